This is an optimization exercise on Yosys and OpenROAD, whose aim is small area, a short achievable clock period and few clock cycles, not a production implementation. Where RTL was checked, it was by simulation tests only, not by an equivalence proof against the original. The runs stand in the order in which they began. Some may have run side by side, so a run need not build on the results above it, and the first need not be the original design. The series may have gaps, and a smaller design here may also do less where the tests do not look. Only the layout flow was run in runs 1 and 8; the RTL was not checked for function there.

### design/flow/run.sh
#!/bin/bash
# synth_recipe.tcl (not shown) runs the flow's synth.tcl, then flattens the netlist and writes it again
# the make line also repeats each setting of config.mk as NAME=value (left out here)
make -C /OpenROAD-flow-scripts/flow DESIGN_CONFIG=/design/flow/config.mk WORK_HOME=/design/flow/orfs CLKGATE_MAP_FILE= SYNTH_SCRIPT=/design/flow/synth_recipe.tcl finish
### design/flow/config.mk
export PLATFORM = sky130hd
export DESIGN_NAME = EC_TOP
export DESIGN_NICKNAME = EC_TOP
export VERILOG_FILES = /design/flow/design.v
export SDC_FILE = /design/flow/constraint.sdc
export NUM_CORES = 4
export LEC_CHECK = 0
export CAP_MARGIN = 20
export CORE_MARGIN = 2
export CORE_UTILIZATION = 30
export PLACE_DENSITY = 0.5
export SLEW_MARGIN = 20
### design/flow/constraint.sdc
create_clock -name core_clock -period 80.0 [get_ports {clk}]
set_input_delay 16.0000 -clock core_clock [delete_from_list [all_inputs] [get_ports {clk}]]
set_output_delay 16.0000 -clock core_clock [all_outputs]
set_load 0.01 [all_outputs]
### design/flow/design.v
module INV_IP #(parameter IP_WIDTH = 6) (
    IN_1, IN_2,
    OUT_INV
);
input      [IP_WIDTH-1:0] IN_1, IN_2;
output reg [IP_WIDTH-1:0] OUT_INV;
wire  [1:128] out;
wire  [IP_WIDTH-1:0]prime;
wire  [IP_WIDTH-1:0]x;
assign prime = (IN_1 > IN_2 ) ? IN_1 : IN_2 ;
assign x     = (IN_1 > IN_2 ) ? IN_2 : IN_1 ;
function [5:0] mod13;
    input [12:0] n;
    input [5:0]  d;
    integer k;
    reg [6:0] r;
    begin
        r = 7'd0;
        for (k = 12; k >= 0; k = k - 1) begin
            r = {r[5:0], n[k]};
            if (r >= {1'b0, d}) r = r - {1'b0, d};
        end
        mod13 = r[5:0];
    end
endfunction
genvar i ;
generate
    for(i=1; i < 64; i= i+1)begin : g_out
        wire [12:0] prod = i * x;
        assign out[i] = (mod13(prod, prime) == 6'd1) ? 1'b1 : 1'b0 ;
    end
    for(i=64; i < 128; i= i+1)begin : g_zero
        assign out[i] = 1'b0 ;
    end
endgenerate
always@(*)begin
    if(x == 1) OUT_INV = 1;
    else if(out[1  ] == 1)  OUT_INV = 1  ;
    else if(out[2  ] == 1)  OUT_INV = 2  ;
    else if(out[3  ] == 1)  OUT_INV = 3  ;
    else if(out[4  ] == 1)  OUT_INV = 4  ;
    else if(out[5  ] == 1)  OUT_INV = 5  ;
    else if(out[6  ] == 1)  OUT_INV = 6  ;
    else if(out[7  ] == 1)  OUT_INV = 7  ;
    else if(out[8  ] == 1)  OUT_INV = 8  ;
    else if(out[9  ] == 1)  OUT_INV = 9  ;
    else if(out[10 ] == 1)  OUT_INV = 10 ;
    else if(out[11 ] == 1)  OUT_INV = 11 ;
    else if(out[12 ] == 1)  OUT_INV = 12 ;
    else if(out[13 ] == 1)  OUT_INV = 13 ;
    else if(out[14 ] == 1)  OUT_INV = 14 ;
    else if(out[15 ] == 1)  OUT_INV = 15 ;
    else if(out[16 ] == 1)  OUT_INV = 16 ;
    else if(out[17 ] == 1)  OUT_INV = 17 ;
    else if(out[18 ] == 1)  OUT_INV = 18 ;
    else if(out[19 ] == 1)  OUT_INV = 19 ;
    else if(out[20 ] == 1)  OUT_INV = 20 ;
    else if(out[21 ] == 1)  OUT_INV = 21 ;
    else if(out[22 ] == 1)  OUT_INV = 22 ;
    else if(out[23 ] == 1)  OUT_INV = 23 ;
    else if(out[24 ] == 1)  OUT_INV = 24 ;
    else if(out[25 ] == 1)  OUT_INV = 25 ;
    else if(out[26 ] == 1)  OUT_INV = 26 ;
    else if(out[27 ] == 1)  OUT_INV = 27 ;
    else if(out[28 ] == 1)  OUT_INV = 28 ;
    else if(out[29 ] == 1)  OUT_INV = 29 ;
    else if(out[30 ] == 1)  OUT_INV = 30 ;
    else if(out[31 ] == 1)  OUT_INV = 31 ;
    else if(out[32 ] == 1)  OUT_INV = 32 ;
    else if(out[33 ] == 1)  OUT_INV = 33 ;
    else if(out[34 ] == 1)  OUT_INV = 34 ;
    else if(out[35 ] == 1)  OUT_INV = 35 ;
    else if(out[36 ] == 1)  OUT_INV = 36 ;
    else if(out[37 ] == 1)  OUT_INV = 37 ;
    else if(out[38 ] == 1)  OUT_INV = 38 ;
    else if(out[39 ] == 1)  OUT_INV = 39 ;
    else if(out[40 ] == 1)  OUT_INV = 40 ;
    else if(out[41 ] == 1)  OUT_INV = 41 ;
    else if(out[42 ] == 1)  OUT_INV = 42 ;
    else if(out[43 ] == 1)  OUT_INV = 43 ;
    else if(out[44 ] == 1)  OUT_INV = 44 ;
    else if(out[45 ] == 1)  OUT_INV = 45 ;
    else if(out[46 ] == 1)  OUT_INV = 46 ;
    else if(out[47 ] == 1)  OUT_INV = 47 ;
    else if(out[48 ] == 1)  OUT_INV = 48 ;
    else if(out[49 ] == 1)  OUT_INV = 49 ;
    else if(out[50 ] == 1)  OUT_INV = 50 ;
    else if(out[51 ] == 1)  OUT_INV = 51 ;
    else if(out[52 ] == 1)  OUT_INV = 52 ;
    else if(out[53 ] == 1)  OUT_INV = 53 ;
    else if(out[54 ] == 1)  OUT_INV = 54 ;
    else if(out[55 ] == 1)  OUT_INV = 55 ;
    else if(out[56 ] == 1)  OUT_INV = 56 ;
    else if(out[57 ] == 1)  OUT_INV = 57 ;
    else if(out[58 ] == 1)  OUT_INV = 58 ;
    else if(out[59 ] == 1)  OUT_INV = 59 ;
    else if(out[60 ] == 1)  OUT_INV = 60 ;
    else if(out[61 ] == 1)  OUT_INV = 61 ;
    else if(out[62 ] == 1)  OUT_INV = 62 ;
    else if(out[63 ] == 1)  OUT_INV = 63 ;
    else if(out[64 ] == 1)  OUT_INV = 64 ;
    else if(out[65 ] == 1)  OUT_INV = 65 ;
    else if(out[66 ] == 1)  OUT_INV = 66 ;
    else if(out[67 ] == 1)  OUT_INV = 67 ;
    else if(out[68 ] == 1)  OUT_INV = 68 ;
    else if(out[69 ] == 1)  OUT_INV = 69 ;
    else if(out[70 ] == 1)  OUT_INV = 70 ;
    else if(out[71] == 1)  OUT_INV =  71;
    else if(out[72] == 1)  OUT_INV =  72;
    else if(out[73] == 1)  OUT_INV =  73;
    else if(out[74] == 1)  OUT_INV =  74;
    else if(out[75] == 1)  OUT_INV =  75;
    else if(out[76] == 1)  OUT_INV =  76;
    else if(out[77] == 1)  OUT_INV =  77;
    else if(out[78] == 1)  OUT_INV =  78;
    else if(out[79] == 1)  OUT_INV =  79;
    else if(out[80] == 1)  OUT_INV =  80;
    else if(out[81] == 1)  OUT_INV =  81;
    else if(out[82] == 1)  OUT_INV =  82;
    else if(out[83] == 1)  OUT_INV =  83;
    else if(out[84] == 1)  OUT_INV =  84;
    else if(out[85] == 1)  OUT_INV =  85;
    else if(out[86] == 1)  OUT_INV =  86;
    else if(out[87] == 1)  OUT_INV =  87;
    else if(out[88] == 1)  OUT_INV =  88;
    else if(out[89] == 1)  OUT_INV =  89;
    else if(out[90] == 1)  OUT_INV =  90;
    else if(out[91 ] == 1)  OUT_INV =  91 ;
    else if(out[92 ] == 1)  OUT_INV =  92 ;
    else if(out[93 ] == 1)  OUT_INV =  93 ;
    else if(out[94 ] == 1)  OUT_INV =  94 ;
    else if(out[95 ] == 1)  OUT_INV =  95 ;
    else if(out[96 ] == 1)  OUT_INV =  96 ;
    else if(out[97 ] == 1)  OUT_INV =  97 ;
    else if(out[98 ] == 1)  OUT_INV =  98 ;
    else if(out[99 ] == 1)  OUT_INV =  99 ;
    else if(out[100] == 1)  OUT_INV =  100;
    else if(out[101] == 1)  OUT_INV =  101;
    else if(out[102] == 1)  OUT_INV =  102;
    else if(out[103] == 1)  OUT_INV =  103;
    else if(out[104] == 1)  OUT_INV =  104;
    else if(out[105] == 1)  OUT_INV =  105;
    else if(out[106] == 1)  OUT_INV =  106;
    else if(out[107] == 1)  OUT_INV =  107;
    else if(out[108] == 1)  OUT_INV =  108;
    else if(out[109] == 1)  OUT_INV =  109;
    else if(out[110] == 1)  OUT_INV =  110;
    else if(out[111] == 1)  OUT_INV = 111 ;
    else if(out[112] == 1)  OUT_INV = 112 ;
    else if(out[113] == 1)  OUT_INV = 113 ;
    else if(out[114] == 1)  OUT_INV = 114 ;
    else if(out[115] == 1)  OUT_INV = 115 ;
    else if(out[116] == 1)  OUT_INV = 116 ;
    else if(out[117] == 1)  OUT_INV = 117 ;
    else if(out[118] == 1)  OUT_INV = 118 ;
    else if(out[119] == 1)  OUT_INV = 119 ;
    else if(out[120] == 1)  OUT_INV = 120 ;
    else if(out[121] == 1)  OUT_INV =  121;
    else if(out[122] == 1)  OUT_INV =  122;
    else if(out[123] == 1)  OUT_INV =  123;
    else if(out[124] == 1)  OUT_INV =  124;
    else if(out[125] == 1)  OUT_INV =  125;
    else if(out[126] == 1)  OUT_INV =  126;
    else if(out[127] == 1)  OUT_INV =  127;
    else  OUT_INV =  0;
end
endmodule
module EC_TOP(
    clk, rst_n, in_valid,
    in_Px, in_Py, in_Qx, in_Qy, in_prime, in_a,
    out_valid, out_Rx, out_Ry
);
input clk, rst_n, in_valid;
input [6-1:0] in_Px, in_Py, in_Qx, in_Qy, in_prime, in_a;
output reg out_valid;
output reg [6-1:0] out_Rx, out_Ry;
parameter IP_WIDTH = 6;
parameter IDLE    = 4'd0; 
parameter COMPUTE_1   = 4'd1;
parameter COMPUTE_2   = 4'd2;
parameter COMPUTE_3   = 4'd3;
parameter COMPUTE_4   = 4'd4;
parameter COMPUTE_5   = 4'd5;
parameter RESULT   = 4'd6;
reg 	[3:0]current_state ;
reg		[3:0]next_state;
reg     [5:0]prime;
reg     [3:0]cnt_in;
reg     [5:0]Px,Py,Qx,Qy,a;
wire     EQUAL;
wire signed [20:0]DOWN;
wire signed [20:0]UP;
wire signed [20:0]DOWN_1;
wire signed [20:0]UP_1;
wire        [5:0]DOWN_pa ;
wire        [5:0]DOWN_INV;
reg         [5:0]DOWN_REG;
reg         [5:0]PRIME_REG;
wire        [5:0]DOWN_IP ;
wire        [5:0]prime_IP;
reg         [5:0]DOWN_RESULT;
wire        [20:0]s;  
reg         [20:0]s_REG;
wire  signed[20:0]x1,x2,x3,x4;
wire        [5:0] x5;
reg         [5:0] x5_REG;
wire  signed[20:0]y1,y2,y3,y4;
wire        [5:0] y5;
reg         [5:0] y4_REG;
assign prime_IP = PRIME_REG;
assign DOWN_IP = DOWN_REG;
INV_IP #(.IP_WIDTH(IP_WIDTH)) IV1(.IN_1(prime), .IN_2(DOWN_IP), .OUT_INV(DOWN_INV));
always@(posedge clk or negedge rst_n)begin
    if(!rst_n) DOWN_REG <= 6'b000000;
    else begin
        case(current_state)
            IDLE : DOWN_REG <= 6'b000000;
            COMPUTE_1 : DOWN_REG <= DOWN_pa;
            default :;
        endcase
    end
end
always@(posedge clk or negedge rst_n)begin
    if(!rst_n) DOWN_RESULT <= 6'b000000;
    else begin
        case(current_state)
            IDLE : DOWN_RESULT <= 6'b000000;
            COMPUTE_2 : DOWN_RESULT <= DOWN_INV;
            default :;
        endcase
    end
end
always @ (posedge clk or negedge rst_n)
begin
    if(!rst_n)  current_state <= IDLE;
    else current_state <= next_state;
end
always@(*)begin
    case(current_state)
        IDLE : begin
            if(!in_valid && cnt_in != 0) next_state = COMPUTE_1;
            else                         next_state = IDLE;
        end
        COMPUTE_1 : begin
            next_state = COMPUTE_2;
        end
        COMPUTE_2 : begin
            next_state = COMPUTE_3;
        end
        COMPUTE_3 : begin
            next_state = COMPUTE_4;
        end
        COMPUTE_4 : begin
            next_state = COMPUTE_5;
        end
        COMPUTE_5 : begin
            next_state = RESULT;
        end
        RESULT : begin
            next_state = IDLE;
        end
        default: next_state = current_state;
    endcase
end
always@(posedge clk or negedge rst_n)begin
    if(!rst_n)begin
        Px <= 6'b000000;
        Py <= 6'b000000;
    end
    else if(in_valid)begin
        Px <= in_Px;
        Py <= in_Py;
    end
    else begin
        Px <= Px;
        Py <= Py;
    end
end
always@(posedge clk or negedge rst_n)begin
    if(!rst_n)begin
        Qx <= 6'b000000;
        Qy <= 6'b000000;
    end
    else if(in_valid)begin
        Qx <= in_Qx;
        Qy <= in_Qy;
    end
    else begin
        Qx <= Qx;
        Qy <= Qy;
    end
end
always@(posedge clk or negedge rst_n)begin
    if(!rst_n)begin
        prime <= 6'b000000;
    end
    else if(in_valid)begin
        prime <= in_prime;
    end
    else begin
        prime <= prime;
    end
end
always@(posedge clk or negedge rst_n)begin
    if(!rst_n)begin
        a <= 6'b000000;
    end
    else if(in_valid)begin
        a <= in_a;
    end
    else begin
        a <= a;
    end
end
always@(posedge clk or negedge rst_n)begin
    if(!rst_n)          cnt_in <= 4'b0000;
    else if(in_valid)   cnt_in <= cnt_in + 1 ;
    else                cnt_in <= 4'b0000;
end
assign EQUAL = ((Px == Qx) && (Py == Qy)) ? 1 : 0;
assign UP    = (EQUAL == 1) ? 3*Px*Px + a  : Qy - Py;
assign DOWN  = (EQUAL == 1) ? 2*Py         : Qx - Px;
assign UP_1   = (UP < 0)   ? UP + prime : UP ;
assign DOWN_1 = (DOWN < 0) ? DOWN + prime : DOWN ;
assign DOWN_pa = DOWN_1 % prime;
assign s = (DOWN_RESULT * UP_1) % prime;
always@(posedge clk or negedge rst_n)begin
    if(!rst_n)  s_REG <= 6'b000000;
    else begin
        case(current_state)
            IDLE : s_REG <= 6'b000000;
            COMPUTE_3 : s_REG <= s;
            default:;
        endcase
    end
end
assign  x1 = s_REG*s_REG - Px;
assign  x2 = (x1 < 0 ) ? x1 + prime : x1;
assign  x3 = x2 - Qx;
assign  x4 = (x3 < 0 ) ? x3 + prime : x3;
assign  x5 = x4 % prime ;
always@(posedge clk or negedge rst_n)begin
    if(!rst_n) x5_REG <= 6'b000000;
    else begin
        case(current_state)
            IDLE : x5_REG <= 6'b000000;
            COMPUTE_4 : x5_REG <= x5;
            default:;
        endcase
    end
end
assign  y1 = Px - x5_REG ;
assign  y2 = (y1 < 0 ) ? y1 + prime : y1;
assign  y3 = s_REG * y2 - Py;
assign  y4 = (y3 < 0 ) ? y3 + prime : y3;
assign  y5 = y4 % prime ;
always@(posedge clk or negedge rst_n)begin
    if(!rst_n)begin
        out_valid <= 0 ;
    end
    else begin
    case(current_state)
        IDLE : out_valid <= 0 ;
        COMPUTE_5 : out_valid <= 1 ;
        default : out_valid <= 0 ;
    endcase
    end
end
always@(posedge clk or negedge rst_n)begin
    if(!rst_n)begin
        out_Rx <= 0 ;
    end
    else begin
    case(current_state)
        IDLE : out_Rx <= 0 ;
        COMPUTE_5 : out_Rx <= x5_REG;
        default : out_Rx <= 0 ;
    endcase
    end
end
always@(posedge clk or negedge rst_n)begin
    if(!rst_n)begin
        out_Ry <= 0 ;
    end
    else begin
    case(current_state)
        IDLE : out_Ry <= 0 ;
        COMPUTE_5 : out_Ry <= y5 ;
        default : out_Ry <= 0 ;
    endcase
    end
end
endmodule 
==> run_results.csv, run 1 <==
group,metric,value,unit
worst_setup_path,critPathMostFrequentCell,"o21a_1",
yosys,synth_warnings,2,
worst_setup_path,cp.arrival,63.32,ns
yosys,synthCells,30500,
worst_setup_path,required,80.29,ns
clock_network,htree_levels,3,
floorplanning,row_count,327,
sta,setup_viol_count_final,0,
job,cap_violations,0,
clock_network,clock_latency,0.41,ns
sta,period_share,78.8,%
floorplanning,initial_core_util,30.1,%
sta,slew_headroom,20.2,%
layout,instances_no_fill,41100,
floorplanning,die_area,0.803,mm^2
sta,maxSlewViolCount,0,
yosys,synthArstFlopShare,100,%
yosys,synth_flop_cell,"dfrtp_1",
worst_setup_path,endpoint,"s_REG[20]",
worst_setup_path,cp-end-kind,"flop",
clock_network,cts_buffers,9,
placement,dp_cells,41100,
sta,rsz0062_at_grt,"false",
grt,track_usage,20.8,%
layout,drive_above_1_share,7.86,%
layout,num-nets-final,36200,
worst_setup_path,cpMaxStageDelayCell,"nor2_1",
worst_setup_path,r2r_slack,16.97,ns
sta,min_period,63.03,ns
yosys,synth-edff-count,0,
worst_setup_path,crit_start,"Px[0]",
sta,fin_tns_setup,0,ns
placement,portBuffers,51,
clock_network,cts.sinks,95,
grt,overflow,0,
placement,hpwl,696,mm
worst_setup_path,max_stage_delay,0.80,ns
grt,antenna_found_initial,42,
sta,tightest_slew,1.19,ns
grt,grt_pass1_wl,1320,mm
layout,fin_util,32.3,%
clock_network,path_clk_slew,0.09,ns
sta,skew,0.0164,ns
grt,grt_pass1_vias,221000,
yosys,synth_area_per_cell,7.84,um^2
min_path,hp-start,"cnt_in[0]",
worst_setup_path,cp_max_fo,17,
detailed_routing,wl_per_cell,21.0,um
sta,finalHoldViolCount,0,
clock_network,cts_setup_buffers,0,
worst_setup_path,critPathLaunchType,"flop",
clock_network,clockBufferDepth,2,
detailed_routing,routed_via_density,5.46,
worst_setup_path,critical_path_class,"reg -> reg",
layout,area_growth,7.16,%
detailed_routing,antenna_left,0,
clock_network,clock-root-buffer,"clkbuf_16",
min_path,hp-class,"reg -> reg",
floorplanning,core-area,0.793,mm^2
worst_setup_path,r2r_end,"s_REG[20]",
worst_setup_path,r2r_start,"Px[0]",
floorplanning,die_w,896,um
yosys,synth.distinct_cells,174,
detailed_routing,wirelength,863,mm
sta,fmax,15.9,MHz
clock_network,cts_tree,"done",
worst_setup_path,worstRegToRegCells,276,
floorplanning,io_pins,52,
placement,dp_slack,17.23,ns
status,outcome,"timing/DRC/antenna clean",
detailed_routing,first_iter_violations,13500,
sta,worst_slack,16.97,ns
detailed_routing,num_vias,224000,
clock_network,cts_resized,0,
yosys,yosysSeqAreaShare,0.995,%
grt,grt_max_degree,74,
yosys,netlist_area,0.239,mm^2
detailed_routing,drc,0,
yosys,ys_ff_latch,95,
floorplanning,die_h,896,um
placement,place.gp.congestion,0.919,
clock_network,hold_buffers,0,
detailed_routing,drtPass1Iterations,6,
[cells in the mapped netlist (677+ instances only)]
| cell type | n | area share, % |
|---|---|---|
| xor2_1 | 1192 | 4.4 |
| ha_1 | 4425 | 23 |
| nand2_1 | 2134 | 3.4 |
| a21o_1 | 1737 | 5.5 |
| nor2_1 | 1912 | 3.0 |
| xnor2_1 | 2075 | 7.6 |
| mux2i_1 | 1125 | 4.7 |
| mux2_2 | 1081 | 5.1 |
| fa_1 | 1233 | 10 |
| inv_1 | 2501 | 3.9 |
| a21oi_1 | 3318 | 7.0 |
| o21bai_1 | 677 | 2.1 |
| o21ai_0 | 1596 | 3.3 |
[sequential cells by signal, summed over array words and instances, names as in the netlist]
signal and cells:
Qy 6, out_Ry 6, s_REG 21, cnt_in 4
DOWN_RESULT 6, current_state 3, out_Rx 6, a 6
DOWN_REG 6, Py 6, prime 6, out_valid 1
Px 6, Qx 6, x5_REG 6
[worst max-delay path: cells and delay by family, from the launching register on]
family | cells | cell delay, ns
buffers and inverters | 23 | 2.26
XOR/XNOR | 4 | 0.93
multiplexers | 4 | 0.95
AO/OA/AOI/OAI | 130 | 27.96
adder cells (fa/ha/maj) | 33 | 11.45
flip-flops | 1 | 0.53
AND/OR/NAND/NOR | 82 | 18.74
[logic make-up (layout without fill, tap and decap cells)]
| family | Yosys count | in the layout | share of synthesized area (%) |
|---|---|---|---|
| buf+inv | 3002 | 3080 | 4.86 |
| compound gates | 9342 | 9342 | 24.6 |
| flops | 95 | 95 | 0.995 |
| other cells | 1 | 19 | 0.00157 |
| mux | 2221 | 2221 | 9.89 |
| xor+xnor | 3279 | 3279 | 12.1 |
| simple gates | 6864 | 6864 | 14.0 |
| fa+ha+maj | 5665 | 5665 | 33.5 |
[stage by stage]
stage	area (um^2)	hold WS (ns)
detailed placement	256000	0.482
global placement	256000	0.477
CTS	256000	0.495
finish	256000	0.491
floorplan	240000	0.452
global route	256000	0.534
[cells in the final DEF, fill, tap and decap left out, types with 483 or more instances in the layout]
| master | netlist | layout |
|---|---|---|
| ha_1 | 4425 | 4414 |
| a21oi_1 | 3318 | 3285 |
| inv_1 | 2501 | 2483 |
| nand2_1 | 2134 | 2111 |
| xnor2_1 | 2075 | 2071 |
| nor2_1 | 1912 | 1904 |
| a21o_1 | 1737 | 1737 |
| o21ai_0 | 1596 | 1543 |
| fa_1 | 1233 | 1233 |
| xor2_1 | 1192 | 1192 |
| mux2i_1 | 1125 | 1086 |
| mux2_2 | 1081 | 1068 |
| o21bai_1 | 677 | 677 |
| buf_4 | 8 | 483 |
[area by class of cell]
type	instances	area, um^2
clock buffer	9	225
sequential	95	2380
multi-input combinational	27400	226000
fill	84100	537000
antenna	17	42.5
inverter	2516	9480
clock inverter	7	85.1
timing repair buffer	548	4420
tap	10500	13200
[layer usage]
layer | global-route usage (%) | wire length (um) | vias to the layer above
li1 | - | - | 111000
met5 | 0 | 13 | -
met1 | 27.4 | 390000 | 108000
met4 | 6.52 | 32700 | 2
met2 | 36.1 | 404000 | 4553
met3 | 1.48 | 35900 | 905
[how the worst min path moves through the flow]
stage                      to  slack, ns  depth (start not counted)
CTS                 cnt_in[0]       0.50                          1
global placement    cnt_in[0]       0.48                          1
floorplan           cnt_in[0]       0.45                          1
finish              cnt_in[0]       0.49                          1
detailed placement  cnt_in[0]       0.48                          1
global route        cnt_in[0]       0.53                          1
Power of run 1 is not shown: default switching activity piles up to over one toggle a cycle in this logic, so the estimate is an artifact.
==> run 2, diff against run 1 <==
==> design/flow/design.v (replaced) <==
module INV_IP (
    input  [5:0] IN_P,
    input  [3:0] IN_M,
    output reg [5:0] OUT_INV
);
always @(*) begin
    case ({IN_P[5:1], IN_M})
        {5'd1, 4'd0}: OUT_INV = 6'd1;
        {5'd2, 4'd0}: OUT_INV = 6'd1;
        {5'd3, 4'd0}: OUT_INV = 6'd1;
        {5'd3, 4'd1}: OUT_INV = 6'd5;
        {5'd5, 4'd0}: OUT_INV = 6'd1;
        {5'd5, 4'd1}: OUT_INV = 6'd4;
        {5'd5, 4'd2}: OUT_INV = 6'd9;
        {5'd6, 4'd0}: OUT_INV = 6'd1;
        {5'd6, 4'd1}: OUT_INV = 6'd9;
        {5'd6, 4'd2}: OUT_INV = 6'd8;
        {5'd8, 4'd0}: OUT_INV = 6'd1;
        {5'd8, 4'd1}: OUT_INV = 6'd6;
        {5'd8, 4'd2}: OUT_INV = 6'd7;
        {5'd8, 4'd3}: OUT_INV = 6'd5;
        {5'd9, 4'd0}: OUT_INV = 6'd1;
        {5'd9, 4'd1}: OUT_INV = 6'd13;
        {5'd9, 4'd2}: OUT_INV = 6'd4;
        {5'd9, 4'd3}: OUT_INV = 6'd11;
        {5'd9, 4'd4}: OUT_INV = 6'd17;
        {5'd11, 4'd0}: OUT_INV = 6'd1;
        {5'd11, 4'd1}: OUT_INV = 6'd8;
        {5'd11, 4'd2}: OUT_INV = 6'd14;
        {5'd11, 4'd3}: OUT_INV = 6'd10;
        {5'd11, 4'd4}: OUT_INV = 6'd18;
        {5'd11, 4'd5}: OUT_INV = 6'd21;
        {5'd14, 4'd0}: OUT_INV = 6'd1;
        {5'd14, 4'd1}: OUT_INV = 6'd10;
        {5'd14, 4'd2}: OUT_INV = 6'd6;
        {5'd14, 4'd3}: OUT_INV = 6'd25;
        {5'd14, 4'd4}: OUT_INV = 6'd13;
        {5'd14, 4'd5}: OUT_INV = 6'd8;
        {5'd14, 4'd6}: OUT_INV = 6'd9;
        {5'd15, 4'd0}: OUT_INV = 6'd1;
        {5'd15, 4'd1}: OUT_INV = 6'd21;
        {5'd15, 4'd2}: OUT_INV = 6'd25;
        {5'd15, 4'd3}: OUT_INV = 6'd9;
        {5'd15, 4'd4}: OUT_INV = 6'd7;
        {5'd15, 4'd5}: OUT_INV = 6'd17;
        {5'd15, 4'd6}: OUT_INV = 6'd12;
        {5'd15, 4'd7}: OUT_INV = 6'd29;
        {5'd18, 4'd0}: OUT_INV = 6'd1;
        {5'd18, 4'd1}: OUT_INV = 6'd25;
        {5'd18, 4'd2}: OUT_INV = 6'd15;
        {5'd18, 4'd3}: OUT_INV = 6'd16;
        {5'd18, 4'd4}: OUT_INV = 6'd33;
        {5'd18, 4'd5}: OUT_INV = 6'd27;
        {5'd18, 4'd6}: OUT_INV = 6'd20;
        {5'd18, 4'd7}: OUT_INV = 6'd5;
        {5'd18, 4'd8}: OUT_INV = 6'd24;
        {5'd20, 4'd0}: OUT_INV = 6'd1;
        {5'd20, 4'd1}: OUT_INV = 6'd14;
        {5'd20, 4'd2}: OUT_INV = 6'd33;
        {5'd20, 4'd3}: OUT_INV = 6'd6;
        {5'd20, 4'd4}: OUT_INV = 6'd32;
        {5'd20, 4'd5}: OUT_INV = 6'd15;
        {5'd20, 4'd6}: OUT_INV = 6'd19;
        {5'd20, 4'd7}: OUT_INV = 6'd11;
        {5'd20, 4'd8}: OUT_INV = 6'd29;
        {5'd20, 4'd9}: OUT_INV = 6'd13;
        {5'd21, 4'd0}: OUT_INV = 6'd1;
        {5'd21, 4'd1}: OUT_INV = 6'd29;
        {5'd21, 4'd2}: OUT_INV = 6'd26;
        {5'd21, 4'd3}: OUT_INV = 6'd37;
        {5'd21, 4'd4}: OUT_INV = 6'd24;
        {5'd21, 4'd5}: OUT_INV = 6'd4;
        {5'd21, 4'd6}: OUT_INV = 6'd10;
        {5'd21, 4'd7}: OUT_INV = 6'd23;
        {5'd21, 4'd8}: OUT_INV = 6'd38;
        {5'd21, 4'd9}: OUT_INV = 6'd34;
        {5'd21, 4'd10}: OUT_INV = 6'd41;
        {5'd23, 4'd0}: OUT_INV = 6'd1;
        {5'd23, 4'd1}: OUT_INV = 6'd16;
        {5'd23, 4'd2}: OUT_INV = 6'd19;
        {5'd23, 4'd3}: OUT_INV = 6'd27;
        {5'd23, 4'd4}: OUT_INV = 6'd21;
        {5'd23, 4'd5}: OUT_INV = 6'd30;
        {5'd23, 4'd6}: OUT_INV = 6'd29;
        {5'd23, 4'd7}: OUT_INV = 6'd22;
        {5'd23, 4'd8}: OUT_INV = 6'd36;
        {5'd23, 4'd9}: OUT_INV = 6'd5;
        {5'd23, 4'd10}: OUT_INV = 6'd9;
        {5'd23, 4'd11}: OUT_INV = 6'd45;
        {5'd26, 4'd0}: OUT_INV = 6'd1;
        {5'd26, 4'd1}: OUT_INV = 6'd18;
        {5'd26, 4'd2}: OUT_INV = 6'd32;
        {5'd26, 4'd3}: OUT_INV = 6'd38;
        {5'd26, 4'd4}: OUT_INV = 6'd6;
        {5'd26, 4'd5}: OUT_INV = 6'd29;
        {5'd26, 4'd6}: OUT_INV = 6'd49;
        {5'd26, 4'd7}: OUT_INV = 6'd46;
        {5'd26, 4'd8}: OUT_INV = 6'd25;
        {5'd26, 4'd9}: OUT_INV = 6'd14;
        {5'd26, 4'd10}: OUT_INV = 6'd48;
        {5'd26, 4'd11}: OUT_INV = 6'd30;
        {5'd26, 4'd12}: OUT_INV = 6'd17;
        {5'd29, 4'd0}: OUT_INV = 6'd1;
        {5'd29, 4'd1}: OUT_INV = 6'd20;
        {5'd29, 4'd2}: OUT_INV = 6'd12;
        {5'd29, 4'd3}: OUT_INV = 6'd17;
        {5'd29, 4'd4}: OUT_INV = 6'd46;
        {5'd29, 4'd5}: OUT_INV = 6'd43;
        {5'd29, 4'd6}: OUT_INV = 6'd50;
        {5'd29, 4'd7}: OUT_INV = 6'd4;
        {5'd29, 4'd8}: OUT_INV = 6'd7;
        {5'd29, 4'd9}: OUT_INV = 6'd28;
        {5'd29, 4'd10}: OUT_INV = 6'd45;
        {5'd29, 4'd11}: OUT_INV = 6'd18;
        {5'd29, 4'd12}: OUT_INV = 6'd26;
        {5'd29, 4'd13}: OUT_INV = 6'd35;
        {5'd29, 4'd14}: OUT_INV = 6'd57;
        {5'd30, 4'd0}: OUT_INV = 6'd1;
        {5'd30, 4'd1}: OUT_INV = 6'd41;
        {5'd30, 4'd2}: OUT_INV = 6'd49;
        {5'd30, 4'd3}: OUT_INV = 6'd35;
        {5'd30, 4'd4}: OUT_INV = 6'd34;
        {5'd30, 4'd5}: OUT_INV = 6'd50;
        {5'd30, 4'd6}: OUT_INV = 6'd47;
        {5'd30, 4'd7}: OUT_INV = 6'd57;
        {5'd30, 4'd8}: OUT_INV = 6'd18;
        {5'd30, 4'd9}: OUT_INV = 6'd45;
        {5'd30, 4'd10}: OUT_INV = 6'd32;
        {5'd30, 4'd11}: OUT_INV = 6'd8;
        {5'd30, 4'd12}: OUT_INV = 6'd22;
        {5'd30, 4'd13}: OUT_INV = 6'd52;
        {5'd30, 4'd14}: OUT_INV = 6'd40;
        default: OUT_INV = 6'd0;
    endcase
end
endmodule
module EC_TOP(
    clk, rst_n, in_valid,
    in_Px, in_Py, in_Qx, in_Qy, in_prime, in_a,
    out_valid, out_Rx, out_Ry
);
input clk, rst_n, in_valid;
input [5:0] in_Px, in_Py, in_Qx, in_Qy, in_prime, in_a;
output reg out_valid;
output [5:0] out_Rx, out_Ry;
function [5:0] red6;      
    input [12:0] n;
    input [7:0]  np;      
    integer k;
    reg [12:0] r;
    reg [7:0]  d;
    begin
        r = n;
        for (k = 5; k >= 0; k = k - 1) begin
            d = {1'b0, r[k +: 7]} + np;
            if (!d[7]) r[k +: 7] = d[6:0];
        end
        red6 = r[5:0];
    end
endfunction
function [5:0] red8;      
    input [13:0] n;
    input [7:0]  np;      
    integer k;
    reg [14:0] r;
    reg [7:0]  d;
    begin
        r = {1'b0, n};
        for (k = 7; k >= 0; k = k - 1) begin
            d = {1'b0, r[k +: 7]} + np;
            if (!d[7]) r[k +: 7] = d[6:0];
        end
        red8 = r[5:0];
    end
endfunction
function [5:0] subm;
    input [5:0] a, b, p;
    reg [6:0] d;
    begin
        d = {1'b0, a} - {1'b0, b};
        subm = d[6] ? d[5:0] + p : d[5:0];
    end
endfunction
function [5:0] halfm;
    input [5:0] v, p;
    reg [6:0] t;
    begin
        t = v[0] ? {1'b0, v} + {1'b0, p} : {1'b0, v};
        halfm = t[6:1];
    end
endfunction
wire [5:0] p = in_prime;
wire [7:0] np1 = 8'd0 - {2'b0, p};
wire dbl = (in_Px == in_Qx) && (in_Py == in_Qy);
wire [11:0] sq   = in_Px * in_Px;
wire [13:0] n3   = {sq, 1'b0} + sq + in_a;
wire [5:0]  numD = red8(n3, np1);
wire [5:0]  numA = subm(in_Qy, in_Py, p);
wire [5:0]  num  = dbl ? numD : numA;
wire [6:0]  py2  = {in_Py, 1'b0};
wire [6:0]  py2r = py2 - {1'b0, p};
wire [5:0]  denD = py2r[6] ? py2[5:0] : py2r[5:0];
wire [5:0]  denA = subm(in_Qx, in_Px, p);
wire [5:0]  den  = dbl ? denD : denA;
wire        neg  = den > {1'b0, p[5:1]};
wire [5:0]  dh   = neg ? p - den : den;      
reg  [2:0]  k;
reg  [4:0]  m;
always @(*) begin
    casez (dh[4:0])
        5'b????1: begin k = 3'd0; m = dh[4:0];        end
        5'b???10: begin k = 3'd1; m = {1'b0, dh[4:1]}; end
        5'b??100: begin k = 3'd2; m = {2'b0, dh[4:2]}; end
        5'b?1000: begin k = 3'd3; m = {3'b0, dh[4:3]}; end
        default:  begin k = 3'd4; m = 5'd1;            end
    endcase
end
wire [5:0] im;
INV_IP u_inv(.IN_P(p), .IN_M(m[4:1]), .OUT_INV(im));
wire [5:0] im1 = (k > 3'd0) ? halfm(im,  p) : im;
wire [5:0] im2 = (k > 3'd1) ? halfm(im1, p) : im1;
wire [5:0] im3 = (k > 3'd2) ? halfm(im2, p) : im2;
wire [5:0] im4 = (k > 3'd3) ? halfm(im3, p) : im3;
wire [5:0] inv = neg ? subm(6'd0, im4, p) : im4;
wire [5:0] s = red6(num * inv, np1);
reg [5:0] s_r, px_r, qx_r, py_r, p_r;
always @(posedge clk) begin
    s_r  <= s;
    px_r <= in_Px;
    qx_r <= in_Qx;
    py_r <= in_Py;
    p_r  <= in_prime;
end
always @(posedge clk or negedge rst_n)
    if (!rst_n) out_valid <= 1'b0;
    else        out_valid <= in_valid;
wire [7:0] np2 = 8'd0 - {2'b0, p_r};
wire [12:0] xs = s_r * s_r + {p_r, 1'b0} - px_r - qx_r;
assign out_Rx  = red6(xs, np2);
wire [5:0]  t  = subm(px_r, out_Rx, p_r);
wire [12:0] ys = s_r * t + p_r - py_r;
assign out_Ry  = red6(ys, np2);
endmodule
==> run 2 against run 1 <==
Still clean. Synthesized cell count decreased by 92%. Cell count fell by 92%. Flip-flop and latch count down 64. Clock-buffer cell count is 4 lower. First-iteration DRC count shrank 90%. Critical path depth decreased by 111. Non-clock buffer count down 465. Worst setup slack better by 10 ns. Area after synthesis down 91%. Core utilization increased by 0.61 points. Sequential share of layout area grew 1.9 points. Largest cell class unchanged. Highest routed layer unchanged.
==> run_results.csv, run 2 <==
group,metric,value,unit
floorplanning,core-area,0.0672,mm^2
yosys,netlist_area,0.0203,mm^2
layout,final_cell_mix,"ha_1 (380), inv_1 (269), a21oi_1 (192)",
sta,min_period,52.99,ns
yosys,synth.top_cell.area_share,23.4,%
layout,area_growth,8.58,%
worst_setup_path,cp-end-kind,"flop",
clock_network,clockBufferDepth,2,
grt,top_usage_layer,"met2",
yosys,synthTopCellsByCount,"ha_1 (380), inv_1 (269), a21oi_1 (192)",
clock_network,clock-root-buffer,"clkbuf_16",
clock_network,cts_buffers,5,
clock_network,cts_resized,0,
sta,setup_viol_count_final,0,
layout,num-nets-final,3081,
worst_setup_path,max_stage_delay,0.64,ns
yosys,synthArstFlopShare,3.23,%
sta,tightest_slew,1.25,ns
yosys,synth.most_common_cell,"ha_1",
sta,rsz0062_at_grt,"false",
sta,fmax,18.9,MHz
worst_setup_path,cp.arrival,53.17,ns
floorplanning,row_count,95,
detailed_routing,first_iter_violations,1317,
grt,antenna_found_initial,4,
yosys,synth-edff-count,0,
yosys,synth_area_leaders,"ha_1 (23%), fa_1 (12%), xnor2_1 (6.5%)",
detailed_routing,routed_via_density,5.47,
yosys,ys_ff_latch,31,
detailed_routing,wl_per_cell,18.3,um
worst_setup_path,cpMaxStageDelayCell,"clkdlybuf4s50_1",
clock_network,cts_tree,"done",
grt,overflow,0,
grt,track_usage,17.7,%
min_path,hp-class,"in -> async",
floorplanning,initial_core_util,30.3,%
grt,met3_usage,1.35,%
worst_setup_path,critical_path_class,"in -> reg",
detailed_routing,drtPass1Iterations,7,
grt,gr-usage-met1,23.8,%
placement,place.gp.congestion,0.954,
placement,hpwl,50.1,mm
sta,period_share,66.2,%
grt,grt_max_degree,36,
placement,portBuffers,51,
worst_setup_path,critPathMostFrequentCell,"a21oi_1",
clock_network,cts_setup_buffers,0,
floorplanning,io_pins,52,
floorplanning,die_h,264,um
yosys,yosysSeqAreaShare,3.08,%
floorplanning,die_area,0.0699,mm^2
yosys,synth.distinct_cells,110,
grt,grt_pass1_wl,101,mm
layout,drive_above_1_share,7.67,%
worst_setup_path,cp_max_fo,10,
sta,slew_headroom,16.2,%
status,outcome,"timing/DRC/antenna clean",
sta,maxSlewViolCount,0,
clock_network,path_clk_slew,0.06,ns
layout,final_common_cell,"ha_1",
layout,diodes,0,
grt,grt_use_met2,31.0,%
clock_network,htree_levels,2,
detailed_routing,antenna_left,0,
sta,fin_tns_setup,0,ns
detailed_routing,wirelength,62.4,mm
yosys,synth_flop_cell,"dfxtp_1",
worst_setup_path,critPathLaunchType,"primary input",
detailed_routing,num_vias,18700,
yosys,synth_warnings,2,
job,cap_violations,0,
grt,grt_pass1_vias,18800,
detailed_routing,drc,0,
sta,finalHoldViolCount,0,
yosys,synthCells,2514,
clock_network,hold_buffers,0,
clock_network,cts.sinks,31,
worst_setup_path,required,80.18,ns
yosys,synth_area_per_cell,8.09,um^2
yosys,synth_top_area_cell,"ha_1",
floorplanning,die_w,264,um
## run 2: cell types whose count changed after synthesis, moves of 622 or more
cell      change
o21bai_1    -622
o21ai_0    -1475
ha_1       -4045
mux2i_1    -1099
a21oi_1    -3126
fa_1       -1111
a21o_1     -1611
inv_1      -2232
xnor2_1    -1925
xor2_1     -1113
mux2_2      -998
nand2_1    -1954
nor2_1     -1786
## run 2: worst paths after layout
| check | from | slack, ns | cells past startpoint | end |
|---|---|---|---|---|
| max | in_Px[3] | 27.01 | 165 | s_r[2] |
| min | rst_n | 15.85 | 1 | out_valid |
| max in group asynchronous | rst_n | 64.06 | 1 | out_valid |
| min in group core_clock | in_valid | 16.15 | 1 | out_valid |
## run 2: cells by family (layout without fill, tap and decap cells)
kind of cell | Yosys count | in the layout | share of synthesized area (%)
AOI/OAI and AO/OA | 753 | 753 | 25.8
and+or+nand+nor | 549 | 549 | 13.2
adders and majority gates | 502 | 502 | 35.4
xor gates and xnor gates | 229 | 229 | 9.86
muxes | 111 | 111 | 6.02
DFF | 31 | 31 | 3.08
buffers and inverters | 339 | 366 | 6.69
## run 2: cell type report
| cell class | count | area (um^2) |
|---|---|---|
| Fill cell | 7023 | 45100 |
| Multi-Input combinational cell | 2144 | 18400 |
| Tap cell | 873 | 1090 |
| Inverter | 275 | 1030 |
| Timing Repair Buffer | 83 | 751 |
| Sequential cell | 31 | 626 |
| Clock buffer | 5 | 125 |
| Clock inverter | 3 | 43.8 |
## run 2: critical path, delay by kind of cell
| kind | cells | cell delay (ns) |
|---|---|---|
| AO/OA/AOI/OAI | 89 | 15.94 |
| adder cells (fa/ha/maj) | 24 | 8.29 |
| XOR/XNOR | 16 | 5.32 |
| multiplexers | 12 | 4.87 |
| buffers and inverters | 13 | 1.75 |
| AND/OR/NAND/NOR | 11 | 0.97 |
## run 2: per-layer routing
| layer | part of all wire (%) | wire length (um) | up-vias |
|---|---|---|---|
| li1 | - | - | 9090 |
| met1 | 46 | 28700 | 9011 |
| met2 | 48 | 29700 | 475 |
| met3 | 4.5 | 2800 | 82 |
| met4 | 1.9 | 1190 | 4 |
| met5 | 0.035 | 22 | - |
## run 2: through the flow
| step | area (um^2) | hold WS, ns | util (%) | instances | setup WS, ns |
|---|---|---|---|---|---|
| after floorplan | 20300 | 15.70 | - | 2514 | 30.84 |
| after global placement | 21900 | 16.15 | 32.6 | 3406 | 27.97 |
| after detailed placement | 21900 | 16.15 | 32.6 | 3406 | 26.78 |
| after CTS | 22100 | 15.84 | 32.9 | 3414 | 27.03 |
| after global routing | 22100 | 15.85 | 32.9 | 3414 | 23.83 |
| final | 22100 | 15.85 | 32.9 | 3414 | 27.01 |
Testbench counts for the RTL of run 2, summed over its fixed seeds: cycles 1,600.
Power of run 2 is left out for the same reason.
==> run 3, diff against run 2 <==
--- a/design/flow/design.v
+++ b/design/flow/design.v
@@ -143,101 +143,190 @@
 input [5:0] in_Px, in_Py, in_Qx, in_Qy, in_prime, in_a;
 output reg out_valid;
 output [5:0] out_Rx, out_Ry;
-function [5:0] red6;      
-    input [12:0] n;
-    input [7:0]  np;      
-    integer k;
-    reg [12:0] r;
-    reg [7:0]  d;
-    begin
-        r = n;
-        for (k = 5; k >= 0; k = k - 1) begin
-            d = {1'b0, r[k +: 7]} + np;
-            if (!d[7]) r[k +: 7] = d[6:0];
-        end
-        red6 = r[5:0];
-    end
-endfunction
-function [5:0] red8;      
-    input [13:0] n;
-    input [7:0]  np;      
-    integer k;
-    reg [14:0] r;
-    reg [7:0]  d;
-    begin
-        r = {1'b0, n};
-        for (k = 7; k >= 0; k = k - 1) begin
-            d = {1'b0, r[k +: 7]} + np;
-            if (!d[7]) r[k +: 7] = d[6:0];
-        end
-        red8 = r[5:0];
-    end
-endfunction
-function [5:0] subm;
-    input [5:0] a, b, p;
-    reg [6:0] d;
-    begin
-        d = {1'b0, a} - {1'b0, b};
-        subm = d[6] ? d[5:0] + p : d[5:0];
-    end
-endfunction
-function [5:0] halfm;
-    input [5:0] v, p;
-    reg [6:0] t;
-    begin
-        t = v[0] ? {1'b0, v} + {1'b0, p} : {1'b0, v};
-        halfm = t[6:1];
-    end
-endfunction
 wire [5:0] p = in_prime;
-wire [7:0] np1 = 8'd0 - {2'b0, p};
 wire dbl = (in_Px == in_Qx) && (in_Py == in_Qy);
-wire [11:0] sq   = in_Px * in_Px;
-wire [13:0] n3   = {sq, 1'b0} + sq + in_a;
-wire [5:0]  numD = red8(n3, np1);
-wire [5:0]  numA = subm(in_Qy, in_Py, p);
-wire [5:0]  num  = dbl ? numD : numA;
-wire [6:0]  py2  = {in_Py, 1'b0};
-wire [6:0]  py2r = py2 - {1'b0, p};
-wire [5:0]  denD = py2r[6] ? py2[5:0] : py2r[5:0];
-wire [5:0]  denA = subm(in_Qx, in_Px, p);
-wire [5:0]  den  = dbl ? denD : denA;
-wire        neg  = den > {1'b0, p[5:1]};
-wire [5:0]  dh   = neg ? p - den : den;      
-reg  [2:0]  k;
-reg  [4:0]  m;
+wire [12:0] sq;
+wire [5:0]  sqr, numD, numA, num;
+ec_sqadd u_sq(.a(in_Px), .c(13'd0), .y(sq));
+ec_red6  u_r0(.n(sq), .p(p), .r(sqr));
+wire [7:0]  n2, n3;
+ec_add #(8) u_n2(.a({1'b0, sqr, 1'b0}), .b({2'b0, sqr}), .cin(1'b0), .s(n2), .co());
+ec_add #(8) u_n3(.a(n2), .b({2'b0, in_a}), .cin(1'b0), .s(n3), .co());    
+ec_red2  u_r1(.n(n3), .p(p), .r(numD));
+ec_subm  u_na(.a(in_Qy), .b(in_Py), .p(p), .r(numA));
+assign num = dbl ? numD : numA;
+wire [6:0] py2;
+wire       py2ge;
+wire [5:0] denD, denA, den;
+ec_sub7 u_py2(.a({in_Py, 1'b0}), .b(p), .ge(py2ge), .d(py2));
+assign denD = py2ge ? py2[5:0] : {in_Py[4:0], 1'b0};
+ec_subm u_da(.a(in_Qx), .b(in_Px), .p(p), .r(denA));
+assign den = dbl ? denD : denA;
+wire [6:0] hc, pd;
+wire       hge;
+ec_sub7 u_hc(.a({2'b0, p[5:1]}), .b(den), .ge(hge), .d(hc));
+wire       neg = ~hge;                       
+ec_sub7 u_pd(.a({1'b0, p}), .b(den), .ge(), .d(pd));
+wire [4:0] dh = neg ? pd[4:0] : den[4:0];    
+reg  [2:0] k;
+reg  [3:0] m;
 always @(*) begin
-    casez (dh[4:0])
-        5'b????1: begin k = 3'd0; m = dh[4:0];        end
-        5'b???10: begin k = 3'd1; m = {1'b0, dh[4:1]}; end
-        5'b??100: begin k = 3'd2; m = {2'b0, dh[4:2]}; end
-        5'b?1000: begin k = 3'd3; m = {3'b0, dh[4:3]}; end
-        default:  begin k = 3'd4; m = 5'd1;            end
+    casez (dh)
+        5'b????1: begin k = 3'd0; m = dh[4:1];         end
+        5'b???10: begin k = 3'd1; m = {1'b0, dh[4:2]}; end
+        5'b??100: begin k = 3'd2; m = {2'b0, dh[4:3]}; end
+        5'b?1000: begin k = 3'd3; m = {3'b0, dh[4]};   end
+        default:  begin k = 3'd4; m = 4'd0;            end
     endcase
 end
-wire [5:0] im;
-INV_IP u_inv(.IN_P(p), .IN_M(m[4:1]), .OUT_INV(im));
-wire [5:0] im1 = (k > 3'd0) ? halfm(im,  p) : im;
-wire [5:0] im2 = (k > 3'd1) ? halfm(im1, p) : im1;
-wire [5:0] im3 = (k > 3'd2) ? halfm(im2, p) : im2;
-wire [5:0] im4 = (k > 3'd3) ? halfm(im3, p) : im3;
-wire [5:0] inv = neg ? subm(6'd0, im4, p) : im4;
-wire [5:0] s = red6(num * inv, np1);
-reg [5:0] s_r, px_r, qx_r, py_r, p_r;
+wire [5:0] im0, im1, im2, im3, im;
+INV_IP u_inv(.IN_P(p), .IN_M(m), .OUT_INV(im0));
+ec_halfm u_h1(.v(im0), .p(p), .en(k > 3'd0), .r(im1));
+ec_halfm u_h2(.v(im1), .p(p), .en(k > 3'd1), .r(im2));
+ec_halfm u_h3(.v(im2), .p(p), .en(k > 3'd2), .r(im3));
+ec_halfm u_h4(.v(im3), .p(p), .en(k > 3'd3), .r(im));
+wire [12:0] prod;
+wire [5:0]  s;
+ec_muladd u_mu(.a(num), .b(im), .c(13'd0), .y(prod));
+ec_red6   u_r2(.n(prod), .p(p), .r(s));
+wire [6:0] pq, c2;
+wire [6:0] pmy;
+ec_add #(7) u_pq(.a({1'b0, in_Px}), .b({1'b0, in_Qx}), .cin(1'b0), .s(pq), .co());
+ec_add #(7) u_c2(.a({p, 1'b0}), .b(~pq), .cin(1'b1), .s(c2), .co());     
+ec_sub7     u_pm(.a({1'b0, p}), .b(in_Py), .ge(), .d(pmy));              
+reg [5:0] s_r, px_r, d_r, p_r;
+reg [6:0] c_r;
+reg       n_r;
 always @(posedge clk) begin
+    n_r  <= neg;
     s_r  <= s;
     px_r <= in_Px;
-    qx_r <= in_Qx;
-    py_r <= in_Py;
+    c_r  <= c2;
+    d_r  <= pmy[5:0];
     p_r  <= in_prime;
 end
 always @(posedge clk or negedge rst_n)
     if (!rst_n) out_valid <= 1'b0;
     else        out_valid <= in_valid;
-wire [7:0] np2 = 8'd0 - {2'b0, p_r};
-wire [12:0] xs = s_r * s_r + {p_r, 1'b0} - px_r - qx_r;
-assign out_Rx  = red6(xs, np2);
-wire [5:0]  t  = subm(px_r, out_Rx, p_r);
-wire [12:0] ys = s_r * t + p_r - py_r;
-assign out_Ry  = red6(ys, np2);
-endmodule
+wire [12:0] xs, ys;
+wire [5:0]  t;
+ec_sqadd  u_xs(.a(s_r), .c({6'd0, c_r}), .y(xs));           
+ec_red6   u_rx(.n(xs), .p(p_r), .r(out_Rx));
+ec_subn   u_t (.a(px_r), .b(out_Rx), .p(p_r), .neg(n_r), .r(t));  
+ec_muladd u_ys(.a(s_r), .b(t), .c({7'd0, d_r}), .y(ys));     
+ec_red6   u_ry(.n(ys), .p(p_r), .r(out_Ry));
+endmodule
+module ec_add #(parameter W = 8) (
+    input  [W-1:0] a, b,
+    input          cin,
+    output [W-1:0] s,
+    output         co
+);
+assign {co, s} = a + b + cin;
+endmodule
+module ec_sub7 (
+    input  [6:0] a,
+    input  [5:0] b,
+    output       ge,
+    output [6:0] d
+);
+ec_add #(7) u(.a(a), .b({1'b1, ~b}), .cin(1'b1), .s(d), .co(ge));
+endmodule
+module ec_red6 (
+    input  [12:0] n,
+    input  [5:0]  p,
+    output [5:0]  r
+);
+wire [12:0] v [0:6];
+assign v[6] = n;
+genvar k;
+generate
+    for (k = 5; k >= 0; k = k - 1) begin : g_st
+        wire [6:0] d;
+        wire       ge;
+        ec_sub7 u(.a(v[k+1][k +: 7]), .b(p), .ge(ge), .d(d));     
+        if (k > 0) begin : g_lo
+            assign v[k] = {v[k+1][12:k+7] & {(6-k){1'b0}}, ge ? d : v[k+1][k +: 7], v[k+1][k-1:0]};
+        end else begin : g_lo0
+            assign v[k] = {6'd0, ge ? d : v[k+1][6:0]};
+        end
+    end
+endgenerate
+assign r = v[0][5:0];
+endmodule
+module ec_red2 (
+    input  [7:0] n,
+    input  [5:0] p,
+    output [5:0] r
+);
+wire [6:0] d1, d0;
+wire       g1, g0;
+ec_sub7 u1(.a(n[7:1]), .b(p), .ge(g1), .d(d1));
+wire [6:0] v1 = {g1 ? d1[5:0] : n[6:1], n[0]};
+ec_sub7 u0(.a(v1), .b(p), .ge(g0), .d(d0));
+assign r = g0 ? d0[5:0] : v1[5:0];
+endmodule
+module ec_subm (
+    input  [5:0] a, b, p,
+    output [5:0] r
+);
+wire [6:0] d;
+wire       ge;
+wire [5:0] dp;
+ec_sub7 u0(.a({1'b0, a}), .b(b), .ge(ge), .d(d));
+ec_add #(6) u1(.a(d[5:0]), .b(p), .cin(1'b0), .s(dp), .co());
+assign r = ge ? d[5:0] : dp;
+endmodule
+module ec_subn (
+    input  [5:0] a, b, p,
+    input        neg,
+    output [5:0] r
+);
+wire [6:0] d;
+wire [5:0] dp;
+ec_add #(7) u0(.a({1'b0, a} ^ {7{neg}}), .b(~{1'b0, b} ^ {7{neg}}), .cin(1'b1), .s(d), .co());
+ec_add #(6) u1(.a(d[5:0]), .b(p), .cin(1'b0), .s(dp), .co());
+assign r = d[6] ? dp : d[5:0];
+endmodule
+module ec_halfm (
+    input  [5:0] v, p,
+    input        en,
+    output [5:0] r
+);
+wire [6:0] t;
+ec_add #(6) u(.a(v), .b(p & {6{v[0]}}), .cin(1'b0), .s(t[5:0]), .co(t[6]));
+assign r = en ? t[6:1] : v;
+endmodule
+module ec_muladd (
+    input  [5:0]  a, b,
+    input  [12:0] c,
+    output [12:0] y
+);
+wire [12:0] acc [0:6];
+assign acc[0] = c;
+genvar i;
+generate
+    for (i = 0; i < 6; i = i + 1) begin : g_row
+        wire [12:0] pp = {7'd0, a & {6{b[i]}}} << i;
+        ec_add #(13) u(.a(acc[i]), .b(pp), .cin(1'b0), .s(acc[i+1]), .co());
+    end
+endgenerate
+assign y = acc[6];
+endmodule
+module ec_sqadd (
+    input  [5:0]  a,
+    input  [12:0] c,
+    output [12:0] y
+);
+wire [12:0] acc [0:5];
+ec_add #(13) u0(.a(c), .b({2'b0, a[5], 1'b0, a[4], 1'b0, a[3], 1'b0, a[2], 1'b0, a[1], 1'b0, a[0]}),
+                .cin(1'b0), .s(acc[0]), .co());
+genvar i;
+generate
+    for (i = 0; i < 5; i = i + 1) begin : g_row
+        wire [12:0] pp = {7'd0, (a >> (i + 1)) & {6{a[i]}}} << (2 * i + 2);
+        ec_add #(13) u(.a(acc[i]), .b(pp), .cin(1'b0), .s(acc[i+1]), .co());
+    end
+endgenerate
+assign y = acc[5];
+endmodule
==> design/flow/flow/run.sh (new file) <==
#!/bin/bash
# The standard layout (standard.sh), with one change to synthesis:
# Yosys's carry-lookahead cells ($lcu) are mapped to ripple carry
# (flow/ripple_lcu.v) instead of ORFS's Kogge-Stone map, which makes the
# many small adders of this design about a fifth smaller.
set -euo pipefail
export SYNTH_OPERATIONS_ARGS="-extra-map $PWD/flow/ripple_lcu.v"
bash standard.sh finish > standard.log 2>&1
==> design/flow/flow/ripple_lcu.v (new file) <==
(* techmap_celltype = "$lcu" *)
module _80_lcu_ripple (P, G, CI, CO);
	parameter WIDTH = 2;

	(* force_downto *)
	input [WIDTH-1:0] P, G;
	input CI;

	(* force_downto *)
	output [WIDTH-1:0] CO;

	integer i;
	(* force_downto *)
	reg [WIDTH-1:0] c;

	wire [1023:0] _TECHMAP_DO_ = "proc; opt -fast";

	always @* begin
		c[0] = G[0] | (P[0] & CI);
		for (i = 1; i < WIDTH; i = i + 1)
			c[i] = G[i] | (P[i] & c[i - 1]);
	end

	assign CO = c;
endmodule
==> design/flow/standard.sh (new file) <==
#!/bin/bash
# synth_recipe.tcl (not shown) runs the flow's synth.tcl, then flattens the netlist and writes it again
# the make line also repeats each setting of config.mk as NAME=value (left out here)
make -C /OpenROAD-flow-scripts/flow DESIGN_CONFIG=/design/flow/config.mk WORK_HOME=/design/flow/orfs CLKGATE_MAP_FILE= SYNTH_SCRIPT=/design/flow/synth_recipe.tcl "${@:-finish}"
removed: design/flow/run.sh
==> run 3 against run 2 <==
Synthesized cell count is 35% lower. Area after synthesis is 26% lower. Design area is 26% lower. Global-route usage down 0.69 points. Still clean on timing, DRC and antenna. Critical path depth decreased by 12. Largest cell class unchanged. Highest routed layer unchanged. Non-clock buffer count shrank 8. Die area down 26%. Clock-buffer cell count did not move.
==> run_results.csv, run 3 <==
group,metric,value,unit
status,outcome,"timing/DRC/antenna clean",
sta,period_share,72.1,%
yosys,synth_warnings,5,
worst_setup_path,cp_max_fo,11,
yosys,ys_ff_latch,33,
clock_network,htree_levels,2,
clock_network,cts.sinks,33,
layout,final_cell_mix,"fa_1 (280), inv_1 (232), ha_1 (109)",
layout,area_growth,9.18,%
placement,place.gp.congestion,0.898,
floorplanning,die_h,228,um
detailed_routing,num_vias,12100,
sta,whs,15.84,ns
placement,dp_cells,2302,
floorplanning,die_area,0.0519,mm^2
grt,grt_max_degree,42,
floorplanning,initial_core_util,30.2,%
floorplanning,die_w,228,um
worst_setup_path,critical_path_class,"in -> reg",
layout,drive_above_1_share,9.46,%
sta,rsz0062_at_grt,"false",
detailed_routing,wirelength,43.7,mm
yosys,synth-edff-count,0,
detailed_routing,wl_met1,19.4,mm
detailed_routing,drc,0,
sta,min_period,57.68,ns
yosys,synthCells,1630,
job,cap_violations,0,
floorplanning,io_pins,52,
worst_setup_path,critPathMostFrequentCell,"fa_1",
detailed_routing,route.met3.wl,2.20,mm
worst_setup_path,cpMaxStageDelayCell,"clkdlybuf4s50_1",
worst_setup_path,max_stage_delay,0.68,ns
yosys,netlist_area,0.0150,mm^2
clock_network,hold_buffers,0,
clock_network,clock-root-buffer,"clkbuf_16",
grt,grt_pass1_wl,70.8,mm
yosys,synth_top_area_cell,"fa_1",
floorplanning,core-area,0.0498,mm^2
sta,setup_viol_count_final,0,
yosys,synthArstFlopShare,3.03,%
detailed_routing,routed_via_density,5.23,
detailed_routing,top_layer_used,"met5",
detailed_routing,first_iter_violations,873,
placement,hpwl,34.8,mm
layout,top_register,"c_r",
detailed_routing,antenna_left,0,
yosys,synth.distinct_cells,96,
yosys,synth_area_leaders,"fa_1 (37%), ha_1 (9.1%), inv_1 (5.8%)",
clock_network,path_clk_slew,0.06,ns
clock_network,cts_buffers,5,
worst_setup_path,required,80.22,ns
grt,overflow,0,
layout,instances_no_fill,2311,
grt,track_usage,17.0,%
grt,antenna_found_initial,2,
yosys,synth_flop_cell,"dfxtp_1",
min_path,hp-class,"in -> async",
layout,diodes,0,
clock_network,cts_resized,0,
yosys,synthTopCellsByCount,"fa_1 (280), inv_1 (232), ha_1 (109)",
sta,finalHoldViolCount,0,
yosys,yosysSeqAreaShare,4.43,%
yosys,synth_area_per_cell,9.22,um^2
sta,fmax,17.3,MHz
sta,tightest_slew,1.04,ns
detailed_routing,wl_per_cell,18.9,um
worst_setup_path,critPathLaunchType,"primary input",
floorplanning,row_count,82,
layout,nFillCells,5180,
worst_setup_path,cp.arrival,57.90,ns
yosys,synth.top_cell.area_share,37.3,%
sta,fin_tns_setup,0,ns
sta,maxSlewViolCount,0,
clock_network,cts_setup_buffers,0,
layout,num-nets-final,2066,
layout,stdcell_area,0.0164,mm^2
detailed_routing,routed-wl-met2,21.1,mm
clock_network,clockBufferDepth,2,
placement,place_area,0.0162,mm^2
layout,largest_reg_flops,7,
sta,slew_headroom,30.0,%
placement,portBuffers,51,
layout,final_common_cell,"fa_1",
worst_setup_path,cp-end-kind,"flop",
grt,grt_pass1_vias,12600,
worst_setup_path,crit_start,"in_Px[1]",
detailed_routing,drtPass1Iterations,6,
clock_network,cts_tree,"done",
yosys,synth.most_common_cell,"fa_1",
[run 3: cell count changes after synthesis, sizes merged, moves of 36 or more]
cell,delta
ha,-271
xor2,-68
nor2,-36
a21o,-120
nand2,-75
mux2i,+57
o21ai,-54
o21bai,-54
fa,+158
a21oi,-104
xnor2,-129
inv,-38
[run 3: area by class of cell]
| class | count | area (um^2) | share of cell area, % |
|---|---|---|---|
| Multi-Input combinational cell | 1284 | 13100 | 80.1 |
| Tap cell | 672 | 841 | 5.12 |
| Clock inverter | 3 | 68.8 | 0.419 |
| Sequential cell | 33 | 666 | 4.06 |
| Clock buffer | 5 | 125 | 0.762 |
| Timing Repair Buffer | 75 | 671 | 4.09 |
| Inverter | 239 | 900 | 5.48 |
[run 3: cells by family (layout without fill, tap and decap cells)]
kind of cell,Yosys count,after routing,share of synthesized area [%]
multiplexers,166,166,12.3
AO/OA/AOI/OAI,331,331,14.9
flip-flops,33,33,4.43
AND/OR/NAND/NOR,366,366,11.8
XOR/XNOR,32,32,1.86
adder cells (fa/ha/maj),389,389,46.4
buffers and inverters,313,322,8.35
[run 3: final timing paths]
check                      slack, ns   endpoint
min in group core_clock        16.07     p_r[1]
max in group asynchronous      64.07  out_valid
min                            15.84  out_valid
max                            22.32     s_r[0]
[run 3: metrics by stage]
step	worst slack (ns)	util, %
2_1_floorplan	25.49	-
3_3_place_gp	23.11	32.6
3_5_place_dp	22.04	32.6
4_1_cts	22.29	33.0
5_1_grt	20.01	33.0
6_report	22.32	33.0
[run 3: layer usage]
layer | vias to the layer above | global-route usage [%]
met3 | 58 | 1.94
met5 | - | 0
met2 | 331 | 28.8
met4 | 4 | 4.21
li1 | 5551 | -
met1 | 6133 | 23.1
[run 3: worst max-delay path, delay by kind of cell]
family	cells	cell delay [ns]
AOI/OAI and AO/OA	19	3.64
xor gates and xnor gates	1	0.14
adders and majority gates	85	30.39
buffers and inverters	29	2.64
muxes	5	1.66
and+or+nand+nor	14	3.39
Testbench counts for the RTL of run 3, summed over its fixed seeds: cycles 1,600.
Power of run 3 is left out for the same reason.
==> run 4, diff against run 3 <==
==> design/flow/run.sh (new file) <==
#!/bin/bash
# synth_recipe.tcl (not shown) runs the flow's synth.tcl, then flattens the netlist and writes it again
# the make line also repeats each setting of config.mk as NAME=value (left out here)
make -C /OpenROAD-flow-scripts/flow DESIGN_CONFIG=/design/flow/config.mk WORK_HOME=/design/flow/orfs CLKGATE_MAP_FILE= SYNTH_SCRIPT=/design/flow/synth_recipe.tcl finish
removed: design/flow/flow/run.sh
removed: design/flow/flow/ripple_lcu.v
removed: design/flow/standard.sh
==> run 4 against run 3 <==
Still clean on timing, DRC and antenna. Die area increased by 17%. Cell count up 32%. Worst setup slack improved by 7.3 ns. Global-route usage is 0.29 points lower. Area after synthesis grew 17%. Critical path depth fell by 8. Clock-buffer cell count is 2 higher. Critical endpoint is now s_r[4].
==> run_results.csv, run 4 <==
group,metric,value,unit
status,outcome,"timing/DRC/antenna clean",
yosys,synthCells,2262,
sta,min_period,50.41,ns
worst_setup_path,worst-path-buf-inv,12,
grt,track_usage,16.7,%
floorplanning,initial_core_util,30.5,%
clock_network,clockBufferDepth,2,
placement,portBuffers,51,
yosys,synth.top_cell.area_share,23.6,%
detailed_routing,wirelength,50.5,mm
clock_network,cts_tree,"done",
yosys,synth.distinct_cells,98,
yosys,synth-edff-count,0,
worst_setup_path,critPathMostFrequentCell,"a21o_1",
worst_setup_path,cp.arrival,50.58,ns
grt,overflow,0,
detailed_routing,drc,0,
floorplanning,core-area,0.0579,mm^2
grt,grt_max_degree,41,
floorplanning,io_pins,52,
detailed_routing,routed_via_density,5.26,
sta,maxSlewViolCount,0,
grt,grt_pass1_wl,83.0,mm
clock_network,htree_levels,2,
layout,num-nets-final,2746,
worst_setup_path,max_stage_delay,0.63,ns
sta,period_share,63.0,%
clock_network,cts.sinks,33,
yosys,ys_ff_latch,33,
detailed_routing,first_iter_violations,908,
yosys,synthTopCellsByCount,"ha_1 (333), inv_1 (237), a21oi_1 (200)",
yosys,synth_warnings,5,
worst_setup_path,cp.depth,145,
worst_setup_path,required,80.18,ns
yosys,synth_flop_cell,"dfxtp_1",
grt,grt_pass1_vias,16100,
detailed_routing,drtPass1Iterations,8,
placement,hpwl,40.0,mm
worst_setup_path,critPathLaunchType,"primary input",
floorplanning,row_count,88,
yosys,synth_area_leaders,"ha_1 (24%), fa_1 (10%), xnor2_1 (6.0%)",
sta,rsz0062_at_grt,"false",
clock_network,cts_setup_buffers,0,
clock_network,path_clk_slew,0.06,ns
yosys,synth.most_common_cell,"ha_1",
layout,nFillCells,6178,
worst_setup_path,cp_max_fo,10,
layout,largest_reg_flops,7,
yosys,netlist_area,0.0176,mm^2
yosys,yosysSeqAreaShare,3.77,%
yosys,synth_top_area_cell,"ha_1",
clock_network,cts_resized,0,
floorplanning,die_area,0.0608,mm^2
detailed_routing,antenna_left,0,
sta,setup_viol_count_final,0,
floorplanning,die_h,247,um
worst_setup_path,critical_path_class,"in -> reg",
min_path,hp-class,"in -> async",
clock_network,hold_buffers,0,
yosys,synth_area_per_cell,7.80,um^2
sta,fin_tns_setup,0,ns
sta,slew_headroom,43.2,%
layout,top_register,"c_r",
grt,antenna_found_initial,1,
sta,finalHoldViolCount,0,
clock_network,cts_buffers,5,
sta,tightest_slew,0.850,ns
placement,place.gp.congestion,0.862,
layout,final_common_cell,"ha_1",
detailed_routing,wl_per_cell,16.5,um
detailed_routing,num_vias,16000,
layout,drive_above_1_share,5.91,%
clock_network,clock-root-buffer,"clkbuf_16",
yosys,synthArstFlopShare,3.03,%
layout,area_growth,8.64,%
layout,final_cell_mix,"ha_1 (333), inv_1 (236), a21oi_1 (200)",
worst_setup_path,cpMaxStageDelayCell,"fa_1",
worst_setup_path,cp-end-kind,"flop",
floorplanning,die_w,247,um
job,cap_violations,0,
sta,fmax,19.8,MHz
worst_setup_path,crit_family,"compound AO/OA/AOI/OAI gates",
[run 4: cell types whose count changed after synthesis, sizes merged, moves of 20 or more]
cell / change
o21bai: +26
a21oi: +109
mux2i: -39
xnor2: +99
mux2: -20
xor2: +63
o21ai: +42
a21o: +112
nor2: +72
nand2: +56
ha: +224
fa: -189
[run 4: layout make-up]
class | count | area (um^2) | share of cell area, %
tap | 765 | 957 | 4.99
inverter | 244 | 917 | 4.78
clock buffer | 7 | 143 | 0.744
timing repair buffer | 75 | 681 | 3.55
sequential | 33 | 666 | 3.47
antenna | 1 | 2.50 | 0.0131
multi-input combinational | 1924 | 15800 | 82.3
clock inverter | 1 | 30.0 | 0.157
[run 4: worst paths after layout]
kind | startpoint | end | slack (ns)
worst max-delay path | in_Px[1] | s_r[4] | 29.59
worst min-delay path | rst_n | out_valid | 15.85
min in group core_clock | in_valid | out_valid | 16.15
max in group asynchronous | rst_n | out_valid | 64.06
[run 4: metal layers]
layer	track usage (%)	vias up	wire length (um)	share of wire, %
li1	-	8042	-	-
met1	22.5	7556	24200	48
met2	28.8	371	23500	46
met3	1.56	62	1990	4.0
met4	3.58	2	809	1.6
met5	0	-	13	0.026
[run 4: logic make-up (layout without fill, tap and decap cells)]
group                    count (synthesis)  count (layout)  share of synthesized area [%]
other                                    0               1                              0
flip-flops                              33              33                           3.77
AO/OA/AOI/OAI                          649             649                           24.2
adder cells (fa/ha/maj)                424             424                           33.9
XOR/XNOR                               194             194                           9.63
buffers and inverters                  305             327                           6.88
AND/OR/NAND/NOR                        550             550                           15.0
multiplexers                           107             107                           6.58
[run 4: stage by stage]
step | setup slack [ns] | cell area (um^2) | cells | utilization (%) | hold slack, ns
floorplan | 33.13 | 17600 | 2262 | - | 15.70
global placement | 30.30 | 19000 | 3041 | 32.8 | 16.15
detailed placement | 29.38 | 19000 | 3041 | 32.8 | 16.15
CTS | 29.57 | 19200 | 3049 | 33.1 | 15.83
global route | 26.62 | 19200 | 3049 | 33.1 | 15.83
finish | 29.59 | 19200 | 3050 | 33.1 | 15.85
Power of run 4 is left out for the same reason.
==> run 5, diff against run 4 <==
==> design/flow/flow/run.sh (new file) <==
#!/bin/bash
# The standard layout (standard.sh), with two changes:
# - synthesis maps Yosys's carry-lookahead cells ($lcu) to ripple carry
#   (flow/ripple_lcu.v) instead of ORFS's Kogge-Stone map, which makes the
#   many small adders of this design about a fifth smaller;
# - timing repair aims for 30 ns of setup slack, so that the resizer speeds
#   up the long adder chains (the constraints themselves are unchanged).
set -euo pipefail
export SYNTH_OPERATIONS_ARGS="-extra-map $PWD/flow/ripple_lcu.v"
bash standard.sh SETUP_SLACK_MARGIN=30 finish > standard.log 2>&1
==> design/flow/flow/ripple_lcu.v (new file) <==
(* techmap_celltype = "$lcu" *)
module _80_lcu_ripple (P, G, CI, CO);
	parameter WIDTH = 2;

	(* force_downto *)
	input [WIDTH-1:0] P, G;
	input CI;

	(* force_downto *)
	output [WIDTH-1:0] CO;

	integer i;
	(* force_downto *)
	reg [WIDTH-1:0] c;

	wire [1023:0] _TECHMAP_DO_ = "proc; opt -fast";

	always @* begin
		c[0] = G[0] | (P[0] & CI);
		for (i = 1; i < WIDTH; i = i + 1)
			c[i] = G[i] | (P[i] & c[i - 1]);
	end

	assign CO = c;
endmodule
==> design/flow/standard.sh (new file) <==
#!/bin/bash
# synth_recipe.tcl (not shown) runs the flow's synth.tcl, then flattens the netlist and writes it again
# the make line also repeats each setting of config.mk as NAME=value (left out here)
make -C /OpenROAD-flow-scripts/flow DESIGN_CONFIG=/design/flow/config.mk WORK_HOME=/design/flow/orfs CLKGATE_MAP_FILE= SYNTH_SCRIPT=/design/flow/synth_recipe.tcl "${@:-finish}"
removed: design/flow/run.sh
==> run 5 against run 4 <==
Still clean. Critical path depth up 7. Non-clock buffer count up 121. Flip-flop and latch count unchanged. Design area down 4.2%. Via count down 22%. Critical endpoint is now s_r[0]. Highest routed layer unchanged.
==> run_results.csv, run 5 <==
group,metric,value,unit
layout,drive_above_1_share,33.5,%
grt,track_usage,18.0,%
floorplanning,initial_core_util,30.2,%
clock_network,cts.sinks,33,
floorplanning,row_count,82,
yosys,ys_ff_latch,33,
job,cap_violations,0,
detailed_routing,drc,0,
grt,grt_pass1_wl,74.2,mm
yosys,synth.distinct_cells,96,
clock_network,htree_levels,2,
clock_network,cts_tree,"done",
sta,period_share,63.7,%
yosys,synth_warnings,5,
yosys,synth.top_cell.area_share,37.3,%
floorplanning,die_area,0.0519,mm^2
worst_setup_path,cp-end-kind,"flop",
floorplanning,die_w,228,um
clock_network,hold_buffers,0,
placement,place.gp.congestion,0.922,
detailed_routing,routed_via_density,5.15,
detailed_routing,wirelength,46.2,mm
sta,min_period,50.98,ns
clock_network,cts_buffers,5,
detailed_routing,wl_met1,20.2,mm
clock_network,clock-root-buffer,"clkbuf_16",
min_path,hp-start,"in_Px[2]",
sta,setup_viol_count_final,0,
yosys,synthTopCellsByCount,"fa_1 (280), inv_1 (232), ha_1 (109)",
detailed_routing,antenna_left,0,
detailed_routing,first_iter_violations,768,
yosys,netlist_area,0.0150,mm^2
min_path,min_path_cells,1,
sta,maxSlewViolCount,0,
status,outcome,"timing/DRC/antenna clean",
yosys,yosysSeqAreaShare,4.43,%
detailed_routing,num_vias,12500,
yosys,synth_area_per_cell,9.22,um^2
sta,fmax,19.6,MHz
detailed_routing,routed-wl-met2,22.8,mm
clock_network,path_clk_slew,0.06,ns
sta,finalHoldViolCount,0,
sta,tightest_slew,1.02,ns
grt,grt_max_degree,42,
worst_setup_path,cpMaxStageDelayCell,"fa_2",
sta,fin_tns_setup,0,ns
placement,portBuffers,51,
worst_setup_path,required,80.22,ns
placement,hpwl,35.3,mm
detailed_routing,top_layer_used,"met5",
layout,final_cell_mix,"inv_1 (172), fa_2 (160), buf_4 (140)",
grt,overflow,0,
worst_setup_path,critPathLaunchType,"primary input",
floorplanning,io_pins,52,
sta,rsz0062_at_grt,"true",
yosys,synth_top_area_cell,"fa_1",
worst_setup_path,cp_max_fo,6,
detailed_routing,route.met3.wl,2.01,mm
layout,final_common_cell,"inv_1",
layout,area_growth,22.2,%
layout,top_register,"c_r",
yosys,synth_area_leaders,"fa_1 (37%), ha_1 (9.1%), inv_1 (5.8%)",
floorplanning,core-area,0.0498,mm^2
grt,grt_pass1_vias,13300,
yosys,synthCells,1630,
min_path,hp-class,"in -> reg",
layout,diodes,0,
worst_setup_path,critPathMostFrequentCell,"fa_2",
floorplanning,die_h,228,um
sta,slew_headroom,30.1,%
yosys,synth_flop_cell,"dfxtp_1",
yosys,synth-edff-count,0,
detailed_routing,wl_per_cell,19.0,um
detailed_routing,drtPass1Iterations,7,
grt,antenna_found_initial,1,
yosys,synthArstFlopShare,3.03,%
yosys,synth.most_common_cell,"fa_1",
clock_network,clockBufferDepth,2,
min_path,holdPathEnd,"px_r[2]",
worst_setup_path,max_stage_delay,0.57,ns
layout,largest_reg_flops,7,
worst_setup_path,critical_path_class,"in -> reg",
layout,num-nets-final,2187,
worst_setup_path,cp.arrival,51.20,ns
[run 5: changes by cell type after synthesis, sizes merged, moves of 39 or more]
cell   delta
nor2     -72
xnor2    -99
a21oi   -109
o21ai    -42
ha      -224
xor2     -63
mux2i    +39
a21o    -112
nand2    -56
fa      +189
[run 5: logic make-up after synthesis]
kind of cell	share of synthesized area [%]
buffers and inverters	8.35
DFF	4.43
muxes	12.3
adders and majority gates	46.4
xor gates and xnor gates	1.86
and+or+nand+nor	11.8
AOI/OAI and AO/OA	14.9
[run 5: area by class of cell]
class / count / area, um^2
fill: 5042 / 31400
multi-input combinational: 1284 / 14100
timing repair buffer: 196 / 1600
inverter: 239 / 921
tap: 672 / 841
sequential: 33 / 676
clock buffer: 5 / 125
clock inverter: 3 / 68.8
[run 5: worst max-delay path by stage]
stage,from,end
6_report,in_Px[4],s_r[0]
5_1_grt,in_Px[3],s_r[0]
4_1_cts,in_Px[4],s_r[0]
3_5_place_dp,in_Px[4],s_r[0]
3_3_place_gp,in_Px[4],s_r[0]
2_1_floorplan,in_Px[3],s_r[0]
[run 5: stage by stage]
step	utilization (%)	cell area [um^2]	setup slack (ns)	instances	hold WS (ns)
after global routing	36.9	18400	27.85	2432	15.81
after floorplan	-	15700	28.74	1630	15.70
after global placement	33.7	16800	26.32	2303	16.15
final	36.9	18400	29.02	2432	15.83
after CTS	36.4	18100	28.79	2406	15.82
after detailed placement	33.7	16800	25.74	2303	16.15
[run 5: routing by layer]
metal / vias to the layer above / global-route usage (%)
li1: 5785 / -
met4: 2 / 5.37
met2: 343 / 31.1
met5: - / 0
met1: 6314 / 23.6
met3: 88 / 1.98
[run 5: timing repair]
action | in CTS | in global routing
setup buffers | 95 | 26
pin swaps | 88 | 49
endpoints found under the setup margin | 12 | 12
gates resized for setup | 219 | 22
[run 5: worst max-delay path: cells and delay by family]
kind                     cells  cell delay, ns
AO/OA/AOI/OAI               18            1.59
XOR/XNOR                     1            0.10
adder cells (fa/ha/maj)     85           28.44
buffers and inverters       29            1.70
multiplexers                 5            1.50
AND/OR/NAND/NOR             14            1.86
Power of run 5 is left out for the same reason.
==> run 6, diff against run 5 <==
==> design/flow/flow/run.sh (replaced) <==
#!/bin/bash
# The standard layout (standard.sh), with two changes:
# - synthesis maps Yosys's carry-lookahead cells ($lcu) to ripple carry
#   (flow/ripple_lcu.v) instead of ORFS's Kogge-Stone map, which makes the
#   many small adders of this design about a fifth smaller;
# - timing repair aims for 45 ns of setup slack, so that the resizer speeds
#   up the long adder chains (the constraints themselves are unchanged).
set -euo pipefail
export SYNTH_OPERATIONS_ARGS="-extra-map $PWD/flow/ripple_lcu.v"
bash standard.sh SETUP_SLACK_MARGIN=45 finish > standard.log 2>&1
==> run 6 against run 5 <==
Global-route usage barely moved. Maximum frequency fell by 0.13%. Synthesized cell count did not move. Critical path depth rose by 2. Critical path type unchanged. First-iteration DRC count rose by 3.3%. Non-clock buffer count fell by 25. Core utilization fell by 0.49 points. Design area fell by 1.3%. Clock-buffer cell count did not move. Area after synthesis did not move. Wire length fell by 0.48%. Worst setup slack got worse by 0.065 ns.
==> run_results.csv, run 6 <==
group,metric,value,unit
layout,final_common_cell,"inv_1",
layout,drive_above_1_share,32.4,%
floorplanning,die_w,228,um
floorplanning,initial_core_util,30.2,%
layout,fin_util,36.4,%
layout,diodes,0,
placement,hpwl,35.5,mm
layout,top_register,"c_r",
layout,nFillCells,5068,
grt,antenna_found_initial,0,
detailed_routing,drtPass1Iterations,5,
yosys,synth_warnings,5,
yosys,synthTopCellsByCount,"fa_1 (280), inv_1 (232), ha_1 (109)",
worst_setup_path,critPathLaunchType,"primary input",
detailed_routing,routed-wl-met2,23.0,mm
sta,whs,15.83,ns
clock_network,htree_levels,2,
yosys,synth_area_per_cell,9.22,um^2
status,outcome,"timing/DRC/antenna clean",
sta,period_share,63.8,%
detailed_routing,num_vias,12500,
layout,area_growth,20.5,%
yosys,synth.distinct_cells,96,
worst_setup_path,critical_path_class,"in -> reg",
grt,grt_max_degree,44,
floorplanning,io_pins,52,
grt,grt_pass1_wl,74.6,mm
detailed_routing,drc,0,
yosys,synth_flop_cell,"dfxtp_1",
yosys,synth.top_cell.area_share,37.3,%
sta,min_period,51.05,ns
sta,slew_headroom,29.9,%
job,cap_violations,0,
clock_network,cts_buffers,5,
clock_network,clockBufferDepth,2,
grt,overflow,0,
worst_setup_path,max_stage_delay,0.55,ns
layout,largest_reg_flops,7,
placement,place.gp.congestion,0.938,
layout,final_cell_mix,"inv_1 (174), fa_2 (161), fa_1 (119)",
sta,maxSlewViolCount,0,
yosys,synth-edff-count,0,
sta,finalHoldViolCount,0,
placement,portBuffers,51,
worst_setup_path,required,80.22,ns
yosys,synth.most_common_cell,"fa_1",
floorplanning,die_area,0.0519,mm^2
sta,rsz0062_at_grt,"true",
min_path,hp-class,"in -> async",
detailed_routing,routed_via_density,5.18,
floorplanning,core-area,0.0498,mm^2
sta,fmax,19.6,MHz
clock_network,cts_tree,"done",
worst_setup_path,cp.depth,154,
worst_setup_path,cp.arrival,51.27,ns
placement,dp_cells,2303,
floorplanning,die_h,228,um
yosys,ys_ff_latch,33,
yosys,synth_area_leaders,"fa_1 (37%), ha_1 (9.1%), inv_1 (5.8%)",
detailed_routing,wl_per_cell,19.1,um
sta,setup_viol_count_final,0,
clock_network,clock-root-buffer,"clkbuf_16",
clock_network,path_clk_slew,0.06,ns
worst_setup_path,cp-end-kind,"flop",
layout,instances_no_fill,2407,
detailed_routing,route.met3.wl,1.86,mm
worst_setup_path,critPathMostFrequentCell,"fa_2",
sta,tightest_slew,1.02,ns
yosys,synthCells,1630,
detailed_routing,top_layer_used,"met4",
worst_setup_path,worst-path-buf-inv,31,
clock_network,cts.sinks,33,
clock_network,hold_buffers,0,
grt,grt_pass1_vias,13200,
sta,fin_tns_setup,0,ns
detailed_routing,wl_met1,20.3,mm
yosys,netlist_area,0.0150,mm^2
detailed_routing,wirelength,46.0,mm
detailed_routing,first_iter_violations,793,
detailed_routing,antenna_left,0,
worst_setup_path,cpMaxStageDelayCell,"fa_1",
yosys,synth_top_area_cell,"fa_1",
floorplanning,row_count,82,
worst_setup_path,cp_max_fo,6,
yosys,yosysSeqAreaShare,4.43,%
yosys,synthArstFlopShare,3.03,%
layout,num-nets-final,2162,
grt,track_usage,18.0,%
worst_setup_path,crit_family,"adder cells",
==> run 6: cell counts after synthesis <==
Identical to the previous run, type by type.
==> run 6: worst max path at each step <==
stage	from	end	slack, ns
finish	in_Px[4]	s_r[0]	28.95
global route	in_Px[3]	s_r[0]	27.73
CTS	in_Px[3]	s_r[0]	28.82
detailed placement	in_Px[1]	s_r[0]	25.67
global placement	in_Px[4]	s_r[0]	26.33
floorplan	in_Px[3]	s_r[0]	28.74
==> run 6: per-layer routing <==
layer,track usage [%],up-vias
li1,-,5727
met1,24.0,6367
met2,31.2,313
met3,1.84,56
met4,4.74,0
met5,0,-
==> run 6: per-stage QoR <==
stage / cell area [um^2] / worst slack, ns
2_1_floorplan: 15800 / 28.74
3_3_place_gp: 16900 / 26.33
4_1_cts: 17800 / 28.82
6_report: 18100 / 28.95
3_5_place_dp: 16900 / 25.67
5_1_grt: 18100 / 27.73
==> run 6: cells by family after synthesis <==
family | count (synthesis) | synth area share, %
AOI/OAI and AO/OA | 331 | 14.9
xor gates and xnor gates | 32 | 1.86
adders and majority gates | 389 | 46.4
buffers and inverters | 313 | 8.35
DFF | 33 | 4.43
muxes | 166 | 12.3
and+or+nand+nor | 366 | 11.8
==> run 6: layout make-up <==
cell class	instances	area, um^2	area share (%)
clock buffer	5	125	0.690
clock inverter	3	46.3	0.255
inverter	239	921	5.08
multi-input combinational	1284	14100	77.8
sequential	33	677	3.74
tap	672	841	4.64
timing repair buffer	171	1420	7.83
==> run 6: what timing repair did <==
action                                  in CTS  in global routing
endpoints found under the setup margin      12                 12
resized for setup                          129                 44
pin swaps                                   77                 57
setup buffers                               68                 28
Power of run 6 is left out for the same reason.
==> run 7, diff against run 6 <==
--- a/design/flow/config.mk
+++ b/design/flow/config.mk
@@ -7,6 +7,6 @@
 export LEC_CHECK = 0
 export CAP_MARGIN = 20
 export CORE_MARGIN = 2
-export CORE_UTILIZATION = 30
-export PLACE_DENSITY = 0.5
+export CORE_UTILIZATION = 55
+export PLACE_DENSITY = 0.65
 export SLEW_MARGIN = 20
==> run 7 against run 6 <==
Critical path depth decreased by 4. Design area decreased by 1.4%. Die area decreased by 45%. Worst hold slack improved by 0.018 ns. Wire length is 5.5% lower. Via count up 2.1%.
==> run_results.csv, run 7 <==
group,metric,value,unit
grt,antenna_found_initial,1,
floorplanning,io_pins,52,
yosys,synthArstFlopShare,3.03,%
floorplanning,die_w,169,um
clock_network,htree_levels,2,
yosys,synth.distinct_cells,96,
grt,grt_max_degree,46,
detailed_routing,drc,0,
detailed_routing,num_vias,12700,
status,outcome,"timing/DRC/antenna clean",
worst_setup_path,crit_family,"adder cells",
sta,maxSlewViolCount,0,
sta,finalHoldViolCount,0,
yosys,synth_flop_cell,"dfxtp_1",
detailed_routing,wl_per_cell,20.7,um
placement,hpwl,32.7,mm
sta,tightest_slew,1.05,ns
min_path,holdPathEnd,"px_r[3]",
min_path,min_path_cells,1,
sta,min_period,51.05,ns
yosys,synth_top_area_cell,"fa_1",
sta,period_share,63.8,%
floorplanning,row_count,60,
yosys,ys_ff_latch,33,
layout,drive_above_1_share,33.3,%
placement,portBuffers,51,
worst_setup_path,max_stage_delay,0.56,ns
layout,final_cell_mix,"inv_1 (171), fa_2 (160), buf_4 (133)",
detailed_routing,drtPass1Iterations,8,
worst_setup_path,cp_max_fo,6,
yosys,synthTopCellsByCount,"fa_1 (280), inv_1 (232), ha_1 (109)",
sta,rsz0062_at_grt,"true",
yosys,synth.most_common_cell,"fa_1",
detailed_routing,antenna_left,0,
clock_network,clock-root-buffer,"clkbuf_16",
layout,largest_reg_flops,7,
yosys,synth_warnings,5,
yosys,synth_area_per_cell,9.22,um^2
min_path,hp-class,"in -> reg",
clock_network,clockBufferDepth,2,
sta,fin_tns_setup,0,ns
min_path,hp-start,"in_Px[3]",
worst_setup_path,critPathMostFrequentCell,"fa_2",
yosys,netlist_area,0.0150,mm^2
yosys,synth-edff-count,0,
clock_network,hold_buffers,0,
layout,num-nets-final,2182,
grt,track_usage,31.3,%
grt,overflow,0,
grt,grt_pass1_vias,13600,
floorplanning,die_h,169,um
yosys,synth.top_cell.area_share,37.3,%
detailed_routing,first_iter_violations,986,
yosys,synthCells,1630,
layout,instances_no_fill,2097,
sta,fmax,19.6,MHz
detailed_routing,routed_via_density,6.07,
clock_network,cts.sinks,33,
layout,final_common_cell,"inv_1",
worst_setup_path,required,80.16,ns
worst_setup_path,cp.depth,150,
floorplanning,initial_core_util,55.9,%
worst_setup_path,critPathLaunchType,"primary input",
placement,place.gp.congestion,0.982,
clock_network,cts_tree,"done",
clock_network,cts_buffers,5,
placement,dp_cells,1969,
clock_network,path_clk_slew,0.06,ns
yosys,yosysSeqAreaShare,4.43,%
yosys,synth_area_leaders,"fa_1 (37%), ha_1 (9.1%), inv_1 (5.8%)",
worst_setup_path,cp-end-kind,"flop",
detailed_routing,wirelength,43.5,mm
worst_setup_path,worst-path-buf-inv,29,
worst_setup_path,critical_path_class,"in -> reg",
worst_setup_path,cpMaxStageDelayCell,"fa_1",
sta,setup_viol_count_final,0,
floorplanning,die_area,0.0287,mm^2
layout,top_register,"c_r",
worst_setup_path,cp.arrival,51.21,ns
grt,grt_pass1_wl,71.0,mm
sta,slew_headroom,30.0,%
floorplanning,core-area,0.0269,mm^2
layout,area_growth,18.9,%
job,cap_violations,0,
==> run 7: cell types whose count changed in the layout (fill, tap and decap cells not counted), moves of 2 or more <==
| cell | delta |
|---|---|
| buf_4 | +17 |
| mux2i_2 | +4 |
| inv_1 | -3 |
| inv_2 | +3 |
| mux2i_1 | -3 |
| a21oi_2 | -2 |
| dlymetal6s2s_1 | +2 |
| ha_2 | -2 |
| ha_4 | +2 |
| o21ai_0 | +2 |
| o21ai_1 | -2 |
==> run 7: area by class of cell <==
| type | count | area (um^2) |
|---|---|---|
| diodes | 1 | 2.50 |
| clock buffers | 6 | 129 |
| clock inverters | 2 | 35.0 |
| fillers | 2220 | 9000 |
| inverters | 239 | 921 |
| multi-input cells | 1284 | 14100 |
| flip-flops and latches | 33 | 679 |
| well taps | 341 | 427 |
| repair buffers | 191 | 1580 |
==> run 7: kinds of logic (layout without fill, tap and decap cells) <==
kind of cell    after synthesis  count (layout)  share of synthesized area (%)
simple gates                366             366                           11.8
compound gates              331             331                           14.9
mux                         166             166                           12.3
flops                        33              33                           4.43
xor+xnor                     32              32                           1.86
other cells                   0               1                              0
buf+inv                     313             438                           8.35
fa+ha+maj                   389             389                           46.4
==> run 7: what timing repair did <==
item | CTS | global route
gates resized for setup | 132 | 37
setup endpoints to repair | 12 | 12
setup buffers | 95 | 24
endpoints found under the hold margin | 0 | 0
pin swaps | 73 | 20
==> run 7: metrics by stage <==
stage | utilization, % | hold slack (ns) | cell area [um^2] | worst slack, ns
floorplan | - | 15.70 | 15800 | 28.74
global placement | 61.2 | 16.15 | 16500 | 26.33
detailed placement | 61.2 | 16.15 | 16500 | 25.67
CTS | 65.5 | 15.85 | 17600 | 28.83
global route | 66.5 | 15.85 | 17900 | 27.82
finish | 66.5 | 15.85 | 17900 | 28.95
==> run 7: worst max-delay path by stage <==
stage,start,endpoint,slack [ns]
after floorplan,in_Px[3],s_r[0],28.74
after global placement,in_Px[4],s_r[0],26.33
final,in_Px[4],s_r[3],28.95
after global routing,in_Px[4],s_r[0],27.82
after CTS,in_Px[2],s_r[3],28.83
after detailed placement,in_Px[1],s_r[0],25.67
==> run 7: routing by layer <==
layer / global-route usage [%] / routed length [um]
met5: 0 / 0
met3: 2.71 / 2260
met1: 38.3 / 17200
met2: 57.8 / 22700
met4: 11.0 / 1380
Power of run 7 is left out for the same reason.
==> run 8, diff against run 7 <==
==> design/flow/design.v (replaced) <==
module INV_IP (
    input  [5:0] IN_P,
    input  [3:0] IN_M,
    output reg [5:0] OUT_INV
);
always @(*) begin
    case ({IN_P[5:1], IN_M})
        {5'd1, 4'd0}: OUT_INV = 6'd1;
        {5'd2, 4'd0}: OUT_INV = 6'd4;
        {5'd3, 4'd0}: OUT_INV = 6'd1;
        {5'd3, 4'd1}: OUT_INV = 6'd5;
        {5'd5, 4'd0}: OUT_INV = 6'd9;
        {5'd5, 4'd1}: OUT_INV = 6'd3;
        {5'd5, 4'd2}: OUT_INV = 6'd4;
        {5'd6, 4'd0}: OUT_INV = 6'd12;
        {5'd6, 4'd1}: OUT_INV = 6'd4;
        {5'd6, 4'd2}: OUT_INV = 6'd5;
        {5'd8, 4'd0}: OUT_INV = 6'd13;
        {5'd8, 4'd1}: OUT_INV = 6'd10;
        {5'd8, 4'd2}: OUT_INV = 6'd6;
        {5'd8, 4'd3}: OUT_INV = 6'd14;
        {5'd9, 4'd0}: OUT_INV = 6'd7;
        {5'd9, 4'd1}: OUT_INV = 6'd15;
        {5'd9, 4'd2}: OUT_INV = 6'd9;
        {5'd9, 4'd3}: OUT_INV = 6'd1;
        {5'd9, 4'd4}: OUT_INV = 6'd5;
        {5'd11, 4'd0}: OUT_INV = 6'd18;
        {5'd11, 4'd1}: OUT_INV = 6'd6;
        {5'd11, 4'd2}: OUT_INV = 6'd22;
        {5'd11, 4'd3}: OUT_INV = 6'd19;
        {5'd11, 4'd4}: OUT_INV = 6'd2;
        {5'd11, 4'd5}: OUT_INV = 6'd10;
        {5'd14, 4'd0}: OUT_INV = 6'd6;
        {5'd14, 4'd1}: OUT_INV = 6'd2;
        {5'd14, 4'd2}: OUT_INV = 6'd7;
        {5'd14, 4'd3}: OUT_INV = 6'd5;
        {5'd14, 4'd4}: OUT_INV = 6'd20;
        {5'd14, 4'd5}: OUT_INV = 6'd19;
        {5'd14, 4'd6}: OUT_INV = 6'd25;
        {5'd15, 4'd0}: OUT_INV = 6'd2;
        {5'd15, 4'd1}: OUT_INV = 6'd11;
        {5'd15, 4'd2}: OUT_INV = 6'd19;
        {5'd15, 4'd3}: OUT_INV = 6'd18;
        {5'd15, 4'd4}: OUT_INV = 6'd14;
        {5'd15, 4'd5}: OUT_INV = 6'd3;
        {5'd15, 4'd6}: OUT_INV = 6'd24;
        {5'd15, 4'd7}: OUT_INV = 6'd27;
        {5'd18, 4'd0}: OUT_INV = 6'd27;
        {5'd18, 4'd1}: OUT_INV = 6'd9;
        {5'd18, 4'd2}: OUT_INV = 6'd35;
        {5'd18, 4'd3}: OUT_INV = 6'd25;
        {5'd18, 4'd4}: OUT_INV = 6'd3;
        {5'd18, 4'd5}: OUT_INV = 6'd26;
        {5'd18, 4'd6}: OUT_INV = 6'd22;
        {5'd18, 4'd7}: OUT_INV = 6'd24;
        {5'd18, 4'd8}: OUT_INV = 6'd19;
        {5'd20, 4'd0}: OUT_INV = 6'd23;
        {5'd20, 4'd1}: OUT_INV = 6'd35;
        {5'd20, 4'd2}: OUT_INV = 6'd21;
        {5'd20, 4'd3}: OUT_INV = 6'd15;
        {5'd20, 4'd4}: OUT_INV = 6'd39;
        {5'd20, 4'd5}: OUT_INV = 6'd17;
        {5'd20, 4'd6}: OUT_INV = 6'd27;
        {5'd20, 4'd7}: OUT_INV = 6'd7;
        {5'd20, 4'd8}: OUT_INV = 6'd11;
        {5'd20, 4'd9}: OUT_INV = 6'd12;
        {5'd21, 4'd0}: OUT_INV = 6'd21;
        {5'd21, 4'd1}: OUT_INV = 6'd7;
        {5'd21, 4'd2}: OUT_INV = 6'd30;
        {5'd21, 4'd3}: OUT_INV = 6'd3;
        {5'd21, 4'd4}: OUT_INV = 6'd31;
        {5'd21, 4'd5}: OUT_INV = 6'd41;
        {5'd21, 4'd6}: OUT_INV = 6'd38;
        {5'd21, 4'd7}: OUT_INV = 6'd10;
        {5'd21, 4'd8}: OUT_INV = 6'd24;
        {5'd21, 4'd9}: OUT_INV = 6'd26;
        {5'd21, 4'd10}: OUT_INV = 6'd1;
        {5'd23, 4'd0}: OUT_INV = 6'd17;
        {5'd23, 4'd1}: OUT_INV = 6'd37;
        {5'd23, 4'd2}: OUT_INV = 6'd41;
        {5'd23, 4'd3}: OUT_INV = 6'd36;
        {5'd23, 4'd4}: OUT_INV = 6'd28;
        {5'd23, 4'd5}: OUT_INV = 6'd40;
        {5'd23, 4'd6}: OUT_INV = 6'd23;
        {5'd23, 4'd7}: OUT_INV = 6'd45;
        {5'd23, 4'd8}: OUT_INV = 6'd1;
        {5'd23, 4'd9}: OUT_INV = 6'd38;
        {5'd23, 4'd10}: OUT_INV = 6'd12;
        {5'd23, 4'd11}: OUT_INV = 6'd13;
        {5'd26, 4'd0}: OUT_INV = 6'd11;
        {5'd26, 4'd1}: OUT_INV = 6'd39;
        {5'd26, 4'd2}: OUT_INV = 6'd34;
        {5'd26, 4'd3}: OUT_INV = 6'd47;
        {5'd26, 4'd4}: OUT_INV = 6'd13;
        {5'd26, 4'd5}: OUT_INV = 6'd1;
        {5'd26, 4'd6}: OUT_INV = 6'd9;
        {5'd26, 4'd7}: OUT_INV = 6'd29;
        {5'd26, 4'd8}: OUT_INV = 6'd10;
        {5'd26, 4'd9}: OUT_INV = 6'd48;
        {5'd26, 4'd10}: OUT_INV = 6'd51;
        {5'd26, 4'd11}: OUT_INV = 6'd12;
        {5'd26, 4'd12}: OUT_INV = 6'd28;
        {5'd29, 4'd0}: OUT_INV = 6'd5;
        {5'd29, 4'd1}: OUT_INV = 6'd41;
        {5'd29, 4'd2}: OUT_INV = 6'd1;
        {5'd29, 4'd3}: OUT_INV = 6'd26;
        {5'd29, 4'd4}: OUT_INV = 6'd53;
        {5'd29, 4'd5}: OUT_INV = 6'd38;
        {5'd29, 4'd6}: OUT_INV = 6'd14;
        {5'd29, 4'd7}: OUT_INV = 6'd20;
        {5'd29, 4'd8}: OUT_INV = 6'd35;
        {5'd29, 4'd9}: OUT_INV = 6'd22;
        {5'd29, 4'd10}: OUT_INV = 6'd48;
        {5'd29, 4'd11}: OUT_INV = 6'd31;
        {5'd29, 4'd12}: OUT_INV = 6'd12;
        {5'd29, 4'd13}: OUT_INV = 6'd57;
        {5'd29, 4'd14}: OUT_INV = 6'd49;
        {5'd30, 4'd0}: OUT_INV = 6'd3;
        {5'd30, 4'd1}: OUT_INV = 6'd1;
        {5'd30, 4'd2}: OUT_INV = 6'd25;
        {5'd30, 4'd3}: OUT_INV = 6'd44;
        {5'd30, 4'd4}: OUT_INV = 6'd41;
        {5'd30, 4'd5}: OUT_INV = 6'd28;
        {5'd30, 4'd6}: OUT_INV = 6'd19;
        {5'd30, 4'd7}: OUT_INV = 6'd49;
        {5'd30, 4'd8}: OUT_INV = 6'd54;
        {5'd30, 4'd9}: OUT_INV = 6'd13;
        {5'd30, 4'd10}: OUT_INV = 6'd35;
        {5'd30, 4'd11}: OUT_INV = 6'd24;
        {5'd30, 4'd12}: OUT_INV = 6'd5;
        {5'd30, 4'd13}: OUT_INV = 6'd34;
        {5'd30, 4'd14}: OUT_INV = 6'd59;
        default: OUT_INV = 6'd0;
    endcase
end
endmodule
module EC_TOP(
    clk, rst_n, in_valid,
    in_Px, in_Py, in_Qx, in_Qy, in_prime, in_a,
    out_valid, out_Rx, out_Ry
);
input clk, rst_n, in_valid;
input [5:0] in_Px, in_Py, in_Qx, in_Qy, in_prime, in_a;
output reg out_valid;
output [5:0] out_Rx, out_Ry;
wire [5:0] p = in_prime;
wire dbl = (in_Px == in_Qx) && (in_Py == in_Qy);
wire [12:0] sq;
wire [13:0] n3;
wire [7:0]  nm;
wire [5:0]  numD, numA, num;
ec_sqadd u_sq(.a(in_Px), .c(13'd0), .y(sq));
assign n3 = {sq, 1'b0} + sq + in_a;                  
ec_redc6 u_rm(.n(n3), .p(p), .r(nm));                
ec_red2  u_r1(.n(nm), .p(p), .r(numD));
ec_subm  u_na(.a(in_Qy), .b(in_Py), .p(p), .r(numA));
assign num = dbl ? numD : numA;
wire [5:0] py1, py2, py3, py4, denD, denA, den;
ec_halfm u_y1(.v(in_Py), .p(p), .en(1'b1), .r(py1));
ec_halfm u_y2(.v(py1),   .p(p), .en(1'b1), .r(py2));
ec_halfm u_y3(.v(py2),   .p(p), .en(1'b1), .r(py3));
ec_halfm u_y4(.v(py3),   .p(p), .en(1'b1), .r(py4));
ec_halfm u_y5(.v(py4),   .p(p), .en(1'b1), .r(denD));
ec_subm  u_da(.a(in_Qx), .b(in_Px), .p(p), .r(denA));
assign den = dbl ? denD : denA;
wire [6:0] hc, pd;
wire       hge;
ec_sub7 u_hc(.a({2'b0, p[5:1]}), .b(den), .ge(hge), .d(hc));
wire       neg = ~hge;                       
ec_sub7 u_pd(.a({1'b0, p}), .b(den), .ge(), .d(pd));
wire [4:0] dh = neg ? pd[4:0] : den[4:0];    
reg  [2:0] k;
reg  [3:0] m;
always @(*) begin
    casez (dh)
        5'b????1: begin k = 3'd0; m = dh[4:1];         end
        5'b???10: begin k = 3'd1; m = {1'b0, dh[4:2]}; end
        5'b??100: begin k = 3'd2; m = {2'b0, dh[4:3]}; end
        5'b?1000: begin k = 3'd3; m = {3'b0, dh[4]};   end
        default:  begin k = 3'd4; m = 4'd0;            end
    endcase
end
wire [5:0] im0, im1, im2, im3, im;
INV_IP u_inv(.IN_P(p), .IN_M(m), .OUT_INV(im0));
ec_halfm u_h1(.v(im0), .p(p), .en(k > 3'd0), .r(im1));
ec_halfm u_h2(.v(im1), .p(p), .en(k > 3'd1), .r(im2));
ec_halfm u_h3(.v(im2), .p(p), .en(k > 3'd2), .r(im3));
ec_halfm u_h4(.v(im3), .p(p), .en(k > 3'd3), .r(im));
wire [12:0] prod;
wire [5:0]  s;
ec_muladd u_mu(.a(num), .b(im), .c(13'd0), .y(prod));
ec_mred   u_r2(.n(prod), .p(p), .r(s));
wire [6:0] pq, c2;
wire [6:0] pmy;
ec_add #(7) u_pq(.a({1'b0, in_Px}), .b({1'b0, in_Qx}), .cin(1'b0), .s(pq), .co());
ec_add #(7) u_c2(.a({p, 1'b0}), .b(~pq), .cin(1'b1), .s(c2), .co());     
ec_sub7     u_pm(.a({1'b0, p}), .b(in_Py), .ge(), .d(pmy));              
wire [12:0] xs;
wire [10:0] xs5;
ec_sqadd  u_xs(.a(s), .c({6'd0, c2}), .y(xs));               
ec_rstep #(5) u_x5(.n(xs), .p(p), .r(xs5));                  
reg [5:0]  s_r, px_r, d_r, p_r;
reg [10:0] x_r;
reg       n_r;
always @(posedge clk) begin
    n_r  <= neg;
    s_r  <= s;
    px_r <= in_Px;
    x_r  <= xs5;
    d_r  <= pmy[5:0];
    p_r  <= in_prime;
end
always @(posedge clk or negedge rst_n)
    if (!rst_n) out_valid <= 1'b0;
    else        out_valid <= in_valid;
wire [12:0] ys;
wire [5:0]  t;
ec_red5   u_rx(.n(x_r), .p(p_r), .r(out_Rx));
ec_subn   u_t (.a(px_r), .b(out_Rx), .p(p_r), .neg(n_r), .r(t));  
ec_muladd u_ys(.a(s_r), .b(t), .c({7'd0, d_r}), .y(ys));     
ec_red6   u_ry(.n(ys), .p(p_r), .r(out_Ry));
endmodule
module ec_add #(parameter W = 8) (
    input  [W-1:0] a, b,
    input          cin,
    output [W-1:0] s,
    output         co
);
assign {co, s} = a + b + cin;
endmodule
module ec_sub7 (
    input  [6:0] a,
    input  [5:0] b,
    output       ge,
    output [6:0] d
);
ec_add #(7) u(.a(a), .b({1'b1, ~b}), .cin(1'b1), .s(d), .co(ge));
endmodule
module ec_red6 (
    input  [12:0] n,
    input  [5:0]  p,
    output [5:0]  r
);
wire [12:0] v [0:6];
assign v[6] = n;
genvar k;
generate
    for (k = 5; k >= 0; k = k - 1) begin : g_st
        wire [6:0] d;
        wire       ge;
        ec_sub7 u(.a(v[k+1][k +: 7]), .b(p), .ge(ge), .d(d));     
        if (k > 0) begin : g_lo
            assign v[k] = {v[k+1][12:k+7] & {(6-k){1'b0}}, ge ? d : v[k+1][k +: 7], v[k+1][k-1:0]};
        end else begin : g_lo0
            assign v[k] = {6'd0, ge ? d : v[k+1][6:0]};
        end
    end
endgenerate
assign r = v[0][5:0];
endmodule
module ec_red5 (
    input  [10:0] n,
    input  [5:0]  p,
    output [5:0]  r
);
wire [10:0] v [0:5];
assign v[5] = n;
genvar k;
generate
    for (k = 4; k >= 0; k = k - 1) begin : g_st
        wire [6:0] d;
        wire       ge;
        ec_sub7 u(.a(v[k+1][k +: 7]), .b(p), .ge(ge), .d(d));     
        if (k == 4) begin : g_top
            assign v[k] = {ge ? d : v[k+1][10:4], v[k+1][3:0]};
        end else if (k > 0) begin : g_lo
            assign v[k] = {v[k+1][10:k+7] & {(4-k){1'b0}}, ge ? d : v[k+1][k +: 7], v[k+1][k-1:0]};
        end else begin : g_lo0
            assign v[k] = {4'd0, ge ? d : v[k+1][6:0]};
        end
    end
endgenerate
assign r = v[0][5:0];
endmodule
module ec_rstep #(parameter K = 5) (
    input  [K+7:0] n,
    input  [5:0]   p,
    output [K+5:0] r
);
wire [6:0] d;
wire       ge;
ec_sub7 u(.a(n[K +: 7]), .b(p), .ge(ge), .d(d));
assign r = {ge ? d[5:0] : n[K +: 6], n[K-1:0]};
endmodule
module ec_mred (
    input  [12:0] n,
    input  [5:0]  p,
    output [5:0]  r
);
wire [14:0] v [0:6];
assign v[0] = {2'b0, n};
genvar i;
generate
    for (i = 0; i < 6; i = i + 1) begin : g_st
        assign v[i+1] = v[i] + ({15{v[i][i]}} & ({9'd0, p} << i));
    end
endgenerate
wire [6:0] u = v[6][12:6];       
wire [6:0] d;
wire       ge;
ec_sub7 uc(.a(u), .b(p), .ge(ge), .d(d));
assign r = ge ? d[5:0] : u[5:0];
endmodule
module ec_redc6 (
    input  [13:0] n,
    input  [5:0]  p,
    output [7:0]  r
);
wire [14:0] v [0:6];
assign v[0] = {1'b0, n};
genvar i;
generate
    for (i = 0; i < 6; i = i + 1) begin : g_st
        assign v[i+1] = v[i] + ({15{v[i][i]}} & ({9'd0, p} << i));
    end
endgenerate
assign r = v[6][13:6];
endmodule
module ec_red2 (
    input  [7:0] n,
    input  [5:0] p,
    output [5:0] r
);
wire [6:0] d1, d0;
wire       g1, g0;
ec_sub7 u1(.a(n[7:1]), .b(p), .ge(g1), .d(d1));
wire [6:0] v1 = {g1 ? d1[5:0] : n[6:1], n[0]};
ec_sub7 u0(.a(v1), .b(p), .ge(g0), .d(d0));
assign r = g0 ? d0[5:0] : v1[5:0];
endmodule
module ec_subm (
    input  [5:0] a, b, p,
    output [5:0] r
);
wire [6:0] d;
wire       ge;
wire [5:0] dp;
ec_sub7 u0(.a({1'b0, a}), .b(b), .ge(ge), .d(d));
ec_add #(6) u1(.a(d[5:0]), .b(p), .cin(1'b0), .s(dp), .co());
assign r = ge ? d[5:0] : dp;
endmodule
module ec_subn (
    input  [5:0] a, b, p,
    input        neg,
    output [5:0] r
);
wire [6:0] d;
wire [5:0] dp;
ec_add #(7) u0(.a({1'b0, a} ^ {7{neg}}), .b(~{1'b0, b} ^ {7{neg}}), .cin(1'b1), .s(d), .co());
ec_add #(6) u1(.a(d[5:0]), .b(p), .cin(1'b0), .s(dp), .co());
assign r = d[6] ? dp : d[5:0];
endmodule
module ec_halfm (
    input  [5:0] v, p,
    input        en,
    output [5:0] r
);
wire [6:0] t;
ec_add #(6) u(.a(v), .b(p & {6{v[0]}}), .cin(1'b0), .s(t[5:0]), .co(t[6]));
assign r = en ? t[6:1] : v;
endmodule
module ec_muladd (
    input  [5:0]  a, b,
    input  [12:0] c,
    output [12:0] y
);
wire [12:0] acc [0:6];
assign acc[0] = c;
genvar i;
generate
    for (i = 0; i < 6; i = i + 1) begin : g_row
        wire [12:0] pp = {7'd0, a & {6{b[i]}}} << i;
        ec_add #(13) u(.a(acc[i]), .b(pp), .cin(1'b0), .s(acc[i+1]), .co());
    end
endgenerate
assign y = acc[6];
endmodule
module ec_sqadd (
    input  [5:0]  a,
    input  [12:0] c,
    output [12:0] y
);
wire [12:0] acc [0:5];
ec_add #(13) u0(.a(c), .b({2'b0, a[5], 1'b0, a[4], 1'b0, a[3], 1'b0, a[2], 1'b0, a[1], 1'b0, a[0]}),
                .cin(1'b0), .s(acc[0]), .co());
genvar i;
generate
    for (i = 0; i < 5; i = i + 1) begin : g_row
        wire [12:0] pp = {7'd0, (a >> (i + 1)) & {6{a[i]}}} << (2 * i + 2);
        ec_add #(13) u(.a(acc[i]), .b(pp), .cin(1'b0), .s(acc[i+1]), .co());
    end
endgenerate
assign y = acc[5];
endmodule
==> design/flow/flow/run.sh (replaced) <==
#!/bin/bash
# The standard layout (standard.sh), with these changes:
# - synthesis maps Yosys's carry-lookahead cells ($lcu) to ripple carry
#   (flow/ripple_lcu.v) instead of ORFS's Kogge-Stone map, which makes the
#   many small adders of this design about a fifth smaller;
# - timing repair aims for 45 ns of setup slack, so that the resizer speeds
#   up the long adder chains (the constraints themselves are unchanged);
# - every port is still buffered, with the smallest buffer cell.
set -euo pipefail
export SYNTH_OPERATIONS_ARGS="-extra-map $PWD/flow/ripple_lcu.v"
export BUFFER_PORTS_ARGS="-buffer_cell sky130_fd_sc_hd__buf_1"
bash standard.sh SETUP_SLACK_MARGIN=45 finish > standard.log 2>&1
--- a/design/flow/config.mk
+++ b/design/flow/config.mk
@@ -7,6 +7,6 @@
 export LEC_CHECK = 0
 export CAP_MARGIN = 20
 export CORE_MARGIN = 2
-export CORE_UTILIZATION = 55
-export PLACE_DENSITY = 0.65
+export CORE_UTILIZATION = 30
+export PLACE_DENSITY = 0.5
 export SLEW_MARGIN = 20
==> run 8 against run 7 <==
Design area rose by 13%. Sequential share of layout area is 0.053 points lower. First-iteration DRC count up 0.30%. Global-route usage is 13 points lower. Worst setup slack improved by 5.0 ns. Via count is 7.9% higher. Cell count up 27%. Highest routed layer is now met5.
==> run_results.csv, run 8 <==
group,metric,value,unit
grt,track_usage,18.7,%
layout,final_cell_mix,"inv_1 (207), fa_1 (184), ha_1 (142)",
layout,area_growth,22.3,%
floorplanning,row_count,86,
sta,tightest_slew,1.03,ns
clock_network,cts.sinks,37,
yosys,ys_ff_latch,37,
sta,slew_headroom,30.9,%
detailed_routing,routed_via_density,5.17,
worst_setup_path,critical_path_class,"reg -> out",
sta,rsz0062_at_grt,"true",
floorplanning,die_h,239,um
detailed_routing,drtPass1Iterations,5,
sta,fmax,21.7,MHz
grt,grt_pass1_vias,14700,
worst_setup_path,cp-end-kind,"output pin",
worst_setup_path,critPathMostFrequentCell,"fa_2",
detailed_routing,first_iter_violations,989,
clock_network,htree_levels,2,
layout,diodes,0,
floorplanning,initial_core_util,30.2,%
worst_setup_path,critPathLaunchType,"flop",
floorplanning,io_pins,52,
yosys,synthTopCellsByCount,"fa_1 (313), inv_1 (264), ha_1 (160)",
yosys,netlist_area,0.0165,mm^2
grt,overflow,0,
yosys,synth_area_per_cell,9.25,um^2
placement,portBuffers,51,
yosys,synthArstFlopShare,2.70,%
layout,top_register,"x_r",
clock_network,cts_tree,"done",
grt,gr-usage-met1,26.2,%
placement,hpwl,39.3,mm
layout,nFillCells,5529,
yosys,synth.top_cell.area_share,37.9,%
worst_setup_path,cp.arrival,30.06,ns
yosys,synth.most_common_cell,"fa_1",
detailed_routing,wirelength,51.9,mm
grt,antenna_found_initial,1,
sta,maxSlewViolCount,0,
status,outcome,"timing/DRC/antenna clean",
yosys,synth_area_leaders,"fa_1 (38%), ha_1 (12%), inv_1 (6.0%)",
clock_network,hold_buffers,0,
worst_setup_path,max_stage_delay,0.52,ns
detailed_routing,drc,0,
grt,grt_max_degree,59,
worst_setup_path,cpMaxStageDelayCell,"fa_1",
detailed_routing,num_vias,13700,
grt,grt_use_met2,30.4,%
detailed_routing,antenna_left,0,
clock_network,path_clk_slew,0.06,ns
clock_network,clock-root-buffer,"clkbuf_16",
yosys,yosysSeqAreaShare,4.51,%
layout,largest_reg_flops,11,
yosys,synth_flop_cell,"dfxtp_1",
sta,setup_viol_count_final,0,
sta,period_share,57.6,%
grt,grt_pass1_wl,83.5,mm
floorplanning,core-area,0.0548,mm^2
sta,fin_tns_setup,0,ns
job,cap_violations,0,
yosys,synth-edff-count,0,
yosys,synth.distinct_cells,109,
grt,top_usage_layer,"met2",
yosys,synth_top_area_cell,"fa_1",
floorplanning,die_w,239,um
yosys,synth_warnings,8,
min_path,hp-class,"in -> async",
worst_setup_path,required,64.00,ns
clock_network,cts_buffers,5,
worst_setup_path,cp_max_fo,7,
placement,place.gp.congestion,0.951,
grt,met3_usage,2.56,%
sta,finalHoldViolCount,0,
detailed_routing,wl_per_cell,19.6,um
floorplanning,die_area,0.0570,mm^2
layout,final_common_cell,"inv_1",
layout,num-nets-final,2462,
layout,drive_above_1_share,29.8,%
yosys,synthCells,1788,
clock_network,clockBufferDepth,2,
sta,min_period,46.06,ns
[run 8: cell count changes after synthesis, moves of 27 or more]
cell | before | now
nand2_1 | 105 | 136
a21oi_1 | 91 | 58
ha_1 | 109 | 160
mux2i_1 | 76 | 49
fa_1 | 280 | 313
inv_1 | 232 | 264
mux2_2 | 74 | 46
nand2b_1 | 9 | 72
[run 8: logic make-up (layout without fill, tap and decap cells)]
kind of cell	after synthesis	in the layout	synth area share (%)
adder cells (fa/ha/maj)	473	473	50.0
flip-flops	37	37	4.51
buffers and inverters	342	504	8.09
AND/OR/NAND/NOR	498	498	15.4
XOR/XNOR	44	44	2.46
multiplexers	102	102	6.68
AO/OA/AOI/OAI	292	293	12.8
[run 8: layout make-up]
class | instances | area, um^2 | share of cell area (%)
multi-input combinational | 1410 | 15600 | 77.1
timing repair buffer | 225 | 1770 | 8.75
inverter | 271 | 1070 | 5.28
tap | 704 | 881 | 4.35
sequential | 37 | 758 | 3.75
clock buffer | 5 | 125 | 0.618
clock inverter | 3 | 23.8 | 0.118
[run 8: worst max-delay path, delay by kind of cell (launching register included)]
family / cells / cell delay (ns)
AND/OR/NAND/NOR: 9 / 1.08
multiplexers: 6 / 1.93
AO/OA/AOI/OAI: 11 / 0.83
adder cells (fa/ha/maj): 73 / 24.27
buffers and inverters: 20 / 1.18
XOR/XNOR: 1 / 0.13
flip-flops: 1 / 0.33
[run 8: metal layers]
metal,routed length [um],up-vias
met5,13,-
met3,3050,107
met1,23400,6935
met2,24100,427
met4,1420,2
li1,-,6257
[run 8: worst paths after layout]
check / depth (start not counted) / startpoint / to / slack [ns]
max in group asynchronous: 1 / rst_n / out_valid / 64.44
min: 1 / rst_n / out_valid / 15.47
min in group core_clock: 1 / in_valid / out_valid / 15.81
max: 120 / x_r[4] / out_Ry[3] / 33.94
[run 8: repair_timing]
action / 4_1_cts / 5_1_grt
pin swaps: 120 / 56
buffers inserted: 130 / 18
gates cloned: 2 / 0
endpoints found under the setup margin: 23 / 23
resized for setup: 142 / 44
[run 8: metrics by stage]
stage	hold slack [ns]	utilization, %	cell area (um^2)	setup slack [ns]	std cells
floorplan	15.70	-	17400	34.22	1788
global placement	15.76	33.2	18200	33.35	2497
detailed placement	15.76	33.2	18200	32.94	2497
CTS	15.46	36.4	19900	33.96	2637
global route	15.46	36.9	20200	33.00	2655
finish	15.47	36.9	20200	33.94	2655
Power of run 8 is left out for the same reason.
==> run 9, diff against run 8 <==
==> design/flow/design.v (replaced) <==
module INV_IP (
    input  [5:0] IN_P,
    input  [4:0] IN_X,
    output [5:0] OUT_INV
);
reg [5:0] lo, hi;
always @(*) begin
    case ({IN_P[4:1], IN_X[3:0]})
        {4'd1, 4'd1}: lo = 6'd1;
        {4'd2, 4'd1}: lo = 6'd4;
        {4'd2, 4'd2}: lo = 6'd2;
        {4'd3, 4'd1}: lo = 6'd1;
        {4'd3, 4'd2}: lo = 6'd4;
        {4'd3, 4'd3}: lo = 6'd5;
        {4'd5, 4'd1}: lo = 6'd9;
        {4'd5, 4'd2}: lo = 6'd10;
        {4'd5, 4'd3}: lo = 6'd3;
        {4'd5, 4'd4}: lo = 6'd5;
        {4'd5, 4'd5}: lo = 6'd4;
        {4'd6, 4'd1}: lo = 6'd12;
        {4'd6, 4'd2}: lo = 6'd6;
        {4'd6, 4'd3}: lo = 6'd4;
        {4'd6, 4'd4}: lo = 6'd3;
        {4'd6, 4'd5}: lo = 6'd5;
        {4'd6, 4'd6}: lo = 6'd2;
        {4'd8, 4'd1}: lo = 6'd13;
        {4'd8, 4'd2}: lo = 6'd15;
        {4'd8, 4'd3}: lo = 6'd10;
        {4'd8, 4'd4}: lo = 6'd16;
        {4'd8, 4'd5}: lo = 6'd6;
        {4'd8, 4'd6}: lo = 6'd5;
        {4'd8, 4'd7}: lo = 6'd14;
        {4'd8, 4'd8}: lo = 6'd8;
        {4'd9, 4'd1}: lo = 6'd7;
        {4'd9, 4'd2}: lo = 6'd13;
        {4'd9, 4'd3}: lo = 6'd15;
        {4'd9, 4'd4}: lo = 6'd16;
        {4'd9, 4'd5}: lo = 6'd9;
        {4'd9, 4'd6}: lo = 6'd17;
        {4'd9, 4'd7}: lo = 6'd1;
        {4'd9, 4'd8}: lo = 6'd8;
        {4'd9, 4'd9}: lo = 6'd5;
        {4'd11, 4'd1}: lo = 6'd18;
        {4'd11, 4'd2}: lo = 6'd9;
        {4'd11, 4'd3}: lo = 6'd6;
        {4'd11, 4'd4}: lo = 6'd16;
        {4'd11, 4'd5}: lo = 6'd22;
        {4'd11, 4'd6}: lo = 6'd3;
        {4'd11, 4'd7}: lo = 6'd19;
        {4'd11, 4'd8}: lo = 6'd8;
        {4'd11, 4'd9}: lo = 6'd2;
        {4'd11, 4'd10}: lo = 6'd11;
        {4'd11, 4'd11}: lo = 6'd10;
        {4'd14, 4'd1}: lo = 6'd6;
        {4'd14, 4'd2}: lo = 6'd3;
        {4'd14, 4'd3}: lo = 6'd2;
        {4'd14, 4'd4}: lo = 6'd16;
        {4'd14, 4'd5}: lo = 6'd7;
        {4'd14, 4'd6}: lo = 6'd1;
        {4'd14, 4'd7}: lo = 6'd5;
        {4'd14, 4'd8}: lo = 6'd8;
        {4'd14, 4'd9}: lo = 6'd20;
        {4'd14, 4'd10}: lo = 6'd18;
        {4'd14, 4'd11}: lo = 6'd19;
        {4'd14, 4'd12}: lo = 6'd15;
        {4'd14, 4'd13}: lo = 6'd25;
        {4'd14, 4'd14}: lo = 6'd17;
        {4'd15, 4'd1}: lo = 6'd2;
        {4'd15, 4'd2}: lo = 6'd1;
        {4'd15, 4'd3}: lo = 6'd11;
        {4'd15, 4'd4}: lo = 6'd16;
        {4'd15, 4'd5}: lo = 6'd19;
        {4'd15, 4'd6}: lo = 6'd21;
        {4'd15, 4'd7}: lo = 6'd18;
        {4'd15, 4'd8}: lo = 6'd8;
        {4'd15, 4'd9}: lo = 6'd14;
        {4'd15, 4'd10}: lo = 6'd25;
        {4'd15, 4'd11}: lo = 6'd3;
        {4'd15, 4'd12}: lo = 6'd26;
        {4'd15, 4'd13}: lo = 6'd24;
        {4'd15, 4'd14}: lo = 6'd9;
        {4'd15, 4'd15}: lo = 6'd27;
        default: lo = 6'd0;
    endcase
end
always @(*) begin
    case ({IN_P[4:1], IN_X})
        {4'd2, 5'd1}: hi = 6'd27;
        {4'd2, 5'd2}: hi = 6'd32;
        {4'd2, 5'd3}: hi = 6'd9;
        {4'd2, 5'd4}: hi = 6'd16;
        {4'd2, 5'd5}: hi = 6'd35;
        {4'd2, 5'd6}: hi = 6'd23;
        {4'd2, 5'd7}: hi = 6'd25;
        {4'd2, 5'd8}: hi = 6'd8;
        {4'd2, 5'd9}: hi = 6'd3;
        {4'd2, 5'd10}: hi = 6'd36;
        {4'd2, 5'd11}: hi = 6'd26;
        {4'd2, 5'd12}: hi = 6'd30;
        {4'd2, 5'd13}: hi = 6'd22;
        {4'd2, 5'd14}: hi = 6'd31;
        {4'd2, 5'd15}: hi = 6'd24;
        {4'd2, 5'd16}: hi = 6'd4;
        {4'd2, 5'd17}: hi = 6'd19;
        {4'd2, 5'd18}: hi = 6'd20;
        {4'd4, 5'd1}: hi = 6'd23;
        {4'd4, 5'd2}: hi = 6'd32;
        {4'd4, 5'd3}: hi = 6'd35;
        {4'd4, 5'd4}: hi = 6'd16;
        {4'd4, 5'd5}: hi = 6'd21;
        {4'd4, 5'd6}: hi = 6'd38;
        {4'd4, 5'd7}: hi = 6'd15;
        {4'd4, 5'd8}: hi = 6'd8;
        {4'd4, 5'd9}: hi = 6'd39;
        {4'd4, 5'd10}: hi = 6'd31;
        {4'd4, 5'd11}: hi = 6'd17;
        {4'd4, 5'd12}: hi = 6'd19;
        {4'd4, 5'd13}: hi = 6'd27;
        {4'd4, 5'd14}: hi = 6'd28;
        {4'd4, 5'd15}: hi = 6'd7;
        {4'd4, 5'd16}: hi = 6'd4;
        {4'd4, 5'd17}: hi = 6'd11;
        {4'd4, 5'd18}: hi = 6'd40;
        {4'd4, 5'd19}: hi = 6'd12;
        {4'd4, 5'd20}: hi = 6'd36;
        {4'd5, 5'd1}: hi = 6'd21;
        {4'd5, 5'd2}: hi = 6'd32;
        {4'd5, 5'd3}: hi = 6'd7;
        {4'd5, 5'd4}: hi = 6'd16;
        {4'd5, 5'd5}: hi = 6'd30;
        {4'd5, 5'd6}: hi = 6'd25;
        {4'd5, 5'd7}: hi = 6'd3;
        {4'd5, 5'd8}: hi = 6'd8;
        {4'd5, 5'd9}: hi = 6'd31;
        {4'd5, 5'd10}: hi = 6'd15;
        {4'd5, 5'd11}: hi = 6'd41;
        {4'd5, 5'd12}: hi = 6'd34;
        {4'd5, 5'd13}: hi = 6'd38;
        {4'd5, 5'd14}: hi = 6'd23;
        {4'd5, 5'd15}: hi = 6'd10;
        {4'd5, 5'd16}: hi = 6'd4;
        {4'd5, 5'd17}: hi = 6'd24;
        {4'd5, 5'd18}: hi = 6'd37;
        {4'd5, 5'd19}: hi = 6'd26;
        {4'd5, 5'd20}: hi = 6'd29;
        {4'd5, 5'd21}: hi = 6'd1;
        {4'd7, 5'd1}: hi = 6'd17;
        {4'd7, 5'd2}: hi = 6'd32;
        {4'd7, 5'd3}: hi = 6'd37;
        {4'd7, 5'd4}: hi = 6'd16;
        {4'd7, 5'd5}: hi = 6'd41;
        {4'd7, 5'd6}: hi = 6'd42;
        {4'd7, 5'd7}: hi = 6'd36;
        {4'd7, 5'd8}: hi = 6'd8;
        {4'd7, 5'd9}: hi = 6'd28;
        {4'd7, 5'd10}: hi = 6'd44;
        {4'd7, 5'd11}: hi = 6'd40;
        {4'd7, 5'd12}: hi = 6'd21;
        {4'd7, 5'd13}: hi = 6'd23;
        {4'd7, 5'd14}: hi = 6'd18;
        {4'd7, 5'd15}: hi = 6'd45;
        {4'd7, 5'd16}: hi = 6'd4;
        {4'd7, 5'd17}: hi = 6'd1;
        {4'd7, 5'd18}: hi = 6'd14;
        {4'd7, 5'd19}: hi = 6'd38;
        {4'd7, 5'd20}: hi = 6'd22;
        {4'd7, 5'd21}: hi = 6'd12;
        {4'd7, 5'd22}: hi = 6'd20;
        {4'd7, 5'd23}: hi = 6'd13;
        {4'd10, 5'd1}: hi = 6'd11;
        {4'd10, 5'd2}: hi = 6'd32;
        {4'd10, 5'd3}: hi = 6'd39;
        {4'd10, 5'd4}: hi = 6'd16;
        {4'd10, 5'd5}: hi = 6'd34;
        {4'd10, 5'd6}: hi = 6'd46;
        {4'd10, 5'd7}: hi = 6'd47;
        {4'd10, 5'd8}: hi = 6'd8;
        {4'd10, 5'd9}: hi = 6'd13;
        {4'd10, 5'd10}: hi = 6'd17;
        {4'd10, 5'd11}: hi = 6'd1;
        {4'd10, 5'd12}: hi = 6'd23;
        {4'd10, 5'd13}: hi = 6'd9;
        {4'd10, 5'd14}: hi = 6'd50;
        {4'd10, 5'd15}: hi = 6'd29;
        {4'd10, 5'd16}: hi = 6'd4;
        {4'd10, 5'd17}: hi = 6'd10;
        {4'd10, 5'd18}: hi = 6'd33;
        {4'd10, 5'd19}: hi = 6'd48;
        {4'd10, 5'd20}: hi = 6'd35;
        {4'd10, 5'd21}: hi = 6'd51;
        {4'd10, 5'd22}: hi = 6'd27;
        {4'd10, 5'd23}: hi = 6'd12;
        {4'd10, 5'd24}: hi = 6'd38;
        {4'd10, 5'd25}: hi = 6'd28;
        {4'd10, 5'd26}: hi = 6'd31;
        {4'd13, 5'd1}: hi = 6'd5;
        {4'd13, 5'd2}: hi = 6'd32;
        {4'd13, 5'd3}: hi = 6'd41;
        {4'd13, 5'd4}: hi = 6'd16;
        {4'd13, 5'd5}: hi = 6'd1;
        {4'd13, 5'd6}: hi = 6'd50;
        {4'd13, 5'd7}: hi = 6'd26;
        {4'd13, 5'd8}: hi = 6'd8;
        {4'd13, 5'd9}: hi = 6'd53;
        {4'd13, 5'd10}: hi = 6'd30;
        {4'd13, 5'd11}: hi = 6'd38;
        {4'd13, 5'd12}: hi = 6'd25;
        {4'd13, 5'd13}: hi = 6'd14;
        {4'd13, 5'd14}: hi = 6'd13;
        {4'd13, 5'd15}: hi = 6'd20;
        {4'd13, 5'd16}: hi = 6'd4;
        {4'd13, 5'd17}: hi = 6'd35;
        {4'd13, 5'd18}: hi = 6'd56;
        {4'd13, 5'd19}: hi = 6'd22;
        {4'd13, 5'd20}: hi = 6'd15;
        {4'd13, 5'd21}: hi = 6'd48;
        {4'd13, 5'd22}: hi = 6'd19;
        {4'd13, 5'd23}: hi = 6'd31;
        {4'd13, 5'd24}: hi = 6'd42;
        {4'd13, 5'd25}: hi = 6'd12;
        {4'd13, 5'd26}: hi = 6'd7;
        {4'd13, 5'd27}: hi = 6'd57;
        {4'd13, 5'd28}: hi = 6'd36;
        {4'd13, 5'd29}: hi = 6'd49;
        {4'd14, 5'd1}: hi = 6'd3;
        {4'd14, 5'd2}: hi = 6'd32;
        {4'd14, 5'd3}: hi = 6'd1;
        {4'd14, 5'd4}: hi = 6'd16;
        {4'd14, 5'd5}: hi = 6'd25;
        {4'd14, 5'd6}: hi = 6'd31;
        {4'd14, 5'd7}: hi = 6'd44;
        {4'd14, 5'd8}: hi = 6'd8;
        {4'd14, 5'd9}: hi = 6'd41;
        {4'd14, 5'd10}: hi = 6'd43;
        {4'd14, 5'd11}: hi = 6'd28;
        {4'd14, 5'd12}: hi = 6'd46;
        {4'd14, 5'd13}: hi = 6'd19;
        {4'd14, 5'd14}: hi = 6'd22;
        {4'd14, 5'd15}: hi = 6'd49;
        {4'd14, 5'd16}: hi = 6'd4;
        {4'd14, 5'd17}: hi = 6'd54;
        {4'd14, 5'd18}: hi = 6'd51;
        {4'd14, 5'd19}: hi = 6'd13;
        {4'd14, 5'd20}: hi = 6'd52;
        {4'd14, 5'd21}: hi = 6'd35;
        {4'd14, 5'd22}: hi = 6'd14;
        {4'd14, 5'd23}: hi = 6'd24;
        {4'd14, 5'd24}: hi = 6'd23;
        {4'd14, 5'd25}: hi = 6'd5;
        {4'd14, 5'd26}: hi = 6'd40;
        {4'd14, 5'd27}: hi = 6'd34;
        {4'd14, 5'd28}: hi = 6'd11;
        {4'd14, 5'd29}: hi = 6'd59;
        {4'd14, 5'd30}: hi = 6'd55;
        default: hi = 6'd0;
    endcase
end
assign OUT_INV = IN_P[5] ? hi : lo;
endmodule
module SQ_IP (
    input  [5:0] IN_P,
    input  [4:0] IN_F,
    output [5:0] OUT_SQ
);
reg [5:0] lo, hi;
always @(*) begin
    case ({IN_P[4:1], IN_F[3:0]})
        {4'd1, 4'd0}: lo = 6'd0;
        {4'd1, 4'd1}: lo = 6'd0;
        {4'd2, 4'd0}: lo = 6'd0;
        {4'd2, 4'd1}: lo = 6'd3;
        {4'd2, 4'd2}: lo = 6'd2;
        {4'd3, 4'd0}: lo = 6'd0;
        {4'd3, 4'd1}: lo = 6'd3;
        {4'd3, 4'd2}: lo = 6'd5;
        {4'd3, 4'd3}: lo = 6'd6;
        {4'd5, 4'd0}: lo = 6'd0;
        {4'd5, 4'd1}: lo = 6'd3;
        {4'd5, 4'd2}: lo = 6'd1;
        {4'd5, 4'd3}: lo = 6'd5;
        {4'd5, 4'd4}: lo = 6'd4;
        {4'd5, 4'd5}: lo = 6'd9;
        {4'd6, 4'd0}: lo = 6'd0;
        {4'd6, 4'd1}: lo = 6'd3;
        {4'd6, 4'd2}: lo = 6'd12;
        {4'd6, 4'd3}: lo = 6'd1;
        {4'd6, 4'd4}: lo = 6'd9;
        {4'd6, 4'd5}: lo = 6'd10;
        {4'd6, 4'd6}: lo = 6'd4;
        {4'd8, 4'd0}: lo = 6'd0;
        {4'd8, 4'd1}: lo = 6'd3;
        {4'd8, 4'd2}: lo = 6'd12;
        {4'd8, 4'd3}: lo = 6'd10;
        {4'd8, 4'd4}: lo = 6'd14;
        {4'd8, 4'd5}: lo = 6'd7;
        {4'd8, 4'd6}: lo = 6'd6;
        {4'd8, 4'd7}: lo = 6'd11;
        {4'd8, 4'd8}: lo = 6'd5;
        {4'd9, 4'd0}: lo = 6'd0;
        {4'd9, 4'd1}: lo = 6'd3;
        {4'd9, 4'd2}: lo = 6'd12;
        {4'd9, 4'd3}: lo = 6'd8;
        {4'd9, 4'd4}: lo = 6'd10;
        {4'd9, 4'd5}: lo = 6'd18;
        {4'd9, 4'd6}: lo = 6'd13;
        {4'd9, 4'd7}: lo = 6'd14;
        {4'd9, 4'd8}: lo = 6'd2;
        {4'd9, 4'd9}: lo = 6'd15;
        {4'd11, 4'd0}: lo = 6'd0;
        {4'd11, 4'd1}: lo = 6'd3;
        {4'd11, 4'd2}: lo = 6'd12;
        {4'd11, 4'd3}: lo = 6'd4;
        {4'd11, 4'd4}: lo = 6'd2;
        {4'd11, 4'd5}: lo = 6'd6;
        {4'd11, 4'd6}: lo = 6'd16;
        {4'd11, 4'd7}: lo = 6'd9;
        {4'd11, 4'd8}: lo = 6'd8;
        {4'd11, 4'd9}: lo = 6'd13;
        {4'd11, 4'd10}: lo = 6'd1;
        {4'd11, 4'd11}: lo = 6'd18;
        {4'd14, 4'd0}: lo = 6'd0;
        {4'd14, 4'd1}: lo = 6'd3;
        {4'd14, 4'd2}: lo = 6'd12;
        {4'd14, 4'd3}: lo = 6'd27;
        {4'd14, 4'd4}: lo = 6'd19;
        {4'd14, 4'd5}: lo = 6'd17;
        {4'd14, 4'd6}: lo = 6'd21;
        {4'd14, 4'd7}: lo = 6'd2;
        {4'd14, 4'd8}: lo = 6'd18;
        {4'd14, 4'd9}: lo = 6'd11;
        {4'd14, 4'd10}: lo = 6'd10;
        {4'd14, 4'd11}: lo = 6'd15;
        {4'd14, 4'd12}: lo = 6'd26;
        {4'd14, 4'd13}: lo = 6'd14;
        {4'd14, 4'd14}: lo = 6'd8;
        {4'd15, 4'd0}: lo = 6'd0;
        {4'd15, 4'd1}: lo = 6'd3;
        {4'd15, 4'd2}: lo = 6'd12;
        {4'd15, 4'd3}: lo = 6'd27;
        {4'd15, 4'd4}: lo = 6'd17;
        {4'd15, 4'd5}: lo = 6'd13;
        {4'd15, 4'd6}: lo = 6'd15;
        {4'd15, 4'd7}: lo = 6'd23;
        {4'd15, 4'd8}: lo = 6'd6;
        {4'd15, 4'd9}: lo = 6'd26;
        {4'd15, 4'd10}: lo = 6'd21;
        {4'd15, 4'd11}: lo = 6'd22;
        {4'd15, 4'd12}: lo = 6'd29;
        {4'd15, 4'd13}: lo = 6'd11;
        {4'd15, 4'd14}: lo = 6'd30;
        {4'd15, 4'd15}: lo = 6'd24;
        default: lo = 6'd0;
    endcase
end
always @(*) begin
    case ({IN_P[4:1], IN_F})
        {4'd2, 5'd0}: hi = 6'd0;
        {4'd2, 5'd1}: hi = 6'd3;
        {4'd2, 5'd2}: hi = 6'd12;
        {4'd2, 5'd3}: hi = 6'd27;
        {4'd2, 5'd4}: hi = 6'd11;
        {4'd2, 5'd5}: hi = 6'd1;
        {4'd2, 5'd6}: hi = 6'd34;
        {4'd2, 5'd7}: hi = 6'd36;
        {4'd2, 5'd8}: hi = 6'd7;
        {4'd2, 5'd9}: hi = 6'd21;
        {4'd2, 5'd10}: hi = 6'd4;
        {4'd2, 5'd11}: hi = 6'd30;
        {4'd2, 5'd12}: hi = 6'd25;
        {4'd2, 5'd13}: hi = 6'd26;
        {4'd2, 5'd14}: hi = 6'd33;
        {4'd2, 5'd15}: hi = 6'd9;
        {4'd2, 5'd16}: hi = 6'd28;
        {4'd2, 5'd17}: hi = 6'd16;
        {4'd2, 5'd18}: hi = 6'd10;
        {4'd4, 5'd0}: hi = 6'd0;
        {4'd4, 5'd1}: hi = 6'd3;
        {4'd4, 5'd2}: hi = 6'd12;
        {4'd4, 5'd3}: hi = 6'd27;
        {4'd4, 5'd4}: hi = 6'd7;
        {4'd4, 5'd5}: hi = 6'd34;
        {4'd4, 5'd6}: hi = 6'd26;
        {4'd4, 5'd7}: hi = 6'd24;
        {4'd4, 5'd8}: hi = 6'd28;
        {4'd4, 5'd9}: hi = 6'd38;
        {4'd4, 5'd10}: hi = 6'd13;
        {4'd4, 5'd11}: hi = 6'd35;
        {4'd4, 5'd12}: hi = 6'd22;
        {4'd4, 5'd13}: hi = 6'd15;
        {4'd4, 5'd14}: hi = 6'd14;
        {4'd4, 5'd15}: hi = 6'd19;
        {4'd4, 5'd16}: hi = 6'd30;
        {4'd4, 5'd17}: hi = 6'd6;
        {4'd4, 5'd18}: hi = 6'd29;
        {4'd4, 5'd19}: hi = 6'd17;
        {4'd4, 5'd20}: hi = 6'd11;
        {4'd5, 5'd0}: hi = 6'd0;
        {4'd5, 5'd1}: hi = 6'd3;
        {4'd5, 5'd2}: hi = 6'd12;
        {4'd5, 5'd3}: hi = 6'd27;
        {4'd5, 5'd4}: hi = 6'd5;
        {4'd5, 5'd5}: hi = 6'd32;
        {4'd5, 5'd6}: hi = 6'd22;
        {4'd5, 5'd7}: hi = 6'd18;
        {4'd5, 5'd8}: hi = 6'd20;
        {4'd5, 5'd9}: hi = 6'd28;
        {4'd5, 5'd10}: hi = 6'd42;
        {4'd5, 5'd11}: hi = 6'd19;
        {4'd5, 5'd12}: hi = 6'd2;
        {4'd5, 5'd13}: hi = 6'd34;
        {4'd5, 5'd14}: hi = 6'd29;
        {4'd5, 5'd15}: hi = 6'd30;
        {4'd5, 5'd16}: hi = 6'd37;
        {4'd5, 5'd17}: hi = 6'd7;
        {4'd5, 5'd18}: hi = 6'd26;
        {4'd5, 5'd19}: hi = 6'd8;
        {4'd5, 5'd20}: hi = 6'd39;
        {4'd5, 5'd21}: hi = 6'd33;
        {4'd7, 5'd0}: hi = 6'd0;
        {4'd7, 5'd1}: hi = 6'd3;
        {4'd7, 5'd2}: hi = 6'd12;
        {4'd7, 5'd3}: hi = 6'd27;
        {4'd7, 5'd4}: hi = 6'd1;
        {4'd7, 5'd5}: hi = 6'd28;
        {4'd7, 5'd6}: hi = 6'd14;
        {4'd7, 5'd7}: hi = 6'd6;
        {4'd7, 5'd8}: hi = 6'd4;
        {4'd7, 5'd9}: hi = 6'd8;
        {4'd7, 5'd10}: hi = 6'd18;
        {4'd7, 5'd11}: hi = 6'd34;
        {4'd7, 5'd12}: hi = 6'd9;
        {4'd7, 5'd13}: hi = 6'd37;
        {4'd7, 5'd14}: hi = 6'd24;
        {4'd7, 5'd15}: hi = 6'd17;
        {4'd7, 5'd16}: hi = 6'd16;
        {4'd7, 5'd17}: hi = 6'd21;
        {4'd7, 5'd18}: hi = 6'd32;
        {4'd7, 5'd19}: hi = 6'd2;
        {4'd7, 5'd20}: hi = 6'd25;
        {4'd7, 5'd21}: hi = 6'd7;
        {4'd7, 5'd22}: hi = 6'd42;
        {4'd7, 5'd23}: hi = 6'd36;
        {4'd10, 5'd0}: hi = 6'd0;
        {4'd10, 5'd1}: hi = 6'd3;
        {4'd10, 5'd2}: hi = 6'd12;
        {4'd10, 5'd3}: hi = 6'd27;
        {4'd10, 5'd4}: hi = 6'd48;
        {4'd10, 5'd5}: hi = 6'd22;
        {4'd10, 5'd6}: hi = 6'd2;
        {4'd10, 5'd7}: hi = 6'd41;
        {4'd10, 5'd8}: hi = 6'd33;
        {4'd10, 5'd9}: hi = 6'd31;
        {4'd10, 5'd10}: hi = 6'd35;
        {4'd10, 5'd11}: hi = 6'd45;
        {4'd10, 5'd12}: hi = 6'd8;
        {4'd10, 5'd13}: hi = 6'd30;
        {4'd10, 5'd14}: hi = 6'd5;
        {4'd10, 5'd15}: hi = 6'd39;
        {4'd10, 5'd16}: hi = 6'd26;
        {4'd10, 5'd17}: hi = 6'd19;
        {4'd10, 5'd18}: hi = 6'd18;
        {4'd10, 5'd19}: hi = 6'd23;
        {4'd10, 5'd20}: hi = 6'd34;
        {4'd10, 5'd21}: hi = 6'd51;
        {4'd10, 5'd22}: hi = 6'd21;
        {4'd10, 5'd23}: hi = 6'd50;
        {4'd10, 5'd24}: hi = 6'd32;
        {4'd10, 5'd25}: hi = 6'd20;
        {4'd10, 5'd26}: hi = 6'd14;
        {4'd13, 5'd0}: hi = 6'd0;
        {4'd13, 5'd1}: hi = 6'd3;
        {4'd13, 5'd2}: hi = 6'd12;
        {4'd13, 5'd3}: hi = 6'd27;
        {4'd13, 5'd4}: hi = 6'd48;
        {4'd13, 5'd5}: hi = 6'd16;
        {4'd13, 5'd6}: hi = 6'd49;
        {4'd13, 5'd7}: hi = 6'd29;
        {4'd13, 5'd8}: hi = 6'd15;
        {4'd13, 5'd9}: hi = 6'd7;
        {4'd13, 5'd10}: hi = 6'd5;
        {4'd13, 5'd11}: hi = 6'd9;
        {4'd13, 5'd12}: hi = 6'd19;
        {4'd13, 5'd13}: hi = 6'd35;
        {4'd13, 5'd14}: hi = 6'd57;
        {4'd13, 5'd15}: hi = 6'd26;
        {4'd13, 5'd16}: hi = 6'd1;
        {4'd13, 5'd17}: hi = 6'd41;
        {4'd13, 5'd18}: hi = 6'd28;
        {4'd13, 5'd19}: hi = 6'd21;
        {4'd13, 5'd20}: hi = 6'd20;
        {4'd13, 5'd21}: hi = 6'd25;
        {4'd13, 5'd22}: hi = 6'd36;
        {4'd13, 5'd23}: hi = 6'd53;
        {4'd13, 5'd24}: hi = 6'd17;
        {4'd13, 5'd25}: hi = 6'd46;
        {4'd13, 5'd26}: hi = 6'd22;
        {4'd13, 5'd27}: hi = 6'd4;
        {4'd13, 5'd28}: hi = 6'd51;
        {4'd13, 5'd29}: hi = 6'd45;
        {4'd14, 5'd0}: hi = 6'd0;
        {4'd14, 5'd1}: hi = 6'd3;
        {4'd14, 5'd2}: hi = 6'd12;
        {4'd14, 5'd3}: hi = 6'd27;
        {4'd14, 5'd4}: hi = 6'd48;
        {4'd14, 5'd5}: hi = 6'd14;
        {4'd14, 5'd6}: hi = 6'd47;
        {4'd14, 5'd7}: hi = 6'd25;
        {4'd14, 5'd8}: hi = 6'd9;
        {4'd14, 5'd9}: hi = 6'd60;
        {4'd14, 5'd10}: hi = 6'd56;
        {4'd14, 5'd11}: hi = 6'd58;
        {4'd14, 5'd12}: hi = 6'd5;
        {4'd14, 5'd13}: hi = 6'd19;
        {4'd14, 5'd14}: hi = 6'd39;
        {4'd14, 5'd15}: hi = 6'd4;
        {4'd14, 5'd16}: hi = 6'd36;
        {4'd14, 5'd17}: hi = 6'd13;
        {4'd14, 5'd18}: hi = 6'd57;
        {4'd14, 5'd19}: hi = 6'd46;
        {4'd14, 5'd20}: hi = 6'd41;
        {4'd14, 5'd21}: hi = 6'd42;
        {4'd14, 5'd22}: hi = 6'd49;
        {4'd14, 5'd23}: hi = 6'd1;
        {4'd14, 5'd24}: hi = 6'd20;
        {4'd14, 5'd25}: hi = 6'd45;
        {4'd14, 5'd26}: hi = 6'd15;
        {4'd14, 5'd27}: hi = 6'd52;
        {4'd14, 5'd28}: hi = 6'd34;
        {4'd14, 5'd29}: hi = 6'd22;
        {4'd14, 5'd30}: hi = 6'd16;
        default: hi = 6'd0;
    endcase
end
assign OUT_SQ = IN_P[5] ? hi : lo;
endmodule
module EC_TOP(
    clk, rst_n, in_valid,
    in_Px, in_Py, in_Qx, in_Qy, in_prime, in_a,
    out_valid, out_Rx, out_Ry
);
input clk, rst_n, in_valid;
input [5:0] in_Px, in_Py, in_Qx, in_Qy, in_prime, in_a;
output reg out_valid;
output [5:0] out_Rx, out_Ry;
wire [5:0] p = in_prime;
wire dbl = (in_Px == in_Qx) && (in_Py == in_Qy);
wire [6:0] fc, fp;
wire       fge;
ec_sub7 u_fc(.a({2'b0, p[5:1]}), .b(in_Px), .ge(fge), .d(fc));
ec_sub7 u_fp(.a({1'b0, p}), .b(in_Px), .ge(), .d(fp));
wire [4:0] pf = fge ? in_Px[4:0] : fp[4:0];         
wire [5:0] sq3;
SQ_IP u_sqt(.IN_P(p), .IN_F(pf), .OUT_SQ(sq3));
wire [6:0] n3 = sq3 + in_a;                          
wire [5:0] numD, numA, num;
wire [6:0] n3d;
wire       n3ge;
ec_sub7 u_r1(.a(n3), .b(p), .ge(n3ge), .d(n3d));
assign numD = n3ge ? n3d[5:0] : n3[5:0];
ec_subm u_na(.a(in_Qy), .b(in_Py), .p(p), .r(numA));
assign num = dbl ? numD : numA;
wire [6:0] py2;
wire       py2ge;
wire [5:0] denD, denA, den;
ec_sub7 u_py2(.a({in_Py, 1'b0}), .b(p), .ge(py2ge), .d(py2));
assign denD = py2ge ? py2[5:0] : {in_Py[4:0], 1'b0};
ec_subm u_da(.a(in_Qx), .b(in_Px), .p(p), .r(denA));
assign den = dbl ? denD : denA;
wire [6:0] hc, pd;
wire       hge;
ec_sub7 u_hc(.a({2'b0, p[5:1]}), .b(den), .ge(hge), .d(hc));
wire       neg = ~hge;                       
ec_sub7 u_pd(.a({1'b0, p}), .b(den), .ge(), .d(pd));
wire [4:0] dh = neg ? pd[4:0] : den[4:0];    
wire [5:0] im;
INV_IP u_inv(.IN_P(p), .IN_X(dh), .OUT_INV(im));
wire [12:0] prod;
wire [5:0]  s;
ec_muladd u_mu(.a(num), .b(im), .c(13'd0), .y(prod));
ec_mred   u_r2(.n(prod), .p(p), .r(s));
wire [6:0] pq, c2;
wire [6:0] pmy;
ec_add #(7) u_pq(.a({1'b0, in_Px}), .b({1'b0, in_Qx}), .cin(1'b0), .s(pq), .co());
ec_add #(7) u_c2(.a({p, 1'b0}), .b(~pq), .cin(1'b1), .s(c2), .co());     
ec_sub7     u_pm(.a({1'b0, p}), .b(in_Py), .ge(), .d(pmy));              
wire [12:0] xs;
wire [10:0] xs5;
wire [9:0]  xs4;
wire [8:0]  xs3;
ec_sqadd  u_xs(.a(s), .c({6'd0, c2}), .y(xs));               
ec_rstep #(5) u_x5(.n(xs), .p(p), .r(xs5));                  
ec_rstep #(4) u_x4(.n({1'b0, xs5}), .p(p), .r(xs4));
ec_rstep #(3) u_x3(.n({1'b0, xs4}), .p(p), .r(xs3));
reg [5:0]  s_r, px_r, d_r, p_r;
reg [8:0]  x_r;
reg       n_r;
always @(posedge clk) begin
    n_r  <= neg;
    s_r  <= s;
    px_r <= in_Px;
    x_r  <= xs3;
    d_r  <= pmy[5:0];
    p_r  <= in_prime;
end
always @(posedge clk or negedge rst_n)
    if (!rst_n) out_valid <= 1'b0;
    else        out_valid <= in_valid;
wire [12:0] ys;
wire [5:0]  t;
ec_redk #(3) u_rx(.n(x_r), .p(p_r), .r(out_Rx));
ec_subn   u_t (.a(px_r), .b(out_Rx), .p(p_r), .neg(n_r), .r(t));  
ec_muladd u_ys(.a(s_r), .b(t), .c({7'd0, d_r}), .y(ys));     
ec_red6   u_ry(.n(ys), .p(p_r), .r(out_Ry));
endmodule
module ec_add #(parameter W = 8) (
    input  [W-1:0] a, b,
    input          cin,
    output [W-1:0] s,
    output         co
);
assign {co, s} = a + b + cin;
endmodule
module ec_sub7 (
    input  [6:0] a,
    input  [5:0] b,
    output       ge,
    output [6:0] d
);
ec_add #(7) u(.a(a), .b({1'b1, ~b}), .cin(1'b1), .s(d), .co(ge));
endmodule
module ec_red6 (
    input  [12:0] n,
    input  [5:0]  p,
    output [5:0]  r
);
wire [12:0] v [0:6];
assign v[6] = n;
genvar k;
generate
    for (k = 5; k >= 0; k = k - 1) begin : g_st
        wire [6:0] d;
        wire       ge;
        ec_sub7 u(.a(v[k+1][k +: 7]), .b(p), .ge(ge), .d(d));     
        if (k > 0) begin : g_lo
            assign v[k] = {v[k+1][12:k+7] & {(6-k){1'b0}}, ge ? d : v[k+1][k +: 7], v[k+1][k-1:0]};
        end else begin : g_lo0
            assign v[k] = {6'd0, ge ? d : v[k+1][6:0]};
        end
    end
endgenerate
assign r = v[0][5:0];
endmodule
module ec_redk #(parameter K = 4) (
    input  [K+5:0] n,
    input  [5:0]   p,
    output [5:0]   r
);
wire [K+5:0] v [0:K];
assign v[K] = n;
genvar k;
generate
    for (k = K - 1; k >= 0; k = k - 1) begin : g_st
        wire [6:0] d;
        wire       ge;
        ec_sub7 u(.a(v[k+1][k +: 7]), .b(p), .ge(ge), .d(d));     
        if (k == K - 1 && k > 0) begin : g_top
            assign v[k] = {ge ? d : v[k+1][K+5:k], v[k+1][k-1:0]};
        end else if (k == K - 1) begin : g_top0
            assign v[k] = ge ? d : v[k+1][6:0];
        end else if (k > 0) begin : g_lo
            assign v[k] = {{(K-1-k){1'b0}}, ge ? d : v[k+1][k +: 7], v[k+1][k-1:0]};
        end else begin : g_lo0
            assign v[k] = {{(K-1){1'b0}}, ge ? d : v[k+1][6:0]};
        end
    end
endgenerate
assign r = v[0][5:0];
endmodule
module ec_rstep #(parameter K = 5) (
    input  [K+7:0] n,
    input  [5:0]   p,
    output [K+5:0] r
);
wire [6:0] d;
wire       ge;
ec_sub7 u(.a(n[K +: 7]), .b(p), .ge(ge), .d(d));
assign r = {ge ? d[5:0] : n[K +: 6], n[K-1:0]};
endmodule
module ec_mred (
    input  [12:0] n,
    input  [5:0]  p,
    output [5:0]  r
);
wire [12:0] v [0:6];              
assign v[0] = n;
genvar i;
generate
    for (i = 0; i < 6; i = i + 1) begin : g_st
        assign v[i+1] = v[i] + ({13{v[i][i]}} & ({7'd0, p} << i));
    end
endgenerate
wire [6:0] u = v[6][12:6];       
wire [6:0] d;
wire       ge;
ec_sub7 uc(.a(u), .b(p), .ge(ge), .d(d));
assign r = ge ? d[5:0] : u[5:0];
endmodule
module ec_subm (
    input  [5:0] a, b, p,
    output [5:0] r
);
wire [6:0] d;
wire       ge;
wire [5:0] dp;
ec_sub7 u0(.a({1'b0, a}), .b(b), .ge(ge), .d(d));
ec_add #(6) u1(.a(d[5:0]), .b(p), .cin(1'b0), .s(dp), .co());
assign r = ge ? d[5:0] : dp;
endmodule
module ec_subn (
    input  [5:0] a, b, p,
    input        neg,
    output [5:0] r
);
wire [6:0] d;
wire [5:0] dp;
ec_add #(7) u0(.a({1'b0, a} ^ {7{neg}}), .b(~{1'b0, b} ^ {7{neg}}), .cin(1'b1), .s(d), .co());
ec_add #(6) u1(.a(d[5:0]), .b(p), .cin(1'b0), .s(dp), .co());
assign r = d[6] ? dp : d[5:0];
endmodule
module ec_muladd (
    input  [5:0]  a, b,
    input  [12:0] c,
    output [12:0] y
);
wire [11:0] acc [0:6];            
assign acc[0] = c[11:0];
genvar i;
generate
    for (i = 0; i < 6; i = i + 1) begin : g_row
        wire [11:0] pp = {6'd0, a & {6{b[i]}}} << i;
        ec_add #(12) u(.a(acc[i]), .b(pp), .cin(1'b0), .s(acc[i+1]), .co());
    end
endgenerate
assign y = {1'b0, acc[6]};
endmodule
module ec_sqadd (
    input  [5:0]  a,
    input  [12:0] c,
    output [12:0] y
);
wire [11:0] acc [0:5];            
ec_add #(12) u0(.a(c[11:0]), .b({1'b0, a[5], 1'b0, a[4], 1'b0, a[3], 1'b0, a[2], 1'b0, a[1], 1'b0, a[0]}),
                .cin(1'b0), .s(acc[0]), .co());
genvar i;
generate
    for (i = 0; i < 5; i = i + 1) begin : g_row
        wire [11:0] pp = {6'd0, (a >> (i + 1)) & {6{a[i]}}} << (2 * i + 2);
        ec_add #(12) u(.a(acc[i]), .b(pp), .cin(1'b0), .s(acc[i+1]), .co());
    end
endgenerate
assign y = {1'b0, acc[5]};
endmodule
==> design/flow/flow/run.sh (replaced) <==
#!/bin/bash
# The standard layout (standard.sh), with these changes:
# - synthesis maps Yosys's carry-lookahead cells ($lcu) to ripple carry
#   (flow/ripple_lcu.v) instead of ORFS's Kogge-Stone map, which makes the
#   many small adders of this design about a fifth smaller;
# - every port is still buffered, with the smallest buffer cell;
# - the clock tree uses small clock buffers and no dummy loads (there are only
#   a few dozen flip-flops).
set -euo pipefail
export SYNTH_OPERATIONS_ARGS="-extra-map $PWD/flow/ripple_lcu.v"
export BUFFER_PORTS_ARGS="-buffer_cell sky130_fd_sc_hd__buf_1"
export CTS_ARGS="-sink_clustering_enable -repair_clock_nets -dont_use_dummy_load -root_buf sky130_fd_sc_hd__clkbuf_4 -buf_list sky130_fd_sc_hd__clkbuf_4"
bash standard.sh finish > standard.log 2>&1
--- a/design/flow/config.mk
+++ b/design/flow/config.mk
@@ -5,6 +5,7 @@
 export SDC_FILE = /design/flow/constraint.sdc
 export NUM_CORES = 4
 export LEC_CHECK = 0
+export ABC_AREA = 1
 export CAP_MARGIN = 20
 export CORE_MARGIN = 2
 export CORE_UTILIZATION = 30
==> run 9 against run 8 <==
Highest routed layer unchanged. Worst hold slack worse by 0.058 ns. Global-route usage is 3.2 points higher. Core utilization shrank 4.6 points. Wire length grew 6.5%. Sequential share of layout area up 0.80 points. Die area shrank 11%. Non-clock buffer count down 154. Critical path type unchanged.
==> run_results.csv, run 9 <==
group,metric,value,unit
worst_setup_path,cpMaxStageDelayCell,"dfxtp_1",
grt,track_usage,21.9,%
worst_setup_path,required,64.00,ns
clock_network,cts_buffers,5,
sta,fin_tns_setup,0,ns
detailed_routing,drtPass1Iterations,6,
layout,largest_reg_flops,9,
floorplanning,io_pins,52,
sta,rsz0062_at_grt,"false",
yosys,synth.top_cell.area_share,30.5,%
worst_setup_path,cp_max_fo,11,
layout,final_cell_mix,"nand2_1 (542), inv_1 (358), fa_1 (223)",
clock_network,cts_tree,"done",
grt,overflow,0,
clock_network,hold_buffers,0,
detailed_routing,drc,0,
job,cap_violations,0,
clock_network,cts_resized,0,
worst_setup_path,critical_path_class,"reg -> out",
layout,num-nets-final,2514,
sta,slew_headroom,35.8,%
placement,hpwl,43.6,mm
placement,place.gp.congestion,0.966,
yosys,synthArstFlopShare,2.86,%
yosys,synth.most_common_cell,"nand2_1",
placement,portBuffers,51,
worst_setup_path,critPathMostFrequentCell,"fa_1",
floorplanning,initial_core_util,30.6,%
grt,antenna_found_initial,3,
clock_network,cts_setup_buffers,0,
worst_setup_path,cp.arrival,29.89,ns
yosys,ys_ff_latch,35,
yosys,synth_area_per_cell,6.94,um^2
detailed_routing,num_vias,14500,
grt,grt_max_degree,50,
floorplanning,die_h,225,um
clock_network,clockBufferDepth,2,
clock_network,clock-root-buffer,"clkbuf_4",
detailed_routing,routed_via_density,5.31,
sta,maxSlewViolCount,0,
detailed_routing,first_iter_violations,1647,
status,outcome,"timing/DRC/antenna clean",
worst_setup_path,cp-end-kind,"output pin",
layout,top_register,"x_r",
floorplanning,die_area,0.0506,mm^2
yosys,synth-edff-count,0,
sta,setup_viol_count_final,0,
sta,fmax,21.8,MHz
detailed_routing,wl_per_cell,20.2,um
worst_setup_path,max_stage_delay,0.76,ns
worst_setup_path,critPathLaunchType,"flop",
layout,nFillCells,5277,
yosys,synth_area_leaders,"fa_1 (30%), nand2_1 (14%), ha_1 (11%)",
floorplanning,die_w,225,um
floorplanning,core-area,0.0479,mm^2
min_path,hp-class,"in -> async",
grt,grt_pass1_vias,14600,
clock_network,htree_levels,2,
detailed_routing,antenna_left,0,
grt,grt_pass1_wl,85.1,mm
sta,tightest_slew,0.955,ns
sta,min_period,45.89,ns
yosys,synthTopCellsByCount,"nand2_1 (542), inv_1 (358), fa_1 (223)",
detailed_routing,wirelength,55.3,mm
sta,finalHoldViolCount,0,
layout,area_growth,5.83,%
yosys,synth_top_area_cell,"fa_1",
sta,period_share,57.4,%
worst_setup_path,worst-path-buf-inv,27,
yosys,synth.distinct_cells,54,
floorplanning,row_count,80,
clock_network,cts.sinks,35,
yosys,synth_flop_cell,"dfxtp_1",
clock_network,path_clk_slew,0.09,ns
yosys,synthCells,2111,
layout,drive_above_1_share,4.34,%
layout,final_common_cell,"nand2_1",
worst_setup_path,crit_family,"adder cells",
yosys,synth_warnings,8,
yosys,netlist_area,0.0147,mm^2
yosys,yosysSeqAreaShare,4.81,%
-- run 9: cell types whose count changed after synthesis, moves of 31 or more --
cell / delta
inv_1: +94
o21ai_0: +47
mux2i_1: -31
nor2_1: +57
nand3_1: +139
mux2_2: -41
and2_1: -57
nand2_1: +406
fa_1: -90
nand2b_1: -72
-- run 9: kinds of logic after synthesis --
group           after synthesis  share of synthesized area (%)
compound gates              289                           11.8
simple gates                937                           26.6
buf+inv                     444                           11.8
flops                        35                           4.81
mux                          23                           1.61
fa+ha+maj                   355                           41.7
xor+xnor                     28                           1.67
-- run 9: layer usage --
metal  vias up  track usage [%]  routed length (um)
li1       6664                -                   -
met1      7026             28.6               23000
met2       688             37.6               26200
met3       147             2.43                3990
met4         4             6.99                2070
met5         -                0                  27
-- run 9: cell type report --
| cell class | instances | area (um^2) | area share, % |
|---|---|---|---|
| inverter | 375 | 1410 | 9.07 |
| timing repair buffer | 71 | 348 | 2.24 |
| antenna | 1 | 2.50 | 0.0161 |
| tap | 615 | 769 | 4.96 |
| clock buffer | 5 | 37.5 | 0.242 |
| multi-input combinational | 1632 | 12200 | 78.9 |
| sequential | 35 | 706 | 4.55 |
-- run 9: how the worst max path moves through the flow --
stage | from | end | slack [ns] | cells past startpoint
floorplan | p_r[1] | out_Ry[5] | 36.22 | 112
global placement | p_r[1] | out_Ry[0] | 35.04 | 113
detailed placement | p_r[1] | out_Ry[0] | 34.33 | 113
CTS | p_r[1] | out_Ry[0] | 33.92 | 113
global route | p_r[1] | out_Ry[0] | 32.26 | 116
finish | p_r[1] | out_Ry[0] | 34.11 | 113
-- run 9: stage by stage --
| stage | setup WS [ns] | instance area (um^2) | hold WS [ns] | std cells | util (%) |
|---|---|---|---|---|---|
| 6_report | 34.11 | 15500 | 15.41 | 2734 | 32.4 |
| 3_3_place_gp | 35.04 | 15500 | 15.76 | 2728 | 32.3 |
| 4_1_cts | 33.92 | 15500 | 15.37 | 2733 | 32.3 |
| 5_1_grt | 32.26 | 15500 | 15.38 | 2734 | 32.4 |
| 3_5_place_dp | 34.33 | 15500 | 15.77 | 2728 | 32.3 |
| 2_1_floorplan | 36.22 | 14700 | 15.70 | 2111 | - |
Testbench counts for the RTL of run 9, summed over its fixed seeds: cycles 1,600.
Power of run 9 is left out for the same reason.
==> run 10, diff against run 9 <==
--- a/design/flow/design.v
+++ b/design/flow/design.v
@@ -584,21 +584,18 @@
 ec_add #(7) u_c2(.a({p, 1'b0}), .b(~pq), .cin(1'b1), .s(c2), .co());     
 ec_sub7     u_pm(.a({1'b0, p}), .b(in_Py), .ge(), .d(pmy));              
 wire [12:0] xs;
-wire [10:0] xs5;
 wire [9:0]  xs4;
-wire [8:0]  xs3;
+wire [7:0]  p3 = {p, 1'b0} + p;                              
 ec_sqadd  u_xs(.a(s), .c({6'd0, c2}), .y(xs));               
-ec_rstep #(5) u_x5(.n(xs), .p(p), .r(xs5));                  
-ec_rstep #(4) u_x4(.n({1'b0, xs5}), .p(p), .r(xs4));
-ec_rstep #(3) u_x3(.n({1'b0, xs4}), .p(p), .r(xs3));
+ec_qstep #(4) u_x4(.n(xs), .p(p), .p3(p3), .r(xs4));         
 reg [5:0]  s_r, px_r, d_r, p_r;
-reg [8:0]  x_r;
+reg [9:0]  x_r;
 reg       n_r;
 always @(posedge clk) begin
     n_r  <= neg;
     s_r  <= s;
     px_r <= in_Px;
-    x_r  <= xs3;
+    x_r  <= xs4;
     d_r  <= pmy[5:0];
     p_r  <= in_prime;
 end
@@ -607,10 +604,13 @@
     else        out_valid <= in_valid;
 wire [12:0] ys;
 wire [5:0]  t;
-ec_redk #(3) u_rx(.n(x_r), .p(p_r), .r(out_Rx));
+wire [7:0] p3_r = {p_r, 1'b0} + p_r;                         
+wire [7:0] x2;
+ec_qstep #(2) u_x2(.n({1'b0, x_r}), .p(p_r), .p3(p3_r), .r(x2));
+ec_qstep #(0) u_x0(.n({1'b0, x2}), .p(p_r), .p3(p3_r), .r(out_Rx));
 ec_subn   u_t (.a(px_r), .b(out_Rx), .p(p_r), .neg(n_r), .r(t));  
 ec_muladd u_ys(.a(s_r), .b(t), .c({7'd0, d_r}), .y(ys));     
-ec_red6   u_ry(.n(ys), .p(p_r), .r(out_Ry));
+ec_red6q  u_ry(.n(ys), .p(p_r), .p3(p3_r), .r(out_Ry));
 endmodule
 module ec_add #(parameter W = 8) (
     input  [W-1:0] a, b,
@@ -648,6 +648,50 @@
         end
     end
 endgenerate
+assign r = v[0][5:0];
+endmodule
+module ec_qstep #(parameter K = 4) (
+    input  [K+8:0] n,
+    input  [5:0]   p,
+    input  [7:0]   p3,
+    output [K+5:0] r
+);
+wire [7:0] w = n[K +: 8];
+wire [8:0] d1 = {1'b0, w} - {3'b0, p};
+wire [8:0] d2 = {1'b0, w} - {2'b0, p, 1'b0};
+wire [8:0] d3 = {1'b0, w} - {1'b0, p3};
+wire [5:0] q  = !d3[8] ? d3[5:0] : !d2[8] ? d2[5:0] : !d1[8] ? d1[5:0] : w[5:0];
+generate
+    if (K > 0) begin : g_lo
+        assign r = {q, n[K-1:0]};
+    end else begin : g_lo0
+        assign r = q;
+    end
+endgenerate
+endmodule
+module ec_red6q (
+    input  [12:0] n,
+    input  [5:0]  p,
+    input  [7:0]  p3,
+    output [5:0]  r
+);
+wire [12:0] v [0:3];
+assign v[3] = n;
+genvar j;
+generate
+    for (j = 2; j >= 0; j = j - 1) begin : g_st
+        wire [7:0] w = v[j+1][2*j +: 8];
+        wire [8:0] d1 = {1'b0, w} - {3'b0, p};
+        wire [8:0] d2 = {1'b0, w} - {2'b0, p, 1'b0};
+        wire [8:0] d3 = {1'b0, w} - {1'b0, p3};
+        wire [5:0] q  = !d3[8] ? d3[5:0] : !d2[8] ? d2[5:0] : !d1[8] ? d1[5:0] : w[5:0];
+        if (j > 0) begin : g_lo
+            assign v[j] = {{(7-2*j){1'b0}}, q, v[j+1][2*j-1:0]};
+        end else begin : g_lo0
+            assign v[j] = {7'd0, q};
+        end
+    end
+endgenerate
 assign r = v[0][5:0];
 endmodule
 module ec_redk #(parameter K = 4) (
==> design/flow/flow/run.sh (replaced) <==
#!/bin/bash
# The standard layout (standard.sh), with these changes:
# - synthesis maps Yosys's carry-lookahead cells ($lcu) to ripple carry
#   (flow/ripple_lcu.v) instead of ORFS's Kogge-Stone map, which makes the
#   many small adders of this design about a fifth smaller;
# - every port is still buffered, with the smallest buffer cell;
# - the clock tree uses mid-sized clock buffers and no dummy loads (there are only
#   a few dozen flip-flops).
set -euo pipefail
export SYNTH_OPERATIONS_ARGS="-extra-map $PWD/flow/ripple_lcu.v"
export BUFFER_PORTS_ARGS="-buffer_cell sky130_fd_sc_hd__buf_1"
export CTS_ARGS="-sink_clustering_enable -repair_clock_nets -dont_use_dummy_load -root_buf sky130_fd_sc_hd__clkbuf_8 -buf_list sky130_fd_sc_hd__clkbuf_8"
bash standard.sh finish > standard.log 2>&1
==> run 10 against run 9 <==
Area after synthesis increased by 9.1%. Largest cell class unchanged. Maximum frequency up 14%. Core utilization shrank 0.23 points. Still clean on timing, DRC and antenna. Synthesized cell count increased by 6.0%. Clock-buffer cell count did not move.
==> run_results.csv, run 10 <==
group,metric,value,unit
yosys,synth_top_area_cell,"fa_1",
clock_network,htree_levels,2,
sta,slew_headroom,31.5,%
yosys,synth.distinct_cells,59,
yosys,ys_ff_latch,36,
floorplanning,core-area,0.0527,mm^2
worst_setup_path,cpMaxStageDelayCell,"o21ai_0",
detailed_routing,first_iter_violations,1345,
yosys,synth.most_common_cell,"nand2_1",
placement,place.gp.congestion,0.995,
layout,final_common_cell,"nand2_1",
clock_network,clockBufferDepth,2,
detailed_routing,wl_per_cell,21.8,um
yosys,synth-edff-count,0,
detailed_routing,antenna_left,0,
floorplanning,die_h,235,um
worst_setup_path,cp-end-kind,"flop",
yosys,synth.top_cell.area_share,31.0,%
clock_network,path_clk_slew,0.08,ns
worst_setup_path,crit_start,"in_prime[1]",
grt,grt_pass1_vias,15900,
worst_setup_path,endpoint,"x_r[8]",
worst_setup_path,critPathLaunchType,"primary input",
detailed_routing,wirelength,64.0,mm
clock_network,cts_resized,0,
yosys,synth_area_per_cell,7.15,um^2
clock_network,cts_setup_buffers,0,
yosys,synth_flop_cell,"dfxtp_1",
layout,area_growth,5.77,%
sta,tightest_slew,1.02,ns
placement,hpwl,51.0,mm
layout,top_register,"x_r",
detailed_routing,drc,0,
worst_setup_path,critPathMostFrequentCell,"fa_1",
yosys,synth_area_leaders,"fa_1 (31%), ha_1 (12%), nand2_1 (11%)",
sta,maxSlewViolCount,0,
detailed_routing,routed_via_density,5.34,
floorplanning,initial_core_util,30.4,%
floorplanning,io_pins,52,
yosys,synthCells,2238,
sta,rsz0062_at_grt,"false",
yosys,synth_warnings,7,
grt,top_usage_layer,"met2",
grt,grt_max_degree,46,
detailed_routing,drtPass1Iterations,6,
worst_setup_path,max_stage_delay,0.57,ns
layout,drive_above_1_share,3.93,%
yosys,netlist_area,0.0160,mm^2
grt,met3_usage,2.64,%
yosys,synthTopCellsByCount,"nand2_1 (467), inv_1 (395), fa_1 (248)",
placement,dp_cells,2924,
sta,setup_viol_count_final,0,
grt,track_usage,22.7,%
layout,instances_no_fill,2931,
floorplanning,row_count,84,
job,cap_violations,0,
detailed_routing,num_vias,15700,
worst_setup_path,critical_path_class,"in -> reg",
clock_network,hold_buffers,0,
grt,grt_use_met2,38.8,%
layout,final_cell_mix,"nand2_1 (467), inv_1 (395), fa_1 (248)",
layout,nFillCells,5780,
worst_setup_path,cp_max_fo,34,
layout,num-nets-final,2686,
status,outcome,"timing/DRC/antenna clean",
sta,fmax,24.8,MHz
yosys,synthArstFlopShare,2.78,%
sta,period_share,50.3,%
layout,fin_util,32.1,%
sta,min_period,40.28,ns
worst_setup_path,cp.arrival,40.44,ns
sta,fin_tns_setup,0,ns
worst_setup_path,required,80.16,ns
grt,grt_pass1_wl,96.5,mm
grt,overflow,0,
clock_network,clock-root-buffer,"clkbuf_8",
clock_network,cts.sinks,36,
clock_network,cts_tree,"done",
clock_network,cts_buffers,5,
sta,finalHoldViolCount,0,
min_path,hp-class,"in -> async",
floorplanning,die_area,0.0552,mm^2
grt,antenna_found_initial,2,
layout,largest_reg_flops,10,
yosys,yosysSeqAreaShare,4.54,%
placement,portBuffers,51,
floorplanning,die_w,235,um
grt,gr-usage-met1,28.5,%
[run 10: cell types whose count changed after synthesis, sizes merged, moves of 9 or more]
cell and change:
ha +24, o21ai +38, a21oi +37, nand2 -65, mux2i -9, fa +25, nand3 -39, a22oi +14
nor2 +21, inv +34
[run 10: layout make-up]
type                       instances  area, um^2  area share [%]
antenna                            2        5.00          0.0296
clock buffer                       5        68.8           0.407
inverter                         413        1550            9.17
multi-input combinational       1716       13400            79.0
sequential                        36         726            4.29
tap                              688         861            5.09
timing repair buffer              71         347            2.05
[run 10: cells by family after synthesis]
logic type,synth area share (%)
AND/OR/NAND/NOR,22.8
buffers and inverters,12.0
AO/OA/AOI/OAI,14.9
adder cells (fa/ha/maj),43.3
XOR/XNOR,1.97
flip-flops,4.54
multiplexers,0.563
[run 10: metal layers]
| layer | routed length (um) | share of wire, % |
|---|---|---|
| met1 | 26400 | 41 |
| met2 | 30600 | 48 |
| met3 | 3740 | 5.8 |
| met4 | 3300 | 5.1 |
| met5 | 0 | 0 |
[run 10: worst min-delay path by stage]
stage | end | from
final | out_valid | rst_n
after global routing | out_valid | rst_n
after CTS | out_valid | rst_n
after detailed placement | out_valid | rst_n
after global placement | out_valid | rst_n
after floorplan | out_valid | rst_n
[run 10: worst max-delay path: cells and delay by family]
family / cells / cell delay, ns
buffers and inverters: 24 / 2.80
adder cells (fa/ha/maj): 39 / 16.49
AND/OR/NAND/NOR: 17 / 2.52
AO/OA/AOI/OAI: 12 / 2.60
[run 10: through the flow]
| stage | worst slack (ns) | hold slack [ns] | cell area (um^2) |
|---|---|---|---|
| global route | 38.42 | 15.44 | 16900 |
| global placement | 39.75 | 15.76 | 16800 |
| floorplan | 42.06 | 15.70 | 16000 |
| detailed placement | 39.57 | 15.77 | 16800 |
| CTS | 39.83 | 15.42 | 16900 |
| finish | 39.72 | 15.43 | 16900 |
Testbench counts for the RTL of run 10, summed over its fixed seeds: cycles 1,600.
Power of run 10 is left out for the same reason.
==> run 11, diff against run 10 <==
==> design/flow/design.v: back to that of run 9 <==
==> run 11 against run 10 <==
Still clean. Area after synthesis down 8.3%. Via count down 7.5%. Cell count down 6.8%. Synthesized cell count down 5.7%. First-iteration DRC count up 27%. Die area down 8.2%. Sequential share of layout area up 0.25 points. Non-clock buffer count unchanged. Critical path type is now reg -> out. Highest routed layer is now met5.
==> run_results.csv, run 11 <==
group,metric,value,unit
layout,top_register,"x_r",
detailed_routing,drtPass1Iterations,6,
layout,final_cell_mix,"nand2_1 (542), inv_1 (358), fa_1 (223)",
detailed_routing,wirelength,55.2,mm
yosys,synthTopCellsByCount,"nand2_1 (542), inv_1 (358), fa_1 (223)",
worst_setup_path,crit_family,"adder cells",
clock_network,clockBufferDepth,2,
job,cap_violations,0,
floorplanning,io_pins,52,
sta,period_share,57.3,%
worst_setup_path,critPathLaunchType,"flop",
worst_setup_path,required,64.00,ns
worst_setup_path,cp_max_fo,11,
sta,fmax,21.8,MHz
sta,whs,15.46,ns
min_path,hp-class,"in -> async",
layout,drive_above_1_share,4.34,%
detailed_routing,routed_via_density,5.30,
worst_setup_path,cp-end-kind,"output pin",
sta,fin_tns_setup,0,ns
clock_network,clock-root-buffer,"clkbuf_8",
floorplanning,core-area,0.0479,mm^2
worst_setup_path,critPathMostFrequentCell,"fa_1",
clock_network,htree_levels,2,
clock_network,hold_buffers,0,
detailed_routing,num_vias,14500,
layout,area_growth,6.03,%
sta,min_period,45.84,ns
sta,rsz0062_at_grt,"false",
sta,maxSlewViolCount,0,
grt,grt_pass1_wl,85.1,mm
yosys,synth_area_leaders,"fa_1 (30%), nand2_1 (14%), ha_1 (11%)",
layout,largest_reg_flops,9,
grt,grt_max_degree,50,
clock_network,cts_setup_buffers,0,
grt,track_usage,21.9,%
detailed_routing,wl_per_cell,20.2,um
sta,slew_headroom,33.6,%
yosys,synthArstFlopShare,2.86,%
grt,antenna_found_initial,2,
sta,finalHoldViolCount,0,
yosys,synth-edff-count,0,
worst_setup_path,cpMaxStageDelayCell,"dfxtp_1",
clock_network,cts_resized,0,
placement,portBuffers,51,
sta,setup_viol_count_final,0,
layout,final_common_cell,"nand2_1",
clock_network,cts_tree,"done",
yosys,yosysSeqAreaShare,4.81,%
floorplanning,die_h,225,um
floorplanning,initial_core_util,30.6,%
placement,place.gp.congestion,0.966,
yosys,synth_top_area_cell,"fa_1",
clock_network,cts_buffers,5,
placement,hpwl,43.6,mm
sta,tightest_slew,0.995,ns
detailed_routing,drc,0,
layout,seqCellArea,706,um^2
worst_setup_path,worst-path-buf-inv,27,
grt,overflow,0,
worst_setup_path,critical_path_class,"reg -> out",
clock_network,cts.sinks,35,
yosys,synth.most_common_cell,"nand2_1",
yosys,synth_flop_cell,"dfxtp_1",
layout,num-nets-final,2514,
status,outcome,"timing/DRC/antenna clean",
layout,nFillCells,5274,
yosys,synth.distinct_cells,54,
layout,instances_no_fill,2733,
clock_network,path_clk_slew,0.07,ns
yosys,synth.top_cell.area_share,30.5,%
yosys,netlist_area,0.0147,mm^2
yosys,synthCells,2111,
detailed_routing,antenna_left,0,
layout,diodes,0,
worst_setup_path,cp.arrival,29.84,ns
layout,multi_input_area,0.0122,mm^2
floorplanning,die_w,225,um
placement,dp_cells,2728,
floorplanning,row_count,80,
detailed_routing,first_iter_violations,1702,
worst_setup_path,max_stage_delay,0.75,ns
yosys,synth_area_per_cell,6.94,um^2
yosys,synth_warnings,8,
grt,grt_pass1_vias,14600,
yosys,ys_ff_latch,35,
floorplanning,die_area,0.0506,mm^2
## run 11: cell types whose count changed in the layout (fill, tap and decap cells not counted), moves of 24 or more
cell and change:
a21oi_1 -39, fa_1 -25, ha_1 -24, inv_1 -37
nand2_1 +75, nand3_1 +41, o21ai_0 -42
## run 11: area by class of cell
class	count	share of cell area [%]
clock buffers	5	0.443
flip-flops and latches	35	4.54
repair buffers	71	2.24
inverters	375	9.06
well taps	615	4.95
multi-input cells	1632	78.8
## run 11: final timing paths
kind / startpoint / to / depth (start not counted)
worst max-delay path: p_r[1] / out_Ry[0] / 113
worst min-delay path: rst_n / out_valid / 1
max in group asynchronous: rst_n / out_valid / 1
min in group core_clock: in_valid / out_valid / 1
## run 11: cells by family (layout without fill, tap and decap cells)
kind of cell,after synthesis,in the layout,synth area share [%]
compound gates,289,289,11.8
xor+xnor,28,28,1.67
fa+ha+maj,355,355,41.7
buf+inv,444,451,11.8
flops,35,35,4.81
mux,23,23,1.61
simple gates,937,937,26.6
## run 11: through the flow
| step | setup WS (ns) | utilization, % | instance area [um^2] |
|---|---|---|---|
| finish | 34.16 | 32.4 | 15500 |
| global route | 32.33 | 32.4 | 15500 |
| CTS | 33.99 | 32.4 | 15500 |
| detailed placement | 34.33 | 32.3 | 15500 |
| global placement | 35.04 | 32.3 | 15500 |
| floorplan | 36.22 | - | 14700 |
## run 11: layer usage
layer	up-vias	global-route usage [%]	routed length, um
li1	6666	-	-
met1	6994	28.6	22500
met2	693	37.6	26400
met3	140	2.43	4310
met5	-	0	27
met4	4	6.99	1990
Testbench counts for the RTL of run 11, summed over its fixed seeds: cycles 1,600.
Power of run 11 is left out for the same reason.
==> run 12, diff against run 11 <==
--- a/design/flow/design.v
+++ b/design/flow/design.v
@@ -533,6 +533,282 @@
 end
 assign OUT_SQ = IN_P[5] ? hi : lo;
 endmodule
+module SQ1_IP (
+    input  [5:0] IN_P,
+    input  [4:0] IN_F,
+    output [5:0] OUT_SQ
+);
+reg [5:0] lo, hi;
+always @(*) begin
+    case ({IN_P[4:1], IN_F[3:0]})
+        {4'd1, 4'd0}: lo = 6'd0;
+        {4'd1, 4'd1}: lo = 6'd1;
+        {4'd2, 4'd0}: lo = 6'd0;
+        {4'd2, 4'd1}: lo = 6'd1;
+        {4'd2, 4'd2}: lo = 6'd4;
+        {4'd3, 4'd0}: lo = 6'd0;
+        {4'd3, 4'd1}: lo = 6'd1;
+        {4'd3, 4'd2}: lo = 6'd4;
+        {4'd3, 4'd3}: lo = 6'd2;
+        {4'd5, 4'd0}: lo = 6'd0;
+        {4'd5, 4'd1}: lo = 6'd1;
+        {4'd5, 4'd2}: lo = 6'd4;
+        {4'd5, 4'd3}: lo = 6'd9;
+        {4'd5, 4'd4}: lo = 6'd5;
+        {4'd5, 4'd5}: lo = 6'd3;
+        {4'd6, 4'd0}: lo = 6'd0;
+        {4'd6, 4'd1}: lo = 6'd1;
+        {4'd6, 4'd2}: lo = 6'd4;
+        {4'd6, 4'd3}: lo = 6'd9;
+        {4'd6, 4'd4}: lo = 6'd3;
+        {4'd6, 4'd5}: lo = 6'd12;
+        {4'd6, 4'd6}: lo = 6'd10;
+        {4'd8, 4'd0}: lo = 6'd0;
+        {4'd8, 4'd1}: lo = 6'd1;
+        {4'd8, 4'd2}: lo = 6'd4;
+        {4'd8, 4'd3}: lo = 6'd9;
+        {4'd8, 4'd4}: lo = 6'd16;
+        {4'd8, 4'd5}: lo = 6'd8;
+        {4'd8, 4'd6}: lo = 6'd2;
+        {4'd8, 4'd7}: lo = 6'd15;
+        {4'd8, 4'd8}: lo = 6'd13;
+        {4'd9, 4'd0}: lo = 6'd0;
+        {4'd9, 4'd1}: lo = 6'd1;
+        {4'd9, 4'd2}: lo = 6'd4;
+        {4'd9, 4'd3}: lo = 6'd9;
+        {4'd9, 4'd4}: lo = 6'd16;
+        {4'd9, 4'd5}: lo = 6'd6;
+        {4'd9, 4'd6}: lo = 6'd17;
+        {4'd9, 4'd7}: lo = 6'd11;
+        {4'd9, 4'd8}: lo = 6'd7;
+        {4'd9, 4'd9}: lo = 6'd5;
+        {4'd11, 4'd0}: lo = 6'd0;
+        {4'd11, 4'd1}: lo = 6'd1;
+        {4'd11, 4'd2}: lo = 6'd4;
+        {4'd11, 4'd3}: lo = 6'd9;
+        {4'd11, 4'd4}: lo = 6'd16;
+        {4'd11, 4'd5}: lo = 6'd2;
+        {4'd11, 4'd6}: lo = 6'd13;
+        {4'd11, 4'd7}: lo = 6'd3;
+        {4'd11, 4'd8}: lo = 6'd18;
+        {4'd11, 4'd9}: lo = 6'd12;
+        {4'd11, 4'd10}: lo = 6'd8;
+        {4'd11, 4'd11}: lo = 6'd6;
+        {4'd14, 4'd0}: lo = 6'd0;
+        {4'd14, 4'd1}: lo = 6'd1;
+        {4'd14, 4'd2}: lo = 6'd4;
+        {4'd14, 4'd3}: lo = 6'd9;
+        {4'd14, 4'd4}: lo = 6'd16;
+        {4'd14, 4'd5}: lo = 6'd25;
+        {4'd14, 4'd6}: lo = 6'd7;
+        {4'd14, 4'd7}: lo = 6'd20;
+        {4'd14, 4'd8}: lo = 6'd6;
+        {4'd14, 4'd9}: lo = 6'd23;
+        {4'd14, 4'd10}: lo = 6'd13;
+        {4'd14, 4'd11}: lo = 6'd5;
+        {4'd14, 4'd12}: lo = 6'd28;
+        {4'd14, 4'd13}: lo = 6'd24;
+        {4'd14, 4'd14}: lo = 6'd22;
+        {4'd15, 4'd0}: lo = 6'd0;
+        {4'd15, 4'd1}: lo = 6'd1;
+        {4'd15, 4'd2}: lo = 6'd4;
+        {4'd15, 4'd3}: lo = 6'd9;
+        {4'd15, 4'd4}: lo = 6'd16;
+        {4'd15, 4'd5}: lo = 6'd25;
+        {4'd15, 4'd6}: lo = 6'd5;
+        {4'd15, 4'd7}: lo = 6'd18;
+        {4'd15, 4'd8}: lo = 6'd2;
+        {4'd15, 4'd9}: lo = 6'd19;
+        {4'd15, 4'd10}: lo = 6'd7;
+        {4'd15, 4'd11}: lo = 6'd28;
+        {4'd15, 4'd12}: lo = 6'd20;
+        {4'd15, 4'd13}: lo = 6'd14;
+        {4'd15, 4'd14}: lo = 6'd10;
+        {4'd15, 4'd15}: lo = 6'd8;
+        default: lo = 6'd0;
+    endcase
+end
+always @(*) begin
+    case ({IN_P[4:1], IN_F})
+        {4'd2, 5'd0}: hi = 6'd0;
+        {4'd2, 5'd1}: hi = 6'd1;
+        {4'd2, 5'd2}: hi = 6'd4;
+        {4'd2, 5'd3}: hi = 6'd9;
+        {4'd2, 5'd4}: hi = 6'd16;
+        {4'd2, 5'd5}: hi = 6'd25;
+        {4'd2, 5'd6}: hi = 6'd36;
+        {4'd2, 5'd7}: hi = 6'd12;
+        {4'd2, 5'd8}: hi = 6'd27;
+        {4'd2, 5'd9}: hi = 6'd7;
+        {4'd2, 5'd10}: hi = 6'd26;
+        {4'd2, 5'd11}: hi = 6'd10;
+        {4'd2, 5'd12}: hi = 6'd33;
+        {4'd2, 5'd13}: hi = 6'd21;
+        {4'd2, 5'd14}: hi = 6'd11;
+        {4'd2, 5'd15}: hi = 6'd3;
+        {4'd2, 5'd16}: hi = 6'd34;
+        {4'd2, 5'd17}: hi = 6'd30;
+        {4'd2, 5'd18}: hi = 6'd28;
+        {4'd4, 5'd0}: hi = 6'd0;
+        {4'd4, 5'd1}: hi = 6'd1;
+        {4'd4, 5'd2}: hi = 6'd4;
+        {4'd4, 5'd3}: hi = 6'd9;
+        {4'd4, 5'd4}: hi = 6'd16;
+        {4'd4, 5'd5}: hi = 6'd25;
+        {4'd4, 5'd6}: hi = 6'd36;
+        {4'd4, 5'd7}: hi = 6'd8;
+        {4'd4, 5'd8}: hi = 6'd23;
+        {4'd4, 5'd9}: hi = 6'd40;
+        {4'd4, 5'd10}: hi = 6'd18;
+        {4'd4, 5'd11}: hi = 6'd39;
+        {4'd4, 5'd12}: hi = 6'd21;
+        {4'd4, 5'd13}: hi = 6'd5;
+        {4'd4, 5'd14}: hi = 6'd32;
+        {4'd4, 5'd15}: hi = 6'd20;
+        {4'd4, 5'd16}: hi = 6'd10;
+        {4'd4, 5'd17}: hi = 6'd2;
+        {4'd4, 5'd18}: hi = 6'd37;
+        {4'd4, 5'd19}: hi = 6'd33;
+        {4'd4, 5'd20}: hi = 6'd31;
+        {4'd5, 5'd0}: hi = 6'd0;
+        {4'd5, 5'd1}: hi = 6'd1;
+        {4'd5, 5'd2}: hi = 6'd4;
+        {4'd5, 5'd3}: hi = 6'd9;
+        {4'd5, 5'd4}: hi = 6'd16;
+        {4'd5, 5'd5}: hi = 6'd25;
+        {4'd5, 5'd6}: hi = 6'd36;
+        {4'd5, 5'd7}: hi = 6'd6;
+        {4'd5, 5'd8}: hi = 6'd21;
+        {4'd5, 5'd9}: hi = 6'd38;
+        {4'd5, 5'd10}: hi = 6'd14;
+        {4'd5, 5'd11}: hi = 6'd35;
+        {4'd5, 5'd12}: hi = 6'd15;
+        {4'd5, 5'd13}: hi = 6'd40;
+        {4'd5, 5'd14}: hi = 6'd24;
+        {4'd5, 5'd15}: hi = 6'd10;
+        {4'd5, 5'd16}: hi = 6'd41;
+        {4'd5, 5'd17}: hi = 6'd31;
+        {4'd5, 5'd18}: hi = 6'd23;
+        {4'd5, 5'd19}: hi = 6'd17;
+        {4'd5, 5'd20}: hi = 6'd13;
+        {4'd5, 5'd21}: hi = 6'd11;
+        {4'd7, 5'd0}: hi = 6'd0;
+        {4'd7, 5'd1}: hi = 6'd1;
+        {4'd7, 5'd2}: hi = 6'd4;
+        {4'd7, 5'd3}: hi = 6'd9;
+        {4'd7, 5'd4}: hi = 6'd16;
+        {4'd7, 5'd5}: hi = 6'd25;
+        {4'd7, 5'd6}: hi = 6'd36;
+        {4'd7, 5'd7}: hi = 6'd2;
+        {4'd7, 5'd8}: hi = 6'd17;
+        {4'd7, 5'd9}: hi = 6'd34;
+        {4'd7, 5'd10}: hi = 6'd6;
+        {4'd7, 5'd11}: hi = 6'd27;
+        {4'd7, 5'd12}: hi = 6'd3;
+        {4'd7, 5'd13}: hi = 6'd28;
+        {4'd7, 5'd14}: hi = 6'd8;
+        {4'd7, 5'd15}: hi = 6'd37;
+        {4'd7, 5'd16}: hi = 6'd21;
+        {4'd7, 5'd17}: hi = 6'd7;
+        {4'd7, 5'd18}: hi = 6'd42;
+        {4'd7, 5'd19}: hi = 6'd32;
+        {4'd7, 5'd20}: hi = 6'd24;
+        {4'd7, 5'd21}: hi = 6'd18;
+        {4'd7, 5'd22}: hi = 6'd14;
+        {4'd7, 5'd23}: hi = 6'd12;
+        {4'd10, 5'd0}: hi = 6'd0;
+        {4'd10, 5'd1}: hi = 6'd1;
+        {4'd10, 5'd2}: hi = 6'd4;
+        {4'd10, 5'd3}: hi = 6'd9;
+        {4'd10, 5'd4}: hi = 6'd16;
+        {4'd10, 5'd5}: hi = 6'd25;
+        {4'd10, 5'd6}: hi = 6'd36;
+        {4'd10, 5'd7}: hi = 6'd49;
+        {4'd10, 5'd8}: hi = 6'd11;
+        {4'd10, 5'd9}: hi = 6'd28;
+        {4'd10, 5'd10}: hi = 6'd47;
+        {4'd10, 5'd11}: hi = 6'd15;
+        {4'd10, 5'd12}: hi = 6'd38;
+        {4'd10, 5'd13}: hi = 6'd10;
+        {4'd10, 5'd14}: hi = 6'd37;
+        {4'd10, 5'd15}: hi = 6'd13;
+        {4'd10, 5'd16}: hi = 6'd44;
+        {4'd10, 5'd17}: hi = 6'd24;
+        {4'd10, 5'd18}: hi = 6'd6;
+        {4'd10, 5'd19}: hi = 6'd43;
+        {4'd10, 5'd20}: hi = 6'd29;
+        {4'd10, 5'd21}: hi = 6'd17;
+        {4'd10, 5'd22}: hi = 6'd7;
+        {4'd10, 5'd23}: hi = 6'd52;
+        {4'd10, 5'd24}: hi = 6'd46;
+        {4'd10, 5'd25}: hi = 6'd42;
+        {4'd10, 5'd26}: hi = 6'd40;
+        {4'd13, 5'd0}: hi = 6'd0;
+        {4'd13, 5'd1}: hi = 6'd1;
+        {4'd13, 5'd2}: hi = 6'd4;
+        {4'd13, 5'd3}: hi = 6'd9;
+        {4'd13, 5'd4}: hi = 6'd16;
+        {4'd13, 5'd5}: hi = 6'd25;
+        {4'd13, 5'd6}: hi = 6'd36;
+        {4'd13, 5'd7}: hi = 6'd49;
+        {4'd13, 5'd8}: hi = 6'd5;
+        {4'd13, 5'd9}: hi = 6'd22;
+        {4'd13, 5'd10}: hi = 6'd41;
+        {4'd13, 5'd11}: hi = 6'd3;
+        {4'd13, 5'd12}: hi = 6'd26;
+        {4'd13, 5'd13}: hi = 6'd51;
+        {4'd13, 5'd14}: hi = 6'd19;
+        {4'd13, 5'd15}: hi = 6'd48;
+        {4'd13, 5'd16}: hi = 6'd20;
+        {4'd13, 5'd17}: hi = 6'd53;
+        {4'd13, 5'd18}: hi = 6'd29;
+        {4'd13, 5'd19}: hi = 6'd7;
+        {4'd13, 5'd20}: hi = 6'd46;
+        {4'd13, 5'd21}: hi = 6'd28;
+        {4'd13, 5'd22}: hi = 6'd12;
+        {4'd13, 5'd23}: hi = 6'd57;
+        {4'd13, 5'd24}: hi = 6'd45;
+        {4'd13, 5'd25}: hi = 6'd35;
+        {4'd13, 5'd26}: hi = 6'd27;
+        {4'd13, 5'd27}: hi = 6'd21;
+        {4'd13, 5'd28}: hi = 6'd17;
+        {4'd13, 5'd29}: hi = 6'd15;
+        {4'd14, 5'd0}: hi = 6'd0;
+        {4'd14, 5'd1}: hi = 6'd1;
+        {4'd14, 5'd2}: hi = 6'd4;
+        {4'd14, 5'd3}: hi = 6'd9;
+        {4'd14, 5'd4}: hi = 6'd16;
+        {4'd14, 5'd5}: hi = 6'd25;
+        {4'd14, 5'd6}: hi = 6'd36;
+        {4'd14, 5'd7}: hi = 6'd49;
+        {4'd14, 5'd8}: hi = 6'd3;
+        {4'd14, 5'd9}: hi = 6'd20;
+        {4'd14, 5'd10}: hi = 6'd39;
+        {4'd14, 5'd11}: hi = 6'd60;
+        {4'd14, 5'd12}: hi = 6'd22;
+        {4'd14, 5'd13}: hi = 6'd47;
+        {4'd14, 5'd14}: hi = 6'd13;
+        {4'd14, 5'd15}: hi = 6'd42;
+        {4'd14, 5'd16}: hi = 6'd12;
+        {4'd14, 5'd17}: hi = 6'd45;
+        {4'd14, 5'd18}: hi = 6'd19;
+        {4'd14, 5'd19}: hi = 6'd56;
+        {4'd14, 5'd20}: hi = 6'd34;
+        {4'd14, 5'd21}: hi = 6'd14;
+        {4'd14, 5'd22}: hi = 6'd57;
+        {4'd14, 5'd23}: hi = 6'd41;
+        {4'd14, 5'd24}: hi = 6'd27;
+        {4'd14, 5'd25}: hi = 6'd15;
+        {4'd14, 5'd26}: hi = 6'd5;
+        {4'd14, 5'd27}: hi = 6'd58;
+        {4'd14, 5'd28}: hi = 6'd52;
+        {4'd14, 5'd29}: hi = 6'd48;
+        {4'd14, 5'd30}: hi = 6'd46;
+        default: hi = 6'd0;
+    endcase
+end
+assign OUT_SQ = IN_P[5] ? hi : lo;
+endmodule
 module EC_TOP(
     clk, rst_n, in_valid,
     in_Px, in_Py, in_Qx, in_Qy, in_prime, in_a,
@@ -577,28 +853,29 @@
 wire [12:0] prod;
 wire [5:0]  s;
 ec_muladd u_mu(.a(num), .b(im), .c(13'd0), .y(prod));
-ec_mred   u_r2(.n(prod), .p(p), .r(s));
+wire [7:0]  p3 = {p, 1'b0} + p;                              
+ec_mred4  u_r2(.n(prod), .p(p), .p3(p3), .r(s));
 wire [6:0] pq, c2;
 wire [6:0] pmy;
 ec_add #(7) u_pq(.a({1'b0, in_Px}), .b({1'b0, in_Qx}), .cin(1'b0), .s(pq), .co());
 ec_add #(7) u_c2(.a({p, 1'b0}), .b(~pq), .cin(1'b1), .s(c2), .co());     
 ec_sub7     u_pm(.a({1'b0, p}), .b(in_Py), .ge(), .d(pmy));              
-wire [12:0] xs;
-wire [10:0] xs5;
-wire [9:0]  xs4;
-wire [8:0]  xs3;
-ec_sqadd  u_xs(.a(s), .c({6'd0, c2}), .y(xs));               
-ec_rstep #(5) u_x5(.n(xs), .p(p), .r(xs5));                  
-ec_rstep #(4) u_x4(.n({1'b0, xs5}), .p(p), .r(xs4));
-ec_rstep #(3) u_x3(.n({1'b0, xs4}), .p(p), .r(xs3));
-reg [5:0]  s_r, px_r, d_r, p_r;
-reg [8:0]  x_r;
+wire [6:0] sc, sp;
+wire       sge;
+ec_sub7 u_sc(.a({2'b0, p[5:1]}), .b(s), .ge(sge), .d(sc));
+ec_sub7 u_sp(.a({1'b0, p}), .b(s), .ge(), .d(sp));
+wire [4:0] sf = sge ? s[4:0] : sp[4:0];
+wire [5:0] w;
+SQ1_IP u_sq1(.IN_P(p), .IN_F(sf), .OUT_SQ(w));
+reg [5:0]  s_r, w_r, px_r, d_r, p_r;
+reg [6:0]  c_r;
 reg       n_r;
 always @(posedge clk) begin
     n_r  <= neg;
     s_r  <= s;
+    w_r  <= w;
     px_r <= in_Px;
-    x_r  <= xs3;
+    c_r  <= c2;
     d_r  <= pmy[5:0];
     p_r  <= in_prime;
 end
@@ -607,10 +884,13 @@
     else        out_valid <= in_valid;
 wire [12:0] ys;
 wire [5:0]  t;
-ec_redk #(3) u_rx(.n(x_r), .p(p_r), .r(out_Rx));
+wire [7:0] p3_r = {p_r, 1'b0} + p_r;                         
+wire [7:0] wc = w_r + c_r;                                    
+ec_qstep #(0) u_x0(.n({1'b0, wc}), .p(p_r), .p3(p3_r), .r(out_Rx));
 ec_subn   u_t (.a(px_r), .b(out_Rx), .p(p_r), .neg(n_r), .r(t));  
-ec_muladd u_ys(.a(s_r), .b(t), .c({7'd0, d_r}), .y(ys));     
-ec_red6   u_ry(.n(ys), .p(p_r), .r(out_Ry));
+wire [7:0] s3_r = {s_r, 1'b0} + s_r;                         
+ec_muladd4 u_ys(.a(s_r), .a3(s3_r), .b(t), .c({7'd0, d_r}), .y(ys));  
+ec_red6q  u_ry(.n(ys), .p(p_r), .p3(p3_r), .r(out_Ry));
 endmodule
 module ec_add #(parameter W = 8) (
     input  [W-1:0] a, b,
@@ -628,63 +908,73 @@
 );
 ec_add #(7) u(.a(a), .b({1'b1, ~b}), .cin(1'b1), .s(d), .co(ge));
 endmodule
-module ec_red6 (
+module ec_qstep #(parameter K = 4) (
+    input  [K+8:0] n,
+    input  [5:0]   p,
+    input  [7:0]   p3,
+    output [K+5:0] r
+);
+wire [7:0] w = n[K +: 8];
+wire [8:0] d1 = {1'b0, w} - {3'b0, p};
+wire [8:0] d2 = {1'b0, w} - {2'b0, p, 1'b0};
+wire [8:0] d3 = {1'b0, w} - {1'b0, p3};
+wire [5:0] q  = !d3[8] ? d3[5:0] : !d2[8] ? d2[5:0] : !d1[8] ? d1[5:0] : w[5:0];
+generate
+    if (K > 0) begin : g_lo
+        assign r = {q, n[K-1:0]};
+    end else begin : g_lo0
+        assign r = q;
+    end
+endgenerate
+endmodule
+module ec_red6q (
     input  [12:0] n,
     input  [5:0]  p,
+    input  [7:0]  p3,
     output [5:0]  r
 );
-wire [12:0] v [0:6];
-assign v[6] = n;
-genvar k;
-generate
-    for (k = 5; k >= 0; k = k - 1) begin : g_st
-        wire [6:0] d;
-        wire       ge;
-        ec_sub7 u(.a(v[k+1][k +: 7]), .b(p), .ge(ge), .d(d));     
-        if (k > 0) begin : g_lo
-            assign v[k] = {v[k+1][12:k+7] & {(6-k){1'b0}}, ge ? d : v[k+1][k +: 7], v[k+1][k-1:0]};
+wire [12:0] v [0:3];
+assign v[3] = n;
+genvar j;
+generate
+    for (j = 2; j >= 0; j = j - 1) begin : g_st
+        wire [7:0] w = v[j+1][2*j +: 8];
+        wire [8:0] d1 = {1'b0, w} - {3'b0, p};
+        wire [8:0] d2 = {1'b0, w} - {2'b0, p, 1'b0};
+        wire [8:0] d3 = {1'b0, w} - {1'b0, p3};
+        wire [5:0] q  = !d3[8] ? d3[5:0] : !d2[8] ? d2[5:0] : !d1[8] ? d1[5:0] : w[5:0];
+        if (j > 0) begin : g_lo
+            assign v[j] = {{(7-2*j){1'b0}}, q, v[j+1][2*j-1:0]};
         end else begin : g_lo0
-            assign v[k] = {6'd0, ge ? d : v[k+1][6:0]};
+            assign v[j] = {7'd0, q};
         end
     end
 endgenerate
 assign r = v[0][5:0];
 endmodule
-module ec_redk #(parameter K = 4) (
-    input  [K+5:0] n,
-    input  [5:0]   p,
-    output [5:0]   r
+module ec_mred4 (
+    input  [12:0] n,
+    input  [5:0]  p,
+    input  [7:0]  p3,
+    output [5:0]  r
 );
-wire [K+5:0] v [0:K];
-assign v[K] = n;
-genvar k;
-generate
-    for (k = K - 1; k >= 0; k = k - 1) begin : g_st
-        wire [6:0] d;
-        wire       ge;
-        ec_sub7 u(.a(v[k+1][k +: 7]), .b(p), .ge(ge), .d(d));     
-        if (k == K - 1 && k > 0) begin : g_top
-            assign v[k] = {ge ? d : v[k+1][K+5:k], v[k+1][k-1:0]};
-        end else if (k == K - 1) begin : g_top0
-            assign v[k] = ge ? d : v[k+1][6:0];
-        end else if (k > 0) begin : g_lo
-            assign v[k] = {{(K-1-k){1'b0}}, ge ? d : v[k+1][k +: 7], v[k+1][k-1:0]};
-        end else begin : g_lo0
-            assign v[k] = {{(K-1){1'b0}}, ge ? d : v[k+1][6:0]};
-        end
+wire [12:0] v [0:3];              
+assign v[0] = n;
+genvar j;
+generate
+    for (j = 0; j < 3; j = j + 1) begin : g_st
+        wire [1:0] b  = v[j][2*j +: 2];
+        wire [1:0] bp = b * p[1:0];
+        wire [1:0] q  = 2'd0 - bp;
+        wire [7:0] qp = (q == 2'd3) ? p3 : (q == 2'd2) ? {1'b0, p, 1'b0} : (q == 2'd1) ? {2'b0, p} : 8'd0;
+        assign v[j+1] = v[j] + ({5'd0, qp} << (2 * j));
     end
 endgenerate
-assign r = v[0][5:0];
-endmodule
-module ec_rstep #(parameter K = 5) (
-    input  [K+7:0] n,
-    input  [5:0]   p,
-    output [K+5:0] r
-);
+wire [6:0] u = v[3][12:6];       
 wire [6:0] d;
 wire       ge;
-ec_sub7 u(.a(n[K +: 7]), .b(p), .ge(ge), .d(d));
-assign r = {ge ? d[5:0] : n[K +: 6], n[K-1:0]};
+ec_sub7 uc(.a(u), .b(p), .ge(ge), .d(d));
+assign r = ge ? d[5:0] : u[5:0];
 endmodule
 module ec_mred (
     input  [12:0] n,
@@ -727,36 +1017,39 @@
 ec_add #(6) u1(.a(d[5:0]), .b(p), .cin(1'b0), .s(dp), .co());
 assign r = d[6] ? dp : d[5:0];
 endmodule
-module ec_muladd (
-    input  [5:0]  a, b,
+module ec_muladd4 (
+    input  [5:0]  a,
+    input  [7:0]  a3,
+    input  [5:0]  b,
     input  [12:0] c,
     output [12:0] y
 );
-wire [11:0] acc [0:6];            
+wire [11:0] acc [0:3];            
 assign acc[0] = c[11:0];
 genvar i;
 generate
-    for (i = 0; i < 6; i = i + 1) begin : g_row
-        wire [11:0] pp = {6'd0, a & {6{b[i]}}} << i;
+    for (i = 0; i < 3; i = i + 1) begin : g_row
+        wire [1:0]  d  = b[2*i +: 2];
+        wire [7:0]  m  = (d == 2'd3) ? a3 : (d == 2'd2) ? {1'b0, a, 1'b0} : (d == 2'd1) ? {2'b0, a} : 8'd0;
+        wire [11:0] pp = {4'd0, m} << (2 * i);
         ec_add #(12) u(.a(acc[i]), .b(pp), .cin(1'b0), .s(acc[i+1]), .co());
     end
 endgenerate
-assign y = {1'b0, acc[6]};
+assign y = {1'b0, acc[3]};
 endmodule
-module ec_sqadd (
-    input  [5:0]  a,
+module ec_muladd (
+    input  [5:0]  a, b,
     input  [12:0] c,
     output [12:0] y
 );
-wire [11:0] acc [0:5];            
-ec_add #(12) u0(.a(c[11:0]), .b({1'b0, a[5], 1'b0, a[4], 1'b0, a[3], 1'b0, a[2], 1'b0, a[1], 1'b0, a[0]}),
-                .cin(1'b0), .s(acc[0]), .co());
+wire [11:0] acc [0:6];            
+assign acc[0] = c[11:0];
 genvar i;
 generate
-    for (i = 0; i < 5; i = i + 1) begin : g_row
-        wire [11:0] pp = {6'd0, (a >> (i + 1)) & {6{a[i]}}} << (2 * i + 2);
+    for (i = 0; i < 6; i = i + 1) begin : g_row
+        wire [11:0] pp = {6'd0, a & {6{b[i]}}} << i;
         ec_add #(12) u(.a(acc[i]), .b(pp), .cin(1'b0), .s(acc[i+1]), .co());
     end
 endgenerate
-assign y = {1'b0, acc[5]};
+assign y = {1'b0, acc[6]};
 endmodule
==> run 12 against run 11 <==
First-iteration DRC count rose by 44%. Still clean on timing, DRC and antenna. Critical endpoint is now w_r[1]. Maximum frequency rose by 21%. Critical path depth fell by 26. Global-route usage rose by 4.0 points. Area after synthesis rose by 13%. Highest routed layer unchanged. Largest cell class unchanged. Core utilization fell by 0.17 points. Flip-flop and latch count rose by 4. Worst setup slack improved by 8.1 ns. Critical path type is now in -> reg.
==> run_results.csv, run 12 <==
group,metric,value,unit
status,outcome,"timing/DRC/antenna clean",
placement,hpwl,57.3,mm
grt,top_usage_layer,"met2",
grt,gr-usage-met1,33.3,%
yosys,synth.top_cell.area_share,24.4,%
yosys,synth_warnings,8,
detailed_routing,drtPass1Iterations,6,
yosys,synth_flop_cell,"dfxtp_1",
placement,place_area,0.0174,mm^2
floorplanning,die_w,239,um
detailed_routing,num_vias,18300,
sta,fin_tns_setup,0,ns
grt,grt_pass1_wl,113,mm
yosys,yosysSeqAreaShare,4.76,%
layout,num-nets-final,2797,
clock_network,cts_resized,0,
clock_network,hold_buffers,0,
job,cap_violations,0,
layout,final_common_cell,"nand2_1",
yosys,synth.most_common_cell,"nand2_1",
yosys,synth-edff-count,0,
layout,top_register,"c_r",
layout,largest_reg_flops,7,
layout,drive_above_1_share,5.39,%
worst_setup_path,critical_path_class,"in -> reg",
clock_network,cts_tree,"done",
placement,dp_cells,3122,
clock_network,cts_setup_buffers,0,
worst_setup_path,critPathMostFrequentCell,"fa_1",
worst_setup_path,max_stage_delay,0.78,ns
sta,finalHoldViolCount,0,
worst_setup_path,cp-end-kind,"flop",
floorplanning,io_pins,52,
layout,area_growth,5.73,%
yosys,netlist_area,0.0165,mm^2
sta,maxSlewViolCount,0,
placement,portBuffers,51,
floorplanning,core-area,0.0541,mm^2
grt,antenna_found_initial,4,
yosys,synth_area_leaders,"fa_1 (24%), nand2_1 (11%), ha_1 (9.4%)",
yosys,synth_area_per_cell,6.77,um^2
clock_network,htree_levels,2,
grt,overflow,0,
clock_network,cts_buffers,5,
worst_setup_path,crit_start,"in_Px[1]",
clock_network,clockBufferDepth,2,
grt,met3_usage,3.76,%
detailed_routing,wl_per_cell,23.7,um
sta,tightest_slew,1.03,ns
worst_setup_path,cp_max_fo,13,
layout,final_cell_mix,"nand2_1 (493), inv_1 (380), fa_1 (201)",
detailed_routing,first_iter_violations,2452,
clock_network,path_clk_slew,0.10,ns
yosys,synth_top_area_cell,"fa_1",
worst_setup_path,crit_family,"adder cells",
detailed_routing,drc,0,
detailed_routing,routed_via_density,5.84,
sta,period_share,47.2,%
detailed_routing,antenna_left,0,
sta,min_period,37.77,ns
grt,grt_max_degree,48,
sta,rsz0062_at_grt,"false",
grt,grt_pass1_vias,18200,
floorplanning,die_h,239,um
yosys,synth.distinct_cells,70,
yosys,synthArstFlopShare,2.56,%
min_path,hp-class,"in -> async",
yosys,ys_ff_latch,39,
clock_network,cts.sinks,39,
sta,fmax,26.5,MHz
sta,whs,15.44,ns
grt,track_usage,25.8,%
detailed_routing,wirelength,74.3,mm
layout,stdcell_area,0.0175,mm^2
placement,place.gp.congestion,1.01,
grt,grt_use_met2,41.8,%
floorplanning,die_area,0.0569,mm^2
layout,instances_no_fill,3130,
floorplanning,row_count,85,
sta,setup_viol_count_final,0,
yosys,synthCells,2440,
worst_setup_path,critPathLaunchType,"primary input",
worst_setup_path,cpMaxStageDelayCell,"o21ai_1",
worst_setup_path,required,80.24,ns
clock_network,clock-root-buffer,"clkbuf_8",
sta,slew_headroom,31.2,%
floorplanning,initial_core_util,30.5,%
worst_setup_path,cp.arrival,38.01,ns
yosys,synthTopCellsByCount,"nand2_1 (493), inv_1 (380), fa_1 (201)",
worst_setup_path,worst-path-buf-inv,18,
run 12: cell types whose count changed after synthesis, sizes merged, moves of 18 or more:
cell,before,now
clkbuf,30,53
nand3,173,138
o22ai,10,28
nor2,161,198
a21oi,71,128
o211ai,25,52
nand2,559,519
o2111ai,3,22
o21ai,136,230
fa,223,201
inv,373,396
nand4,13,31
o221ai,6,25
run 12: per-stage QoR:
stage,util (%),setup WS (ns)
floorplan,-,45.39
global placement,32.1,42.46
detailed placement,32.1,42.26
CTS,32.2,42.57
global route,32.2,40.68
finish,32.2,42.23
run 12: layer usage:
| metal | routed length (um) | share of wire (%) |
|---|---|---|
| met5 | 22 | 0.030 |
| met1 | 30000 | 40 |
| met4 | 4430 | 6.0 |
| met3 | 6320 | 8.5 |
| met2 | 33500 | 45 |
run 12: cell type report:
| class | instances | area, um^2 |
|---|---|---|
| tap | 696 | 871 |
| antenna | 3 | 7.51 |
| multi-input combinational | 1894 | 13700 |
| fill | 5931 | 36700 |
| inverter | 407 | 1530 |
| sequential | 39 | 786 |
| timing repair buffer | 86 | 460 |
| clock buffer | 5 | 68.8 |
run 12: how the worst max path moves through the flow:
stage                     cells past startpoint      to  slack, ns
final                                        87  w_r[1]      42.23
after global routing                         87  w_r[1]      40.68
after CTS                                    87  w_r[1]      42.57
after detailed placement                     87  w_r[1]      42.26
after global placement                       87  w_r[1]      42.46
after floorplan                              92  w_r[4]      45.39
run 12: logic make-up (layout without fill, tap and decap cells):
kind of cell    count (synthesis)  in the layout  share of synthesized area (%)
simple gates                  931            931                           24.6
compound gates                600            600                           22.5
buf+inv                       507            498                           12.2
fa+ha+maj                     325            325                           33.8
flops                          39             39                           4.76
xor+xnor                       31             31                           1.74
mux                             7              7                          0.424
other cells                     0              3                              0
Testbench counts for the RTL of run 12, summed over its fixed seeds: cycles 1,600.
Power of run 12 is left out for the same reason.
==> run 13, diff against run 12 <==
==> design/flow/design.v (replaced) <==
module INV_IP (
    input  [5:0] IN_P,
    input  [4:0] IN_X,
    output [5:0] OUT_INV
);
reg [5:0] lo, hi;
always @(*) begin
    case ({IN_P[4:1], IN_X[3:0]})
        {4'd1, 4'd1}: lo = 6'd1;
        {4'd2, 4'd1}: lo = 6'd1;
        {4'd2, 4'd2}: lo = 6'd3;
        {4'd3, 4'd1}: lo = 6'd1;
        {4'd3, 4'd2}: lo = 6'd4;
        {4'd3, 4'd3}: lo = 6'd5;
        {4'd5, 4'd1}: lo = 6'd4;
        {4'd5, 4'd2}: lo = 6'd2;
        {4'd5, 4'd3}: lo = 6'd5;
        {4'd5, 4'd4}: lo = 6'd1;
        {4'd5, 4'd5}: lo = 6'd3;
        {4'd6, 4'd1}: lo = 6'd1;
        {4'd6, 4'd2}: lo = 6'd7;
        {4'd6, 4'd3}: lo = 6'd9;
        {4'd6, 4'd4}: lo = 6'd10;
        {4'd6, 4'd5}: lo = 6'd8;
        {4'd6, 4'd6}: lo = 6'd11;
        {4'd8, 4'd1}: lo = 6'd16;
        {4'd8, 4'd2}: lo = 6'd8;
        {4'd8, 4'd3}: lo = 6'd11;
        {4'd8, 4'd4}: lo = 6'd4;
        {4'd8, 4'd5}: lo = 6'd10;
        {4'd8, 4'd6}: lo = 6'd14;
        {4'd8, 4'd7}: lo = 6'd12;
        {4'd8, 4'd8}: lo = 6'd2;
        {4'd9, 4'd1}: lo = 6'd11;
        {4'd9, 4'd2}: lo = 6'd15;
        {4'd9, 4'd3}: lo = 6'd10;
        {4'd9, 4'd4}: lo = 6'd17;
        {4'd9, 4'd5}: lo = 6'd6;
        {4'd9, 4'd6}: lo = 6'd5;
        {4'd9, 4'd7}: lo = 6'd7;
        {4'd9, 4'd8}: lo = 6'd18;
        {4'd9, 4'd9}: lo = 6'd16;
        {4'd11, 4'd1}: lo = 6'd2;
        {4'd11, 4'd2}: lo = 6'd1;
        {4'd11, 4'd3}: lo = 6'd16;
        {4'd11, 4'd4}: lo = 6'd12;
        {4'd11, 4'd5}: lo = 6'd5;
        {4'd11, 4'd6}: lo = 6'd8;
        {4'd11, 4'd7}: lo = 6'd20;
        {4'd11, 4'd8}: lo = 6'd6;
        {4'd11, 4'd9}: lo = 6'd13;
        {4'd11, 4'd10}: lo = 6'd14;
        {4'd11, 4'd11}: lo = 6'd19;
        {4'd14, 4'd1}: lo = 6'd7;
        {4'd14, 4'd2}: lo = 6'd18;
        {4'd14, 4'd3}: lo = 6'd12;
        {4'd14, 4'd4}: lo = 6'd9;
        {4'd14, 4'd5}: lo = 6'd13;
        {4'd14, 4'd6}: lo = 6'd6;
        {4'd14, 4'd7}: lo = 6'd1;
        {4'd14, 4'd8}: lo = 6'd19;
        {4'd14, 4'd9}: lo = 6'd4;
        {4'd14, 4'd10}: lo = 6'd21;
        {4'd14, 4'd11}: lo = 6'd27;
        {4'd14, 4'd12}: lo = 6'd3;
        {4'd14, 4'd13}: lo = 6'd5;
        {4'd14, 4'd14}: lo = 6'd15;
        {4'd15, 4'd1}: lo = 6'd4;
        {4'd15, 4'd2}: lo = 6'd2;
        {4'd15, 4'd3}: lo = 6'd22;
        {4'd15, 4'd4}: lo = 6'd1;
        {4'd15, 4'd5}: lo = 6'd7;
        {4'd15, 4'd6}: lo = 6'd11;
        {4'd15, 4'd7}: lo = 6'd5;
        {4'd15, 4'd8}: lo = 6'd16;
        {4'd15, 4'd9}: lo = 6'd28;
        {4'd15, 4'd10}: lo = 6'd19;
        {4'd15, 4'd11}: lo = 6'd6;
        {4'd15, 4'd12}: lo = 6'd21;
        {4'd15, 4'd13}: lo = 6'd17;
        {4'd15, 4'd14}: lo = 6'd18;
        {4'd15, 4'd15}: lo = 6'd23;
        default: lo = 6'd0;
    endcase
end
always @(*) begin
    case ({IN_P[4:1], IN_X})
        {4'd2, 5'd1}: hi = 6'd26;
        {4'd2, 5'd2}: hi = 6'd13;
        {4'd2, 5'd3}: hi = 6'd21;
        {4'd2, 5'd4}: hi = 6'd25;
        {4'd2, 5'd5}: hi = 6'd20;
        {4'd2, 5'd6}: hi = 6'd29;
        {4'd2, 5'd7}: hi = 6'd9;
        {4'd2, 5'd8}: hi = 6'd31;
        {4'd2, 5'd9}: hi = 6'd7;
        {4'd2, 5'd10}: hi = 6'd10;
        {4'd2, 5'd11}: hi = 6'd36;
        {4'd2, 5'd12}: hi = 6'd33;
        {4'd2, 5'd13}: hi = 6'd2;
        {4'd2, 5'd14}: hi = 6'd23;
        {4'd2, 5'd15}: hi = 6'd19;
        {4'd2, 5'd16}: hi = 6'd34;
        {4'd2, 5'd17}: hi = 6'd32;
        {4'd2, 5'd18}: hi = 6'd22;
        {4'd4, 5'd1}: hi = 6'd37;
        {4'd4, 5'd2}: hi = 6'd39;
        {4'd4, 5'd3}: hi = 6'd26;
        {4'd4, 5'd4}: hi = 6'd40;
        {4'd4, 5'd5}: hi = 6'd32;
        {4'd4, 5'd6}: hi = 6'd13;
        {4'd4, 5'd7}: hi = 6'd17;
        {4'd4, 5'd8}: hi = 6'd20;
        {4'd4, 5'd9}: hi = 6'd36;
        {4'd4, 5'd10}: hi = 6'd16;
        {4'd4, 5'd11}: hi = 6'd22;
        {4'd4, 5'd12}: hi = 6'd27;
        {4'd4, 5'd13}: hi = 6'd6;
        {4'd4, 5'd14}: hi = 6'd29;
        {4'd4, 5'd15}: hi = 6'd38;
        {4'd4, 5'd16}: hi = 6'd10;
        {4'd4, 5'd17}: hi = 6'd7;
        {4'd4, 5'd18}: hi = 6'd18;
        {4'd4, 5'd19}: hi = 6'd30;
        {4'd4, 5'd20}: hi = 6'd8;
        {4'd5, 5'd1}: hi = 6'd11;
        {4'd5, 5'd2}: hi = 6'd27;
        {4'd5, 5'd3}: hi = 6'd18;
        {4'd5, 5'd4}: hi = 6'd35;
        {4'd5, 5'd5}: hi = 6'd28;
        {4'd5, 5'd6}: hi = 6'd9;
        {4'd5, 5'd7}: hi = 6'd20;
        {4'd5, 5'd8}: hi = 6'd39;
        {4'd5, 5'd9}: hi = 6'd6;
        {4'd5, 5'd10}: hi = 6'd14;
        {4'd5, 5'd11}: hi = 6'd1;
        {4'd5, 5'd12}: hi = 6'd26;
        {4'd5, 5'd13}: hi = 6'd24;
        {4'd5, 5'd14}: hi = 6'd10;
        {4'd5, 5'd15}: hi = 6'd38;
        {4'd5, 5'd16}: hi = 6'd41;
        {4'd5, 5'd17}: hi = 6'd31;
        {4'd5, 5'd18}: hi = 6'd3;
        {4'd5, 5'd19}: hi = 6'd30;
        {4'd5, 5'd20}: hi = 6'd7;
        {4'd5, 5'd21}: hi = 6'd21;
        {4'd7, 5'd1}: hi = 6'd7;
        {4'd7, 5'd2}: hi = 6'd27;
        {4'd7, 5'd3}: hi = 6'd18;
        {4'd7, 5'd4}: hi = 6'd37;
        {4'd7, 5'd5}: hi = 6'd39;
        {4'd7, 5'd6}: hi = 6'd9;
        {4'd7, 5'd7}: hi = 6'd1;
        {4'd7, 5'd8}: hi = 6'd42;
        {4'd7, 5'd9}: hi = 6'd6;
        {4'd7, 5'd10}: hi = 6'd43;
        {4'd7, 5'd11}: hi = 6'd22;
        {4'd7, 5'd12}: hi = 6'd28;
        {4'd7, 5'd13}: hi = 6'd15;
        {4'd7, 5'd14}: hi = 6'd24;
        {4'd7, 5'd15}: hi = 6'd13;
        {4'd7, 5'd16}: hi = 6'd21;
        {4'd7, 5'd17}: hi = 6'd17;
        {4'd7, 5'd18}: hi = 6'd3;
        {4'd7, 5'd19}: hi = 6'd35;
        {4'd7, 5'd20}: hi = 6'd45;
        {4'd7, 5'd21}: hi = 6'd16;
        {4'd7, 5'd22}: hi = 6'd11;
        {4'd7, 5'd23}: hi = 6'd33;
        {4'd10, 5'd1}: hi = 6'd15;
        {4'd10, 5'd2}: hi = 6'd34;
        {4'd10, 5'd3}: hi = 6'd5;
        {4'd10, 5'd4}: hi = 6'd17;
        {4'd10, 5'd5}: hi = 6'd3;
        {4'd10, 5'd6}: hi = 6'd29;
        {4'd10, 5'd7}: hi = 6'd40;
        {4'd10, 5'd8}: hi = 6'd35;
        {4'd10, 5'd9}: hi = 6'd37;
        {4'd10, 5'd10}: hi = 6'd28;
        {4'd10, 5'd11}: hi = 6'd11;
        {4'd10, 5'd12}: hi = 6'd41;
        {4'd10, 5'd13}: hi = 6'd46;
        {4'd10, 5'd14}: hi = 6'd20;
        {4'd10, 5'd15}: hi = 6'd1;
        {4'd10, 5'd16}: hi = 6'd44;
        {4'd10, 5'd17}: hi = 6'd4;
        {4'd10, 5'd18}: hi = 6'd45;
        {4'd10, 5'd19}: hi = 6'd51;
        {4'd10, 5'd20}: hi = 6'd14;
        {4'd10, 5'd21}: hi = 6'd31;
        {4'd10, 5'd22}: hi = 6'd32;
        {4'd10, 5'd23}: hi = 6'd26;
        {4'd10, 5'd24}: hi = 6'd47;
        {4'd10, 5'd25}: hi = 6'd43;
        {4'd10, 5'd26}: hi = 6'd23;
        {4'd13, 5'd1}: hi = 6'd25;
        {4'd13, 5'd2}: hi = 6'd42;
        {4'd13, 5'd3}: hi = 6'd28;
        {4'd13, 5'd4}: hi = 6'd21;
        {4'd13, 5'd5}: hi = 6'd5;
        {4'd13, 5'd6}: hi = 6'd14;
        {4'd13, 5'd7}: hi = 6'd12;
        {4'd13, 5'd8}: hi = 6'd40;
        {4'd13, 5'd9}: hi = 6'd29;
        {4'd13, 5'd10}: hi = 6'd32;
        {4'd13, 5'd11}: hi = 6'd13;
        {4'd13, 5'd12}: hi = 6'd7;
        {4'd13, 5'd13}: hi = 6'd11;
        {4'd13, 5'd14}: hi = 6'd6;
        {4'd13, 5'd15}: hi = 6'd41;
        {4'd13, 5'd16}: hi = 6'd20;
        {4'd13, 5'd17}: hi = 6'd57;
        {4'd13, 5'd18}: hi = 6'd44;
        {4'd13, 5'd19}: hi = 6'd51;
        {4'd13, 5'd20}: hi = 6'd16;
        {4'd13, 5'd21}: hi = 6'd4;
        {4'd13, 5'd22}: hi = 6'd36;
        {4'd13, 5'd23}: hi = 6'd37;
        {4'd13, 5'd24}: hi = 6'd33;
        {4'd13, 5'd25}: hi = 6'd1;
        {4'd13, 5'd26}: hi = 6'd35;
        {4'd13, 5'd27}: hi = 6'd49;
        {4'd13, 5'd28}: hi = 6'd3;
        {4'd13, 5'd29}: hi = 6'd9;
        {4'd14, 5'd1}: hi = 6'd9;
        {4'd14, 5'd2}: hi = 6'd35;
        {4'd14, 5'd3}: hi = 6'd3;
        {4'd14, 5'd4}: hi = 6'd48;
        {4'd14, 5'd5}: hi = 6'd14;
        {4'd14, 5'd6}: hi = 6'd32;
        {4'd14, 5'd7}: hi = 6'd10;
        {4'd14, 5'd8}: hi = 6'd24;
        {4'd14, 5'd9}: hi = 6'd1;
        {4'd14, 5'd10}: hi = 6'd7;
        {4'd14, 5'd11}: hi = 6'd23;
        {4'd14, 5'd12}: hi = 6'd16;
        {4'd14, 5'd13}: hi = 6'd57;
        {4'd14, 5'd14}: hi = 6'd5;
        {4'd14, 5'd15}: hi = 6'd25;
        {4'd14, 5'd16}: hi = 6'd12;
        {4'd14, 5'd17}: hi = 6'd40;
        {4'd14, 5'd18}: hi = 6'd31;
        {4'd14, 5'd19}: hi = 6'd39;
        {4'd14, 5'd20}: hi = 6'd34;
        {4'd14, 5'd21}: hi = 6'd44;
        {4'd14, 5'd22}: hi = 6'd42;
        {4'd14, 5'd23}: hi = 6'd11;
        {4'd14, 5'd24}: hi = 6'd8;
        {4'd14, 5'd25}: hi = 6'd15;
        {4'd14, 5'd26}: hi = 6'd59;
        {4'd14, 5'd27}: hi = 6'd41;
        {4'd14, 5'd28}: hi = 6'd33;
        {4'd14, 5'd29}: hi = 6'd55;
        {4'd14, 5'd30}: hi = 6'd43;
        default: hi = 6'd0;
    endcase
end
assign OUT_INV = IN_P[5] ? hi : lo;
endmodule
module SQ_IP (
    input  [5:0] IN_P,
    input  [4:0] IN_F,
    output [5:0] OUT_SQ
);
reg [5:0] lo, hi;
always @(*) begin
    case ({IN_P[4:1], IN_F[3:0]})
        {4'd1, 4'd0}: lo = 6'd0;
        {4'd1, 4'd1}: lo = 6'd0;
        {4'd2, 4'd0}: lo = 6'd0;
        {4'd2, 4'd1}: lo = 6'd3;
        {4'd2, 4'd2}: lo = 6'd2;
        {4'd3, 4'd0}: lo = 6'd0;
        {4'd3, 4'd1}: lo = 6'd3;
        {4'd3, 4'd2}: lo = 6'd5;
        {4'd3, 4'd3}: lo = 6'd6;
        {4'd5, 4'd0}: lo = 6'd0;
        {4'd5, 4'd1}: lo = 6'd3;
        {4'd5, 4'd2}: lo = 6'd1;
        {4'd5, 4'd3}: lo = 6'd5;
        {4'd5, 4'd4}: lo = 6'd4;
        {4'd5, 4'd5}: lo = 6'd9;
        {4'd6, 4'd0}: lo = 6'd0;
        {4'd6, 4'd1}: lo = 6'd3;
        {4'd6, 4'd2}: lo = 6'd12;
        {4'd6, 4'd3}: lo = 6'd1;
        {4'd6, 4'd4}: lo = 6'd9;
        {4'd6, 4'd5}: lo = 6'd10;
        {4'd6, 4'd6}: lo = 6'd4;
        {4'd8, 4'd0}: lo = 6'd0;
        {4'd8, 4'd1}: lo = 6'd3;
        {4'd8, 4'd2}: lo = 6'd12;
        {4'd8, 4'd3}: lo = 6'd10;
        {4'd8, 4'd4}: lo = 6'd14;
        {4'd8, 4'd5}: lo = 6'd7;
        {4'd8, 4'd6}: lo = 6'd6;
        {4'd8, 4'd7}: lo = 6'd11;
        {4'd8, 4'd8}: lo = 6'd5;
        {4'd9, 4'd0}: lo = 6'd0;
        {4'd9, 4'd1}: lo = 6'd3;
        {4'd9, 4'd2}: lo = 6'd12;
        {4'd9, 4'd3}: lo = 6'd8;
        {4'd9, 4'd4}: lo = 6'd10;
        {4'd9, 4'd5}: lo = 6'd18;
        {4'd9, 4'd6}: lo = 6'd13;
        {4'd9, 4'd7}: lo = 6'd14;
        {4'd9, 4'd8}: lo = 6'd2;
        {4'd9, 4'd9}: lo = 6'd15;
        {4'd11, 4'd0}: lo = 6'd0;
        {4'd11, 4'd1}: lo = 6'd3;
        {4'd11, 4'd2}: lo = 6'd12;
        {4'd11, 4'd3}: lo = 6'd4;
        {4'd11, 4'd4}: lo = 6'd2;
        {4'd11, 4'd5}: lo = 6'd6;
        {4'd11, 4'd6}: lo = 6'd16;
        {4'd11, 4'd7}: lo = 6'd9;
        {4'd11, 4'd8}: lo = 6'd8;
        {4'd11, 4'd9}: lo = 6'd13;
        {4'd11, 4'd10}: lo = 6'd1;
        {4'd11, 4'd11}: lo = 6'd18;
        {4'd14, 4'd0}: lo = 6'd0;
        {4'd14, 4'd1}: lo = 6'd3;
        {4'd14, 4'd2}: lo = 6'd12;
        {4'd14, 4'd3}: lo = 6'd27;
        {4'd14, 4'd4}: lo = 6'd19;
        {4'd14, 4'd5}: lo = 6'd17;
        {4'd14, 4'd6}: lo = 6'd21;
        {4'd14, 4'd7}: lo = 6'd2;
        {4'd14, 4'd8}: lo = 6'd18;
        {4'd14, 4'd9}: lo = 6'd11;
        {4'd14, 4'd10}: lo = 6'd10;
        {4'd14, 4'd11}: lo = 6'd15;
        {4'd14, 4'd12}: lo = 6'd26;
        {4'd14, 4'd13}: lo = 6'd14;
        {4'd14, 4'd14}: lo = 6'd8;
        {4'd15, 4'd0}: lo = 6'd0;
        {4'd15, 4'd1}: lo = 6'd3;
        {4'd15, 4'd2}: lo = 6'd12;
        {4'd15, 4'd3}: lo = 6'd27;
        {4'd15, 4'd4}: lo = 6'd17;
        {4'd15, 4'd5}: lo = 6'd13;
        {4'd15, 4'd6}: lo = 6'd15;
        {4'd15, 4'd7}: lo = 6'd23;
        {4'd15, 4'd8}: lo = 6'd6;
        {4'd15, 4'd9}: lo = 6'd26;
        {4'd15, 4'd10}: lo = 6'd21;
        {4'd15, 4'd11}: lo = 6'd22;
        {4'd15, 4'd12}: lo = 6'd29;
        {4'd15, 4'd13}: lo = 6'd11;
        {4'd15, 4'd14}: lo = 6'd30;
        {4'd15, 4'd15}: lo = 6'd24;
        default: lo = 6'd0;
    endcase
end
always @(*) begin
    case ({IN_P[4:1], IN_F})
        {4'd2, 5'd0}: hi = 6'd0;
        {4'd2, 5'd1}: hi = 6'd3;
        {4'd2, 5'd2}: hi = 6'd12;
        {4'd2, 5'd3}: hi = 6'd27;
        {4'd2, 5'd4}: hi = 6'd11;
        {4'd2, 5'd5}: hi = 6'd1;
        {4'd2, 5'd6}: hi = 6'd34;
        {4'd2, 5'd7}: hi = 6'd36;
        {4'd2, 5'd8}: hi = 6'd7;
        {4'd2, 5'd9}: hi = 6'd21;
        {4'd2, 5'd10}: hi = 6'd4;
        {4'd2, 5'd11}: hi = 6'd30;
        {4'd2, 5'd12}: hi = 6'd25;
        {4'd2, 5'd13}: hi = 6'd26;
        {4'd2, 5'd14}: hi = 6'd33;
        {4'd2, 5'd15}: hi = 6'd9;
        {4'd2, 5'd16}: hi = 6'd28;
        {4'd2, 5'd17}: hi = 6'd16;
        {4'd2, 5'd18}: hi = 6'd10;
        {4'd4, 5'd0}: hi = 6'd0;
        {4'd4, 5'd1}: hi = 6'd3;
        {4'd4, 5'd2}: hi = 6'd12;
        {4'd4, 5'd3}: hi = 6'd27;
        {4'd4, 5'd4}: hi = 6'd7;
        {4'd4, 5'd5}: hi = 6'd34;
        {4'd4, 5'd6}: hi = 6'd26;
        {4'd4, 5'd7}: hi = 6'd24;
        {4'd4, 5'd8}: hi = 6'd28;
        {4'd4, 5'd9}: hi = 6'd38;
        {4'd4, 5'd10}: hi = 6'd13;
        {4'd4, 5'd11}: hi = 6'd35;
        {4'd4, 5'd12}: hi = 6'd22;
        {4'd4, 5'd13}: hi = 6'd15;
        {4'd4, 5'd14}: hi = 6'd14;
        {4'd4, 5'd15}: hi = 6'd19;
        {4'd4, 5'd16}: hi = 6'd30;
        {4'd4, 5'd17}: hi = 6'd6;
        {4'd4, 5'd18}: hi = 6'd29;
        {4'd4, 5'd19}: hi = 6'd17;
        {4'd4, 5'd20}: hi = 6'd11;
        {4'd5, 5'd0}: hi = 6'd0;
        {4'd5, 5'd1}: hi = 6'd3;
        {4'd5, 5'd2}: hi = 6'd12;
        {4'd5, 5'd3}: hi = 6'd27;
        {4'd5, 5'd4}: hi = 6'd5;
        {4'd5, 5'd5}: hi = 6'd32;
        {4'd5, 5'd6}: hi = 6'd22;
        {4'd5, 5'd7}: hi = 6'd18;
        {4'd5, 5'd8}: hi = 6'd20;
        {4'd5, 5'd9}: hi = 6'd28;
        {4'd5, 5'd10}: hi = 6'd42;
        {4'd5, 5'd11}: hi = 6'd19;
        {4'd5, 5'd12}: hi = 6'd2;
        {4'd5, 5'd13}: hi = 6'd34;
        {4'd5, 5'd14}: hi = 6'd29;
        {4'd5, 5'd15}: hi = 6'd30;
        {4'd5, 5'd16}: hi = 6'd37;
        {4'd5, 5'd17}: hi = 6'd7;
        {4'd5, 5'd18}: hi = 6'd26;
        {4'd5, 5'd19}: hi = 6'd8;
        {4'd5, 5'd20}: hi = 6'd39;
        {4'd5, 5'd21}: hi = 6'd33;
        {4'd7, 5'd0}: hi = 6'd0;
        {4'd7, 5'd1}: hi = 6'd3;
        {4'd7, 5'd2}: hi = 6'd12;
        {4'd7, 5'd3}: hi = 6'd27;
        {4'd7, 5'd4}: hi = 6'd1;
        {4'd7, 5'd5}: hi = 6'd28;
        {4'd7, 5'd6}: hi = 6'd14;
        {4'd7, 5'd7}: hi = 6'd6;
        {4'd7, 5'd8}: hi = 6'd4;
        {4'd7, 5'd9}: hi = 6'd8;
        {4'd7, 5'd10}: hi = 6'd18;
        {4'd7, 5'd11}: hi = 6'd34;
        {4'd7, 5'd12}: hi = 6'd9;
        {4'd7, 5'd13}: hi = 6'd37;
        {4'd7, 5'd14}: hi = 6'd24;
        {4'd7, 5'd15}: hi = 6'd17;
        {4'd7, 5'd16}: hi = 6'd16;
        {4'd7, 5'd17}: hi = 6'd21;
        {4'd7, 5'd18}: hi = 6'd32;
        {4'd7, 5'd19}: hi = 6'd2;
        {4'd7, 5'd20}: hi = 6'd25;
        {4'd7, 5'd21}: hi = 6'd7;
        {4'd7, 5'd22}: hi = 6'd42;
        {4'd7, 5'd23}: hi = 6'd36;
        {4'd10, 5'd0}: hi = 6'd0;
        {4'd10, 5'd1}: hi = 6'd3;
        {4'd10, 5'd2}: hi = 6'd12;
        {4'd10, 5'd3}: hi = 6'd27;
        {4'd10, 5'd4}: hi = 6'd48;
        {4'd10, 5'd5}: hi = 6'd22;
        {4'd10, 5'd6}: hi = 6'd2;
        {4'd10, 5'd7}: hi = 6'd41;
        {4'd10, 5'd8}: hi = 6'd33;
        {4'd10, 5'd9}: hi = 6'd31;
        {4'd10, 5'd10}: hi = 6'd35;
        {4'd10, 5'd11}: hi = 6'd45;
        {4'd10, 5'd12}: hi = 6'd8;
        {4'd10, 5'd13}: hi = 6'd30;
        {4'd10, 5'd14}: hi = 6'd5;
        {4'd10, 5'd15}: hi = 6'd39;
        {4'd10, 5'd16}: hi = 6'd26;
        {4'd10, 5'd17}: hi = 6'd19;
        {4'd10, 5'd18}: hi = 6'd18;
        {4'd10, 5'd19}: hi = 6'd23;
        {4'd10, 5'd20}: hi = 6'd34;
        {4'd10, 5'd21}: hi = 6'd51;
        {4'd10, 5'd22}: hi = 6'd21;
        {4'd10, 5'd23}: hi = 6'd50;
        {4'd10, 5'd24}: hi = 6'd32;
        {4'd10, 5'd25}: hi = 6'd20;
        {4'd10, 5'd26}: hi = 6'd14;
        {4'd13, 5'd0}: hi = 6'd0;
        {4'd13, 5'd1}: hi = 6'd3;
        {4'd13, 5'd2}: hi = 6'd12;
        {4'd13, 5'd3}: hi = 6'd27;
        {4'd13, 5'd4}: hi = 6'd48;
        {4'd13, 5'd5}: hi = 6'd16;
        {4'd13, 5'd6}: hi = 6'd49;
        {4'd13, 5'd7}: hi = 6'd29;
        {4'd13, 5'd8}: hi = 6'd15;
        {4'd13, 5'd9}: hi = 6'd7;
        {4'd13, 5'd10}: hi = 6'd5;
        {4'd13, 5'd11}: hi = 6'd9;
        {4'd13, 5'd12}: hi = 6'd19;
        {4'd13, 5'd13}: hi = 6'd35;
        {4'd13, 5'd14}: hi = 6'd57;
        {4'd13, 5'd15}: hi = 6'd26;
        {4'd13, 5'd16}: hi = 6'd1;
        {4'd13, 5'd17}: hi = 6'd41;
        {4'd13, 5'd18}: hi = 6'd28;
        {4'd13, 5'd19}: hi = 6'd21;
        {4'd13, 5'd20}: hi = 6'd20;
        {4'd13, 5'd21}: hi = 6'd25;
        {4'd13, 5'd22}: hi = 6'd36;
        {4'd13, 5'd23}: hi = 6'd53;
        {4'd13, 5'd24}: hi = 6'd17;
        {4'd13, 5'd25}: hi = 6'd46;
        {4'd13, 5'd26}: hi = 6'd22;
        {4'd13, 5'd27}: hi = 6'd4;
        {4'd13, 5'd28}: hi = 6'd51;
        {4'd13, 5'd29}: hi = 6'd45;
        {4'd14, 5'd0}: hi = 6'd0;
        {4'd14, 5'd1}: hi = 6'd3;
        {4'd14, 5'd2}: hi = 6'd12;
        {4'd14, 5'd3}: hi = 6'd27;
        {4'd14, 5'd4}: hi = 6'd48;
        {4'd14, 5'd5}: hi = 6'd14;
        {4'd14, 5'd6}: hi = 6'd47;
        {4'd14, 5'd7}: hi = 6'd25;
        {4'd14, 5'd8}: hi = 6'd9;
        {4'd14, 5'd9}: hi = 6'd60;
        {4'd14, 5'd10}: hi = 6'd56;
        {4'd14, 5'd11}: hi = 6'd58;
        {4'd14, 5'd12}: hi = 6'd5;
        {4'd14, 5'd13}: hi = 6'd19;
        {4'd14, 5'd14}: hi = 6'd39;
        {4'd14, 5'd15}: hi = 6'd4;
        {4'd14, 5'd16}: hi = 6'd36;
        {4'd14, 5'd17}: hi = 6'd13;
        {4'd14, 5'd18}: hi = 6'd57;
        {4'd14, 5'd19}: hi = 6'd46;
        {4'd14, 5'd20}: hi = 6'd41;
        {4'd14, 5'd21}: hi = 6'd42;
        {4'd14, 5'd22}: hi = 6'd49;
        {4'd14, 5'd23}: hi = 6'd1;
        {4'd14, 5'd24}: hi = 6'd20;
        {4'd14, 5'd25}: hi = 6'd45;
        {4'd14, 5'd26}: hi = 6'd15;
        {4'd14, 5'd27}: hi = 6'd52;
        {4'd14, 5'd28}: hi = 6'd34;
        {4'd14, 5'd29}: hi = 6'd22;
        {4'd14, 5'd30}: hi = 6'd16;
        default: hi = 6'd0;
    endcase
end
assign OUT_SQ = IN_P[5] ? hi : lo;
endmodule
module SQ1_IP (
    input  [5:0] IN_P,
    input  [4:0] IN_F,
    output [5:0] OUT_SQ
);
reg [5:0] lo, hi;
always @(*) begin
    case ({IN_P[4:1], IN_F[3:0]})
        {4'd1, 4'd0}: lo = 6'd0;
        {4'd1, 4'd1}: lo = 6'd1;
        {4'd2, 4'd0}: lo = 6'd0;
        {4'd2, 4'd1}: lo = 6'd1;
        {4'd2, 4'd2}: lo = 6'd4;
        {4'd3, 4'd0}: lo = 6'd0;
        {4'd3, 4'd1}: lo = 6'd1;
        {4'd3, 4'd2}: lo = 6'd4;
        {4'd3, 4'd3}: lo = 6'd2;
        {4'd5, 4'd0}: lo = 6'd0;
        {4'd5, 4'd1}: lo = 6'd3;
        {4'd5, 4'd2}: lo = 6'd1;
        {4'd5, 4'd3}: lo = 6'd5;
        {4'd5, 4'd4}: lo = 6'd4;
        {4'd5, 4'd5}: lo = 6'd9;
        {4'd6, 4'd0}: lo = 6'd0;
        {4'd6, 4'd1}: lo = 6'd1;
        {4'd6, 4'd2}: lo = 6'd4;
        {4'd6, 4'd3}: lo = 6'd9;
        {4'd6, 4'd4}: lo = 6'd3;
        {4'd6, 4'd5}: lo = 6'd12;
        {4'd6, 4'd6}: lo = 6'd10;
        {4'd8, 4'd0}: lo = 6'd0;
        {4'd8, 4'd1}: lo = 6'd16;
        {4'd8, 4'd2}: lo = 6'd13;
        {4'd8, 4'd3}: lo = 6'd8;
        {4'd8, 4'd4}: lo = 6'd1;
        {4'd8, 4'd5}: lo = 6'd9;
        {4'd8, 4'd6}: lo = 6'd15;
        {4'd8, 4'd7}: lo = 6'd2;
        {4'd8, 4'd8}: lo = 6'd4;
        {4'd9, 4'd0}: lo = 6'd0;
        {4'd9, 4'd1}: lo = 6'd7;
        {4'd9, 4'd2}: lo = 6'd9;
        {4'd9, 4'd3}: lo = 6'd6;
        {4'd9, 4'd4}: lo = 6'd17;
        {4'd9, 4'd5}: lo = 6'd4;
        {4'd9, 4'd6}: lo = 6'd5;
        {4'd9, 4'd7}: lo = 6'd1;
        {4'd9, 4'd8}: lo = 6'd11;
        {4'd9, 4'd9}: lo = 6'd16;
        {4'd11, 4'd0}: lo = 6'd0;
        {4'd11, 4'd1}: lo = 6'd12;
        {4'd11, 4'd2}: lo = 6'd2;
        {4'd11, 4'd3}: lo = 6'd16;
        {4'd11, 4'd4}: lo = 6'd8;
        {4'd11, 4'd5}: lo = 6'd1;
        {4'd11, 4'd6}: lo = 6'd18;
        {4'd11, 4'd7}: lo = 6'd13;
        {4'd11, 4'd8}: lo = 6'd9;
        {4'd11, 4'd9}: lo = 6'd6;
        {4'd11, 4'd10}: lo = 6'd4;
        {4'd11, 4'd11}: lo = 6'd3;
        {4'd14, 4'd0}: lo = 6'd0;
        {4'd14, 4'd1}: lo = 6'd25;
        {4'd14, 4'd2}: lo = 6'd13;
        {4'd14, 4'd3}: lo = 6'd22;
        {4'd14, 4'd4}: lo = 6'd23;
        {4'd14, 4'd5}: lo = 6'd16;
        {4'd14, 4'd6}: lo = 6'd1;
        {4'd14, 4'd7}: lo = 6'd7;
        {4'd14, 4'd8}: lo = 6'd5;
        {4'd14, 4'd9}: lo = 6'd24;
        {4'd14, 4'd10}: lo = 6'd6;
        {4'd14, 4'd11}: lo = 6'd9;
        {4'd14, 4'd12}: lo = 6'd4;
        {4'd14, 4'd13}: lo = 6'd20;
        {4'd14, 4'd14}: lo = 6'd28;
        {4'd15, 4'd0}: lo = 6'd0;
        {4'd15, 4'd1}: lo = 6'd8;
        {4'd15, 4'd2}: lo = 6'd1;
        {4'd15, 4'd3}: lo = 6'd10;
        {4'd15, 4'd4}: lo = 6'd4;
        {4'd15, 4'd5}: lo = 6'd14;
        {4'd15, 4'd6}: lo = 6'd9;
        {4'd15, 4'd7}: lo = 6'd20;
        {4'd15, 4'd8}: lo = 6'd16;
        {4'd15, 4'd9}: lo = 6'd28;
        {4'd15, 4'd10}: lo = 6'd25;
        {4'd15, 4'd11}: lo = 6'd7;
        {4'd15, 4'd12}: lo = 6'd5;
        {4'd15, 4'd13}: lo = 6'd19;
        {4'd15, 4'd14}: lo = 6'd18;
        {4'd15, 4'd15}: lo = 6'd2;
        default: lo = 6'd0;
    endcase
end
always @(*) begin
    case ({IN_P[4:1], IN_F})
        {4'd2, 5'd0}: hi = 6'd0;
        {4'd2, 5'd1}: hi = 6'd10;
        {4'd2, 5'd2}: hi = 6'd3;
        {4'd2, 5'd3}: hi = 6'd16;
        {4'd2, 5'd4}: hi = 6'd12;
        {4'd2, 5'd5}: hi = 6'd28;
        {4'd2, 5'd6}: hi = 6'd27;
        {4'd2, 5'd7}: hi = 6'd9;
        {4'd2, 5'd8}: hi = 6'd11;
        {4'd2, 5'd9}: hi = 6'd33;
        {4'd2, 5'd10}: hi = 6'd1;
        {4'd2, 5'd11}: hi = 6'd26;
        {4'd2, 5'd12}: hi = 6'd34;
        {4'd2, 5'd13}: hi = 6'd25;
        {4'd2, 5'd14}: hi = 6'd36;
        {4'd2, 5'd15}: hi = 6'd30;
        {4'd2, 5'd16}: hi = 6'd7;
        {4'd2, 5'd17}: hi = 6'd4;
        {4'd2, 5'd18}: hi = 6'd21;
        {4'd4, 5'd0}: hi = 6'd0;
        {4'd4, 5'd1}: hi = 6'd10;
        {4'd4, 5'd2}: hi = 6'd40;
        {4'd4, 5'd3}: hi = 6'd8;
        {4'd4, 5'd4}: hi = 6'd37;
        {4'd4, 5'd5}: hi = 6'd4;
        {4'd4, 5'd6}: hi = 6'd32;
        {4'd4, 5'd7}: hi = 6'd39;
        {4'd4, 5'd8}: hi = 6'd25;
        {4'd4, 5'd9}: hi = 6'd31;
        {4'd4, 5'd10}: hi = 6'd16;
        {4'd4, 5'd11}: hi = 6'd21;
        {4'd4, 5'd12}: hi = 6'd5;
        {4'd4, 5'd13}: hi = 6'd9;
        {4'd4, 5'd14}: hi = 6'd33;
        {4'd4, 5'd15}: hi = 6'd36;
        {4'd4, 5'd16}: hi = 6'd18;
        {4'd4, 5'd17}: hi = 6'd20;
        {4'd4, 5'd18}: hi = 6'd1;
        {4'd4, 5'd19}: hi = 6'd2;
        {4'd4, 5'd20}: hi = 6'd23;
        {4'd5, 5'd0}: hi = 6'd0;
        {4'd5, 5'd1}: hi = 6'd4;
        {4'd5, 5'd2}: hi = 6'd16;
        {4'd5, 5'd3}: hi = 6'd36;
        {4'd5, 5'd4}: hi = 6'd21;
        {4'd5, 5'd5}: hi = 6'd14;
        {4'd5, 5'd6}: hi = 6'd15;
        {4'd5, 5'd7}: hi = 6'd24;
        {4'd5, 5'd8}: hi = 6'd41;
        {4'd5, 5'd9}: hi = 6'd23;
        {4'd5, 5'd10}: hi = 6'd13;
        {4'd5, 5'd11}: hi = 6'd11;
        {4'd5, 5'd12}: hi = 6'd17;
        {4'd5, 5'd13}: hi = 6'd31;
        {4'd5, 5'd14}: hi = 6'd10;
        {4'd5, 5'd15}: hi = 6'd40;
        {4'd5, 5'd16}: hi = 6'd35;
        {4'd5, 5'd17}: hi = 6'd38;
        {4'd5, 5'd18}: hi = 6'd6;
        {4'd5, 5'd19}: hi = 6'd25;
        {4'd5, 5'd20}: hi = 6'd9;
        {4'd5, 5'd21}: hi = 6'd1;
        {4'd7, 5'd0}: hi = 6'd0;
        {4'd7, 5'd1}: hi = 6'd27;
        {4'd7, 5'd2}: hi = 6'd14;
        {4'd7, 5'd3}: hi = 6'd8;
        {4'd7, 5'd4}: hi = 6'd9;
        {4'd7, 5'd5}: hi = 6'd17;
        {4'd7, 5'd6}: hi = 6'd32;
        {4'd7, 5'd7}: hi = 6'd7;
        {4'd7, 5'd8}: hi = 6'd36;
        {4'd7, 5'd9}: hi = 6'd25;
        {4'd7, 5'd10}: hi = 6'd21;
        {4'd7, 5'd11}: hi = 6'd24;
        {4'd7, 5'd12}: hi = 6'd34;
        {4'd7, 5'd13}: hi = 6'd4;
        {4'd7, 5'd14}: hi = 6'd28;
        {4'd7, 5'd15}: hi = 6'd12;
        {4'd7, 5'd16}: hi = 6'd3;
        {4'd7, 5'd17}: hi = 6'd1;
        {4'd7, 5'd18}: hi = 6'd6;
        {4'd7, 5'd19}: hi = 6'd18;
        {4'd7, 5'd20}: hi = 6'd37;
        {4'd7, 5'd21}: hi = 6'd16;
        {4'd7, 5'd22}: hi = 6'd2;
        {4'd7, 5'd23}: hi = 6'd42;
        {4'd10, 5'd0}: hi = 6'd0;
        {4'd10, 5'd1}: hi = 6'd46;
        {4'd10, 5'd2}: hi = 6'd25;
        {4'd10, 5'd3}: hi = 6'd43;
        {4'd10, 5'd4}: hi = 6'd47;
        {4'd10, 5'd5}: hi = 6'd37;
        {4'd10, 5'd6}: hi = 6'd13;
        {4'd10, 5'd7}: hi = 6'd28;
        {4'd10, 5'd8}: hi = 6'd29;
        {4'd10, 5'd9}: hi = 6'd16;
        {4'd10, 5'd10}: hi = 6'd42;
        {4'd10, 5'd11}: hi = 6'd1;
        {4'd10, 5'd12}: hi = 6'd52;
        {4'd10, 5'd13}: hi = 6'd36;
        {4'd10, 5'd14}: hi = 6'd6;
        {4'd10, 5'd15}: hi = 6'd15;
        {4'd10, 5'd16}: hi = 6'd10;
        {4'd10, 5'd17}: hi = 6'd44;
        {4'd10, 5'd18}: hi = 6'd11;
        {4'd10, 5'd19}: hi = 6'd17;
        {4'd10, 5'd20}: hi = 6'd9;
        {4'd10, 5'd21}: hi = 6'd40;
        {4'd10, 5'd22}: hi = 6'd4;
        {4'd10, 5'd23}: hi = 6'd7;
        {4'd10, 5'd24}: hi = 6'd49;
        {4'd10, 5'd25}: hi = 6'd24;
        {4'd10, 5'd26}: hi = 6'd38;
        {4'd13, 5'd0}: hi = 6'd0;
        {4'd13, 5'd1}: hi = 6'd26;
        {4'd13, 5'd2}: hi = 6'd45;
        {4'd13, 5'd3}: hi = 6'd57;
        {4'd13, 5'd4}: hi = 6'd3;
        {4'd13, 5'd5}: hi = 6'd1;
        {4'd13, 5'd6}: hi = 6'd51;
        {4'd13, 5'd7}: hi = 6'd35;
        {4'd13, 5'd8}: hi = 6'd12;
        {4'd13, 5'd9}: hi = 6'd41;
        {4'd13, 5'd10}: hi = 6'd4;
        {4'd13, 5'd11}: hi = 6'd19;
        {4'd13, 5'd12}: hi = 6'd27;
        {4'd13, 5'd13}: hi = 6'd28;
        {4'd13, 5'd14}: hi = 6'd22;
        {4'd13, 5'd15}: hi = 6'd9;
        {4'd13, 5'd16}: hi = 6'd48;
        {4'd13, 5'd17}: hi = 6'd21;
        {4'd13, 5'd18}: hi = 6'd46;
        {4'd13, 5'd19}: hi = 6'd5;
        {4'd13, 5'd20}: hi = 6'd16;
        {4'd13, 5'd21}: hi = 6'd20;
        {4'd13, 5'd22}: hi = 6'd17;
        {4'd13, 5'd23}: hi = 6'd7;
        {4'd13, 5'd24}: hi = 6'd49;
        {4'd13, 5'd25}: hi = 6'd25;
        {4'd13, 5'd26}: hi = 6'd53;
        {4'd13, 5'd27}: hi = 6'd15;
        {4'd13, 5'd28}: hi = 6'd29;
        {4'd13, 5'd29}: hi = 6'd36;
        {4'd14, 5'd0}: hi = 6'd0;
        {4'd14, 5'd1}: hi = 6'd34;
        {4'd14, 5'd2}: hi = 6'd14;
        {4'd14, 5'd3}: hi = 6'd1;
        {4'd14, 5'd4}: hi = 6'd56;
        {4'd14, 5'd5}: hi = 6'd57;
        {4'd14, 5'd6}: hi = 6'd4;
        {4'd14, 5'd7}: hi = 6'd19;
        {4'd14, 5'd8}: hi = 6'd41;
        {4'd14, 5'd9}: hi = 6'd9;
        {4'd14, 5'd10}: hi = 6'd45;
        {4'd14, 5'd11}: hi = 6'd27;
        {4'd14, 5'd12}: hi = 6'd16;
        {4'd14, 5'd13}: hi = 6'd12;
        {4'd14, 5'd14}: hi = 6'd15;
        {4'd14, 5'd15}: hi = 6'd25;
        {4'd14, 5'd16}: hi = 6'd42;
        {4'd14, 5'd17}: hi = 6'd5;
        {4'd14, 5'd18}: hi = 6'd36;
        {4'd14, 5'd19}: hi = 6'd13;
        {4'd14, 5'd20}: hi = 6'd58;
        {4'd14, 5'd21}: hi = 6'd49;
        {4'd14, 5'd22}: hi = 6'd47;
        {4'd14, 5'd23}: hi = 6'd52;
        {4'd14, 5'd24}: hi = 6'd3;
        {4'd14, 5'd25}: hi = 6'd22;
        {4'd14, 5'd26}: hi = 6'd48;
        {4'd14, 5'd27}: hi = 6'd20;
        {4'd14, 5'd28}: hi = 6'd60;
        {4'd14, 5'd29}: hi = 6'd46;
        {4'd14, 5'd30}: hi = 6'd39;
        default: hi = 6'd0;
    endcase
end
assign OUT_SQ = IN_P[5] ? hi : lo;
endmodule
module EC_TOP(
    clk, rst_n, in_valid,
    in_Px, in_Py, in_Qx, in_Qy, in_prime, in_a,
    out_valid, out_Rx, out_Ry
);
input clk, rst_n, in_valid;
input [5:0] in_Px, in_Py, in_Qx, in_Qy, in_prime, in_a;
output reg out_valid;
output [5:0] out_Rx, out_Ry;
wire [5:0] p = in_prime;
wire dbl = (in_Px == in_Qx) && (in_Py == in_Qy);
wire [6:0] fc, fp;
wire       fge;
ec_sub7 u_fc(.a({2'b0, p[5:1]}), .b(in_Px), .ge(fge), .d(fc));
ec_sub7 u_fp(.a({1'b0, p}), .b(in_Px), .ge(), .d(fp));
wire [4:0] pf = fge ? in_Px[4:0] : fp[4:0];         
wire [5:0] sq3;
SQ_IP u_sqt(.IN_P(p), .IN_F(pf), .OUT_SQ(sq3));
wire [6:0] n3 = sq3 + in_a;                          
wire [5:0] numD, numA, num;
wire [6:0] n3d;
wire       n3ge;
ec_sub7 u_r1(.a(n3), .b(p), .ge(n3ge), .d(n3d));
assign numD = n3ge ? n3d[5:0] : n3[5:0];
ec_subm u_na(.a(in_Qy), .b(in_Py), .p(p), .r(numA));
assign num = dbl ? numD : numA;
wire [6:0] py2;
wire       py2ge;
wire [5:0] denD, denA, den;
ec_sub7 u_py2(.a({in_Py, 1'b0}), .b(p), .ge(py2ge), .d(py2));
assign denD = py2ge ? py2[5:0] : {in_Py[4:0], 1'b0};
ec_subm u_da(.a(in_Qx), .b(in_Px), .p(p), .r(denA));
assign den = dbl ? denD : denA;
wire [6:0] hc, pd;
wire       hge;
ec_sub7 u_hc(.a({2'b0, p[5:1]}), .b(den), .ge(hge), .d(hc));
wire       neg = ~hge;                       
ec_sub7 u_pd(.a({1'b0, p}), .b(den), .ge(), .d(pd));
wire [4:0] dh = neg ? pd[4:0] : den[4:0];    
wire [5:0] im;
INV_IP u_inv(.IN_P(p), .IN_X(dh), .OUT_INV(im));
wire [12:0] prod;
wire [5:0]  sm;
ec_muladd u_mu(.a(num), .b(im), .c(13'd0), .y(prod));
wire [7:0]  p3 = {p, 1'b0} + p;                              
ec_mred4  u_r2(.n(prod), .p(p), .p3(p3), .r(sm));
wire [6:0] pq, c2;
wire [6:0] pmy;
ec_add #(7) u_pq(.a({1'b0, in_Px}), .b({1'b0, in_Qx}), .cin(1'b0), .s(pq), .co());
ec_add #(7) u_c2(.a({p, 1'b0}), .b(~pq), .cin(1'b1), .s(c2), .co());     
ec_sub7     u_pm(.a({1'b0, p}), .b(in_Py), .ge(), .d(pmy));              
wire [6:0] sc, sp;
wire       sge;
ec_sub7 u_sc(.a({2'b0, p[5:1]}), .b(sm), .ge(sge), .d(sc));
ec_sub7 u_sp(.a({1'b0, p}), .b(sm), .ge(), .d(sp));
wire [4:0] sf = sge ? sm[4:0] : sp[4:0];
wire [5:0] w;
SQ1_IP u_sq1(.IN_P(p), .IN_F(sf), .OUT_SQ(w));
reg [5:0]  s_r, w_r, px_r, d_r, p_r;
reg [6:0]  c_r;
reg       n_r;
always @(posedge clk) begin
    n_r  <= neg;
    s_r  <= sm;
    w_r  <= w;
    px_r <= in_Px;
    c_r  <= c2;
    d_r  <= pmy[5:0];
    p_r  <= in_prime;
end
always @(posedge clk or negedge rst_n)
    if (!rst_n) out_valid <= 1'b0;
    else        out_valid <= in_valid;
wire [12:0] ys;
wire [5:0]  t;
wire [7:0] p3_r = {p_r, 1'b0} + p_r;                         
wire [7:0] wc = w_r + c_r;                                    
ec_qstep #(0) u_x0(.n({1'b0, wc}), .p(p_r), .p3(p3_r), .r(out_Rx));
ec_subn   u_t (.a(px_r), .b(out_Rx), .p(p_r), .neg(n_r), .r(t));  
wire [7:0] s3_r = {s_r, 1'b0} + s_r;                         
wire [7:0] ym;
ec_muladd4 u_ys(.a(s_r), .a3(s3_r), .b(t), .c({1'b0, d_r, 6'd0}), .y(ys));
ec_redc4  u_ry(.n(ys), .p(p_r), .p3(p3_r), .r(ym));          
ec_qstep #(0) u_y0(.n({1'b0, ym}), .p(p_r), .p3(p3_r), .r(out_Ry));
endmodule
module ec_add #(parameter W = 8) (
    input  [W-1:0] a, b,
    input          cin,
    output [W-1:0] s,
    output         co
);
assign {co, s} = a + b + cin;
endmodule
module ec_sub7 (
    input  [6:0] a,
    input  [5:0] b,
    output       ge,
    output [6:0] d
);
ec_add #(7) u(.a(a), .b({1'b1, ~b}), .cin(1'b1), .s(d), .co(ge));
endmodule
module ec_qstep #(parameter K = 4) (
    input  [K+8:0] n,
    input  [5:0]   p,
    input  [7:0]   p3,
    output [K+5:0] r
);
wire [7:0] w = n[K +: 8];
wire [8:0] d1 = {1'b0, w} - {3'b0, p};
wire [8:0] d2 = {1'b0, w} - {2'b0, p, 1'b0};
wire [8:0] d3 = {1'b0, w} - {1'b0, p3};
wire [5:0] q  = !d3[8] ? d3[5:0] : !d2[8] ? d2[5:0] : !d1[8] ? d1[5:0] : w[5:0];
generate
    if (K > 0) begin : g_lo
        assign r = {q, n[K-1:0]};
    end else begin : g_lo0
        assign r = q;
    end
endgenerate
endmodule
module ec_red6q (
    input  [12:0] n,
    input  [5:0]  p,
    input  [7:0]  p3,
    output [5:0]  r
);
wire [12:0] v [0:3];
assign v[3] = n;
genvar j;
generate
    for (j = 2; j >= 0; j = j - 1) begin : g_st
        wire [7:0] w = v[j+1][2*j +: 8];
        wire [8:0] d1 = {1'b0, w} - {3'b0, p};
        wire [8:0] d2 = {1'b0, w} - {2'b0, p, 1'b0};
        wire [8:0] d3 = {1'b0, w} - {1'b0, p3};
        wire [5:0] q  = !d3[8] ? d3[5:0] : !d2[8] ? d2[5:0] : !d1[8] ? d1[5:0] : w[5:0];
        if (j > 0) begin : g_lo
            assign v[j] = {{(7-2*j){1'b0}}, q, v[j+1][2*j-1:0]};
        end else begin : g_lo0
            assign v[j] = {7'd0, q};
        end
    end
endgenerate
assign r = v[0][5:0];
endmodule
module ec_redc4 (
    input  [12:0] n,
    input  [5:0]  p,
    input  [7:0]  p3,
    output [7:0]  r
);
wire [13:0] v [0:3];              
assign v[0] = {1'b0, n};
genvar j;
generate
    for (j = 0; j < 3; j = j + 1) begin : g_st
        wire [1:0] b  = v[j][2*j +: 2];
        wire [1:0] bp = b * p[1:0];
        wire [1:0] q  = 2'd0 - bp;
        wire [7:0] qp = (q == 2'd3) ? p3 : (q == 2'd2) ? {1'b0, p, 1'b0} : (q == 2'd1) ? {2'b0, p} : 8'd0;
        assign v[j+1] = v[j] + ({6'd0, qp} << (2 * j));
    end
endgenerate
assign r = v[3][13:6];
endmodule
module ec_mred4 (
    input  [12:0] n,
    input  [5:0]  p,
    input  [7:0]  p3,
    output [5:0]  r
);
wire [12:0] v [0:3];              
assign v[0] = n;
genvar j;
generate
    for (j = 0; j < 3; j = j + 1) begin : g_st
        wire [1:0] b  = v[j][2*j +: 2];
        wire [1:0] bp = b * p[1:0];
        wire [1:0] q  = 2'd0 - bp;
        wire [7:0] qp = (q == 2'd3) ? p3 : (q == 2'd2) ? {1'b0, p, 1'b0} : (q == 2'd1) ? {2'b0, p} : 8'd0;
        assign v[j+1] = v[j] + ({5'd0, qp} << (2 * j));
    end
endgenerate
wire [6:0] u = v[3][12:6];       
wire [6:0] d;
wire       ge;
ec_sub7 uc(.a(u), .b(p), .ge(ge), .d(d));
assign r = ge ? d[5:0] : u[5:0];
endmodule
module ec_mred (
    input  [12:0] n,
    input  [5:0]  p,
    output [5:0]  r
);
wire [12:0] v [0:6];              
assign v[0] = n;
genvar i;
generate
    for (i = 0; i < 6; i = i + 1) begin : g_st
        assign v[i+1] = v[i] + ({13{v[i][i]}} & ({7'd0, p} << i));
    end
endgenerate
wire [6:0] u = v[6][12:6];       
wire [6:0] d;
wire       ge;
ec_sub7 uc(.a(u), .b(p), .ge(ge), .d(d));
assign r = ge ? d[5:0] : u[5:0];
endmodule
module ec_subm (
    input  [5:0] a, b, p,
    output [5:0] r
);
wire [6:0] d;
wire       ge;
wire [5:0] dp;
ec_sub7 u0(.a({1'b0, a}), .b(b), .ge(ge), .d(d));
ec_add #(6) u1(.a(d[5:0]), .b(p), .cin(1'b0), .s(dp), .co());
assign r = ge ? d[5:0] : dp;
endmodule
module ec_subn (
    input  [5:0] a, b, p,
    input        neg,
    output [5:0] r
);
wire [6:0] d;
wire [5:0] dp;
ec_add #(7) u0(.a({1'b0, a} ^ {7{neg}}), .b(~{1'b0, b} ^ {7{neg}}), .cin(1'b1), .s(d), .co());
ec_add #(6) u1(.a(d[5:0]), .b(p), .cin(1'b0), .s(dp), .co());
assign r = d[6] ? dp : d[5:0];
endmodule
module ec_muladd4 (
    input  [5:0]  a,
    input  [7:0]  a3,
    input  [5:0]  b,
    input  [12:0] c,
    output [12:0] y
);
wire [12:0] acc [0:3];            
assign acc[0] = c;
genvar i;
generate
    for (i = 0; i < 3; i = i + 1) begin : g_row
        wire [1:0]  d  = b[2*i +: 2];
        wire [7:0]  m  = (d == 2'd3) ? a3 : (d == 2'd2) ? {1'b0, a, 1'b0} : (d == 2'd1) ? {2'b0, a} : 8'd0;
        wire [12:0] pp = {5'd0, m} << (2 * i);
        ec_add #(13) u(.a(acc[i]), .b(pp), .cin(1'b0), .s(acc[i+1]), .co());
    end
endgenerate
assign y = acc[3];
endmodule
module ec_muladd (
    input  [5:0]  a, b,
    input  [12:0] c,
    output [12:0] y
);
wire [11:0] acc [0:6];            
assign acc[0] = c[11:0];
genvar i;
generate
    for (i = 0; i < 6; i = i + 1) begin : g_row
        wire [11:0] pp = {6'd0, a & {6{b[i]}}} << i;
        ec_add #(12) u(.a(acc[i]), .b(pp), .cin(1'b0), .s(acc[i+1]), .co());
    end
endgenerate
assign y = {1'b0, acc[6]};
endmodule
==> run 13 against run 12 <==
Worst setup slack better by 0.12 ns. Die area is 1.8% lower. Via count is 0.21% higher. Critical path depth is 6 lower. Clock-buffer cell count stayed put. Flip-flop and latch count stayed put. Global-route usage is 0.64 points lower. Area after synthesis is 1.8% lower. First-iteration DRC count is 14% lower. Design area is 1.5% lower. Non-clock buffer count stayed put. Largest cell class unchanged.
==> run_results.csv, run 13 <==
group,metric,value,unit
status,outcome,"timing/DRC/antenna clean",
worst_setup_path,cp-end-kind,"flop",
sta,setup_viol_count_final,0,
layout,fin_util,32.1,%
floorplanning,initial_core_util,30.2,%
layout,final_cell_mix,"nand2_1 (480), inv_1 (415), nor2_1 (229)",
yosys,synth_flop_cell,"dfxtp_1",
placement,portBuffers,51,
layout,seqCellArea,786,um^2
yosys,synthCells,2460,
yosys,synth_area_leaders,"fa_1 (24%), nand2_1 (11%), inv_1 (9.7%)",
yosys,synth_top_area_cell,"fa_1",
floorplanning,io_pins,52,
clock_network,cts_tree,"done",
worst_setup_path,max_stage_delay,0.87,ns
layout,area_growth,6.02,%
yosys,synth.top_cell.area_share,23.6,%
detailed_routing,num_vias,18300,
floorplanning,die_area,0.0559,mm^2
yosys,synth.distinct_cells,67,
sta,fin_tns_setup,0,ns
worst_setup_path,critPathLaunchType,"primary input",
worst_setup_path,crit_start,"in_Px[0]",
yosys,ys_ff_latch,39,
yosys,yosysSeqAreaShare,4.85,%
clock_network,cts_buffers,5,
clock_network,htree_levels,2,
worst_setup_path,cp_max_fo,31,
clock_network,path_clk_slew,0.09,ns
sta,finalHoldViolCount,0,
sta,min_period,37.65,ns
layout,multi_input_area,0.0134,mm^2
yosys,synthArstFlopShare,2.56,%
sta,rsz0062_at_grt,"false",
yosys,synth_warnings,8,
sta,period_share,47.1,%
detailed_routing,routed_via_density,5.81,
detailed_routing,wl_per_cell,22.8,um
min_path,hp-class,"in -> async",
layout,drive_above_1_share,4.15,%
detailed_routing,drtPass1Iterations,7,
worst_setup_path,cp.arrival,37.86,ns
clock_network,cts_setup_buffers,0,
layout,nFillCells,6045,
worst_setup_path,critPathMostFrequentCell,"fa_1",
yosys,netlist_area,0.0162,mm^2
sta,slew_headroom,31.1,%
clock_network,hold_buffers,0,
sta,tightest_slew,1.03,ns
sta,worst_slack,42.35,ns
sta,maxSlewViolCount,0,
clock_network,cts_resized,0,
placement,place.gp.congestion,1.00,
job,cap_violations,0,
clock_network,clock-root-buffer,"clkbuf_8",
yosys,synthTopCellsByCount,"nand2_1 (480), inv_1 (417), nor2_1 (229)",
grt,grt_pass1_vias,18200,
worst_setup_path,required,80.21,ns
grt,antenna_found_initial,5,
yosys,synth_area_per_cell,6.59,um^2
floorplanning,core-area,0.0536,mm^2
floorplanning,die_h,236,um
layout,final_common_cell,"nand2_1",
layout,top_register,"c_r",
clock_network,cts.sinks,39,
floorplanning,row_count,85,
detailed_routing,wirelength,72.0,mm
grt,overflow,0,
layout,num-nets-final,2811,
yosys,synth.most_common_cell,"nand2_1",
clock_network,clockBufferDepth,2,
yosys,synth-edff-count,0,
placement,hpwl,55.7,mm
worst_setup_path,endpoint,"w_r[5]",
detailed_routing,first_iter_violations,2100,
floorplanning,die_w,236,um
sta,whs,15.45,ns
detailed_routing,antenna_left,0,
detailed_routing,drc,0,
worst_setup_path,cpMaxStageDelayCell,"o21ai_0",
worst_setup_path,critical_path_class,"in -> reg",
placement,dp_slack,42.35,ns
grt,grt_max_degree,53,
layout,largest_reg_flops,7,
grt,track_usage,25.2,%
sta,fmax,26.6,MHz
grt,grt_pass1_wl,109,mm
-- run 13: changes by cell type in the layout (fill, tap and decap cells not counted), moves of 10 or more --
cell | before | now
o2111ai_1 | 22 | 10
o21ai_0 | 197 | 219
fa_1 | 201 | 191
nand2_1 | 493 | 480
a31oi_1 | 18 | 41
inv_1 | 380 | 415
nor2_1 | 189 | 229
nand4_1 | 31 | 15
-- run 13: how the worst min path moves through the flow --
stage,from,end,cells after the start
floorplan,rst_n,out_valid,0
global placement,rst_n,out_valid,1
detailed placement,rst_n,out_valid,1
CTS,rst_n,out_valid,1
global route,rst_n,out_valid,1
finish,rst_n,out_valid,1
-- run 13: cell type report --
cell class	count	area share [%]
tap	696	5.07
antenna	2	0.0291
timing repair buffer	86	2.75
sequential	39	4.57
multi-input combinational	1895	77.8
clock buffer	5	0.400
inverter	430	9.40
-- run 13: layer usage --
layer / wire (um) / GRT usage [%] / share of wire [%] / vias to the layer above
met4: 4470 / 13.3 / 6.2 / 4
li1: - / - / - / 8122
met1: 28200 / 31.6 / 39 / 8673
met5: 32 / 0 / 0.044 / -
met2: 33000 / 42.0 / 46 / 1196
met3: 6300 / 3.54 / 8.7 / 337
-- run 13: metrics by stage --
step,cell area [um^2],cells
3_5_place_dp,17100,3146
4_1_cts,17200,3151
6_report,17200,3153
5_1_grt,17200,3152
2_1_floorplan,16200,2460
3_3_place_gp,17100,3146
-- run 13: logic make-up (layout without fill, tap and decap cells) --
kind of cell | after synthesis | after routing | synth area share (%)
AOI/OAI and AO/OA | 620 | 620 | 23.2
xor gates and xnor gates | 32 | 32 | 1.78
adders and majority gates | 315 | 315 | 33.2
buffers and inverters | 526 | 521 | 12.8
DFF | 39 | 39 | 4.85
muxes | 5 | 5 | 0.309
other | 0 | 2 | 0
and+or+nand+nor | 923 | 923 | 23.9
-- run 13: critical path, delay by kind of cell --
family / cells / cell delay, ns
buffers and inverters: 18 / 2.52
AND/OR/NAND/NOR: 13 / 2.85
adder cells (fa/ha/maj): 32 / 11.86
XOR/XNOR: 2 / 0.86
AO/OA/AOI/OAI: 16 / 3.74
Testbench counts for the RTL of run 13, summed over its fixed seeds: cycles 1,600.
Power of run 13 is left out for the same reason.
==> run 14, diff against run 13 <==
--- a/design/flow/flow/run.sh
+++ b/design/flow/flow/run.sh
@@ -10,4 +10,4 @@
 export SYNTH_OPERATIONS_ARGS="-extra-map $PWD/flow/ripple_lcu.v"
 export BUFFER_PORTS_ARGS="-buffer_cell sky130_fd_sc_hd__buf_1"
 export CTS_ARGS="-sink_clustering_enable -repair_clock_nets -dont_use_dummy_load -root_buf sky130_fd_sc_hd__clkbuf_8 -buf_list sky130_fd_sc_hd__clkbuf_8"
-bash standard.sh finish > standard.log 2>&1
+bash standard.sh SETUP_SLACK_MARGIN=44 finish > standard.log 2>&1
==> run 14 against run 13 <==
Synthesized cell count stayed put. Flip-flop and latch count stayed put. Non-clock buffer count is 9 higher. Via count is 0.72% higher. Worst setup slack better by 2.5 ns. Clock-buffer cell count stayed put. First-iteration DRC count is 3.4% higher. Global-route usage hardly changed. Worst hold slack worse by 0.0015 ns. Wire length is 0.68% higher. Maximum frequency is 7.2% higher. Core utilization is 0.72 points higher. Highest routed layer unchanged.
==> run_results.csv, run 14 <==
group,metric,value,unit
floorplanning,die_area,0.0559,mm^2
worst_setup_path,cp_max_fo,52,
yosys,synth_area_per_cell,6.59,um^2
layout,largest_reg_flops,7,
yosys,synthArstFlopShare,2.56,%
status,outcome,"timing/DRC/antenna clean",
clock_network,htree_levels,2,
detailed_routing,antenna_left,0,
detailed_routing,first_iter_violations,2171,
yosys,yosysSeqAreaShare,4.85,%
floorplanning,die_w,236,um
worst_setup_path,critPathLaunchType,"primary input",
grt,track_usage,25.2,%
layout,final_common_cell,"nand2_1",
detailed_routing,wirelength,72.5,mm
sta,finalHoldViolCount,0,
layout,drive_above_1_share,6.37,%
yosys,synth-edff-count,0,
layout,multi_input_area,0.0136,mm^2
placement,portBuffers,51,
layout,nFillCells,6027,
placement,hpwl,55.7,mm
sta,setup_viol_count_final,0,
layout,num-nets-final,2821,
sta,min_period,35.13,ns
yosys,ys_ff_latch,39,
detailed_routing,num_vias,18500,
sta,period_share,43.9,%
yosys,synth_warnings,8,
clock_network,hold_buffers,0,
worst_setup_path,critPathMostFrequentCell,"fa_1",
worst_setup_path,max_stage_delay,0.55,ns
layout,area_growth,8.41,%
yosys,synthTopCellsByCount,"nand2_1 (480), inv_1 (417), nor2_1 (229)",
worst_setup_path,cpMaxStageDelayCell,"fa_1",
sta,slew_headroom,35.5,%
clock_network,clock-root-buffer,"clkbuf_8",
sta,tightest_slew,0.965,ns
clock_network,path_clk_slew,0.09,ns
detailed_routing,wl_per_cell,22.9,um
yosys,synth_area_leaders,"fa_1 (24%), nand2_1 (11%), inv_1 (9.7%)",
detailed_routing,drtPass1Iterations,6,
sta,rsz0062_at_grt,"false",
min_path,hp-class,"in -> async",
floorplanning,row_count,85,
worst_setup_path,cp.arrival,35.31,ns
placement,place_area,0.0171,mm^2
yosys,synth_flop_cell,"dfxtp_1",
worst_setup_path,cp-end-kind,"flop",
yosys,synth.most_common_cell,"nand2_1",
job,cap_violations,0,
layout,seqCellArea,786,um^2
detailed_routing,drc,0,
layout,final_cell_mix,"nand2_1 (469), inv_1 (410), nor2_1 (218)",
yosys,synthCells,2460,
sta,maxSlewViolCount,0,
sta,fin_tns_setup,0,ns
yosys,synth_top_area_cell,"fa_1",
floorplanning,core-area,0.0536,mm^2
grt,antenna_found_initial,3,
detailed_routing,routed_via_density,5.84,
floorplanning,die_h,236,um
yosys,netlist_area,0.0162,mm^2
clock_network,cts.sinks,39,
layout,top_register,"c_r",
floorplanning,initial_core_util,30.2,%
layout,stdcell_area,0.0176,mm^2
worst_setup_path,required,80.19,ns
yosys,synth.distinct_cells,67,
sta,fmax,28.5,MHz
floorplanning,io_pins,52,
grt,grt_pass1_wl,109,mm
clock_network,cts_tree,"done",
grt,grt_max_degree,53,
placement,place.gp.congestion,1.00,
clock_network,cts_buffers,5,
worst_setup_path,critical_path_class,"in -> reg",
yosys,synth.top_cell.area_share,23.6,%
grt,grt_pass1_vias,18300,
grt,overflow,0,
clock_network,clockBufferDepth,2,
## run 14: path summary, 6_finish.rpt
check                             from        end  slack (ns)
setup / recovery           in_prime[1]     w_r[3]       44.87
hold / removal                   rst_n  out_valid       15.45
max in group asynchronous        rst_n  out_valid       64.45
min in group core_clock       in_valid  out_valid       15.80
## run 14: critical path, delay by kind of cell
family	cells	cell delay (ns)
AOI/OAI and AO/OA	23	3.61
adders and majority gates	28	10.64
and+or+nand+nor	21	2.42
xor gates and xnor gates	1	0.26
buffers and inverters	21	2.29
## run 14: routing by layer
layer  GRT usage (%)  vias up  share of wire (%)
li1                -     8142                  -
met1            31.4     8717                 39
met2            42.1     1244                 46
met3            3.47      357                8.7
met4            13.5        4                6.3
met5               0        -              0.044
## run 14: final cells by class
| class | count | area share (%) |
|---|---|---|
| multi-input cells | 1896 | 77.2 |
| inverters | 430 | 9.35 |
| well taps | 696 | 4.95 |
| flip-flops and latches | 39 | 4.47 |
| repair buffers | 95 | 3.56 |
| clock buffers | 5 | 0.392 |
| diodes | 2 | 0.0285 |
## run 14: logic make-up after synthesis
group	after synthesis	share of synthesized area [%]
flip-flops	39	4.85
XOR/XNOR	32	1.78
buffers and inverters	526	12.8
adder cells (fa/ha/maj)	315	33.2
multiplexers	5	0.309
AND/OR/NAND/NOR	923	23.9
AO/OA/AOI/OAI	620	23.2
## run 14: metrics by stage
step           cells  setup WS (ns)  hold WS (ns)  util (%)
2_1_floorplan   2460          46.03         15.70         -
3_3_place_gp    3146          42.40         15.76      31.9
3_5_place_dp    3146          42.35         15.76      31.9
4_1_cts         3152          44.01         15.43      32.2
5_1_grt         3162          44.04         15.45      32.8
6_report        3163          44.87         15.45      32.8
## run 14: timing repair
item	CTS	global route
pin swaps	1	5
cloned	0	2
resized for setup	18	74
setup endpoints to repair	6	6
setup buffers	1	7
Power of run 14 is left out for the same reason.
==> run 15, diff against run 14 <==
--- a/design/flow/flow/run.sh
+++ b/design/flow/flow/run.sh
@@ -10,4 +10,4 @@
 export SYNTH_OPERATIONS_ARGS="-extra-map $PWD/flow/ripple_lcu.v"
 export BUFFER_PORTS_ARGS="-buffer_cell sky130_fd_sc_hd__buf_1"
 export CTS_ARGS="-sink_clustering_enable -repair_clock_nets -dont_use_dummy_load -root_buf sky130_fd_sc_hd__clkbuf_8 -buf_list sky130_fd_sc_hd__clkbuf_8"
-bash standard.sh SETUP_SLACK_MARGIN=44 finish > standard.log 2>&1
+bash standard.sh SETUP_SLACK_MARGIN=47 finish > standard.log 2>&1
==> run 15 against run 14 <==
Non-clock buffer count increased by 123. Design area rose by 15%. Maximum frequency up 4.7%. Core utilization grew 5.1 points. Clock-buffer cell count stayed put. Flip-flop and latch count is the same.
==> run_results.csv, run 15 <==
group,metric,value,unit
status,outcome,"timing/DRC/antenna clean",
floorplanning,row_count,85,
floorplanning,die_area,0.0559,mm^2
layout,final_cell_mix,"nand2_1 (410), inv_1 (370), nor2_1 (185)",
detailed_routing,route.met3.wl,8.53,mm
detailed_routing,antenna_left,0,
clock_network,clockBufferDepth,2,
yosys,synthArstFlopShare,2.56,%
clock_network,path_clk_slew,0.09,ns
detailed_routing,drc,0,
floorplanning,io_pins,52,
layout,top_register,"c_r",
job,cap_violations,0,
clock_network,clock-root-buffer,"clkbuf_8",
detailed_routing,routed_via_density,5.95,
grt,grt_pass1_wl,118,mm
yosys,ys_ff_latch,39,
placement,place.gp.congestion,1.05,
floorplanning,core-area,0.0536,mm^2
yosys,netlist_area,0.0162,mm^2
worst_setup_path,cp-end-kind,"flop",
layout,area_growth,25.1,%
sta,period_share,42.0,%
yosys,synth.most_common_cell,"nand2_1",
grt,antenna_found_initial,2,
layout,drive_above_1_share,20.9,%
sta,maxSlewViolCount,0,
clock_network,htree_levels,2,
worst_setup_path,max_stage_delay,0.56,ns
detailed_routing,first_iter_violations,2669,
worst_setup_path,cp.arrival,33.79,ns
yosys,synth_area_leaders,"fa_1 (24%), nand2_1 (11%), inv_1 (9.7%)",
grt,overflow,0,
placement,hpwl,55.9,mm
sta,finalHoldViolCount,0,
yosys,synth-edff-count,0,
min_path,hp-class,"in -> async",
worst_setup_path,critPathMostFrequentCell,"fa_2",
yosys,synth_flop_cell,"dfxtp_1",
detailed_routing,wirelength,79.5,mm
layout,final_common_cell,"nand2_1",
detailed_routing,routed-wl-met2,35.0,mm
clock_network,cts_buffers,5,
floorplanning,die_h,236,um
sta,min_period,33.57,ns
detailed_routing,drtPass1Iterations,10,
sta,tightest_slew,1.05,ns
layout,num-nets-final,2951,
worst_setup_path,cpMaxStageDelayCell,"fa_1",
yosys,synth_warnings,8,
worst_setup_path,crit_family,"adder cells",
yosys,synthTopCellsByCount,"nand2_1 (480), inv_1 (417), nor2_1 (229)",
sta,fin_tns_setup,0,ns
clock_network,cts.sinks,39,
floorplanning,initial_core_util,30.2,%
detailed_routing,wl_met1,30.0,mm
sta,rsz0062_at_grt,"true",
yosys,synth_xor_area_share,1.78,%
yosys,synthCells,2460,
yosys,synth.distinct_cells,67,
worst_setup_path,worst-path-buf-inv,20,
sta,slew_headroom,29.1,%
grt,track_usage,27.5,%
yosys,muxShareOfSynthArea,0.309,%
layout,largest_reg_flops,7,
sta,fmax,29.8,MHz
placement,portBuffers,51,
yosys,synth_compound_area_share,23.2,%
yosys,synth_top_family_by_area,"adder cells",
detailed_routing,wl_per_cell,24.1,um
yosys,synth.top_cell.area_share,23.6,%
yosys,synthAdderAreaFrac,33.2,%
worst_setup_path,critPathLaunchType,"primary input",
grt,grt_max_degree,50,
yosys,synth_area_per_cell,6.59,um^2
yosys,yosysSeqAreaShare,4.85,%
detailed_routing,num_vias,19600,
worst_setup_path,required,80.22,ns
floorplanning,die_w,236,um
yosys,synth_top_area_cell,"fa_1",
clock_network,cts_tree,"done",
worst_setup_path,critical_path_class,"in -> reg",
detailed_routing,top_layer_used,"met5",
grt,grt_pass1_vias,19400,
worst_setup_path,cp_max_fo,15,
sta,setup_viol_count_final,0,
yosys,yosys.area_share.simple,23.9,%
==> run 15: what timing repair did <==
item                                    in CTS  in global routing
pin swaps                                   66                 59
hold buffers                                 0                  0
cloned                                      16                  3
gates resized for setup                    327                177
setup buffers                               84                 36
endpoints found under the setup margin      18                 12
==> run 15: area by class of cell <==
class	instances	area [um^2]
antenna	2	5.00
clock buffer	5	68.8
fill	5662	33300
inverter	430	1740
multi-input combinational	1899	14800
sequential	39	790
tap	696	871
timing repair buffer	218	1920
timing repair inverter	4	50.0
==> run 15: per-layer routing <==
layer / GRT usage, % / vias to the layer above
met2: 44.6 / 1467
met5: 0 / -
li1: - / 8423
met3: 4.88 / 477
met4: 15.8 / 4
met1: 34.3 / 9238
==> run 15: final timing paths <==
path                       slack (ns)  cells after the start        end   startpoint
max                             46.43                     92     w_r[2]  in_prime[2]
min                             15.43                      1  out_valid        rst_n
max in group asynchronous       64.48                      1  out_valid        rst_n
min in group core_clock         15.79                      1  out_valid     in_valid
==> run 15: per-stage QoR <==
stage | cells | setup WS (ns) | util [%] | cell area (um^2) | hold slack (ns)
2_1_floorplan | 2460 | 47.04 | - | 16400 | 15.70
3_3_place_gp | 3147 | 43.09 | 32.1 | 17200 | 15.76
3_5_place_dp | 3147 | 43.03 | 32.1 | 17200 | 15.76
4_1_cts | 3252 | 46.80 | 36.1 | 19300 | 15.41
5_1_grt | 3291 | 46.02 | 37.8 | 20300 | 15.42
6_report | 3293 | 46.43 | 37.8 | 20300 | 15.43
==> run 15: cell families after synthesis <==
| kind of cell | Yosys count |
|---|---|
| compound gates | 620 |
| xor+xnor | 32 |
| fa+ha+maj | 315 |
| buf+inv | 526 |
| flops | 39 |
| mux | 5 |
| simple gates | 923 |
Power of run 15 is left out for the same reason.
==> run 16, diff against run 15 <==
==> design/flow/flow/run.sh (replaced) <==
#!/bin/bash
# The standard layout (standard.sh), with these changes:
# - synthesis maps Yosys's carry-lookahead cells ($lcu) to ripple carry
#   (flow/ripple_lcu.v) instead of ORFS's Kogge-Stone map, which makes the
#   many small adders of this design about a fifth smaller;
# - every port is still buffered, with the smallest buffer cell;
# - the clock tree uses mid-sized clock buffers and no dummy loads (there are
#   only a few dozen flip-flops);
# - timing repair aims for MARGIN ns of setup slack, a few ns above what the
#   layout reaches without it, so that the resizer speeds up the slowest
#   paths (the clock period and constraints are unchanged).
set -euo pipefail
MARGIN=44
export SYNTH_OPERATIONS_ARGS="-extra-map $PWD/flow/ripple_lcu.v"
export BUFFER_PORTS_ARGS="-buffer_cell sky130_fd_sc_hd__buf_1"
export CTS_ARGS="-sink_clustering_enable -repair_clock_nets -dont_use_dummy_load -root_buf sky130_fd_sc_hd__clkbuf_8 -buf_list sky130_fd_sc_hd__clkbuf_8"
bash standard.sh SETUP_SLACK_MARGIN=$MARGIN finish > standard.log 2>&1
==> run 16 against run 15 <==
Still clean. Wire length fell by 8.8%. First-iteration DRC count fell by 19%. Maximum frequency fell by 4.4%. Cell count fell by 3.9%. Via count fell by 5.8%. Critical endpoint is now w_r[3].
==> run_results.csv, run 16 <==
group,metric,value,unit
status,outcome,"timing/DRC/antenna clean",
yosys,synth.most_common_cell,"nand2_1",
sta,period_share,43.9,%
yosys,synth_top_area_cell,"fa_1",
floorplanning,die_h,236,um
detailed_routing,routed_via_density,5.84,
min_path,hp-class,"in -> async",
sta,slew_headroom,35.5,%
floorplanning,row_count,85,
yosys,synthCells,2460,
layout,nFillCells,6027,
yosys,synth_warnings,8,
yosys,ys_ff_latch,39,
yosys,synth_area_per_cell,6.59,um^2
detailed_routing,num_vias,18500,
layout,top_register,"c_r",
detailed_routing,wl_per_cell,22.9,um
worst_setup_path,critPathLaunchType,"primary input",
floorplanning,io_pins,52,
yosys,synth_area_leaders,"fa_1 (24%), nand2_1 (11%), inv_1 (9.7%)",
worst_setup_path,cpMaxStageDelayCell,"fa_1",
clock_network,clockBufferDepth,2,
placement,hpwl,55.7,mm
worst_setup_path,max_stage_delay,0.55,ns
layout,final_cell_mix,"nand2_1 (469), inv_1 (410), nor2_1 (218)",
worst_setup_path,critPathMostFrequentCell,"fa_1",
job,cap_violations,0,
yosys,synthTopCellsByCount,"nand2_1 (480), inv_1 (417), nor2_1 (229)",
worst_setup_path,cp_max_fo,52,
floorplanning,core-area,0.0536,mm^2
worst_setup_path,required,80.19,ns
yosys,synth.distinct_cells,67,
layout,multi_input_area,0.0136,mm^2
sta,tightest_slew,0.965,ns
worst_setup_path,critical_path_class,"in -> reg",
grt,track_usage,25.2,%
sta,min_period,35.13,ns
floorplanning,initial_core_util,30.2,%
sta,fmax,28.5,MHz
sta,setup_viol_count_final,0,
layout,final_common_cell,"nand2_1",
placement,portBuffers,51,
grt,grt_pass1_vias,18300,
layout,area_growth,8.41,%
grt,overflow,0,
clock_network,cts.sinks,39,
floorplanning,die_w,236,um
detailed_routing,wirelength,72.5,mm
yosys,yosysSeqAreaShare,4.85,%
worst_setup_path,cp.arrival,35.31,ns
layout,seqCellArea,786,um^2
grt,grt_pass1_wl,109,mm
yosys,synth_flop_cell,"dfxtp_1",
yosys,synth-edff-count,0,
yosys,synth.top_cell.area_share,23.6,%
layout,fin_util,32.8,%
detailed_routing,antenna_left,0,
worst_setup_path,cp-end-kind,"flop",
clock_network,cts_buffers,5,
placement,place.gp.congestion,1.00,
clock_network,clock-root-buffer,"clkbuf_8",
floorplanning,die_area,0.0559,mm^2
sta,fin_tns_setup,0,ns
grt,grt_max_degree,53,
clock_network,path_clk_slew,0.09,ns
sta,finalHoldViolCount,0,
layout,largest_reg_flops,7,
layout,drive_above_1_share,6.37,%
yosys,netlist_area,0.0162,mm^2
grt,antenna_found_initial,3,
sta,maxSlewViolCount,0,
clock_network,cts_tree,"done",
sta,rsz0062_at_grt,"false",
yosys,synthArstFlopShare,2.56,%
detailed_routing,drtPass1Iterations,6,
detailed_routing,first_iter_violations,2171,
detailed_routing,drc,0,
layout,num-nets-final,2821,
clock_network,htree_levels,2,
## run 16: cell counts after synthesis
Identical to the previous run, type by type.
## run 16: final cells by class
| type | count | share of cell area (%) |
|---|---|---|
| Clock buffer | 5 | 0.392 |
| Antenna cell | 2 | 0.0285 |
| Timing Repair Buffer | 95 | 3.56 |
| Tap cell | 696 | 4.95 |
| Sequential cell | 39 | 4.47 |
| Multi-Input combinational cell | 1896 | 77.2 |
| Inverter | 430 | 9.35 |
## run 16: routing by layer
metal  GRT usage (%)  part of all wire (%)  vias up
li1                -                     -     8142
met1            31.4                    39     8717
met2            42.1                    46     1244
met3            3.47                   8.7      357
met4            13.5                   6.3        4
met5               0                 0.044        -
## run 16: timing repair
item                                   CTS  global route
pin swaps                                1             5
hold buffers                             0             0
gates resized for setup                 18            74
cloned                                   0             2
buffers inserted                         1             7
endpoints found under the hold margin    0             0
setup endpoints to repair                6             6
## run 16: worst max-delay path: cells and delay by family
kind | cells | cell delay (ns)
fa+ha+maj | 28 | 10.64
compound gates | 23 | 3.61
simple gates | 21 | 2.42
buf+inv | 21 | 2.29
xor+xnor | 1 | 0.26
## run 16: cells by family (layout without fill, tap and decap cells)
logic type	count (synthesis)	after routing	synth area share, %
and+or+nand+nor	923	923	23.9
AOI/OAI and AO/OA	620	620	23.2
buffers and inverters	526	530	12.8
adders and majority gates	315	315	33.2
DFF	39	39	4.85
xor gates and xnor gates	32	33	1.78
muxes	5	5	0.309
other	0	2	0
## run 16: path summary, 6_finish.rpt
check / start / endpoint / slack, ns
max: in_prime[1] / w_r[3] / 44.87
min: rst_n / out_valid / 15.45
max in group asynchronous: rst_n / out_valid / 64.45
min in group core_clock: in_valid / out_valid / 15.80
## run 16: through the flow
step | setup WS (ns) | std cells | instance area, um^2 | hold slack (ns)
3_5_place_dp | 42.35 | 3146 | 17100 | 15.76
6_report | 44.87 | 3163 | 17600 | 15.45
5_1_grt | 44.04 | 3162 | 17600 | 15.45
4_1_cts | 44.01 | 3152 | 17300 | 15.43
3_3_place_gp | 42.40 | 3146 | 17100 | 15.76
2_1_floorplan | 46.03 | 2460 | 16200 | 15.70
Power of run 16 is left out for the same reason.
==> run 17, diff against run 16 <==
==> design/flow/flow/run.sh (replaced) <==
#!/bin/bash
# The standard layout (standard.sh), with these changes:
# - synthesis maps Yosys's carry-lookahead cells ($lcu) to ripple carry
#   (flow/ripple_lcu.v) instead of ORFS's Kogge-Stone map, which makes the
#   many small adders of this design about a fifth smaller;
# - every port is still buffered, with the smallest buffer cell;
# - the clock tree uses mid-sized clock buffers and no dummy loads (there are only
#   a few dozen flip-flops).
set -euo pipefail
export SYNTH_OPERATIONS_ARGS="-extra-map $PWD/flow/ripple_lcu.v"
export BUFFER_PORTS_ARGS="-buffer_cell sky130_fd_sc_hd__buf_1"
export CTS_ARGS="-sink_clustering_enable -repair_clock_nets -dont_use_dummy_load -root_buf sky130_fd_sc_hd__clkbuf_8 -buf_list sky130_fd_sc_hd__clkbuf_8"
bash standard.sh SETUP_SLACK_MARGIN=45 finish > standard.log 2>&1
==> run 17 against run 16 <==
Worst setup slack gained 0.76 ns. First-iteration DRC count grew 13%. Worst hold slack is the same. Clock-buffer cell count is the same. Critical path depth shrank 4. Non-clock buffer count grew 36. Area after synthesis is the same. Cell count grew 1.1%. Sequential share of layout area shrank 0.18 points. Via count grew 1.3%. Critical path type unchanged. Critical endpoint unchanged. Highest routed layer unchanged.
==> run_results.csv, run 17 <==
group,metric,value,unit
worst_setup_path,required,80.18,ns
floorplanning,io_pins,52,
layout,area_growth,12.9,%
sta,finalHoldViolCount,0,
yosys,synth.top_cell.area_share,23.6,%
detailed_routing,wirelength,74.7,mm
clock_network,path_clk_slew,0.09,ns
placement,hpwl,55.7,mm
grt,grt_use_met2,42.5,%
worst_setup_path,critPathLaunchType,"primary input",
grt,grt_max_degree,53,
worst_setup_path,crit_start,"in_Px[1]",
floorplanning,row_count,85,
sta,setup_viol_count_final,0,
yosys,synth.distinct_cells,67,
yosys,ys_ff_latch,39,
yosys,synth_compound_area_share,23.2,%
grt,gr-usage-met1,31.8,%
yosys,synth_top_family_by_area,"adder cells",
yosys,synth-edff-count,0,
sta,min_period,34.37,ns
layout,final_cell_mix,"nand2_1 (457), inv_1 (404), nor2_1 (212)",
layout,final_common_cell,"nand2_1",
yosys,synth_area_per_cell,6.59,um^2
yosys,synthCells,2460,
sta,maxSlewViolCount,0,
placement,place.gp.congestion,1.00,
grt,overflow,0,
yosys,synth_flop_cell,"dfxtp_1",
floorplanning,die_h,236,um
sta,fin_tns_setup,0,ns
yosys,synthTopCellsByCount,"nand2_1 (480), inv_1 (417), nor2_1 (229)",
worst_setup_path,critPathMostFrequentCell,"fa_1",
worst_setup_path,cp_max_fo,27,
layout,fin_util,34.1,%
clock_network,clockBufferDepth,2,
grt,track_usage,25.5,%
yosys,yosys.area_share.simple,23.9,%
detailed_routing,antenna_left,0,
floorplanning,core-area,0.0536,mm^2
clock_network,htree_levels,2,
detailed_routing,drtPass1Iterations,6,
yosys,synth_xor_area_share,1.78,%
placement,portBuffers,51,
detailed_routing,num_vias,18700,
yosys,netlist_area,0.0162,mm^2
yosys,synth_top_area_cell,"fa_1",
layout,largest_reg_flops,7,
grt,grt_pass1_wl,110,mm
yosys,synthArstFlopShare,2.56,%
worst_setup_path,max_stage_delay,0.54,ns
detailed_routing,wl_per_cell,23.3,um
grt,antenna_found_initial,2,
detailed_routing,routed_via_density,5.85,
detailed_routing,first_iter_violations,2459,
yosys,muxShareOfSynthArea,0.309,%
sta,tightest_slew,0.961,ns
sta,slew_headroom,35.8,%
grt,grt_pass1_vias,18400,
layout,top_register,"c_r",
worst_setup_path,cp-end-kind,"flop",
min_path,hp-class,"in -> async",
job,cap_violations,0,
yosys,yosysSeqAreaShare,4.85,%
grt,top_usage_layer,"met2",
clock_network,cts_buffers,5,
worst_setup_path,critical_path_class,"in -> reg",
yosys,synth_area_leaders,"fa_1 (24%), nand2_1 (11%), inv_1 (9.7%)",
sta,rsz0062_at_grt,"false",
floorplanning,initial_core_util,30.2,%
clock_network,clock-root-buffer,"clkbuf_8",
yosys,synthAdderAreaFrac,33.2,%
floorplanning,die_area,0.0559,mm^2
status,outcome,"timing/DRC/antenna clean",
grt,met3_usage,3.72,%
clock_network,cts.sinks,39,
clock_network,hold_buffers,0,
worst_setup_path,cp.arrival,34.55,ns
layout,drive_above_1_share,9.76,%
layout,num-nets-final,2857,
clock_network,cts_tree,"done",
worst_setup_path,cpMaxStageDelayCell,"fa_1",
detailed_routing,drc,0,
sta,period_share,43.0,%
yosys,synth.most_common_cell,"nand2_1",
yosys,synth_warnings,8,
floorplanning,die_w,236,um
sta,fmax,29.1,MHz
## run 17: per-layer routing
layer	part of all wire [%]	vias to the layer above
met5	0.024	-
met4	6.4	2
met3	9.1	373
met2	46	1250
met1	39	8846
li1	-	8229
## run 17: stage by stage
stage | cell area, um^2 | setup slack (ns) | hold slack [ns] | instances
finish | 18300 | 45.63 | 15.45 | 3199
global route | 18300 | 44.99 | 15.45 | 3198
CTS | 17500 | 45.01 | 15.43 | 3161
detailed placement | 17100 | 42.35 | 15.76 | 3146
global placement | 17100 | 42.40 | 15.76 | 3146
floorplan | 16200 | 46.03 | 15.70 | 2460
## run 17: kinds of logic (layout without fill, tap and decap cells)
logic type / after synthesis / in the layout
other: 0 / 2
adder cells (fa/ha/maj): 315 / 315
XOR/XNOR: 32 / 32
AO/OA/AOI/OAI: 620 / 620
AND/OR/NAND/NOR: 923 / 924
buffers and inverters: 526 / 566
multiplexers: 5 / 5
flip-flops: 39 / 39
## run 17: critical path, delay by kind of cell
family / cells / cell delay, ns
xor+xnor: 1 / 0.18
compound gates: 22 / 3.26
buf+inv: 20 / 2.33
simple gates: 17 / 1.84
fa+ha+maj: 30 / 10.91
## run 17: what timing repair did
item | CTS | global route
cloned | 1 | 9
setup buffers | 9 | 27
pin swaps | 4 | 14
setup endpoints to repair | 6 | 12
resized for setup | 72 | 118
## run 17: final timing paths
| check | endpoint | slack (ns) | cells past startpoint |
|---|---|---|---|
| worst max-delay path | w_r[3] | 45.63 | 90 |
| min in group core_clock | out_valid | 15.80 | 1 |
| max in group asynchronous | out_valid | 64.45 | 1 |
| worst min-delay path | out_valid | 15.45 | 1 |
## run 17: cell type report
cell class                      count  area [um^2]
Fill cell                        5997        35300
Tap cell                          696          871
Inverter                          430         1690
Sequential cell                    39          786
Timing Repair Buffer              131         1060
Multi-Input combinational cell   1896        13800
Clock buffer                        5         68.8
Antenna cell                        2         5.00
Power of run 17 is left out for the same reason.
==> run 18, diff against run 17 <==
--- a/design/flow/flow/run.sh
+++ b/design/flow/flow/run.sh
@@ -10,4 +10,4 @@
 export SYNTH_OPERATIONS_ARGS="-extra-map $PWD/flow/ripple_lcu.v"
 export BUFFER_PORTS_ARGS="-buffer_cell sky130_fd_sc_hd__buf_1"
 export CTS_ARGS="-sink_clustering_enable -repair_clock_nets -dont_use_dummy_load -root_buf sky130_fd_sc_hd__clkbuf_8 -buf_list sky130_fd_sc_hd__clkbuf_8"
-bash standard.sh SETUP_SLACK_MARGIN=45 finish > standard.log 2>&1
+bash standard.sh SETUP_SLACK_MARGIN=43 finish > standard.log 2>&1
==> run 18 against run 17 <==
Global-route usage fell by 0.31 points. Via count shrank 2.0%. Die area stayed put. Area after synthesis unchanged. First-iteration DRC count decreased by 17%. Non-clock buffer count decreased by 38. Critical path type unchanged. Clock-buffer cell count stayed put. Cell count decreased by 1.2%. Wire length shrank 3.7%.
==> run_results.csv, run 18 <==
group,metric,value,unit
floorplanning,die_h,236,um
yosys,synth_warnings,8,
yosys,synth_area_per_cell,6.59,um^2
detailed_routing,wirelength,71.9,mm
detailed_routing,drtPass1Iterations,8,
sta,slew_headroom,34.1,%
sta,worst_slack,43.90,ns
detailed_routing,first_iter_violations,2047,
yosys,synth_flop_cell,"dfxtp_1",
layout,num-nets-final,2818,
sta,finalHoldViolCount,0,
clock_network,hold_buffers,0,
yosys,synth.distinct_cells,67,
sta,period_share,45.1,%
yosys,synth-edff-count,0,
layout,area_growth,6.78,%
min_path,hp-class,"in -> async",
layout,nFillCells,6037,
grt,grt_pass1_wl,109,mm
grt,track_usage,25.2,%
detailed_routing,wl_per_cell,22.8,um
worst_setup_path,critPathMostFrequentCell,"fa_1",
detailed_routing,drc,0,
job,cap_violations,0,
layout,final_common_cell,"nand2_1",
worst_setup_path,cp.arrival,36.31,ns
sta,min_period,36.10,ns
grt,grt_max_degree,53,
clock_network,clockBufferDepth,2,
clock_network,cts_buffers,5,
yosys,synth_area_leaders,"fa_1 (24%), nand2_1 (11%), inv_1 (9.7%)",
yosys,synthCells,2460,
detailed_routing,num_vias,18300,
clock_network,htree_levels,2,
yosys,synthTopCellsByCount,"nand2_1 (480), inv_1 (417), nor2_1 (229)",
yosys,synthArstFlopShare,2.56,%
clock_network,clock-root-buffer,"clkbuf_8",
detailed_routing,antenna_left,0,
sta,fin_tns_setup,0,ns
layout,top_register,"c_r",
placement,portBuffers,51,
grt,overflow,0,
worst_setup_path,critPathLaunchType,"primary input",
yosys,netlist_area,0.0162,mm^2
sta,setup_viol_count_final,0,
sta,maxSlewViolCount,0,
yosys,yosysSeqAreaShare,4.85,%
placement,hpwl,55.7,mm
floorplanning,row_count,85,
sta,fmax,27.7,MHz
status,outcome,"timing/DRC/antenna clean",
worst_setup_path,cp_max_fo,12,
sta,tightest_slew,0.986,ns
floorplanning,die_area,0.0559,mm^2
worst_setup_path,cpMaxStageDelayCell,"xor2_2",
worst_setup_path,required,80.21,ns
grt,grt_pass1_vias,18200,
yosys,synth.most_common_cell,"nand2_1",
placement,place.gp.congestion,1.00,
layout,final_cell_mix,"nand2_1 (479), inv_1 (414), nor2_1 (226)",
worst_setup_path,max_stage_delay,0.60,ns
detailed_routing,routed_via_density,5.80,
floorplanning,core-area,0.0536,mm^2
clock_network,cts.sinks,39,
placement,place_area,0.0171,mm^2
floorplanning,io_pins,52,
clock_network,path_clk_slew,0.09,ns
yosys,synth.top_cell.area_share,23.6,%
layout,stdcell_area,0.0173,mm^2
worst_setup_path,critical_path_class,"in -> reg",
yosys,ys_ff_latch,39,
yosys,synth_top_area_cell,"fa_1",
layout,fin_util,32.3,%
layout,largest_reg_flops,7,
worst_setup_path,cp-end-kind,"flop",
sta,rsz0062_at_grt,"false",
layout,drive_above_1_share,4.87,%
placement,dp_slack,42.35,ns
floorplanning,initial_core_util,30.2,%
grt,antenna_found_initial,5,
floorplanning,die_w,236,um
clock_network,cts_tree,"done",
==> run 18: per-stage QoR <==
stage	instances	hold slack, ns
floorplan	2460	15.70
global placement	3146	15.76
detailed placement	3146	15.76
CTS	3151	15.43
global route	3159	15.45
finish	3160	15.45
==> run 18: worst max-delay path: cells and delay by family <==
family / cells / cell delay, ns
AO/OA/AOI/OAI: 20 / 3.35
adder cells (fa/ha/maj): 29 / 10.87
XOR/XNOR: 1 / 0.60
AND/OR/NAND/NOR: 20 / 3.57
buffers and inverters: 19 / 1.87
==> run 18: repair_timing <==
action                     CTS  global route
pin swaps                    0             1
setup endpoints to repair    6             6
buffers inserted             0             7
gates resized for setup      2            20
==> run 18: cell families after synthesis <==
logic type	synth area share, %
AND/OR/NAND/NOR	23.9
AO/OA/AOI/OAI	23.2
buffers and inverters	12.8
adder cells (fa/ha/maj)	33.2
flip-flops	4.85
XOR/XNOR	1.78
multiplexers	0.309
==> run 18: area by class of cell <==
| class | instances | area (um^2) | share of cell area (%) |
|---|---|---|---|
| Antenna cell | 2 | 5.00 | 0.0289 |
| Clock buffer | 5 | 68.8 | 0.398 |
| Inverter | 430 | 1630 | 9.39 |
| Multi-Input combinational cell | 1895 | 13400 | 77.5 |
| Sequential cell | 39 | 786 | 4.54 |
| Tap cell | 696 | 871 | 5.03 |
| Timing Repair Buffer | 93 | 537 | 3.10 |
==> run 18: how the worst max path moves through the flow <==
stage / startpoint / endpoint / slack, ns
floorplan: in_prime[0] / w_r[2] / 46.03
global placement: in_Px[0] / w_r[5] / 42.40
detailed placement: in_Px[0] / w_r[5] / 42.35
CTS: in_Px[0] / w_r[5] / 43.03
global route: in_prime[0] / w_r[2] / 42.97
finish: in_Px[1] / w_r[5] / 43.90
==> run 18: layer usage <==
| layer | wire (um) | global-route usage [%] | vias to the layer above |
|---|---|---|---|
| li1 | - | - | 8127 |
| met1 | 27900 | 31.5 | 8663 |
| met2 | 32900 | 42.0 | 1193 |
| met3 | 6410 | 3.54 | 335 |
| met4 | 4610 | 13.5 | 6 |
| met5 | 40 | 0 | - |
Power of run 18 is left out for the same reason.
==> run 19, diff against run 18 <==
--- a/design/flow/design.v
+++ b/design/flow/design.v
@@ -820,6 +820,7 @@
 output [5:0] out_Rx, out_Ry;
 wire [5:0] p = in_prime;
 wire dbl = (in_Px == in_Qx) && (in_Py == in_Qy);
+wire [7:0] p3 = {p, 1'b0} + p;                               
 wire [6:0] fc, fp;
 wire       fge;
 ec_sub7 u_fc(.a({2'b0, p[5:1]}), .b(in_Px), .ge(fge), .d(fc));
@@ -853,28 +854,22 @@
 wire [12:0] prod;
 wire [5:0]  sm;
 ec_muladd u_mu(.a(num), .b(im), .c(13'd0), .y(prod));
-wire [7:0]  p3 = {p, 1'b0} + p;                              
 ec_mred4  u_r2(.n(prod), .p(p), .p3(p3), .r(sm));
+wire [7:0] e3 = {1'b0, in_Px, 1'b0} + in_Qx;                 
+wire [5:0] e;
+ec_qstep #(0) u_e(.n({1'b0, e3}), .p(p), .p3(p3), .r(e));
 wire [6:0] pq, c2;
 wire [6:0] pmy;
 ec_add #(7) u_pq(.a({1'b0, in_Px}), .b({1'b0, in_Qx}), .cin(1'b0), .s(pq), .co());
 ec_add #(7) u_c2(.a({p, 1'b0}), .b(~pq), .cin(1'b1), .s(c2), .co());     
 ec_sub7     u_pm(.a({1'b0, p}), .b(in_Py), .ge(), .d(pmy));              
-wire [6:0] sc, sp;
-wire       sge;
-ec_sub7 u_sc(.a({2'b0, p[5:1]}), .b(sm), .ge(sge), .d(sc));
-ec_sub7 u_sp(.a({1'b0, p}), .b(sm), .ge(), .d(sp));
-wire [4:0] sf = sge ? sm[4:0] : sp[4:0];
-wire [5:0] w;
-SQ1_IP u_sq1(.IN_P(p), .IN_F(sf), .OUT_SQ(w));
-reg [5:0]  s_r, w_r, px_r, d_r, p_r;
+reg [5:0]  s_r, e_r, d_r, p_r;
 reg [6:0]  c_r;
 reg       n_r;
 always @(posedge clk) begin
     n_r  <= neg;
     s_r  <= sm;
-    w_r  <= w;
-    px_r <= in_Px;
+    e_r  <= e;
     c_r  <= c2;
     d_r  <= pmy[5:0];
     p_r  <= in_prime;
@@ -885,9 +880,16 @@
 wire [12:0] ys;
 wire [5:0]  t;
 wire [7:0] p3_r = {p_r, 1'b0} + p_r;                         
-wire [7:0] wc = w_r + c_r;                                    
+wire [6:0] sc, sp;
+wire       sge;
+ec_sub7 u_sc(.a({2'b0, p_r[5:1]}), .b(s_r), .ge(sge), .d(sc));
+ec_sub7 u_sp(.a({1'b0, p_r}), .b(s_r), .ge(), .d(sp));
+wire [4:0] sf = sge ? s_r[4:0] : sp[4:0];
+wire [5:0] w;
+SQ1_IP u_sq1(.IN_P(p_r), .IN_F(sf), .OUT_SQ(w));
+wire [7:0] wc = w + c_r;                                      
 ec_qstep #(0) u_x0(.n({1'b0, wc}), .p(p_r), .p3(p3_r), .r(out_Rx));
-ec_subn   u_t (.a(px_r), .b(out_Rx), .p(p_r), .neg(n_r), .r(t));  
+ec_subn   u_t (.a(e_r), .b(w), .p(p_r), .neg(n_r), .r(t));   
 wire [7:0] s3_r = {s_r, 1'b0} + s_r;                         
 wire [7:0] ym;
 ec_muladd4 u_ys(.a(s_r), .a3(s3_r), .b(t), .c({1'b0, d_r, 6'd0}), .y(ys));
@@ -929,31 +931,6 @@
     end
 endgenerate
 endmodule
-module ec_red6q (
-    input  [12:0] n,
-    input  [5:0]  p,
-    input  [7:0]  p3,
-    output [5:0]  r
-);
-wire [12:0] v [0:3];
-assign v[3] = n;
-genvar j;
-generate
-    for (j = 2; j >= 0; j = j - 1) begin : g_st
-        wire [7:0] w = v[j+1][2*j +: 8];
-        wire [8:0] d1 = {1'b0, w} - {3'b0, p};
-        wire [8:0] d2 = {1'b0, w} - {2'b0, p, 1'b0};
-        wire [8:0] d3 = {1'b0, w} - {1'b0, p3};
-        wire [5:0] q  = !d3[8] ? d3[5:0] : !d2[8] ? d2[5:0] : !d1[8] ? d1[5:0] : w[5:0];
-        if (j > 0) begin : g_lo
-            assign v[j] = {{(7-2*j){1'b0}}, q, v[j+1][2*j-1:0]};
-        end else begin : g_lo0
-            assign v[j] = {7'd0, q};
-        end
-    end
-endgenerate
-assign r = v[0][5:0];
-endmodule
 module ec_redc4 (
     input  [12:0] n,
     input  [5:0]  p,
@@ -996,25 +973,6 @@
 wire [6:0] d;
 wire       ge;
 ec_sub7 uc(.a(u), .b(p), .ge(ge), .d(d));
-assign r = ge ? d[5:0] : u[5:0];
-endmodule
-module ec_mred (
-    input  [12:0] n,
-    input  [5:0]  p,
-    output [5:0]  r
-);
-wire [12:0] v [0:6];              
-assign v[0] = n;
-genvar i;
-generate
-    for (i = 0; i < 6; i = i + 1) begin : g_st
-        assign v[i+1] = v[i] + ({13{v[i][i]}} & ({7'd0, p} << i));
-    end
-endgenerate
-wire [6:0] u = v[6][12:6];       
-wire [6:0] d;
-wire       ge;
-ec_sub7 uc(.a(u), .b(p), .ge(ge), .d(d));
 assign r = ge ? d[5:0] : u[5:0];
 endmodule
 module ec_subm (
==> design/flow/flow/run.sh (replaced) <==
#!/bin/bash
# The standard layout (standard.sh), with these changes:
# - synthesis maps Yosys's carry-lookahead cells ($lcu) to ripple carry
#   (flow/ripple_lcu.v) instead of ORFS's Kogge-Stone map, which makes the
#   many small adders of this design about a fifth smaller;
# - every port is still buffered, with the smallest buffer cell;
# - the clock tree uses mid-sized clock buffers and no dummy loads (there are
#   only a few dozen flip-flops);
# - timing repair aims for MARGIN ns of setup slack, a few ns above what the
#   layout reaches without it, so that the resizer speeds up the slowest
#   paths (the clock period and constraints are unchanged).
set -euo pipefail
MARGIN=48
export SYNTH_OPERATIONS_ARGS="-extra-map $PWD/flow/ripple_lcu.v"
export BUFFER_PORTS_ARGS="-buffer_cell sky130_fd_sc_hd__buf_1"
export CTS_ARGS="-sink_clustering_enable -repair_clock_nets -dont_use_dummy_load -root_buf sky130_fd_sc_hd__clkbuf_8 -buf_list sky130_fd_sc_hd__clkbuf_8"
bash standard.sh SETUP_SLACK_MARGIN=$MARGIN finish > standard.log 2>&1
==> run 19 against run 18 <==
Critical endpoint is now s_r[5]. Worst hold slack got worse by 0.012 ns. Still clean on timing, DRC and antenna. Global-route usage decreased by 0.92 points. Area after synthesis increased by 5.0%. Maximum frequency increased by 15%. Wire length increased by 4.4%. Clock-buffer cell count unchanged. Non-clock buffer count increased by 62. Die area increased by 4.9%.
==> run_results.csv, run 19 <==
group,metric,value,unit
status,outcome,"timing/DRC/antenna clean",
clock_network,cts_tree,"done",
grt,grt_use_met2,39.6,%
layout,num-nets-final,2996,
min_path,hp-class,"in -> async",
detailed_routing,routed_via_density,5.85,
floorplanning,initial_core_util,30.3,%
grt,antenna_found_initial,3,
grt,gr-usage-met1,31.7,%
clock_network,cts.sinks,33,
sta,min_period,31.43,ns
worst_setup_path,cp.arrival,31.66,ns
yosys,synth-edff-count,0,
yosys,yosysSeqAreaShare,3.91,%
detailed_routing,first_iter_violations,2740,
clock_network,path_clk_slew,0.08,ns
layout,drive_above_1_share,12.1,%
worst_setup_path,max_stage_delay,0.53,ns
floorplanning,die_h,242,um
clock_network,cts_buffers,5,
detailed_routing,drtPass1Iterations,15,
grt,top_usage_layer,"met2",
placement,place.gp.congestion,1.05,
worst_setup_path,cp_max_fo,43,
layout,area_growth,13.9,%
worst_setup_path,critPathLaunchType,"primary input",
detailed_routing,wl_per_cell,22.3,um
yosys,synth_warnings,8,
layout,diodes,0,
detailed_routing,drc,0,
floorplanning,row_count,87,
yosys,synthArstFlopShare,3.03,%
yosys,synth_top_area_cell,"fa_1",
floorplanning,io_pins,52,
yosys,netlist_area,0.0170,mm^2
sta,rsz0062_at_grt,"false",
yosys,synth.top_cell.area_share,24.7,%
layout,final_common_cell,"nand2_1",
clock_network,htree_levels,2,
yosys,synth_area_leaders,"fa_1 (25%), nand2_1 (11%), ha_1 (10%)",
worst_setup_path,cp-end-kind,"flop",
sta,whs,15.44,ns
sta,tightest_slew,0.931,ns
grt,met3_usage,3.59,%
yosys,synthTopCellsByCount,"nand2_1 (497), inv_1 (415), o21ai_0 (230)",
yosys,synthCells,2552,
worst_setup_path,critical_path_class,"in -> reg",
placement,hpwl,54.5,mm
floorplanning,die_area,0.0587,mm^2
grt,grt_pass1_wl,112,mm
clock_network,clockBufferDepth,2,
yosys,ys_ff_latch,33,
grt,track_usage,24.3,%
worst_setup_path,critPathMostFrequentCell,"fa_1",
yosys,synth_flop_cell,"dfxtp_1",
layout,top_register,"c_r",
grt,grt_pass1_vias,18800,
sta,setup_viol_count_final,0,
grt,overflow,0,
worst_setup_path,required,80.23,ns
worst_setup_path,cpMaxStageDelayCell,"fa_1",
yosys,synth.distinct_cells,63,
sta,slew_headroom,37.7,%
placement,portBuffers,51,
detailed_routing,wirelength,75.1,mm
sta,fin_tns_setup,0,ns
yosys,synth_area_per_cell,6.67,um^2
floorplanning,die_w,242,um
job,cap_violations,0,
sta,period_share,39.3,%
clock_network,clock-root-buffer,"clkbuf_8",
layout,largest_reg_flops,7,
sta,maxSlewViolCount,0,
sta,finalHoldViolCount,0,
grt,grt_max_degree,48,
detailed_routing,num_vias,19700,
detailed_routing,antenna_left,0,
floorplanning,core-area,0.0563,mm^2
sta,fmax,31.8,MHz
layout,final_cell_mix,"nand2_1 (477), inv_1 (400), o21ai_0 (213)",
yosys,synth.most_common_cell,"nand2_1",
-- run 19: cell types whose count changed in the layout (fill, tap and decap cells not counted), sizes merged, moves of 8 or more --
cell	previous run	this run
nor2	235	200
ha	124	137
buf	86	143
a221oi	2	10
a31oi	41	25
nand2	503	528
nand3	131	171
fa	191	210
a21oi	130	138
clkinv	4	13
o21ai	242	255
-- run 19: path summary, 6_finish.rpt --
kind,start,endpoint,slack (ns)
setup / recovery,in_prime[0],s_r[5],48.57
max in group asynchronous,rst_n,out_valid,64.46
min in group core_clock,in_valid,out_valid,15.80
hold / removal,rst_n,out_valid,15.44
-- run 19: worst max-delay path, delay by kind of cell --
kind	cells	cell delay, ns
and+or+nand+nor	10	1.17
buffers and inverters	17	1.64
AOI/OAI and AO/OA	12	1.65
adders and majority gates	29	11.15
-- run 19: stage by stage --
stage / setup slack, ns / instances / util (%) / cell area [um^2]
after floorplan: 48.73 / 2552 / - / 17000
after global placement: 46.71 / 3288 / 31.9 / 18000
after detailed placement: 46.39 / 3288 / 31.9 / 18000
after CTS: 48.01 / 3309 / 32.8 / 18500
after global routing: 47.93 / 3364 / 34.5 / 19400
final: 48.57 / 3364 / 34.5 / 19400
-- run 19: area by class of cell --
type,count,area (um^2)
Tap cell,756,946
Sequential cell,33,686
Inverter,442,1730
Timing Repair Buffer,155,1240
Clock buffer,5,68.8
Timing Repair inverter,2,10.0
Multi-Input combinational cell,1971,14700
Fill cell,6138,36900
-- run 19: metal layers --
layer	up-vias	wire, um
met5	-	36
met4	6	4200
met3	366	7530
met2	1470	33800
met1	9271	29500
li1	8571	-
-- run 19: repair_timing --
action	4_1_cts	5_1_grt
cloned	3	9
buffers inserted	13	46
hold buffers	0	0
setup endpoints to repair	12	12
gates resized for setup	82	137
pin swaps	5	32
-- run 19: cells by family after synthesis --
group | Yosys count | share of synthesized area, %
adder cells (fa/ha/maj) | 347 | 34.8
AO/OA/AOI/OAI | 631 | 22.5
flip-flops | 33 | 3.91
buffers and inverters | 549 | 12.6
AND/OR/NAND/NOR | 957 | 24.3
multiplexers | 7 | 0.412
XOR/XNOR | 28 | 1.44
Testbench counts for the RTL of run 19, summed over its fixed seeds: cycles 1,600.
Power of run 19 is left out for the same reason.
==> run 20, diff against run 19 <==
--- a/design/flow/flow/run.sh
+++ b/design/flow/flow/run.sh
@@ -10,7 +10,7 @@
 #   layout reaches without it, so that the resizer speeds up the slowest
 #   paths (the clock period and constraints are unchanged).
 set -euo pipefail
-MARGIN=48
+MARGIN=46
 export SYNTH_OPERATIONS_ARGS="-extra-map $PWD/flow/ripple_lcu.v"
 export BUFFER_PORTS_ARGS="-buffer_cell sky130_fd_sc_hd__buf_1"
 export CTS_ARGS="-sink_clustering_enable -repair_clock_nets -dont_use_dummy_load -root_buf sky130_fd_sc_hd__clkbuf_8 -buf_list sky130_fd_sc_hd__clkbuf_8"
==> run 20 against run 19 <==
Highest routed layer unchanged. Wire length shrank 3.4%. Maximum frequency down 4.6%. Via count fell by 3.1%. Worst setup slack got worse by 1.5 ns. Core utilization shrank 2.2 points. Synthesized cell count stayed put. Die area unchanged. Worst hold slack got worse by 0.0010 ns. Largest cell class unchanged. Non-clock buffer count fell by 67. Sequential share of layout area up 0.16 points.
==> run_results.csv, run 20 <==
group,metric,value,unit
yosys,synthArstFlopShare,3.03,%
clock_network,path_clk_slew,0.08,ns
sta,slew_headroom,32.2,%
worst_setup_path,required,80.18,ns
grt,grt_pass1_wl,111,mm
floorplanning,row_count,87,
sta,rsz0062_at_grt,"false",
worst_setup_path,cp.arrival,33.11,ns
layout,largest_reg_flops,7,
floorplanning,die_area,0.0587,mm^2
sta,period_share,41.2,%
floorplanning,io_pins,52,
layout,final_common_cell,"nand2_1",
yosys,synth.top_cell.area_share,24.7,%
clock_network,cts.sinks,33,
detailed_routing,wirelength,72.6,mm
grt,track_usage,24.0,%
clock_network,cts_tree,"done",
worst_setup_path,critical_path_class,"in -> reg",
floorplanning,die_h,242,um
detailed_routing,wl_per_cell,22.0,um
sta,setup_viol_count_final,0,
layout,top_register,"c_r",
yosys,synth_area_per_cell,6.67,um^2
status,outcome,"timing/DRC/antenna clean",
placement,portBuffers,51,
worst_setup_path,cp-end-kind,"flop",
layout,area_growth,6.58,%
grt,overflow,0,
worst_setup_path,critPathLaunchType,"primary input",
worst_setup_path,max_stage_delay,0.61,ns
worst_setup_path,cpMaxStageDelayCell,"clkinv_1",
job,cap_violations,0,
yosys,synth_warnings,8,
floorplanning,initial_core_util,30.3,%
layout,final_cell_mix,"nand2_1 (496), inv_1 (414), o21ai_0 (228)",
clock_network,cts_setup_buffers,0,
yosys,synth.most_common_cell,"nand2_1",
grt,grt_max_degree,54,
min_path,hp-class,"in -> async",
sta,min_period,32.93,ns
yosys,netlist_area,0.0170,mm^2
yosys,synth.distinct_cells,63,
clock_network,cts_buffers,5,
grt,antenna_found_initial,4,
detailed_routing,antenna_left,0,
detailed_routing,drtPass1Iterations,8,
worst_setup_path,critPathMostFrequentCell,"fa_1",
yosys,ys_ff_latch,33,
layout,multi_input_area,0.0143,mm^2
detailed_routing,first_iter_violations,2538,
detailed_routing,num_vias,19100,
detailed_routing,drc,0,
sta,fin_tns_setup,0,ns
detailed_routing,routed_via_density,5.79,
yosys,synth-edff-count,0,
yosys,yosysSeqAreaShare,3.91,%
placement,hpwl,54.5,mm
clock_network,clock-root-buffer,"clkbuf_8",
yosys,synthTopCellsByCount,"nand2_1 (497), inv_1 (415), o21ai_0 (230)",
layout,seqCellArea,671,um^2
grt,grt_pass1_vias,18700,
layout,drive_above_1_share,5.48,%
layout,num-nets-final,2926,
yosys,synthCells,2552,
sta,tightest_slew,1.02,ns
yosys,synth_flop_cell,"dfxtp_1",
worst_setup_path,cp_max_fo,35,
clock_network,clockBufferDepth,2,
floorplanning,core-area,0.0563,mm^2
sta,fmax,30.4,MHz
sta,maxSlewViolCount,0,
yosys,synth_top_area_cell,"fa_1",
clock_network,htree_levels,2,
yosys,synth_area_leaders,"fa_1 (25%), nand2_1 (11%), ha_1 (10%)",
placement,place.gp.congestion,1.05,
layout,nFillCells,6234,
floorplanning,die_w,242,um
sta,finalHoldViolCount,0,
-- run 20: worst max-delay path by stage --
stage                start         to  slack (ns)  depth (start not counted)
2_1_floorplan       p_r[0]  out_Ry[0]       48.73                         74
3_3_place_gp        p_r[0]  out_Ry[0]       46.71                         72
3_5_place_dp        p_r[0]  out_Ry[0]       46.39                         72
4_1_cts             p_r[0]  out_Ry[0]       46.04                         72
5_1_grt             s_r[1]  out_Ry[1]       46.02                         86
6_report       in_prime[1]     s_r[0]       47.07                         70
-- run 20: cell families (layout without fill, tap and decap cells) --
group	count (synthesis)	in the layout	share of synthesized area [%]
flops	33	33	3.91
simple gates	957	957	24.3
xor+xnor	28	28	1.44
mux	7	7	0.412
buf+inv	549	535	12.6
fa+ha+maj	347	347	34.8
other cells	0	2	0
compound gates	631	631	22.5
-- run 20: stage by stage --
stage          setup WS (ns)  hold WS (ns)  util (%)  cells  cell area, um^2
6_report               47.07         15.44      32.2   3296            18100
5_1_grt                46.02         15.44      32.2   3294            18100
4_1_cts                46.04         15.43      32.1   3293            18000
3_5_place_dp           46.39         15.77      31.9   3288            18000
3_3_place_gp           46.71         15.76      31.9   3288            18000
2_1_floorplan          48.73         15.70         -   2552            17000
-- run 20: cell type report --
cell class / count / area share, %
antenna: 2 / 0.0276
clock buffer: 5 / 0.379
inverter: 442 / 9.18
multi-input combinational: 1970 / 78.7
sequential: 33 / 3.70
tap: 756 / 5.21
timing repair buffer: 88 / 2.82
-- run 20: worst max-delay path: cells and delay by family --
kind	cells	cell delay, ns
buffers and inverters	16	2.86
adder cells (fa/ha/maj)	26	9.61
AO/OA/AOI/OAI	13	2.09
AND/OR/NAND/NOR	15	2.49
-- run 20: layer usage --
layer	share of wire (%)	up-vias	global-route usage, %
met5	0.030	-	0
met4	5.2	4	11.0
met3	9.2	294	3.28
met2	45	1276	39.1
met1	40	9055	31.4
li1	-	8443	-
-- run 20: what timing repair did --
action,4_1_cts,5_1_grt
hold buffers,0,0
endpoints found under the setup margin,0,6
gates resized for setup,0,28
Power of run 20 is left out for the same reason.
==> run 21, diff against run 20 <==
--- a/design/flow/flow/run.sh
+++ b/design/flow/flow/run.sh
@@ -10,7 +10,7 @@
 #   layout reaches without it, so that the resizer speeds up the slowest
 #   paths (the clock period and constraints are unchanged).
 set -euo pipefail
-MARGIN=46
+MARGIN=44
 export SYNTH_OPERATIONS_ARGS="-extra-map $PWD/flow/ripple_lcu.v"
 export BUFFER_PORTS_ARGS="-buffer_cell sky130_fd_sc_hd__buf_1"
 export CTS_ARGS="-sink_clustering_enable -repair_clock_nets -dont_use_dummy_load -root_buf sky130_fd_sc_hd__clkbuf_8 -buf_list sky130_fd_sc_hd__clkbuf_8"
==> run 21 against run 20 <==
Via count is essentially flat. Flip-flop and latch count unchanged. Maximum frequency fell by 3.7%. Cell count hardly changed. Worst hold slack lost 0.0039 ns. Global-route usage unchanged. Clock-buffer cell count unchanged. Worst setup slack lost 1.3 ns. Non-clock buffer count shrank 1. Critical path type is now reg -> out.
==> run_results.csv, run 21 <==
group,metric,value,unit
status,outcome,"timing/DRC/antenna clean",
yosys,synth-edff-count,0,
placement,hpwl,54.5,mm
layout,fin_util,32.1,%
sta,period_share,42.7,%
detailed_routing,wirelength,72.1,mm
worst_setup_path,max_stage_delay,0.54,ns
grt,overflow,0,
layout,num-nets-final,2925,
sta,slew_headroom,32.1,%
worst_setup_path,worst-path-buf-inv,18,
grt,track_usage,24.0,%
layout,drive_above_1_share,4.81,%
layout,final_common_cell,"nand2_1",
job,cap_violations,0,
yosys,synth.most_common_cell,"nand2_1",
floorplanning,die_w,242,um
yosys,synthArstFlopShare,3.03,%
worst_setup_path,cpMaxStageDelayCell,"fa_1",
yosys,synth.top_cell.area_share,24.7,%
floorplanning,initial_core_util,30.3,%
min_path,hp-class,"in -> async",
floorplanning,die_h,242,um
placement,dp_slack,46.39,ns
worst_setup_path,critPathMostFrequentCell,"fa_1",
worst_setup_path,cp-end-kind,"output pin",
worst_setup_path,required,64.00,ns
clock_network,cts_resized,0,
grt,grt_max_degree,54,
yosys,synth_area_per_cell,6.67,um^2
sta,maxSlewViolCount,0,
clock_network,cts_setup_buffers,0,
yosys,ys_ff_latch,33,
sta,tightest_slew,1.01,ns
detailed_routing,num_vias,19100,
sta,min_period,34.19,ns
detailed_routing,antenna_left,0,
layout,final_cell_mix,"nand2_1 (497), inv_1 (415), o21ai_0 (228)",
yosys,synth.distinct_cells,63,
placement,place_area,0.0180,mm^2
layout,area_growth,6.01,%
detailed_routing,routed_via_density,5.78,
yosys,synthTopCellsByCount,"nand2_1 (497), inv_1 (415), o21ai_0 (230)",
yosys,synth_warnings,8,
clock_network,cts.sinks,33,
detailed_routing,wl_per_cell,21.9,um
worst_setup_path,crit_family,"adder cells",
worst_setup_path,cp_max_fo,53,
floorplanning,die_area,0.0587,mm^2
yosys,synth_area_leaders,"fa_1 (25%), nand2_1 (11%), ha_1 (10%)",
grt,grt_pass1_wl,111,mm
clock_network,cts_buffers,5,
clock_network,hold_buffers,0,
floorplanning,core-area,0.0563,mm^2
yosys,synth_top_area_cell,"fa_1",
placement,place.gp.congestion,1.05,
placement,portBuffers,51,
detailed_routing,drtPass1Iterations,6,
floorplanning,row_count,87,
sta,finalHoldViolCount,0,
clock_network,clock-root-buffer,"clkbuf_8",
layout,top_register,"c_r",
grt,antenna_found_initial,4,
floorplanning,io_pins,52,
sta,fin_tns_setup,0,ns
sta,rsz0062_at_grt,"false",
sta,fmax,29.2,MHz
yosys,netlist_area,0.0170,mm^2
clock_network,cts_tree,"done",
clock_network,clockBufferDepth,2,
detailed_routing,drc,0,
yosys,synth_flop_cell,"dfxtp_1",
worst_setup_path,critical_path_class,"reg -> out",
yosys,synthCells,2552,
worst_setup_path,critPathLaunchType,"flop",
worst_setup_path,cp.arrival,18.19,ns
yosys,yosysSeqAreaShare,3.91,%
sta,setup_viol_count_final,0,
layout,largest_reg_flops,7,
detailed_routing,first_iter_violations,2481,
sta,worst_slack,45.81,ns
layout,stdcell_area,0.0181,mm^2
clock_network,path_clk_slew,0.08,ns
grt,grt_pass1_vias,18700,
clock_network,htree_levels,2,
## run 21: cell types whose count changed in the layout (fill, tap and decap cells not counted), sizes merged
cell,change
inv,-2
clkinv,+2
clkbuf,-1
## run 21: final cells by class
type	count	area, um^2
sequential	33	666
clock buffer	5	68.8
inverter	442	1660
timing repair buffer	87	467
antenna	2	5.00
fill	6248	38200
tap	756	946
multi-input combinational	1970	14200
## run 21: final timing paths
check / startpoint / endpoint / cells past startpoint
max: p_r[0] / out_Ry[1] / 79
min: rst_n / out_valid / 1
max in group asynchronous: rst_n / out_valid / 1
min in group core_clock: in_valid / out_valid / 1
## run 21: stage by stage
step	instances	hold slack, ns
2_1_floorplan	2552	15.70
3_3_place_gp	3288	15.76
3_5_place_dp	3288	15.77
4_1_cts	3293	15.43
5_1_grt	3293	15.44
6_report	3295	15.44
## run 21: layer usage
metal  track usage (%)  vias to the layer above  part of all wire, %
met5                 0                        -                0.028
met1              31.4                     9096                   41
met4              11.0                        4                  5.2
met2              39.1                     1235                   45
met3              3.28                      284                  9.1
li1                  -                     8434                    -
## run 21: logic make-up (layout without fill, tap and decap cells)
logic type | count (synthesis) | after routing | synth area share (%)
XOR/XNOR | 28 | 28 | 1.44
adder cells (fa/ha/maj) | 347 | 347 | 34.8
buffers and inverters | 549 | 534 | 12.6
other | 0 | 2 | 0
AND/OR/NAND/NOR | 957 | 957 | 24.3
flip-flops | 33 | 33 | 3.91
AO/OA/AOI/OAI | 631 | 631 | 22.5
multiplexers | 7 | 7 | 0.412
Power of run 21 is left out for the same reason.
==> run 22, diff against run 21 <==
--- a/design/flow/design.v
+++ b/design/flow/design.v
@@ -857,7 +857,7 @@
 ec_mred4  u_r2(.n(prod), .p(p), .p3(p3), .r(sm));
 wire [7:0] e3 = {1'b0, in_Px, 1'b0} + in_Qx;                 
 wire [5:0] e;
-ec_qstep #(0) u_e(.n({1'b0, e3}), .p(p), .p3(p3), .r(e));
+ec_red3 u_e(.n(e3), .p(p), .r(e));
 wire [6:0] pq, c2;
 wire [6:0] pmy;
 ec_add #(7) u_pq(.a({1'b0, in_Px}), .b({1'b0, in_Qx}), .cin(1'b0), .s(pq), .co());
@@ -888,13 +888,13 @@
 wire [5:0] w;
 SQ1_IP u_sq1(.IN_P(p_r), .IN_F(sf), .OUT_SQ(w));
 wire [7:0] wc = w + c_r;                                      
-ec_qstep #(0) u_x0(.n({1'b0, wc}), .p(p_r), .p3(p3_r), .r(out_Rx));
+ec_red3 u_x0(.n(wc), .p(p_r), .r(out_Rx));
 ec_subn   u_t (.a(e_r), .b(w), .p(p_r), .neg(n_r), .r(t));   
 wire [7:0] s3_r = {s_r, 1'b0} + s_r;                         
 wire [7:0] ym;
 ec_muladd4 u_ys(.a(s_r), .a3(s3_r), .b(t), .c({1'b0, d_r, 6'd0}), .y(ys));
 ec_redc4  u_ry(.n(ys), .p(p_r), .p3(p3_r), .r(ym));          
-ec_qstep #(0) u_y0(.n({1'b0, ym}), .p(p_r), .p3(p3_r), .r(out_Ry));
+ec_red3 u_y0(.n(ym), .p(p_r), .r(out_Ry));
 endmodule
 module ec_add #(parameter W = 8) (
     input  [W-1:0] a, b,
@@ -912,24 +912,14 @@
 );
 ec_add #(7) u(.a(a), .b({1'b1, ~b}), .cin(1'b1), .s(d), .co(ge));
 endmodule
-module ec_qstep #(parameter K = 4) (
-    input  [K+8:0] n,
-    input  [5:0]   p,
-    input  [7:0]   p3,
-    output [K+5:0] r
+module ec_red3 (
+    input  [7:0] n,
+    input  [5:0] p,
+    output [5:0] r
 );
-wire [7:0] w = n[K +: 8];
-wire [8:0] d1 = {1'b0, w} - {3'b0, p};
-wire [8:0] d2 = {1'b0, w} - {2'b0, p, 1'b0};
-wire [8:0] d3 = {1'b0, w} - {1'b0, p3};
-wire [5:0] q  = !d3[8] ? d3[5:0] : !d2[8] ? d2[5:0] : !d1[8] ? d1[5:0] : w[5:0];
-generate
-    if (K > 0) begin : g_lo
-        assign r = {q, n[K-1:0]};
-    end else begin : g_lo0
-        assign r = q;
-    end
-endgenerate
+wire [8:0] d1 = {1'b0, n} - {3'b0, p};
+wire [8:0] d2 = {1'b0, n} - {2'b0, p, 1'b0};
+assign r = !d2[8] ? d2[5:0] : !d1[8] ? d1[5:0] : n[5:0];
 endmodule
 module ec_redc4 (
     input  [12:0] n,
--- a/design/flow/flow/run.sh
+++ b/design/flow/flow/run.sh
@@ -10,7 +10,7 @@
 #   layout reaches without it, so that the resizer speeds up the slowest
 #   paths (the clock period and constraints are unchanged).
 set -euo pipefail
-MARGIN=44
+MARGIN=46
 export SYNTH_OPERATIONS_ARGS="-extra-map $PWD/flow/ripple_lcu.v"
 export BUFFER_PORTS_ARGS="-buffer_cell sky130_fd_sc_hd__buf_1"
 export CTS_ARGS="-sink_clustering_enable -repair_clock_nets -dont_use_dummy_load -root_buf sky130_fd_sc_hd__clkbuf_8 -buf_list sky130_fd_sc_hd__clkbuf_8"
==> run 22 against run 21 <==
Still clean. Wire length down 3.7%. Clock-buffer cell count unchanged. Via count down 3.7%. Critical endpoint is now out_Ry[0].
==> run_results.csv, run 22 <==
group,metric,value,unit
clock_network,clockBufferDepth,2,
clock_network,clock-root-buffer,"clkbuf_8",
layout,num-nets-final,2869,
clock_network,cts_tree,"done",
sta,maxSlewViolCount,0,
yosys,synth-edff-count,0,
sta,period_share,41.0,%
placement,portBuffers,51,
worst_setup_path,cp-end-kind,"output pin",
layout,final_common_cell,"nand2_1",
placement,hpwl,53.7,mm
grt,grt_pass1_wl,106,mm
layout,final_cell_mix,"nand2_1 (467), inv_1 (418), nor2_1 (247)",
detailed_routing,antenna_left,0,
detailed_routing,routed_via_density,5.73,
yosys,yosysSeqAreaShare,4.06,%
floorplanning,die_w,238,um
worst_setup_path,critical_path_class,"reg -> out",
worst_setup_path,cpMaxStageDelayCell,"fa_1",
worst_setup_path,required,64.00,ns
sta,min_period,32.76,ns
worst_setup_path,max_stage_delay,0.51,ns
yosys,ys_ff_latch,33,
yosys,synth_flop_cell,"dfxtp_1",
yosys,synthCells,2500,
floorplanning,io_pins,52,
yosys,synthArstFlopShare,3.03,%
grt,antenna_found_initial,3,
clock_network,cts_buffers,5,
yosys,synth_top_area_cell,"fa_1",
layout,top_register,"c_r",
worst_setup_path,cp_max_fo,36,
layout,drive_above_1_share,5.47,%
yosys,synth.most_common_cell,"nand2_1",
worst_setup_path,critPathLaunchType,"flop",
yosys,synth_area_leaders,"fa_1 (24%), nand2_1 (11%), ha_1 (9.9%)",
sta,rsz0062_at_grt,"false",
worst_setup_path,cp.arrival,16.76,ns
clock_network,cts.sinks,33,
yosys,synth_warnings,8,
sta,setup_viol_count_final,0,
detailed_routing,num_vias,18300,
detailed_routing,wirelength,69.4,mm
sta,fin_tns_setup,0,ns
clock_network,htree_levels,2,
yosys,synth_area_per_cell,6.55,um^2
layout,area_growth,7.03,%
clock_network,path_clk_slew,0.08,ns
min_path,hp-class,"in -> async",
detailed_routing,drtPass1Iterations,8,
floorplanning,die_h,238,um
yosys,synthTopCellsByCount,"nand2_1 (471), inv_1 (423), nor2_1 (250)",
grt,overflow,0,
placement,place.gp.congestion,1.03,
layout,largest_reg_flops,7,
sta,slew_headroom,40.5,%
yosys,netlist_area,0.0164,mm^2
floorplanning,initial_core_util,30.4,%
grt,track_usage,24.2,%
status,outcome,"timing/DRC/antenna clean",
job,cap_violations,0,
yosys,synth.distinct_cells,63,
sta,tightest_slew,0.892,ns
sta,fmax,30.5,MHz
sta,finalHoldViolCount,0,
grt,grt_pass1_vias,18100,
detailed_routing,first_iter_violations,2154,
detailed_routing,wl_per_cell,21.7,um
worst_setup_path,critPathMostFrequentCell,"fa_1",
floorplanning,die_area,0.0565,mm^2
yosys,synth.top_cell.area_share,23.8,%
floorplanning,row_count,85,
detailed_routing,drc,0,
grt,grt_max_degree,43,
floorplanning,core-area,0.0539,mm^2
run 22: changes by cell type after synthesis, sizes merged, moves of 10 or more:
cell,previous run,this run
a21oi,138,122
nand2,527,489
nor3,25,42
a211oi,8,18
fa,210,195
inv,429,439
nor2,200,257
nand3,171,128
run 22: kinds of logic (layout without fill, tap and decap cells):
logic type	count (synthesis)	in the layout	synth area share (%)
other cells	0	1	0
flops	33	33	4.06
mux	9	9	0.565
fa+ha+maj	324	324	33.7
compound gates	619	619	23.2
xor+xnor	29	29	1.55
simple gates	942	942	24.2
buf+inv	544	548	12.7
run 22: stage by stage:
stage	setup WS (ns)	instance area (um^2)	std cells	util [%]	hold slack [ns]
2_1_floorplan	48.82	16400	2500	-	15.70
3_3_place_gp	46.75	17300	3189	32.2	15.76
3_5_place_dp	46.68	17300	3189	32.2	15.77
4_1_cts	46.29	17400	3194	32.3	15.42
5_1_grt	45.99	17500	3201	32.5	15.44
6_report	47.24	17500	3201	32.5	15.45
run 22: final timing paths:
check,cells past startpoint,to,from
max in group asynchronous,1,out_valid,rst_n
min in group core_clock,1,out_valid,in_valid
min,1,out_valid,rst_n
max,76,out_Ry[0],p_r[0]
run 22: cell type report:
cell class / count / area, um^2
antenna: 1 / 2.50
clock buffer: 5 / 68.8
fill: 5981 / 36400
inverter: 448 / 1690
multi-input combinational: 1923 / 13700
sequential: 33 / 669
tap: 696 / 871
timing repair buffer: 95 / 543
run 22: routing by layer:
metal  wire (um)  GRT usage [%]
met5          22              0
met3        5760           3.31
met1       26800           29.3
met4        4240           13.7
met2       32600           41.4
run 22: worst max-delay path, delay by kind of cell (launching register included):
kind,cells,cell delay (ns)
buffers and inverters,20,2.69
DFF,1,0.42
muxes,1,0.33
adders and majority gates,24,8.77
xor gates and xnor gates,3,0.56
and+or+nand+nor,14,1.81
AOI/OAI and AO/OA,14,1.86
run 22: what timing repair did:
action | in CTS | in global routing
hold buffers | 0 | 0
gates resized for setup | 0 | 27
endpoints found under the setup margin | 0 | 6
hold endpoints to repair | 0 | 0
buffers inserted | 0 | 6
Testbench counts for the RTL of run 22, summed over its fixed seeds: cycles 1,600.
Power of run 22 is left out for the same reason.
==> run 23, diff against run 22 <==
--- a/design/flow/flow/run.sh
+++ b/design/flow/flow/run.sh
@@ -10,7 +10,7 @@
 #   layout reaches without it, so that the resizer speeds up the slowest
 #   paths (the clock period and constraints are unchanged).
 set -euo pipefail
-MARGIN=46
+MARGIN=48
 export SYNTH_OPERATIONS_ARGS="-extra-map $PWD/flow/ripple_lcu.v"
 export BUFFER_PORTS_ARGS="-buffer_cell sky130_fd_sc_hd__buf_1"
 export CTS_ARGS="-sink_clustering_enable -repair_clock_nets -dont_use_dummy_load -root_buf sky130_fd_sc_hd__clkbuf_8 -buf_list sky130_fd_sc_hd__clkbuf_8"
==> run 23 against run 22 <==
Critical path depth decreased by 11. Die area unchanged. Wire length up 2.8%. Non-clock buffer count grew 60. Worst hold slack got worse by 0.0014 ns. Critical path type is now in -> reg. Critical endpoint is now s_r[5].
==> run_results.csv, run 23 <==
group,metric,value,unit
placement,dp_cells,3189,
sta,period_share,39.3,%
grt,grt_pass1_vias,18300,
layout,final_common_cell,"nand2_1",
layout,num-nets-final,2929,
sta,maxSlewViolCount,0,
detailed_routing,antenna_left,0,
detailed_routing,drc,0,
layout,top_register,"c_r",
yosys,synth_area_leaders,"fa_1 (24%), nand2_1 (11%), ha_1 (9.9%)",
layout,instances_no_fill,3263,
sta,slew_headroom,40.3,%
floorplanning,core-area,0.0539,mm^2
detailed_routing,routed_via_density,5.73,
worst_setup_path,required,80.23,ns
detailed_routing,wirelength,71.4,mm
placement,place.gp.congestion,1.03,
worst_setup_path,cp-end-kind,"flop",
worst_setup_path,crit_family,"adder cells",
yosys,synth_warnings,8,
yosys,yosysSeqAreaShare,4.06,%
worst_setup_path,worst-path-buf-inv,17,
grt,antenna_found_initial,3,
clock_network,cts.sinks,33,
worst_setup_path,cp_max_fo,39,
min_path,hp-class,"in -> async",
grt,grt_max_degree,43,
yosys,synth.distinct_cells,63,
yosys,ys_ff_latch,33,
clock_network,clockBufferDepth,2,
yosys,synth_top_area_cell,"fa_1",
yosys,synthArstFlopShare,3.03,%
clock_network,htree_levels,2,
grt,grt_pass1_wl,107,mm
yosys,synth-edff-count,0,
sta,tightest_slew,0.894,ns
job,cap_violations,0,
floorplanning,die_h,238,um
yosys,netlist_area,0.0164,mm^2
clock_network,cts_tree,"done",
floorplanning,initial_core_util,30.4,%
layout,largest_reg_flops,7,
floorplanning,row_count,85,
worst_setup_path,max_stage_delay,0.60,ns
layout,area_growth,13.5,%
worst_setup_path,critPathMostFrequentCell,"fa_1",
grt,track_usage,24.6,%
grt,overflow,0,
yosys,synth_area_per_cell,6.55,um^2
layout,drive_above_1_share,11.2,%
worst_setup_path,critical_path_class,"in -> reg",
worst_setup_path,critPathLaunchType,"primary input",
clock_network,path_clk_slew,0.06,ns
sta,fin_tns_setup,0,ns
sta,min_period,31.46,ns
floorplanning,io_pins,52,
floorplanning,die_w,238,um
yosys,synth.top_cell.area_share,23.8,%
detailed_routing,drtPass1Iterations,6,
layout,final_cell_mix,"nand2_1 (451), inv_1 (400), nor2_1 (231)",
detailed_routing,wl_per_cell,21.9,um
clock_network,clock-root-buffer,"clkbuf_8",
detailed_routing,first_iter_violations,2087,
placement,dp_slack,46.68,ns
floorplanning,die_area,0.0565,mm^2
placement,hpwl,53.7,mm
sta,worst_slack,48.54,ns
worst_setup_path,cpMaxStageDelayCell,"fa_1",
yosys,synthCells,2500,
status,outcome,"timing/DRC/antenna clean",
worst_setup_path,cp.arrival,31.68,ns
layout,nFillCells,5921,
sta,fmax,31.8,MHz
layout,multi_input_area,0.0140,mm^2
placement,portBuffers,51,
yosys,synthTopCellsByCount,"nand2_1 (471), inv_1 (423), nor2_1 (250)",
layout,seqCellArea,677,um^2
sta,rsz0062_at_grt,"false",
yosys,synth_flop_cell,"dfxtp_1",
sta,setup_viol_count_final,0,
yosys,synth.most_common_cell,"nand2_1",
detailed_routing,num_vias,18700,
clock_network,cts_buffers,5,
sta,finalHoldViolCount,0,
-- run 23: final cells by class --
type                            instances  area share, %
Clock buffer                            5          0.370
Sequential cell                        33           3.64
Inverter                              448           9.44
Tap cell                              696           4.68
Timing Repair Buffer                  155           6.36
Multi-Input combinational cell       1923           75.5
Antenna cell                            3         0.0404
-- run 23: stage by stage --
step	cell area, um^2	hold WS, ns	utilization (%)
after floorplan	16400	15.70	-
after global placement	17300	15.76	32.2
after detailed placement	17300	15.77	32.2
after CTS	17700	15.42	32.9
after global routing	18600	15.44	34.5
final	18600	15.45	34.5
-- run 23: worst max-delay path by stage --
stage,startpoint,end,slack [ns],cells after the start
after detailed placement,s_r[1],out_Ry[0],46.68,82
after floorplan,s_r[1],out_Ry[0],48.82,81
after global routing,in_prime[0],s_r[4],47.87,70
after CTS,p_r[0],out_Ry[0],47.98,78
final,in_prime[0],s_r[5],48.54,65
after global placement,s_r[1],out_Ry[0],46.75,82
-- run 23: cell families (layout without fill, tap and decap cells) --
kind of cell	Yosys count	after routing	share of synthesized area [%]
fa+ha+maj	324	324	33.7
other cells	0	3	0
compound gates	619	619	23.2
flops	33	33	4.06
mux	9	9	0.565
buf+inv	544	608	12.7
simple gates	942	942	24.2
xor+xnor	29	29	1.55
-- run 23: what timing repair did --
item	in CTS	in global routing
endpoints found under the setup margin	12	12
pin swaps	1	23
gates cloned	1	3
gates resized for setup	61	136
setup buffers	14	48
hold endpoints to repair	0	0
hold buffers	0	0
-- run 23: routing by layer --
metal	global-route usage [%]	up-vias	wire length, um
met1	29.6	8808	27300
met2	41.8	1178	33600
li1	-	8404	-
met3	3.40	291	6030
met5	0	-	0
met4	14.2	0	4450
Power of run 23 is left out for the same reason.

-- separate check: timing with driven ports --
Ports are ideal in the flow. The routed layouts listed here were re-timed in OpenROAD.
Step 1 assumes that a clkbuf_16 drives the clock port and a buf_2 every other input.
Step 2 adds t to the input delays and takes it off the output delays; t is the mean of the earliest and latest rising clock arrival at the registers after step 1. Input paths then give back, and output paths get back, about the clock's delay inside the block.
Three values: ideal ports, drivers, drivers and shift; two values: the first two.
| run | t (ns) | setup WS [ns] | worst setup path after step 2 | latest minus earliest clock arrival (ns) | worst register clock-pin slew, ns |
|---|---|---|---|---|---|
| run 1 | 0.480 | 16.973 / 16.973 / 16.973 | register to register | 0.016 / 0.016 | 0.09 / 0.09 |
| run 2 | 0.326 | 27.009 / 26.982 / 26.656 | input to register | 0.004 / 0.004 | 0.06 / 0.06 |
| run 3 | 0.341 | 22.324 / 22.349 / 22.009 | input to register | 0.008 / 0.007 | 0.06 / 0.06 |
| run 4 | 0.338 | 29.594 / 29.626 / 29.288 | input to register | 0.006 / 0.007 | 0.06 / 0.06 |
| run 5 | 0.345 | 29.018 / 29.007 / 28.663 | input to register | 0.006 / 0.005 | 0.06 / 0.06 |
| run 6 | 0.346 | 28.952 / 28.952 / 28.606 | input to register | 0.010 / 0.010 | 0.06 / 0.06 |
| run 7 | 0.305 | 28.949 / 28.940 / 28.635 | input to register | 0.008 / 0.008 | 0.06 / 0.06 |
| run 8 | 0.318 | 33.945 / 33.907 / 34.225 | register to output | 0.007 / 0.007 | 0.06 / 0.06 |
| run 9 | 0.372 | 34.110 / 34.079 / 34.452 | register to output | 0.025 / 0.025 | 0.12 / 0.12 |
| run 10 | 0.346 | 39.722 / 39.745 / 39.399 | input to register | 0.032 / 0.033 | 0.08 / 0.08 |
| run 11 | 0.320 | 34.158 / 34.126 / 34.446 | register to output | 0.014 / 0.014 | 0.08 / 0.08 |
| run 12 | 0.330 | 42.233 / 42.235 / 41.905 | input to register | 0.032 / 0.032 | 0.10 / 0.10 |
| run 13 | 0.322 | 42.351 / 42.312 / 41.990 | input to register | 0.029 / 0.029 | 0.09 / 0.09 |
| run 14 | 0.322 | 44.872 / 44.839 / 44.518 | input to register | 0.027 / 0.027 | 0.09 / 0.09 |
| run 15 | 0.342 | 46.434 / 46.439 / 46.097 | input to register | 0.020 / 0.020 | 0.09 / 0.09 |
| run 16 | 0.322 | 44.872 / 44.839 / 44.518 | input to register | 0.027 / 0.027 | 0.09 / 0.09 |
| run 17 | 0.321 | 45.633 / 45.586 / 45.266 | input to register | 0.026 / 0.025 | 0.09 / 0.09 |
| run 18 | 0.322 | 43.900 / 43.857 / 43.535 | input to register | 0.029 / 0.028 | 0.09 / 0.09 |
| run 19 | 0.318 | 48.570 / 48.558 / 48.240 | input to register | 0.024 / 0.024 | 0.08 / 0.08 |
| run 20 | 0.318 | 47.069 / 47.069 / 46.751 | input to register | 0.027 / 0.027 | 0.08 / 0.08 |
| run 21 | 0.321 | 45.808 / 45.778 / 46.099 | register to output | 0.028 / 0.028 | 0.08 / 0.08 |
| run 22 | 0.347 | 47.236 / 47.192 / 47.129 | input to register | 0.015 / 0.014 | 0.08 / 0.08 |
| run 23 | 0.349 | 48.544 / 48.567 / 48.218 | input to register | 0.016 / 0.016 | 0.08 / 0.08 |
After both steps every run listed still meets setup and hold. The setup slack of run 17, which loses most, moves by -0.047 ns with the drivers and by -0.367 ns with both steps.
